From an optimization exercise on the open Yosys and OpenROAD flow, aimed at small area, a short achievable clock period and few clock cycles per item; shortcuts taken in it are not production practice.
Function was checked by simulation only, so behaviour that the tests miss may differ from the original.
Order is by start time. A run may have started before the one above it ended, and the first run may already hold edits.
The series may have gaps, and a smaller design here may also do less where the tests do not look.

[flow/run.sh]
#!/bin/bash
# synth_recipe.tcl (not shown) runs the flow's synth.tcl, then flattens the netlist and writes it again
# the make line also repeats each setting of config.mk as NAME=value (left out here)
make -C /OpenROAD-flow-scripts/flow DESIGN_CONFIG=/design/flow/config.mk WORK_HOME=/design/flow/orfs CLKGATE_MAP_FILE= SYNTH_SCRIPT=/design/flow/synth_recipe.tcl finish
[flow/config.mk]
export PLATFORM = sky130hd
export DESIGN_NAME = PixelSolver
export DESIGN_NICKNAME = PixelSolver
export VERILOG_FILES = /design/flow/design.v
export SDC_FILE = /design/flow/constraint.sdc
export NUM_CORES = 4
export LEC_CHECK = 0
export CAP_MARGIN = 20
export CORE_MARGIN = 2
export CORE_UTILIZATION = 40
export SLEW_MARGIN = 20
[flow/constraint.sdc]
create_clock -name core_clock -period 12.0 [get_ports {clk}]
set_input_delay 2.4000 -clock core_clock [delete_from_list [all_inputs] [get_ports {clk}]]
set_output_delay 2.4000 -clock core_clock [all_outputs]
set_load 0.01 [all_outputs]
[flow/design.v]
`timescale 1ns/1ps 
module PixelSolver (
  input               io_cmd_valid,
  output              io_cmd_ready,
  input      [27:0]   io_cmd_payload_x,
  input      [27:0]   io_cmd_payload_y,
  output              io_rsp_valid,
  input               io_rsp_ready,
  output     [5:0]    io_rsp_payload_iteration,
  input               clk,
  input               reset
);
  wire       [2:0]    _zz_Inserter_taskId_valueNext;
  wire       [0:0]    _zz_Inserter_taskId_valueNext_1;
  wire       [35:0]   _zz_Mulstage_output_payload_xx;
  wire       [55:0]   _zz_Mulstage_output_payload_xx_1;
  wire       [35:0]   _zz_Mulstage_output_payload_yy;
  wire       [55:0]   _zz_Mulstage_output_payload_yy_1;
  wire       [35:0]   _zz_Mulstage_output_payload_xy;
  wire       [55:0]   _zz_Mulstage_output_payload_xy_1;
  wire       [27:0]   _zz_AddStage_output_payload_x;
  wire       [28:0]   _zz_AddStage_output_payload_y;
  wire       [28:0]   _zz_AddStage_output_payload_y_1;
  wire       [28:0]   _zz_AddStage_output_payload_y_2;
  wire       [27:0]   _zz_AddStage_output_payload_done;
  wire       [27:0]   _zz_AddStage_output_payload_done_1;
  wire       [5:0]    _zz_AddStage_output_payload_iteration;
  wire       [0:0]    _zz_AddStage_output_payload_iteration_1;
  wire       [2:0]    _zz_Rounter_taskId_valueNext;
  wire       [0:0]    _zz_Rounter_taskId_valueNext_1;
  wire       [2:0]    Inserter_cmdContext_id;
  wire       [27:0]   Inserter_cmdContext_x0;
  wire       [27:0]   Inserter_cmdContext_y0;
  wire       [5:0]    Inserter_cmdContext_iteration;
  wire                Inserter_cmdContext_done;
  wire       [27:0]   Inserter_cmdContext_x;
  wire       [27:0]   Inserter_cmdContext_y;
  wire                Inserter_loopBack_valid;
  wire                Inserter_loopBack_ready;
  wire       [2:0]    Inserter_loopBack_payload_id;
  wire       [27:0]   Inserter_loopBack_payload_x0;
  wire       [27:0]   Inserter_loopBack_payload_y0;
  wire       [5:0]    Inserter_loopBack_payload_iteration;
  wire                Inserter_loopBack_payload_done;
  wire       [27:0]   Inserter_loopBack_payload_x;
  wire       [27:0]   Inserter_loopBack_payload_y;
  wire                Inserter_output_valid;
  reg                 Inserter_output_ready;
  reg        [2:0]    Inserter_output_payload_id;
  reg        [27:0]   Inserter_output_payload_x0;
  reg        [27:0]   Inserter_output_payload_y0;
  reg        [5:0]    Inserter_output_payload_iteration;
  reg                 Inserter_output_payload_done;
  reg        [27:0]   Inserter_output_payload_x;
  reg        [27:0]   Inserter_output_payload_y;
  wire                io_cmd_fire;
  reg                 Inserter_taskId_willIncrement;
  wire                Inserter_taskId_willClear;
  reg        [2:0]    Inserter_taskId_valueNext;
  reg        [2:0]    Inserter_taskId_value;
  wire                Inserter_taskId_willOverflowIfInc;
  wire                Inserter_taskId_willOverflow;
  wire                Inserter_output_m2sPipe_valid;
  wire                Inserter_output_m2sPipe_ready;
  wire       [2:0]    Inserter_output_m2sPipe_payload_id;
  wire       [27:0]   Inserter_output_m2sPipe_payload_x0;
  wire       [27:0]   Inserter_output_m2sPipe_payload_y0;
  wire       [5:0]    Inserter_output_m2sPipe_payload_iteration;
  wire                Inserter_output_m2sPipe_payload_done;
  wire       [27:0]   Inserter_output_m2sPipe_payload_x;
  wire       [27:0]   Inserter_output_m2sPipe_payload_y;
  reg                 Inserter_output_rValid;
  reg        [2:0]    Inserter_output_rData_id;
  reg        [27:0]   Inserter_output_rData_x0;
  reg        [27:0]   Inserter_output_rData_y0;
  reg        [5:0]    Inserter_output_rData_iteration;
  reg                 Inserter_output_rData_done;
  reg        [27:0]   Inserter_output_rData_x;
  reg        [27:0]   Inserter_output_rData_y;
  wire                when_Stream_l342;
  wire                Mulstage_input_valid;
  wire                Mulstage_input_ready;
  wire       [2:0]    Mulstage_input_payload_id;
  wire       [27:0]   Mulstage_input_payload_x0;
  wire       [27:0]   Mulstage_input_payload_y0;
  wire       [5:0]    Mulstage_input_payload_iteration;
  wire                Mulstage_input_payload_done;
  wire       [27:0]   Mulstage_input_payload_x;
  wire       [27:0]   Mulstage_input_payload_y;
  reg                 Inserter_output_m2sPipe_rValid;
  reg        [2:0]    Inserter_output_m2sPipe_rData_id;
  reg        [27:0]   Inserter_output_m2sPipe_rData_x0;
  reg        [27:0]   Inserter_output_m2sPipe_rData_y0;
  reg        [5:0]    Inserter_output_m2sPipe_rData_iteration;
  reg                 Inserter_output_m2sPipe_rData_done;
  reg        [27:0]   Inserter_output_m2sPipe_rData_x;
  reg        [27:0]   Inserter_output_m2sPipe_rData_y;
  wire                Mulstage_output_valid;
  reg                 Mulstage_output_ready;
  wire       [2:0]    Mulstage_output_payload_id;
  wire       [27:0]   Mulstage_output_payload_x0;
  wire       [27:0]   Mulstage_output_payload_y0;
  wire       [5:0]    Mulstage_output_payload_iteration;
  wire                Mulstage_output_payload_done;
  wire       [27:0]   Mulstage_output_payload_xx;
  wire       [27:0]   Mulstage_output_payload_yy;
  wire       [27:0]   Mulstage_output_payload_xy;
  wire                AddStage_input_valid;
  wire                AddStage_input_ready;
  wire       [2:0]    AddStage_input_payload_id;
  wire       [27:0]   AddStage_input_payload_x0;
  wire       [27:0]   AddStage_input_payload_y0;
  wire       [5:0]    AddStage_input_payload_iteration;
  wire                AddStage_input_payload_done;
  wire       [27:0]   AddStage_input_payload_xx;
  wire       [27:0]   AddStage_input_payload_yy;
  wire       [27:0]   AddStage_input_payload_xy;
  reg                 Mulstage_output_rValid;
  reg        [2:0]    Mulstage_output_rData_id;
  reg        [27:0]   Mulstage_output_rData_x0;
  reg        [27:0]   Mulstage_output_rData_y0;
  reg        [5:0]    Mulstage_output_rData_iteration;
  reg                 Mulstage_output_rData_done;
  reg        [27:0]   Mulstage_output_rData_xx;
  reg        [27:0]   Mulstage_output_rData_yy;
  reg        [27:0]   Mulstage_output_rData_xy;
  wire                when_Stream_l342_1;
  wire                AddStage_output_valid;
  reg                 AddStage_output_ready;
  wire       [2:0]    AddStage_output_payload_id;
  wire       [27:0]   AddStage_output_payload_x0;
  wire       [27:0]   AddStage_output_payload_y0;
  reg        [5:0]    AddStage_output_payload_iteration;
  reg                 AddStage_output_payload_done;
  wire       [27:0]   AddStage_output_payload_x;
  wire       [27:0]   AddStage_output_payload_y;
  wire                AddStage_output_m2sPipe_valid;
  wire                AddStage_output_m2sPipe_ready;
  wire       [2:0]    AddStage_output_m2sPipe_payload_id;
  wire       [27:0]   AddStage_output_m2sPipe_payload_x0;
  wire       [27:0]   AddStage_output_m2sPipe_payload_y0;
  wire       [5:0]    AddStage_output_m2sPipe_payload_iteration;
  wire                AddStage_output_m2sPipe_payload_done;
  wire       [27:0]   AddStage_output_m2sPipe_payload_x;
  wire       [27:0]   AddStage_output_m2sPipe_payload_y;
  reg                 AddStage_output_rValid;
  reg        [2:0]    AddStage_output_rData_id;
  reg        [27:0]   AddStage_output_rData_x0;
  reg        [27:0]   AddStage_output_rData_y0;
  reg        [5:0]    AddStage_output_rData_iteration;
  reg                 AddStage_output_rData_done;
  reg        [27:0]   AddStage_output_rData_x;
  reg        [27:0]   AddStage_output_rData_y;
  wire                when_Stream_l342_2;
  wire                Rounter_input_valid;
  wire                Rounter_input_ready;
  wire       [2:0]    Rounter_input_payload_id;
  wire       [27:0]   Rounter_input_payload_x0;
  wire       [27:0]   Rounter_input_payload_y0;
  wire       [5:0]    Rounter_input_payload_iteration;
  wire                Rounter_input_payload_done;
  wire       [27:0]   Rounter_input_payload_x;
  wire       [27:0]   Rounter_input_payload_y;
  reg                 AddStage_output_m2sPipe_rValid;
  reg        [2:0]    AddStage_output_m2sPipe_rData_id;
  reg        [27:0]   AddStage_output_m2sPipe_rData_x0;
  reg        [27:0]   AddStage_output_m2sPipe_rData_y0;
  reg        [5:0]    AddStage_output_m2sPipe_rData_iteration;
  reg                 AddStage_output_m2sPipe_rData_done;
  reg        [27:0]   AddStage_output_m2sPipe_rData_x;
  reg        [27:0]   AddStage_output_m2sPipe_rData_y;
  wire                io_rsp_fire;
  reg                 Rounter_taskId_willIncrement;
  wire                Rounter_taskId_willClear;
  reg        [2:0]    Rounter_taskId_valueNext;
  reg        [2:0]    Rounter_taskId_value;
  wire                Rounter_taskId_willOverflowIfInc;
  wire                Rounter_taskId_willOverflow;
  assign _zz_Inserter_taskId_valueNext_1 = Inserter_taskId_willIncrement;
  assign _zz_Inserter_taskId_valueNext = {2'd0, _zz_Inserter_taskId_valueNext_1};
  assign _zz_Mulstage_output_payload_xx = (_zz_Mulstage_output_payload_xx_1 >>> 20);
  assign _zz_Mulstage_output_payload_xx_1 = ($signed(Mulstage_input_payload_x) * $signed(Mulstage_input_payload_x));
  assign _zz_Mulstage_output_payload_yy = (_zz_Mulstage_output_payload_yy_1 >>> 20);
  assign _zz_Mulstage_output_payload_yy_1 = ($signed(Mulstage_input_payload_y) * $signed(Mulstage_input_payload_y));
  assign _zz_Mulstage_output_payload_xy = (_zz_Mulstage_output_payload_xy_1 >>> 20);
  assign _zz_Mulstage_output_payload_xy_1 = ($signed(Mulstage_input_payload_x) * $signed(Mulstage_input_payload_y));
  assign _zz_AddStage_output_payload_x = ($signed(AddStage_input_payload_xx) - $signed(AddStage_input_payload_yy));
  assign _zz_AddStage_output_payload_y = ($signed(_zz_AddStage_output_payload_y_1) + $signed(_zz_AddStage_output_payload_y_2));
  assign _zz_AddStage_output_payload_y_1 = ({1'd0,AddStage_input_payload_xy} <<< 1);
  assign _zz_AddStage_output_payload_y_2 = {{1{AddStage_input_payload_y0[27]}}, AddStage_input_payload_y0};
  assign _zz_AddStage_output_payload_done = 28'h0400000;
  assign _zz_AddStage_output_payload_done_1 = ($signed(AddStage_input_payload_xx) + $signed(AddStage_input_payload_yy));
  assign _zz_AddStage_output_payload_iteration_1 = (! AddStage_output_payload_done);
  assign _zz_AddStage_output_payload_iteration = {5'd0, _zz_AddStage_output_payload_iteration_1};
  assign _zz_Rounter_taskId_valueNext_1 = Rounter_taskId_willIncrement;
  assign _zz_Rounter_taskId_valueNext = {2'd0, _zz_Rounter_taskId_valueNext_1};
  assign io_cmd_fire = (io_cmd_valid && io_cmd_ready);
  always @(*) begin
    Inserter_taskId_willIncrement = 1'b0;
    if(io_cmd_fire) begin
      Inserter_taskId_willIncrement = 1'b1;
    end
  end
  assign Inserter_taskId_willClear = 1'b0;
  assign Inserter_taskId_willOverflowIfInc = (Inserter_taskId_value == 3'b111);
  assign Inserter_taskId_willOverflow = (Inserter_taskId_willOverflowIfInc && Inserter_taskId_willIncrement);
  always @(*) begin
    Inserter_taskId_valueNext = (Inserter_taskId_value + _zz_Inserter_taskId_valueNext);
    if(Inserter_taskId_willClear) begin
      Inserter_taskId_valueNext = 3'b000;
    end
  end
  assign Inserter_cmdContext_id = Inserter_taskId_value;
  assign Inserter_cmdContext_x0 = io_cmd_payload_x;
  assign Inserter_cmdContext_y0 = io_cmd_payload_y;
  assign Inserter_cmdContext_x = 28'h0;
  assign Inserter_cmdContext_y = 28'h0;
  assign Inserter_cmdContext_iteration = 6'h0;
  assign Inserter_cmdContext_done = 1'b0;
  assign Inserter_output_valid = (io_cmd_valid || Inserter_loopBack_valid);
  always @(*) begin
    if(Inserter_loopBack_valid) begin
      Inserter_output_payload_id = Inserter_loopBack_payload_id;
    end else begin
      Inserter_output_payload_id = Inserter_cmdContext_id;
    end
  end
  always @(*) begin
    if(Inserter_loopBack_valid) begin
      Inserter_output_payload_x0 = Inserter_loopBack_payload_x0;
    end else begin
      Inserter_output_payload_x0 = Inserter_cmdContext_x0;
    end
  end
  always @(*) begin
    if(Inserter_loopBack_valid) begin
      Inserter_output_payload_y0 = Inserter_loopBack_payload_y0;
    end else begin
      Inserter_output_payload_y0 = Inserter_cmdContext_y0;
    end
  end
  always @(*) begin
    if(Inserter_loopBack_valid) begin
      Inserter_output_payload_iteration = Inserter_loopBack_payload_iteration;
    end else begin
      Inserter_output_payload_iteration = Inserter_cmdContext_iteration;
    end
  end
  always @(*) begin
    if(Inserter_loopBack_valid) begin
      Inserter_output_payload_done = Inserter_loopBack_payload_done;
    end else begin
      Inserter_output_payload_done = Inserter_cmdContext_done;
    end
  end
  always @(*) begin
    if(Inserter_loopBack_valid) begin
      Inserter_output_payload_x = Inserter_loopBack_payload_x;
    end else begin
      Inserter_output_payload_x = Inserter_cmdContext_x;
    end
  end
  always @(*) begin
    if(Inserter_loopBack_valid) begin
      Inserter_output_payload_y = Inserter_loopBack_payload_y;
    end else begin
      Inserter_output_payload_y = Inserter_cmdContext_y;
    end
  end
  assign io_cmd_ready = (! Inserter_loopBack_valid);
  assign Inserter_loopBack_ready = Inserter_output_ready;
  always @(*) begin
    Inserter_output_ready = Inserter_output_m2sPipe_ready;
    if(when_Stream_l342) begin
      Inserter_output_ready = 1'b1;
    end
  end
  assign when_Stream_l342 = (! Inserter_output_m2sPipe_valid);
  assign Inserter_output_m2sPipe_valid = Inserter_output_rValid;
  assign Inserter_output_m2sPipe_payload_id = Inserter_output_rData_id;
  assign Inserter_output_m2sPipe_payload_x0 = Inserter_output_rData_x0;
  assign Inserter_output_m2sPipe_payload_y0 = Inserter_output_rData_y0;
  assign Inserter_output_m2sPipe_payload_iteration = Inserter_output_rData_iteration;
  assign Inserter_output_m2sPipe_payload_done = Inserter_output_rData_done;
  assign Inserter_output_m2sPipe_payload_x = Inserter_output_rData_x;
  assign Inserter_output_m2sPipe_payload_y = Inserter_output_rData_y;
  assign Inserter_output_m2sPipe_ready = (! Inserter_output_m2sPipe_rValid);
  assign Mulstage_input_valid = (Inserter_output_m2sPipe_valid || Inserter_output_m2sPipe_rValid);
  assign Mulstage_input_payload_id = (Inserter_output_m2sPipe_rValid ? Inserter_output_m2sPipe_rData_id : Inserter_output_m2sPipe_payload_id);
  assign Mulstage_input_payload_x0 = (Inserter_output_m2sPipe_rValid ? Inserter_output_m2sPipe_rData_x0 : Inserter_output_m2sPipe_payload_x0);
  assign Mulstage_input_payload_y0 = (Inserter_output_m2sPipe_rValid ? Inserter_output_m2sPipe_rData_y0 : Inserter_output_m2sPipe_payload_y0);
  assign Mulstage_input_payload_iteration = (Inserter_output_m2sPipe_rValid ? Inserter_output_m2sPipe_rData_iteration : Inserter_output_m2sPipe_payload_iteration);
  assign Mulstage_input_payload_done = (Inserter_output_m2sPipe_rValid ? Inserter_output_m2sPipe_rData_done : Inserter_output_m2sPipe_payload_done);
  assign Mulstage_input_payload_x = (Inserter_output_m2sPipe_rValid ? Inserter_output_m2sPipe_rData_x : Inserter_output_m2sPipe_payload_x);
  assign Mulstage_input_payload_y = (Inserter_output_m2sPipe_rValid ? Inserter_output_m2sPipe_rData_y : Inserter_output_m2sPipe_payload_y);
  assign Mulstage_output_valid = Mulstage_input_valid;
  assign Mulstage_output_payload_id = Mulstage_input_payload_id;
  assign Mulstage_output_payload_x0 = Mulstage_input_payload_x0;
  assign Mulstage_output_payload_y0 = Mulstage_input_payload_y0;
  assign Mulstage_output_payload_iteration = Mulstage_input_payload_iteration;
  assign Mulstage_output_payload_done = Mulstage_input_payload_done;
  assign Mulstage_output_payload_xx = _zz_Mulstage_output_payload_xx[27:0];
  assign Mulstage_output_payload_yy = _zz_Mulstage_output_payload_yy[27:0];
  assign Mulstage_output_payload_xy = _zz_Mulstage_output_payload_xy[27:0];
  assign Mulstage_input_ready = Mulstage_output_ready;
  always @(*) begin
    Mulstage_output_ready = AddStage_input_ready;
    if(when_Stream_l342_1) begin
      Mulstage_output_ready = 1'b1;
    end
  end
  assign when_Stream_l342_1 = (! AddStage_input_valid);
  assign AddStage_input_valid = Mulstage_output_rValid;
  assign AddStage_input_payload_id = Mulstage_output_rData_id;
  assign AddStage_input_payload_x0 = Mulstage_output_rData_x0;
  assign AddStage_input_payload_y0 = Mulstage_output_rData_y0;
  assign AddStage_input_payload_iteration = Mulstage_output_rData_iteration;
  assign AddStage_input_payload_done = Mulstage_output_rData_done;
  assign AddStage_input_payload_xx = Mulstage_output_rData_xx;
  assign AddStage_input_payload_yy = Mulstage_output_rData_yy;
  assign AddStage_input_payload_xy = Mulstage_output_rData_xy;
  assign AddStage_output_valid = AddStage_input_valid;
  assign AddStage_output_payload_id = AddStage_input_payload_id;
  assign AddStage_output_payload_x0 = AddStage_input_payload_x0;
  assign AddStage_output_payload_y0 = AddStage_input_payload_y0;
  always @(*) begin
    AddStage_output_payload_iteration = AddStage_input_payload_iteration;
    AddStage_output_payload_iteration = (AddStage_input_payload_iteration + _zz_AddStage_output_payload_iteration);
  end
  always @(*) begin
    AddStage_output_payload_done = AddStage_input_payload_done;
    AddStage_output_payload_done = ((AddStage_input_payload_done || ($signed(_zz_AddStage_output_payload_done) <= $signed(_zz_AddStage_output_payload_done_1))) || (AddStage_input_payload_iteration == 6'h3f));
  end
  assign AddStage_output_payload_x = ($signed(_zz_AddStage_output_payload_x) + $signed(AddStage_input_payload_x0));
  assign AddStage_output_payload_y = _zz_AddStage_output_payload_y[27:0];
  assign AddStage_input_ready = AddStage_output_ready;
  always @(*) begin
    AddStage_output_ready = AddStage_output_m2sPipe_ready;
    if(when_Stream_l342_2) begin
      AddStage_output_ready = 1'b1;
    end
  end
  assign when_Stream_l342_2 = (! AddStage_output_m2sPipe_valid);
  assign AddStage_output_m2sPipe_valid = AddStage_output_rValid;
  assign AddStage_output_m2sPipe_payload_id = AddStage_output_rData_id;
  assign AddStage_output_m2sPipe_payload_x0 = AddStage_output_rData_x0;
  assign AddStage_output_m2sPipe_payload_y0 = AddStage_output_rData_y0;
  assign AddStage_output_m2sPipe_payload_iteration = AddStage_output_rData_iteration;
  assign AddStage_output_m2sPipe_payload_done = AddStage_output_rData_done;
  assign AddStage_output_m2sPipe_payload_x = AddStage_output_rData_x;
  assign AddStage_output_m2sPipe_payload_y = AddStage_output_rData_y;
  assign AddStage_output_m2sPipe_ready = (! AddStage_output_m2sPipe_rValid);
  assign Rounter_input_valid = (AddStage_output_m2sPipe_valid || AddStage_output_m2sPipe_rValid);
  assign Rounter_input_payload_id = (AddStage_output_m2sPipe_rValid ? AddStage_output_m2sPipe_rData_id : AddStage_output_m2sPipe_payload_id);
  assign Rounter_input_payload_x0 = (AddStage_output_m2sPipe_rValid ? AddStage_output_m2sPipe_rData_x0 : AddStage_output_m2sPipe_payload_x0);
  assign Rounter_input_payload_y0 = (AddStage_output_m2sPipe_rValid ? AddStage_output_m2sPipe_rData_y0 : AddStage_output_m2sPipe_payload_y0);
  assign Rounter_input_payload_iteration = (AddStage_output_m2sPipe_rValid ? AddStage_output_m2sPipe_rData_iteration : AddStage_output_m2sPipe_payload_iteration);
  assign Rounter_input_payload_done = (AddStage_output_m2sPipe_rValid ? AddStage_output_m2sPipe_rData_done : AddStage_output_m2sPipe_payload_done);
  assign Rounter_input_payload_x = (AddStage_output_m2sPipe_rValid ? AddStage_output_m2sPipe_rData_x : AddStage_output_m2sPipe_payload_x);
  assign Rounter_input_payload_y = (AddStage_output_m2sPipe_rValid ? AddStage_output_m2sPipe_rData_y : AddStage_output_m2sPipe_payload_y);
  assign io_rsp_fire = (io_rsp_valid && io_rsp_ready);
  always @(*) begin
    Rounter_taskId_willIncrement = 1'b0;
    if(io_rsp_fire) begin
      Rounter_taskId_willIncrement = 1'b1;
    end
  end
  assign Rounter_taskId_willClear = 1'b0;
  assign Rounter_taskId_willOverflowIfInc = (Rounter_taskId_value == 3'b111);
  assign Rounter_taskId_willOverflow = (Rounter_taskId_willOverflowIfInc && Rounter_taskId_willIncrement);
  always @(*) begin
    Rounter_taskId_valueNext = (Rounter_taskId_value + _zz_Rounter_taskId_valueNext);
    if(Rounter_taskId_willClear) begin
      Rounter_taskId_valueNext = 3'b000;
    end
  end
  assign io_rsp_valid = ((Rounter_input_valid && Rounter_input_payload_done) && (Rounter_taskId_value == Rounter_input_payload_id));
  assign io_rsp_payload_iteration = Rounter_input_payload_iteration;
  assign Inserter_loopBack_valid = (Rounter_input_valid && ((! (Rounter_input_payload_done && (Rounter_taskId_value == Rounter_input_payload_id))) || (! io_rsp_ready)));
  assign Inserter_loopBack_payload_id = Rounter_input_payload_id;
  assign Inserter_loopBack_payload_x0 = Rounter_input_payload_x0;
  assign Inserter_loopBack_payload_y0 = Rounter_input_payload_y0;
  assign Inserter_loopBack_payload_iteration = Rounter_input_payload_iteration;
  assign Inserter_loopBack_payload_done = Rounter_input_payload_done;
  assign Inserter_loopBack_payload_x = Rounter_input_payload_x;
  assign Inserter_loopBack_payload_y = Rounter_input_payload_y;
  assign Rounter_input_ready = (io_rsp_ready || Inserter_loopBack_valid);
  always @(posedge clk or posedge reset) begin
    if(reset) begin
      Inserter_taskId_value <= 3'b000;
      Inserter_output_rValid <= 1'b0;
      Inserter_output_m2sPipe_rValid <= 1'b0;
      Mulstage_output_rValid <= 1'b0;
      AddStage_output_rValid <= 1'b0;
      AddStage_output_m2sPipe_rValid <= 1'b0;
      Rounter_taskId_value <= 3'b000;
    end else begin
      Inserter_taskId_value <= Inserter_taskId_valueNext;
      if(Inserter_output_ready) begin
        Inserter_output_rValid <= Inserter_output_valid;
      end
      if(Inserter_output_m2sPipe_valid) begin
        Inserter_output_m2sPipe_rValid <= 1'b1;
      end
      if(Mulstage_input_ready) begin
        Inserter_output_m2sPipe_rValid <= 1'b0;
      end
      if(Mulstage_output_ready) begin
        Mulstage_output_rValid <= Mulstage_output_valid;
      end
      if(AddStage_output_ready) begin
        AddStage_output_rValid <= AddStage_output_valid;
      end
      if(AddStage_output_m2sPipe_valid) begin
        AddStage_output_m2sPipe_rValid <= 1'b1;
      end
      if(Rounter_input_ready) begin
        AddStage_output_m2sPipe_rValid <= 1'b0;
      end
      Rounter_taskId_value <= Rounter_taskId_valueNext;
    end
  end
  always @(posedge clk) begin
    if(Inserter_output_ready) begin
      Inserter_output_rData_id <= Inserter_output_payload_id;
      Inserter_output_rData_x0 <= Inserter_output_payload_x0;
      Inserter_output_rData_y0 <= Inserter_output_payload_y0;
      Inserter_output_rData_iteration <= Inserter_output_payload_iteration;
      Inserter_output_rData_done <= Inserter_output_payload_done;
      Inserter_output_rData_x <= Inserter_output_payload_x;
      Inserter_output_rData_y <= Inserter_output_payload_y;
    end
    if(Inserter_output_m2sPipe_ready) begin
      Inserter_output_m2sPipe_rData_id <= Inserter_output_m2sPipe_payload_id;
      Inserter_output_m2sPipe_rData_x0 <= Inserter_output_m2sPipe_payload_x0;
      Inserter_output_m2sPipe_rData_y0 <= Inserter_output_m2sPipe_payload_y0;
      Inserter_output_m2sPipe_rData_iteration <= Inserter_output_m2sPipe_payload_iteration;
      Inserter_output_m2sPipe_rData_done <= Inserter_output_m2sPipe_payload_done;
      Inserter_output_m2sPipe_rData_x <= Inserter_output_m2sPipe_payload_x;
      Inserter_output_m2sPipe_rData_y <= Inserter_output_m2sPipe_payload_y;
    end
    if(Mulstage_output_ready) begin
      Mulstage_output_rData_id <= Mulstage_output_payload_id;
      Mulstage_output_rData_x0 <= Mulstage_output_payload_x0;
      Mulstage_output_rData_y0 <= Mulstage_output_payload_y0;
      Mulstage_output_rData_iteration <= Mulstage_output_payload_iteration;
      Mulstage_output_rData_done <= Mulstage_output_payload_done;
      Mulstage_output_rData_xx <= Mulstage_output_payload_xx;
      Mulstage_output_rData_yy <= Mulstage_output_payload_yy;
      Mulstage_output_rData_xy <= Mulstage_output_payload_xy;
    end
    if(AddStage_output_ready) begin
      AddStage_output_rData_id <= AddStage_output_payload_id;
      AddStage_output_rData_x0 <= AddStage_output_payload_x0;
      AddStage_output_rData_y0 <= AddStage_output_payload_y0;
      AddStage_output_rData_iteration <= AddStage_output_payload_iteration;
      AddStage_output_rData_done <= AddStage_output_payload_done;
      AddStage_output_rData_x <= AddStage_output_payload_x;
      AddStage_output_rData_y <= AddStage_output_payload_y;
    end
    if(AddStage_output_m2sPipe_ready) begin
      AddStage_output_m2sPipe_rData_id <= AddStage_output_m2sPipe_payload_id;
      AddStage_output_m2sPipe_rData_x0 <= AddStage_output_m2sPipe_payload_x0;
      AddStage_output_m2sPipe_rData_y0 <= AddStage_output_m2sPipe_payload_y0;
      AddStage_output_m2sPipe_rData_iteration <= AddStage_output_m2sPipe_payload_iteration;
      AddStage_output_m2sPipe_rData_done <= AddStage_output_m2sPipe_payload_done;
      AddStage_output_m2sPipe_rData_x <= AddStage_output_m2sPipe_payload_x;
      AddStage_output_m2sPipe_rData_y <= AddStage_output_m2sPipe_payload_y;
    end
  end
endmodule
==> results of run 1 <==
per-stage QoR:
stage	utilization, %	cells
global route	43.4	12000
finish	43.4	12000
detailed placement	42.3	11900
floorplan	-	8991
CTS	43.4	12000
global placement	42.3	11900
layout make-up:
type / instances / area, um2 / area share [%]
multi-input cells: 5701 / 65800 / 66.1
clock buffers: 98 / 1990 / 2.00
repair buffers: 217 / 1860 / 1.87
flip-flops and latches: 647 / 16900 / 17.0
clock inverters: 36 / 445 / 0.448
diodes: 4 / 10.0 / 0.0101
well taps: 3026 / 3790 / 3.81
inverters: 2309 / 8670 / 8.72
logic make-up (layout without fill, tap and decap cells):
kind of cell | Yosys count | after routing | share of synthesized area [%]
AND/OR/NAND/NOR | 2085 | 2085 | 9.08
multiplexers | 243 | 243 | 2.89
AO/OA/AOI/OAI | 454 | 454 | 3.21
other | 1 | 5 | 0.00408
XOR/XNOR | 240 | 240 | 2.28
buffers and inverters | 2643 | 2660 | 10.8
adder cells (fa/ha/maj) | 2678 | 2678 | 53.3
flip-flops | 647 | 647 | 18.4
metal layers:
layer	vias to the layer above	global-route usage, %
met5	-	0
met4	10	11.2
met3	604	4.61
met1	31700	29.2
li1	26400	-
met2	2513	36.8
worst max-delay path by stage:
stage / endpoint
6_report: Mulstage_output_rData_yy[27]$_DFFE_PN_
5_1_grt: Mulstage_output_rData_yy[27]$_DFFE_PN_
4_1_cts: Mulstage_output_rData_yy[14]$_DFFE_PN_
3_5_place_dp: Mulstage_output_rData_yy[27]$_DFFE_PN_
3_3_place_gp: Mulstage_output_rData_yy[27]$_DFFE_PN_
2_1_floorplan: Mulstage_output_rData_xx[24]$_DFFE_PN_
layout by cell type, fill, tap and decap left out, types with 61 or more instances in the layout:
master and instances:
sky130_fd_sc_hd__a21o_1 61, sky130_fd_sc_hd__a21oi_1 142, sky130_fd_sc_hd__and2_1 66, sky130_fd_sc_hd__buf_4 145, sky130_fd_sc_hd__clkbuf_16 73, sky130_fd_sc_hd__clkdlybuf4s50_1 67
sky130_fd_sc_hd__dfxtp_1 244, sky130_fd_sc_hd__edfxtp_1 392, sky130_fd_sc_hd__fa_1 2074, sky130_fd_sc_hd__ha_1 596, sky130_fd_sc_hd__inv_1 2282, sky130_fd_sc_hd__mux2_2 184
sky130_fd_sc_hd__nand2_1 994, sky130_fd_sc_hd__nor2_1 859, sky130_fd_sc_hd__o21ai_0 79, sky130_fd_sc_hd__xnor2_1 180
==> notes.md, run 1 <==
- The depth of the CTS H-tree is 3.
- In the synthesized netlist, the cells that appear most often are sky130_fd_sc_hd__inv_1, sky130_fd_sc_hd__fa_1, sky130_fd_sc_hd__nand2_1, sky130_fd_sc_hd__nor2_1, sky130_fd_sc_hd__ha_1.
- The met1 layer wirelength in the final routing is between 100000 and 150000 um.
- The final setup violation count is 0.
- In this run, CTS created clock tree buffers numbering 72.
- The cell with the biggest individual delay on the critical path is sky130_fd_sc_hd__mux2i_2.
- The CTS sink count is 647.
- The end of the worst hold path is AddStage_output_rData_x0[12]$_DFFE_PP_.
- The via count of the first global-routing pass came to approximately 67000.
- The worst hold-check slack is 0.415 ns.
- For this run, the top clock speed supported by timing is 0.0973 GHz.
- The launch point of the worst path is Inserter_output_m2sPipe_rValid$_DFFE_PP0P_.
- The number of remaining DRC errors is 0.
- The fraction of layout instances using a drive strength above 1 is between 5 and 6%.
- Counting the fill cells in the layout gives about 22000.
- The horizontal die dimension is a little under 500 um.
- The worst pin sits at a relative slew slack of about a quarter.
- Row generation in the floorplan step produced 176 rows.
- The largest net degree at the start of global routing is 91.
- The floorplan step set the die height to 484 um.
- The final weighted congestion in routability-driven placement is 0.966.
- Gates resized during post-CTS repair numbered 0.
- The routed design uses about 22000 um of met3 wire.
- The residual antenna-violating net count after detailed routing is 0.
- The TritonCTS clock tree is yes.
- The global route total overflow is 0.
- Global routing used a little under a quarter of the available tracks across all layers.
- In this run the worst hold path is classified as register to register.
- The number of antenna violations at the first check in global routing came to 9.
- The family with the most delay on the worst path is adder cells.
- The post-place setup slack is between 1.5 and 2 ns.
- The synthesized design contains around 390 enable-type register cells.
- The number of instances in the synthesized netlist is between 8000 and 9000.
- Once the floorplan was initialized, standard cells occupied 40.1% of the core.
- Relative to the synthesized area, the layout overhead comes to 8.08%.
- The final-report hold violation count is 0.
- The critical path in this run is classified as register to register.
- The highest signal layer in the routed design is met5.
- Setup repair after global routing left no endpoint under its margin.
- For the pin with the worst max-slew slack, the measured transition is 1.12 ns.
- The number of nets at the end of the flow is ~12000.
- The source-to-sink clock delay at the later pin of the worst-skew pair is 0.71 ns.
- The total negative slack for setup checks is 0 ns.
- The cts-stage hold buffer count is 0.
- The floorplan step defined a die boundary enclosing between 200000 and 250000 um2.
- The maximum single-stage delay on the critical path is around 0.84 ns.
- For this block, the via count after detailed routing is between 60000 and 70000.
- After detailed placement, the total cell area comes to between 90000 and 100000 um2.
- The hold path startpoint is Mulstage_output_rData_x0[12]$_DFFE_PN_.
- Measured in cells, the most critical reg-to-reg path has a length of 26.
- The iteration count of the initial detailed-routing pass is 6.
- The most numerous cell in the Yosys netlist is sky130_fd_sc_hd__inv_1.
- The region available for standard cell placement spans 229000 um2.
- The sum of met2 wire segment lengths after detailed routing is roughly 120000 um.
- After detailed routing, the number of vias per cell comes to 5.09.
- The post-layout minimum cycle time is between 10 and 15 ns.
- Counting along the longest clock path gives a buffer depth of 3.
- The critical path runs through a total of 26 cells.
- The cell sitting at the root of the clock tree is a sky130_fd_sc_hd__clkbuf_16.
- For flop-to-flop paths, the worst setup slack is 1.72 ns.
- The critical path contains buffers and inverters numbering 5 combined.
- The wire length of the first global-routing pass is about 400000 um.
- Post-CTS timing repair inserted 0 buffers for setup.
- For this run, the register share of the synthesized area comes to 18.4%.
- STA classifies the critical path endpoint as a register.
- The worst register-to-register path begins at Inserter_output_m2sPipe_rValid$_DFFE_PP0P_.
- The quantity of I/O buffers inserted on ports is 67.
- 68 I/O pins were placed.
- The terminus of the critical flop-to-flop path is Mulstage_output_rData_yy[27]$_DFFE_PN_.
- The final layout contains routed wiring with a total length of 259000 um.
- The share of Yosys cell area claimed by the top area cell type is a little under half.
- Along the worst path, the maximum fanout reaches 31.
- Of the available clock period, the critical path in the final layout requires a little under nine tenths.
- The area of the mapped netlist is 92000 um2.
- At the worst endpoint, the required time is ~12 ns.
- The kind of start point of the critical path is a register.
- Synthesis produced a netlist with a net count of 11700.
- After detailed routing, the average wire length per cell comes to between 20 and 25 um.
- For the final database, setup skew stands at between 0.07 and 0.08 ns.
- Counting flops and latches in the post-synthesis netlist gives about 650.
- The cell depth of the worst hold path is 0.
- By instance count, the cell type seen most on the critical path is sky130_fd_sc_hd__fa_1.
- The reported max-cap violation count is 0.
- After synthesis, the netlist uses 78 different library cells.
- By area the synthesized netlist is led by sky130_fd_sc_hd__fa_1, sky130_fd_sc_hd__edfxtp_1, sky130_fd_sc_hd__inv_1.
- The clock transition at the registers of the reported paths is 0.06 ns.
- The dominant synthesized flop cell is sky130_fd_sc_hd__edfxtp_1.
- The final max-slew violation count was 0.
- The detailed router finished its first iteration with ~4700 violations.
- The detailed-placement wirelength estimate is 204000 um.
- After layout, the worst setup slack is between 1.5 and 2 ns.
- The cell type with the highest aggregate area in the netlist is sky130_fd_sc_hd__fa_1.
- The final design instance area without fill is 99400 um2.
- The flow ran to the end and the layout has no timing, DRC or antenna violations.
- Of all flip-flops after synthesis, the portion carrying an async set or reset was 1.70%.
- Data arrives at the worst endpoint at about 11 ns.
- For this run, the number of Yosys warnings is 1.
- The mean cell area of the mapped netlist is a little over 10 um2.
Testbench counts, summed over its fixed seeds: cycles 69,599, pixels 2,048.
Power of run 1 is left out: the tool's default activity adds up to more than one toggle a clock period on the data nets, which glitch-free logic cannot reach.
--- run 2: outline of the changes from run 1 ---
flow/design.v: 471 -> 9575 lines; modules unchanged: 0
  PixelSolver: edited, 470 -> 9574 lines, shown in part
==> module PixelSolver as of run 2, first 111 of 9574 lines <==
module PixelSolver (
  input               io_cmd_valid,
  output              io_cmd_ready,
  input      [27:0]   io_cmd_payload_x,
  input      [27:0]   io_cmd_payload_y,
  output              io_rsp_valid,
  input               io_rsp_ready,
  output     [5:0]    io_rsp_payload_iteration,
  input               clk,
  input               reset
);
  reg         e_v;
  reg  [27:0] x, y, x0, y0;
  reg  [5:0]  it;
  reg         b_v;
  reg  [27:0] bx, by;
  reg         r_v;
  reg  [5:0]  r_it;
  wire pp_1;
  wire pp_2;
  wire pp_3;
  wire pp_4;
  wire pp_5;
  wire pp_6;
  wire pp_7;
  wire pp_8;
  wire pp_9;
  wire pp_10;
  wire pp_11;
  wire pp_12;
  wire pp_13;
  wire pp_14;
  wire pp_15;
  wire pp_16;
  wire pp_17;
  wire pp_18;
  wire pp_19;
  wire pp_20;
  wire pp_21;
  wire pp_22;
  wire pp_23;
  wire pp_24;
  wire pp_25;
  wire pp_26;
  wire pp_27;
  wire pp_28;
  wire pp_29;
  wire pp_30;
  wire pp_31;
  wire pp_32;
  wire pp_33;
  wire pp_34;
  wire pp_35;
  wire pp_36;
  wire pp_37;
  wire pp_38;
  wire pp_39;
  wire pp_40;
  wire pp_41;
  wire pp_42;
  wire pp_43;
  wire pp_44;
  wire pp_45;
  wire pp_46;
  wire pp_47;
  wire pp_48;
  wire pp_49;
  wire pp_50;
  wire pp_51;
  wire pp_52;
  wire pp_53;
  wire pp_54;
  wire pp_55;
  wire pp_56;
  wire pp_57;
  wire pp_58;
  wire pp_59;
  wire pp_60;
  wire pp_61;
  wire pp_62;
  wire pp_63;
  wire pp_64;
  wire pp_65;
  wire pp_66;
  wire pp_67;
  wire pp_68;
  wire pp_69;
  wire pp_70;
  wire pp_71;
  wire pp_72;
  wire pp_73;
  wire pp_74;
  wire pp_75;
  wire pp_76;
  wire pp_77;
  wire pp_78;
  wire pp_79;
  wire pp_80;
  wire pp_81;
  wire pp_82;
  wire pp_83;
  wire pp_84;
  wire pp_85;
  wire pp_86;
  wire pp_87;
  wire pp_88;
  wire pp_89;
  wire pp_90;
  wire pp_91;
  wire pp_92;
  wire pp_93;
==> notes.md, run 2 <==
- The run finished, with violations left.
- The checks that failed: setup timing.
- The fraction of layout instances using a drive strength above 1 is around a tenth.
- Headroom to the max-slew limit came out at approximately a third.
- The post-detailed-route wirelength per cell is about 23 um.
- The final-report hold violation count is 0.
- The type of the setup path with the least slack is register to register.
- In this run, the number of DRC markers left after iteration 0 of detailed routing was 3032.
- Hold repair after CTS inserted 0 buffers.
- The minimum setup slack in the final design is -1.72 ns.
- Once the floorplan was initialized, standard cells occupied between 40% and 50% of the core.
- The final setup violation count is 245.
- The TritonCTS clock tree is yes.
- Routability-driven placement finished with a final weighted congestion of approximately 0.9.
- The end of the worst hold path is it[1]$_SDFFE_PP0P_.
- The post-synth net total is 7651.
- Measured on the finished design, the core utilization comes to ~44%.
- In this run the vertical extent of the chip is 381 um.
- Of all flip-flops after synthesis, the portion carrying an async set or reset was 1.64%.
- Setup repair after global routing could not meet its margin everywhere.
- The post-place setup slack is -1.79 ns.
- The most numerous cell in the Yosys netlist is sky130_fd_sc_hd__fa_1.
- The largest individual stage delay along the critical path comes from the cell sky130_fd_sc_hd__edfxtp_1.
- In this design, the largest share of critical-path delay is due to adder cells.
- The area of the mapped netlist is between 50000 and 60000 um2.
- The synthesis warning total is 1.
- The setup clock skew after layout is 0.0202 ns.
- Counting cells, the worst reg-to-reg path comes to 46.
- By area the synthesized netlist is led by sky130_fd_sc_hd__fa_1, sky130_fd_sc_hd__inv_1, sky130_fd_sc_hd__edfxtp_1.
- In the finished design, the share of the clock period the worst path needs comes to 114%.
- The worst path in the final design needs a cycle of 13.72 ns, including I/O delays and setup.
- The iteration count of the initial detailed-routing pass is 6.
- In this run the register-to-register setup slack is -1.72 ns.
- Counting flops with a built-in enable in the synthesized netlist gives 174.
- The count of boundary I/O pins is slightly below 70.
- The number of antenna violations at the first check in global routing is 7.
- The share of the Yosys chip area taken by registers is 9.53%.
- The reported max-cap violation count is 0.
- In the synthesized netlist the dominant register cell turns out to be sky130_fd_sc_hd__edfxtp_1.
- The number of nets at the end of the flow is about 7700.
- The number of remaining DRC errors is 0.
- Summed over all nets, the half-perimeter wirelength after detailed placement is ~140000 um.
- The instance area at placement is approximately 61000 um2.
- In this run the worst path has a maximum fanout of 23.
- The first global-routing pass estimated between 200000 and 300000 um of wire.
- Summed over all instances, the cell type with the most area after synthesis is sky130_fd_sc_hd__fa_1.
- The library cell used as clock root buffer is sky130_fd_sc_hd__clkbuf_16.
- The cell depth of the worst hold path is 2.
- The maximum single-stage delay on the critical path is around 0.53 ns.
- The largest net degree at the start of global routing is 62.
- The horizontal die dimension is between 300 and 400 um.
- Once detail routing completed, the nets flagged for antenna violations numbered 0.
- The critical path data required time is roughly 12 ns.
- The area of the core is about 140000 um2.
- After floorplanning, the core was divided into 138 placement rows.
- The buffer depth of the longest clock path is 2.
- In this run, synthesis produced a sequential element count of 183.
- The final max-slew violation count came to 0.
- The area growth from synthesis to layout is 10.4%.
- Counting instances in the post-synthesis netlist gives the leading cell types as sky130_fd_sc_hd__fa_1, sky130_fd_sc_hd__inv_1, sky130_fd_sc_hd__nand2_1, sky130_fd_sc_hd__and2_1, sky130_fd_sc_hd__clkbuf_1.
- Clock tree synthesis found a total of 183 sinks.
- For the worst-skew pair, the clock arrives at the later sink with an insertion delay of roughly 0.56 ns.
- The actual transition at the worst max-transition pin is 1.01 ns.
- Dividing the detail-routed via count by the number of cells gives a little over 5.
- The highest clock frequency the design can meet is between 0.07 and 0.08 GHz.
- The H-tree was split into 4 levels.
- The element type at the critical path end is a register.
- The layout filler cell count is ~14000.
- The clock transition at the registers of the reported paths is approximately 0.080 ns.
- STA puts the critical path data arrival time at approximately 14 ns.
- The most prevalent standard cell on the critical path is sky130_fd_sc_hd__fa_2.
- The number of instances in the synthesized netlist is approximately 6000.
- The area enclosed by the die boundary is between 100000 and 150000 um2.
- The final design instance area without fill is 62800 um2.
- The leading cell type in the layout, fill and taps excluded is sky130_fd_sc_hd__fa_1.
- The path class of the tightest hold or removal check is register to register.
- The hold path startpoint is it[1]$_SDFFE_PP0P_.
- The mean cell area of the mapped netlist is between 9 and 10 um2.
- The via count of the first global-routing pass was roughly 45000.
- Port buffering added 67 buffers.
- In this run the critical register-to-register path is captured at bx[0]$_DFFE_PP_.
- The CTS buffer count is 17.
- The global route total overflow is 0.
- The sum of routed wire length over all layers is between 150000 and 200000 um.
- The number of distinct library cells after synthesis is 78.
- Leaving out fill and tap cells, the most frequent cells in the layout are sky130_fd_sc_hd__fa_1, sky130_fd_sc_hd__inv_1, sky130_fd_sc_hd__nand2_1, sky130_fd_sc_hd__and2_1, sky130_fd_sc_hd__buf_4.
- The startpoint of the most critical register-to-register path is y[1]$_DFFE_PP_.
- In the global route stage, overall resource usage came out at between 20% and 30%.
- The kind of start point of the critical path is a register.
- The count of buffering cells on the critical path with inverters included is 5.
- The share of Yosys cell area claimed by the top area cell type is 54.4%.
- Across all layers, the routed design uses just over 40000 vias.
-- run 2: cell count changes in the layout (fill, tap and decap cells not counted), sizes merged, moves of 112 or more --
cell | previous run | this run
and2 | 66 | 374
buf | 150 | 327
dfxtp | 244 | 6
edfxtp | 392 | 174
fa | 2074 | 1545
ha | 596 | 186
inv | 2300 | 1462
nor2 | 859 | 147
xnor2 | 182 | 70
-- run 2: cells by family (layout without fill, tap and decap cells) --
kind of cell | after synthesis | in the layout | share of synthesized area (%)
AOI/OAI and AO/OA | 236 | 236 | 2.79
xor gates and xnor gates | 94 | 94 | 1.49
adders and majority gates | 1731 | 1731 | 58.5
buffers and inverters | 1788 | 1896 | 11.9
DFF | 183 | 183 | 9.53
muxes | 110 | 110 | 2.17
other | 0 | 4 | 0
and+or+nand+nor | 1718 | 1718 | 13.6
-- run 2: cell type report --
type	count	area [um2]	share of cell area, %
diodes	4	10.0	0.0159
repair buffers	396	3740	5.95
flip-flops and latches	183	5420	8.64
clock buffers	18	429	0.684
clock inverters	14	135	0.215
well taps	1890	2360	3.77
multi-input cells	3889	45100	71.9
inverters	1468	5540	8.82
-- run 2: routing by layer --
layer	up-vias	global-route usage [%]	part of all wire, %	wire length (um)
met5	-	0	0	0
met4	0	12.5	5.6	10000
met3	432	5.01	8.7	15600
met2	1896	41.2	47	85100
met1	21200	32.9	38	68500
li1	17000	-	-	-
-- run 2: worst max path at each step --
stage	start	to	slack (ns)	cells past startpoint
finish	y[1]$_DFFE_PP_	bx[0]$_DFFE_PP_	-1.72	46
global route	y[1]$_DFFE_PP_	x0[24]$_DFFE_PP_	-2.04	49
CTS	y[1]$_DFFE_PP_	y[12]$_DFFE_PP_	-1.66	46
detailed placement	y[1]$_DFFE_PP_	y[12]$_DFFE_PP_	-1.79	44
global placement	y[1]$_DFFE_PP_	y[4]$_DFFE_PP_	-1.66	46
floorplan	y[3]$_DFFE_PP_	bx[0]$_DFFE_PP_	-2.07	45
-- run 2: timing repair --
action	CTS	global route
endpoints found under the setup margin	245	245
buffers inserted	28	18
pin swaps	3	1
cloned	11	3
resized for setup	57	42
hold endpoints to repair	0	0
-- run 2: through the flow --
step	hold slack [ns]	setup TNS, ns	cells
6_report	0.549	-388.69	7862
5_1_grt	0.575	-467.36	7858
4_1_cts	0.539	-375.23	7844
3_5_place_dp	0.523	-394.83	7773
3_3_place_gp	0.529	-373.70	7772
2_1_floorplan	0.477	-302.10	5860
-- run 2: worst min-delay path, cell delays in order, from the launching register on --
cell                      delay, ns
sky130_fd_sc_hd__dfxtp_1       0.36
sky130_fd_sc_hd__nand2_1       0.09
sky130_fd_sc_hd__a21oi_2       0.06
Testbench counts for the RTL of run 2, summed over its fixed seeds: cycles 16,063, pixels 2,048.
Power of run 2 is left out for the same reason.
==> run 3: too many edits to list; what changed since run 2 <==
flow/design.v: 9575 -> 9799 lines; modules unchanged: 0
  PixelSolver: edited, 9574 -> 9798 lines, shown in part
==> module PixelSolver, changes in run 3, first 94 of 10537 lines <==
@@ -837,89 +837,89 @@
   wire sqx_s_819;
   wire sqx_c_820;
   wire sqx_s_821;
-  wire sqx_c_822;
-  wire sqx_s_823;
-  wire sqx_c_824;
-  wire sqx_s_825;
-  wire sqx_c_826;
-  wire sqx_s_827;
-  wire sqx_c_828;
-  wire sqx_s_829;
-  wire sqx_c_830;
-  wire sqx_s_831;
-  wire sqx_c_832;
-  wire sqx_s_833;
-  wire sqx_c_834;
-  wire sqx_s_835;
-  wire sqx_c_836;
-  wire sqx_s_837;
-  wire sqx_c_838;
-  wire sqx_s_839;
-  wire sqx_c_840;
-  wire sqx_s_841;
-  wire sqx_c_842;
-  wire sqx_s_843;
-  wire sqx_c_844;
-  wire sqx_s_845;
-  wire sqx_c_846;
-  wire sqx_s_847;
-  wire sqx_c_848;
-  wire sqx_s_849;
-  wire sqx_c_850;
-  wire sqx_s_851;
-  wire sqx_c_852;
-  wire sqx_s_853;
-  wire sqx_c_854;
-  wire sqx_s_855;
-  wire sqx_c_856;
-  wire sqx_s_857;
-  wire sqx_c_858;
-  wire sqx_s_859;
-  wire sqx_c_860;
-  wire sqx_s_861;
-  wire sqx_c_862;
-  wire sqx_s_863;
-  wire sqx_c_864;
-  wire sqx_s_865;
-  wire sqx_c_866;
-  wire sqx_s_867;
-  wire sqx_c_868;
-  wire sqx_s_869;
-  wire sqx_c_870;
-  wire sqx_s_871;
-  wire sqx_c_872;
-  wire sqx_s_873;
-  wire sqx_c_874;
-  wire sqx_s_875;
-  wire sqx_c_876;
-  wire sqx_s_877;
-  wire sqx_c_878;
-  wire sqx_s_879;
-  wire sqx_c_880;
-  wire sqx_s_881;
-  wire sqx_c_882;
-  wire sqx_s_883;
-  wire sqx_c_884;
-  wire sqx_s_885;
-  wire sqx_c_886;
-  wire sqx_s_887;
-  wire sqx_c_888;
-  wire sqx_s_889;
-  wire sqx_c_890;
-  wire sqx_s_891;
-  wire sqx_c_892;
-  wire sqx_s_893;
-  wire sqx_c_894;
-  wire sqx_s_895;
-  wire sqx_c_896;
-  wire sqx_s_897;
-  wire sqx_c_898;
-  wire sqx_s_899;
-  wire sqx_c_900;
-  wire sqx_s_901;
-  wire sqx_c_902;
-  wire sqx_s_903;
-  wire sqx_c_904;
+  wire sqx_s_822;
+  wire sqx_c_823;
+  wire sqx_s_824;
+  wire sqx_c_825;
+  wire sqx_s_826;
+  wire sqx_c_827;
+  wire sqx_s_828;
==> notes.md, run 3 <==
- The TritonCTS clock tree is yes.
- The element type at the critical path end is a register.
- In the final layout, the share of cells above drive strength 1 is 4.39%.
- In this run the cell area of the synthesized design comes to 60900 um2.
- Yosys instantiated no cell more often than sky130_fd_sc_hd__inv_1.
- Counting stages on the worst path, the most repeated cell is sky130_fd_sc_hd__fa_1.
- The number of nets at the end of the flow is 8234.
- The flow ran to the end and the layout has no timing, DRC or antenna violations.
- The setup slack of the most critical reg-to-reg path is 1.24 ns.
- The actual transition at the worst max-transition pin is about 1.1 ns.
- The worst-path maximum fanout is 34.
- The biggest area contributor in the post-synthesis netlist is sky130_fd_sc_hd__fa_1.
- The setup clock skew after layout is 0.0222 ns.
- For the finished layout, the period the worst path requires is between 10 and 15 ns.
- The synthesized design contains about 180 register bits.
- Data on the critical path arrives at its endpoint at ~11 ns.
- The detailed router finished its first iteration with between 2000 and 3000 violations.
- The total area inside the core boundary comes to 152000 um2.
- Once the floorplan was initialized, standard cells occupied ~40% of the core.
- The cell with the biggest individual delay on the critical path is sky130_fd_sc_hd__o311ai_0.
- The number of placement rows is 143.
- The mean cell area of the mapped netlist is between 9 and 10 um2.
- The average vias per placed instance is about 5.1.
- The detailed-placement wirelength estimate is around 130000 um.
- In this design, the largest share of critical-path delay is due to adder cells.
- The dominant synthesized flop cell is sky130_fd_sc_hd__edfxtp_1.
- The area enclosed by the die boundary is approximately 160000 um2.
- The count of buffering cells on the critical path with inverters included is 7.
- At the worst endpoint, the required time is ~12 ns.
- The headroom to the max-slew limit is 28.0%.
- The count of buffers added on input and output ports is 67.
- The minimum setup slack in the final design is between 1 and 1.5 ns.
- Counting every instance in the synthesized netlist gives ~6400.
- The post-place setup slack is 1.36 ns.
- The highest clock frequency the design can meet is approximately 0.093 GHz.
- The horizontal die dimension is just under 400 um.
- The cts-stage hold buffer count is 0.
- The CTS buffer count is 17.
- The number of antenna violations at the first check in global routing is 1.
- The fraction of registers with async set/reset is roughly 1.6%.
- The die is between 300 and 400 um tall.
- The post-synth net total is approximately 8400.
- The total global routing track utilization is roughly a quarter.
- In the layout the commonest cells are sky130_fd_sc_hd__inv_1, sky130_fd_sc_hd__fa_1, sky130_fd_sc_hd__nand2_1, sky130_fd_sc_hd__and2_1, sky130_fd_sc_hd__ha_1.
- For this run, design rule violations remaining after detail routing come to 0.
- 68 I/O pins were placed.
- The count of cells resized by post-cts repair is 0.
- The via count of the first global-routing pass is roughly 47000.
- The tool flagged a number of max-cap violations equal to 0.
- The iteration count of the initial detailed-routing pass is 6.
- The post-CTS setup-driven buffer insertion count is 0.
- The worst setup path is of the register to register kind.
- By area the synthesized netlist is led by sky130_fd_sc_hd__fa_1, sky130_fd_sc_hd__inv_1, sky130_fd_sc_hd__edfxtp_1.
- Global routing finished with a remaining overflow of 0.
- The count of flip-flops with a built-in enable after synthesis is around 170.
- The buffer depth of the longest clock path is 2.
- For this run, the register share of the synthesized area comes to between 8 and 9%.
- The number of distinct library cells after synthesis is 73.
- Setup violations remaining at the end of the flow were counted as 0.
- The final critical path takes up 89.7% of the cycle.
- The fraction of the mapped netlist area in simple logic gates is between 10 and 15%.
- The post-synthesis mux area share is ~2.4%.
- The compound-gate portion of the synthesized area is approximately 3.6%.
- The clock transition at the registers of the reported paths is 0.10 ns.
- The final max-slew violation count is 0.
- After synthesis, the most frequently instantiated cells are sky130_fd_sc_hd__inv_1, sky130_fd_sc_hd__fa_1, sky130_fd_sc_hd__nand2_1, sky130_fd_sc_hd__and2_1, sky130_fd_sc_hd__ha_1.
- The first global-routing pass estimated approximately 280000 um of wire.
- In the final timing run, aggregate negative setup slack is 0 ns.
- For this run, the number of Yosys warnings is 1.
- Of the total synthesized cell area, the portion taken by XOR and XNOR cells is 1.53%.
- Wires add up to roughly 170000 um.
- The largest net degree at the start of global routing is 60.
- The kind of start point of the critical path is a register.
- The clock reaches the later pin of the worst-skew pair after approximately 0.54 ns.
- The post-detailed-route wirelength per cell is 20.8 um.
- The count of antenna diodes in the layout is 0.
- Setup repair after global routing left no endpoint under its margin.
- The share of Yosys cell area claimed by the top area cell type is just under 50%.
- The final weighted congestion in routability-driven placement is 0.947.
- The synthesized netlist devotes approximately 57% of its cell area to adder and majority cells.
- In this run the clock root is driven by a sky130_fd_sc_hd__clkbuf_16.
- Summing over every cut layer, the via total after detailed routing is roughly 42000.
- The maximum single-stage delay on the critical path is 0.61 ns.
- The CTS sink count is around 180.
- The area growth from synthesis to layout is 5.77%.
- The final-report hold violation count is 0.
- The H-tree generated during clock tree synthesis spans 4 levels.
- The residual antenna-violating net count after detailed routing is 0.
- By area, the combinational part of the netlist is dominated by adder cells.
- The leading cell type in the layout, fill and taps excluded is sky130_fd_sc_hd__inv_1.
- The min-delay analysis places its worst path in the category register to register.
run 3: changes by cell type after synthesis, sizes merged, moves of 11 or more:
| cell | previous run | this run |
|---|---|---|
| inv | 1455 | 1725 |
| ha | 186 | 415 |
| and2 | 374 | 602 |
| nand2 | 1050 | 880 |
| fa | 1545 | 1480 |
| nor2 | 147 | 108 |
| a21oi | 64 | 93 |
| clkbuf | 292 | 317 |
| o21ai | 31 | 54 |
| buf | 28 | 14 |
| xnor2 | 70 | 81 |
run 3: metrics by stage:
step	cells	util, %	cell area (um2)	hold slack [ns]
after floorplan	6405	-	60900	0.474
after global placement	8290	42.1	63800	0.500
after detailed placement	8290	42.1	63800	0.511
after CTS	8322	42.5	64400	0.526
after global routing	8322	42.5	64400	0.573
final	8322	42.5	64400	0.520
run 3: final timing paths:
| kind | depth (start not counted) | from | to |
|---|---|---|---|
| setup reg to reg | 31 | x[12]$_DFFE_PP_ | x[1]$_DFFE_PP_ |
| setup / recovery | 31 | x[12]$_DFFE_PP_ | x[1]$_DFFE_PP_ |
| min in group asynchronous | 2 | reset | r_v$_DFF_PP0_ |
| hold reg to reg | 2 | it[4]$_SDFFE_PP0P_ | it[4]$_SDFFE_PP0P_ |
| hold / removal | 2 | it[4]$_SDFFE_PP0P_ | it[4]$_SDFFE_PP0P_ |
| max in group asynchronous | 2 | reset | b_v$_DFF_PP0_ |
run 3: cells by family after synthesis:
logic type               after synthesis
AND/OR/NAND/NOR                     1723
XOR/XNOR                             105
AO/OA/AOI/OAI                        325
multiplexers                         115
flip-flops                           183
adder cells (fa/ha/maj)             1895
buffers and inverters               2059
run 3: layout make-up:
cell class | instances | area, um2
flip-flops and latches | 183 | 5420
repair buffers | 186 | 1650
fillers | 14900 | 87200
clock buffers | 19 | 443
well taps | 2030 | 2540
inverters | 1728 | 6490
multi-input cells | 4163 | 47700
clock inverters | 13 | 155
run 3: metal layers:
metal / track usage [%] / part of all wire (%) / vias to the layer above
met5: 0 / 0.0075 / -
met3: 3.24 / 6.7 / 363
met4: 8.98 / 4.1 / 2
met1: 30.7 / 40 / 22200
met2: 39.4 / 49 / 1614
li1: - / - / 18200
run 3: worst min-delay path, stage by stage (launching register included):
cell	delay (ns)
sky130_fd_sc_hd__dfxtp_1	0.34
sky130_fd_sc_hd__o21ai_0	0.08
sky130_fd_sc_hd__a21oi_1	0.06
Testbench counts for the RTL of run 3, summed over its fixed seeds: cycles 16,063, pixels 2,048.
Power of run 3 is left out for the same reason.
==> run 4, diff against run 3 <==
--- a/flow/config.mk
+++ b/flow/config.mk
@@ -8,4 +8,5 @@
 export CAP_MARGIN = 20
 export CORE_MARGIN = 2
 export CORE_UTILIZATION = 40
+export SETUP_SLACK_MARGIN = 4
 export SLEW_MARGIN = 20
==> notes.md, run 4 <==
- Sequential cells were found to cover slightly below 9% of the synthesized design area.
- Once placement completed, the tool counted placed cells totaling 8293.
- The source-to-sink clock delay at the later pin of the worst-skew pair is between 0.5 and 0.6 ns.
- Clock tree synthesis found a total of ~180 sinks.
- The instance area at placement is approximately 64000 um2.
- The core occupancy in the finished layout is a little under half.
- The synthesized netlist occupies a cell area of between 60000 and 70000 um2.
- The number of remaining DRC errors is 0.
- The total negative slack for setup checks is 0 ns.
- The residual antenna-violating net count after detailed routing is 0.
- The total of flip-flops plus latches after synthesis is ~180.
- The tool flagged a number of max-cap violations equal to 0.
- Synthesis instantiated between 70 and 80 different standard cells from the library.
- The most common cell in the synthesized netlist is sky130_fd_sc_hd__inv_1.
- After detailed routing, the number of vias per cell comes to 5.12.
- The element type at the critical path end is a register.
- The final design instance area without fill is 68600 um2.
- The post-layout minimum cycle time is about 9.5 ns.
- The number of DRC violations after detailed-routing iteration 0 is ~3100.
- The via count of the first global-routing pass came to 48500.
- The count of boundary I/O pins is 68.
- Across all layers, the routed design uses 43900 vias.
- The synthesis warning total is 1.
- The type of the worst min-delay path is register to register.
- Timing would allow up to 0.105 GHz.
- When the netlist entered floorplanning its net count stood at about 8400.
- The first TritonRoute pass finished after 6 iterations.
- Setup violations remaining at the end of the flow were counted as 0.
- The area growth from synthesis to layout is 12.6%.
- The TritonCTS clock tree is yes.
- The height of the die is a little under 400 um.
- In the layout the commonest cells are sky130_fd_sc_hd__inv_1, sky130_fd_sc_hd__fa_1, sky130_fd_sc_hd__nand2_1, sky130_fd_sc_hd__and2_1, sky130_fd_sc_hd__ha_1.
- For this block, the routed nets add up to about 180000 um of wire.
- The most prevalent standard cell on the critical path is sky130_fd_sc_hd__fa_1.
- The critical path is of the register to register type.
- The area of the core is between 150000 and 200000 um2.
- The run finished with no timing, DRC or antenna violations.
- The number of antenna violations at the first check in global routing is 3.
- Global routing consumed, over all layers together, between 20% and 30% of the routing resources.
- The clock transition at the registers of the reported paths is 0.09 ns.
- In the synthesized netlist the dominant register cell turns out to be sky130_fd_sc_hd__edfxtp_1.
- The layout filler cell count is between 10000 and 15000.
- The library cell used as clock root buffer is sky130_fd_sc_hd__clkbuf_16.
- The maximum single-stage delay on the critical path is 0.73 ns.
- Summed over all instances, the cell type with the most area after synthesis is sky130_fd_sc_hd__fa_1.
- The number of instances in the synthesized netlist is 6405.
- The finished layout holds between 8000 and 9000 standard cells, fillers aside.
- The library cell used most frequently in the layout, excluding fill and tap cells, is sky130_fd_sc_hd__inv_1.
- At the worst endpoint, the arrival time is between 9 and 10 ns.
- The die covers between 150000 and 200000 um2.
- The final-report hold violation count is 0.
- Counting flops with an async set or reset pin after synthesis yields a share of between 1.5 and 2%.
- The share of Yosys cell area claimed by the top area cell type is between 40% and 50%.
- The initial core utilization is between 40% and 50%.
- The mean cell area of the mapped netlist is 9.51 um2.
- The buffer depth of the longest clock path is 2.
- The number of placement rows is around 140.
- In the post-synthesis netlist, the biggest area contributors are sky130_fd_sc_hd__fa_1, sky130_fd_sc_hd__inv_1, sky130_fd_sc_hd__edfxtp_1.
- The congestion estimate from routability-driven global placement came to roughly 0.91.
- After clock tree synthesis, the flow added hold-fix buffers numbering 0.
- The headroom to the max-slew limit is a little over a third.
- Broken down by cell family, the worst path's largest delay share belongs to adder cells.
- The wire-length estimate of the detail-placed layout is 134000 um.
- The number of nets at the end of the flow is 8487.
- By count the netlist is led by sky130_fd_sc_hd__inv_1, sky130_fd_sc_hd__fa_1, sky130_fd_sc_hd__nand2_1, sky130_fd_sc_hd__and2_1, sky130_fd_sc_hd__ha_1.
- The fraction of layout instances using a drive strength above 1 is approximately a tenth.
- The floorplan step set the die width to 394 um.
- The quantity of I/O buffers inserted on ports is 67.
- Setup repair after global routing could not meet its margin everywhere.
- The critical path contains buffers and inverters numbering 11 combined.
- The wire length of the first global-routing pass is about 290000 um.
- The setup clock skew after layout is around 0.027 ns.
- Dividing the detail-routed wire length by the instance count gives between 20 and 25 um.
- In this run the number of H-tree levels came out at 4.
- Global routing finished with a remaining overflow of 0.
- The largest net degree at the start of global routing is just under 60.
- Among all stages on the critical path, the largest delay is contributed by sky130_fd_sc_hd__edfxtp_1.
- The final critical path takes up around 80% of the cycle.
- For the pin with the worst max-slew slack, the measured transition is between 0.9 and 1 ns.
- The kind of start point of the critical path is a register.
- Counting flops with a built-in enable in the synthesized netlist gives between 150 and 200.
- The CTS buffer count is 17.
- The worst-path maximum fanout is 11.
- The final max-slew violation count is 0.
- For the worst setup path, the data required time is around 12 ns.
==> run 4: layout make-up <==
cell class              instances  area [um2]  area share [%]
diodes                          2        5.00         0.00730
clock buffers                  17         425           0.621
clock inverters                15         188           0.274
inverters                    1728        6540            9.54
multi-input cells            4164       48500            70.7
flip-flops and latches        183        5420            7.91
well taps                    2030        2540            3.70
repair buffers                438        4960            7.23
==> run 4: routing by layer <==
| layer | part of all wire, % | vias to the layer above | global-route usage [%] |
|---|---|---|---|
| li1 | - | 18800 | - |
| met1 | 39 | 23000 | 31.5 |
| met2 | 49 | 1755 | 41.3 |
| met3 | 7.1 | 418 | 4.04 |
| met4 | 4.8 | 0 | 10.8 |
| met5 | 0 | - | 0 |
==> run 4: kinds of logic (layout without fill, tap and decap cells) <==
group / Yosys count / count (layout) / share of synthesized area (%)
mux: 115 / 115 / 2.42
xor+xnor: 105 / 105 / 1.53
other cells: 0 / 2 / 0
buf+inv: 2059 / 2198 / 12.8
simple gates: 1723 / 1724 / 13.6
flops: 183 / 183 / 8.90
compound gates: 325 / 325 / 3.58
fa+ha+maj: 1895 / 1895 / 57.2
==> run 4: worst paths after layout <==
| path | from | end | slack (ns) | cells after the start |
|---|---|---|---|---|
| min | it[5]$_SDFFE_PP0P_ | it[5]$_SDFFE_PP0P_ | 0.52 | 2 |
| max reg2reg | y[21]$_DFFE_PP_ | x[0]$_DFFE_PP_ | 2.46 | 34 |
| min in group asynchronous | reset | b_v$_DFF_PP0_ | 2.00 | 2 |
| min reg2reg | it[5]$_SDFFE_PP0P_ | it[5]$_SDFFE_PP0P_ | 0.52 | 2 |
| max | y[21]$_DFFE_PP_ | x[0]$_DFFE_PP_ | 2.46 | 34 |
| max in group asynchronous | reset | b_v$_DFF_PP0_ | 9.86 | 2 |
==> run 4: worst min-delay path, delay by kind of cell, from the launching register on <==
family | cells | cell delay [ns]
AO/OA/AOI/OAI | 2 | 0.15
flip-flops | 1 | 0.34
==> run 4: through the flow <==
stage          hold WS [ns]  worst slack [ns]
3_5_place_dp          0.506              1.35
6_report              0.524              2.46
2_1_floorplan         0.474              2.73
4_1_cts               0.527              2.66
5_1_grt               0.545              2.27
3_3_place_gp          0.521              1.47
==> run 4: timing repair <==
item,4_1_cts,5_1_grt
endpoints found under the hold margin,0,0
pin swaps,75,64
setup endpoints to repair,189,189
gates cloned,26,0
setup buffers,181,43
gates resized for setup,233,55
Power of run 4 is left out for the same reason.
==> run 5: too many edits to list; what changed since run 4 <==
flow/design.v: 9799 -> 9861 lines; modules unchanged: 0
  PixelSolver: edited, 9798 -> 9860 lines, shown in part
==> module PixelSolver, changes in run 5, first 91 of 9944 lines <==
@@ -9,13 +9,19 @@
   input               clk,
   input               reset
 );
-  reg         e_v;
-  reg  [27:0] x, y, x0, y0;
-  reg  [5:0]  it;
+  reg         v1;
+  reg  [27:0] x, y, x01, y01;
+  reg  [5:0]  it1;
+  reg  [3:0]  tg1;
+  reg         v2;
+  reg  [27:0] x02, y02;
+  reg  [5:0]  it2;
+  reg  [3:0]  tg2;
   reg         b_v;
   reg  [27:0] bx, by;
-  reg         r_v;
-  reg  [5:0]  r_it;
+  reg  [15:0] rb_v;
+  reg  [5:0]  rb [0:15];
+  reg  [4:0]  head, tail;
   wire pp_1;
   wire pp_2;
   wire pp_3;
@@ -1007,7 +1013,8 @@
   wire sqx_s_989;
   wire sqx_c_990;
   wire sqx_s_991;
-  wire [20:0] lowx;
+  reg [47:0] px1;
+  reg [47:0] px2;
   wire pp_992;
   wire pp_993;
   wire pp_994;
@@ -1999,394 +2006,393 @@
   wire sqy_s_1980;
   wire sqy_c_1981;
   wire sqy_s_1982;
-  wire [20:0] lowy;
-  wire xn_s_1983;
-  wire xn_c_1984;
-  wire xn_s_1985;
-  wire xn_c_1986;
-  wire xn_s_1987;
-  wire xn_c_1988;
-  wire xn_s_1989;
-  wire xn_c_1990;
-  wire xn_s_1991;
-  wire xn_c_1992;
-  wire xn_s_1993;
-  wire xn_c_1994;
-  wire xn_s_1995;
-  wire xn_c_1996;
-  wire xn_s_1997;
-  wire xn_c_1998;
-  wire xn_s_1999;
-  wire xn_c_2000;
-  wire xn_s_2001;
-  wire xn_c_2002;
-  wire xn_s_2003;
-  wire xn_c_2004;
-  wire xn_s_2005;
-  wire xn_c_2006;
-  wire xn_s_2007;
-  wire xn_c_2008;
-  wire xn_s_2009;
-  wire xn_c_2010;
-  wire xn_s_2011;
-  wire xn_c_2012;
-  wire xn_s_2013;
-  wire xn_c_2014;
-  wire xn_s_2015;
-  wire xn_c_2016;
-  wire xn_s_2017;
-  wire xn_c_2018;
-  wire xn_s_2019;
-  wire xn_c_2020;
-  wire xn_s_2021;
-  wire xn_c_2022;
-  wire xn_s_2023;
-  wire xn_c_2024;
-  wire xn_s_2025;
-  wire xn_c_2026;
-  wire xn_s_2027;
-  wire xn_c_2028;
-  wire xn_s_2029;
-  wire xn_c_2030;
-  wire xn_s_2031;
-  wire xn_c_2032;
-  wire xn_s_2033;
--- a/flow/config.mk
+++ b/flow/config.mk
@@ -8,5 +8,4 @@
 export CAP_MARGIN = 20
 export CORE_MARGIN = 2
 export CORE_UTILIZATION = 40
-export SETUP_SLACK_MARGIN = 4
 export SLEW_MARGIN = 20
==> notes.md, run 5 <==
- The final max-slew violation count was 0.
- Entering global routing, the biggest net connects 60 pins.
- Detailed placement finished with a half-perimeter wire length of approximately 140000 um.
- The TritonCTS clock tree is yes.
- For this run, the register share of the synthesized area comes to 19.4%.
- The library cell used as clock root buffer is sky130_fd_sc_hd__clkbuf_16.
- The number of DRC violations after detailed-routing iteration 0 is between 2000 and 3000.
- The number of cells on the worst reg-to-reg path is 23.
- Synthesis instantiated 80 different standard cells from the library.
- The post-route netlist has 6.08% of its cells at a drive strength greater than 1.
- For this run, the detailed router's first-pass iteration total came to 6.
- For the worst-skew pair, the clock arrives at the later sink with an insertion delay of 0.75 ns.
- The post-synth net total is between 9000 and 10000.
- Summing all placed instances gives a cell area of between 70000 and 80000 um2.
- The post-layout minimum cycle time is 6.94 ns.
- The actual transition at the worst max-transition pin is approximately 1.1 ns.
- The buffer depth of the longest clock path is 3.
- Timing would allow up to between 0.1 and 0.15 GHz.
- The number of placement rows is between 150 and 200.
- The final setup violation count is 0.
- The worst-path maximum fanout is 48.
- The most numerous cell in the Yosys netlist is sky130_fd_sc_hd__inv_1.
- For this design the top-level I/O count stands at just under 70.
- The number of nets at the end of the flow is between 9000 and 10000.
- The post-CTS setup-driven buffer insertion count is 0.
- Counting stages on the worst path, the most repeated cell is sky130_fd_sc_hd__inv_1.
- The H-tree generated during clock tree synthesis spans 3 levels.
- The post-detailed-route wirelength per cell is 20.5 um.
- Setup total negative slack on the finished layout was measured at 0 ns.
- The kind of start point of the critical path is a register.
- In this run the tightest slew margin relative to its limit is between 20% and 30%.
- The setup slack of the most critical reg-to-reg path is between 5 and 6 ns.
- The area growth from synthesis to layout is 7.87%.
- The largest total area in the synthesized netlist belongs to sky130_fd_sc_hd__fa_1.
- The final cell count without fillers is approximately 9700.
- By area the synthesized netlist is led by sky130_fd_sc_hd__fa_1, sky130_fd_sc_hd__dfxtp_1, sky130_fd_sc_hd__and2_1.
- The type of the setup path with the least slack is register to register.
- For this run the aggregate overflow at the end of global routing stands at 0.
- By count the netlist is led by sky130_fd_sc_hd__inv_1, sky130_fd_sc_hd__fa_1, sky130_fd_sc_hd__and2_1, sky130_fd_sc_hd__dfxtp_1, sky130_fd_sc_hd__ha_1.
- The worst register-to-register path ends at y01[1]$_DFF_P_.
- The worst setup path is captured at a register.
- The signal on the critical path passes through ha_1 > inv_1 > fa_1 > inv_1 > fa_1 > inv_1 > ha_1 > inv_1 > fa_1 > inv_1 > fa_1 > ha_1 > nand3_1 > a21oi_1 > o41ai_1 > a21oi_1 > o21ai_0 > xnor2_1 > nor4_4 > nand3b_4 > nor2_4 > buf_4 > mux2_2.
- Leaving out fill and tap cells, the most frequent cells in the layout are sky130_fd_sc_hd__inv_1, sky130_fd_sc_hd__fa_1, sky130_fd_sc_hd__and2_1, sky130_fd_sc_hd__dfxtp_1, sky130_fd_sc_hd__ha_1.
- The library cell used most frequently in the layout, excluding fill and tap cells, is sky130_fd_sc_hd__inv_1.
- Buffers inserted to repair hold after CTS numbered 0.
- The sum of routed wire length over all layers is about 200000 um.
- Averaged over all synthesized cells, the footprint is around 10 um2.
- At the worst endpoint, the arrival time is around 7.5 ns.
- The flow ran to the end and the layout has no timing, DRC or antenna violations.
- Tracing the worst setup path back leads to its startpoint at px1[35]$_DFF_P_.
- Once the floorplan was initialized, standard cells occupied roughly two fifths of the core.
- The CTS buffer count is 80.
- The capture point of the critical path is y01[1]$_DFF_P_.
- The core region is between 150000 and 200000 um2.
- The final worst-path cycle share is 57.8%.
- The final-report hold violation count is 0.
- Measured along the x axis, the die boundary spans 436 um.
- The count of cells resized by post-cts repair is 0.
- The count of flip-flops with a built-in enable after synthesis is roughly 150.
- The number of instances in the synthesized netlist is around 7300.
- The clock drives 642 sinks.
- The flip-flop count of the largest register after layout is 96.
- In the global route stage, overall resource usage came out at 21.5%.
- Clock-pin slew was measured on the worst setup and hold paths at approximately 0.06 ns.
- The area of the mapped netlist is 74700 um2.
- The average vias per placed instance is 4.93.
- The final design instance area without fill is around 81000 um2.
- The critical path data required time is 12.57 ns.
- The first global-routing pass estimated 315000 um of wire.
- The worst register-to-register path begins at px1[35]$_DFF_P_.
- The synthesis warning total is 1.
- Input and output buffers added on the ports amount to 67.
- The via count of the first global-routing pass is 53000.
- In this run the remaining antenna-violating nets after routing total 0.
- In this run the vertical extent of the chip is ~440 um.
- The final weighted congestion in routability-driven placement is around 0.91.
- The maximum single-stage delay on the critical path is 0.67 ns.
- Setup repair after global routing left no endpoint under its margin.
- The share of synthesized area in the top cell type comes to about two fifths.
- The post-placement cell count is between 9000 and 10000.
- After synthesis the netlist holds a flip-flop and latch count of ~640.
- The setup clock skew after layout is 0.0770 ns.
- The number of remaining DRC errors is 0.
- Across the run, the number of max-cap violations was 0.
- Counting flops per register, the top entry is rb.
- The most used flip-flop cell after synthesis is sky130_fd_sc_hd__dfxtp_1.
- The min-delay analysis places its worst path in the category register to register.
- The fraction of registers with async set/reset is 4.52%.
- The number of antenna violations at the first check in global routing came to 16.
- The cell with the biggest individual delay on the critical path is sky130_fd_sc_hd__buf_4.
- The vias after detailed routing is around 48000.
- The floorplan step defined a die boundary enclosing roughly 190000 um2.
-- run 5: changes by cell type after synthesis, sizes merged, moves of 20 or more --
cell,before,now
a21o,42,62
and2,602,1344
dfrtp,3,29
dfxtp,6,461
edfxtp,174,152
inv,1725,1876
mux2,109,132
mux2i,6,40
mux4,0,35
nand2,880,187
nand3,28,48
nor2,108,83
o21ai,54,85
-- run 5: worst max-delay path, delay by kind of cell (launching register included) --
| family | cells | cell delay, ns |
|---|---|---|
| AOI/OAI and AO/OA | 4 | 0.76 |
| xor gates and xnor gates | 1 | 0.29 |
| adders and majority gates | 7 | 2.94 |
| buffers and inverters | 6 | 1.06 |
| DFF | 1 | 0.38 |
| muxes | 1 | 0.41 |
| and+or+nand+nor | 4 | 0.82 |
-- run 5: per-stage QoR --
stage	utilization (%)	worst slack (ns)	hold WS [ns]
2_1_floorplan	-	6.57	0.310
3_3_place_gp	41.8	5.09	0.310
3_5_place_dp	41.8	5.04	0.312
4_1_cts	43.4	4.98	0.265
5_1_grt	43.4	4.66	0.273
6_report	43.4	5.06	0.274
-- run 5: cells by family after synthesis --
| logic type | after synthesis | share of synthesized area (%) |
|---|---|---|
| XOR/XNOR | 118 | 1.40 |
| adder cells (fa/ha/maj) | 1882 | 46.4 |
| buffers and inverters | 2230 | 11.4 |
| AND/OR/NAND/NOR | 1796 | 14.1 |
| flip-flops | 642 | 19.4 |
| AO/OA/AOI/OAI | 388 | 3.44 |
| multiplexers | 207 | 3.80 |
-- run 5: per-layer routing --
| layer | global-route usage, % | share of wire (%) | up-vias |
|---|---|---|---|
| met5 | 0 | 0.0091 | - |
| met4 | 5.44 | 2.3 | 4 |
| met3 | 3.29 | 5.8 | 280 |
| met2 | 35.5 | 47 | 1226 |
| met1 | 29.6 | 45 | 25200 |
| li1 | - | - | 21000 |
-- run 5: final cells by class --
| cell class | count | area (um2) |
|---|---|---|
| Inverter | 1876 | 7040 |
| Sequential cell | 642 | 14600 |
| Fill cell | 17900 | 105000 |
| Timing Repair Buffer | 135 | 1190 |
| Clock inverter | 46 | 657 |
| Multi-Input combinational cell | 4391 | 51700 |
| Tap cell | 2480 | 3100 |
| Antenna cell | 2 | 5.00 |
| Clock buffer | 103 | 2280 |
-- run 5: how the worst min path moves through the flow --
stage | from | endpoint | slack (ns) | cells after the start
finish | y01[1]$_DFF_P_ | y02[1]$_DFF_P_ | 0.27 | 0
global route | y01[1]$_DFF_P_ | y02[1]$_DFF_P_ | 0.27 | 0
CTS | y01[1]$_DFF_P_ | y02[1]$_DFF_P_ | 0.26 | 0
detailed placement | x01[3]$_DFF_P_ | x02[3]$_DFF_P_ | 0.31 | 0
global placement | x01[27]$_DFF_P_ | x02[27]$_DFF_P_ | 0.31 | 0
floorplan | it1[0]$_SDFF_PP1_ | it2[0]$_DFF_P_ | 0.31 | 0
Testbench counts for the RTL of run 5, summed over its fixed seeds: cycles 16,379, pixels 2,048.
Power of run 5 is left out for the same reason.
## Run 6: large edit since run 5, in outline
flow/design.v: 9861 -> 10725 lines; modules unchanged: 0
  PixelSolver: edited, 9860 -> 10724 lines, shown in part
==> module PixelSolver, changes in run 6, first 88 of 2189 lines <==
@@ -12,7 +12,8 @@
   reg         v1;
   reg  [27:0] x, y, x01, y01;
   reg  [5:0]  it1;
-  reg  [3:0]  tg1;
+  reg  [3:0]  tg1, tgn;
+  reg         n1;
   reg         v2;
   reg  [27:0] x02, y02;
   reg  [5:0]  it2;
@@ -4599,12 +4600,12 @@
   wire ct0_s_4563;
   wire ct0_c_4564;
   wire ct0_s_4565;
-  wire ct0_s_4566;
-  wire ct0_c_4567;
-  wire ct0_s_4568;
-  wire ct0_c_4569;
-  wire ct0_s_4570;
-  wire ct0_c_4571;
+  wire ct0_c_4566;
+  wire ct0_s_4567;
+  wire ct0_c_4568;
+  wire ct0_s_4569;
+  wire ct0_c_4570;
+  wire ct0_s_4571;
   wire ct0_s_4572;
   wire ct0_c_4573;
   wire ct0_s_4574;
@@ -4634,149 +4635,149 @@
   wire ct0_s_4598;
   wire ct0_c_4599;
   wire ct0_s_4600;
-  wire ct0_s_4601;
-  wire ct0_c_4602;
-  wire ct0_s_4603;
-  wire ct0_c_4604;
-  wire ct0_s_4605;
-  wire ct0_c_4606;
-  wire ct0_s_4607;
-  wire ct0_c_4608;
-  wire ct0_s_4609;
-  wire ct0_c_4610;
-  wire ct0_s_4611;
-  wire ct0_c_4612;
-  wire ct0_s_4613;
-  wire ct0_c_4614;
-  wire ct0_s_4615;
-  wire ct0_c_4616;
-  wire ct0_s_4617;
-  wire ct0_c_4618;
-  wire ct0_s_4619;
-  wire ct0_c_4620;
-  wire ct0_s_4621;
-  wire ct0_c_4622;
-  wire ct0_s_4623;
-  wire ct0_c_4624;
-  wire ct0_s_4625;
-  wire ct0_c_4626;
-  wire ct0_s_4627;
-  wire ct0_c_4628;
-  wire ct0_s_4629;
-  wire ct0_c_4630;
-  wire ct0_s_4631;
-  wire ct0_c_4632;
-  wire ct0_s_4633;
-  wire ct0_c_4634;
-  wire ct0_s_4635;
-  wire ct0_c_4636;
-  wire ct0_s_4637;
+  wire ct0_c_4601;
+  wire ct0_s_4602;
+  wire ct0_c_4603;
+  wire ct0_s_4604;
+  wire ct0_c_4605;
+  wire ct0_s_4606;
+  wire ct0_c_4607;
+  wire ct0_s_4608;
   wire [21:0] ct0_sum;
-  wire ct1_s_4638;
-  wire ct1_c_4639;
-  wire ct1_s_4640;
-  wire ct1_c_4641;
-  wire ct1_s_4642;
-  wire ct1_c_4643;
-  wire ct1_s_4644;
-  wire ct1_c_4645;
-  wire ct1_s_4646;
--- a/flow/config.mk
+++ b/flow/config.mk
@@ -8,4 +8,5 @@
 export CAP_MARGIN = 20
 export CORE_MARGIN = 2
 export CORE_UTILIZATION = 40
+export SETUP_SLACK_MARGIN = 5
 export SLEW_MARGIN = 20
==> notes.md, run 6 <==
- The worst-path maximum fanout is 32.
- The quantity of I/O buffers inserted on ports is 67.
- The fraction of synthesized cell area in xor and xnor cells is 1.74%.
- The register area share after synthesis is between 10% and 20%.
- Setup repair after global routing could not meet its margin everywhere.
- The number of antenna violations at the first check in global routing is 19.
- For the worst setup path, the data arrival time is between 7 and 8 ns.
- The cell type with the highest aggregate area in the netlist is sky130_fd_sc_hd__fa_1.
- The fraction of layout instances using a drive strength above 1 is 5.49%.
- The final critical path takes up a little under three fifths of the cycle.
- Data on the critical path is required at its endpoint by 12.36 ns.
- The post-synthesis mux area share is 3.32%.
- In the synthesized netlist the async set-or-reset flop fraction comes to 4.48%.
- The type of the setup path with the least slack is register to register.
- The flip-flop count of the largest register after layout is between 90 and 100.
- Clock tree synthesis found a total of roughly 650 sinks.
- The vias after detailed routing is about 51000.
- The filler cells instantiated in the layout total ~19000.
- The initial core utilization is 40.2%.
- By instance count, the leading cell after synthesis is sky130_fd_sc_hd__inv_1.
- The post-placement cell count is roughly 10000.
- The number of nets in the synthesized netlist is a little under 10000.
- In the layout the commonest cells are sky130_fd_sc_hd__inv_1, sky130_fd_sc_hd__fa_1, sky130_fd_sc_hd__and2_1, sky130_fd_sc_hd__ha_1, sky130_fd_sc_hd__dfxtp_1.
- The final max-slew violation count is 0.
- The area enclosed by the die boundary is approximately 200000 um2.
- The commonest cells after synthesis are sky130_fd_sc_hd__inv_1, sky130_fd_sc_hd__fa_1, sky130_fd_sc_hd__and2_1, sky130_fd_sc_hd__ha_1, sky130_fd_sc_hd__dfxtp_1.
- The post-synthesis share of cell area spent on full adders, half adders and majority gates is 48.4%.
- Summing the areas of all compound-gate instances in the mapped netlist gives between 3 and 4% of the synthesized area.
- The via count of the first global-routing pass came to 57800.
- The post-layout minimum cycle time is 6.70 ns.
- In this run the horizontal extent of the chip is roughly 450 um.
- Among all flip-flop cells after synthesis, the most frequent one is sky130_fd_sc_hd__dfxtp_1.
- The library cell used as clock root buffer is sky130_fd_sc_hd__clkbuf_16.
- The share of Yosys cell area claimed by the top area cell type is 40.9%.
- Derived from the worst setup path, the maximum achievable clock frequency is 0.149 GHz.
- The iteration count of the initial detailed-routing pass is 5.
- The kind of start point of the critical path is a register.
- For this run, the total global-route usage over all layers was measured as 22.8%.
- The cts-stage hold buffer count is 0.
- The sum of routed wire length over all layers is 224000 um.
- Setup violations remaining at the end of the flow were counted as 0.
- Synthesis instantiated between 70 and 80 different standard cells from the library.
- The number of placement rows is approximately 160.
- Yosys attributes the largest share of cell area to sky130_fd_sc_hd__fa_1, sky130_fd_sc_hd__dfxtp_1, sky130_fd_sc_hd__and2_1.
- Across the run, the number of max-cap violations was 0.
- The die is 449 um tall.
- The main combinational cell family by area after synthesis is adder cells.
- The final-report hold violation count is 0.
- The number of instances in the synthesized netlist is between 7000 and 8000.
- The global route total overflow is 0.
- The total negative slack for setup checks is 0 ns.
- Yosys mapped a number of flops with a built-in enable equal to approximately 150.
- The run finished with no timing, DRC or antenna violations.
- The core region is a little under 200000 um2.
- Dividing the detail-routed via count by the number of cells gives ~5.
- The TritonCTS clock tree is yes.
- Entering global routing, the biggest net connects 58 pins.
- For the pin with the worst max-slew slack, the measured transition is ~1.1 ns.
- After the last flow step, the layout net total stands at 9758.
- The library cell used most frequently in the layout, excluding fill and tap cells, is sky130_fd_sc_hd__inv_1.
- CTS built an H-tree with a depth of 3.
- The area of the mapped netlist is 79300 um2.
- The number of remaining DRC errors is 0.
- The number of DRC violations after detailed-routing iteration 0 is around 3000.
- The wire length of the first global-routing pass is 350000 um.
- rb holds more flip-flops than any other register.
- Pin placement for this block handled 68 I/O pins.
- The final cell count without fillers is ~10000.
- The detailed-placement wirelength estimate is approximately 160000 um.
- At the later pin of the worst-skew pair, clock insertion delay measures 0.74 ns.
- The clock passes through at most 3 buffers.
- The type of the worst min-delay path is register to register.
- The headroom to the max-slew limit is 25.8%.
- The area growth from synthesis to layout is 8.01%.
- After Yosys synthesis, and, or, nand and nor cells account for 13.2% of the synthesized area.
- The CTS buffer count is 79.
- The mean cell area of the mapped netlist is approximately 10 um2.
- For this run, the number of Yosys warnings is 1.
- STA classifies the critical path endpoint as a register.
- The clock arrives with 0.0647 ns of skew.
- After clock tree synthesis, the clock-pin slew on the worst setup and hold paths is roughly 0.06 ns.
- The post-detailed-route wirelength per cell is 21.7 um.
- The total of flip-flops plus latches after synthesis is ~650.
- Once detail routing completed, the nets flagged for antenna violations numbered 0.
- The final weighted congestion in routability-driven placement is roughly 1.
-- run 6: cell count changes in the layout (fill, tap and decap cells not counted), moves of 14 or more --
cell / previous run / this run
sky130_fd_sc_hd__nor2_1: 82 / 68
sky130_fd_sc_hd__mux2_2: 87 / 68
sky130_fd_sc_hd__buf_4: 67 / 90
sky130_fd_sc_hd__xor2_1: 28 / 50
sky130_fd_sc_hd__mux2i_1: 40 / 99
sky130_fd_sc_hd__fa_1: 1480 / 1620
sky130_fd_sc_hd__ha_1: 402 / 475
sky130_fd_sc_hd__a21oi_1: 94 / 121
sky130_fd_sc_hd__nand2_1: 187 / 222
sky130_fd_sc_hd__mux2_4: 44 / 0
sky130_fd_sc_hd__inv_1: 1876 / 2035
-- run 6: worst max-delay path: stages, from the launching register on --
cell                       delay (ns)
sky130_fd_sc_hd__dfxtp_1         0.39
sky130_fd_sc_hd__ha_1            0.17
sky130_fd_sc_hd__inv_1           0.05
sky130_fd_sc_hd__fa_1            0.46
sky130_fd_sc_hd__fa_1            0.75
sky130_fd_sc_hd__inv_1           0.16
sky130_fd_sc_hd__ha_1            0.55
sky130_fd_sc_hd__inv_1           0.10
sky130_fd_sc_hd__fa_1            0.49
sky130_fd_sc_hd__inv_1           0.06
sky130_fd_sc_hd__fa_1            0.40
sky130_fd_sc_hd__ha_1            0.33
sky130_fd_sc_hd__a21oi_1         0.18
sky130_fd_sc_hd__nor2_1          0.08
sky130_fd_sc_hd__a211oi_1        0.25
sky130_fd_sc_hd__nand3_1         0.12
sky130_fd_sc_hd__o21ai_0         0.22
sky130_fd_sc_hd__xnor2_1         0.14
sky130_fd_sc_hd__nor4_4          0.34
sky130_fd_sc_hd__a21oi_4         0.09
sky130_fd_sc_hd__buf_12          0.15
sky130_fd_sc_hd__and2_1          0.16
sky130_fd_sc_hd__buf_6           0.22
sky130_fd_sc_hd__nor4_4          0.48
-- run 6: stage by stage --
step	instance area, um2	setup slack (ns)	hold slack [ns]	utilization [%]
after floorplan	79300	5.71	0.324	-
after global placement	82700	4.75	0.333	41.9
after detailed placement	82700	4.60	0.335	41.9
after CTS	85500	5.00	0.322	43.4
after global routing	85700	4.99	0.337	43.4
final	85700	5.30	0.321	43.4
-- run 6: worst paths after layout --
path / start / end / slack (ns) / cells after the start
max: px1[34]$_DFF_P_ / rb[2][0]$_DFFE_PP_ / 5.30 / 23
min: x02[5]$_DFF_P_ / x01[5]$_DFF_P_ / 0.32 / 0
max reg2reg: px1[34]$_DFF_P_ / rb[2][0]$_DFFE_PP_ / 5.30 / 23
min reg2reg: x02[5]$_DFF_P_ / x01[5]$_DFF_P_ / 0.32 / 0
max in group asynchronous: reset / b_v$_DFF_PP0_ / 9.61 / 3
min in group asynchronous: reset / head[0]$_DFFE_PP0P_ / 2.07 / 3
-- run 6: cells by family (layout without fill, tap and decap cells) --
kind of cell	after synthesis	count (layout)
buffers and inverters	2401	2344
adders and majority gates	2097	2097
and+or+nand+nor	1796	1797
DFF	648	648
AOI/OAI and AO/OA	418	418
muxes	210	210
xor gates and xnor gates	154	154
other	0	1
-- run 6: routing by layer --
layer	track usage, %	vias up	share of wire [%]
met3	2.83	402	5.5
met1	30.0	27000	42
li1	-	22300	-
met2	38.7	1426	48
met4	8.51	4	4.1
met5	0	-	0.010
-- run 6: cell type report --
cell class | count | area, um2 | share of cell area, %
Antenna cell | 1 | 2.50 | 0.00292
Clock buffer | 103 | 2230 | 2.61
Clock inverter | 45 | 567 | 0.662
Inverter | 2035 | 7640 | 8.92
Multi-Input combinational cell | 4676 | 55800 | 65.1
Sequential cell | 648 | 14700 | 17.2
Tap cell | 2640 | 3300 | 3.86
Timing Repair Buffer | 161 | 1410 | 1.64
-- run 6: repair_timing --
item,CTS,global route
cloned,1,0
buffers inserted,1,4
endpoints found under the setup margin,61,116
pin swaps,0,6
resized for setup,8,16
Testbench counts for the RTL of run 6, summed over its fixed seeds: cycles 13,265, pixels 2,048.
Power of run 6 is left out for the same reason.
==> run 7, diff against run 6 <==
==> flow/flow/run.sh (new file) <==
#!/bin/bash
set -euo pipefail
bash standard.sh SETUP_SLACK_MARGIN=7 finish > standard_flow.log 2>&1
==> flow/standard.sh (new file) <==
#!/bin/bash
# synth_recipe.tcl (not shown) runs the flow's synth.tcl, then flattens the netlist and writes it again
# the make line also repeats each setting of config.mk as NAME=value (left out here)
make -C /OpenROAD-flow-scripts/flow DESIGN_CONFIG=/design/flow/config.mk WORK_HOME=/design/flow/orfs CLKGATE_MAP_FILE= SYNTH_SCRIPT=/design/flow/synth_recipe.tcl "${@:-finish}"
--- a/flow/config.mk
+++ b/flow/config.mk
@@ -8,5 +8,4 @@
 export CAP_MARGIN = 20
 export CORE_MARGIN = 2
 export CORE_UTILIZATION = 40
-export SETUP_SLACK_MARGIN = 5
 export SLEW_MARGIN = 20
removed: flow/run.sh
==> notes.md, run 7 <==
- The floorplan step set the die height to ~450 um.
- Ranked by instance count, the synthesized netlist is headed by sky130_fd_sc_hd__inv_1, sky130_fd_sc_hd__fa_1, sky130_fd_sc_hd__and2_1, sky130_fd_sc_hd__ha_1, sky130_fd_sc_hd__dfxtp_1.
- The register with the highest flop count is rb.
- The global route total overflow is 0.
- The post-synthesis mux area share is under 10%.
- The area enclosed by the die boundary is around 200000 um2.
- In this run, synthesis produced a sequential element count of 648.
- Global routing used a little under a quarter of the available tracks.
- The leading cell type in the layout, fill and taps excluded is sky130_fd_sc_hd__inv_1.
- The cts-stage hold buffer count is 0.
- The synthesis warning total is 1.
- The main combinational cell family by area after synthesis is adder cells.
- The compound-gate portion of the synthesized area is about 3.4%.
- In this run the count of I/O pins placed on the die edge is 68.
- The residual antenna-violating net count after detailed routing is 0.
- The layout filler cell count is between 15000 and 20000.
- After detailed routing, the number of vias per cell comes to about 5.
- The worst-path maximum fanout is 8.
- With fillers left out, the area of the finished cells amounts to approximately 88000 um2.
- The dominant synthesized flop cell is sky130_fd_sc_hd__dfxtp_1.
- The flip-flop count of the largest register after layout is 96.
- In the final layout, the share of cells above drive strength 1 is 9.16%.
- The final max-slew violation count is 0.
- TritonCTS built the clock tree.
- After clock tree synthesis, the clock-pin slew on the worst setup and hold paths is roughly 0.070 ns.
- The first detailed-routing pass took 6 iterations.
- Buffers placed on the I/O ports in this run total 67.
- The count of flip-flops with a built-in enable after synthesis is 152.
- The area growth from synthesis to layout is 11.1%.
- The source-to-sink clock delay at the later pin of the worst-skew pair is 0.76 ns.
- The most numerous cell in the Yosys netlist is sky130_fd_sc_hd__inv_1.
- Routability-driven placement finished with a final weighted congestion of 0.906.
- After detailed routing, the number of remaining DRC violations is 0.
- The cell count after synthesis came out at between 7000 and 8000.
- STA puts the critical path data arrival time at ~6.4 ns.
- The post-layout minimum cycle time is ~5.9 ns.
- The number of antenna violations at the first check in global routing is 19.
- The via count of the first global-routing pass came to around 59000.
- The actual transition at the worst max-transition pin is roughly 1.2 ns.
- The top cell type by area accounts for around two fifths of the synthesized area.
- The initial utilization of the core area, before any placement, comes to 40.2%.
- The final layout contains just under 10000 nets.
- The share of the Yosys chip area taken by registers is a little under a fifth.
- The instance area at placement is 83000 um2.
- The mapped netlist covers approximately 80000 um2.
- Summing the areas of all xor and xnor instances in the mapped netlist gives roughly 1.7% of the synthesized area.
- After detailed routing, the average wire length per cell comes to between 20 and 25 um.
- The cell type with the highest aggregate area in the netlist is sky130_fd_sc_hd__fa_1.
- The worst hold path belongs to the class register to register.
- The slowest stage of the critical path belongs to the cell sky130_fd_sc_hd__fa_2.
- The CTS sink count is between 600 and 700.
- The root buffer cell chosen for the clock tree is sky130_fd_sc_hd__clkbuf_16.
- The most prevalent standard cell on the critical path is sky130_fd_sc_hd__fa_1.
- Entering global routing, the biggest net connects slightly below 60 pins.
- The worst hold-check slack is 0.350 ns.
- Counting the buffers created by CTS gives between 70 and 80.
- After the first detailed-routing iteration, the DRC count stood at 3054.
- The first global-routing pass estimated 355000 um of wire.
- The kind of start point of the critical path is a register.
- The critical path data required time is between 10 and 15 ns.
- In the layout the commonest cells are sky130_fd_sc_hd__inv_1, sky130_fd_sc_hd__fa_1, sky130_fd_sc_hd__and2_1, sky130_fd_sc_hd__ha_1, sky130_fd_sc_hd__dfxtp_1.
- The critical path is of the register to register type.
- The run finished with no timing, DRC or antenna violations.
- After routing, the total negative slack on setup checks comes to 0 ns.
- In this run the core area contains 163 standard-cell rows.
- A synthesized cell averages just over 10 um2.
- The maximum single-stage delay on the critical path is approximately 0.7 ns.
- The depth of the CTS H-tree is 3.
- The area of the core is just under 200000 um2.
- Setup repair after global routing could not meet its margin everywhere.
- The final setup violation count is 0.
- The worst setup path is captured at a register.
- The final worst-path cycle share is 49.4%.
- By area the synthesized netlist is led by sky130_fd_sc_hd__fa_1, sky130_fd_sc_hd__dfxtp_1, sky130_fd_sc_hd__and2_1.
- The post-synthesis share of cell area spent on full adders, half adders and majority gates is a little under 50%.
- The buffer depth of the longest clock path is 3.
- The routed design has about 230000 um of wire.
- The detailed-placement wirelength estimate is 163000 um.
- The highest clock frequency the design can meet is approximately 0.17 GHz.
- The setup clock skew after layout is roughly 0.075 ns.
- Traced cell by cell, the critical path runs through ha_2 > inv_2 > fa_1 > fa_2 > clkinv_4 > ha_4 > inv_2 > fa_1 > inv_1 > fa_1 > ha_4 > o21ai_2 > a2111oi_4 > o41ai_4 > nand4_1 > o211ai_1 > xnor2_2 > nor4_4 > a21oi_4 > buf_12 > and2_4 > nor4_4 > buf_4.
- Measured against its own limit, the worst slew margin works out to 20.0%.
- The reported max-cap violation count is 0.
- The fraction of registers with async set/reset is 4.48%.
- The number of nets handed over by synthesis was between 9000 and 10000.
- The final-report hold violation count came to 0.
- The vias after detailed routing is 52100.
- Yosys mapped the design onto between 70 and 80 distinct sky130hd cell types.
- Summing the areas of all and, or, nand and nor instances in the mapped netlist gives about an eighth of the synthesized area.
- The horizontal die dimension is 449 um.
[run 7: cell families (layout without fill, tap and decap cells)]
logic type	after synthesis	in the layout
other cells	0	4
flops	648	648
mux	210	210
simple gates	1796	1805
xor+xnor	154	154
buf+inv	2401	2473
fa+ha+maj	2097	2097
compound gates	418	418
[run 7: stage by stage]
| stage | std cells | worst slack, ns | util (%) |
|---|---|---|---|
| 6_report | 10400 | 6.08 | 44.7 |
| 5_1_grt | 10400 | 5.81 | 44.7 |
| 4_1_cts | 10400 | 6.06 | 44.1 |
| 3_5_place_dp | 10200 | 4.69 | 42.1 |
| 3_3_place_gp | 10200 | 4.78 | 42.1 |
| 2_1_floorplan | 7724 | 6.49 | - |
[run 7: critical path: cells and delay by family (launching register included)]
kind | cells | cell delay [ns]
buffers and inverters | 6 | 0.59
AO/OA/AOI/OAI | 5 | 0.81
flip-flops | 1 | 0.33
adder cells (fa/ha/maj) | 7 | 2.85
XOR/XNOR | 1 | 0.19
AND/OR/NAND/NOR | 4 | 0.84
[run 7: routing by layer]
| metal | part of all wire [%] | track usage [%] |
|---|---|---|
| met5 | 0.014 | 0 |
| met4 | 3.9 | 8.21 |
| met3 | 6.0 | 3.36 |
| met2 | 48 | 39.1 |
| met1 | 42 | 30.4 |
[run 7: layout make-up]
cell class	count	area (um2)	area share [%]
Antenna cell	4	10.0	0.0114
Clock buffer	98	2160	2.45
Clock inverter	50	691	0.784
Inverter	2035	7660	8.69
Multi-Input combinational cell	4684	56600	64.2
Sequential cell	648	14800	16.7
Tap cell	2640	3300	3.75
Timing Repair Buffer	290	2930	3.33
[run 7: repair_timing]
| item | 4_1_cts | 5_1_grt |
|---|---|---|
| setup endpoints to repair | 287 | 286 |
| gates resized for setup | 155 | 129 |
| gates cloned | 9 | 7 |
| pin swaps | 64 | 47 |
| buffers inserted | 71 | 53 |
[run 7: worst paths after layout]
path,from,to,slack [ns],cells past startpoint
min reg2reg,v1$_DFF_PP0_,v2$_DFF_PP0_,0.35,0
max,px1[33]$_DFF_P_,rb[0][2]$_DFFE_PP_,6.08,23
min in group asynchronous,reset,rb_v[9]$_DFF_PP0_,2.04,3
min,v1$_DFF_PP0_,v2$_DFF_PP0_,0.35,0
max in group asynchronous,reset,b_v$_DFF_PP0_,9.62,3
max reg2reg,px1[33]$_DFF_P_,rb[0][2]$_DFFE_PP_,6.08,23
Power of run 7 is left out for the same reason.
==> run 8, diff against run 7 <==
==> flow/flow/run.sh (replaced) <==
#!/bin/bash
set -euo pipefail
RES="$PWD/orfs/results/sky130hd/PixelSolver/base"
bash standard.sh synth > standard_synth.log 2>&1
cp "$RES/1_2_yosys.v" "$RES/1_2_yosys.std.v"
python3 flow/polarity.py "$RES/1_2_yosys.std.v" "$RES/1_2_yosys.pol.v" > polarity.log 2>&1
sleep 1
cp "$RES/1_2_yosys.pol.v" "$RES/1_2_yosys.v"
touch "$RES/1_2_yosys.v"
bash standard.sh SETUP_SLACK_MARGIN=7 finish > standard_flow.log 2>&1
==> flow/flow/polarity.py (new file) <==
#!/usr/bin/env python3
"""Remove inverters around full adders in a Yosys gate netlist.

A full adder is self-dual: FA(~a, ~b, ~c) = ~FA(a, b, c) for both SUM and
COUT. Every sky130 fa cell may therefore be "flipped": its inputs are fed
the complements and its outputs then carry the complements. This script
collapses the netlist's inverters into (signal, phase) pairs, picks a flip
for every full adder that needs the fewest inverters (greedy passes), and
writes the netlist back with one inverter per signal that is still needed
in the opposite phase. The logic function of every register input and
output port is unchanged; no register is touched.

usage: polarity.py in.v out.v
"""
import re
import sys

OUTPINS = {'X', 'Y', 'Q', 'Q_N', 'SUM', 'COUT', 'HI', 'LO'}
INV_RE = re.compile(r'sky130_fd_sc_hd__(inv|clkinv)_\d+$')
FA_RE = re.compile(r'sky130_fd_sc_hd__fa_\d+$')

src = open(sys.argv[1]).read()
m = re.search(r'\bmodule\s+(\w+)\s*\((.*?)\);', src, re.S)
mod_start = m.end()
end_idx = src.rindex('endmodule')
body = src[mod_start:end_idx]

# ports
ports = set()
for d in re.finditer(r'^\s*(input|output|inout)\s+(\[[^\]]*\]\s*)?([^;]+);', body, re.M):
    for n in d.group(3).split(','):
        ports.add(n.strip())


def net_is_port(n):
    base = n.split('[')[0].strip().lstrip('\\').strip()
    return base in ports or n.strip() in ports


cell_re = re.compile(r'(\(\*[^*]*\*\)\s*)?(sky130_fd_sc_hd__\w+)\s+(\S+)\s*\((.*?)\);', re.S)
pin_re = re.compile(r'\.(\w+)\(\s*(.*?)\s*\)\s*(?:,|$)', re.S)

cells = []   # dict(type, name, pins{pin:net}, span)
for cm in cell_re.finditer(body):
    pins = {}
    for pm in pin_re.finditer(cm.group(4)):
        pins[pm.group(1)] = pm.group(2).strip()
    cells.append({'type': cm.group(2), 'name': cm.group(3), 'pins': pins,
                  'span': (cm.start(), cm.end())})


def norm(n):
    return n.strip()


def is_const(n):
    return re.fullmatch(r"1'[bh][01]", n) is not None


driver = {}
for i, c in enumerate(cells):
    for p, n in c['pins'].items():
        if p in OUTPINS:
            driver[norm(n)] = (i, p)

# collapsible inverters: output not a port
collapse = set()
for i, c in enumerate(cells):
    if INV_RE.match(c['type']) and not net_is_port(c['pins']['Y']):
        collapse.add(i)

memo = {}


def base_of(n):
    n = norm(n)
    if n in memo:
        return memo[n]
    d = driver.get(n)
    if d is not None and d[0] in collapse:
        b, p = base_of(cells[d[0]]['pins']['A'])
        r = (b, p ^ 1)
    else:
        r = (n, 0)
    memo[n] = r
    return r


fa = [i for i, c in enumerate(cells) if FA_RE.match(c['type'])]
fa_idx = {i: k for k, i in enumerate(fa)}
flip = [0] * len(fa)

# loads: (cell index, pin, base, parity)
loads = []
loads_of_base = {}
for i, c in enumerate(cells):
    if i in collapse:
        continue
    for p, n in c['pins'].items():
        if p in OUTPINS or is_const(n):
            continue
        b, par = base_of(n)
        k = len(loads)
        loads.append((i, p, b, par))
        loads_of_base.setdefault(b, []).append(k)
# port nets driven through collapsed inverters: the port itself is a load
# (only if a port net is driven by a collapsible inverter, which we excluded)

fa_out_bases = {}
for k, i in enumerate(fa):
    outs = []
    for p in ('SUM', 'COUT'):
        n = cells[i]['pins'].get(p)
        if n is not None:
            outs.append(norm(n))
    fa_out_bases[k] = outs
base_driver_fa = {}
for k, outs in fa_out_bases.items():
    for b in outs:
        base_driver_fa[b] = k


def need(b):
    """does base b need an inverter under the current flips?"""
    prod = flip[base_driver_fa[b]] if b in base_driver_fa else 0
    for k in loads_of_base.get(b, ()):
        i, p, _, par = loads[k]
        f = flip[fa_idx[i]] if i in fa_idx else 0
        if par ^ f ^ prod:
            return True
    return False


def touched(k):
    i = fa[k]
    s = set(fa_out_bases[k])
    for p, n in cells[i]['pins'].items():
        if p not in OUTPINS and not is_const(n):
            s.add(base_of(n)[0])
    return s


def cost_all():
    return sum(1 for b in loads_of_base if need(b))


before = cost_all()
for it in range(20):
    changed = 0
    for k in range(len(fa)):
        t = touched(k)
        c0 = sum(need(b) for b in t)
        flip[k] ^= 1
        c1 = sum(need(b) for b in t)
        if c1 < c0:
            changed += 1
        else:
            flip[k] ^= 1
    if not changed:
        break
after = cost_all()
orig_inv = len(collapse)
print('inverters: %d collapsible in netlist, %d needed before flips, %d after, %d adders flipped'
      % (orig_inv, before, after, sum(flip)), file=sys.stderr)

# rebuild
newinv = {}
extra_decl = []
extra_cells = []


def inv_net(b):
    if b not in newinv:
        nm = 'polinv_%d' % len(newinv)
        newinv[b] = nm
        extra_decl.append('  wire %s;' % nm)
        extra_cells.append('  sky130_fd_sc_hd__inv_1 %s_c (\n    .A(%s ),\n    .Y(%s )\n  );' % (nm, b, nm))
    return newinv[b]


newpins = {}
for k_, (i, p, b, par) in enumerate(loads):
    prod = flip[base_driver_fa[b]] if b in base_driver_fa else 0
    f = flip[fa_idx[i]] if i in fa_idx else 0
    r = par ^ f ^ prod
    newpins.setdefault(i, {})[p] = inv_net(b) if r else b
# constants on flipped adders
for k, i in enumerate(fa):
    if flip[k]:
        for p, n in cells[i]['pins'].items():
            if p not in OUTPINS and is_const(n):
                newpins.setdefault(i, {})[p] = "1'h1" if n.endswith('0') else "1'h0"

out = []
pos = 0
for i, c in enumerate(cells):
    s, e = c['span']
    out.append(body[pos:s])
    pos = e
    if i in collapse:
        continue
    pins = dict(c['pins'])
    pins.update(newpins.get(i, {}))
    txt = '%s %s (\n%s\n  );' % (c['type'], c['name'],
                                 ',\n'.join('    .%s(%s )' % (p, n) for p, n in pins.items()))
    out.append(txt)
out.append(body[pos:])
newbody = ''.join(out)
# declarations first, then cells
newsrc = src[:mod_start] + '\n' + '\n'.join(extra_decl) + newbody + '\n'.join(extra_cells) + '\n' + src[end_idx:]
open(sys.argv[2], 'w').write(newsrc)
==> notes.md, run 8 <==
- The TritonCTS clock tree is yes.
- The layout filler cell count is around 17000.
- The area enclosed by the die boundary is 187000 um2.
- The reported max-cap violation count is 0.
- The cell depth of the worst hold path is 0.
- The tree is rooted in a sky130_fd_sc_hd__clkbuf_16.
- For the final routed database, the setup TNS stands at 0 ns.
- The first TritonRoute pass finished after 5 iterations.
- The quantity of I/O buffers inserted on ports is 67.
- The largest net degree at the start of global routing is 58.
- For the worst setup path, the data arrival time is 6.21 ns.
- The mean cell area of the mapped netlist is ~12 um2.
- The routed layout has 45700 vias.
- At the pin with the least slew margin, the transition time is roughly 1.1 ns.
- The endpoint identified for the worst register-to-register timing path is rb[1][5]$_DFFE_PP_.
- The setup clock skew after layout is between 0.05 and 0.06 ns.
- The instance area at placement is 76500 um2.
- In the global route stage, met3 resource usage came out at ~3.8%.
- The kind of start point of the critical path is a register.
- The critical path is of the register to register type.
- Setup violations remaining at the end of the flow were counted as 0.
- The smallest clock period supported by the final layout is computed as slightly below 6 ns.
- The flow ran to the end and the layout has no timing, DRC or antenna violations.
- Ranked by flip-flop count, first place goes to rb.
- The met2 track utilization from global routing is between 30% and 40%.
- Counting every instance in the synthesized netlist gives approximately 6000.
- The number of antenna violations at the first check in global routing is 7.
- The wire length of the first global-routing pass is 325000 um.
- The number of placement rows is 157.
- The area of the mapped netlist is roughly 73000 um2.
- The clock transition at the registers of the reported paths is ~0.06 ns.
- The register with the most flip-flops in the layout has 96 of them.
- For this run, the total global-route usage over all layers was measured as between 20% and 30%.
- In this run the worst path has a maximum fanout of 8.
- The critical path data required time is about 12 ns.
- Summed over all layers, the routed wires come to 209000 um.
- The final max-slew violation count is 0.
- The final-report hold violation count came to 0.
- The final weighted congestion in routability-driven placement is slightly above 0.9.
- In this run the horizontal extent of the chip is 432 um.
- The setup slack of the most critical reg-to-reg path is slightly above 6 ns.
- The post-detailed-route wirelength per cell is about 24 um.
- In this run the tightest slew margin relative to its limit is just under 30%.
- The final design instance area without fill is a little over 80000 um2.
- Based on the critical path, the design can be clocked at up to ~0.17 GHz.
- The number of DRC violations after detailed-routing iteration 0 is approximately 3000.
- The path class of the tightest hold or removal check is register to register.
- The number of cells on the worst reg-to-reg path is 20.
- The via count of the first global-routing pass is 52100.
- In this run the critical register-to-register path is launched from px1[38]$_DFF_P_.
- Leaving out fill and tap cells, the most frequent cells in the layout are sky130_fd_sc_hd__fa_1, sky130_fd_sc_hd__and2_1, sky130_fd_sc_hd__ha_1, sky130_fd_sc_hd__dfxtp_1, sky130_fd_sc_hd__inv_1.
- The height of the die is approximately 430 um.
- For this run the aggregate overflow at the end of global routing stands at 0.
- The tree built by TritonCTS fans out to 648 sinks.
- For this run, design rule violations remaining after detail routing come to 0.
- Of the cells placed in the final design, the portion with a size suffix greater than 1 is 9.72%.
- a little under 70 I/O pins were placed.
- The clock reaches the later pin of the worst-skew pair after about 0.73 ns.
- The post-placement cell count is ~8300.
- The final cell count without fillers is 8533.
- In the global route stage, met1 resource usage came out at 30.9%.
- The longest clock path from root to sink contains 3 buffers.
- The hold path startpoint is x02[6]$_DFF_P_.
- The residual antenna-violating net count after detailed routing is 0.
- For this run, the number of Yosys warnings is 1.
- The area growth from synthesis to layout is 10.4%.
- The number of clock buffers added by TritonCTS is just under 80.
- Once detailed placement completed, the half-perimeter wirelength came to 144000 um.
- The number of nets at the end of the flow is a little over 8000.
- CTS built an H-tree with a depth of 3.
- Hold is met by between 0.3 and 0.4 ns.
- The final worst-path cycle share is just under 50%.
- The worst hold path terminates at x01[6]$_DFF_P_.
- Setup repair after global routing could not meet its margin everywhere.
- STA classifies the critical path endpoint as a register.
- The area of the core is 182000 um2.
- The average vias per placed instance is ~5.4.
- When the netlist entered floorplanning its net count stood at 8269.
- The initial core utilization is 40.2%.
- Leaving out fill and tap cells, the most frequent cell in the layout is sky130_fd_sc_hd__fa_1.
- met2 is the most crowded layer.
## run 8: layout make-up
type	count	area, um2	area share, %
Clock inverter	40	490	0.606
Tap cell	2385	2980	3.69
Sequential cell	648	14700	18.2
Antenna cell	4	10.0	0.0124
Clock buffer	107	2270	2.80
Multi-Input combinational cell	4685	56300	69.6
Inverter	423	1590	1.97
Timing Repair Buffer	241	2500	3.08
## run 8: worst max-delay path: stages, from the launching register on
cell	delay [ns]
sky130_fd_sc_hd__dfxtp_1	0.33
sky130_fd_sc_hd__ha_1	0.21
sky130_fd_sc_hd__fa_1	0.47
sky130_fd_sc_hd__fa_2	0.68
sky130_fd_sc_hd__inv_1	0.07
sky130_fd_sc_hd__ha_2	0.16
sky130_fd_sc_hd__a21o_1	0.16
sky130_fd_sc_hd__fa_1	0.50
sky130_fd_sc_hd__fa_1	0.46
sky130_fd_sc_hd__ha_4	0.31
sky130_fd_sc_hd__nand3_4	0.09
sky130_fd_sc_hd__a2111oi_4	0.25
sky130_fd_sc_hd__o41ai_4	0.18
sky130_fd_sc_hd__nand4_1	0.13
sky130_fd_sc_hd__o211ai_1	0.20
sky130_fd_sc_hd__xnor2_2	0.22
sky130_fd_sc_hd__nor4_4	0.21
sky130_fd_sc_hd__a21oi_4	0.15
sky130_fd_sc_hd__and2_4	0.24
sky130_fd_sc_hd__nor4_4	0.30
sky130_fd_sc_hd__buf_4	0.19
## run 8: layer usage
metal  wire, um  share of wire [%]  up-vias
met1      87900                 42    24600
met4       6770                3.2        0
met2     101000                 48     1453
li1           -                  -    19300
met3      13100                6.3      335
met5          0                  0        -
## run 8: how the worst max path moves through the flow
| stage | startpoint | endpoint | slack [ns] | cells past startpoint |
|---|---|---|---|---|
| global route | px1[38]$_DFF_P_ | rb[1][0]$_DFFE_PP_ | 6.00 | 19 |
| floorplan | px1[39]$_DFF_P_ | rb[8][0]$_DFFE_PP_ | 6.49 | 20 |
| CTS | px1[39]$_DFF_P_ | rb[1][5]$_DFFE_PP_ | 6.20 | 19 |
| finish | px1[38]$_DFF_P_ | rb[1][5]$_DFFE_PP_ | 6.21 | 20 |
| detailed placement | py1[4]$_DFF_P_ | y[21]$_DFF_P_ | 4.85 | 22 |
| global placement | py1[4]$_DFF_P_ | y[21]$_DFF_P_ | 4.94 | 22 |
## run 8: per-stage QoR
stage               util, %  setup slack, ns
floorplan                 -             6.49
global placement       41.9             4.94
detailed placement     41.9             4.85
CTS                    44.1             6.20
global route           44.3             6.00
finish                 44.3             6.21
## run 8: repair_timing
item                                    CTS  global route
pin swaps                                71            28
gates cloned                             14             2
endpoints found under the setup margin  288           287
buffers inserted                         66            24
gates resized for setup                 149            36
hold buffers                              0             0
Power of run 8 is left out for the same reason.
==> run 9: too many edits to list; what changed since run 8 <==
flow/design.v: 10725 -> 10623 lines; modules unchanged: 0
  PixelSolver: edited, 10724 -> 10622 lines, shown in part
==> module PixelSolver, changes in run 9, first 91 of 3381 lines <==
@@ -13,10 +13,11 @@
   reg  [27:0] x, y, x01, y01;
   reg  [5:0]  it1;
   reg  [3:0]  tg1, tgn;
-  reg         n1;
+  reg         n1, ins1;
   reg         v2;
   reg  [27:0] x02, y02;
   reg  [5:0]  it2;
+  reg         ins2;
   reg  [3:0]  tg2;
   reg         b_v;
   reg  [27:0] bx, by;
@@ -4433,124 +4434,126 @@
   wire es_s_4398;
   wire es_c_4399;
   wire es_s_4400;
-  wire es_s_4401;
-  wire es_c_4402;
-  wire es_s_4403;
-  wire es_c_4404;
-  wire es_s_4405;
-  wire es_c_4406;
-  wire es_s_4407;
-  wire es_c_4408;
-  wire es_s_4409;
-  wire es_c_4410;
-  wire es_s_4411;
-  wire es_c_4412;
-  wire es_s_4413;
-  wire es_c_4414;
-  wire es_s_4415;
-  wire es_c_4416;
-  wire es_s_4417;
-  wire es_c_4418;
-  wire es_s_4419;
-  wire es_c_4420;
-  wire es_s_4421;
-  wire es_c_4422;
-  wire es_s_4423;
-  wire es_c_4424;
-  wire es_s_4425;
-  wire es_c_4426;
-  wire es_s_4427;
-  wire es_c_4428;
-  wire es_s_4429;
-  wire es_c_4430;
-  wire es_s_4431;
-  wire es_c_4432;
-  wire es_s_4433;
-  wire es_c_4434;
-  wire es_s_4435;
-  wire es_c_4436;
-  wire es_s_4437;
-  wire es_c_4438;
-  wire es_s_4439;
-  wire es_c_4440;
-  wire es_s_4441;
-  wire es_c_4442;
-  wire es_s_4443;
-  wire es_c_4444;
-  wire es_s_4445;
-  wire es_c_4446;
-  wire es_s_4447;
-  wire es_c_4448;
-  wire es_s_4449;
-  wire es_c_4450;
-  wire es_s_4451;
-  wire es_c_4452;
-  wire es_s_4453;
-  wire es_c_4454;
-  wire es_s_4455;
-  wire [28:0] es_sum;
-  wire yn_s_4456;
-  wire yn_c_4457;
-  wire yn_s_4458;
-  wire yn_c_4459;
-  wire yn_s_4460;
-  wire yn_c_4461;
-  wire yn_s_4462;
-  wire yn_c_4463;
-  wire yn_s_4464;
-  wire yn_c_4465;
-  wire yn_s_4466;
-  wire yn_c_4467;
-  wire yn_s_4468;
-  wire yn_c_4469;
-  wire yn_s_4470;
-  wire yn_c_4471;
-  wire yn_s_4472;
-  wire yn_c_4473;
==> notes.md, run 9 <==
- The CTS buffer count is 76.
- STA classifies the critical path endpoint as a primary output.
- For the worst-skew pair, the clock arrives at the later sink with an insertion delay of 0.74 ns.
- The library cells used most frequently in the layout, excluding fill and tap cells, are sky130_fd_sc_hd__fa_1, sky130_fd_sc_hd__and2_1, sky130_fd_sc_hd__ha_1, sky130_fd_sc_hd__inv_1, sky130_fd_sc_hd__dfxtp_1.
- The via count of the first global-routing pass is slightly above 50000.
- The number of antenna violations at the first check in global routing came to 13.
- The core occupancy in the finished layout is around 44%.
- Global routing used 23.5% of the available tracks across all layers.
- Summed over all layers, the routed wires come to 211000 um.
- The clock transition at the registers of the reported paths is roughly 0.06 ns.
- The fraction of layout instances using a drive strength above 1 is under 10%.
- The average instance in the mapped netlist occupies about 12 um2.
- Including well taps, the total number of placed cells is 8215.
- The register with the most flip-flops in the layout has 96 of them.
- In this design, the stage delay of the slowest critical-path cell is 0.54 ns.
- Synthesis produced ~6000 cells.
- The number of nets at the end of the flow is between 8000 and 9000.
- Setup repair after global routing could not meet its margin everywhere.
- The final-report hold violation count was 0.
- The minimum setup slack in the final design is roughly 7 ns.
- The register with the highest flop count is rb.
- The average vias per placed instance is between 5 and 6.
- The worst path uses between 40% and 50% of the clock period.
- The final max-slew violation count was 0.
- The first detailed-routing pass took 5 iterations.
- The die is between 400 and 500 um tall.
- Headroom to the max-slew limit came out at roughly 30%.
- The reported max-cap violation count is 0.
- The quantity of I/O buffers inserted on ports is 67.
- For this block, the initial DRC count from the detailed router was ~2800.
- The highest clock frequency the design can meet is roughly 0.20 GHz.
- For this run, the number of Yosys warnings is 1.
- The TritonCTS clock tree is yes.
- The count of boundary I/O pins is 68.
- The kind of start point of the critical path is a register.
- Setup violations remaining at the end of the flow were counted as 0.
- Excluding fillers, the count of instances in the completed layout stands at between 8000 and 9000.
- The horizontal die dimension is between 400 and 500 um.
- The clock arrives with roughly 0.055 ns of skew.
- Data on the critical path arrives at its endpoint at around 2.6 ns.
- Summing all flip-flop and latch instances after layout gives roughly 15000 um2.
- The core region is between 150000 and 200000 um2.
- The post-detailed-route wirelength per cell is around 25 um.
- The vias after detailed routing is approximately 45000.
- The global route total overflow is 0.
- The min-delay analysis places its worst path in the category register to register.
- For the pin with the worst max-slew slack, the measured transition is 1.05 ns.
- The area of the mapped netlist is 72500 um2.
- The floorplan step defined a die boundary enclosing between 150000 and 200000 um2.
- The critical path data required time is 9.60 ns.
- The CTS sink count is 650.
- The run finished with no timing, DRC or antenna violations.
- The library cell used as clock root buffer is sky130_fd_sc_hd__clkbuf_16.
- The area of the multi-input gates is ~55000 um2.
- The initial core utilization is 40.2%.
- The detail route stage leaves a number of antenna-violating nets equal to 0.
- The worst path needs between 5 and 6 ns of the cycle, external delays included.
- The detailed-placement wirelength estimate is 151000 um.
- The critical path goes through buf_12 > buf_6 > mux4_2 > mux4_2 > buf_6.
- The number of placement rows is about 160.
- The depth of the CTS H-tree is 3.
- The type of the setup path with the least slack is register to primary output.
- The number of remaining DRC errors is 0.
- Counting the fill cells in the layout gives 16600.
- Setup total negative slack on the finished layout was measured at 0 ns.
- The post-place setup slack is between 6 and 7 ns.
- Relative to the synthesized area, the layout overhead comes to 9.22%.
- The post-synth net total is around 8200.
- The cell with the biggest individual delay on the critical path is sky130_fd_sc_hd__mux4_2.
- The wire length of the first global-routing pass is ~330000 um.
- In this run the worst path has a maximum fanout of 7.
- The congestion estimate from routability-driven global placement came to ~0.9.
- In this run the deepest clock path goes through 3 buffers.
- The library cell used most frequently in the layout, excluding fill and tap cells, is sky130_fd_sc_hd__fa_1.
- The largest net degree at the start of global routing is 79.
- The setup slack of the most critical reg-to-reg path is slightly above 7 ns.
run 9: cell count changes in the layout (fill, tap and decap cells not counted), sizes merged, moves of 23 or more:
cell	change
buf	-52
a21o	+23
mux2i	-60
nor2	+24
nand2	-28
ha	-26
run 9: repair_timing:
| action | CTS | global route |
|---|---|---|
| endpoints found under the setup margin | 72 | 166 |
| hold buffers | 0 | 0 |
| cloned | 3 | 2 |
| resized for setup | 112 | 56 |
| pin swaps | 14 | 33 |
| buffers inserted | 23 | 20 |
run 9: path summary, 6_finish.rpt:
| kind | startpoint | endpoint | depth (start not counted) |
|---|---|---|---|
| max in group asynchronous | reset | b_v$_DFF_PP0_ | 2 |
| max reg2reg | x02[21]$_DFF_P_ | ins1$_DFF_P_ | 14 |
| min | x02[5]$_DFF_P_ | x01[5]$_DFF_P_ | 0 |
| min in group asynchronous | reset | tail[0]$_DFFE_PP0P_ | 2 |
| min reg2reg | x02[5]$_DFF_P_ | x01[5]$_DFF_P_ | 0 |
| max | head[0]$_DFFE_PP0P_ | io_rsp_payload_iteration[2] | 5 |
run 9: metrics by stage:
step,hold slack (ns),instance area [um2]
after global routing,0.348,79200
after CTS,0.349,78700
after global placement,0.335,75400
after detailed placement,0.339,75400
final,0.350,79200
after floorplan,0.331,72500
run 9: area by class of cell:
cell class / count / share of cell area (%)
well taps: 2370 / 3.74
clock inverters: 37 / 0.602
flip-flops and latches: 650 / 18.7
repair buffers: 189 / 2.27
multi-input cells: 4606 / 69.7
diodes: 6 / 0.0190
inverters: 449 / 2.15
clock buffers: 104 / 2.83
run 9: per-layer routing:
layer,wire length (um),GRT usage (%),vias to the layer above
met4,7570,7.90,4
li1,-,-,18900
met2,101000,38.5,1419
met3,13200,4.14,350
met1,89500,31.5,24200
met5,23,0,-
run 9: worst max-delay path: cells and delay by family, from the launching register on:
kind / cells / cell delay (ns)
buf+inv: 3 / 0.41
mux: 2 / 1.05
flops: 1 / 0.46
Testbench counts for the RTL of run 9, summed over its fixed seeds: cycles 13,598, pixels 2,048.
Power of run 9 is left out for the same reason.
==> run 10, diff against run 9 <==
--- a/flow/flow/polarity.py
+++ b/flow/flow/polarity.py
@@ -18,6 +18,8 @@
 OUTPINS = {'X', 'Y', 'Q', 'Q_N', 'SUM', 'COUT', 'HI', 'LO'}
 INV_RE = re.compile(r'sky130_fd_sc_hd__(inv|clkinv)_\d+$')
 FA_RE = re.compile(r'sky130_fd_sc_hd__fa_\d+$')
+SWAP = {'sky130_fd_sc_hd__and2_1': 'sky130_fd_sc_hd__nand2_1'}
+INV_AREA, SWAP_GAIN = 3.75, 2.5
 
 src = open(sys.argv[1]).read()
 m = re.search(r'\bmodule\s+(\w+)\s*\((.*?)\);', src, re.S)
@@ -118,11 +120,24 @@
 for k, outs in fa_out_bases.items():
     for b in outs:
         base_driver_fa[b] = k
+sw = [i for i, c in enumerate(cells) if c['type'] in SWAP]
+gsw = [1] * len(sw)
+base_driver_sw = {}
+for k, i in enumerate(sw):
+    base_driver_sw[norm(cells[i]['pins']['X'])] = k
+
+
+def produced(b):
+    if b in base_driver_fa:
+        return flip[base_driver_fa[b]]
+    if b in base_driver_sw:
+        return gsw[base_driver_sw[b]]
+    return 0
 
 
 def need(b):
     """does base b need an inverter under the current flips?"""
-    prod = flip[base_driver_fa[b]] if b in base_driver_fa else 0
+    prod = produced(b)
     for k in loads_of_base.get(b, ()):
         i, p, _, par = loads[k]
         f = flip[fa_idx[i]] if i in fa_idx else 0
@@ -141,7 +156,7 @@
 
 
 def cost_all():
-    return sum(1 for b in loads_of_base if need(b))
+    return sum(1 for b in loads_of_base if need(b)) * INV_AREA - sum(gsw) * SWAP_GAIN
 
 
 before = cost_all()
@@ -156,12 +171,21 @@
             changed += 1
         else:
             flip[k] ^= 1
+    for k in range(len(sw)):
+        b = norm(cells[sw[k]]['pins']['X'])
+        c0 = need(b) * INV_AREA - gsw[k] * SWAP_GAIN
+        gsw[k] ^= 1
+        c1 = need(b) * INV_AREA - gsw[k] * SWAP_GAIN
+        if c1 < c0:
+            changed += 1
+        else:
+            gsw[k] ^= 1
     if not changed:
         break
 after = cost_all()
 orig_inv = len(collapse)
-print('inverters: %d collapsible in netlist, %d needed before flips, %d after, %d adders flipped'
-      % (orig_inv, before, after, sum(flip)), file=sys.stderr)
+print('inverters: %d collapsible in netlist; cost (um2) before %.0f, after %.0f; %d adders flipped, %d and2 made nand2'
+      % (orig_inv, before, after, sum(flip), sum(gsw)), file=sys.stderr)
 
 # rebuild
 newinv = {}
@@ -180,7 +204,7 @@
 
 newpins = {}
 for k_, (i, p, b, par) in enumerate(loads):
-    prod = flip[base_driver_fa[b]] if b in base_driver_fa else 0
+    prod = produced(b)
     f = flip[fa_idx[i]] if i in fa_idx else 0
     r = par ^ f ^ prod
     newpins.setdefault(i, {})[p] = inv_net(b) if r else b
@@ -191,6 +215,7 @@
             if p not in OUTPINS and is_const(n):
                 newpins.setdefault(i, {})[p] = "1'h1" if n.endswith('0') else "1'h0"
 
+sw_idx = {i: k for k, i in enumerate(sw)}
 out = []
 pos = 0
 for i, c in enumerate(cells):
@@ -201,7 +226,11 @@
         continue
     pins = dict(c['pins'])
     pins.update(newpins.get(i, {}))
-    txt = '%s %s (\n%s\n  );' % (c['type'], c['name'],
+    typ = c['type']
+    if i in sw_idx and gsw[sw_idx[i]]:
+        typ = SWAP[typ]
+        pins = {('Y' if p == 'X' else p): n for p, n in pins.items()}
+    txt = '%s %s (\n%s\n  );' % (typ, c['name'],
                                  ',\n'.join('    .%s(%s )' % (p, n) for p, n in pins.items()))
     out.append(txt)
 out.append(body[pos:])
==> notes.md, run 10 <==
- In the final routed layout, each cell accounts on average for ~23 um.
- Along the worst hold path, the cell count comes to 0.
- The min-delay analysis places its worst path in the category register to register.
- The initial core utilization is between 40% and 50%.
- Counting along the longest clock path gives a buffer depth of 3.
- The library cell used as clock root buffer is sky130_fd_sc_hd__clkbuf_16.
- The total global routing track utilization is 22.5%.
- Entering global routing, the biggest net connects 64 pins.
- The headroom to the max-slew limit is about a fifth.
- The wire length of the first global-routing pass is between 300000 and 400000 um.
- The clock transition at the registers of the reported paths is around 0.060 ns.
- The area enclosed by the die boundary is 180000 um2.
- The synthesis warning total is 1.
- The endpoint identified for the worst register-to-register timing path is pm2[29]$_DFF_P_.
- The worst setup path is launched from a register.
- The depth of the CTS H-tree is 3.
- The worst setup path is captured at a primary output.
- The floorplan step set the die height to roughly 420 um.
- The final worst-path cycle share is a little over two fifths.
- Data on the critical path is required at its endpoint by 9.60 ns.
- The number of placement rows is about 150.
- The worst-path maximum fanout is 11.
- The count of boundary I/O pins is between 60 and 70.
- The run finished with no timing, DRC or antenna violations.
- The reported max-cap violation count is 0.
- The final-report hold violation count came to 0.
- In this run the critical register-to-register path is launched from x[13]$_DFF_P_.
- The flip-flop count of the largest register after layout is 96.
- The maximum single-stage delay on the critical path is 0.55 ns.
- The residual antenna-violating net count after detailed routing is 0.
- In this run the horizontal extent of the chip is 424 um.
- The number of antenna violations at the first check in global routing is 4.
- The type of the setup path with the least slack is register to primary output.
- The congestion estimate from routability-driven global placement came to approximately 0.9.
- The end of the worst hold path is x01[4]$_DFF_P_.
- In this run the most critical hold path is launched from x02[4]$_DFF_P_.
- Derived from the worst setup path, the maximum achievable clock frequency is 0.200 GHz.
- The number of stages on the worst setup path is 4.
- For the pin with the worst max-slew slack, the measured transition is 1.21 ns.
- The total negative slack for setup checks is 0 ns.
- The post-synth net total is 8432.
- The register with the highest flop count is rb.
- The HPWL after detailed placement is 137000 um.
- The signal on the critical path passes through buf_12 > mux4_2 > mux4_2 > buf_6.
- The area of the mapped netlist is ~71000 um2.
- The final max-slew violation count was 0.
- The slowest stage of the critical path is the sky130_fd_sc_hd__mux4_2 cell.
- The leading cell type in the layout, fill and taps excluded is sky130_fd_sc_hd__fa_1.
- The number of buffers and inverters on the critical path is 2.
- The core occupancy in the finished layout is roughly 44%.
- The final setup violation count is 0.
- In this design, the critical path's most frequently occurring cell is sky130_fd_sc_hd__mux4_2.
- The source-to-sink clock delay at the later pin of the worst-skew pair is 0.73 ns.
- The arrival time at the worst endpoint is roughly 2.6 ns.
- Counting the buffers created by CTS gives 80.
- Counting cells, the worst reg-to-reg path comes to 9.
- Of the cells placed in the final design, the portion with a size suffix greater than 1 is roughly 8.4%.
- Summed over all layers, the routed wires come to between 150000 and 200000 um.
- Summed over all layers, the global routing overflow is 0.
- The smallest clock period supported by the final layout is computed as approximately 5.0 ns.
- Fill cells in the final layout number between 15000 and 20000.
- The setup slack of the most critical reg-to-reg path is a little over 7 ns.
- The average vias per placed instance is around 5.3.
- The setup clock skew after layout is roughly 0.044 ns.
- Grouping stages by cell kind, the critical path spends the most delay in multiplexers.
- At the end of the flow, the number of nets in the layout was ~8300.
- Relative to the synthesized area, the layout overhead comes to 9.48%.
- After detailed routing, the number of remaining DRC violations is 0.
- Input and output buffers added on the ports amount to 67.
- The number of instances in the synthesized netlist is around 6300.
- The vias after detailed routing is roughly 45000.
- The area of the core is 176000 um2.
- The TritonCTS clock tree is yes.
- The number of DRC violations after detailed-routing iteration 0 is ~2800.
- For this run, the detailed router's first-pass iteration total came to 6.
- The mean cell area of the mapped netlist is 11.2 um2.
- In the layout the commonest cells are sky130_fd_sc_hd__fa_1, sky130_fd_sc_hd__nand2_1, sky130_fd_sc_hd__inv_1, sky130_fd_sc_hd__ha_1, sky130_fd_sc_hd__dfxtp_1.
- Setup repair after global routing could not meet its margin everywhere.
- The via count of the first global-routing pass is just over 50000.
- Clock tree synthesis found a total of between 600 and 700 sinks.
-- run 10: layer usage --
metal,up-vias,track usage (%),share of wire (%)
li1,19300,-,-
met1,23900,29.4,40
met2,1687,37.4,49
met3,423,3.76,6.5
met4,2,8.87,4.4
met5,-,0,0.0036
-- run 10: what timing repair did --
action,CTS,global route
gates resized for setup,102,84
hold buffers,0,0
hold endpoints to repair,0,0
gates cloned,2,0
setup endpoints to repair,57,148
pin swaps,14,47
buffers inserted,16,28
-- run 10: cell type report --
| type | instances | area, um2 | area share (%) |
|---|---|---|---|
| Antenna cell | 1 | 2.50 | 0.00324 |
| Clock buffer | 111 | 2260 | 2.92 |
| Clock inverter | 36 | 558 | 0.722 |
| Inverter | 682 | 2590 | 3.35 |
| Multi-Input combinational cell | 4607 | 52500 | 67.9 |
| Sequential cell | 650 | 14800 | 19.2 |
| Tap cell | 2340 | 2930 | 3.79 |
| Timing Repair Buffer | 181 | 1670 | 2.16 |
-- run 10: stage by stage --
step | setup WS (ns) | hold WS [ns] | area (um2) | std cells
5_1_grt | 6.88 | 0.337 | 77300 | 8608
4_1_cts | 6.92 | 0.344 | 76700 | 8579
3_3_place_gp | 6.22 | 0.334 | 73500 | 8414
2_1_floorplan | 7.04 | 0.331 | 70600 | 6299
3_5_place_dp | 6.17 | 0.336 | 73500 | 8414
6_report | 7.00 | 0.346 | 77300 | 8608
-- run 10: worst max path at each step --
stage | slack (ns) | from | end
2_1_floorplan | 7.04 | head[0]$_DFFE_PP0P_ | io_rsp_payload_iteration[0]
3_3_place_gp | 6.22 | py1[4]$_DFF_P_ | y[26]$_DFF_P_
3_5_place_dp | 6.17 | px1[42]$_DFF_P_ | y[26]$_DFF_P_
4_1_cts | 6.92 | head[0]$_DFFE_PP0P_ | io_rsp_payload_iteration[2]
5_1_grt | 6.88 | x02[11]$_DFF_P_ | x[27]$_DFF_P_
6_report | 7.00 | head[0]$_DFFE_PP0P_ | io_rsp_payload_iteration[2]
-- run 10: worst reg2reg max path: stages, from the launching register on --
cell and delay (ns):
sky130_fd_sc_hd__dfxtp_2 1.05, sky130_fd_sc_hd__nand2_1 0.26, sky130_fd_sc_hd__fa_1 0.52, sky130_fd_sc_hd__fa_1 0.54, sky130_fd_sc_hd__fa_1 0.58, sky130_fd_sc_hd__fa_1 0.44
sky130_fd_sc_hd__fa_1 0.42, sky130_fd_sc_hd__fa_1 0.46, sky130_fd_sc_hd__fa_1 0.50, sky130_fd_sc_hd__inv_1 0.04
Power of run 10 is left out for the same reason.
==> run 11, diff against run 10 <==
--- a/flow/design.v
+++ b/flow/design.v
@@ -25,6 +25,8 @@
   reg  [15:0] rb_v;
   reg  [5:0]  rb [0:15];
   reg  [4:0]  head, tail;
+  reg         o_v;
+  reg  [5:0]  o_it;
   wire pp_1;
   wire pp_2;
   wire pp_3;
@@ -10572,10 +10574,11 @@
   wire load = ~cont & take;
   wire [27:0] lx = b_v ? bx : io_cmd_payload_x;
   wire [27:0] ly = b_v ? by : io_cmd_payload_y;
-  wire rsp_fire = rb_v[head[3:0]] & io_rsp_ready;
+  wire o_free = ~o_v | io_rsp_ready;
+  wire pop = o_free & rb_v[head[3:0]];
   assign io_cmd_ready = ~b_v;
-  assign io_rsp_valid = rb_v[head[3:0]];
-  assign io_rsp_payload_iteration = rb[head[3:0]];
+  assign io_rsp_valid = o_v;
+  assign io_rsp_payload_iteration = o_it;
   always @(posedge clk or posedge reset) begin
     if (reset) begin
       v1 <= 1'b0;
@@ -10583,17 +10586,20 @@
       b_v <= 1'b0;
       rb_v <= 16'd0;
       head <= 5'd0;
+      o_v <= 1'b0;
       tail <= 5'd0;
     end else begin
       v1 <= cont | load;
       v2 <= v1;
       b_v <= b_v ? ~load : (cmd_fire & ~load);
       if (load) tail <= tail + 5'd1;
-      if (rsp_fire) head <= head + 5'd1;
-      rb_v <= (rb_v & ~({{15{1'b0}}, rsp_fire} << head[3:0])) | ({{15{1'b0}}, fin} << tg2);
+      if (pop) head <= head + 5'd1;
+      if (o_free) o_v <= rb_v[head[3:0]];
+      rb_v <= (rb_v & ~({{15{1'b0}}, pop} << head[3:0])) | ({{15{1'b0}}, fin} << tg2);
     end
   end
   always @(posedge clk) begin
+    if (pop) o_it <= rb[head[3:0]];
     if (cmd_fire) begin
       bx <= io_cmd_payload_x;
       by <= io_cmd_payload_y;
--- a/flow/flow/run.sh
+++ b/flow/flow/run.sh
@@ -7,4 +7,4 @@
 sleep 1
 cp "$RES/1_2_yosys.pol.v" "$RES/1_2_yosys.v"
 touch "$RES/1_2_yosys.v"
-bash standard.sh SETUP_SLACK_MARGIN=7 finish > standard_flow.log 2>&1
+bash standard.sh SETUP_SLACK_MARGIN=8 finish > standard_flow.log 2>&1
==> notes.md, run 11 <==
- The first global-routing pass estimated ~360000 um of wire.
- From synthesis to final layout, the design area changed by 21.9%.
- The CTS sink count is 657.
- The worst pin sits at a relative slew slack of between 20% and 30%.
- The critical path data required time is roughly 13 ns.
- The actual transition at the worst max-transition pin is ~1.1 ns.
- The cts-stage hold buffer count is 0.
- In this run the most critical hold path is launched from v1$_DFF_PP0_.
- The synthesis warning total is 1.
- The highest signal layer in the routed design is met5.
- The final max-slew violation count is 0.
- The mean cell area of the mapped netlist is around 11 um2.
- After detailed routing, the met3 layer carries around 27000 um of wire.
- The average vias per placed instance is approximately 5.6.
- The number of remaining DRC errors is 0.
- The largest net degree at the start of global routing is just under 60.
- Synthesis produced a netlist whose cell count is ~6300.
- 68 I/O pins were placed.
- At the end of the flow, the number of nets in the layout was about 8800.
- The area of the core is about 180000 um2.
- For this run, the top clock speed supported by timing is 0.200 GHz.
- Of the available clock period, the critical path in the final layout requires 41.7%.
- The post-layout minimum cycle time is between 5 and 6 ns.
- The number of placement rows is between 150 and 200.
- STA classifies the critical path startpoint as a register.
- In this run, the number of DRC markers left after iteration 0 of detailed routing was ~4600.
- The height of the die is around 420 um.
- The setup clock skew after layout is roughly 0.043 ns.
- The die covers around 180000 um2.
- The maximum single-stage delay on the critical path is 0.58 ns.
- The worst setup path is captured at a register.
- The worst hold path belongs to the class register to register.
- The library cell used as clock root buffer is sky130_fd_sc_hd__clkbuf_16.
- The layout filler cell count is between 15000 and 20000.
- Cells with a size suffix above 1 make up about a fifth of the layout.
- Measured in cells, the most critical reg-to-reg path has a length of 17.
- Adding up every negative setup slack in the final design gives 0 ns.
- The number of antenna violations at the first check in global routing came to 10.
- The worst register-to-register path ends at ins1$_DFF_P_.
- The source-to-sink clock delay at the later pin of the worst-skew pair is 0.74 ns.
- The sum of routed wire length over all layers is 241000 um.
- For this configuration, the core starts out at a cell density of 40.2%.
- The flip-flop count of the largest register after layout is 96.
- Clock-pin slew was measured on the worst setup and hold paths at ~0.06 ns.
- Setup repair after global routing could not meet its margin everywhere.
- The met1 layer wirelength in the final routing is slightly below 90000 um.
- The reported max-cap violation count is 0.
- Synthesis produced a netlist with a net count of around 8400.
- Clock tree synthesis inserted a total of 80 buffers.
- The worst-path maximum fanout is 7.
- The total global routing track utilization is between 20% and 30%.
- The cell with the biggest individual delay on the critical path is sky130_fd_sc_hd__fa_1.
- The iteration count of the initial detailed-routing pass is 6.
- The worst register-to-register path has a setup slack of 6.99 ns.
- The vias after detailed routing is just over 50000.
- The end of the worst hold path is v2$_DFF_PP0_.
- The post-detailed-route wirelength per cell is 26.7 um.
- The type of the setup path with the least slack is register to register.
- The TritonCTS clock tree is yes.
- The final-report hold violation count is 0.
- The via count of the first global-routing pass came to ~56000.
- The startpoint of the most critical register-to-register path is px1[30]$_DFF_P_.
- The global route total overflow is 0.
- The horizontal die dimension is between 400 and 500 um.
- CTS built an H-tree with a depth of 3.
- In this run the deepest clock path goes through 3 buffers.
- The run finished with no timing, DRC or antenna violations.
- After synthesis the cells add up to 70800 um2.
- Along the worst hold path, the cell count comes to 0.
- The routed design uses 108000 um of met2 wire.
- rb holds more flip-flops than any other register.
- Leaving out fill and tap cells, the most frequent cells in the layout are sky130_fd_sc_hd__fa_1, sky130_fd_sc_hd__nand2_1, sky130_fd_sc_hd__inv_1, sky130_fd_sc_hd__ha_1, sky130_fd_sc_hd__dfxtp_1.
- Data on the critical path arrives at its endpoint at roughly 5.6 ns.
- The leading cell type in the layout, fill and taps excluded is sky130_fd_sc_hd__fa_1.
- After legalization and detailed placement, the total HPWL measured between 100000 and 150000 um.
- Once detail routing completed, the nets flagged for antenna violations numbered 0.
- Setup violations remaining at the end of the flow were counted as 0.
- The final weighted congestion in routability-driven placement is 0.873.
- The signal on the critical path passes through fa_1 > inv_1 > fa_2 > inv_1 > fa_1 > inv_1 > fa_1 > ha_1 > a21o_1 > a2111oi_2 > o31ai_2 > a211o_1 > a21oi_1 > xnor2_1 > and3_1 > mux2i_1 > o22ai_1.
- During placement, the flow inserted port buffers numbering 67.
run 11: changes by cell type in the layout (fill, tap and decap cells not counted), moves of 29 or more:
| cell | delta |
|---|---|
| sky130_fd_sc_hd__nand2_1 | -32 |
| sky130_fd_sc_hd__o21ai_1 | -30 |
| sky130_fd_sc_hd__nor2_1 | -29 |
| sky130_fd_sc_hd__buf_6 | +51 |
| sky130_fd_sc_hd__buf_12 | +91 |
| sky130_fd_sc_hd__fa_1 | -282 |
| sky130_fd_sc_hd__inv_1 | -30 |
| sky130_fd_sc_hd__buf_4 | +146 |
| sky130_fd_sc_hd__fa_2 | +282 |
| sky130_fd_sc_hd__nor2_4 | +29 |
| sky130_fd_sc_hd__buf_16 | +67 |
| sky130_fd_sc_hd__bufbuf_16 | +41 |
run 11: worst max-delay path by stage:
stage	from	to	slack [ns]	cells past startpoint
3_3_place_gp	py1[38]$_DFF_P_	y[9]$_DFF_P_	5.79	13
5_1_grt	py1[30]$_DFF_P_	ins1$_DFF_P_	6.80	18
2_1_floorplan	py1[39]$_DFF_P_	ins1$_DFF_P_	7.50	17
6_report	px1[30]$_DFF_P_	ins1$_DFF_P_	6.99	17
3_5_place_dp	py1[38]$_DFF_P_	y[25]$_DFF_P_	5.73	13
4_1_cts	py1[35]$_DFF_P_	ins1$_DFF_P_	6.93	18
run 11: cell type report:
type,instances,area (um2),share of cell area (%)
diodes,6,15.0,0.0174
repair buffers,605,8750,10.1
flip-flops and latches,657,15100,17.5
well taps,2340,2930,3.39
clock buffers,118,2330,2.70
inverters,680,2580,2.99
multi-input cells,4620,54200,62.8
clock inverters,31,410,0.475
run 11: metal layers:
| layer | up-vias | GRT usage [%] |
|---|---|---|
| li1 | 20300 | - |
| met1 | 26200 | 33.8 |
| met2 | 2886 | 42.5 |
| met3 | 905 | 8.78 |
| met4 | 6 | 14.2 |
| met5 | - | 0 |
run 11: stage by stage:
step,cells,utilization (%),instance area (um2),setup WS (ns),hold slack (ns)
4_1_cts,8977,48.1,84500,6.93,0.358
6_report,9057,49.1,86300,6.99,0.360
5_1_grt,9052,49.1,86300,6.80,0.370
3_5_place_dp,8426,42.1,74000,5.73,0.343
2_1_floorplan,6306,-,72000,7.50,0.331
3_3_place_gp,8426,42.1,74000,5.79,0.342
run 11: worst max-delay path, delay by kind of cell (launching register included):
kind | cells | cell delay (ns)
buf+inv | 3 | 0.32
simple gates | 1 | 0.17
fa+ha+maj | 5 | 2.19
flops | 1 | 0.34
mux | 1 | 0.20
compound gates | 6 | 1.57
xor+xnor | 1 | 0.11
run 11: timing repair:
item | 4_1_cts | 5_1_grt
setup endpoints to repair | 322 | 254
pin swaps | 169 | 210
resized for setup | 622 | 349
cloned | 83 | 5
buffers inserted | 319 | 69
Testbench counts for the RTL of run 11, summed over its fixed seeds: cycles 13,606, pixels 2,048.
Power of run 11 is left out for the same reason.
==> run 12: too many edits to list; what changed since run 11 <==
flow/design.v: 10629 -> 8194 lines; modules unchanged: 0
  PixelSolver: edited, 10628 -> 8193 lines, shown in part
==> module PixelSolver as of run 12, first 106 of 8193 lines <==
module PixelSolver (
  input               io_cmd_valid,
  output              io_cmd_ready,
  input      [27:0]   io_cmd_payload_x,
  input      [27:0]   io_cmd_payload_y,
  output              io_rsp_valid,
  input               io_rsp_ready,
  output     [5:0]    io_rsp_payload_iteration,
  input               clk,
  input               reset
);
  reg         v1;
  reg  [27:0] x, y, x01, y01;
  reg  [5:0]  it1;
  reg  [3:0]  tg1, tgn;
  reg         n1;
  reg         v2;
  reg  [27:0] x02, y02;
  reg  [5:0]  it2;
  reg         ins2;
  reg  [3:0]  tg2;
  reg         b_v;
  reg  [27:0] bx, by;
  reg  [15:0] rb_v;
  reg  [5:0]  rb [0:15];
  reg  [4:0]  head, tail;
  reg         o_v;
  reg  [5:0]  o_it;
  wire pp_1;
  wire pp_2;
  wire pp_3;
  wire pp_4;
  wire pp_5;
  wire pp_6;
  wire pp_7;
  wire pp_8;
  wire pp_9;
  wire pp_10;
  wire pp_11;
  wire pp_12;
  wire pp_13;
  wire pp_14;
  wire pp_15;
  wire pp_16;
  wire pp_17;
  wire pp_18;
  wire pp_19;
  wire pp_20;
  wire pp_21;
  wire pp_22;
  wire pp_23;
  wire pp_24;
  wire pp_25;
  wire pp_26;
  wire pp_27;
  wire pp_28;
  wire pp_29;
  wire pp_30;
  wire pp_31;
  wire pp_32;
  wire pp_33;
  wire pp_34;
  wire pp_35;
  wire pp_36;
  wire pp_37;
  wire pp_38;
  wire pp_39;
  wire pp_40;
  wire pp_41;
  wire pp_42;
  wire pp_43;
  wire pp_44;
  wire pp_45;
  wire pp_46;
  wire pp_47;
  wire pp_48;
  wire pp_49;
  wire pp_50;
  wire pp_51;
  wire pp_52;
  wire pp_53;
  wire pp_54;
  wire pp_55;
  wire pp_56;
  wire pp_57;
  wire pp_58;
  wire pp_59;
  wire pp_60;
  wire pp_61;
  wire pp_62;
  wire pp_63;
  wire pp_64;
  wire pp_65;
  wire pp_66;
  wire pp_67;
  wire pp_68;
  wire pp_69;
  wire pp_70;
  wire pp_71;
  wire pp_72;
  wire pp_73;
  wire pp_74;
  wire pp_75;
  wire pp_76;
  wire pp_77;
  wire pp_78;
--- a/flow/flow/run.sh
+++ b/flow/flow/run.sh
@@ -7,4 +7,4 @@
 sleep 1
 cp "$RES/1_2_yosys.pol.v" "$RES/1_2_yosys.v"
 touch "$RES/1_2_yosys.v"
-bash standard.sh SETUP_SLACK_MARGIN=8 finish > standard_flow.log 2>&1
+bash standard.sh SETUP_SLACK_MARGIN=7 finish > standard_flow.log 2>&1
--- a/flow/flow/polarity.py
+++ b/flow/flow/polarity.py
@@ -18,8 +18,13 @@
 OUTPINS = {'X', 'Y', 'Q', 'Q_N', 'SUM', 'COUT', 'HI', 'LO'}
 INV_RE = re.compile(r'sky130_fd_sc_hd__(inv|clkinv)_\d+$')
 FA_RE = re.compile(r'sky130_fd_sc_hd__fa_\d+$')
-SWAP = {'sky130_fd_sc_hd__and2_1': 'sky130_fd_sc_hd__nand2_1'}
-INV_AREA, SWAP_GAIN = 3.75, 2.5
+SWAP = {'sky130_fd_sc_hd__and2_1': ('sky130_fd_sc_hd__nand2_1', 2.5),
+        'sky130_fd_sc_hd__or2_1': ('sky130_fd_sc_hd__nor2_1', 2.5),
+        'sky130_fd_sc_hd__xor2_1': ('sky130_fd_sc_hd__xnor2_1', 0.0),
+        'sky130_fd_sc_hd__xnor2_1': ('sky130_fd_sc_hd__xor2_1', 0.0),
+        'sky130_fd_sc_hd__nand2_1': ('sky130_fd_sc_hd__and2_1', -2.5),
+        'sky130_fd_sc_hd__nor2_1': ('sky130_fd_sc_hd__or2_1', -2.5)}
+INV_AREA = 3.75
 
 src = open(sys.argv[1]).read()
 m = re.search(r'\bmodule\s+(\w+)\s*\((.*?)\);', src, re.S)
@@ -120,11 +125,16 @@
 for k, outs in fa_out_bases.items():
     for b in outs:
         base_driver_fa[b] = k
+def outpin(c):
+    return 'X' if 'X' in c['pins'] else 'Y'
+
+
 sw = [i for i, c in enumerate(cells) if c['type'] in SWAP]
-gsw = [1] * len(sw)
+gain = [SWAP[cells[i]['type']][1] for i in sw]
+gsw = [1 if g > 0 else 0 for g in gain]
 base_driver_sw = {}
 for k, i in enumerate(sw):
-    base_driver_sw[norm(cells[i]['pins']['X'])] = k
+    base_driver_sw[norm(cells[i]['pins'][outpin(cells[i])])] = k
 
 
 def produced(b):
@@ -156,7 +166,7 @@
 
 
 def cost_all():
-    return sum(1 for b in loads_of_base if need(b)) * INV_AREA - sum(gsw) * SWAP_GAIN
+    return sum(1 for b in loads_of_base if need(b)) * INV_AREA - sum(g for g, s in zip(gain, gsw) if s)
 
 
 before = cost_all()
@@ -172,10 +182,10 @@
         else:
             flip[k] ^= 1
     for k in range(len(sw)):
-        b = norm(cells[sw[k]]['pins']['X'])
-        c0 = need(b) * INV_AREA - gsw[k] * SWAP_GAIN
+        b = norm(cells[sw[k]]['pins'][outpin(cells[sw[k]])])
+        c0 = need(b) * INV_AREA - gsw[k] * gain[k]
         gsw[k] ^= 1
-        c1 = need(b) * INV_AREA - gsw[k] * SWAP_GAIN
+        c1 = need(b) * INV_AREA - gsw[k] * gain[k]
         if c1 < c0:
             changed += 1
         else:
@@ -184,7 +194,7 @@
         break
 after = cost_all()
 orig_inv = len(collapse)
-print('inverters: %d collapsible in netlist; cost (um2) before %.0f, after %.0f; %d adders flipped, %d and2 made nand2'
+print('inverters: %d collapsible in netlist; cost (um2) before %.0f, after %.0f; %d adders flipped, %d gates swapped for their complement'
       % (orig_inv, before, after, sum(flip), sum(gsw)), file=sys.stderr)
 
 # rebuild
@@ -228,8 +238,9 @@
     pins.update(newpins.get(i, {}))
     typ = c['type']
     if i in sw_idx and gsw[sw_idx[i]]:
-        typ = SWAP[typ]
-        pins = {('Y' if p == 'X' else p): n for p, n in pins.items()}
+        typ = SWAP[typ][0]
+        o = outpin(c)
+        pins = {(('Y' if o == 'X' else 'X') if p == o else p): n for p, n in pins.items()}
     txt = '%s %s (\n%s\n  );' % (typ, c['name'],
                                  ',\n'.join('    .%s(%s )' % (p, n) for p, n in pins.items()))
     out.append(txt)
==> notes.md, run 12 <==
- For this run, the number of Yosys warnings is 1.
- More flip-flops sit in one register than any other, and that register is rb.
- The clock passes through at most 3 buffers.
- The actual transition at the worst max-transition pin is ~1.2 ns.
- The run finished with no timing, DRC or antenna violations.
- Counting the fill cells in the layout gives around 16000.
- After routing, the total negative slack on setup checks comes to 0 ns.
- The via count of the first global-routing pass is about 51000.
- After detailed routing, the met3 layer carries 18100 um of wire.
- The detailed router finished its first iteration with a little under 4000 violations.
- The quantity of I/O buffers inserted on ports is 67.
- In this run the tightest slew margin relative to its limit is between 10% and 20%.
- Subtracting the final worst setup slack from the clock period gives 4.98 ns.
- The leading cell type in the layout, fill and taps excluded is sky130_fd_sc_hd__fa_1.
- The initial utilization of the core area, before any placement, comes to 40.2%.
- The cell with the biggest individual delay on the critical path is sky130_fd_sc_hd__dfxtp_2.
- The final critical path takes up around two fifths of the cycle.
- The kind of start point of the critical path is a register.
- In this run the critical register-to-register path is launched from x[20]$_DFF_P_.
- The region available for standard cell placement spans around 170000 um2.
- Detailed placement finished with a half-perimeter wire length of around 140000 um.
- The wire length of the first global-routing pass is 315000 um.
- The horizontal die dimension is ~410 um.
- The largest registers in the layout are rb: 96 flops, pm1: 47 flops.
- The sum of routed wire length over all layers is 208000 um.
- The most critical setup path has its startpoint at x[20]$_DFF_P_.
- The largest net degree at the start of global routing is 64.
- The number of instances in the synthesized netlist is roughly 6300.
- The number of clock buffers added by TritonCTS is 77.
- TritonCTS built the clock tree.
- The hold path startpoint is v1$_DFF_PP0_.
- The final weighted congestion in routability-driven placement is 0.888.
- The number of antenna violations at the first check in global routing came to 3.
- Summing all flip-flop and latch instances after layout gives between 15000 and 20000 um2.
- The critical path in this run is classified as register to register.
- Using the TritonRoute via totals, the vias-per-cell ratio works out to about 5.7.
- In this run the core area contains 150 standard-cell rows.
- The clock reaches the later pin of the worst-skew pair after approximately 0.71 ns.
- The area of the multi-input gates is slightly below 50000 um2.
- On the final layout, the worst clock skew is ~0.045 ns.
- The first TritonRoute pass finished after 6 iterations.
- Compared with the post-synthesis result, the final layout area differs by 8.92%.
- The most prevalent standard cell on the critical path is sky130_fd_sc_hd__fa_1.
- The depth of the CTS H-tree is 3.
- The height of the die is around 410 um.
- Traced cell by cell, the critical path runs through buf_4 > a22oi_1 > xnor2_1 > fa_1 > fa_1 > fa_1 > fa_1 > fa_2 > fa_1 > inv_1.
- The register with the most flip-flops in the layout has 96 of them.
- In the final layout, the share of cells above drive strength 1 is 7.31%.
- The tool flagged a number of max-cap violations equal to 0.
- The detailed router placed roughly 47000 vias in this run.
- The total global routing track utilization is around 24%.
- The highest clock frequency the design can meet is 0.201 GHz.
- The final-report hold violation count is 0.
- For this block, wires on met1 add up to between 80000 and 90000 um.
- In the final routed layout, each cell accounts on average for roughly 25 um.
- The area enclosed by the die boundary is 171000 um2.
- For this run, design rule violations remaining after detail routing come to 0.
- The top cell types in the final layout, fill and taps aside, are sky130_fd_sc_hd__fa_1, sky130_fd_sc_hd__nand2_1, sky130_fd_sc_hd__inv_1, sky130_fd_sc_hd__ha_1, sky130_fd_sc_hd__dfxtp_1.
- STA classifies the critical path endpoint as a register.
- The sum of met2 wire segment lengths after detailed routing is between 90000 and 100000 um.
- In this run the remaining antenna-violating nets after routing total 0.
- The type of the worst min-delay path is register to register.
- For this design the top-level I/O count stands at 68.
- The final max-slew violation count was 0.
- At the end of the flow, the number of nets in the layout was 7792.
- Setup repair after global routing left no endpoint under its margin.
- The worst-path maximum fanout is 35.
- The maximum single-stage delay on the critical path is about 0.98 ns.
- The highest signal layer in the routed design is met4.
- The number of nets in the synthesized netlist is between 7000 and 8000.
- The area of the mapped netlist is roughly 67000 um2.
- Counting every sink on the clock net gives 674.
- STA puts the critical path data arrival time at about 5.6 ns.
- The global route total overflow is 0.
- The final setup violation count is 0.
- After clock tree synthesis, the clock-pin slew on the worst setup and hold paths is 0.06 ns.
- The tree is rooted in a sky130_fd_sc_hd__clkbuf_16.
- The cts-stage hold buffer count is 0.
- The critical path data required time is 12.64 ns.
- Averaged over all synthesized cells, the footprint is approximately 11 um2.
[run 12: stage by stage]
| stage | hold slack, ns | utilization, % | area (um2) | setup WS (ns) | cells |
|---|---|---|---|---|---|
| after floorplan | 0.329 | - | 67200 | 7.31 | 6258 |
| after global placement | 0.343 | 41.9 | 69900 | 5.91 | 8179 |
| after detailed placement | 0.341 | 41.9 | 69900 | 5.91 | 8179 |
| after CTS | 0.356 | 43.6 | 72800 | 6.96 | 8327 |
| after global routing | 0.358 | 43.8 | 73200 | 6.92 | 8337 |
| final | 0.351 | 43.8 | 73200 | 7.02 | 8337 |
[run 12: path summary, 6_finish.rpt]
kind / end / slack [ns] / cells after the start
setup / recovery: pm2[31]$_DFF_P_ / 7.02 / 10
hold / removal: v2$_DFF_PP0_ / 0.35 / 0
setup reg to reg: pm2[31]$_DFF_P_ / 7.02 / 10
hold reg to reg: v2$_DFF_PP0_ / 0.35 / 0
max in group asynchronous: b_v$_DFF_PP0_ / 9.57 / 3
min in group asynchronous: head[1]$_DFFE_PP0P_ / 2.11 / 3
[run 12: per-layer routing]
layer | GRT usage [%] | vias to the layer above
li1 | - | 20000
met1 | 32.0 | 24400
met2 | 38.9 | 2271
met3 | 5.10 | 585
met4 | 11.3 | 0
met5 | 0 | -
[run 12: what timing repair did]
| item | in CTS | in global routing |
|---|---|---|
| resized for setup | 57 | 49 |
| setup buffers | 3 | 4 |
| setup endpoints to repair | 218 | 155 |
| gates cloned | 2 | 5 |
| pin swaps | 4 | 10 |
[run 12: worst max-delay path: cells and delay by family (launching register included)]
kind	cells	cell delay [ns]
adders and majority gates	6	2.74
DFF	1	0.98
buffers and inverters	2	0.78
AOI/OAI and AO/OA	1	0.22
xor gates and xnor gates	1	0.18
[run 12: layout make-up]
| class | instances | share of cell area (%) |
|---|---|---|
| tap | 2204 | 3.77 |
| clock buffer | 99 | 2.91 |
| clock inverter | 44 | 0.752 |
| timing repair buffer | 187 | 2.56 |
| sequential | 674 | 20.9 |
| multi-input combinational | 4518 | 65.9 |
| inverter | 610 | 3.13 |
| antenna | 1 | 0.00342 |
Testbench counts for the RTL of run 12, summed over its fixed seeds: cycles 13,606, pixels 2,048.
Power of run 12 is left out for the same reason.
==> run 13, diff against run 12 <==
--- a/flow/flow/run.sh
+++ b/flow/flow/run.sh
@@ -7,4 +7,4 @@
 sleep 1
 cp "$RES/1_2_yosys.pol.v" "$RES/1_2_yosys.v"
 touch "$RES/1_2_yosys.v"
-bash standard.sh SETUP_SLACK_MARGIN=7 finish > standard_flow.log 2>&1
+bash standard.sh SETUP_SLACK_MARGIN=6 finish > standard_flow.log 2>&1
==> notes.md, run 13 <==
- The final worst-path cycle share is between 40 and 50%.
- Summing every instance area after synthesis gives about 67000 um2.
- The post-synth net total is around 8000.
- Max-cap violations in this run came to 0.
- In this run the worst path has a maximum fanout of 46.
- The final max-slew violation count came to 0.
- After the last flow step, the layout net total stands at 7786.
- The number of instances in the synthesized netlist is 6258.
- The busiest layer in global routing is met2.
- The slowest stage of the critical path belongs to the cell sky130_fd_sc_hd__o21ai_4.
- The final setup violation count is 0.
- Clock tree synthesis inserted a total of 82 buffers.
- The critical path goes through buf_4 > nand2_1 > o21ai_4 > a22oi_1 > xor2_1 > fa_1 > fa_1 > fa_1 > inv_1 > fa_1 > fa_1.
- The average vias per placed instance is between 5 and 6.
- Global routing consumed, over all layers together, 24.5% of the routing resources.
- The core occupancy in the finished layout is 43.6%.
- The library cell used as clock root buffer is sky130_fd_sc_hd__clkbuf_16.
- The most prevalent standard cell on the critical path is sky130_fd_sc_hd__fa_1.
- Together, buffers and inverters on the worst path number 2.
- Global routing finished with a remaining overflow of 0.
- The die covers 171000 um2.
- The highest clock frequency the design can meet is 0.177 GHz.
- The actual transition at the worst max-transition pin is roughly 1.1 ns.
- The area growth from synthesis to layout is 8.48%.
- The count of boundary I/O pins is 68.
- Buffers inserted to repair hold after CTS numbered 0.
- The headroom to the max-slew limit is between 20% and 30%.
- The routed design could run at a clock period as short as roughly 5.7 ns.
- For this run, global-route usage on met1 was measured as between 30% and 40%.
- The TritonCTS clock tree is yes.
- The run finished with no timing, DRC or antenna violations.
- The min-delay analysis places its worst path in the category register to register.
- For this run, design rule violations remaining after detail routing come to 0.
- The via count of the first global-routing pass came to around 50000.
- A synthesized cell averages 10.7 um2.
- The number of stages on the worst setup path is 11.
- The buffer depth of the longest clock path is 3.
- The met2 track utilization from global routing is 38.4%.
- The number of DRC violations after detailed-routing iteration 0 is slightly above 4000.
- The kind of start point of the critical path is a register.
- The final weighted congestion in routability-driven placement is 0.898.
- From bottom edge to top edge, the die measures slightly above 400 um.
- Summing all placed instances gives a cell area of 69900 um2.
- The number of cells on the worst reg-to-reg path is 11.
- The vias after detailed routing is about 47000.
- The setup path with the least slack is of type register to register.
- The number of antenna violations at the first check in global routing is 3.
- The residual antenna-violating net count after detailed routing is 0.
- The count of antenna diodes in the layout is 0.
- For this run, the number of Yosys warnings is 1.
- The fraction of layout instances using a drive strength above 1 is under 10%.
- The register with the most flip-flops in the final layout is rb.
- Buffers placed on the I/O ports in this run total between 60 and 70.
- The total negative slack for setup checks is 0 ns.
- In the layout the commonest cells are sky130_fd_sc_hd__fa_1, sky130_fd_sc_hd__nand2_1, sky130_fd_sc_hd__inv_1, sky130_fd_sc_hd__ha_1, sky130_fd_sc_hd__dfxtp_1.
- The floorplan step defined a core boundary enclosing between 150000 and 200000 um2.
- The leading cell type in the layout, fill and taps excluded is sky130_fd_sc_hd__fa_1.
- STA puts the critical path data required time at 12.59 ns.
- Summed over all layers, the routed wires come to about 210000 um.
- CTS saw slightly below 700 sinks.
- Along the worst hold path, the cell count comes to 0.
- The flip-flop count of the largest register after layout is 96.
- In this run the core area contains 150 standard-cell rows.
- After clock tree synthesis, the clock-pin slew on the worst setup and hold paths is approximately 0.06 ns.
- The finished cells cover about 73000 um2.
- The depth of the CTS H-tree is 3.
- The kind of cell with the highest combined delay along the critical path is adder cells.
- The later pin in the worst-skew pair is clocked with a latency of between 0.7 and 0.8 ns.
- The wire length of the first global-routing pass is approximately 320000 um.
- The setup clock skew after layout is 0.0494 ns.
- Once the floorplan was initialized, standard cells occupied between 40% and 50% of the core.
- For met3 alone, demand over resource in global routing was under 10%.
- The iteration count of the initial detailed-routing pass is 9.
- In the final layout, the registers with the most flip-flops are rb: 96 flops, pm1: 47 flops.
- The floorplan step set the die width to between 400 and 500 um.
- The final-report hold violation count is 0.
- The wire-length estimate of the detail-placed layout is approximately 140000 um.
- The post-detailed-route wirelength per cell is around 25 um.
- The element type at the critical path end is a register.
- At the worst endpoint, the arrival time is roughly 6.3 ns.
- The layout filler cell count is ~16000.
- For this run, the slowest stage of the critical path takes 0.91 ns.
- The largest net degree at the start of global routing is around 60.
- Setup repair after global routing left no endpoint under its margin.
run 13: timing repair:
item | CTS | global route
resized for setup | 2 | 3
setup buffers | 0 | 0
endpoints found under the hold margin | 0 | 0
setup endpoints to repair | 8 | 35
run 13: cell type report:
class	instances	area, um2	area share (%)
multi-input cells	4516	48100	66.0
flip-flops and latches	674	15300	21.0
inverters	610	2290	3.14
repair buffers	178	1520	2.09
well taps	2204	2760	3.78
clock buffers	113	2330	3.20
clock inverters	41	597	0.819
run 13: final timing paths:
| path | slack [ns] | from | end |
|---|---|---|---|
| setup reg to reg | 6.34 | y[15]$_DFF_P_ | pm2[28]$_DFF_P_ |
| hold reg to reg | 0.34 | x02[7]$_DFF_P_ | x01[7]$_DFF_P_ |
| min in group asynchronous | 2.10 | reset | tail[3]$_DFFE_PP0P_ |
| max in group asynchronous | 9.57 | reset | b_v$_DFF_PP0_ |
| hold / removal | 0.34 | x02[7]$_DFF_P_ | x01[7]$_DFF_P_ |
| setup / recovery | 6.34 | y[15]$_DFF_P_ | pm2[28]$_DFF_P_ |
run 13: per-layer routing:
| layer | vias up | part of all wire, % |
|---|---|---|
| met4 | 0 | 4.7 |
| met3 | 491 | 9.3 |
| met2 | 2327 | 45 |
| met5 | - | 0 |
| li1 | 20000 | - |
| met1 | 24300 | 41 |
run 13: worst register-to-register path, delay by kind of cell, from the launching register on:
family | cells | cell delay, ns
XOR/XNOR | 1 | 0.24
adder cells (fa/ha/maj) | 5 | 2.48
AND/OR/NAND/NOR | 1 | 0.22
flip-flops | 1 | 0.64
AO/OA/AOI/OAI | 2 | 1.13
buffers and inverters | 2 | 0.85
run 13: stage by stage:
step                setup slack (ns)  hold slack (ns)  instances
finish                          6.34            0.345       8336
global route                    6.08            0.349       8336
CTS                             6.05            0.337       8334
detailed placement              5.95            0.337       8180
global placement                5.90            0.343       8180
floorplan                       6.65            0.329       6258
Power of run 13 is left out for the same reason.
==> run 14, diff against run 13 <==
--- a/flow/design.v
+++ b/flow/design.v
@@ -12,6 +12,7 @@
 );
   reg         v1;
   reg  [27:0] x, y, x01, y01;
+  reg  [27:0] xb;
   reg  [5:0]  it1;
   reg  [3:0]  tg1, tgn;
   reg         n1;
@@ -6061,418 +6062,418 @@
   assign sqy_s_1982 = sqy_s_1812 ^ sqy_s_1895 ^ sqy_c_1894;
   assign bone_1983 = y[0] ^ 1'b0;
   assign btwo_1984 = (y[1] & ~y[0] & ~1'b0) | (~y[1] & y[0] & 1'b0);
-  assign bpp_1985 = (bone_1983 & x[0]) ^ y[1];
-  assign bpp_1986 = ((bone_1983 & x[1]) | (btwo_1984 & x[0])) ^ y[1];
-  assign bpp_1987 = ((bone_1983 & x[2]) | (btwo_1984 & x[1])) ^ y[1];
-  assign bpp_1988 = ((bone_1983 & x[3]) | (btwo_1984 & x[2])) ^ y[1];
-  assign bpp_1989 = ((bone_1983 & x[4]) | (btwo_1984 & x[3])) ^ y[1];
-  assign bpp_1990 = ((bone_1983 & x[5]) | (btwo_1984 & x[4])) ^ y[1];
-  assign bpp_1991 = ((bone_1983 & x[6]) | (btwo_1984 & x[5])) ^ y[1];
-  assign bpp_1992 = ((bone_1983 & x[7]) | (btwo_1984 & x[6])) ^ y[1];
-  assign bpp_1993 = ((bone_1983 & x[8]) | (btwo_1984 & x[7])) ^ y[1];
-  assign bpp_1994 = ((bone_1983 & x[9]) | (btwo_1984 & x[8])) ^ y[1];
-  assign bpp_1995 = ((bone_1983 & x[10]) | (btwo_1984 & x[9])) ^ y[1];
-  assign bpp_1996 = ((bone_1983 & x[11]) | (btwo_1984 & x[10])) ^ y[1];
-  assign bpp_1997 = ((bone_1983 & x[12]) | (btwo_1984 & x[11])) ^ y[1];
-  assign bpp_1998 = ((bone_1983 & x[13]) | (btwo_1984 & x[12])) ^ y[1];
-  assign bpp_1999 = ((bone_1983 & x[14]) | (btwo_1984 & x[13])) ^ y[1];
-  assign bpp_2000 = ((bone_1983 & x[15]) | (btwo_1984 & x[14])) ^ y[1];
-  assign bpp_2001 = ((bone_1983 & x[16]) | (btwo_1984 & x[15])) ^ y[1];
-  assign bpp_2002 = ((bone_1983 & x[17]) | (btwo_1984 & x[16])) ^ y[1];
-  assign bpp_2003 = ((bone_1983 & x[18]) | (btwo_1984 & x[17])) ^ y[1];
-  assign bpp_2004 = ((bone_1983 & x[19]) | (btwo_1984 & x[18])) ^ y[1];
-  assign bpp_2005 = ((bone_1983 & x[20]) | (btwo_1984 & x[19])) ^ y[1];
-  assign bpp_2006 = ((bone_1983 & x[21]) | (btwo_1984 & x[20])) ^ y[1];
-  assign bpp_2007 = ((bone_1983 & x[22]) | (btwo_1984 & x[21])) ^ y[1];
-  assign bpp_2008 = ((bone_1983 & x[23]) | (btwo_1984 & x[22])) ^ y[1];
-  assign bpp_2009 = ((bone_1983 & x[24]) | (btwo_1984 & x[23])) ^ y[1];
-  assign bpp_2010 = ((bone_1983 & x[25]) | (btwo_1984 & x[24])) ^ y[1];
-  assign bpp_2011 = ((bone_1983 & x[26]) | (btwo_1984 & x[25])) ^ y[1];
-  assign bpp_2012 = ((bone_1983 & x[27]) | (btwo_1984 & x[26])) ^ y[1];
-  assign bpp_2013 = ~(((bone_1983 | btwo_1984) & x[27]) ^ y[1]);
+  assign bpp_1985 = (bone_1983 & ~xb[0]) ^ y[1];
+  assign bpp_1986 = ((bone_1983 & ~xb[1]) | (btwo_1984 & ~xb[0])) ^ y[1];
+  assign bpp_1987 = ((bone_1983 & ~xb[2]) | (btwo_1984 & ~xb[1])) ^ y[1];
+  assign bpp_1988 = ((bone_1983 & ~xb[3]) | (btwo_1984 & ~xb[2])) ^ y[1];
+  assign bpp_1989 = ((bone_1983 & ~xb[4]) | (btwo_1984 & ~xb[3])) ^ y[1];
+  assign bpp_1990 = ((bone_1983 & ~xb[5]) | (btwo_1984 & ~xb[4])) ^ y[1];
+  assign bpp_1991 = ((bone_1983 & ~xb[6]) | (btwo_1984 & ~xb[5])) ^ y[1];
+  assign bpp_1992 = ((bone_1983 & ~xb[7]) | (btwo_1984 & ~xb[6])) ^ y[1];
+  assign bpp_1993 = ((bone_1983 & ~xb[8]) | (btwo_1984 & ~xb[7])) ^ y[1];
+  assign bpp_1994 = ((bone_1983 & ~xb[9]) | (btwo_1984 & ~xb[8])) ^ y[1];
+  assign bpp_1995 = ((bone_1983 & ~xb[10]) | (btwo_1984 & ~xb[9])) ^ y[1];
+  assign bpp_1996 = ((bone_1983 & ~xb[11]) | (btwo_1984 & ~xb[10])) ^ y[1];
+  assign bpp_1997 = ((bone_1983 & ~xb[12]) | (btwo_1984 & ~xb[11])) ^ y[1];
+  assign bpp_1998 = ((bone_1983 & ~xb[13]) | (btwo_1984 & ~xb[12])) ^ y[1];
+  assign bpp_1999 = ((bone_1983 & ~xb[14]) | (btwo_1984 & ~xb[13])) ^ y[1];
+  assign bpp_2000 = ((bone_1983 & ~xb[15]) | (btwo_1984 & ~xb[14])) ^ y[1];
+  assign bpp_2001 = ((bone_1983 & ~xb[16]) | (btwo_1984 & ~xb[15])) ^ y[1];
+  assign bpp_2002 = ((bone_1983 & ~xb[17]) | (btwo_1984 & ~xb[16])) ^ y[1];
+  assign bpp_2003 = ((bone_1983 & ~xb[18]) | (btwo_1984 & ~xb[17])) ^ y[1];
+  assign bpp_2004 = ((bone_1983 & ~xb[19]) | (btwo_1984 & ~xb[18])) ^ y[1];
+  assign bpp_2005 = ((bone_1983 & ~xb[20]) | (btwo_1984 & ~xb[19])) ^ y[1];
+  assign bpp_2006 = ((bone_1983 & ~xb[21]) | (btwo_1984 & ~xb[20])) ^ y[1];
+  assign bpp_2007 = ((bone_1983 & ~xb[22]) | (btwo_1984 & ~xb[21])) ^ y[1];
+  assign bpp_2008 = ((bone_1983 & ~xb[23]) | (btwo_1984 & ~xb[22])) ^ y[1];
+  assign bpp_2009 = ((bone_1983 & ~xb[24]) | (btwo_1984 & ~xb[23])) ^ y[1];
+  assign bpp_2010 = ((bone_1983 & ~xb[25]) | (btwo_1984 & ~xb[24])) ^ y[1];
+  assign bpp_2011 = ((bone_1983 & ~xb[26]) | (btwo_1984 & ~xb[25])) ^ y[1];
+  assign bpp_2012 = ((bone_1983 & ~xb[27]) | (btwo_1984 & ~xb[26])) ^ y[1];
+  assign bpp_2013 = ~(((bone_1983 | btwo_1984) & ~xb[27]) ^ y[1]);
   assign bone_2014 = y[2] ^ y[1];
   assign btwo_2015 = (y[3] & ~y[2] & ~y[1]) | (~y[3] & y[2] & y[1]);
-  assign bpp_2016 = (bone_2014 & x[0]) ^ y[3];
-  assign bpp_2017 = ((bone_2014 & x[1]) | (btwo_2015 & x[0])) ^ y[3];
-  assign bpp_2018 = ((bone_2014 & x[2]) | (btwo_2015 & x[1])) ^ y[3];
-  assign bpp_2019 = ((bone_2014 & x[3]) | (btwo_2015 & x[2])) ^ y[3];
-  assign bpp_2020 = ((bone_2014 & x[4]) | (btwo_2015 & x[3])) ^ y[3];
-  assign bpp_2021 = ((bone_2014 & x[5]) | (btwo_2015 & x[4])) ^ y[3];
-  assign bpp_2022 = ((bone_2014 & x[6]) | (btwo_2015 & x[5])) ^ y[3];
-  assign bpp_2023 = ((bone_2014 & x[7]) | (btwo_2015 & x[6])) ^ y[3];
-  assign bpp_2024 = ((bone_2014 & x[8]) | (btwo_2015 & x[7])) ^ y[3];
-  assign bpp_2025 = ((bone_2014 & x[9]) | (btwo_2015 & x[8])) ^ y[3];
-  assign bpp_2026 = ((bone_2014 & x[10]) | (btwo_2015 & x[9])) ^ y[3];
-  assign bpp_2027 = ((bone_2014 & x[11]) | (btwo_2015 & x[10])) ^ y[3];
-  assign bpp_2028 = ((bone_2014 & x[12]) | (btwo_2015 & x[11])) ^ y[3];
-  assign bpp_2029 = ((bone_2014 & x[13]) | (btwo_2015 & x[12])) ^ y[3];
-  assign bpp_2030 = ((bone_2014 & x[14]) | (btwo_2015 & x[13])) ^ y[3];
-  assign bpp_2031 = ((bone_2014 & x[15]) | (btwo_2015 & x[14])) ^ y[3];
-  assign bpp_2032 = ((bone_2014 & x[16]) | (btwo_2015 & x[15])) ^ y[3];
-  assign bpp_2033 = ((bone_2014 & x[17]) | (btwo_2015 & x[16])) ^ y[3];
-  assign bpp_2034 = ((bone_2014 & x[18]) | (btwo_2015 & x[17])) ^ y[3];
-  assign bpp_2035 = ((bone_2014 & x[19]) | (btwo_2015 & x[18])) ^ y[3];
-  assign bpp_2036 = ((bone_2014 & x[20]) | (btwo_2015 & x[19])) ^ y[3];
-  assign bpp_2037 = ((bone_2014 & x[21]) | (btwo_2015 & x[20])) ^ y[3];
-  assign bpp_2038 = ((bone_2014 & x[22]) | (btwo_2015 & x[21])) ^ y[3];
-  assign bpp_2039 = ((bone_2014 & x[23]) | (btwo_2015 & x[22])) ^ y[3];
-  assign bpp_2040 = ((bone_2014 & x[24]) | (btwo_2015 & x[23])) ^ y[3];
-  assign bpp_2041 = ((bone_2014 & x[25]) | (btwo_2015 & x[24])) ^ y[3];
-  assign bpp_2042 = ((bone_2014 & x[26]) | (btwo_2015 & x[25])) ^ y[3];
-  assign bpp_2043 = ((bone_2014 & x[27]) | (btwo_2015 & x[26])) ^ y[3];
-  assign bpp_2044 = ~(((bone_2014 | btwo_2015) & x[27]) ^ y[3]);
+  assign bpp_2016 = (bone_2014 & ~xb[0]) ^ y[3];
+  assign bpp_2017 = ((bone_2014 & ~xb[1]) | (btwo_2015 & ~xb[0])) ^ y[3];
+  assign bpp_2018 = ((bone_2014 & ~xb[2]) | (btwo_2015 & ~xb[1])) ^ y[3];
+  assign bpp_2019 = ((bone_2014 & ~xb[3]) | (btwo_2015 & ~xb[2])) ^ y[3];
+  assign bpp_2020 = ((bone_2014 & ~xb[4]) | (btwo_2015 & ~xb[3])) ^ y[3];
+  assign bpp_2021 = ((bone_2014 & ~xb[5]) | (btwo_2015 & ~xb[4])) ^ y[3];
+  assign bpp_2022 = ((bone_2014 & ~xb[6]) | (btwo_2015 & ~xb[5])) ^ y[3];
+  assign bpp_2023 = ((bone_2014 & ~xb[7]) | (btwo_2015 & ~xb[6])) ^ y[3];
+  assign bpp_2024 = ((bone_2014 & ~xb[8]) | (btwo_2015 & ~xb[7])) ^ y[3];
+  assign bpp_2025 = ((bone_2014 & ~xb[9]) | (btwo_2015 & ~xb[8])) ^ y[3];
+  assign bpp_2026 = ((bone_2014 & ~xb[10]) | (btwo_2015 & ~xb[9])) ^ y[3];
+  assign bpp_2027 = ((bone_2014 & ~xb[11]) | (btwo_2015 & ~xb[10])) ^ y[3];
+  assign bpp_2028 = ((bone_2014 & ~xb[12]) | (btwo_2015 & ~xb[11])) ^ y[3];
+  assign bpp_2029 = ((bone_2014 & ~xb[13]) | (btwo_2015 & ~xb[12])) ^ y[3];
+  assign bpp_2030 = ((bone_2014 & ~xb[14]) | (btwo_2015 & ~xb[13])) ^ y[3];
+  assign bpp_2031 = ((bone_2014 & ~xb[15]) | (btwo_2015 & ~xb[14])) ^ y[3];
+  assign bpp_2032 = ((bone_2014 & ~xb[16]) | (btwo_2015 & ~xb[15])) ^ y[3];
+  assign bpp_2033 = ((bone_2014 & ~xb[17]) | (btwo_2015 & ~xb[16])) ^ y[3];
+  assign bpp_2034 = ((bone_2014 & ~xb[18]) | (btwo_2015 & ~xb[17])) ^ y[3];
+  assign bpp_2035 = ((bone_2014 & ~xb[19]) | (btwo_2015 & ~xb[18])) ^ y[3];
+  assign bpp_2036 = ((bone_2014 & ~xb[20]) | (btwo_2015 & ~xb[19])) ^ y[3];
+  assign bpp_2037 = ((bone_2014 & ~xb[21]) | (btwo_2015 & ~xb[20])) ^ y[3];
+  assign bpp_2038 = ((bone_2014 & ~xb[22]) | (btwo_2015 & ~xb[21])) ^ y[3];
+  assign bpp_2039 = ((bone_2014 & ~xb[23]) | (btwo_2015 & ~xb[22])) ^ y[3];
+  assign bpp_2040 = ((bone_2014 & ~xb[24]) | (btwo_2015 & ~xb[23])) ^ y[3];
+  assign bpp_2041 = ((bone_2014 & ~xb[25]) | (btwo_2015 & ~xb[24])) ^ y[3];
+  assign bpp_2042 = ((bone_2014 & ~xb[26]) | (btwo_2015 & ~xb[25])) ^ y[3];
+  assign bpp_2043 = ((bone_2014 & ~xb[27]) | (btwo_2015 & ~xb[26])) ^ y[3];
+  assign bpp_2044 = ~(((bone_2014 | btwo_2015) & ~xb[27]) ^ y[3]);
   assign bone_2045 = y[4] ^ y[3];
   assign btwo_2046 = (y[5] & ~y[4] & ~y[3]) | (~y[5] & y[4] & y[3]);
-  assign bpp_2047 = (bone_2045 & x[0]) ^ y[5];
-  assign bpp_2048 = ((bone_2045 & x[1]) | (btwo_2046 & x[0])) ^ y[5];
-  assign bpp_2049 = ((bone_2045 & x[2]) | (btwo_2046 & x[1])) ^ y[5];
-  assign bpp_2050 = ((bone_2045 & x[3]) | (btwo_2046 & x[2])) ^ y[5];
-  assign bpp_2051 = ((bone_2045 & x[4]) | (btwo_2046 & x[3])) ^ y[5];
-  assign bpp_2052 = ((bone_2045 & x[5]) | (btwo_2046 & x[4])) ^ y[5];
-  assign bpp_2053 = ((bone_2045 & x[6]) | (btwo_2046 & x[5])) ^ y[5];
-  assign bpp_2054 = ((bone_2045 & x[7]) | (btwo_2046 & x[6])) ^ y[5];
-  assign bpp_2055 = ((bone_2045 & x[8]) | (btwo_2046 & x[7])) ^ y[5];
-  assign bpp_2056 = ((bone_2045 & x[9]) | (btwo_2046 & x[8])) ^ y[5];
-  assign bpp_2057 = ((bone_2045 & x[10]) | (btwo_2046 & x[9])) ^ y[5];
-  assign bpp_2058 = ((bone_2045 & x[11]) | (btwo_2046 & x[10])) ^ y[5];
-  assign bpp_2059 = ((bone_2045 & x[12]) | (btwo_2046 & x[11])) ^ y[5];
-  assign bpp_2060 = ((bone_2045 & x[13]) | (btwo_2046 & x[12])) ^ y[5];
-  assign bpp_2061 = ((bone_2045 & x[14]) | (btwo_2046 & x[13])) ^ y[5];
-  assign bpp_2062 = ((bone_2045 & x[15]) | (btwo_2046 & x[14])) ^ y[5];
-  assign bpp_2063 = ((bone_2045 & x[16]) | (btwo_2046 & x[15])) ^ y[5];
-  assign bpp_2064 = ((bone_2045 & x[17]) | (btwo_2046 & x[16])) ^ y[5];
-  assign bpp_2065 = ((bone_2045 & x[18]) | (btwo_2046 & x[17])) ^ y[5];
-  assign bpp_2066 = ((bone_2045 & x[19]) | (btwo_2046 & x[18])) ^ y[5];
-  assign bpp_2067 = ((bone_2045 & x[20]) | (btwo_2046 & x[19])) ^ y[5];
-  assign bpp_2068 = ((bone_2045 & x[21]) | (btwo_2046 & x[20])) ^ y[5];
-  assign bpp_2069 = ((bone_2045 & x[22]) | (btwo_2046 & x[21])) ^ y[5];
-  assign bpp_2070 = ((bone_2045 & x[23]) | (btwo_2046 & x[22])) ^ y[5];
-  assign bpp_2071 = ((bone_2045 & x[24]) | (btwo_2046 & x[23])) ^ y[5];
-  assign bpp_2072 = ((bone_2045 & x[25]) | (btwo_2046 & x[24])) ^ y[5];
-  assign bpp_2073 = ((bone_2045 & x[26]) | (btwo_2046 & x[25])) ^ y[5];
-  assign bpp_2074 = ((bone_2045 & x[27]) | (btwo_2046 & x[26])) ^ y[5];
-  assign bpp_2075 = ~(((bone_2045 | btwo_2046) & x[27]) ^ y[5]);
+  assign bpp_2047 = (bone_2045 & ~xb[0]) ^ y[5];
+  assign bpp_2048 = ((bone_2045 & ~xb[1]) | (btwo_2046 & ~xb[0])) ^ y[5];
+  assign bpp_2049 = ((bone_2045 & ~xb[2]) | (btwo_2046 & ~xb[1])) ^ y[5];
+  assign bpp_2050 = ((bone_2045 & ~xb[3]) | (btwo_2046 & ~xb[2])) ^ y[5];
+  assign bpp_2051 = ((bone_2045 & ~xb[4]) | (btwo_2046 & ~xb[3])) ^ y[5];
+  assign bpp_2052 = ((bone_2045 & ~xb[5]) | (btwo_2046 & ~xb[4])) ^ y[5];
+  assign bpp_2053 = ((bone_2045 & ~xb[6]) | (btwo_2046 & ~xb[5])) ^ y[5];
+  assign bpp_2054 = ((bone_2045 & ~xb[7]) | (btwo_2046 & ~xb[6])) ^ y[5];
+  assign bpp_2055 = ((bone_2045 & ~xb[8]) | (btwo_2046 & ~xb[7])) ^ y[5];
+  assign bpp_2056 = ((bone_2045 & ~xb[9]) | (btwo_2046 & ~xb[8])) ^ y[5];
+  assign bpp_2057 = ((bone_2045 & ~xb[10]) | (btwo_2046 & ~xb[9])) ^ y[5];
+  assign bpp_2058 = ((bone_2045 & ~xb[11]) | (btwo_2046 & ~xb[10])) ^ y[5];
+  assign bpp_2059 = ((bone_2045 & ~xb[12]) | (btwo_2046 & ~xb[11])) ^ y[5];
+  assign bpp_2060 = ((bone_2045 & ~xb[13]) | (btwo_2046 & ~xb[12])) ^ y[5];
+  assign bpp_2061 = ((bone_2045 & ~xb[14]) | (btwo_2046 & ~xb[13])) ^ y[5];
+  assign bpp_2062 = ((bone_2045 & ~xb[15]) | (btwo_2046 & ~xb[14])) ^ y[5];
+  assign bpp_2063 = ((bone_2045 & ~xb[16]) | (btwo_2046 & ~xb[15])) ^ y[5];
+  assign bpp_2064 = ((bone_2045 & ~xb[17]) | (btwo_2046 & ~xb[16])) ^ y[5];
+  assign bpp_2065 = ((bone_2045 & ~xb[18]) | (btwo_2046 & ~xb[17])) ^ y[5];
+  assign bpp_2066 = ((bone_2045 & ~xb[19]) | (btwo_2046 & ~xb[18])) ^ y[5];
+  assign bpp_2067 = ((bone_2045 & ~xb[20]) | (btwo_2046 & ~xb[19])) ^ y[5];
+  assign bpp_2068 = ((bone_2045 & ~xb[21]) | (btwo_2046 & ~xb[20])) ^ y[5];
+  assign bpp_2069 = ((bone_2045 & ~xb[22]) | (btwo_2046 & ~xb[21])) ^ y[5];
+  assign bpp_2070 = ((bone_2045 & ~xb[23]) | (btwo_2046 & ~xb[22])) ^ y[5];
+  assign bpp_2071 = ((bone_2045 & ~xb[24]) | (btwo_2046 & ~xb[23])) ^ y[5];
+  assign bpp_2072 = ((bone_2045 & ~xb[25]) | (btwo_2046 & ~xb[24])) ^ y[5];
+  assign bpp_2073 = ((bone_2045 & ~xb[26]) | (btwo_2046 & ~xb[25])) ^ y[5];
+  assign bpp_2074 = ((bone_2045 & ~xb[27]) | (btwo_2046 & ~xb[26])) ^ y[5];
+  assign bpp_2075 = ~(((bone_2045 | btwo_2046) & ~xb[27]) ^ y[5]);
   assign bone_2076 = y[6] ^ y[5];
   assign btwo_2077 = (y[7] & ~y[6] & ~y[5]) | (~y[7] & y[6] & y[5]);
-  assign bpp_2078 = (bone_2076 & x[0]) ^ y[7];
-  assign bpp_2079 = ((bone_2076 & x[1]) | (btwo_2077 & x[0])) ^ y[7];
-  assign bpp_2080 = ((bone_2076 & x[2]) | (btwo_2077 & x[1])) ^ y[7];
-  assign bpp_2081 = ((bone_2076 & x[3]) | (btwo_2077 & x[2])) ^ y[7];
-  assign bpp_2082 = ((bone_2076 & x[4]) | (btwo_2077 & x[3])) ^ y[7];
-  assign bpp_2083 = ((bone_2076 & x[5]) | (btwo_2077 & x[4])) ^ y[7];
-  assign bpp_2084 = ((bone_2076 & x[6]) | (btwo_2077 & x[5])) ^ y[7];
-  assign bpp_2085 = ((bone_2076 & x[7]) | (btwo_2077 & x[6])) ^ y[7];
-  assign bpp_2086 = ((bone_2076 & x[8]) | (btwo_2077 & x[7])) ^ y[7];
-  assign bpp_2087 = ((bone_2076 & x[9]) | (btwo_2077 & x[8])) ^ y[7];
-  assign bpp_2088 = ((bone_2076 & x[10]) | (btwo_2077 & x[9])) ^ y[7];
-  assign bpp_2089 = ((bone_2076 & x[11]) | (btwo_2077 & x[10])) ^ y[7];
-  assign bpp_2090 = ((bone_2076 & x[12]) | (btwo_2077 & x[11])) ^ y[7];
-  assign bpp_2091 = ((bone_2076 & x[13]) | (btwo_2077 & x[12])) ^ y[7];
-  assign bpp_2092 = ((bone_2076 & x[14]) | (btwo_2077 & x[13])) ^ y[7];
-  assign bpp_2093 = ((bone_2076 & x[15]) | (btwo_2077 & x[14])) ^ y[7];
-  assign bpp_2094 = ((bone_2076 & x[16]) | (btwo_2077 & x[15])) ^ y[7];
-  assign bpp_2095 = ((bone_2076 & x[17]) | (btwo_2077 & x[16])) ^ y[7];
-  assign bpp_2096 = ((bone_2076 & x[18]) | (btwo_2077 & x[17])) ^ y[7];
-  assign bpp_2097 = ((bone_2076 & x[19]) | (btwo_2077 & x[18])) ^ y[7];
-  assign bpp_2098 = ((bone_2076 & x[20]) | (btwo_2077 & x[19])) ^ y[7];
-  assign bpp_2099 = ((bone_2076 & x[21]) | (btwo_2077 & x[20])) ^ y[7];
-  assign bpp_2100 = ((bone_2076 & x[22]) | (btwo_2077 & x[21])) ^ y[7];
-  assign bpp_2101 = ((bone_2076 & x[23]) | (btwo_2077 & x[22])) ^ y[7];
-  assign bpp_2102 = ((bone_2076 & x[24]) | (btwo_2077 & x[23])) ^ y[7];
-  assign bpp_2103 = ((bone_2076 & x[25]) | (btwo_2077 & x[24])) ^ y[7];
-  assign bpp_2104 = ((bone_2076 & x[26]) | (btwo_2077 & x[25])) ^ y[7];
-  assign bpp_2105 = ((bone_2076 & x[27]) | (btwo_2077 & x[26])) ^ y[7];
-  assign bpp_2106 = ~(((bone_2076 | btwo_2077) & x[27]) ^ y[7]);
+  assign bpp_2078 = (bone_2076 & ~xb[0]) ^ y[7];
+  assign bpp_2079 = ((bone_2076 & ~xb[1]) | (btwo_2077 & ~xb[0])) ^ y[7];
+  assign bpp_2080 = ((bone_2076 & ~xb[2]) | (btwo_2077 & ~xb[1])) ^ y[7];
+  assign bpp_2081 = ((bone_2076 & ~xb[3]) | (btwo_2077 & ~xb[2])) ^ y[7];
+  assign bpp_2082 = ((bone_2076 & ~xb[4]) | (btwo_2077 & ~xb[3])) ^ y[7];
+  assign bpp_2083 = ((bone_2076 & ~xb[5]) | (btwo_2077 & ~xb[4])) ^ y[7];
+  assign bpp_2084 = ((bone_2076 & ~xb[6]) | (btwo_2077 & ~xb[5])) ^ y[7];
+  assign bpp_2085 = ((bone_2076 & ~xb[7]) | (btwo_2077 & ~xb[6])) ^ y[7];
+  assign bpp_2086 = ((bone_2076 & ~xb[8]) | (btwo_2077 & ~xb[7])) ^ y[7];
+  assign bpp_2087 = ((bone_2076 & ~xb[9]) | (btwo_2077 & ~xb[8])) ^ y[7];
+  assign bpp_2088 = ((bone_2076 & ~xb[10]) | (btwo_2077 & ~xb[9])) ^ y[7];
+  assign bpp_2089 = ((bone_2076 & ~xb[11]) | (btwo_2077 & ~xb[10])) ^ y[7];
+  assign bpp_2090 = ((bone_2076 & ~xb[12]) | (btwo_2077 & ~xb[11])) ^ y[7];
+  assign bpp_2091 = ((bone_2076 & ~xb[13]) | (btwo_2077 & ~xb[12])) ^ y[7];
+  assign bpp_2092 = ((bone_2076 & ~xb[14]) | (btwo_2077 & ~xb[13])) ^ y[7];
+  assign bpp_2093 = ((bone_2076 & ~xb[15]) | (btwo_2077 & ~xb[14])) ^ y[7];
+  assign bpp_2094 = ((bone_2076 & ~xb[16]) | (btwo_2077 & ~xb[15])) ^ y[7];
+  assign bpp_2095 = ((bone_2076 & ~xb[17]) | (btwo_2077 & ~xb[16])) ^ y[7];
+  assign bpp_2096 = ((bone_2076 & ~xb[18]) | (btwo_2077 & ~xb[17])) ^ y[7];
+  assign bpp_2097 = ((bone_2076 & ~xb[19]) | (btwo_2077 & ~xb[18])) ^ y[7];
+  assign bpp_2098 = ((bone_2076 & ~xb[20]) | (btwo_2077 & ~xb[19])) ^ y[7];
+  assign bpp_2099 = ((bone_2076 & ~xb[21]) | (btwo_2077 & ~xb[20])) ^ y[7];
+  assign bpp_2100 = ((bone_2076 & ~xb[22]) | (btwo_2077 & ~xb[21])) ^ y[7];
+  assign bpp_2101 = ((bone_2076 & ~xb[23]) | (btwo_2077 & ~xb[22])) ^ y[7];
+  assign bpp_2102 = ((bone_2076 & ~xb[24]) | (btwo_2077 & ~xb[23])) ^ y[7];
+  assign bpp_2103 = ((bone_2076 & ~xb[25]) | (btwo_2077 & ~xb[24])) ^ y[7];
+  assign bpp_2104 = ((bone_2076 & ~xb[26]) | (btwo_2077 & ~xb[25])) ^ y[7];
+  assign bpp_2105 = ((bone_2076 & ~xb[27]) | (btwo_2077 & ~xb[26])) ^ y[7];
+  assign bpp_2106 = ~(((bone_2076 | btwo_2077) & ~xb[27]) ^ y[7]);
   assign bone_2107 = y[8] ^ y[7];
   assign btwo_2108 = (y[9] & ~y[8] & ~y[7]) | (~y[9] & y[8] & y[7]);
-  assign bpp_2109 = (bone_2107 & x[0]) ^ y[9];
-  assign bpp_2110 = ((bone_2107 & x[1]) | (btwo_2108 & x[0])) ^ y[9];
-  assign bpp_2111 = ((bone_2107 & x[2]) | (btwo_2108 & x[1])) ^ y[9];
-  assign bpp_2112 = ((bone_2107 & x[3]) | (btwo_2108 & x[2])) ^ y[9];
-  assign bpp_2113 = ((bone_2107 & x[4]) | (btwo_2108 & x[3])) ^ y[9];
-  assign bpp_2114 = ((bone_2107 & x[5]) | (btwo_2108 & x[4])) ^ y[9];
-  assign bpp_2115 = ((bone_2107 & x[6]) | (btwo_2108 & x[5])) ^ y[9];
-  assign bpp_2116 = ((bone_2107 & x[7]) | (btwo_2108 & x[6])) ^ y[9];
-  assign bpp_2117 = ((bone_2107 & x[8]) | (btwo_2108 & x[7])) ^ y[9];
-  assign bpp_2118 = ((bone_2107 & x[9]) | (btwo_2108 & x[8])) ^ y[9];
-  assign bpp_2119 = ((bone_2107 & x[10]) | (btwo_2108 & x[9])) ^ y[9];
-  assign bpp_2120 = ((bone_2107 & x[11]) | (btwo_2108 & x[10])) ^ y[9];
-  assign bpp_2121 = ((bone_2107 & x[12]) | (btwo_2108 & x[11])) ^ y[9];
-  assign bpp_2122 = ((bone_2107 & x[13]) | (btwo_2108 & x[12])) ^ y[9];
-  assign bpp_2123 = ((bone_2107 & x[14]) | (btwo_2108 & x[13])) ^ y[9];
-  assign bpp_2124 = ((bone_2107 & x[15]) | (btwo_2108 & x[14])) ^ y[9];
-  assign bpp_2125 = ((bone_2107 & x[16]) | (btwo_2108 & x[15])) ^ y[9];
-  assign bpp_2126 = ((bone_2107 & x[17]) | (btwo_2108 & x[16])) ^ y[9];
-  assign bpp_2127 = ((bone_2107 & x[18]) | (btwo_2108 & x[17])) ^ y[9];
-  assign bpp_2128 = ((bone_2107 & x[19]) | (btwo_2108 & x[18])) ^ y[9];
-  assign bpp_2129 = ((bone_2107 & x[20]) | (btwo_2108 & x[19])) ^ y[9];
-  assign bpp_2130 = ((bone_2107 & x[21]) | (btwo_2108 & x[20])) ^ y[9];
-  assign bpp_2131 = ((bone_2107 & x[22]) | (btwo_2108 & x[21])) ^ y[9];
-  assign bpp_2132 = ((bone_2107 & x[23]) | (btwo_2108 & x[22])) ^ y[9];
-  assign bpp_2133 = ((bone_2107 & x[24]) | (btwo_2108 & x[23])) ^ y[9];
-  assign bpp_2134 = ((bone_2107 & x[25]) | (btwo_2108 & x[24])) ^ y[9];
-  assign bpp_2135 = ((bone_2107 & x[26]) | (btwo_2108 & x[25])) ^ y[9];
-  assign bpp_2136 = ((bone_2107 & x[27]) | (btwo_2108 & x[26])) ^ y[9];
-  assign bpp_2137 = ~(((bone_2107 | btwo_2108) & x[27]) ^ y[9]);
+  assign bpp_2109 = (bone_2107 & ~xb[0]) ^ y[9];
+  assign bpp_2110 = ((bone_2107 & ~xb[1]) | (btwo_2108 & ~xb[0])) ^ y[9];
+  assign bpp_2111 = ((bone_2107 & ~xb[2]) | (btwo_2108 & ~xb[1])) ^ y[9];
+  assign bpp_2112 = ((bone_2107 & ~xb[3]) | (btwo_2108 & ~xb[2])) ^ y[9];
+  assign bpp_2113 = ((bone_2107 & ~xb[4]) | (btwo_2108 & ~xb[3])) ^ y[9];
+  assign bpp_2114 = ((bone_2107 & ~xb[5]) | (btwo_2108 & ~xb[4])) ^ y[9];
+  assign bpp_2115 = ((bone_2107 & ~xb[6]) | (btwo_2108 & ~xb[5])) ^ y[9];
+  assign bpp_2116 = ((bone_2107 & ~xb[7]) | (btwo_2108 & ~xb[6])) ^ y[9];
+  assign bpp_2117 = ((bone_2107 & ~xb[8]) | (btwo_2108 & ~xb[7])) ^ y[9];
+  assign bpp_2118 = ((bone_2107 & ~xb[9]) | (btwo_2108 & ~xb[8])) ^ y[9];
+  assign bpp_2119 = ((bone_2107 & ~xb[10]) | (btwo_2108 & ~xb[9])) ^ y[9];
+  assign bpp_2120 = ((bone_2107 & ~xb[11]) | (btwo_2108 & ~xb[10])) ^ y[9];
+  assign bpp_2121 = ((bone_2107 & ~xb[12]) | (btwo_2108 & ~xb[11])) ^ y[9];
+  assign bpp_2122 = ((bone_2107 & ~xb[13]) | (btwo_2108 & ~xb[12])) ^ y[9];
+  assign bpp_2123 = ((bone_2107 & ~xb[14]) | (btwo_2108 & ~xb[13])) ^ y[9];
+  assign bpp_2124 = ((bone_2107 & ~xb[15]) | (btwo_2108 & ~xb[14])) ^ y[9];
+  assign bpp_2125 = ((bone_2107 & ~xb[16]) | (btwo_2108 & ~xb[15])) ^ y[9];
+  assign bpp_2126 = ((bone_2107 & ~xb[17]) | (btwo_2108 & ~xb[16])) ^ y[9];
+  assign bpp_2127 = ((bone_2107 & ~xb[18]) | (btwo_2108 & ~xb[17])) ^ y[9];
+  assign bpp_2128 = ((bone_2107 & ~xb[19]) | (btwo_2108 & ~xb[18])) ^ y[9];
+  assign bpp_2129 = ((bone_2107 & ~xb[20]) | (btwo_2108 & ~xb[19])) ^ y[9];
+  assign bpp_2130 = ((bone_2107 & ~xb[21]) | (btwo_2108 & ~xb[20])) ^ y[9];
+  assign bpp_2131 = ((bone_2107 & ~xb[22]) | (btwo_2108 & ~xb[21])) ^ y[9];
+  assign bpp_2132 = ((bone_2107 & ~xb[23]) | (btwo_2108 & ~xb[22])) ^ y[9];
+  assign bpp_2133 = ((bone_2107 & ~xb[24]) | (btwo_2108 & ~xb[23])) ^ y[9];
+  assign bpp_2134 = ((bone_2107 & ~xb[25]) | (btwo_2108 & ~xb[24])) ^ y[9];
+  assign bpp_2135 = ((bone_2107 & ~xb[26]) | (btwo_2108 & ~xb[25])) ^ y[9];
+  assign bpp_2136 = ((bone_2107 & ~xb[27]) | (btwo_2108 & ~xb[26])) ^ y[9];
+  assign bpp_2137 = ~(((bone_2107 | btwo_2108) & ~xb[27]) ^ y[9]);
   assign bone_2138 = y[10] ^ y[9];
   assign btwo_2139 = (y[11] & ~y[10] & ~y[9]) | (~y[11] & y[10] & y[9]);
-  assign bpp_2140 = (bone_2138 & x[0]) ^ y[11];
-  assign bpp_2141 = ((bone_2138 & x[1]) | (btwo_2139 & x[0])) ^ y[11];
-  assign bpp_2142 = ((bone_2138 & x[2]) | (btwo_2139 & x[1])) ^ y[11];
-  assign bpp_2143 = ((bone_2138 & x[3]) | (btwo_2139 & x[2])) ^ y[11];
-  assign bpp_2144 = ((bone_2138 & x[4]) | (btwo_2139 & x[3])) ^ y[11];
-  assign bpp_2145 = ((bone_2138 & x[5]) | (btwo_2139 & x[4])) ^ y[11];
-  assign bpp_2146 = ((bone_2138 & x[6]) | (btwo_2139 & x[5])) ^ y[11];
-  assign bpp_2147 = ((bone_2138 & x[7]) | (btwo_2139 & x[6])) ^ y[11];
-  assign bpp_2148 = ((bone_2138 & x[8]) | (btwo_2139 & x[7])) ^ y[11];
-  assign bpp_2149 = ((bone_2138 & x[9]) | (btwo_2139 & x[8])) ^ y[11];
-  assign bpp_2150 = ((bone_2138 & x[10]) | (btwo_2139 & x[9])) ^ y[11];
-  assign bpp_2151 = ((bone_2138 & x[11]) | (btwo_2139 & x[10])) ^ y[11];
-  assign bpp_2152 = ((bone_2138 & x[12]) | (btwo_2139 & x[11])) ^ y[11];
-  assign bpp_2153 = ((bone_2138 & x[13]) | (btwo_2139 & x[12])) ^ y[11];
-  assign bpp_2154 = ((bone_2138 & x[14]) | (btwo_2139 & x[13])) ^ y[11];
-  assign bpp_2155 = ((bone_2138 & x[15]) | (btwo_2139 & x[14])) ^ y[11];
-  assign bpp_2156 = ((bone_2138 & x[16]) | (btwo_2139 & x[15])) ^ y[11];
-  assign bpp_2157 = ((bone_2138 & x[17]) | (btwo_2139 & x[16])) ^ y[11];
-  assign bpp_2158 = ((bone_2138 & x[18]) | (btwo_2139 & x[17])) ^ y[11];
-  assign bpp_2159 = ((bone_2138 & x[19]) | (btwo_2139 & x[18])) ^ y[11];
-  assign bpp_2160 = ((bone_2138 & x[20]) | (btwo_2139 & x[19])) ^ y[11];
-  assign bpp_2161 = ((bone_2138 & x[21]) | (btwo_2139 & x[20])) ^ y[11];
-  assign bpp_2162 = ((bone_2138 & x[22]) | (btwo_2139 & x[21])) ^ y[11];
-  assign bpp_2163 = ((bone_2138 & x[23]) | (btwo_2139 & x[22])) ^ y[11];
-  assign bpp_2164 = ((bone_2138 & x[24]) | (btwo_2139 & x[23])) ^ y[11];
-  assign bpp_2165 = ((bone_2138 & x[25]) | (btwo_2139 & x[24])) ^ y[11];
-  assign bpp_2166 = ((bone_2138 & x[26]) | (btwo_2139 & x[25])) ^ y[11];
-  assign bpp_2167 = ((bone_2138 & x[27]) | (btwo_2139 & x[26])) ^ y[11];
-  assign bpp_2168 = ~(((bone_2138 | btwo_2139) & x[27]) ^ y[11]);
+  assign bpp_2140 = (bone_2138 & ~xb[0]) ^ y[11];
+  assign bpp_2141 = ((bone_2138 & ~xb[1]) | (btwo_2139 & ~xb[0])) ^ y[11];
+  assign bpp_2142 = ((bone_2138 & ~xb[2]) | (btwo_2139 & ~xb[1])) ^ y[11];
+  assign bpp_2143 = ((bone_2138 & ~xb[3]) | (btwo_2139 & ~xb[2])) ^ y[11];
+  assign bpp_2144 = ((bone_2138 & ~xb[4]) | (btwo_2139 & ~xb[3])) ^ y[11];
+  assign bpp_2145 = ((bone_2138 & ~xb[5]) | (btwo_2139 & ~xb[4])) ^ y[11];
+  assign bpp_2146 = ((bone_2138 & ~xb[6]) | (btwo_2139 & ~xb[5])) ^ y[11];
+  assign bpp_2147 = ((bone_2138 & ~xb[7]) | (btwo_2139 & ~xb[6])) ^ y[11];
+  assign bpp_2148 = ((bone_2138 & ~xb[8]) | (btwo_2139 & ~xb[7])) ^ y[11];
+  assign bpp_2149 = ((bone_2138 & ~xb[9]) | (btwo_2139 & ~xb[8])) ^ y[11];
+  assign bpp_2150 = ((bone_2138 & ~xb[10]) | (btwo_2139 & ~xb[9])) ^ y[11];
+  assign bpp_2151 = ((bone_2138 & ~xb[11]) | (btwo_2139 & ~xb[10])) ^ y[11];
+  assign bpp_2152 = ((bone_2138 & ~xb[12]) | (btwo_2139 & ~xb[11])) ^ y[11];
+  assign bpp_2153 = ((bone_2138 & ~xb[13]) | (btwo_2139 & ~xb[12])) ^ y[11];
+  assign bpp_2154 = ((bone_2138 & ~xb[14]) | (btwo_2139 & ~xb[13])) ^ y[11];
+  assign bpp_2155 = ((bone_2138 & ~xb[15]) | (btwo_2139 & ~xb[14])) ^ y[11];
+  assign bpp_2156 = ((bone_2138 & ~xb[16]) | (btwo_2139 & ~xb[15])) ^ y[11];
+  assign bpp_2157 = ((bone_2138 & ~xb[17]) | (btwo_2139 & ~xb[16])) ^ y[11];
+  assign bpp_2158 = ((bone_2138 & ~xb[18]) | (btwo_2139 & ~xb[17])) ^ y[11];
+  assign bpp_2159 = ((bone_2138 & ~xb[19]) | (btwo_2139 & ~xb[18])) ^ y[11];
+  assign bpp_2160 = ((bone_2138 & ~xb[20]) | (btwo_2139 & ~xb[19])) ^ y[11];
+  assign bpp_2161 = ((bone_2138 & ~xb[21]) | (btwo_2139 & ~xb[20])) ^ y[11];
+  assign bpp_2162 = ((bone_2138 & ~xb[22]) | (btwo_2139 & ~xb[21])) ^ y[11];
+  assign bpp_2163 = ((bone_2138 & ~xb[23]) | (btwo_2139 & ~xb[22])) ^ y[11];
+  assign bpp_2164 = ((bone_2138 & ~xb[24]) | (btwo_2139 & ~xb[23])) ^ y[11];
+  assign bpp_2165 = ((bone_2138 & ~xb[25]) | (btwo_2139 & ~xb[24])) ^ y[11];
+  assign bpp_2166 = ((bone_2138 & ~xb[26]) | (btwo_2139 & ~xb[25])) ^ y[11];
+  assign bpp_2167 = ((bone_2138 & ~xb[27]) | (btwo_2139 & ~xb[26])) ^ y[11];
+  assign bpp_2168 = ~(((bone_2138 | btwo_2139) & ~xb[27]) ^ y[11]);
   assign bone_2169 = y[12] ^ y[11];
   assign btwo_2170 = (y[13] & ~y[12] & ~y[11]) | (~y[13] & y[12] & y[11]);
-  assign bpp_2171 = (bone_2169 & x[0]) ^ y[13];
-  assign bpp_2172 = ((bone_2169 & x[1]) | (btwo_2170 & x[0])) ^ y[13];
-  assign bpp_2173 = ((bone_2169 & x[2]) | (btwo_2170 & x[1])) ^ y[13];
-  assign bpp_2174 = ((bone_2169 & x[3]) | (btwo_2170 & x[2])) ^ y[13];
-  assign bpp_2175 = ((bone_2169 & x[4]) | (btwo_2170 & x[3])) ^ y[13];
-  assign bpp_2176 = ((bone_2169 & x[5]) | (btwo_2170 & x[4])) ^ y[13];
-  assign bpp_2177 = ((bone_2169 & x[6]) | (btwo_2170 & x[5])) ^ y[13];
-  assign bpp_2178 = ((bone_2169 & x[7]) | (btwo_2170 & x[6])) ^ y[13];
-  assign bpp_2179 = ((bone_2169 & x[8]) | (btwo_2170 & x[7])) ^ y[13];
-  assign bpp_2180 = ((bone_2169 & x[9]) | (btwo_2170 & x[8])) ^ y[13];
-  assign bpp_2181 = ((bone_2169 & x[10]) | (btwo_2170 & x[9])) ^ y[13];
-  assign bpp_2182 = ((bone_2169 & x[11]) | (btwo_2170 & x[10])) ^ y[13];
-  assign bpp_2183 = ((bone_2169 & x[12]) | (btwo_2170 & x[11])) ^ y[13];
-  assign bpp_2184 = ((bone_2169 & x[13]) | (btwo_2170 & x[12])) ^ y[13];
-  assign bpp_2185 = ((bone_2169 & x[14]) | (btwo_2170 & x[13])) ^ y[13];
-  assign bpp_2186 = ((bone_2169 & x[15]) | (btwo_2170 & x[14])) ^ y[13];
-  assign bpp_2187 = ((bone_2169 & x[16]) | (btwo_2170 & x[15])) ^ y[13];
-  assign bpp_2188 = ((bone_2169 & x[17]) | (btwo_2170 & x[16])) ^ y[13];
-  assign bpp_2189 = ((bone_2169 & x[18]) | (btwo_2170 & x[17])) ^ y[13];
-  assign bpp_2190 = ((bone_2169 & x[19]) | (btwo_2170 & x[18])) ^ y[13];
-  assign bpp_2191 = ((bone_2169 & x[20]) | (btwo_2170 & x[19])) ^ y[13];
-  assign bpp_2192 = ((bone_2169 & x[21]) | (btwo_2170 & x[20])) ^ y[13];
-  assign bpp_2193 = ((bone_2169 & x[22]) | (btwo_2170 & x[21])) ^ y[13];
-  assign bpp_2194 = ((bone_2169 & x[23]) | (btwo_2170 & x[22])) ^ y[13];
-  assign bpp_2195 = ((bone_2169 & x[24]) | (btwo_2170 & x[23])) ^ y[13];
-  assign bpp_2196 = ((bone_2169 & x[25]) | (btwo_2170 & x[24])) ^ y[13];
-  assign bpp_2197 = ((bone_2169 & x[26]) | (btwo_2170 & x[25])) ^ y[13];
-  assign bpp_2198 = ((bone_2169 & x[27]) | (btwo_2170 & x[26])) ^ y[13];
-  assign bpp_2199 = ~(((bone_2169 | btwo_2170) & x[27]) ^ y[13]);
+  assign bpp_2171 = (bone_2169 & ~xb[0]) ^ y[13];
+  assign bpp_2172 = ((bone_2169 & ~xb[1]) | (btwo_2170 & ~xb[0])) ^ y[13];
+  assign bpp_2173 = ((bone_2169 & ~xb[2]) | (btwo_2170 & ~xb[1])) ^ y[13];
+  assign bpp_2174 = ((bone_2169 & ~xb[3]) | (btwo_2170 & ~xb[2])) ^ y[13];
+  assign bpp_2175 = ((bone_2169 & ~xb[4]) | (btwo_2170 & ~xb[3])) ^ y[13];
+  assign bpp_2176 = ((bone_2169 & ~xb[5]) | (btwo_2170 & ~xb[4])) ^ y[13];
+  assign bpp_2177 = ((bone_2169 & ~xb[6]) | (btwo_2170 & ~xb[5])) ^ y[13];
+  assign bpp_2178 = ((bone_2169 & ~xb[7]) | (btwo_2170 & ~xb[6])) ^ y[13];
+  assign bpp_2179 = ((bone_2169 & ~xb[8]) | (btwo_2170 & ~xb[7])) ^ y[13];
+  assign bpp_2180 = ((bone_2169 & ~xb[9]) | (btwo_2170 & ~xb[8])) ^ y[13];
+  assign bpp_2181 = ((bone_2169 & ~xb[10]) | (btwo_2170 & ~xb[9])) ^ y[13];
+  assign bpp_2182 = ((bone_2169 & ~xb[11]) | (btwo_2170 & ~xb[10])) ^ y[13];
+  assign bpp_2183 = ((bone_2169 & ~xb[12]) | (btwo_2170 & ~xb[11])) ^ y[13];
+  assign bpp_2184 = ((bone_2169 & ~xb[13]) | (btwo_2170 & ~xb[12])) ^ y[13];
+  assign bpp_2185 = ((bone_2169 & ~xb[14]) | (btwo_2170 & ~xb[13])) ^ y[13];
+  assign bpp_2186 = ((bone_2169 & ~xb[15]) | (btwo_2170 & ~xb[14])) ^ y[13];
+  assign bpp_2187 = ((bone_2169 & ~xb[16]) | (btwo_2170 & ~xb[15])) ^ y[13];
+  assign bpp_2188 = ((bone_2169 & ~xb[17]) | (btwo_2170 & ~xb[16])) ^ y[13];
+  assign bpp_2189 = ((bone_2169 & ~xb[18]) | (btwo_2170 & ~xb[17])) ^ y[13];
+  assign bpp_2190 = ((bone_2169 & ~xb[19]) | (btwo_2170 & ~xb[18])) ^ y[13];
+  assign bpp_2191 = ((bone_2169 & ~xb[20]) | (btwo_2170 & ~xb[19])) ^ y[13];
+  assign bpp_2192 = ((bone_2169 & ~xb[21]) | (btwo_2170 & ~xb[20])) ^ y[13];
+  assign bpp_2193 = ((bone_2169 & ~xb[22]) | (btwo_2170 & ~xb[21])) ^ y[13];
+  assign bpp_2194 = ((bone_2169 & ~xb[23]) | (btwo_2170 & ~xb[22])) ^ y[13];
+  assign bpp_2195 = ((bone_2169 & ~xb[24]) | (btwo_2170 & ~xb[23])) ^ y[13];
+  assign bpp_2196 = ((bone_2169 & ~xb[25]) | (btwo_2170 & ~xb[24])) ^ y[13];
+  assign bpp_2197 = ((bone_2169 & ~xb[26]) | (btwo_2170 & ~xb[25])) ^ y[13];
+  assign bpp_2198 = ((bone_2169 & ~xb[27]) | (btwo_2170 & ~xb[26])) ^ y[13];
+  assign bpp_2199 = ~(((bone_2169 | btwo_2170) & ~xb[27]) ^ y[13]);
   assign bone_2200 = y[14] ^ y[13];
   assign btwo_2201 = (y[15] & ~y[14] & ~y[13]) | (~y[15] & y[14] & y[13]);
-  assign bpp_2202 = (bone_2200 & x[0]) ^ y[15];
-  assign bpp_2203 = ((bone_2200 & x[1]) | (btwo_2201 & x[0])) ^ y[15];
-  assign bpp_2204 = ((bone_2200 & x[2]) | (btwo_2201 & x[1])) ^ y[15];
-  assign bpp_2205 = ((bone_2200 & x[3]) | (btwo_2201 & x[2])) ^ y[15];
-  assign bpp_2206 = ((bone_2200 & x[4]) | (btwo_2201 & x[3])) ^ y[15];
-  assign bpp_2207 = ((bone_2200 & x[5]) | (btwo_2201 & x[4])) ^ y[15];
-  assign bpp_2208 = ((bone_2200 & x[6]) | (btwo_2201 & x[5])) ^ y[15];
-  assign bpp_2209 = ((bone_2200 & x[7]) | (btwo_2201 & x[6])) ^ y[15];
-  assign bpp_2210 = ((bone_2200 & x[8]) | (btwo_2201 & x[7])) ^ y[15];
-  assign bpp_2211 = ((bone_2200 & x[9]) | (btwo_2201 & x[8])) ^ y[15];
-  assign bpp_2212 = ((bone_2200 & x[10]) | (btwo_2201 & x[9])) ^ y[15];
-  assign bpp_2213 = ((bone_2200 & x[11]) | (btwo_2201 & x[10])) ^ y[15];
-  assign bpp_2214 = ((bone_2200 & x[12]) | (btwo_2201 & x[11])) ^ y[15];
-  assign bpp_2215 = ((bone_2200 & x[13]) | (btwo_2201 & x[12])) ^ y[15];
-  assign bpp_2216 = ((bone_2200 & x[14]) | (btwo_2201 & x[13])) ^ y[15];
-  assign bpp_2217 = ((bone_2200 & x[15]) | (btwo_2201 & x[14])) ^ y[15];
-  assign bpp_2218 = ((bone_2200 & x[16]) | (btwo_2201 & x[15])) ^ y[15];
-  assign bpp_2219 = ((bone_2200 & x[17]) | (btwo_2201 & x[16])) ^ y[15];
-  assign bpp_2220 = ((bone_2200 & x[18]) | (btwo_2201 & x[17])) ^ y[15];
-  assign bpp_2221 = ((bone_2200 & x[19]) | (btwo_2201 & x[18])) ^ y[15];
-  assign bpp_2222 = ((bone_2200 & x[20]) | (btwo_2201 & x[19])) ^ y[15];
-  assign bpp_2223 = ((bone_2200 & x[21]) | (btwo_2201 & x[20])) ^ y[15];
-  assign bpp_2224 = ((bone_2200 & x[22]) | (btwo_2201 & x[21])) ^ y[15];
-  assign bpp_2225 = ((bone_2200 & x[23]) | (btwo_2201 & x[22])) ^ y[15];
-  assign bpp_2226 = ((bone_2200 & x[24]) | (btwo_2201 & x[23])) ^ y[15];
-  assign bpp_2227 = ((bone_2200 & x[25]) | (btwo_2201 & x[24])) ^ y[15];
-  assign bpp_2228 = ((bone_2200 & x[26]) | (btwo_2201 & x[25])) ^ y[15];
-  assign bpp_2229 = ((bone_2200 & x[27]) | (btwo_2201 & x[26])) ^ y[15];
-  assign bpp_2230 = ~(((bone_2200 | btwo_2201) & x[27]) ^ y[15]);
+  assign bpp_2202 = (bone_2200 & ~xb[0]) ^ y[15];
+  assign bpp_2203 = ((bone_2200 & ~xb[1]) | (btwo_2201 & ~xb[0])) ^ y[15];
+  assign bpp_2204 = ((bone_2200 & ~xb[2]) | (btwo_2201 & ~xb[1])) ^ y[15];
+  assign bpp_2205 = ((bone_2200 & ~xb[3]) | (btwo_2201 & ~xb[2])) ^ y[15];
+  assign bpp_2206 = ((bone_2200 & ~xb[4]) | (btwo_2201 & ~xb[3])) ^ y[15];
+  assign bpp_2207 = ((bone_2200 & ~xb[5]) | (btwo_2201 & ~xb[4])) ^ y[15];
+  assign bpp_2208 = ((bone_2200 & ~xb[6]) | (btwo_2201 & ~xb[5])) ^ y[15];
+  assign bpp_2209 = ((bone_2200 & ~xb[7]) | (btwo_2201 & ~xb[6])) ^ y[15];
+  assign bpp_2210 = ((bone_2200 & ~xb[8]) | (btwo_2201 & ~xb[7])) ^ y[15];
+  assign bpp_2211 = ((bone_2200 & ~xb[9]) | (btwo_2201 & ~xb[8])) ^ y[15];
+  assign bpp_2212 = ((bone_2200 & ~xb[10]) | (btwo_2201 & ~xb[9])) ^ y[15];
+  assign bpp_2213 = ((bone_2200 & ~xb[11]) | (btwo_2201 & ~xb[10])) ^ y[15];
+  assign bpp_2214 = ((bone_2200 & ~xb[12]) | (btwo_2201 & ~xb[11])) ^ y[15];
+  assign bpp_2215 = ((bone_2200 & ~xb[13]) | (btwo_2201 & ~xb[12])) ^ y[15];
+  assign bpp_2216 = ((bone_2200 & ~xb[14]) | (btwo_2201 & ~xb[13])) ^ y[15];
+  assign bpp_2217 = ((bone_2200 & ~xb[15]) | (btwo_2201 & ~xb[14])) ^ y[15];
+  assign bpp_2218 = ((bone_2200 & ~xb[16]) | (btwo_2201 & ~xb[15])) ^ y[15];
+  assign bpp_2219 = ((bone_2200 & ~xb[17]) | (btwo_2201 & ~xb[16])) ^ y[15];
+  assign bpp_2220 = ((bone_2200 & ~xb[18]) | (btwo_2201 & ~xb[17])) ^ y[15];
+  assign bpp_2221 = ((bone_2200 & ~xb[19]) | (btwo_2201 & ~xb[18])) ^ y[15];
+  assign bpp_2222 = ((bone_2200 & ~xb[20]) | (btwo_2201 & ~xb[19])) ^ y[15];
+  assign bpp_2223 = ((bone_2200 & ~xb[21]) | (btwo_2201 & ~xb[20])) ^ y[15];
+  assign bpp_2224 = ((bone_2200 & ~xb[22]) | (btwo_2201 & ~xb[21])) ^ y[15];
+  assign bpp_2225 = ((bone_2200 & ~xb[23]) | (btwo_2201 & ~xb[22])) ^ y[15];
+  assign bpp_2226 = ((bone_2200 & ~xb[24]) | (btwo_2201 & ~xb[23])) ^ y[15];
+  assign bpp_2227 = ((bone_2200 & ~xb[25]) | (btwo_2201 & ~xb[24])) ^ y[15];
+  assign bpp_2228 = ((bone_2200 & ~xb[26]) | (btwo_2201 & ~xb[25])) ^ y[15];
+  assign bpp_2229 = ((bone_2200 & ~xb[27]) | (btwo_2201 & ~xb[26])) ^ y[15];
+  assign bpp_2230 = ~(((bone_2200 | btwo_2201) & ~xb[27]) ^ y[15]);
   assign bone_2231 = y[16] ^ y[15];
   assign btwo_2232 = (y[17] & ~y[16] & ~y[15]) | (~y[17] & y[16] & y[15]);
-  assign bpp_2233 = (bone_2231 & x[0]) ^ y[17];
-  assign bpp_2234 = ((bone_2231 & x[1]) | (btwo_2232 & x[0])) ^ y[17];
-  assign bpp_2235 = ((bone_2231 & x[2]) | (btwo_2232 & x[1])) ^ y[17];
-  assign bpp_2236 = ((bone_2231 & x[3]) | (btwo_2232 & x[2])) ^ y[17];
-  assign bpp_2237 = ((bone_2231 & x[4]) | (btwo_2232 & x[3])) ^ y[17];
-  assign bpp_2238 = ((bone_2231 & x[5]) | (btwo_2232 & x[4])) ^ y[17];
-  assign bpp_2239 = ((bone_2231 & x[6]) | (btwo_2232 & x[5])) ^ y[17];
-  assign bpp_2240 = ((bone_2231 & x[7]) | (btwo_2232 & x[6])) ^ y[17];
-  assign bpp_2241 = ((bone_2231 & x[8]) | (btwo_2232 & x[7])) ^ y[17];
-  assign bpp_2242 = ((bone_2231 & x[9]) | (btwo_2232 & x[8])) ^ y[17];
-  assign bpp_2243 = ((bone_2231 & x[10]) | (btwo_2232 & x[9])) ^ y[17];
-  assign bpp_2244 = ((bone_2231 & x[11]) | (btwo_2232 & x[10])) ^ y[17];
-  assign bpp_2245 = ((bone_2231 & x[12]) | (btwo_2232 & x[11])) ^ y[17];
-  assign bpp_2246 = ((bone_2231 & x[13]) | (btwo_2232 & x[12])) ^ y[17];
-  assign bpp_2247 = ((bone_2231 & x[14]) | (btwo_2232 & x[13])) ^ y[17];
-  assign bpp_2248 = ((bone_2231 & x[15]) | (btwo_2232 & x[14])) ^ y[17];
-  assign bpp_2249 = ((bone_2231 & x[16]) | (btwo_2232 & x[15])) ^ y[17];
-  assign bpp_2250 = ((bone_2231 & x[17]) | (btwo_2232 & x[16])) ^ y[17];
-  assign bpp_2251 = ((bone_2231 & x[18]) | (btwo_2232 & x[17])) ^ y[17];
-  assign bpp_2252 = ((bone_2231 & x[19]) | (btwo_2232 & x[18])) ^ y[17];
-  assign bpp_2253 = ((bone_2231 & x[20]) | (btwo_2232 & x[19])) ^ y[17];
-  assign bpp_2254 = ((bone_2231 & x[21]) | (btwo_2232 & x[20])) ^ y[17];
-  assign bpp_2255 = ((bone_2231 & x[22]) | (btwo_2232 & x[21])) ^ y[17];
-  assign bpp_2256 = ((bone_2231 & x[23]) | (btwo_2232 & x[22])) ^ y[17];
-  assign bpp_2257 = ((bone_2231 & x[24]) | (btwo_2232 & x[23])) ^ y[17];
-  assign bpp_2258 = ((bone_2231 & x[25]) | (btwo_2232 & x[24])) ^ y[17];
-  assign bpp_2259 = ((bone_2231 & x[26]) | (btwo_2232 & x[25])) ^ y[17];
-  assign bpp_2260 = ((bone_2231 & x[27]) | (btwo_2232 & x[26])) ^ y[17];
-  assign bpp_2261 = ~(((bone_2231 | btwo_2232) & x[27]) ^ y[17]);
+  assign bpp_2233 = (bone_2231 & ~xb[0]) ^ y[17];
+  assign bpp_2234 = ((bone_2231 & ~xb[1]) | (btwo_2232 & ~xb[0])) ^ y[17];
+  assign bpp_2235 = ((bone_2231 & ~xb[2]) | (btwo_2232 & ~xb[1])) ^ y[17];
+  assign bpp_2236 = ((bone_2231 & ~xb[3]) | (btwo_2232 & ~xb[2])) ^ y[17];
+  assign bpp_2237 = ((bone_2231 & ~xb[4]) | (btwo_2232 & ~xb[3])) ^ y[17];
+  assign bpp_2238 = ((bone_2231 & ~xb[5]) | (btwo_2232 & ~xb[4])) ^ y[17];
+  assign bpp_2239 = ((bone_2231 & ~xb[6]) | (btwo_2232 & ~xb[5])) ^ y[17];
+  assign bpp_2240 = ((bone_2231 & ~xb[7]) | (btwo_2232 & ~xb[6])) ^ y[17];
+  assign bpp_2241 = ((bone_2231 & ~xb[8]) | (btwo_2232 & ~xb[7])) ^ y[17];
+  assign bpp_2242 = ((bone_2231 & ~xb[9]) | (btwo_2232 & ~xb[8])) ^ y[17];
+  assign bpp_2243 = ((bone_2231 & ~xb[10]) | (btwo_2232 & ~xb[9])) ^ y[17];
+  assign bpp_2244 = ((bone_2231 & ~xb[11]) | (btwo_2232 & ~xb[10])) ^ y[17];
+  assign bpp_2245 = ((bone_2231 & ~xb[12]) | (btwo_2232 & ~xb[11])) ^ y[17];
+  assign bpp_2246 = ((bone_2231 & ~xb[13]) | (btwo_2232 & ~xb[12])) ^ y[17];
+  assign bpp_2247 = ((bone_2231 & ~xb[14]) | (btwo_2232 & ~xb[13])) ^ y[17];
+  assign bpp_2248 = ((bone_2231 & ~xb[15]) | (btwo_2232 & ~xb[14])) ^ y[17];
+  assign bpp_2249 = ((bone_2231 & ~xb[16]) | (btwo_2232 & ~xb[15])) ^ y[17];
+  assign bpp_2250 = ((bone_2231 & ~xb[17]) | (btwo_2232 & ~xb[16])) ^ y[17];
+  assign bpp_2251 = ((bone_2231 & ~xb[18]) | (btwo_2232 & ~xb[17])) ^ y[17];
+  assign bpp_2252 = ((bone_2231 & ~xb[19]) | (btwo_2232 & ~xb[18])) ^ y[17];
+  assign bpp_2253 = ((bone_2231 & ~xb[20]) | (btwo_2232 & ~xb[19])) ^ y[17];
+  assign bpp_2254 = ((bone_2231 & ~xb[21]) | (btwo_2232 & ~xb[20])) ^ y[17];
+  assign bpp_2255 = ((bone_2231 & ~xb[22]) | (btwo_2232 & ~xb[21])) ^ y[17];
+  assign bpp_2256 = ((bone_2231 & ~xb[23]) | (btwo_2232 & ~xb[22])) ^ y[17];
+  assign bpp_2257 = ((bone_2231 & ~xb[24]) | (btwo_2232 & ~xb[23])) ^ y[17];
+  assign bpp_2258 = ((bone_2231 & ~xb[25]) | (btwo_2232 & ~xb[24])) ^ y[17];
+  assign bpp_2259 = ((bone_2231 & ~xb[26]) | (btwo_2232 & ~xb[25])) ^ y[17];
+  assign bpp_2260 = ((bone_2231 & ~xb[27]) | (btwo_2232 & ~xb[26])) ^ y[17];
+  assign bpp_2261 = ~(((bone_2231 | btwo_2232) & ~xb[27]) ^ y[17]);
   assign bone_2262 = y[18] ^ y[17];
   assign btwo_2263 = (y[19] & ~y[18] & ~y[17]) | (~y[19] & y[18] & y[17]);
-  assign bpp_2264 = (bone_2262 & x[0]) ^ y[19];
-  assign bpp_2265 = ((bone_2262 & x[1]) | (btwo_2263 & x[0])) ^ y[19];
-  assign bpp_2266 = ((bone_2262 & x[2]) | (btwo_2263 & x[1])) ^ y[19];
-  assign bpp_2267 = ((bone_2262 & x[3]) | (btwo_2263 & x[2])) ^ y[19];
-  assign bpp_2268 = ((bone_2262 & x[4]) | (btwo_2263 & x[3])) ^ y[19];
-  assign bpp_2269 = ((bone_2262 & x[5]) | (btwo_2263 & x[4])) ^ y[19];
-  assign bpp_2270 = ((bone_2262 & x[6]) | (btwo_2263 & x[5])) ^ y[19];
-  assign bpp_2271 = ((bone_2262 & x[7]) | (btwo_2263 & x[6])) ^ y[19];
-  assign bpp_2272 = ((bone_2262 & x[8]) | (btwo_2263 & x[7])) ^ y[19];
-  assign bpp_2273 = ((bone_2262 & x[9]) | (btwo_2263 & x[8])) ^ y[19];
-  assign bpp_2274 = ((bone_2262 & x[10]) | (btwo_2263 & x[9])) ^ y[19];
-  assign bpp_2275 = ((bone_2262 & x[11]) | (btwo_2263 & x[10])) ^ y[19];
-  assign bpp_2276 = ((bone_2262 & x[12]) | (btwo_2263 & x[11])) ^ y[19];
-  assign bpp_2277 = ((bone_2262 & x[13]) | (btwo_2263 & x[12])) ^ y[19];
-  assign bpp_2278 = ((bone_2262 & x[14]) | (btwo_2263 & x[13])) ^ y[19];
-  assign bpp_2279 = ((bone_2262 & x[15]) | (btwo_2263 & x[14])) ^ y[19];
-  assign bpp_2280 = ((bone_2262 & x[16]) | (btwo_2263 & x[15])) ^ y[19];
-  assign bpp_2281 = ((bone_2262 & x[17]) | (btwo_2263 & x[16])) ^ y[19];
-  assign bpp_2282 = ((bone_2262 & x[18]) | (btwo_2263 & x[17])) ^ y[19];
-  assign bpp_2283 = ((bone_2262 & x[19]) | (btwo_2263 & x[18])) ^ y[19];
-  assign bpp_2284 = ((bone_2262 & x[20]) | (btwo_2263 & x[19])) ^ y[19];
-  assign bpp_2285 = ((bone_2262 & x[21]) | (btwo_2263 & x[20])) ^ y[19];
-  assign bpp_2286 = ((bone_2262 & x[22]) | (btwo_2263 & x[21])) ^ y[19];
-  assign bpp_2287 = ((bone_2262 & x[23]) | (btwo_2263 & x[22])) ^ y[19];
-  assign bpp_2288 = ((bone_2262 & x[24]) | (btwo_2263 & x[23])) ^ y[19];
-  assign bpp_2289 = ((bone_2262 & x[25]) | (btwo_2263 & x[24])) ^ y[19];
-  assign bpp_2290 = ((bone_2262 & x[26]) | (btwo_2263 & x[25])) ^ y[19];
-  assign bpp_2291 = ((bone_2262 & x[27]) | (btwo_2263 & x[26])) ^ y[19];
-  assign bpp_2292 = ~(((bone_2262 | btwo_2263) & x[27]) ^ y[19]);
+  assign bpp_2264 = (bone_2262 & ~xb[0]) ^ y[19];
+  assign bpp_2265 = ((bone_2262 & ~xb[1]) | (btwo_2263 & ~xb[0])) ^ y[19];
+  assign bpp_2266 = ((bone_2262 & ~xb[2]) | (btwo_2263 & ~xb[1])) ^ y[19];
+  assign bpp_2267 = ((bone_2262 & ~xb[3]) | (btwo_2263 & ~xb[2])) ^ y[19];
+  assign bpp_2268 = ((bone_2262 & ~xb[4]) | (btwo_2263 & ~xb[3])) ^ y[19];
+  assign bpp_2269 = ((bone_2262 & ~xb[5]) | (btwo_2263 & ~xb[4])) ^ y[19];
+  assign bpp_2270 = ((bone_2262 & ~xb[6]) | (btwo_2263 & ~xb[5])) ^ y[19];
+  assign bpp_2271 = ((bone_2262 & ~xb[7]) | (btwo_2263 & ~xb[6])) ^ y[19];
+  assign bpp_2272 = ((bone_2262 & ~xb[8]) | (btwo_2263 & ~xb[7])) ^ y[19];
+  assign bpp_2273 = ((bone_2262 & ~xb[9]) | (btwo_2263 & ~xb[8])) ^ y[19];
+  assign bpp_2274 = ((bone_2262 & ~xb[10]) | (btwo_2263 & ~xb[9])) ^ y[19];
+  assign bpp_2275 = ((bone_2262 & ~xb[11]) | (btwo_2263 & ~xb[10])) ^ y[19];
+  assign bpp_2276 = ((bone_2262 & ~xb[12]) | (btwo_2263 & ~xb[11])) ^ y[19];
+  assign bpp_2277 = ((bone_2262 & ~xb[13]) | (btwo_2263 & ~xb[12])) ^ y[19];
+  assign bpp_2278 = ((bone_2262 & ~xb[14]) | (btwo_2263 & ~xb[13])) ^ y[19];
+  assign bpp_2279 = ((bone_2262 & ~xb[15]) | (btwo_2263 & ~xb[14])) ^ y[19];
+  assign bpp_2280 = ((bone_2262 & ~xb[16]) | (btwo_2263 & ~xb[15])) ^ y[19];
+  assign bpp_2281 = ((bone_2262 & ~xb[17]) | (btwo_2263 & ~xb[16])) ^ y[19];
+  assign bpp_2282 = ((bone_2262 & ~xb[18]) | (btwo_2263 & ~xb[17])) ^ y[19];
+  assign bpp_2283 = ((bone_2262 & ~xb[19]) | (btwo_2263 & ~xb[18])) ^ y[19];
+  assign bpp_2284 = ((bone_2262 & ~xb[20]) | (btwo_2263 & ~xb[19])) ^ y[19];
+  assign bpp_2285 = ((bone_2262 & ~xb[21]) | (btwo_2263 & ~xb[20])) ^ y[19];
+  assign bpp_2286 = ((bone_2262 & ~xb[22]) | (btwo_2263 & ~xb[21])) ^ y[19];
+  assign bpp_2287 = ((bone_2262 & ~xb[23]) | (btwo_2263 & ~xb[22])) ^ y[19];
+  assign bpp_2288 = ((bone_2262 & ~xb[24]) | (btwo_2263 & ~xb[23])) ^ y[19];
+  assign bpp_2289 = ((bone_2262 & ~xb[25]) | (btwo_2263 & ~xb[24])) ^ y[19];
+  assign bpp_2290 = ((bone_2262 & ~xb[26]) | (btwo_2263 & ~xb[25])) ^ y[19];
+  assign bpp_2291 = ((bone_2262 & ~xb[27]) | (btwo_2263 & ~xb[26])) ^ y[19];
+  assign bpp_2292 = ~(((bone_2262 | btwo_2263) & ~xb[27]) ^ y[19]);
   assign bone_2293 = y[20] ^ y[19];
   assign btwo_2294 = (y[21] & ~y[20] & ~y[19]) | (~y[21] & y[20] & y[19]);
-  assign bpp_2295 = (bone_2293 & x[0]) ^ y[21];
-  assign bpp_2296 = ((bone_2293 & x[1]) | (btwo_2294 & x[0])) ^ y[21];
-  assign bpp_2297 = ((bone_2293 & x[2]) | (btwo_2294 & x[1])) ^ y[21];
-  assign bpp_2298 = ((bone_2293 & x[3]) | (btwo_2294 & x[2])) ^ y[21];
-  assign bpp_2299 = ((bone_2293 & x[4]) | (btwo_2294 & x[3])) ^ y[21];
-  assign bpp_2300 = ((bone_2293 & x[5]) | (btwo_2294 & x[4])) ^ y[21];
-  assign bpp_2301 = ((bone_2293 & x[6]) | (btwo_2294 & x[5])) ^ y[21];
-  assign bpp_2302 = ((bone_2293 & x[7]) | (btwo_2294 & x[6])) ^ y[21];
-  assign bpp_2303 = ((bone_2293 & x[8]) | (btwo_2294 & x[7])) ^ y[21];
-  assign bpp_2304 = ((bone_2293 & x[9]) | (btwo_2294 & x[8])) ^ y[21];
-  assign bpp_2305 = ((bone_2293 & x[10]) | (btwo_2294 & x[9])) ^ y[21];
-  assign bpp_2306 = ((bone_2293 & x[11]) | (btwo_2294 & x[10])) ^ y[21];
-  assign bpp_2307 = ((bone_2293 & x[12]) | (btwo_2294 & x[11])) ^ y[21];
-  assign bpp_2308 = ((bone_2293 & x[13]) | (btwo_2294 & x[12])) ^ y[21];
-  assign bpp_2309 = ((bone_2293 & x[14]) | (btwo_2294 & x[13])) ^ y[21];
-  assign bpp_2310 = ((bone_2293 & x[15]) | (btwo_2294 & x[14])) ^ y[21];
-  assign bpp_2311 = ((bone_2293 & x[16]) | (btwo_2294 & x[15])) ^ y[21];
-  assign bpp_2312 = ((bone_2293 & x[17]) | (btwo_2294 & x[16])) ^ y[21];
-  assign bpp_2313 = ((bone_2293 & x[18]) | (btwo_2294 & x[17])) ^ y[21];
-  assign bpp_2314 = ((bone_2293 & x[19]) | (btwo_2294 & x[18])) ^ y[21];
-  assign bpp_2315 = ((bone_2293 & x[20]) | (btwo_2294 & x[19])) ^ y[21];
-  assign bpp_2316 = ((bone_2293 & x[21]) | (btwo_2294 & x[20])) ^ y[21];
-  assign bpp_2317 = ((bone_2293 & x[22]) | (btwo_2294 & x[21])) ^ y[21];
-  assign bpp_2318 = ((bone_2293 & x[23]) | (btwo_2294 & x[22])) ^ y[21];
-  assign bpp_2319 = ((bone_2293 & x[24]) | (btwo_2294 & x[23])) ^ y[21];
-  assign bpp_2320 = ((bone_2293 & x[25]) | (btwo_2294 & x[24])) ^ y[21];
-  assign bpp_2321 = ((bone_2293 & x[26]) | (btwo_2294 & x[25])) ^ y[21];
+  assign bpp_2295 = (bone_2293 & ~xb[0]) ^ y[21];
+  assign bpp_2296 = ((bone_2293 & ~xb[1]) | (btwo_2294 & ~xb[0])) ^ y[21];
+  assign bpp_2297 = ((bone_2293 & ~xb[2]) | (btwo_2294 & ~xb[1])) ^ y[21];
+  assign bpp_2298 = ((bone_2293 & ~xb[3]) | (btwo_2294 & ~xb[2])) ^ y[21];
+  assign bpp_2299 = ((bone_2293 & ~xb[4]) | (btwo_2294 & ~xb[3])) ^ y[21];
+  assign bpp_2300 = ((bone_2293 & ~xb[5]) | (btwo_2294 & ~xb[4])) ^ y[21];
+  assign bpp_2301 = ((bone_2293 & ~xb[6]) | (btwo_2294 & ~xb[5])) ^ y[21];
+  assign bpp_2302 = ((bone_2293 & ~xb[7]) | (btwo_2294 & ~xb[6])) ^ y[21];
+  assign bpp_2303 = ((bone_2293 & ~xb[8]) | (btwo_2294 & ~xb[7])) ^ y[21];
+  assign bpp_2304 = ((bone_2293 & ~xb[9]) | (btwo_2294 & ~xb[8])) ^ y[21];
+  assign bpp_2305 = ((bone_2293 & ~xb[10]) | (btwo_2294 & ~xb[9])) ^ y[21];
+  assign bpp_2306 = ((bone_2293 & ~xb[11]) | (btwo_2294 & ~xb[10])) ^ y[21];
+  assign bpp_2307 = ((bone_2293 & ~xb[12]) | (btwo_2294 & ~xb[11])) ^ y[21];
+  assign bpp_2308 = ((bone_2293 & ~xb[13]) | (btwo_2294 & ~xb[12])) ^ y[21];
+  assign bpp_2309 = ((bone_2293 & ~xb[14]) | (btwo_2294 & ~xb[13])) ^ y[21];
+  assign bpp_2310 = ((bone_2293 & ~xb[15]) | (btwo_2294 & ~xb[14])) ^ y[21];
+  assign bpp_2311 = ((bone_2293 & ~xb[16]) | (btwo_2294 & ~xb[15])) ^ y[21];
+  assign bpp_2312 = ((bone_2293 & ~xb[17]) | (btwo_2294 & ~xb[16])) ^ y[21];
+  assign bpp_2313 = ((bone_2293 & ~xb[18]) | (btwo_2294 & ~xb[17])) ^ y[21];
+  assign bpp_2314 = ((bone_2293 & ~xb[19]) | (btwo_2294 & ~xb[18])) ^ y[21];
+  assign bpp_2315 = ((bone_2293 & ~xb[20]) | (btwo_2294 & ~xb[19])) ^ y[21];
+  assign bpp_2316 = ((bone_2293 & ~xb[21]) | (btwo_2294 & ~xb[20])) ^ y[21];
+  assign bpp_2317 = ((bone_2293 & ~xb[22]) | (btwo_2294 & ~xb[21])) ^ y[21];
+  assign bpp_2318 = ((bone_2293 & ~xb[23]) | (btwo_2294 & ~xb[22])) ^ y[21];
+  assign bpp_2319 = ((bone_2293 & ~xb[24]) | (btwo_2294 & ~xb[23])) ^ y[21];
+  assign bpp_2320 = ((bone_2293 & ~xb[25]) | (btwo_2294 & ~xb[24])) ^ y[21];
+  assign bpp_2321 = ((bone_2293 & ~xb[26]) | (btwo_2294 & ~xb[25])) ^ y[21];
   assign bone_2322 = y[22] ^ y[21];
   assign btwo_2323 = (y[23] & ~y[22] & ~y[21]) | (~y[23] & y[22] & y[21]);
-  assign bpp_2324 = (bone_2322 & x[0]) ^ y[23];
-  assign bpp_2325 = ((bone_2322 & x[1]) | (btwo_2323 & x[0])) ^ y[23];
-  assign bpp_2326 = ((bone_2322 & x[2]) | (btwo_2323 & x[1])) ^ y[23];
-  assign bpp_2327 = ((bone_2322 & x[3]) | (btwo_2323 & x[2])) ^ y[23];
-  assign bpp_2328 = ((bone_2322 & x[4]) | (btwo_2323 & x[3])) ^ y[23];
-  assign bpp_2329 = ((bone_2322 & x[5]) | (btwo_2323 & x[4])) ^ y[23];
-  assign bpp_2330 = ((bone_2322 & x[6]) | (btwo_2323 & x[5])) ^ y[23];
-  assign bpp_2331 = ((bone_2322 & x[7]) | (btwo_2323 & x[6])) ^ y[23];
-  assign bpp_2332 = ((bone_2322 & x[8]) | (btwo_2323 & x[7])) ^ y[23];
-  assign bpp_2333 = ((bone_2322 & x[9]) | (btwo_2323 & x[8])) ^ y[23];
-  assign bpp_2334 = ((bone_2322 & x[10]) | (btwo_2323 & x[9])) ^ y[23];
-  assign bpp_2335 = ((bone_2322 & x[11]) | (btwo_2323 & x[10])) ^ y[23];
-  assign bpp_2336 = ((bone_2322 & x[12]) | (btwo_2323 & x[11])) ^ y[23];
-  assign bpp_2337 = ((bone_2322 & x[13]) | (btwo_2323 & x[12])) ^ y[23];
-  assign bpp_2338 = ((bone_2322 & x[14]) | (btwo_2323 & x[13])) ^ y[23];
-  assign bpp_2339 = ((bone_2322 & x[15]) | (btwo_2323 & x[14])) ^ y[23];
-  assign bpp_2340 = ((bone_2322 & x[16]) | (btwo_2323 & x[15])) ^ y[23];
-  assign bpp_2341 = ((bone_2322 & x[17]) | (btwo_2323 & x[16])) ^ y[23];
-  assign bpp_2342 = ((bone_2322 & x[18]) | (btwo_2323 & x[17])) ^ y[23];
-  assign bpp_2343 = ((bone_2322 & x[19]) | (btwo_2323 & x[18])) ^ y[23];
-  assign bpp_2344 = ((bone_2322 & x[20]) | (btwo_2323 & x[19])) ^ y[23];
-  assign bpp_2345 = ((bone_2322 & x[21]) | (btwo_2323 & x[20])) ^ y[23];
-  assign bpp_2346 = ((bone_2322 & x[22]) | (btwo_2323 & x[21])) ^ y[23];
-  assign bpp_2347 = ((bone_2322 & x[23]) | (btwo_2323 & x[22])) ^ y[23];
-  assign bpp_2348 = ((bone_2322 & x[24]) | (btwo_2323 & x[23])) ^ y[23];
+  assign bpp_2324 = (bone_2322 & ~xb[0]) ^ y[23];
+  assign bpp_2325 = ((bone_2322 & ~xb[1]) | (btwo_2323 & ~xb[0])) ^ y[23];
+  assign bpp_2326 = ((bone_2322 & ~xb[2]) | (btwo_2323 & ~xb[1])) ^ y[23];
+  assign bpp_2327 = ((bone_2322 & ~xb[3]) | (btwo_2323 & ~xb[2])) ^ y[23];
+  assign bpp_2328 = ((bone_2322 & ~xb[4]) | (btwo_2323 & ~xb[3])) ^ y[23];
+  assign bpp_2329 = ((bone_2322 & ~xb[5]) | (btwo_2323 & ~xb[4])) ^ y[23];
+  assign bpp_2330 = ((bone_2322 & ~xb[6]) | (btwo_2323 & ~xb[5])) ^ y[23];
+  assign bpp_2331 = ((bone_2322 & ~xb[7]) | (btwo_2323 & ~xb[6])) ^ y[23];
+  assign bpp_2332 = ((bone_2322 & ~xb[8]) | (btwo_2323 & ~xb[7])) ^ y[23];
+  assign bpp_2333 = ((bone_2322 & ~xb[9]) | (btwo_2323 & ~xb[8])) ^ y[23];
+  assign bpp_2334 = ((bone_2322 & ~xb[10]) | (btwo_2323 & ~xb[9])) ^ y[23];
+  assign bpp_2335 = ((bone_2322 & ~xb[11]) | (btwo_2323 & ~xb[10])) ^ y[23];
+  assign bpp_2336 = ((bone_2322 & ~xb[12]) | (btwo_2323 & ~xb[11])) ^ y[23];
+  assign bpp_2337 = ((bone_2322 & ~xb[13]) | (btwo_2323 & ~xb[12])) ^ y[23];
+  assign bpp_2338 = ((bone_2322 & ~xb[14]) | (btwo_2323 & ~xb[13])) ^ y[23];
+  assign bpp_2339 = ((bone_2322 & ~xb[15]) | (btwo_2323 & ~xb[14])) ^ y[23];
+  assign bpp_2340 = ((bone_2322 & ~xb[16]) | (btwo_2323 & ~xb[15])) ^ y[23];
+  assign bpp_2341 = ((bone_2322 & ~xb[17]) | (btwo_2323 & ~xb[16])) ^ y[23];
+  assign bpp_2342 = ((bone_2322 & ~xb[18]) | (btwo_2323 & ~xb[17])) ^ y[23];
+  assign bpp_2343 = ((bone_2322 & ~xb[19]) | (btwo_2323 & ~xb[18])) ^ y[23];
+  assign bpp_2344 = ((bone_2322 & ~xb[20]) | (btwo_2323 & ~xb[19])) ^ y[23];
+  assign bpp_2345 = ((bone_2322 & ~xb[21]) | (btwo_2323 & ~xb[20])) ^ y[23];
+  assign bpp_2346 = ((bone_2322 & ~xb[22]) | (btwo_2323 & ~xb[21])) ^ y[23];
+  assign bpp_2347 = ((bone_2322 & ~xb[23]) | (btwo_2323 & ~xb[22])) ^ y[23];
+  assign bpp_2348 = ((bone_2322 & ~xb[24]) | (btwo_2323 & ~xb[23])) ^ y[23];
   assign bone_2349 = y[24] ^ y[23];
   assign btwo_2350 = (y[25] & ~y[24] & ~y[23]) | (~y[25] & y[24] & y[23]);
-  assign bpp_2351 = (bone_2349 & x[0]) ^ y[25];
-  assign bpp_2352 = ((bone_2349 & x[1]) | (btwo_2350 & x[0])) ^ y[25];
-  assign bpp_2353 = ((bone_2349 & x[2]) | (btwo_2350 & x[1])) ^ y[25];
-  assign bpp_2354 = ((bone_2349 & x[3]) | (btwo_2350 & x[2])) ^ y[25];
-  assign bpp_2355 = ((bone_2349 & x[4]) | (btwo_2350 & x[3])) ^ y[25];
-  assign bpp_2356 = ((bone_2349 & x[5]) | (btwo_2350 & x[4])) ^ y[25];
-  assign bpp_2357 = ((bone_2349 & x[6]) | (btwo_2350 & x[5])) ^ y[25];
-  assign bpp_2358 = ((bone_2349 & x[7]) | (btwo_2350 & x[6])) ^ y[25];
-  assign bpp_2359 = ((bone_2349 & x[8]) | (btwo_2350 & x[7])) ^ y[25];
-  assign bpp_2360 = ((bone_2349 & x[9]) | (btwo_2350 & x[8])) ^ y[25];
-  assign bpp_2361 = ((bone_2349 & x[10]) | (btwo_2350 & x[9])) ^ y[25];
-  assign bpp_2362 = ((bone_2349 & x[11]) | (btwo_2350 & x[10])) ^ y[25];
-  assign bpp_2363 = ((bone_2349 & x[12]) | (btwo_2350 & x[11])) ^ y[25];
-  assign bpp_2364 = ((bone_2349 & x[13]) | (btwo_2350 & x[12])) ^ y[25];
-  assign bpp_2365 = ((bone_2349 & x[14]) | (btwo_2350 & x[13])) ^ y[25];
-  assign bpp_2366 = ((bone_2349 & x[15]) | (btwo_2350 & x[14])) ^ y[25];
-  assign bpp_2367 = ((bone_2349 & x[16]) | (btwo_2350 & x[15])) ^ y[25];
-  assign bpp_2368 = ((bone_2349 & x[17]) | (btwo_2350 & x[16])) ^ y[25];
-  assign bpp_2369 = ((bone_2349 & x[18]) | (btwo_2350 & x[17])) ^ y[25];
-  assign bpp_2370 = ((bone_2349 & x[19]) | (btwo_2350 & x[18])) ^ y[25];
-  assign bpp_2371 = ((bone_2349 & x[20]) | (btwo_2350 & x[19])) ^ y[25];
-  assign bpp_2372 = ((bone_2349 & x[21]) | (btwo_2350 & x[20])) ^ y[25];
-  assign bpp_2373 = ((bone_2349 & x[22]) | (btwo_2350 & x[21])) ^ y[25];
+  assign bpp_2351 = (bone_2349 & ~xb[0]) ^ y[25];
+  assign bpp_2352 = ((bone_2349 & ~xb[1]) | (btwo_2350 & ~xb[0])) ^ y[25];
+  assign bpp_2353 = ((bone_2349 & ~xb[2]) | (btwo_2350 & ~xb[1])) ^ y[25];
+  assign bpp_2354 = ((bone_2349 & ~xb[3]) | (btwo_2350 & ~xb[2])) ^ y[25];
+  assign bpp_2355 = ((bone_2349 & ~xb[4]) | (btwo_2350 & ~xb[3])) ^ y[25];
+  assign bpp_2356 = ((bone_2349 & ~xb[5]) | (btwo_2350 & ~xb[4])) ^ y[25];
+  assign bpp_2357 = ((bone_2349 & ~xb[6]) | (btwo_2350 & ~xb[5])) ^ y[25];
+  assign bpp_2358 = ((bone_2349 & ~xb[7]) | (btwo_2350 & ~xb[6])) ^ y[25];
+  assign bpp_2359 = ((bone_2349 & ~xb[8]) | (btwo_2350 & ~xb[7])) ^ y[25];
+  assign bpp_2360 = ((bone_2349 & ~xb[9]) | (btwo_2350 & ~xb[8])) ^ y[25];
+  assign bpp_2361 = ((bone_2349 & ~xb[10]) | (btwo_2350 & ~xb[9])) ^ y[25];
+  assign bpp_2362 = ((bone_2349 & ~xb[11]) | (btwo_2350 & ~xb[10])) ^ y[25];
+  assign bpp_2363 = ((bone_2349 & ~xb[12]) | (btwo_2350 & ~xb[11])) ^ y[25];
+  assign bpp_2364 = ((bone_2349 & ~xb[13]) | (btwo_2350 & ~xb[12])) ^ y[25];
+  assign bpp_2365 = ((bone_2349 & ~xb[14]) | (btwo_2350 & ~xb[13])) ^ y[25];
+  assign bpp_2366 = ((bone_2349 & ~xb[15]) | (btwo_2350 & ~xb[14])) ^ y[25];
+  assign bpp_2367 = ((bone_2349 & ~xb[16]) | (btwo_2350 & ~xb[15])) ^ y[25];
+  assign bpp_2368 = ((bone_2349 & ~xb[17]) | (btwo_2350 & ~xb[16])) ^ y[25];
+  assign bpp_2369 = ((bone_2349 & ~xb[18]) | (btwo_2350 & ~xb[17])) ^ y[25];
+  assign bpp_2370 = ((bone_2349 & ~xb[19]) | (btwo_2350 & ~xb[18])) ^ y[25];
+  assign bpp_2371 = ((bone_2349 & ~xb[20]) | (btwo_2350 & ~xb[19])) ^ y[25];
+  assign bpp_2372 = ((bone_2349 & ~xb[21]) | (btwo_2350 & ~xb[20])) ^ y[25];
+  assign bpp_2373 = ((bone_2349 & ~xb[22]) | (btwo_2350 & ~xb[21])) ^ y[25];
   assign bone_2374 = y[26] ^ y[25];
   assign btwo_2375 = (y[27] & ~y[26] & ~y[25]) | (~y[27] & y[26] & y[25]);
-  assign bpp_2376 = (bone_2374 & x[0]) ^ y[27];
-  assign bpp_2377 = ((bone_2374 & x[1]) | (btwo_2375 & x[0])) ^ y[27];
-  assign bpp_2378 = ((bone_2374 & x[2]) | (btwo_2375 & x[1])) ^ y[27];
-  assign bpp_2379 = ((bone_2374 & x[3]) | (btwo_2375 & x[2])) ^ y[27];
-  assign bpp_2380 = ((bone_2374 & x[4]) | (btwo_2375 & x[3])) ^ y[27];
-  assign bpp_2381 = ((bone_2374 & x[5]) | (btwo_2375 & x[4])) ^ y[27];
-  assign bpp_2382 = ((bone_2374 & x[6]) | (btwo_2375 & x[5])) ^ y[27];
-  assign bpp_2383 = ((bone_2374 & x[7]) | (btwo_2375 & x[6])) ^ y[27];
-  assign bpp_2384 = ((bone_2374 & x[8]) | (btwo_2375 & x[7])) ^ y[27];
-  assign bpp_2385 = ((bone_2374 & x[9]) | (btwo_2375 & x[8])) ^ y[27];
-  assign bpp_2386 = ((bone_2374 & x[10]) | (btwo_2375 & x[9])) ^ y[27];
-  assign bpp_2387 = ((bone_2374 & x[11]) | (btwo_2375 & x[10])) ^ y[27];
-  assign bpp_2388 = ((bone_2374 & x[12]) | (btwo_2375 & x[11])) ^ y[27];
-  assign bpp_2389 = ((bone_2374 & x[13]) | (btwo_2375 & x[12])) ^ y[27];
-  assign bpp_2390 = ((bone_2374 & x[14]) | (btwo_2375 & x[13])) ^ y[27];
-  assign bpp_2391 = ((bone_2374 & x[15]) | (btwo_2375 & x[14])) ^ y[27];
-  assign bpp_2392 = ((bone_2374 & x[16]) | (btwo_2375 & x[15])) ^ y[27];
-  assign bpp_2393 = ((bone_2374 & x[17]) | (btwo_2375 & x[16])) ^ y[27];
-  assign bpp_2394 = ((bone_2374 & x[18]) | (btwo_2375 & x[17])) ^ y[27];
-  assign bpp_2395 = ((bone_2374 & x[19]) | (btwo_2375 & x[18])) ^ y[27];
-  assign bpp_2396 = ((bone_2374 & x[20]) | (btwo_2375 & x[19])) ^ y[27];
+  assign bpp_2376 = (bone_2374 & ~xb[0]) ^ y[27];
+  assign bpp_2377 = ((bone_2374 & ~xb[1]) | (btwo_2375 & ~xb[0])) ^ y[27];
+  assign bpp_2378 = ((bone_2374 & ~xb[2]) | (btwo_2375 & ~xb[1])) ^ y[27];
+  assign bpp_2379 = ((bone_2374 & ~xb[3]) | (btwo_2375 & ~xb[2])) ^ y[27];
+  assign bpp_2380 = ((bone_2374 & ~xb[4]) | (btwo_2375 & ~xb[3])) ^ y[27];
+  assign bpp_2381 = ((bone_2374 & ~xb[5]) | (btwo_2375 & ~xb[4])) ^ y[27];
+  assign bpp_2382 = ((bone_2374 & ~xb[6]) | (btwo_2375 & ~xb[5])) ^ y[27];
+  assign bpp_2383 = ((bone_2374 & ~xb[7]) | (btwo_2375 & ~xb[6])) ^ y[27];
+  assign bpp_2384 = ((bone_2374 & ~xb[8]) | (btwo_2375 & ~xb[7])) ^ y[27];
+  assign bpp_2385 = ((bone_2374 & ~xb[9]) | (btwo_2375 & ~xb[8])) ^ y[27];
+  assign bpp_2386 = ((bone_2374 & ~xb[10]) | (btwo_2375 & ~xb[9])) ^ y[27];
+  assign bpp_2387 = ((bone_2374 & ~xb[11]) | (btwo_2375 & ~xb[10])) ^ y[27];
+  assign bpp_2388 = ((bone_2374 & ~xb[12]) | (btwo_2375 & ~xb[11])) ^ y[27];
+  assign bpp_2389 = ((bone_2374 & ~xb[13]) | (btwo_2375 & ~xb[12])) ^ y[27];
+  assign bpp_2390 = ((bone_2374 & ~xb[14]) | (btwo_2375 & ~xb[13])) ^ y[27];
+  assign bpp_2391 = ((bone_2374 & ~xb[15]) | (btwo_2375 & ~xb[14])) ^ y[27];
+  assign bpp_2392 = ((bone_2374 & ~xb[16]) | (btwo_2375 & ~xb[15])) ^ y[27];
+  assign bpp_2393 = ((bone_2374 & ~xb[17]) | (btwo_2375 & ~xb[16])) ^ y[27];
+  assign bpp_2394 = ((bone_2374 & ~xb[18]) | (btwo_2375 & ~xb[17])) ^ y[27];
+  assign bpp_2395 = ((bone_2374 & ~xb[19]) | (btwo_2375 & ~xb[18])) ^ y[27];
+  assign bpp_2396 = ((bone_2374 & ~xb[20]) | (btwo_2375 & ~xb[19])) ^ y[27];
   assign mxy_s_2397 = y[25] ^ bpp_2009;
   assign mxy_c_2398 = y[25] & bpp_2009;
   assign mxy_s_2399 = bpp_2010 ^ bpp_2039;
@@ -8171,6 +8172,7 @@
     end
     if (v2) rb[tg2] <= res;
     x <= cont ? x_new : lx;
+    xb <= ~(cont ? x_new : lx);
     y <= cont ? y_new : ly;
     n1 <= ~cont;
     x01 <= x02;
--- a/flow/flow/run.sh
+++ b/flow/flow/run.sh
@@ -7,4 +7,4 @@
 sleep 1
 cp "$RES/1_2_yosys.pol.v" "$RES/1_2_yosys.v"
 touch "$RES/1_2_yosys.v"
-bash standard.sh SETUP_SLACK_MARGIN=6 finish > standard_flow.log 2>&1
+bash standard.sh SETUP_SLACK_MARGIN=7 finish > standard_flow.log 2>&1
==> notes.md, run 14 <==
- The worst setup path is of the register to register kind.
- The via count of the first global-routing pass is about 52000.
- The library cells used most frequently in the layout, excluding fill and tap cells, are sky130_fd_sc_hd__fa_1, sky130_fd_sc_hd__nand2_1, sky130_fd_sc_hd__inv_1, sky130_fd_sc_hd__ha_1, sky130_fd_sc_hd__dfxtp_1.
- The highest clock frequency the design can meet is just over 0.2 GHz.
- The hold path startpoint is v1$_DFF_PP0_.
- The kind of start point of the critical path is a register.
- Clock-pin slew was measured on the worst setup and hold paths at approximately 0.07 ns.
- The global routing met3 resource utilization is roughly 3.7%.
- Across the run, the number of max-cap violations was 0.
- For this run, global-route usage on met2 was measured as 39.0%.
- The final-report hold violation count was 0.
- The area growth from synthesis to layout is 8.77%.
- The area of the mapped netlist is about 68000 um2.
- The wire length of the first global-routing pass is 316000 um.
- The worst hold path passes through 0 cells.
- Averaged over all synthesized cells, the footprint is between 10 and 15 um2.
- The floorplan step defined a die boundary enclosing between 150000 and 200000 um2.
- The number of DRC violations after detailed-routing iteration 0 is ~3900.
- The post-layout minimum cycle time is approximately 4.9 ns.
- The iteration count of the initial detailed-routing pass is 5.
- The clock drives 702 sinks.
- The total global routing track utilization is a little under a quarter.
- The headroom to the max-slew limit is a little under a third.
- The height of the die is 418 um.
- The quantity of I/O buffers inserted on ports is between 60 and 70.
- The source-to-sink clock delay at the later pin of the worst-skew pair is 0.70 ns.
- The type of the worst min-delay path is register to register.
- The residual antenna-violating net count after detailed routing is 0.
- The area of the core is ~170000 um2.
- The detailed router placed roughly 48000 vias in this run.
- The sum of routed wire length over all layers is 204000 um.
- The element type at the critical path end is a register.
- The largest net degree at the start of global routing is 96.
- The synthesis warning total is 1.
- The final setup violation count is 0.
- For the pin with the worst max-slew slack, the measured transition is slightly above 1 ns.
- Setup repair after global routing left no endpoint under its margin.
- The arrival time at the worst endpoint is about 5.5 ns.
- The global route total overflow is 0.
- The clock passes through at most 3 buffers.
- The final weighted congestion in routability-driven placement is roughly 0.9.
- The register with the most flip-flops in the final layout is rb.
- The leading cell type in the layout, fill and taps excluded is sky130_fd_sc_hd__fa_1.
- The met1 track utilization from global routing is between 30% and 40%.
- The depth of the CTS H-tree is 3.
- After detailed routing, the average wire length per cell comes to about 24 um.
- TritonCTS built the clock tree.
- The fraction of layout instances using a drive strength above 1 is 7.29%.
- The total negative slack for setup checks is 0 ns.
- The final max-slew violation count was 0.
- The number of instances in the synthesized netlist is between 6000 and 7000.
- The horizontal die dimension is approximately 420 um.
- The number of antenna violations at the first check in global routing came to 1.
- For this run, the post-layout net count is 7944.
- After floorplanning, the core was divided into 151 placement rows.
- In this run the most used layer during global routing was met2.
- The post-synth net total is a little over 8000.
- Once the floorplan was initialized, standard cells occupied around 40% of the core.
- The run finished with no timing, DRC or antenna violations.
- During I/O placement, the number of pins put on the boundary was between 60 and 70.
- The endpoint identified for the worst register-to-register timing path is pm2[33]$_DFF_P_.
- The end of the worst hold path is v2$_DFF_PP0_.
- The library cell used as clock root buffer is sky130_fd_sc_hd__clkbuf_16.
- After detailed routing, the number of remaining DRC violations is 0.
- At the worst endpoint, the required time is about 13 ns.
- Across the routed clock network, the largest skew measured is just under 0.04 ns.
- The detailed-placement wirelength estimate is 145000 um.
- The cts-stage hold buffer count is 0.
- The startpoint identified for the worst register-to-register timing path is y[15]$_DFF_P_.
- The largest registers in the layout are rb: 96 flops, pm1: 47 flops.
- Along the worst path, the maximum fanout reaches 40.
- Buffers inserted during clock tree synthesis total 80.
- Across all register-to-register paths, the minimum setup slack is roughly 7.1 ns.
- The final worst-path cycle share is between 40% and 50%.
- Counting cells, the worst reg-to-reg path comes to 12.
- In the routed layout, each cell is associated on average with a via count of between 5 and 6.
- The register with the most flip-flops in the layout has 96 of them.
run 14: through the flow:
step	area, um2	utilization [%]	worst slack (ns)	cells	hold WS [ns]
final	74500	43.9	7.12	8504	0.350
after global routing	74500	43.9	6.99	8502	0.366
after CTS	74200	43.7	7.01	8495	0.352
after floorplan	68500	-	7.46	6368	0.331
after global placement	71400	42.1	6.46	8345	0.333
after detailed placement	71400	42.1	6.35	8345	0.337
run 14: worst max path at each step:
| stage | end | slack, ns | start | cells past startpoint |
|---|---|---|---|---|
| 2_1_floorplan | pm2[30]$_DFF_P_ | 7.46 | y[5]$_DFF_P_ | 13 |
| 6_report | pm2[33]$_DFF_P_ | 7.12 | y[15]$_DFF_P_ | 12 |
| 4_1_cts | pm2[29]$_DFF_P_ | 7.01 | y[1]$_DFF_P_ | 14 |
| 3_5_place_dp | y[23]$_DFF_P_ | 6.35 | py1[4]$_DFF_P_ | 20 |
| 5_1_grt | pm2[29]$_DFF_P_ | 6.99 | y[1]$_DFF_P_ | 14 |
| 3_3_place_gp | pm2[34]$_DFF_P_ | 6.46 | y[15]$_DFF_P_ | 11 |
run 14: routing by layer:
metal | wire, um | part of all wire, % | vias up
met2 | 96800 | 48 | 1962
met3 | 14900 | 7.3 | 397
met4 | 7540 | 3.7 | 0
met1 | 84300 | 41 | 24600
met5 | 0 | 0 | -
li1 | - | - | 20600
run 14: layout make-up:
class                   count  area, um2
fillers                 15900      95200
inverters                 635       2380
well taps                2218       2780
clock inverters            39        463
multi-input cells        4593      48800
diodes                      2       5.00
flip-flops and latches    702      15800
repair buffers            208       1900
clock buffers             107       2270
run 14: worst max-delay path: stages (launching register included):
cell and delay [ns]:
sky130_fd_sc_hd__dfxtp_4 0.68, sky130_fd_sc_hd__buf_8 0.41, sky130_fd_sc_hd__nor2_1 0.14, sky130_fd_sc_hd__a21oi_4 0.16, sky130_fd_sc_hd__buf_4 0.43, sky130_fd_sc_hd__o22ai_1 0.18
sky130_fd_sc_hd__xnor2_1 0.19, sky130_fd_sc_hd__fa_1 0.59, sky130_fd_sc_hd__fa_1 0.45, sky130_fd_sc_hd__fa_1 0.54, sky130_fd_sc_hd__fa_1 0.43, sky130_fd_sc_hd__fa_1 0.51
sky130_fd_sc_hd__inv_1 0.03
run 14: what timing repair did:
action                     in CTS  in global routing
pin swaps                       2                  1
buffers inserted                2                  7
setup endpoints to repair     217                152
gates cloned                    2                  0
resized for setup              21                 39
Testbench counts for the RTL of run 14, summed over its fixed seeds: cycles 13,606, pixels 2,048.
Power of run 14 is left out for the same reason.
==> run 15, diff against run 14 <==
--- a/flow/config.mk
+++ b/flow/config.mk
@@ -7,5 +7,5 @@
 export LEC_CHECK = 0
 export CAP_MARGIN = 20
 export CORE_MARGIN = 2
-export CORE_UTILIZATION = 40
+export CORE_UTILIZATION = 55
 export SLEW_MARGIN = 20
==> notes.md, run 15 <==
- Across every metal layer, demand over resource in global routing totals 33.0%.
- Global routing finished with a remaining overflow of 0.
- The type of the setup path with the least slack is register to register.
- The top cell types in the final layout, fill and taps aside, are sky130_fd_sc_hd__fa_1, sky130_fd_sc_hd__nand2_1, sky130_fd_sc_hd__inv_1, sky130_fd_sc_hd__ha_1, sky130_fd_sc_hd__dfxtp_1.
- The mapped netlist covers roughly 70000 um2.
- Dividing the detail-routed via count by the number of cells gives approximately 6.0.
- The flip-flop count of the largest register after layout is 96.
- The count of boundary I/O pins is a little under 70.
- During placement, the flow inserted port buffers numbering 67.
- The type of the worst min-delay path is register to register.
- The setup clock skew after layout is around 0.037 ns.
- Before antenna repair, the detailed router went through 8 iterations.
- The setup slack of the most critical reg-to-reg path is 7.10 ns.
- The mean cell area of the mapped netlist is roughly 11 um2.
- The initialized floorplan defines approximately 130 standard-cell rows.
- In this run, the number of DRC markers left after iteration 0 of detailed routing was about 4100.
- For the worst setup path, the data arrival time is 5.48 ns.
- The final setup violation count is 0.
- The final-report hold violation count is 0.
- The largest registers in the layout are rb: 96 flops, pm1: 47 flops.
- The flow ran to the end and the layout has no timing, DRC or antenna violations.
- The core region is around 120000 um2.
- The number of nets at the end of the flow is 7937.
- For the pin with the worst max-slew slack, the measured transition is between 1 and 1.5 ns.
- TritonCTS built the clock tree.
- The initial core utilization is 55.4%.
- The final worst-path cycle share is 40.8%.
- Once detailed placement completed, the half-perimeter wirelength came to around 140000 um.
- The final max-slew violation count came to 0.
- The residual antenna-violating net count after detailed routing is 0.
- The final weighted congestion in routability-driven placement is ~0.9.
- The headroom to the max-slew limit is between 20% and 30%.
- The worst-path maximum fanout is 34.
- Cells with a size suffix above 1 make up 7.45% of the layout.
- The synthesis warning total is 1.
- The total negative slack for setup checks is 0 ns.
- The post-detailed-route wirelength per cell is 26.0 um.
- The number of remaining DRC errors is 0.
- At the worst endpoint, the required time is between 10 and 15 ns.
- The area growth from synthesis to layout is 7.89%.
- The clock transition at the registers of the reported paths is roughly 0.06 ns.
- The final route contains between 40000 and 50000 vias.
- For this run, the top clock speed supported by timing is approximately 0.20 GHz.
- Clock tree synthesis selected as its root buffer the cell sky130_fd_sc_hd__clkbuf_16.
- The library cell used most frequently in the layout, excluding fill and tap cells, is sky130_fd_sc_hd__fa_1.
- Buffers inserted to repair hold after CTS numbered 0.
- The via count of the first global-routing pass came to 50800.
- Setup repair after global routing could not meet its margin everywhere.
- The clock drives 702 sinks.
- The post-synth net total is 8092.
- CTS built an H-tree with a depth of 3.
- The first global-routing pass estimated around 310000 um of wire.
- Subtracting the final worst setup slack from the clock period gives 4.90 ns.
- The horizontal die dimension is about 360 um.
- The clock passes through at most 3 buffers.
- The source-to-sink clock delay at the later pin of the worst-skew pair is 0.70 ns.
- The number of instances in the synthesized netlist is between 6000 and 7000.
- The number of antenna violations at the first check in global routing is 4.
- The height of the die is 357 um.
- The CTS buffer count is 83.
- The die covers around 130000 um2.
- The register with the highest flop count is rb.
- The element type at the critical path end is a register.
- The largest net degree at the start of global routing is just over 90.
- For this block, the routed nets add up to 206000 um of wire.
- STA classifies the critical path startpoint as a register.
- The tool flagged a number of max-cap violations equal to 0.
## run 15: cell count changes in the layout (fill, tap and decap cells not counted), moves of 2 or more
cell,delta
sky130_fd_sc_hd__xnor2_2,-3
sky130_fd_sc_hd__clkinv_2,+2
sky130_fd_sc_hd__clkinv_1,-3
sky130_fd_sc_hd__clkbuf_4,+3
sky130_fd_sc_hd__inv_1,-3
sky130_fd_sc_hd__dfxtp_1,-6
sky130_fd_sc_hd__buf_12,+4
sky130_fd_sc_hd__clkbuf_16,+4
sky130_fd_sc_hd__buf_4,-16
sky130_fd_sc_hd__buf_8,-5
sky130_fd_sc_hd__xnor2_1,+3
sky130_fd_sc_hd__clkbuf_8,+2
sky130_fd_sc_hd__buf_6,+3
sky130_fd_sc_hd__dfxtp_2,+7
## run 15: final cells by class
cell class | count | area, um2
clock buffers | 115 | 2390
diodes | 2 | 5.00
well taps | 1637 | 2050
repair buffers | 195 | 1840
multi-input cells | 4595 | 48800
fillers | 10500 | 49800
inverters | 635 | 2390
repair inverters | 1 | 7.51
clock inverters | 38 | 478
flip-flops and latches | 702 | 15900
## run 15: what timing repair did
item / 4_1_cts / 5_1_grt
cloned: 4 / 2
pin swaps: 3 / 3
setup buffers: 4 / 10
resized for setup: 32 / 30
endpoints found under the setup margin: 222 / 204
## run 15: per-layer routing
metal,global-route usage (%),wire length [um]
met1,44.9,85100
met2,53.4,96800
met3,5.54,16300
met4,12.3,7930
met5,0,11
## run 15: path summary, 6_finish.rpt
path                       cells past startpoint    startpoint         endpoint
setup / recovery                              14  y[7]$_DFF_P_  pm2[31]$_DFF_P_
hold / removal                                 0  v1$_DFF_PP0_     v2$_DFF_PP0_
setup reg to reg                              14  y[7]$_DFF_P_  pm2[31]$_DFF_P_
hold reg to reg                                0  v1$_DFF_PP0_     v2$_DFF_PP0_
max in group asynchronous                      3         reset    b_v$_DFF_PP0_
min in group asynchronous                      3         reset  o_v$_DFFE_PP0P_
## run 15: worst max-delay path, stage by stage (launching register included)
cell and delay (ns):
sky130_fd_sc_hd__dfxtp_2 0.33, sky130_fd_sc_hd__buf_6 0.29, sky130_fd_sc_hd__buf_12 0.33, sky130_fd_sc_hd__nor2_1 0.12, sky130_fd_sc_hd__a21oi_2 0.14, sky130_fd_sc_hd__buf_6 0.30
sky130_fd_sc_hd__o22ai_1 0.16, sky130_fd_sc_hd__xnor2_1 0.18, sky130_fd_sc_hd__fa_1 0.43, sky130_fd_sc_hd__fa_1 0.48, sky130_fd_sc_hd__fa_1 0.55, sky130_fd_sc_hd__fa_1 0.41
sky130_fd_sc_hd__fa_1 0.45, sky130_fd_sc_hd__fa_1 0.52, sky130_fd_sc_hd__inv_1 0.04
## run 15: metrics by stage
| stage | hold WS, ns | setup WS [ns] | util (%) | cells | cell area, um2 |
|---|---|---|---|---|---|
| 4_1_cts | 0.349 | 7.01 | 59.5 | 7906 | 73600 |
| 2_1_floorplan | 0.331 | 7.46 | - | 6368 | 68500 |
| 6_report | 0.346 | 7.10 | 59.7 | 7920 | 73900 |
| 3_5_place_dp | 0.336 | 6.22 | 57.0 | 7745 | 70500 |
| 3_3_place_gp | 0.332 | 6.22 | 57.0 | 7745 | 70500 |
| 5_1_grt | 0.367 | 6.95 | 59.7 | 7918 | 73900 |
Power of run 15 is left out for the same reason.
==> run 16, diff against run 15 <==
--- a/flow/flow/run.sh
+++ b/flow/flow/run.sh
@@ -7,4 +7,4 @@
 sleep 1
 cp "$RES/1_2_yosys.pol.v" "$RES/1_2_yosys.v"
 touch "$RES/1_2_yosys.v"
-bash standard.sh SETUP_SLACK_MARGIN=7 finish > standard_flow.log 2>&1
+bash standard.sh SETUP_SLACK_MARGIN=7.5 finish > standard_flow.log 2>&1
--- a/flow/config.mk
+++ b/flow/config.mk
@@ -7,5 +7,5 @@
 export LEC_CHECK = 0
 export CAP_MARGIN = 20
 export CORE_MARGIN = 2
-export CORE_UTILIZATION = 55
+export CORE_UTILIZATION = 40
 export SLEW_MARGIN = 20
==> notes.md, run 16 <==
- In this run the remaining antenna-violating nets after routing total 0.
- The congestion estimate from routability-driven global placement came to ~0.9.
- The clock passes through at most 3 buffers.
- Leaving out fill and tap cells, the most frequent cells in the layout are sky130_fd_sc_hd__fa_1, sky130_fd_sc_hd__nand2_1, sky130_fd_sc_hd__inv_1, sky130_fd_sc_hd__ha_1, sky130_fd_sc_hd__dfxtp_1.
- TritonCTS built the clock tree.
- The tightest min-delay check is of the register to register type.
- The startpoint of the most critical register-to-register path is y[18]$_DFF_P_.
- The initial core utilization is between 40% and 50%.
- The path with the worst hold slack has its endpoint at v2$_DFF_PP0_.
- The area of the core is between 150000 and 200000 um2.
- The number of hold buffers added after CTS was 0.
- For the final routed database, the setup TNS stands at 0 ns.
- Based on the critical path, the design can be clocked at up to between 0.2 and 0.25 GHz.
- The flip-flop count of the largest register after layout is 96.
- Data arrives at the worst endpoint at approximately 5 ns.
- The critical path is of the register to register type.
- The terminus of the critical flop-to-flop path is pm2[34]$_DFF_P_.
- Clock-pin slew was measured on the worst setup and hold paths at approximately 0.060 ns.
- The number of cells on the worst reg-to-reg path is 12.
- Global routing consumed, over all layers together, roughly a quarter of the routing resources.
- The first detailed-routing pass took 6 iterations.
- The number of placement rows is approximately 150.
- The library cell used most frequently in the layout, excluding fill and tap cells, is sky130_fd_sc_hd__fa_1.
- Setup repair after global routing could not meet its margin everywhere.
- The global route total overflow is 0.
- A synthesized cell averages roughly 11 um2.
- The cell depth of the worst hold path is 0.
- Entering global routing, the biggest net connects 70 pins.
- The hold path startpoint is v1$_DFF_PP0_.
- For this run, the number of Yosys warnings is 1.
- The final max-slew violation count is 0.
- Counting flops per register, the top entry is rb.
- The kind of start point of the critical path is a register.
- For this design, the sink count on the clock tree is roughly 700.
- The horizontal die dimension is approximately 420 um.
- After detailed placement, the total cell area comes to 71300 um2.
- The finished cells cover approximately 77000 um2.
- The post-synth net total is between 8000 and 9000.
- The fraction of layout instances using a drive strength above 1 is between 10% and 20%.
- Registers take around 16000 um2.
- Counting I/O delays and the setup requirement, the final critical path takes approximately 4.5 ns.
- The setup slack of the most critical reg-to-reg path is roughly 7.5 ns.
- The depth of the CTS H-tree is 3.
- The area enclosed by the die boundary is roughly 170000 um2.
- Relative to the synthesized area, the layout overhead comes to 12.4%.
- The critical path data required time is 12.59 ns.
- The run finished with no timing, DRC or antenna violations.
- After legalization and detailed placement, the total HPWL measured 145000 um.
- The count of boundary I/O pins is 68.
- The post-detailed-route wirelength per cell is 24.6 um.
- The first global-routing pass estimated 322000 um of wire.
- The multi-input combinational cells in the finished layout cover a total of 49400 um2.
- The final-report hold violation count came to 0.
- The number of nets at the end of the flow is between 8000 and 9000.
- The number of DRC violations after detailed-routing iteration 0 is approximately 4000.
- The actual transition at the worst max-transition pin is about 1.0 ns.
- After layout, the worst path uses a little under two fifths of the clock period.
- The routed layout has about 49000 vias.
- The area of the mapped netlist is roughly 68000 um2.
- Along the worst path, the maximum fanout reaches 31.
- For the final database, setup skew stands at roughly 0.023 ns.
- The average vias per placed instance is between 5 and 6.
- The tool flagged a number of max-cap violations equal to 0.
- The via count of the first global-routing pass is 52400.
- The final setup violation count is 0.
- The number of antenna violations at the first check in global routing was 4.
- After technology mapping, the gate count stands at approximately 6400.
- The number of remaining DRC errors is 0.
- The height of the die is around 420 um.
- The element type at the critical path end is a register.
- The root buffer cell chosen for the clock tree is sky130_fd_sc_hd__clkbuf_16.
- The CTS buffer count is 82.
- The count of buffers added on input and output ports is 67.
- The sum of routed wire length over all layers is about 210000 um.
- The largest registers in the layout are rb: 96 flops, pm1: 47 flops.
- The layout filler cell count is 15600.
- Measured against its own limit, the worst slew margin works out to about 30%.
- The later pin in the worst-skew pair is clocked with a latency of approximately 0.7 ns.
## run 16: per-layer routing
layer | global-route usage (%) | wire [um] | up-vias
met1 | 31.9 | 85000 | 25200
met4 | 9.34 | 8710 | 0
met5 | 0 | 0 | -
met2 | 39.9 | 100000 | 2142
met3 | 4.74 | 18200 | 469
li1 | - | - | 20900
## run 16: what timing repair did
action	CTS	global route
endpoints found under the setup margin	269	162
resized for setup	148	165
gates cloned	14	9
endpoints found under the hold margin	0	0
pin swaps	17	78
setup buffers	47	71
## run 16: area by class of cell
| type | instances | share of cell area, % |
|---|---|---|
| multi-input cells | 4594 | 64.2 |
| flip-flops and latches | 702 | 20.6 |
| clock inverters | 36 | 0.541 |
| diodes | 1 | 0.00325 |
| inverters | 635 | 3.10 |
| well taps | 2218 | 3.60 |
| clock buffers | 116 | 3.05 |
| repair buffers | 331 | 4.82 |
## run 16: worst max-delay path, cell delays in order (launching register included)
cell	delay, ns
sky130_fd_sc_hd__dfxtp_1	0.33
sky130_fd_sc_hd__clkbuf_8	0.31
sky130_fd_sc_hd__ha_1	0.30
sky130_fd_sc_hd__inv_1	0.07
sky130_fd_sc_hd__clkbuf_8	0.34
sky130_fd_sc_hd__o22ai_1	0.16
sky130_fd_sc_hd__xnor2_1	0.19
sky130_fd_sc_hd__fa_1	0.59
sky130_fd_sc_hd__fa_1	0.49
sky130_fd_sc_hd__fa_1	0.54
sky130_fd_sc_hd__fa_1	0.44
sky130_fd_sc_hd__fa_1	0.52
sky130_fd_sc_hd__inv_1	0.04
## run 16: worst max path at each step
stage,from,endpoint,slack (ns),cells past startpoint
after global routing,py2[4]$_DFF_P_,xb[21]$_DFF_P_,7.38,21
after global placement,y[15]$_DFF_P_,pm2[34]$_DFF_P_,6.40,11
after floorplan,y[4]$_DFF_P_,pm2[29]$_DFF_P_,7.52,13
after detailed placement,y[15]$_DFF_P_,pm2[34]$_DFF_P_,6.27,11
after CTS,y[9]$_DFF_P_,pm2[34]$_DFF_P_,7.46,12
final,y[18]$_DFF_P_,pm2[34]$_DFF_P_,7.52,12
## run 16: through the flow
step | hold slack [ns] | setup slack (ns) | cells | util, %
2_1_floorplan | 0.331 | 7.52 | 6368 | -
3_3_place_gp | 0.332 | 6.40 | 8339 | 42.0
3_5_place_dp | 0.337 | 6.27 | 8339 | 42.0
4_1_cts | 0.355 | 7.46 | 8552 | 44.5
5_1_grt | 0.361 | 7.38 | 8632 | 45.4
6_report | 0.352 | 7.52 | 8633 | 45.4
Power of run 16 is left out for the same reason.
--- run 17: outline of the changes from run 16 ---
flow/design.v: 8196 -> 8171 lines; modules unchanged: 0
  PixelSolver: edited, 8195 -> 8170 lines, shown in part
==> module PixelSolver, changes in run 17, first 92 of 5424 lines <==
@@ -12,6 +12,9 @@
   reg         v1;
   reg  [27:0] x, y, x01, y01;
   reg  [27:0] xb;
+  reg  [13:0] bone, btwo;
+  wire [27:0] y_next = cont ? y_new : ly;
+  wire [28:0] y_ext = {y_next, 1'b0};
   reg  [5:0]  it1;
   reg  [3:0]  tg1, tgn;
   reg         n1;
@@ -2013,8 +2016,8 @@
   wire sqy_s_1982;
   reg [47:0] py1;
   reg [47:0] py2;
-  wire bone_1983;
-  wire btwo_1984;
+  wire bpp_1983;
+  wire bpp_1984;
   wire bpp_1985;
   wire bpp_1986;
   wire bpp_1987;
@@ -2044,8 +2047,8 @@
   wire bpp_2011;
   wire bpp_2012;
   wire bpp_2013;
-  wire bone_2014;
-  wire btwo_2015;
+  wire bpp_2014;
+  wire bpp_2015;
   wire bpp_2016;
   wire bpp_2017;
   wire bpp_2018;
@@ -2075,8 +2078,8 @@
   wire bpp_2042;
   wire bpp_2043;
   wire bpp_2044;
-  wire bone_2045;
-  wire btwo_2046;
+  wire bpp_2045;
+  wire bpp_2046;
   wire bpp_2047;
   wire bpp_2048;
   wire bpp_2049;
@@ -2106,8 +2109,8 @@
   wire bpp_2073;
   wire bpp_2074;
   wire bpp_2075;
-  wire bone_2076;
-  wire btwo_2077;
+  wire bpp_2076;
+  wire bpp_2077;
   wire bpp_2078;
   wire bpp_2079;
   wire bpp_2080;
@@ -2137,8 +2140,8 @@
   wire bpp_2104;
   wire bpp_2105;
   wire bpp_2106;
-  wire bone_2107;
-  wire btwo_2108;
+  wire bpp_2107;
+  wire bpp_2108;
   wire bpp_2109;
   wire bpp_2110;
   wire bpp_2111;
@@ -2168,8 +2171,8 @@
   wire bpp_2135;
   wire bpp_2136;
   wire bpp_2137;
-  wire bone_2138;
-  wire btwo_2139;
+  wire bpp_2138;
+  wire bpp_2139;
   wire bpp_2140;
   wire bpp_2141;
   wire bpp_2142;
@@ -2199,8 +2202,8 @@
   wire bpp_2166;
   wire bpp_2167;
   wire bpp_2168;
-  wire bone_2169;
-  wire btwo_2170;
+  wire bpp_2169;
+  wire bpp_2170;
   wire bpp_2171;
   wire bpp_2172;
   wire bpp_2173;
@@ -2230,8 +2233,8 @@
   wire bpp_2197;
   wire bpp_2198;
   wire bpp_2199;
-  wire bone_2200;
==> notes.md, run 17 <==
- By startpoint and endpoint, the worst setup path is classified as register to register.
- The final max-slew violation count is 0.
- In this run, CTS created clock tree buffers numbering 86.
- The library cell used as clock root buffer is sky130_fd_sc_hd__clkbuf_16.
- In the final design database the tool counted between 7000 and 8000 nets.
- The reported max-cap violation count is 0.
- The setup slack of the most critical reg-to-reg path is ~6.6 ns.
- The worst setup path is captured at a register.
- For this run the aggregate overflow at the end of global routing stands at 0.
- The register with the most flip-flops in the layout has 96 of them.
- More flip-flops sit in one register than any other, and that register is rb.
- The post-layout minimum cycle time is roughly 5.4 ns.
- Dividing the detail-routed via count by the number of cells gives 5.54.
- between 60 and 70 I/O pins were placed.
- The wire length of the first global-routing pass is roughly 300000 um.
- Summed over all failing endpoints, the final setup total negative slack is 0 ns.
- In this run the cell area of the synthesized design comes to 67300 um2.
- The height of the die is around 410 um.
- Synthesis handed over a netlist of ~6000 instances.
- Counting along the longest clock path gives a buffer depth of 3.
- For the worst-skew pair, the clock arrives at the later sink with an insertion delay of 0.76 ns.
- The detailed-placement wirelength estimate is 137000 um.
- The clock drives 729 sinks.
- At the end of routability-driven placement, the weighted congestion stood at just under 0.9.
- In the routed design, unresolved DRC markers number 0.
- The largest registers in the layout are rb: 96 flops, pm1: 47 flops.
- The most prevalent standard cell on the critical path is sky130_fd_sc_hd__a21o_1.
- The quantity of I/O buffers inserted on ports is 67.
- The arrival time at the worst endpoint is ~6.0 ns.
- The total global routing track utilization is around a quarter.
- The final-report hold violation count was 0.
- The fraction of layout instances using a drive strength above 1 is 10.0%.
- The final setup violation count is 0.
- The worst-path maximum fanout is 7.
- Once detail routing completed, the nets flagged for antenna violations numbered 0.
- From left edge to right edge, the die measures ~410 um.
- In the final routed layout, each cell accounts on average for 24.0 um.
- Row generation in the floorplan step produced 150 rows.
- The area of the core is approximately 170000 um2.
- Of the available clock period, the critical path in the final layout requires 45.1%.
- The number of antenna violations at the first check in global routing was 5.
- Clock skew on the completed layout was measured at ~0.076 ns.
- Fill cells in the final layout number around 16000.
- The area growth from synthesis to layout is 11.5%.
- For the pin with the worst max-slew slack, the measured transition is 1.13 ns.
- Once the floorplan was initialized, standard cells occupied between 40% and 50% of the core.
- Headroom to the max-slew limit came out at about a quarter.
- Counting every net in the synthesized netlist gives 7827.
- The mean cell area of the mapped netlist is 11.0 um2.
- For this run, the number of Yosys warnings is 1.
- The via count of the first global-routing pass is ~50000.
- The largest net degree at the start of global routing is 68.
- The highest clock frequency the design can meet is approximately 0.18 GHz.
- TritonCTS built the clock tree.
- The sum of routed wire length over all layers is 200000 um.
- The top cell types in the final layout, fill and taps aside, are sky130_fd_sc_hd__fa_1, sky130_fd_sc_hd__nand2_1, sky130_fd_sc_hd__inv_1, sky130_fd_sc_hd__dfxtp_1, sky130_fd_sc_hd__ha_1.
- The kind of start point of the critical path is a register.
- The critical path data required time is 12.62 ns.
- The library cell used most frequently in the layout, excluding fill and tap cells, is sky130_fd_sc_hd__fa_1.
- The depth of the CTS H-tree is 3.
- Detailed routing inserted a total of 46400 vias.
- For this design, the slowest cell found on the critical path is sky130_fd_sc_hd__a221o_1.
- The maximum single-stage delay on the critical path is 0.39 ns.
- The min-delay analysis places its worst path in the category register to register.
- The first TritonRoute pass finished after 6 iterations.
- The first routing iteration left 3905 violations.
- The area enclosed by the die boundary is between 150000 and 200000 um2.
- Clock-pin slew was measured on the worst setup and hold paths at roughly 0.06 ns.
- The run finished with no timing, DRC or antenna violations.
- Setup repair after global routing could not meet its margin everywhere.
run 17: changes by cell type in the layout (fill, tap and decap cells not counted), sizes merged, moves of 14 or more:
cell	before	now
a22oi	78	2
buf	241	166
o22ai	300	368
xor2	101	140
nor2	150	113
a21o	102	68
maj3	34	0
nand2	688	657
dfxtp	514	541
a21oi	171	150
a22o	20	0
o21ai	141	124
o21a	38	22
xnor2	386	400
run 17: metal layers:
layer	vias to the layer above	GRT usage, %	routed length [um]
met5	-	0.278	69
met4	2	10.3	9420
met3	485	4.16	15900
met2	2028	37.7	93600
met1	24000	30.9	81500
li1	19800	-	-
run 17: critical path, delay by kind of cell, from the launching register on:
kind            cells  cell delay [ns]
compound gates     16             2.88
fa+ha+maj           2             0.53
buf+inv             5             0.82
flops               1             0.33
mux                 1             0.26
simple gates        4             0.48
run 17: timing repair:
| action | in CTS | in global routing |
|---|---|---|
| endpoints found under the hold margin | 0 | 0 |
| cloned | 7 | 9 |
| buffers inserted | 35 | 23 |
| setup endpoints to repair | 242 | 243 |
| resized for setup | 132 | 89 |
| pin swaps | 43 | 21 |
| hold buffers | 0 | 0 |
run 17: per-stage QoR:
step | utilization, % | std cells | setup slack (ns) | hold slack [ns] | cell area (um2)
detailed placement | 42.0 | 8115 | 5.88 | 0.340 | 70200
floorplan | - | 6115 | 7.32 | 0.329 | 67400
global route | 44.9 | 8359 | 6.34 | 0.355 | 75000
global placement | 42.0 | 8115 | 5.92 | 0.338 | 70200
finish | 44.9 | 8360 | 6.59 | 0.355 | 75000
CTS | 44.5 | 8319 | 6.49 | 0.354 | 74300
run 17: cell type report:
cell class                      count  area, um2  share of cell area, %
Antenna cell                        9       22.5                 0.0300
Clock buffer                      116       2490                   3.32
Clock inverter                     46        586                  0.781
Inverter                          653       2470                   3.30
Multi-Input combinational cell   4364      47900                   63.9
Sequential cell                   729      16400                   21.9
Tap cell                         2204       2760                   3.68
Timing Repair Buffer              238       2360                   3.14
Timing Repair inverter              1       5.00                0.00667
run 17: path summary, 6_finish.rpt:
kind                                       end             from  depth (start not counted)
max in group asynchronous        b_v$_DFF_PP0_            reset                          3
setup reg to reg               btwo[5]$_DFF_P_   py2[4]$_DFF_P_                         28
min in group asynchronous  tail[4]$_DFFE_PP0P_            reset                          3
setup / recovery               btwo[5]$_DFF_P_   py2[4]$_DFF_P_                         28
hold reg to reg                x01[25]$_DFF_P_  x02[25]$_DFF_P_                          0
hold / removal                 x01[25]$_DFF_P_  x02[25]$_DFF_P_                          0
Testbench counts for the RTL of run 17, summed over its fixed seeds: cycles 13,606, pixels 2,048.
Power of run 17 is left out for the same reason.
==> run 18, diff against run 17 <==
==> flow/design.v: back to that of run 14 <==
--- a/flow/flow/run.sh
+++ b/flow/flow/run.sh
@@ -7,4 +7,4 @@
 sleep 1
 cp "$RES/1_2_yosys.pol.v" "$RES/1_2_yosys.v"
 touch "$RES/1_2_yosys.v"
-bash standard.sh SETUP_SLACK_MARGIN=7.5 finish > standard_flow.log 2>&1
+bash standard.sh SETUP_SLACK_MARGIN=8 finish > standard_flow.log 2>&1
==> notes.md, run 18 <==
- The maximum single-stage delay on the critical path is roughly 0.53 ns.
- The mean cell area of the mapped netlist is approximately 11 um2.
- TritonCTS built the clock tree.
- In the layout the commonest cells are sky130_fd_sc_hd__fa_1, sky130_fd_sc_hd__nand2_1, sky130_fd_sc_hd__inv_1, sky130_fd_sc_hd__ha_1, sky130_fd_sc_hd__dfxtp_1.
- The kind of start point of the critical path is a register.
- Summed over all layers, the routed wires come to around 230000 um.
- From synthesis to final layout, the design area changed by 22.5%.
- The floorplan step set the die width to approximately 420 um.
- The highest signal layer in the routed design is met5.
- Dividing the final minimum period by the clock period gives 36.9%.
- Measured on the finished design, the core utilization comes to 49.4%.
- Global routing used between 20% and 30% of the available tracks across all layers.
- During placement, the flow inserted port buffers numbering 67.
- The area of the core is 170000 um2.
- After clock tree synthesis, the clock-pin slew on the worst setup and hold paths is approximately 0.06 ns.
- Global routing finished with a remaining overflow of 0.
- The CTS sink count is around 700.
- The routed design could run at a clock period as short as approximately 4.4 ns.
- The CTS buffer count is 84.
- The depth of the CTS H-tree is 3.
- The arrival time at the worst endpoint is approximately 5 ns.
- The worst setup path is captured at a register.
- The clock reaches the later pin of the worst-skew pair after 0.72 ns.
- Entering global routing, the biggest net connects between 50 and 60 pins.
- After detailed routing, the average wire length per cell comes to roughly 26 um.
- In this run the vertical extent of the chip is between 400 and 500 um.
- The most prevalent standard cell on the critical path is sky130_fd_sc_hd__fa_1.
- The iteration count of the initial detailed-routing pass is 7.
- The setup path with the least slack is of type register to register.
- In this run the worst hold path is classified as register to register.
- The number of remaining DRC errors is 0.
- The leading cell type in the layout, fill and taps excluded is sky130_fd_sc_hd__fa_1.
- In this run the core area contains between 150 and 200 standard-cell rows.
- Buffers inserted to repair hold after CTS numbered 0.
- The worst-path maximum fanout is 5.
- Measured against its own limit, the worst slew margin works out to 32.8%.
- The final setup violation count is 0.
- In this run the remaining antenna-violating nets after routing total 0.
- The register with the highest flop count is rb.
- The first global-routing pass estimated ~350000 um of wire.
- The detailed router put a total of ~90000 um of wire on met1.
- The largest registers in the layout are rb: 96 flops, pm1: 47 flops.
- In this run, the number of DRC markers left after iteration 0 of detailed routing was slightly below 5000.
- The flow ran to the end and the layout has no timing, DRC or antenna violations.
- In this run the count of I/O pins placed on the die edge is between 60 and 70.
- The average vias per placed instance is a little under 6.
- The post-synth net total is 8092.
- The number of nets at the end of the flow is about 8300.
- The sum of met2 wire segment lengths after detailed routing is between 100000 and 150000 um.
- The final max-slew violation count was 0.
- The number of antenna violations at the first check in global routing came to 6.
- The fraction of layout instances using a drive strength above 1 is 21.3%.
- The final-report hold violation count came to 0.
- The buffer depth of the longest clock path is 3.
- Setup repair after global routing could not meet its margin everywhere.
- The via count of the first global-routing pass is 54500.
- Based on the critical path, the design can be clocked at up to 0.226 GHz.
- The largest individual stage delay along the critical path comes from the cell sky130_fd_sc_hd__fa_1.
- The synthesis warning total is 1.
- The actual transition at the worst max-transition pin is ~0.99 ns.
- The detailed-placement wirelength estimate is 145000 um.
- At the worst endpoint, the required time is ~13 ns.
- The area enclosed by the die boundary is approximately 170000 um2.
- The final weighted congestion in routability-driven placement is 0.890.
- After technology mapping, the gate count stands at roughly 6400.
- For the final routed database, the setup TNS stands at 0 ns.
- The root buffer cell chosen for the clock tree is sky130_fd_sc_hd__clkbuf_16.
- For this block, the via count after detailed routing is a little over 50000.
- Between clock sinks in the finished design, the worst skew comes to ~0.051 ns.
- The register with the most flip-flops in the layout has 96 of them.
- Max-cap violations in this run came to 0.
- Detailed routing placed a total of roughly 22000 um of wire on met3.
- The initial utilization of the core area, before any placement, comes to about 40%.
- Traced cell by cell, the critical path runs through inv_1 > fa_1 > fa_1 > fa_1 > ha_1 > nand3_1 > nor2_1 > a21oi_1 > a21bo_2 > a311o_1 > a31o_2 > a21oi_4 > xor2_2 > buf_6 > mux2_2.
- The synthesized netlist occupies a cell area of ~68000 um2.
==> run 18: layout make-up <==
class | count | area, um2
multi-input cells | 4606 | 52100
well taps | 2218 | 2780
inverters | 635 | 2460
fillers | 14700 | 85800
clock inverters | 43 | 718
diodes | 3 | 7.51
repair buffers | 578 | 7410
flip-flops and latches | 702 | 16000
clock buffers | 113 | 2380
==> run 18: final timing paths <==
check | slack (ns) | depth (start not counted) | start | endpoint
setup / recovery | 7.58 | 15 | py1[27]$_DFF_P_ | xb[21]$_DFF_P_
hold / removal | 0.35 | 0 | v1$_DFF_PP0_ | v2$_DFF_PP0_
setup reg to reg | 7.58 | 15 | py1[27]$_DFF_P_ | xb[21]$_DFF_P_
hold reg to reg | 0.35 | 0 | v1$_DFF_PP0_ | v2$_DFF_PP0_
max in group asynchronous | 9.58 | 3 | reset | b_v$_DFF_PP0_
min in group asynchronous | 2.11 | 3 | reset | head[2]$_DFFE_PP0P_
==> run 18: routing by layer <==
metal / GRT usage (%) / vias to the layer above
li1: - / 21400
met1: 33.8 / 26300
met2: 42.2 / 2768
met3: 5.40 / 832
met4: 13.4 / 6
met5: 0 / -
==> run 18: through the flow <==
step,area [um2],worst slack (ns),cells,hold WS (ns)
floorplan,68900,7.92,6368,0.331
global placement,71400,6.56,8335,0.335
detailed placement,71400,6.48,8335,0.342
CTS,81200,7.55,8794,0.355
global route,83900,7.40,8895,0.363
finish,83900,7.58,8898,0.349
==> run 18: worst max-delay path, delay by kind of cell, from the launching register on <==
| kind | cells | cell delay (ns) |
|---|---|---|
| AO/OA/AOI/OAI | 5 | 1.24 |
| XOR/XNOR | 1 | 0.09 |
| adder cells (fa/ha/maj) | 4 | 1.82 |
| buffers and inverters | 2 | 0.22 |
| flip-flops | 1 | 0.39 |
| multiplexers | 1 | 0.26 |
| AND/OR/NAND/NOR | 2 | 0.26 |
==> run 18: what timing repair did <==
action / in CTS / in global routing
setup buffers: 234 / 97
pin swaps: 249 / 238
resized for setup: 703 / 389
gates cloned: 69 / 4
setup endpoints to repair: 328 / 258
Testbench counts for the RTL of run 18, summed over its fixed seeds: cycles 13,606, pixels 2,048.
Power of run 18 is left out for the same reason.
==> run 19: too many edits to list; what changed since run 18 <==
flow/design.v: 8196 -> 9506 lines; modules unchanged: 0
  PixelSolver: edited, 8195 -> 9505 lines, shown in part
==> module PixelSolver, changes in run 19, first 93 of 5138 lines <==
@@ -3121,961 +3121,1616 @@
   wire mxy_s_3088;
   reg [46:0] pm1;
   reg [46:0] pm2;
-  wire [20:0] lowx;
-  wire [20:0] lowy;
-  wire [20:0] lowxy;
-  wire xn_s_3089;
-  wire xn_c_3090;
-  wire xn_s_3091;
-  wire xn_c_3092;
-  wire xn_s_3093;
-  wire xn_c_3094;
-  wire xn_s_3095;
-  wire xn_c_3096;
-  wire xn_s_3097;
-  wire xn_c_3098;
-  wire xn_s_3099;
-  wire xn_c_3100;
-  wire xn_s_3101;
-  wire xn_c_3102;
-  wire xn_s_3103;
-  wire xn_c_3104;
-  wire xn_s_3105;
-  wire xn_c_3106;
-  wire xn_s_3107;
-  wire xn_c_3108;
-  wire xn_s_3109;
-  wire xn_c_3110;
-  wire xn_s_3111;
-  wire xn_c_3112;
-  wire xn_s_3113;
-  wire xn_c_3114;
-  wire xn_s_3115;
-  wire xn_c_3116;
-  wire xn_s_3117;
-  wire xn_c_3118;
-  wire xn_s_3119;
-  wire xn_c_3120;
-  wire xn_s_3121;
-  wire xn_c_3122;
-  wire xn_s_3123;
-  wire xn_c_3124;
-  wire xn_s_3125;
-  wire xn_c_3126;
-  wire xn_s_3127;
-  wire xn_c_3128;
-  wire xn_s_3129;
-  wire xn_c_3130;
-  wire xn_s_3131;
-  wire xn_c_3132;
-  wire xn_s_3133;
-  wire xn_c_3134;
-  wire xn_s_3135;
-  wire xn_c_3136;
-  wire xn_s_3137;
-  wire xn_c_3138;
-  wire xn_s_3139;
-  wire xn_c_3140;
-  wire xn_s_3141;
-  wire xn_c_3142;
-  wire xn_s_3143;
-  wire xn_c_3144;
-  wire xn_s_3145;
-  wire xn_c_3146;
-  wire xn_s_3147;
-  wire xn_c_3148;
-  wire xn_s_3149;
-  wire xn_c_3150;
-  wire xn_s_3151;
-  wire xn_c_3152;
-  wire xn_s_3153;
-  wire xn_c_3154;
-  wire xn_s_3155;
-  wire xn_c_3156;
-  wire xn_s_3157;
-  wire xn_c_3158;
-  wire xn_s_3159;
-  wire xn_c_3160;
-  wire xn_s_3161;
-  wire xn_c_3162;
-  wire xn_s_3163;
-  wire xn_c_3164;
-  wire xn_s_3165;
-  wire xn_c_3166;
-  wire xn_s_3167;
-  wire xn_c_3168;
-  wire xn_s_3169;
-  wire xn_c_3170;
-  wire xn_s_3171;
-  wire xn_c_3172;
-  wire xn_s_3173;
-  wire xn_c_3174;
--- a/flow/flow/run.sh
+++ b/flow/flow/run.sh
@@ -7,4 +7,4 @@
 sleep 1
 cp "$RES/1_2_yosys.pol.v" "$RES/1_2_yosys.v"
 touch "$RES/1_2_yosys.v"
-bash standard.sh SETUP_SLACK_MARGIN=8 finish > standard_flow.log 2>&1
+bash standard.sh SETUP_SLACK_MARGIN=7.5 finish > standard_flow.log 2>&1
==> notes.md, run 19 <==
- The post-layout minimum cycle time is 4.50 ns.
- Synthesis produced 6455 cells.
- The final weighted congestion in routability-driven placement is ~0.9.
- The final worst-path cycle share is ~38%.
- The TritonCTS clock tree is yes.
- The die covers around 170000 um2.
- For this block, the via count after detailed routing is 48900.
- The most prevalent standard cell on the critical path is sky130_fd_sc_hd__inv_1.
- For this block, the routed nets add up to between 200000 and 250000 um of wire.
- Buffers placed on the I/O ports in this run total 67.
- The maximum single-stage delay on the critical path is 0.55 ns.
- For this run, design rule violations remaining after detail routing come to 0.
- In this run, post-CTS hold repair placed 0 buffers.
- The run finished with no timing, DRC or antenna violations.
- The fraction of layout instances using a drive strength above 1 is roughly 9.2%.
- After detailed routing, the number of vias per cell comes to between 5 and 6.
- The layout filler cell count is approximately 16000.
- For this run, the number of Yosys warnings is 1.
- The first global-routing pass estimated ~330000 um of wire.
- The buffer depth of the longest clock path is 3.
- The post-synth net total is slightly above 8000.
- The element type at the critical path end is a register.
- The critical path data required time is approximately 13 ns.
- The cell with the biggest individual delay on the critical path is sky130_fd_sc_hd__fa_1.
- The reported max-cap violation count is 0.
- For the final database, setup skew stands at between 0.03 and 0.04 ns.
- The total negative slack for setup checks is 0 ns.
- In the final layout, the registers with the most flip-flops are rb: 96 flops, pm1: 47 flops.
- The met1 track utilization from global routing is between 30% and 40%.
- In this run the core area contains between 150 and 200 standard-cell rows.
- The initial core utilization is about two fifths.
- The total global routing track utilization is approximately 25%.
- The register area is between 15000 and 20000 um2.
- The area of the multi-input gates is between 40000 and 50000 um2.
- The net count of the finished layout is approximately 8000.
- The final-report hold violation count is 0.
- The worst-path maximum fanout is 22.
- After synthesis, the mean cell area works out to about 11 um2.
- The global route total overflow is 0.
- Clock latency on the worst-skew pair, taken at its later pin, is just over 0.7 ns.
- The detailed-placement wirelength estimate is between 100000 and 150000 um.
- Setup repair after global routing could not meet its margin everywhere.
- STA classifies the critical path startpoint as a register.
- Once layout is done, the placed cells without fillers occupy 75700 um2.
- The largest net degree at the start of global routing is 85.
- The area of the core is around 170000 um2.
- The number of antenna violations at the first check in global routing is 1.
- The placed instances occupy a cell area of a little over 70000 um2.
- The critical path goes through inv_1 > fa_1 > inv_1 > fa_1 > inv_1 > ha_1 > or4_4 > nor2_1 > nand2_1 > and4b_2 > buf_4 > a21boi_4 > a41oi_4 > a31oi_4 > inv_2 > buf_12 > or3_4 > o21a_1.
- For the pin with the worst max-slew slack, the measured transition is approximately 1.2 ns.
- The busiest layer in global routing is met2.
- The final max-slew violation count is 0.
- The register with the highest flop count is rb.
- Leaving out fill and tap cells, the most frequent cell in the layout is sky130_fd_sc_hd__fa_1.
- After clock tree synthesis, the clock-pin slew on the worst setup and hold paths is about 0.060 ns.
- The flip-flop count of the largest register after layout is 96.
- The number of DRC violations after detailed-routing iteration 0 is approximately 4400.
- The count of boundary I/O pins is around 70.
- The headroom to the max-slew limit is 20.9%.
- The depth of the CTS H-tree is 3.
- The count of antenna diodes in the layout is 0.
- The highest clock frequency the design can meet is approximately 0.22 GHz.
- The number of clock buffers added by TritonCTS is between 80 and 90.
- The global routing met3 resource utilization is 5.76%.
- Global routing consumed, on the met2 layer, ~40% of the routing resources.
- From synthesis to final layout, the design area changed by 11.3%.
- The detail route stage leaves a number of antenna-violating nets equal to 0.
- The arrival time at the worst endpoint is a little over 5 ns.
- The final setup violation count is 0.
- The library cells used most frequently in the layout, excluding fill and tap cells, are sky130_fd_sc_hd__fa_1, sky130_fd_sc_hd__nand2_1, sky130_fd_sc_hd__inv_1, sky130_fd_sc_hd__dfxtp_1, sky130_fd_sc_hd__ha_1.
- The area of the mapped netlist is 68000 um2.
- The type of the worst min-delay path is register to register.
- After detailed routing, the average wire length per cell comes to 24.8 um.
- The library cell used as clock root buffer is sky130_fd_sc_hd__clkbuf_16.
- The iteration count of the initial detailed-routing pass is 6.
- For this design, the sink count on the clock tree is about 700.
- The height of the die is between 400 and 500 um.
- The horizontal die dimension is between 400 and 500 um.
- The via count of the first global-routing pass was about 52000.
- The critical path is of the register to register type.
## run 19: changes by cell type in the layout (fill, tap and decap cells not counted), moves of 55 or more
cell / previous run / this run
sky130_fd_sc_hd__buf_6: 86 / 20
sky130_fd_sc_hd__o21ai_0: 105 / 172
sky130_fd_sc_hd__buf_4: 263 / 117
sky130_fd_sc_hd__inv_1: 593 / 667
sky130_fd_sc_hd__nor2_1: 107 / 165
sky130_fd_sc_hd__fa_1: 1028 / 1156
sky130_fd_sc_hd__buf_12: 75 / 20
sky130_fd_sc_hd__o22ai_1: 229 / 316
sky130_fd_sc_hd__fa_2: 145 / 16
## run 19: worst paths after layout
| kind | slack [ns] | cells past startpoint | from | end |
|---|---|---|---|---|
| worst max-delay path | 7.50 | 18 | py1[32]$_DFF_P_ | xb[13]$_DFF_P_ |
| worst min-delay path | 0.36 | 0 | v1$_DFF_PP0_ | v2$_DFF_PP0_ |
| worst max register to register | 7.50 | 18 | py1[32]$_DFF_P_ | xb[13]$_DFF_P_ |
| worst min register to register | 0.36 | 0 | v1$_DFF_PP0_ | v2$_DFF_PP0_ |
| max in group asynchronous | 9.58 | 3 | reset | b_v$_DFF_PP0_ |
| min in group asynchronous | 2.08 | 3 | reset | o_v$_DFFE_PP0P_ |
## run 19: critical path: cells and delay by family, from the launching register on
family | cells | cell delay, ns
AND/OR/NAND/NOR | 5 | 1.42
adder cells (fa/ha/maj) | 3 | 1.31
AO/OA/AOI/OAI | 4 | 0.69
buffers and inverters | 6 | 0.60
flip-flops | 1 | 0.35
## run 19: what timing repair did
item / 4_1_cts / 5_1_grt
gates cloned: 11 / 7
endpoints found under the setup margin: 274 / 202
pin swaps: 24 / 42
resized for setup: 129 / 152
buffers inserted: 39 / 21
## run 19: layout make-up
| type | count | share of cell area, % |
|---|---|---|
| clock buffers | 112 | 3.13 |
| clock inverters | 40 | 0.613 |
| inverters | 676 | 3.37 |
| multi-input cells | 4643 | 64.4 |
| flip-flops and latches | 702 | 21.0 |
| well taps | 2218 | 3.66 |
| repair buffers | 255 | 3.85 |
| repair inverters | 2 | 0.0165 |
## run 19: metal layers
metal  vias to the layer above  part of all wire [%]
met5                         -                     0
li1                      20900                     -
met3                       485                   9.6
met4                         0                   4.2
met2                      2311                    46
met1                     25200                    40
## run 19: through the flow
stage	worst slack [ns]	hold WS [ns]	cells	utilization, %
floorplan	7.52	0.329	6455	-
global placement	6.13	0.342	8418	41.9
detailed placement	6.12	0.335	8418	41.9
CTS	7.46	0.355	8620	44.3
global route	7.35	0.374	8648	44.8
finish	7.50	0.361	8648	44.8
Testbench counts for the RTL of run 19, summed over its fixed seeds: cycles 13,606, pixels 2,048.
Power of run 19 is left out for the same reason.
==> run 20, diff against run 19 <==
--- a/flow/flow/run.sh
+++ b/flow/flow/run.sh
@@ -7,4 +7,4 @@
 sleep 1
 cp "$RES/1_2_yosys.pol.v" "$RES/1_2_yosys.v"
 touch "$RES/1_2_yosys.v"
-bash standard.sh SETUP_SLACK_MARGIN=7.5 finish > standard_flow.log 2>&1
+bash standard.sh SETUP_SLACK_MARGIN=7.75 finish > standard_flow.log 2>&1
==> notes.md, run 20 <==
- The run finished with no timing, DRC or antenna violations.
- For the worst-skew pair, the clock arrives at the later sink with an insertion delay of slightly above 0.7 ns.
- The sum of routed wire length over all layers is between 200000 and 250000 um.
- The number of nets at the end of the flow is 8210.
- The mean cell area of the mapped netlist is 10.5 um2.
- The largest net degree at the start of global routing is 82.
- The tightest min-delay check is of the register to register type.
- The CTS sink count is 702.
- The area of the mapped netlist is between 60000 and 70000 um2.
- The final max-slew violation count came to 0.
- Row generation in the floorplan step produced between 150 and 200 rows.
- The quantity of I/O buffers inserted on ports is 67.
- The die covers ~170000 um2.
- The final worst-path cycle share is a little under two fifths.
- The final-report hold violation count was 0.
- Registers take around 16000 um2.
- The floorplan step set the die height to 416 um.
- The count of boundary I/O pins is between 60 and 70.
- The flip-flop count of the largest register after layout is 96.
- The H-tree was split into 3 levels.
- The met1 track utilization from global routing is between 30% and 40%.
- For this run, the number of Yosys warnings is 1.
- Global routing finished with a remaining overflow of 0.
- The via count of the first global-routing pass is between 50000 and 60000.
- The global routing met3 resource utilization is between 5 and 6%.
- The element type at the critical path end is a register.
- The initial core utilization is between 40% and 50%.
- The vias after detailed routing is 49900.
- Leaving out fill and tap cells, the most frequent cells in the layout are sky130_fd_sc_hd__fa_1, sky130_fd_sc_hd__nand2_1, sky130_fd_sc_hd__inv_1, sky130_fd_sc_hd__dfxtp_1, sky130_fd_sc_hd__ha_1.
- In the synthesized netlist, the number of instances is 6455.
- The number of cells on the worst reg-to-reg path is 20.
- The cell depth of the worst hold path is 0.
- After the first detailed-routing iteration, the DRC count stood at approximately 4700.
- Buffers inserted during clock tree synthesis total just over 80.
- STA puts the critical path data arrival time at just over 5 ns.
- In this run the horizontal extent of the chip is about 420 um.
- Compared with the post-synthesis result, the final layout area differs by 16.1%.
- Synthesis produced a netlist with a net count of approximately 8100.
- Setup violations remaining at the end of the flow were counted as 0.
- The number of hold buffers added after CTS was 0.
- The busiest layer in global routing is met2.
- The fraction of layout instances using a drive strength above 1 is between 10% and 20%.
- Detailed placement ended at an HPWL of ~150000 um.
- Adding up every negative setup slack in the final design gives 0 ns.
- The post-layout minimum cycle time is 4.50 ns.
- The clock passes through at most 3 buffers.
- The clock transition at the registers of the reported paths is approximately 0.060 ns.
- The met2 track utilization from global routing is about two fifths.
- The detail route stage leaves a number of antenna-violating nets equal to 0.
- The worst pin sits at a relative slew slack of between 20% and 30%.
- The maximum single-stage delay on the critical path is roughly 0.53 ns.
- The TritonCTS clock tree is yes.
- The critical path is of the register to register type.
- The worst-path maximum fanout is 3.
- The total global routing track utilization is around a quarter.
- At the pin with the least slew margin, the transition time is about 1.1 ns.
- The post-detailed-route wirelength per cell is roughly 25 um.
- The wire length of the first global-routing pass is between 300000 and 400000 um.
- In the routed design, unresolved DRC markers number 0.
- The reported max-cap violation count is 0.
- The layout filler cell count is approximately 15000.
- For this run, the top clock speed supported by timing is 0.222 GHz.
- On the final layout, the worst clock skew is 0.0801 ns.
- The register with the highest flop count is rb.
- The leading cell type in the layout, fill and taps excluded is sky130_fd_sc_hd__fa_1.
- The kind of start point of the critical path is a register.
- The area of the multi-input gates is around 50000 um2.
- At the end of routability-driven placement, the weighted congestion stood at approximately 0.93.
- Setup repair after global routing could not meet its margin everywhere.
- The setup slack of the most critical reg-to-reg path is about 7.5 ns.
- Traced cell by cell, the critical path runs through inv_1 > fa_1 > inv_1 > fa_1 > inv_1 > ha_1 > or4_4 > nor2_1 > nand2_1 > and4b_2 > buf_4 > a21boi_2 > a41oi_2 > a31oi_4 > buf_12 > clkinvlp_4 > buf_12 > buf_12 > or3_4 > o21a_1.
- The iteration count of the initial detailed-routing pass is 7.
- For the worst setup path, the data required time is ~13 ns.
- The area of the core is 169000 um2.
- The number of antenna violations at the first check in global routing came to 12.
- The cell with the biggest individual delay on the critical path is sky130_fd_sc_hd__fa_1.
- In the final layout, the registers with the most flip-flops are rb: 96 flops, pm1: 47 flops.
- The library cell used as clock root buffer is sky130_fd_sc_hd__clkbuf_16.
- After detailed routing, the number of vias per cell comes to between 5 and 6.
==> run 20: final timing paths <==
kind	startpoint	endpoint
max in group asynchronous	reset	b_v$_DFF_PP0_
min in group asynchronous	reset	rb_v[0]$_DFF_PP0_
max	py1[32]$_DFF_P_	xb[13]$_DFF_P_
min	x02[19]$_DFF_P_	x01[19]$_DFF_P_
max reg2reg	py1[32]$_DFF_P_	xb[13]$_DFF_P_
min reg2reg	x02[19]$_DFF_P_	x01[19]$_DFF_P_
==> run 20: per-layer routing <==
metal  part of all wire (%)  wire length (um)  up-vias
met1                     39             87300    25600
li1                       -                 -    21300
met3                    9.6             21500      589
met2                     46            104000     2475
met4                    5.0             11100        4
met5                  0.011                25        -
==> run 20: critical path, delay by kind of cell (launching register included) <==
family	cells	cell delay (ns)
flops	1	0.36
compound gates	4	0.56
simple gates	5	1.31
fa+ha+maj	3	1.28
buf+inv	8	0.89
==> run 20: metrics by stage <==
stage / instance area [um2] / hold slack, ns / std cells / utilization, % / setup WS, ns
CTS: 76300 / 0.353 / 8683 / 45.1 / 7.57
global route: 79000 / 0.351 / 8822 / 46.7 / 7.34
finish: 79000 / 0.350 / 8823 / 46.7 / 7.50
floorplan: 68100 / 0.329 / 6455 / - / 7.76
detailed placement: 70900 / 0.337 / 8421 / 41.9 / 6.49
global placement: 70800 / 0.338 / 8420 / 41.9 / 6.58
==> run 20: final cells by class <==
| cell class | count | area share, % |
|---|---|---|
| diodes | 2 | 0.00633 |
| clock buffers | 103 | 2.85 |
| clock inverters | 48 | 0.659 |
| inverters | 676 | 3.29 |
| multi-input cells | 4647 | 62.7 |
| flip-flops and latches | 702 | 20.2 |
| well taps | 2218 | 3.51 |
| repair buffers | 426 | 6.78 |
| repair inverters | 1 | 0.0111 |
==> run 20: what timing repair did <==
action	in CTS	in global routing
endpoints found under the setup margin	310	228
pin swaps	42	113
resized for setup	292	273
setup buffers	88	104
cloned	23	33
Power of run 20 is left out for the same reason.
==> run 21, diff against run 20 <==
--- a/flow/flow/run.sh
+++ b/flow/flow/run.sh
@@ -7,4 +7,4 @@
 sleep 1
 cp "$RES/1_2_yosys.pol.v" "$RES/1_2_yosys.v"
 touch "$RES/1_2_yosys.v"
-bash standard.sh SETUP_SLACK_MARGIN=7.75 finish > standard_flow.log 2>&1
+bash standard.sh SETUP_SLACK_MARGIN=7.4 finish > standard_flow.log 2>&1
==> notes.md, run 21 <==
- The clock tree synthesis step divided the H-tree into 3 levels.
- The initial core utilization is between 40% and 50%.
- The number of DRC violations after detailed-routing iteration 0 is 4300.
- The kind of start point of the critical path is a register.
- The average vias per placed instance is approximately 5.6.
- The largest registers in the layout are rb: 96 flops, pm1: 47 flops.
- The element type at the critical path end is a register.
- TritonCTS built the clock tree.
- The final max-slew violation count came to 0.
- The type of the setup path with the least slack is register to register.
- The clock passes through at most 3 buffers.
- The register with the most flip-flops in the layout has between 90 and 100 of them.
- The number of antenna violations at the first check in global routing is 6.
- The height of the die is ~420 um.
- The mean cell area of the mapped netlist is 10.5 um2.
- The library cells used most frequently in the layout, excluding fill and tap cells, are sky130_fd_sc_hd__fa_1, sky130_fd_sc_hd__nand2_1, sky130_fd_sc_hd__inv_1, sky130_fd_sc_hd__dfxtp_1, sky130_fd_sc_hd__ha_1.
- The area growth from synthesis to layout is 10.9%.
- The reported max-cap violation count is 0.
- For the pin with the worst max-slew slack, the measured transition is around 1.2 ns.
- The CTS sink count is roughly 700.
- The synthesis warning total is 1.
- The quantity of I/O buffers inserted on ports is 67.
- The die covers ~170000 um2.
- The run finished with no timing, DRC or antenna violations.
- The detailed-placement wirelength estimate is 147000 um.
- Cells with a size suffix above 1 make up around 8.6% of the layout.
- The post-detailed-route wirelength per cell is ~25 um.
- At the worst endpoint, the required time is between 10 and 15 ns.
- The post-synth net total is slightly above 8000.
- The register with the highest flop count is rb.
- The number of placement rows is 151.
- The final-report hold violation count is 0.
- The final setup violation count is 0.
- Global routing used roughly 25% of the available tracks.
- The clock period could shrink to about 4.5 ns.
- The final weighted congestion in routability-driven placement is a little over 0.9.
- The die is between 400 and 500 um wide.
- Counting the buffers created by CTS gives 85.
- Adding up every negative setup slack in the final design gives 0 ns.
- The via count of the first global-routing pass is between 50000 and 60000.
- Timing would allow up to 0.221 GHz.
- 68 I/O pins were placed.
- Along the worst path, the maximum fanout reaches 47.
- The sum of routed wire length over all layers is around 220000 um.
- The later pin in the worst-skew pair is clocked with a latency of 0.71 ns.
- In this run the remaining antenna-violating nets after routing total 0.
- After the last flow step, the layout net total stands at about 8000.
- STA puts the critical path data arrival time at around 5.1 ns.
- The final worst-path cycle share is 37.7%.
- The wire length of the first global-routing pass is roughly 330000 um.
- In this run the cell area of the synthesized design comes to approximately 68000 um2.
- The global route total overflow is 0.
- The area of the core is 169000 um2.
- The count of antenna diodes in the layout is 0.
- For the final database, setup skew stands at between 0.03 and 0.04 ns.
- The largest net degree at the start of global routing is 82.
- The type of the worst min-delay path is register to register.
- Setup repair after global routing could not meet its margin everywhere.
- The number of instances in the synthesized netlist is approximately 6500.
- The iteration count of the initial detailed-routing pass is 7.
- The clock transition at the registers of the reported paths is roughly 0.07 ns.
- The leading cell type in the layout, fill and taps excluded is sky130_fd_sc_hd__fa_1.
- The vias after detailed routing is 48800.
- Measured against its own limit, the worst slew margin works out to between 10% and 20%.
- In the routed design, unresolved DRC markers number 0.
- The tree is rooted in a sky130_fd_sc_hd__clkbuf_16.
==> run 21: cell count changes in the layout (fill, tap and decap cells not counted), moves of 14 or more <==
cell	delta
sky130_fd_sc_hd__o21ai_0	+19
sky130_fd_sc_hd__dfxtp_1	+14
sky130_fd_sc_hd__buf_4	-91
sky130_fd_sc_hd__fa_2	-25
sky130_fd_sc_hd__inv_1	+16
sky130_fd_sc_hd__buf_12	-37
sky130_fd_sc_hd__xnor2_1	+14
sky130_fd_sc_hd__nor2_1	+14
sky130_fd_sc_hd__xnor2_2	-14
sky130_fd_sc_hd__dfxtp_4	-15
sky130_fd_sc_hd__fa_1	+25
sky130_fd_sc_hd__nand2_1	+18
sky130_fd_sc_hd__o22ai_1	+23
sky130_fd_sc_hd__clkbuf_16	-18
==> run 21: worst max-delay path, stage by stage (launching register included) <==
cell and delay [ns]:
sky130_fd_sc_hd__dfxtp_4 0.40, sky130_fd_sc_hd__buf_16 0.27, sky130_fd_sc_hd__ha_1 0.35, sky130_fd_sc_hd__inv_1 0.15
sky130_fd_sc_hd__buf_12 0.24, sky130_fd_sc_hd__o22ai_1 0.14, sky130_fd_sc_hd__xnor2_1 0.19, sky130_fd_sc_hd__fa_1 0.60
sky130_fd_sc_hd__fa_1 0.45, sky130_fd_sc_hd__fa_1 0.55, sky130_fd_sc_hd__fa_1 0.45, sky130_fd_sc_hd__fa_1 0.51
sky130_fd_sc_hd__inv_1 0.04
==> run 21: metal layers <==
| layer | global-route usage, % | wire, um |
|---|---|---|
| met1 | 33.4 | 89100 |
| met2 | 39.6 | 99600 |
| met3 | 4.85 | 18400 |
| met4 | 8.67 | 8110 |
| met5 | 0 | 18 |
==> run 21: cell type report <==
class | instances | area, um2
clock inverters | 52 | 534
multi-input cells | 4643 | 48600
flip-flops and latches | 702 | 15900
well taps | 2218 | 2780
clock buffers | 106 | 2340
inverters | 676 | 2560
repair buffers | 254 | 2840
repair inverters | 1 | 5.00
fillers | 15700 | 93600
==> run 21: final timing paths <==
check / start / to / slack, ns / depth (start not counted)
worst min register to register: y02[27]$_DFF_P_ / y01[27]$_DFF_P_ / 0.36 / 0
worst max register to register: y[15]$_DFF_P_ / pm2[33]$_DFF_P_ / 7.47 / 12
worst min-delay path: y02[27]$_DFF_P_ / y01[27]$_DFF_P_ / 0.36 / 0
max in group asynchronous: reset / b_v$_DFF_PP0_ / 9.52 / 3
min in group asynchronous: reset / o_v$_DFFE_PP0P_ / 2.15 / 3
worst max-delay path: y[15]$_DFF_P_ / pm2[33]$_DFF_P_ / 7.47 / 12
==> run 21: stage by stage <==
stage | std cells | setup slack (ns) | cell area [um2] | util (%) | hold slack, ns
after floorplan | 6455 | 7.46 | 68000 | - | 0.329
after CTS | 8622 | 7.32 | 74700 | 44.2 | 0.363
final | 8652 | 7.47 | 75500 | 44.6 | 0.362
after detailed placement | 8416 | 6.18 | 70800 | 41.9 | 0.347
after global routing | 8652 | 7.33 | 75500 | 44.6 | 0.374
after global placement | 8416 | 6.24 | 70800 | 41.9 | 0.333
==> run 21: repair_timing <==
| action | in CTS | in global routing |
|---|---|---|
| gates resized for setup | 88 | 110 |
| hold buffers | 0 | 0 |
| setup buffers | 35 | 22 |
| gates cloned | 13 | 7 |
| setup endpoints to repair | 278 | 228 |
| pin swaps | 17 | 25 |
Power of run 21 is left out for the same reason.

==> static timing again, ports no longer ideal <==
How much do the figures lean on ideal ports? The routed layouts below were timed once more, with nothing changed but the port constraints.
Step 1: set_driving_cell puts a clkbuf_16 on clk and a buf_2 on each other input, an assumption about the parent block.
Step 2, shift: input delay + t, output delay - t, t = (earliest + latest rising clock arrival at the registers) / 2. This alone moves slack from input paths to output paths.
Three values: ideal ports, drivers, drivers and shift; two values: the first two.
run | shift t [ns] | setup WS [ns] | hold slack, ns
run 1 | 0.738 | 1.718 / 1.718 / 1.718 | 0.415 / 0.415 / 0.415
run 2 | 0.622 | -1.724 / -1.724 / -1.724 | 0.549 / 0.549 / 0.549
run 3 | 0.601 | 1.242 / 1.242 / 1.242 | 0.520 / 0.520 / 0.520
run 4 | 0.629 | 2.456 / 2.456 / 2.456 | 0.524 / 0.524 / 0.524
run 5 | 0.792 | 5.059 / 5.059 / 5.059 | 0.274 / 0.274 / 0.274
run 6 | 0.800 | 5.297 / 5.297 / 5.297 | 0.321 / 0.321 / 0.321
run 7 | 0.820 | 6.077 / 6.077 / 6.077 | 0.350 / 0.350 / 0.350
run 8 | 0.796 | 6.205 / 6.205 / 6.205 | 0.354 / 0.354 / 0.354
run 9 | 0.792 | 6.970 / 6.890 / 7.082 | 0.350 / 0.350 / 0.350
run 10 | 0.794 | 7.004 / 6.920 / 7.080 | 0.346 / 0.346 / 0.346
run 11 | 0.795 | 6.993 / 6.993 / 6.993 | 0.360 / 0.360 / 0.360
run 12 | 0.760 | 7.020 / 7.020 / 7.020 | 0.351 / 0.351 / 0.351
run 13 | 0.778 | 6.337 / 6.337 / 6.337 | 0.345 / 0.345 / 0.345
run 14 | 0.754 | 7.122 / 7.122 / 7.122 | 0.350 / 0.350 / 0.350
run 15 | 0.755 | 7.098 / 7.098 / 7.098 | 0.346 / 0.346 / 0.346
run 16 | 0.762 | 7.516 / 7.516 / 7.492 | 0.352 / 0.352 / 0.352
run 17 | 0.796 | 6.592 / 6.592 / 6.592 | 0.355 / 0.355 / 0.355
run 18 | 0.768 | 7.576 / 7.576 / 7.454 | 0.349 / 0.349 / 0.349
run 19 | 0.768 | 7.495 / 7.495 / 7.161 | 0.361 / 0.361 / 0.361
run 20 | 0.754 | 7.495 / 7.495 / 7.495 | 0.350 / 0.350 / 0.350
run 21 | 0.770 | 7.471 / 7.432 / 7.081 | 0.362 / 0.362 / 0.362
For run 21, which loses most, drivers alone change the setup slack by -0.039 ns; drivers and shift together by -0.390 ns.
